Source: an optimization exercise on an open RTL-to-GDS flow (aim: small area, a short achievable clock period and few clock cycles per item). Production flows keep margins and buffers that such runs may drop. The RTL was checked by simulation tests, not by an equivalence proof against the original design. Order is by start time. A run may have started before the one above it ended, and the first run may already hold edits. The series may have gaps, and a smaller design here may also do less where the tests do not look. Power and IR drop assume default switching activity.

==> run.sh <==
#!/bin/bash
# synth_recipe.tcl (not shown) runs the flow's synth.tcl, then flattens the netlist and writes it again
# the make line also repeats each setting of config.mk as NAME=value (left out here)
make -C /OpenROAD-flow-scripts/flow DESIGN_CONFIG=/design/flow/config.mk WORK_HOME=/design/flow/orfs CLKGATE_MAP_FILE= SYNTH_SCRIPT=/design/flow/synth_recipe.tcl finish
==> config.mk <==
export PLATFORM = sky130hd
export DESIGN_NAME = geofence
export DESIGN_NICKNAME = geofence
export VERILOG_FILES = /design/flow/design.v
export SDC_FILE = /design/flow/constraint.sdc
export NUM_CORES = 4
export LEC_CHECK = 0
export CAP_MARGIN = 20
export CORE_MARGIN = 2
export CORE_UTILIZATION = 35
export SLEW_MARGIN = 20
==> constraint.sdc <==
create_clock -name core_clock -period 11.5 [get_ports {clk}]
set_input_delay 2.3000 -clock core_clock [delete_from_list [all_inputs] [get_ports {clk}]]
set_output_delay 2.3000 -clock core_clock [all_outputs]
set_load 0.01 [all_outputs]
==> design.v <==
module geofence ( clk,reset,X,Y,valid,is_inside);
input clk;
input reset;
input [9:0] X;
input [9:0] Y;
output valid;
output is_inside;
reg [3:0]cur_st,nex_st;
reg [3:0]counter_7_read;
reg [3:0]counter_5_site;
reg [2:0]counter_pos;
reg [2:0]counter_neg;
reg [1:0]counter_4;
reg [2:0]counter_6_judge;
reg [2:0]judge_ans;
reg curve_ans;
reg [2:0]right_place;
reg [9:0]out_x[5:0];
reg [9:0]out_y[5:0];
reg [9:0]right_x[5:0];
reg [9:0]right_y[5:0];
reg [9:0]dot_x;
reg [9:0]dot_y;
reg [9:0]first_temp_x;
reg [9:0]first_temp_y;
reg [9:0]end_temp_x;
reg [9:0]end_temp_y;
reg [9:0]temp_x;
reg [9:0]temp_y;
parameter IDLE=4'd0,READ=4'd1,CAL=4'd2,SITE=4'd3,MOVE=4'd4,JUDGE=4'd5,OUTPUT=4'd6;
assign is_inside=((judge_ans==6)||(judge_ans==0))?1:0;
assign valid=(cur_st==OUTPUT)?1:0;
always @(posedge clk) begin
    if(reset)
        cur_st<=IDLE;
    else
        cur_st<=nex_st;
end
always @(*) begin
    case(cur_st)
        IDLE:nex_st=READ;
        READ:nex_st=(counter_7_read==7)?CAL:READ;
        CAL:nex_st=(counter_4==3)?SITE:CAL;
        SITE:nex_st=MOVE;
        MOVE:nex_st=(counter_5_site==5)?JUDGE:CAL;
        JUDGE:nex_st=(counter_6_judge==5)?OUTPUT:JUDGE;
        OUTPUT:nex_st=IDLE;
        default:nex_st=IDLE;
    endcase
end
always @(posedge clk) begin
    if(reset)
        counter_7_read<=0;
    else if(cur_st==READ)
        counter_7_read<=counter_7_read+1;
    else if(cur_st==CAL)
        counter_7_read<=0;
end
always @(posedge clk) begin
    if(reset)
        counter_4<=0;
    else if(cur_st==CAL)
        counter_4<=counter_4+1;
    else 
        counter_4<=0;
end
always @(*) begin
    case(counter_5_site)
    0:begin
        case(counter_4)
        0:begin
            temp_x=out_x[2];
            temp_y=out_y[2];
        end
        1:begin
            temp_x=out_x[3];
            temp_y=out_y[3];
        end
        2:begin
            temp_x=out_x[4];
            temp_y=out_y[4];
        end
        3:begin
            temp_x=out_x[5];
            temp_y=out_y[5];
        end
        endcase
    end
    1:begin
        case(counter_4)
        0:begin
            temp_x=out_x[1];
            temp_y=out_y[1];
        end
        1:begin
            temp_x=out_x[3];
            temp_y=out_y[3];
        end
        2:begin
            temp_x=out_x[4];
            temp_y=out_y[4];
        end
        3:begin
            temp_x=out_x[5];
            temp_y=out_y[5];
        end
        endcase
    end
    2:begin
        case(counter_4)
        0:begin
            temp_x=out_x[1];
            temp_y=out_y[1];
        end
        1:begin
            temp_x=out_x[2];
            temp_y=out_y[2];
        end
        2:begin
            temp_x=out_x[4];
            temp_y=out_y[4];
        end
        3:begin
            temp_x=out_x[5];
            temp_y=out_y[5];
        end
        endcase
    end
    3:begin
        case(counter_4)
        0:begin
            temp_x=out_x[1];
            temp_y=out_y[1];
        end
        1:begin
            temp_x=out_x[2];
            temp_y=out_y[2];
        end
        2:begin
            temp_x=out_x[3];
            temp_y=out_y[3];
        end
        3:begin
            temp_x=out_x[5];
            temp_y=out_y[5];
        end
        endcase
    end
    4:begin
        case(counter_4)
        0:begin
            temp_x=out_x[1];
            temp_y=out_y[1];
        end
        1:begin
            temp_x=out_x[2];
            temp_y=out_y[2];
        end
        2:begin
            temp_x=out_x[3];
            temp_y=out_y[3];
        end
        3:begin
            temp_x=out_x[4];
            temp_y=out_y[4];
        end
        endcase
    end
    default:begin
        temp_x=0;
        temp_y=0;
    end
    endcase
end
always @(posedge clk) begin
    if(reset)begin
        dot_x<=0;
        dot_y<=0;
    end
    else if(cur_st==IDLE)
        if(counter_7_read==0)begin
            dot_x<=X;
            dot_y<=Y;
        end
end
always @(posedge clk) begin
    if(cur_st==READ)begin
        case(counter_7_read)
        0:out_x[0]<=X;
        1:out_x[1]<=X;
        2:out_x[2]<=X;
        3:out_x[3]<=X;
        4:out_x[4]<=X;
        5:out_x[5]<=X;
        endcase
    end
end
always @(posedge clk) begin
    if(cur_st==READ)begin
        case(counter_7_read)
        0:out_y[0]<=Y;
        1:out_y[1]<=Y;
        2:out_y[2]<=Y;
        3:out_y[3]<=Y;
        4:out_y[4]<=Y;
        5:out_y[5]<=Y;
        endcase
    end
end
always @(posedge clk) begin
    if(reset)
    counter_pos<=0;
    else if(cur_st==CAL)begin
        if(curve_ans==1) 
        counter_pos<=counter_pos+1;
    end
    else if(cur_st==MOVE)
        counter_pos<=0;
end
always @(posedge clk) begin
    if(reset)
    counter_neg<=0;
    else if(cur_st==CAL)begin
        if(curve_ans==0)
        counter_neg<=counter_neg+1;
    end
    else if(cur_st==MOVE)
        counter_neg<=0;
end
always @(posedge clk) begin
    if(reset)
        counter_5_site<=0;
    else if(counter_4==3)
        counter_5_site<=counter_5_site+1;
    else if(cur_st==JUDGE)
        counter_5_site<=0;
end
always @(posedge clk) begin
    if(cur_st==SITE)
        case (counter_pos)
            3'b100: right_place<=5;
            3'b011: right_place<=4;
            3'b010: right_place<=3;
            3'b001: right_place<=2;
            3'b000: right_place<=1;
            default: right_place<=0;
        endcase
end
always @(posedge clk) begin
    if(cur_st==CAL)
    right_x[0]<=out_x[0];
    else if(cur_st==MOVE)begin
        case(right_place)
        1:right_x[1]<=out_x[counter_5_site];
        2:right_x[2]<=out_x[counter_5_site];
        3:right_x[3]<=out_x[counter_5_site];
        4:right_x[4]<=out_x[counter_5_site];
        5:right_x[5]<=out_x[counter_5_site];
        default:right_x[0]<=out_x[0];
    endcase
    end
end
always @(posedge clk) begin
    if(cur_st==CAL)
    right_y[0]<=out_y[0];
    if(cur_st==MOVE)begin
        case(right_place)
        1:right_y[1]<=out_y[counter_5_site];
        2:right_y[2]<=out_y[counter_5_site];
        3:right_y[3]<=out_y[counter_5_site];
        4:right_y[4]<=out_y[counter_5_site];
        5:right_y[5]<=out_y[counter_5_site];
        default:right_y[0]<=out_y[0];
    endcase
    end
end
always @(posedge clk) begin
    if(reset)
        counter_6_judge<=0;
    else if(cur_st==JUDGE)
        counter_6_judge<=counter_6_judge+1;
    else if(cur_st==OUTPUT)
        counter_6_judge<=0;
end
always @(*) begin
    if(cur_st==CAL)begin
        case (counter_5_site)
            0: first_temp_x=out_x[1];
            1: first_temp_x=out_x[2];
            2: first_temp_x=out_x[3];
            3: first_temp_x=out_x[4];
            4: first_temp_x=out_x[5];
            default: first_temp_x=0;
        endcase
    end
    else if(cur_st==JUDGE)begin
        case (counter_6_judge)
            0:first_temp_x=right_x[1];
            1:first_temp_x=right_x[2];
            2:first_temp_x=right_x[3];
            3:first_temp_x=right_x[4];
            4:first_temp_x=right_x[5];
            5:first_temp_x=right_x[0];
            default:first_temp_x=0;
        endcase
    end
    else
        first_temp_x=0;
end
always @(*) begin
    if(cur_st==CAL)begin
        case(counter_5_site)
            0: first_temp_y=out_y[1];
            1: first_temp_y=out_y[2];
            2: first_temp_y=out_y[3];
            3: first_temp_y=out_y[4];
            4: first_temp_y=out_y[5];
            default: first_temp_y=0; 
        endcase 
    end
    else if(cur_st==JUDGE)begin
        case (counter_6_judge)
            0:first_temp_y=right_y[1];
            1:first_temp_y=right_y[2];
            2:first_temp_y=right_y[3];
            3:first_temp_y=right_y[4];
            4:first_temp_y=right_y[5];
            5:first_temp_y=right_y[0];
            default:first_temp_y=0;
        endcase
    end
    else
        first_temp_y=0;
end
always @(*) begin
    if(cur_st==JUDGE)begin
        case (counter_6_judge)
        0:end_temp_x=right_x[0];
        1:end_temp_x=right_x[1];
        2:end_temp_x=right_x[2];
        3:end_temp_x=right_x[3];
        4:end_temp_x=right_x[4];
        5:end_temp_x=right_x[5];
        default:end_temp_x=0;
        endcase
    end
    else end_temp_x=0;
end
always @(*) begin
    if(cur_st==JUDGE)begin
        case (counter_6_judge)
        0:end_temp_y=right_y[0];
        1:end_temp_y=right_y[1];
        2:end_temp_y=right_y[2];
        3:end_temp_y=right_y[3];
        4:end_temp_y=right_y[4];
        5:end_temp_y=right_y[5];
        default:end_temp_y=0;
        endcase
    end
    else end_temp_y=0;
end
always @(*) begin
    if(cur_st==CAL)begin
        curve_ans=curve(first_temp_x,first_temp_y,temp_x,temp_y,out_x[0],out_y[0]);
    end
    else if(cur_st==JUDGE)begin
        curve_ans=curve(dot_x,dot_y,first_temp_x,first_temp_y,end_temp_x,end_temp_y);
    end
    else curve_ans=0;
end
always @(posedge clk) begin
    if(reset)
        judge_ans<=0;
    else if(cur_st==JUDGE)begin
        if(curve_ans==1)
            judge_ans<=judge_ans+1;
    end
    else if(cur_st==READ)
        judge_ans<=0;
end
function curve;
input [9:0]Ax,Ay,Bx,By,Cx,Cy;
reg signed [10:0]dis_1,dis_2,dis_3,dis_4;
reg signed [22:0]mul_1,mul_2; 
begin
    dis_1=Ax-Cx;
    dis_2=Ay-Cy;
    dis_3=Bx-Cx;
    dis_4=By-Cy;
    mul_1=dis_1*dis_4;
    mul_2=dis_3*dis_2;
    if(mul_1>mul_2)
        curve=1; 
    else
        curve=0; 
end
endfunction
endmodule
==> out/qor_table.md, run 1 <==
| Item | Value | Unit |
|---|---|---|
| Outcome | complete, no violations | - |
| Pin count of the biggest net entering global routing | 79 | - |
| Total negative slack | 0 | ps |
| Global Route Usage Sum | 19.8 | % |
| Post-cts gate resize count | 0 | - |
| Total DRC errors in the routed layout | 0 | - |
| Global-route wire length before repair | 167 | mm |
| Worst hold endpoint | dot_x[9] | - |
| Register bit count reported by yosys | 285 | - |
| Final critical-path required period | 10830 | ps |
| Worst slew margin relative to its limit | 21.0 | % |
| Category of the worst setup path capture point | flip-flop | - |
| Overall die width | 328 | µm |
| Vias per cell | 5.34 | - |
| Max-slew violations | 0 | - |
| Warnings from Yosys | 5 | - |
| Count of hold buffers inserted by post-cts repair | 0 | - |
| Mux cell area share after synthesis | 2.01 | % |
| Measured slew at the worst slew-check pin | 1180 | ps |
| Setup repair after global routing missed its margin | false | - |
| Element type at the critical path start | flip-flop | - |
| Required time reported for the critical path endpoint | 11930 | ps |
| Adder-cell share of the synthesized area | 37.5 | % |
| FF+latch area | 8040 | µm² |
| Clock tree from TritonCTS | done | - |
| Number of instances on the worst hold path | 2 | - |
| Router iterations before antenna repair | 9 | - |
| Synth Area per Inst | 9.34 | µm² |
| Remaining global-route overflow | 0 | - |
| Effective utilization at floorplan | 35.4 | % |
| Area of the core | 104000 | µm² |
| Total CTS buffers | 30 | - |
| Min-Delay Startpoint | dot_x[9] | - |
| Number of antenna violations at the first check in global routing | 2 | - |
| Total via count in the routed design | 28600 | - |
| Final setup violating endpoints | 0 | - |
| Footprint of the multi-input gates | 25900 | µm² |
| Io pins | 24 | - |
| Clock insertion delay at the later pin of the skew report | 590 | ps |
| Most used cell along the critical path | fa_1 | - |
| 1st-iter DRT viols | 2995 | - |
| Gate count after technology mapping | 3943 | - |
| CP Max Fanout | 14 | - |
| Max-capacitance violation count | 0 | - |
| Average routed wire per standard cell | 19.9 | µm |
| Final setup skew | 21.7 | ps |
| Class of the tightest hold or removal check | flip-flop to flip-flop | - |
| Most common cell after layout, fill and taps aside | inv_1 | - |
| Fraction of final layout cells with drive strength greater than 1 | 6.86 | % |
| Sinks on Clock Net | 285 | - |
| Number of rows created at floorplan | 118 | - |
| Total Routed Length | 106 | mm |
| Cell family contributing the most delay on the critical path | adder cells | - |
| Dominant register cell in the synthesized netlist | edfxtp_1 | - |
| Data arrival time of the critical path | 11270 | ps |
| Most frequent cells in the layout | inv_1 (644), fa_1 (480), nand2_1 (447) | - |
| Number of buffer cells added on primary ports | 23 | - |
| Worst r2r dst | judge_ans[1] | - |
| Synth unique cells | 73 | - |
| Clock slew at reported path FFs | 60 | ps |
| Final number of hold-violating endpoints | 0 | - |
| DP Wirelength | 84.9 | mm |
| Simple-gate area share of the yosys netlist | 12.9 | % |
| Post-CTS setup-driven buffer insertion count | 0 | - |
| Combinational family with the most area after synthesis | adder cells | - |
| Final worst-path cycle share | 94.2 | % |
| Type of the worst setup path | flip-flop to flip-flop | - |
| Fill count | 10500 | - |
| Xor and xnor fraction of the mapped netlist area | 4.61 | % |
| Clock root buffer | clkbuf_16 | - |
| Via count of the first global-routing pass | 29000 | - |
| Number of levels the H-tree was split into | 1 | - |
| Launching point of the worst reg2reg path | counter_5_site[0] | - |
| Worst reg-to-reg setup slack | 670 | ps |
| Critical path buffers and inverters | 8 | - |
| Length in cells of the worst reg-to-reg path | 42 | - |
| Die Area | 108000 | µm² |
| Async set or reset register ratio after synthesis | 0 | % |
| Slowest stage delay, CP | 500 | ps |
| Combined area of all synthesized cells | 36800 | µm² |
| Slowest cell on crit path | a221oi_1 | - |
| Stages on worst setup path | 42 | - |
| Final nets | 4779 | - |
| Syn-to-layout area delta | 9.12 | % |
| Gpl congestion | 0.930 | - |
| Height of the chip | 328 | µm |
| Number of flops mapped to enable cells by yosys | 233 | - |
| Antenna cell count | 0 | - |
| Number of buffers on the longest clock path | 3 | - |
| Part of the Yosys area used for sequential elements | 21.8 | % |
| Post-synthesis compound-gate area fraction | 13.0 | % |
| Maximum operating frequency | 0.0923 | GHz |
| DRT antenna net count | 0 | - |
-- flip-flops by register name, indices dropped and copies added, names as in the netlist --
signal / count
counter_4: 2
out_x: 60
dot_x: 10
dot_y: 10
cur_st: 3
right_x: 60
out_y: 60
counter_7_read: 4
right_place: 3
judge_ans: 3
right_y: 60
counter_pos: 3
counter_5_site: 4
counter_6_judge: 3
-- layout make-up --
type / instances / share of cell area (%)
well taps: 1380 / 4.30
clock buffers: 37 / 2.17
flip-flops and latches: 285 / 20.0
clock inverters: 19 / 0.588
repair buffers: 127 / 2.53
multi-input cells: 2853 / 64.4
inverters: 645 / 6.02
-- per-stage QoR --
stage / hold WS [ps] / instances / worst slack (ps) / cell area (µm²) / utilization [%]
2_1_floorplan: 432 / 3943 / 1660 / 36800 / -
3_3_place_gp: 444 / 5289 / 738 / 39000 / 37.5
3_5_place_dp: 448 / 5290 / 669 / 39000 / 37.5
4_1_cts: 457 / 5346 / 619 / 40100 / 38.6
5_1_grt: 477 / 5346 / 6.41 / 40200 / 38.7
6_report: 455 / 5346 / 667 / 40200 / 38.7
-- Yosys cell counts (4+ instances only) --
cell type | instances | area share [%]
inv_1 | 644 | 6.6
fa_1 | 480 | 26
nand2_1 | 449 | 4.6
nor2_1 | 363 | 3.7
ha_1 | 335 | 11
edfxtp_1 | 233 | 19
a21oi_1 | 168 | 2.3
clkbuf_1 | 139 | 1.4
xnor2_1 | 119 | 2.8
o21ai_0 | 81 | 1.1
xor2_1 | 75 | 1.8
a22oi_1 | 68 | 1.4
a222oi_1 | 62 | 1.7
mux2_2 | 62 | 1.9
a221oi_1 | 53 | 1.3
nor2b_1 | 53 | 0.90
dfxtp_1 | 52 | 2.8
and2_1 | 51 | 0.87
a21o_1 | 48 | 0.98
nand2b_1 | 40 | 0.68
nand3_1 | 38 | 0.52
and3_1 | 28 | 0.48
a31oi_1 | 25 | 0.42
nor3_1 | 25 | 0.34
o21a_1 | 24 | 0.49
o22ai_1 | 24 | 0.41
o21ai_1 | 22 | 0.30
a211oi_1 | 21 | 0.43
buf_1 | 11 | 0.11
a21boi_0 | 10 | 0.20
buf_2 | 10 | 0.14
or2_1 | 9 | 0.15
nand4_1 | 8 | 0.14
o21bai_1 | 8 | 0.16
or2_2 | 8 | 0.14
a31o_1 | 6 | 0.14
o211ai_1 | 6 | 0.12
a221o_1 | 5 | 0.14
a31o_2 | 5 | 0.12
a32o_1 | 5 | 0.14
a32oi_1 | 5 | 0.12
or3_1 | 5 | 0.085
a21oi_2 | 4 | 0.095
a22o_1 | 4 | 0.095
o2111ai_1 | 4 | 0.095
-- metal layers --
metal	vias to the layer above	global-route usage, %	part of all wire (%)
met4	4	5.73	3.4
met3	201	2.86	8.0
met1	14100	27.6	43
met5	-	0	0.030
met2	1148	32.0	46
li1	13100	-	-
-- how the worst max path moves through the flow --
stage	startpoint	endpoint	slack, ps
CTS	counter_5_site[0]	counter_pos[0]	620
finish	counter_5_site[0]	judge_ans[1]	670
detailed placement	counter_5_site[0]	counter_pos[0]	670
global route	counter_5_site[0]	counter_pos[0]	6
floorplan	counter_6_judge[2]	judge_ans[1]	1660
global placement	counter_5_site[0]	judge_ans[1]	740
-- cell families (layout without fill, tap and decap cells) --
| kind of cell | after synthesis | count (layout) |
|---|---|---|
| compound gates | 687 | 687 |
| xor+xnor | 194 | 194 |
| fa+ha+maj | 815 | 815 |
| buf+inv | 805 | 828 |
| simple gates | 1091 | 1091 |
| flops | 285 | 285 |
| mux | 66 | 66 |
-- worst register-to-register path: cells and delay by family, from the launching register on --
kind	cells	cell delay (ps)
buffers and inverters	8	1110
muxes	1	180
and+or+nand+nor	9	1840
xor gates and xnor gates	3	650
DFF	1	390
adders and majority gates	9	3750
AOI/OAI and AO/OA	12	2740
Testbench counts, summed over its fixed seeds: cycles 73,600, items 1,600.
Power of run 1 is not shown: the default activity estimate is doubtful for this run.
==> run 2, diff against run 1 <==
==> design.v (replaced) <==
module geofence (clk, reset, X, Y, valid, is_inside);
input clk;
input reset;
input [9:0] X;
input [9:0] Y;
output valid;
output is_inside;
reg [2:0] k;             
reg [9:0] px, py;        
reg signed [10:0] rx, ry, lx, ly;    
reg sur;                 
reg line;                
assign valid = (k == 3'd7);
assign is_inside = sur;
wire signed [10:0] xs = {1'b0, X};
wire signed [10:0] ys = {1'b0, Y};
wire signed [10:0] pxs = {1'b0, px};
wire signed [10:0] pys = {1'b0, py};
wire signed [10:0] qx = xs - pxs;
wire signed [10:0] qy = ys - pys;
wire signed [22:0] cr = rx * qy - ry * qx;     
wire signed [22:0] cl = lx * qy - ly * qx;     
wire cr_neg = cr[22];
wire cr_pos = !cr[22] && (cr != 23'sd0);
wire cl_neg = cl[22];
wire cl_pos = !cl[22] && (cl != 23'sd0);
wire cr_zero = !cr_neg && !cr_pos;
wire cl_zero = !cl_neg && !cl_pos;
wire opp = (rx[10] && !qx[10] && qx != 11'sd0) || (!rx[10] && rx != 11'sd0 && qx[10]) ||
           (ry[10] && !qy[10] && qy != 11'sd0) || (!ry[10] && ry != 11'sd0 && qy[10]);
always @(posedge clk) begin
    if (reset)
        k <= 3'd0;
    else
        k <= k + 3'd1;
end
always @(posedge clk) begin
    if (k == 3'd0) begin
        px <= X;
        py <= Y;
    end
end
always @(posedge clk) begin
    if (k == 3'd1) begin
        rx <= qx; ry <= qy;
        lx <= qx; ly <= qy;
        sur <= 1'b0;
        line <= 1'b0;
    end else if (k != 3'd0 && k != 3'd7 && !sur) begin
        if (line) begin
            line <= 1'b0;
            if (cr_neg) begin
                rx <= lx; ry <= ly;
                lx <= rx; ly <= ry;
            end
        end else if (cr_neg && cl_pos) begin
            sur <= 1'b1;
        end else if (!cr_neg && cl_pos) begin
            lx <= qx; ly <= qy;
        end else if (cr_neg && !cl_pos) begin
            rx <= qx; ry <= qy;
        end else if (cr_zero && cl_zero && opp) begin
            lx <= qx; ly <= qy;
            line <= 1'b1;
        end
    end
end
endmodule
==> run 2 against run 1 <==
Net effect: flip-flop and latch count decreased by 216; still clean on timing, DRC and antenna; largest cell class unchanged; register-to-register slack improved by 1800 ps; clock skew decreased by 2.8 ps; critical path depth decreased by 15; maximum frequency decreased by 2.0%; design area decreased by 34%; non-clock buffer count increased by 38; critical endpoint is now ly[7].
==> out/qor_table.md, run 2 <==
| Item | Value | Unit | vs previous |
|---|---|---|---|
| Outcome | complete, no violations | - |  |
| Final setup skew | 18.9 | ps | -2.78 ps |
| DP Wirelength | 49.4 | mm | -42% |
| Class of the tightest hold or removal check | flip-flop to flip-flop | - |  |
| Number of levels the H-tree was split into | 3 | - | +2 |
| Gpl congestion | 0.858 | - | -7.7% |
| Final number of hold-violating endpoints | 0 | - | unchanged |
| Antenna cell count | 0 | - | unchanged |
| Router iterations before antenna repair | 5 | - | -4 |
| DRT antenna net count | 0 | - | unchanged |
| Number of cells after detailed placement | 3488 | - | -34% |
| Slowest cell on crit path | fa_1 | - |  |
| Final critical-path required period | 11050 | ps | +218 ps |
| Area share of the largest cell type after synthesis | 46.2 | % | +20 points |
| Max-capacitance violation count | 0 | - | unchanged |
| Most frequent cells in the layout | inv_1 (663), fa_1 (552), nand2_1 (275) | - |  |
| Most common cell after layout, fill and taps aside | inv_1 | - |  |
| Number of buffers on the longest clock path | 2 | - | -1 |
| Die Area | 70400 | µm² | -35% |
| Type of the worst setup path | input pin to flip-flop | - |  |
| CP Max Fanout | 22 | - | +8 |
| Dominant cells by area after synthesis | fa_1 (46%), inv_1 (10%), ha_1 (9.9%) | - |  |
| Required time reported for the critical path endpoint | 11560 | ps | -370 ps |
| Critical path buffers and inverters | 6 | - | -2 |
| Area of the core | 67400 | µm² | -35% |
| Number of instances on the worst hold path | 1 | - | -1 |
| Part of the Yosys area used for sequential elements | 8.46 | % | -13 points |
| Clock slew at reported path FFs | 70 | ps | about the same |
| Global Route Usage Sum | 17.9 | % | -1.9 points |
| Most frequently used cell type in the post-synthesis netlist | inv_1 | - |  |
| Combined area of all synthesized cells | 23900 | µm² | -35% |
| Element type at the critical path start | input pin | - |  |
| Synth Area per Inst | 9.37 | µm² | +0.32% |
| Most used cell along the critical path | fa_1 | - |  |
| Total CTS buffers | 9 | - | -70% |
| Clock tree from TritonCTS | done | - |  |
| Measured slew at the worst slew-check pin | 956 | ps | -223 ps |
| Setup repair after global routing missed its margin | false | - |  |
| Warnings from Yosys | 1 | - | -4 |
| Gate count after technology mapping | 2550 | - | -35% |
| Total via count in the routed design | 16800 | - | -41% |
| FF+latch area | 2020 | µm² | -75% |
| Clock root buffer | clkbuf_16 | - |  |
| Final setup violating endpoints | 0 | - | unchanged |
| Average routed wire per standard cell | 16.9 | µm | -15% |
| Synth unique cells | 85 | - | +16% |
| Async set or reset register ratio after synthesis | 0 | % | unchanged |
| Number of rows created at floorplan | 95 | - | -19% |
| Remaining global-route overflow | 0 | - | unchanged |
| Pin count of the biggest net entering global routing | 43 | - | -46% |
| Cell family contributing the most delay on the critical path | adder cells | - |  |
| Cell type contributing the most total cell area after synthesis | fa_1 | - |  |
| Io pins | 24 | - | unchanged |
| Stages on worst setup path | 27 | - | -36% |
| Via count of the first global-routing pass | 18200 | - | -37% |
| Count of hold buffers inserted by post-cts repair | 0 | - | unchanged |
| Syn-to-layout area delta | 11.3 | % |  |
| Slowest stage delay, CP | 600 | ps | +100 ps |
| Max-slew violations | 0 | - | unchanged |
| Register bit count reported by yosys | 69 | - | -76% |
| Sinks on Clock Net | 69 | - | -76% |
| Footprint of the multi-input gates | 19200 | µm² | -26% |
| Effective utilization at floorplan | 35.5 | % | about the same |
| Total DRC errors in the routed layout | 0 | - | unchanged |
| Fraction of final layout cells with drive strength greater than 1 | 8.06 | % | +1.2 points |
| Number of flops mapped to enable cells by yosys | 64 | - | -73% |
| Length in cells of the worst reg-to-reg path | 27 | - | -36% |
| Vias per cell | 4.78 | - | -10% |
| Height of the chip | 265 | µm | -19% |
| Number of antenna violations at the first check in global routing | 2 | - | unchanged |
| Category of the worst setup path capture point | flip-flop | - |  |
| Worst slew margin relative to its limit | 36.0 | % | +15 points |
| Clock insertion delay at the later pin of the skew report | 360 | ps | -230 ps |
| Overall die width | 265 | µm | -19% |
| Final nets | 3390 | - | -29% |
| Most used standard cells in the synthesized netlist | inv_1 (663), fa_1 (552), nand2_1 (276) | - |  |
| Number of buffer cells added on primary ports | 23 | - | unchanged |
| 1st-iter DRT viols | 1030 | - | -66% |
| Dominant register cell in the synthesized netlist | edfxtp_1 | - |  |
| Final standard cell count with taps included and fillers excluded | 3504 | - | -34% |
| Fill count | 6730 | - | -36% |
| Global-route wire length before repair | 98.9 | mm | -41% |
| Maximum operating frequency | 0.0905 | GHz | -2.0% |
| Final worst-path cycle share | 96.1 | % | +1.9 points |
| Data arrival time of the critical path | 11110 | ps | -160 ps |
| Total Routed Length | 59.1 | mm | -44% |
==> run 2: final timing paths <==
check | start | end | slack, ps
setup / recovery | Y[3] | ly[7] | 450
hold / removal | k[0] | k[0] | 480
setup reg to reg | py[3] | ly[7] | 2510
hold reg to reg | k[0] | k[0] | 480
==> run 2: layer usage <==
metal	routed length [µm]	GRT usage [%]
met5	13	0
met3	3440	2.23
met1	25800	24.7
met2	28600	30.3
met4	1270	3.83
==> run 2: stage by stage <==
stage          instance area, µm²  setup TNS [ps]  setup WS (ps)  hold WS (ps)  utilization (%)
2_1_floorplan               23900               0            403           433                -
3_3_place_gp                26200           -2170          -98.8           458             38.9
3_5_place_dp                26200           -4380           -158           465             38.9
4_1_cts                     26500               0            146           480             39.4
5_1_grt                     26600               0           6.69           514             39.4
6_report                    26600               0            449           480             39.4
==> run 2: cell families (layout without fill, tap and decap cells) <==
| logic type | Yosys count | in the layout | synth area share (%) |
|---|---|---|---|
| buffers and inverters | 764 | 845 | 12.1 |
| adders and majority gates | 742 | 742 | 56.2 |
| AOI/OAI and AO/OA | 185 | 185 | 5.45 |
| and+or+nand+nor | 723 | 723 | 15.3 |
| DFF | 69 | 69 | 8.46 |
| xor gates and xnor gates | 63 | 63 | 2.31 |
| muxes | 4 | 4 | 0.173 |
==> run 2: what timing repair did <==
| action | in CTS | in global routing |
|---|---|---|
| endpoints found under the setup margin | 0 | 44 |
| gates resized for setup | 0 | 11 |
| endpoints found under the hold margin | 0 | 0 |
| buffers inserted | 0 | 0 |
==> run 2: cell type report <==
type | instances | share of cell area (%)
clock buffers | 9 | 0.847
clock inverters | 7 | 0.306
inverters | 664 | 9.37
multi-input cells | 1717 | 72.1
flip-flops and latches | 69 | 7.61
well taps | 873 | 4.11
repair buffers | 165 | 5.68
Testbench counts for the RTL of run 2, summed over its fixed seeds: cycles 12,800, items 1,600.
Power of run 2 is not shown: default switching activity piles up to over one toggle a cycle in this logic, so the estimate is an artifact.
==> run 3, diff against run 2 <==
==> design.v (replaced) <==
module geofence (clk, reset, X, Y, valid, is_inside);
input clk;
input reset;
input [9:0] X;
input [9:0] Y;
output valid;
output is_inside;
reg [3:0] k;
reg [9:0] px, py;        
reg qxs, qys;            
reg [9:0] qxm, qym;
reg axs, ays, bxs, bys;  
reg [9:0] axm, aym, bxm, bym;
reg rxs, rys, lxs, lys;  
reg [9:0] rxm, rym, lxm, lym;
reg crn, crp;            
reg sur;                 
reg line;                
reg [15:0] occ;          
wire ixs = X < px;
wire iys = Y < py;
always @(posedge clk) begin
    qxs <= ixs;
    qys <= iys;
    qxm <= ixs ? px - X : X - px;
    qym <= iys ? py - Y : Y - py;
end
always @(posedge clk) begin
    if (reset)
        k <= 4'd0;
    else if (valid)
        k <= 4'd0;
    else
        k <= k + 4'd1;
end
always @(posedge clk) begin
    if (k == 4'd0) begin
        px <= X;
        py <= Y;
    end
end
wire qxz = qxm == 10'd0;
wire qyz = qym == 10'd0;
wire ygt = qym > qxm;
wire yeq = qym == qxm;
reg [15:0] cls;
always @(*) begin
    cls = 16'd0;
    if (qyz) begin
        if (!qxz) cls[qxs ? 8 : 0] = 1'b1;
    end else if (qxz) begin
        cls[qys ? 12 : 4] = 1'b1;
    end else begin
        case ({qxs, qys})
        2'b00: cls[yeq ? 2 : (ygt ? 3 : 1)] = 1'b1;
        2'b10: cls[yeq ? 6 : (ygt ? 5 : 7)] = 1'b1;
        2'b11: cls[yeq ? 10 : (ygt ? 11 : 9)] = 1'b1;
        default: cls[yeq ? 14 : (ygt ? 13 : 15)] = 1'b1;
        endcase
    end
end
always @(posedge clk) begin
    if (k == 4'd2)
        occ <= cls;
    else if (k < 4'd8)
        occ <= occ | cls;
end
wire [15:0] allc = occ | cls;    
wire [31:0] allc2 = {allc, allc};
reg q_in, q_out;
integer c, m;
always @(*) begin
    q_in = 1'b1;
    for (c = 0; c < 16; c = c + 1)
        if (allc2[c] && allc2[c + 1 +: 7] == 7'd0)
            q_in = 1'b0;
    q_out = 1'b0;
    for (m = 0; m < 16; m = m + 2)
        if (allc2[m + 9 +: 7] == 7'd0)
            q_out = 1'b1;
end
wire wr = (k == 4'd3) || !k[0];
wire wxs = wr ? rxs : lxs;
wire wys = wr ? rys : lys;
wire [9:0] wxm = wr ? rxm : lxm;
wire [9:0] wym = wr ? rym : lym;
reg uxs, uys;
reg [9:0] uxm, uym;
always @(*) begin
    case (k)
    4'd3, 4'd4: begin uxs = qxs; uys = qys; uxm = qxm; uym = qym; end
    4'd5, 4'd8, 4'd9: begin uxs = axs; uys = ays; uxm = axm; uym = aym; end
    default: begin uxs = bxs; uys = bys; uxm = bxm; uym = bym; end
    endcase
end
always @(posedge clk) begin
    if (k == 4'd4 || k == 4'd6) begin
        axs <= qxs; ays <= qys; axm <= qxm; aym <= qym;
    end
    if (k == 4'd5 || k == 4'd7) begin
        bxs <= qxs; bys <= qys; bxm <= qxm; bym <= qym;
    end
end
reg [20:0] d;            
integer i;
always @(*) begin
    d = 21'd10;
    for (i = 0; i < 10; i = i + 1) begin
        d = d + ({21{uym[i]}} & ({11'd0, wxm} << i));
        d = d + ~({21{uxm[i]}} & ({11'd0, wym} << i));
    end
end
wire sa = wxs ^ uys;
wire sb = wys ^ uxs;
wire dz = d == 21'd0;
wire anz = wxm != 10'd0 && uym != 10'd0;
wire bnz = wym != 10'd0 && uxm != 10'd0;
wire cn = (sa == sb) ? (sa ? !d[20] && !dz : d[20]) : (sa && (anz || bnz));
wire cp = (sa == sb) ? (sa ? d[20] : !d[20] && !dz) : (!sa && (anz || bnz));
always @(posedge clk) begin
    crn <= cn;
    crp <= cp;
end
wire upd = (k == 4'd3) || (k[0] && k >= 4'd5 && k <= 4'd11);
wire rn = (k == 4'd3) ? cn : crn;
wire rp = (k == 4'd3) ? cp : crp;
wire opp = (wxm != 10'd0 && uxm != 10'd0 && wxs != uxs) ||
           (wym != 10'd0 && uym != 10'd0 && wys != uys);
always @(posedge clk) begin
    if (k == 4'd2) begin
        rxs <= qxs; rys <= qys; rxm <= qxm; rym <= qym;
        lxs <= qxs; lys <= qys; lxm <= qxm; lym <= qym;
        sur <= 1'b0;
        line <= 1'b0;
    end else if (upd && !sur) begin
        if (line) begin
            line <= 1'b0;
            if (rn) begin
                rxs <= lxs; rys <= lys; rxm <= lxm; rym <= lym;
                lxs <= rxs; lys <= rys; lxm <= rxm; lym <= rym;
            end
        end else if (rn && cp) begin
            sur <= 1'b1;
        end else if (!rn && cp) begin
            lxs <= uxs; lys <= uys; lxm <= uxm; lym <= uym;
        end else if (rn && !cp) begin
            rxs <= uxs; rys <= uys; rxm <= uxm; rym <= uym;
        end else if (!rn && !rp && !cn && !cp && opp) begin
            lxs <= uxs; lys <= uys; lxm <= uxm; lym <= uym;
            line <= 1'b1;
        end
    end
end
assign valid = ((k == 4'd7) && (q_in || q_out || sur)) ||
               (k > 4'd7 && (sur || k == 4'd12));
assign is_inside = sur || ((k == 4'd7) && q_in);
endmodule
==> run 3 against run 2 <==
Net effect: critical path type is now flip-flop to flip-flop; design area shrank 34%; register-to-register slack got worse by 1800 ps; maximum frequency rose by 2.8%; sequential share of layout area is 17 points higher; hold slack gained 67 ps; global-route usage increased by 0.78 points; critical endpoint is now lym[4]; clock-buffer cell count rose by 13; still clean; synthesized cell count decreased by 36%; setup slack better by 300 ps.
==> out/qor_table.md, run 3 <==
| Item | Value | Unit | vs previous |
|---|---|---|---|
| Maximum operating frequency | 0.0930 | GHz | +2.8% |
| Total negative slack | 0 | ps | unchanged |
| Overall die width | 217 | µm | -18% |
| Count of hold buffers inserted by post-cts repair | 0 | - | unchanged |
| Combinational family with the most area after synthesis | adder cells | - |  |
| Simple-gate area share of the yosys netlist | 15.6 | % | +0.29 points |
| Number of buffers on the longest clock path | 2 | - | unchanged |
| Global-route wire length before repair | 69.1 | mm | -30% |
| Most common cell after layout, fill and taps aside | inv_1 | - |  |
| DRT antenna net count | 0 | - | unchanged |
| CP Max Fanout | 29 | - | +32% |
| Global Route Usage Sum | 18.7 | % | +0.78 points |
| Total DRC errors in the routed layout | 0 | - | unchanged |
| Via count of the first global-routing pass | 12500 | - | -31% |
| Number of antenna violations at the first check in global routing | 0 | - | -2 |
| Largest Register | occ | - |  |
| Clock insertion delay at the later pin of the skew report | 430 | ps | +70 ps |
| Final nets | 1982 | - | -42% |
| Register bit count reported by yosys | 154 | - | +120% |
| Total Routed Length | 43.3 | mm | -27% |
| Mux cell area share after synthesis | 4.26 | % | +4.1 points |
| Routed wl met3 | 2.14 | mm | -38% |
| Data arrival time of the critical path | 10850 | ps | -260 ps |
| Clock tree from TritonCTS | done | - |  |
| Clock slew at reported path FFs | 70 | ps | about the same |
| Min-Delay Startpoint | qxm[6] | - |  |
| Fraction of final layout cells with drive strength greater than 1 | 6.57 | % | -1.5 points |
| Final setup violating endpoints | 0 | - | unchanged |
| Combined area of all synthesized cells | 15800 | µm² | -34% |
| Adder-cell share of the synthesized area | 31.6 | % | -25 points |
| Required time reported for the critical path endpoint | 11590 | ps | +30 ps |
| Most frequent cells in the layout | inv_1 (222), nand2_1 (169), fa_1 (169) | - |  |
| Type of the worst setup path | flip-flop to flip-flop | - |  |
| Effective utilization at floorplan | 35.6 | % | +0.16 points |
| Vias per cell | 5.39 | - | +13% |
| Number of flops mapped to enable cells by yosys | 124 | - | +94% |
| Element type at the critical path start | flip-flop | - |  |
| Launching point of the worst reg2reg path | k[0] | - |  |
| Gate count after technology mapping | 1632 | - | -36% |
| Final setup skew | 11.9 | ps | -6.99 ps |
| Number of buffer cells added on primary ports | 23 | - | unchanged |
| Average routed wire per standard cell | 19.1 | µm | +13% |
| Number of cells after detailed placement | 2235 | - | -36% |
| Wire length the detailed router placed on met1 | 19.8 | mm | -23% |
| Final worst-path cycle share | 93.5 | % | -2.6 points |
| DP Wirelength | 34.1 | mm | -31% |
| Measured slew at the worst slew-check pin | 1080 | ps | +126 ps |
| Xor and xnor fraction of the mapped netlist area | 1.61 | % | -0.70 points |
| Final number of hold-violating endpoints | 0 | - | unchanged |
| Fill count | 4411 | - | -34% |
| Area share of the largest cell type after synthesis | 23.5 | % | -23 points |
| Part of the Yosys area used for sequential elements | 27.3 | % | +19 points |
| Post-cts gate resize count | 0 | - | unchanged |
| Io pins | 24 | - | unchanged |
| Outcome | complete, no violations | - |  |
| Synth Area per Inst | 9.69 | µm² | +3.4% |
| Worst slew margin relative to its limit | 27.9 | % | -8.1 points |
| Synth unique cells | 81 | - | -4.7% |
| Most frequently used cell type in the post-synthesis netlist | inv_1 | - |  |
| Final standard cell count with taps included and fillers excluded | 2267 | - | -35% |
| Sinks on Clock Net | 154 | - | +120% |
| Category of the worst setup path capture point | flip-flop | - |  |
| Number of levels the H-tree was split into | 4 | - | +1 |
| Router iterations before antenna repair | 6 | - | +1 |
| Warnings from Yosys | 1 | - | unchanged |
| Max-slew violations | 0 | - | unchanged |
| Area of the core | 44400 | µm² | -34% |
| Max-capacitance violation count | 0 | - | unchanged |
| Number of rows created at floorplan | 77 | - | -19% |
| Dominant cells by area after synthesis | edfxtp_1 (24%), fa_1 (21%), ha_1 (10%) | - |  |
| Post-CTS setup-driven buffer insertion count | 0 | - | unchanged |
| 1st-iter DRT viols | 973 | - | -5.5% |
| Post-synthesis compound-gate area fraction | 13.0 | % | +7.6 points |
| Number of instances on the worst hold path | 0 | - | -1 |
| Die Area | 46900 | µm² | -33% |
| Cell type contributing the most total cell area after synthesis | edfxtp_1 | - |  |
| Flip-flop count of the largest register after layout | 16 | - |  |
| Dominant register cell in the synthesized netlist | edfxtp_1 | - |  |
| Met2 WL | 20.3 | mm | -29% |
| Final critical-path required period | 10750 | ps | -298 ps |
| Class of the tightest hold or removal check | flip-flop to flip-flop | - |  |
| Total CTS buffers | 17 | - | +8 |
| Syn-to-layout area delta | 10.4 | % |  |
| Async set or reset register ratio after synthesis | 0 | % | unchanged |
| Height of the chip | 217 | µm | -18% |
| Antenna cell count | 0 | - | unchanged |
| Length in cells of the worst reg-to-reg path | 27 | - | unchanged |
| Total via count in the routed design | 12200 | - | -27% |
| Source of the critical timing path | k[0] | - |  |
| DR top layer | met4 | - |  |
| Pin count of the biggest net entering global routing | 73 | - | +70% |
| Setup repair after global routing missed its margin | false | - |  |
| Gpl congestion | 0.902 | - | +5.1% |
| Clock root buffer | clkbuf_16 | - |  |
| Remaining global-route overflow | 0 | - | unchanged |
| Most used standard cells in the synthesized netlist | inv_1 (222), nand2_1 (170), fa_1 (169) | - |  |
==> run 3: final timing paths <==
check | end | slack (ps)
min | bxm[6] | 550
max reg2reg | lym[4] | 750
max | lym[4] | 750
min reg2reg | bxm[6] | 550
==> run 3: kinds of logic (layout without fill, tap and decap cells) <==
group,after synthesis,in the layout
adders and majority gates,298,298
AOI/OAI and AO/OA,305,305
xor gates and xnor gates,29,29
DFF,154,154
and+or+nand+nor,514,514
muxes,64,64
buffers and inverters,268,311
==> run 3: worst max-delay path, cell delays in order, from the launching register on <==
cell and delay, ps:
dfxtp_1 480, ha_1 340, or3b_4 450, nand2_2 660, mux2i_1 650, nor2_1 140
fa_1 560, inv_1 50, fa_1 540, fa_1 470, fa_1 530, fa_1 520
fa_1 520, fa_1 440, ha_1 450, nor2b_1 110, a2111oi_0 650, nand4_1 200
or3_1 340, or4_1 400, a2111oi_1 450, buf_4 220, o21ai_0 130, a21oi_4 220
inv_2 50, a2111o_1 360, o211ai_2 70, buf_4 350
==> run 3: through the flow <==
stage	utilization (%)	hold slack, ps	setup WS, ps	instance area [µm²]
2_1_floorplan	-	458	1030	15800
3_3_place_gp	37.9	529	488	16800
3_5_place_dp	38.0	533	782	16900
4_1_cts	39.3	553	794	17500
5_1_grt	39.3	558	273	17500
6_report	39.3	547	747	17500
==> run 3: layout make-up <==
type	instances	area (µm²)	area share, %
Clock inverter	10	103	0.587
Sequential cell	154	4320	24.8
Inverter	223	837	4.79
Tap cell	592	741	4.24
Timing Repair Buffer	56	473	2.71
Clock buffer	22	508	2.91
Multi-Input combinational cell	1210	10500	60.0
==> run 3: metal layers <==
layer,GRT usage (%),up-vias
li1,-,5688
met1,25.6,6107
met2,31.4,357
met3,1.67,64
met4,5.87,0
met5,0,-
Testbench counts for the RTL of run 3, summed over its fixed seeds: cycles 13,797, items 1,600.
Power of run 3 is left out for the same reason.
==> run 4, diff against run 3 <==
--- a/config.mk
+++ b/config.mk
@@ -5,7 +5,9 @@
 export SDC_FILE = /design/flow/constraint.sdc
 export NUM_CORES = 4
 export LEC_CHECK = 0
+export ABC_CLOCK_PERIOD_IN_PS = 5000
 export CAP_MARGIN = 20
 export CORE_MARGIN = 2
 export CORE_UTILIZATION = 35
+export SETUP_SLACK_MARGIN = 5
 export SLEW_MARGIN = 20
==> run 4 against run 3 <==
Net effect: still clean; hold slack worse by 32 ps; clock skew hardly changed; cell count is 7.4% higher; die area stayed put; synthesized area stayed put; critical path depth is 6 higher; flip-flop and latch count stayed put; synthesized cell count stayed put; sequential share of layout area is 3.3 points lower; routed wire length is 13% higher.
==> out/qor_table.md, run 4 <==
| Item | Value | Unit | vs previous |
|---|---|---|---|
| Slowest stage delay, CP | 590 | ps | -70 ps |
| Total negative slack | 0 | ps | unchanged |
| Mux cell area share after synthesis | 4.26 | % | unchanged |
| CP Max Fanout | 8 | - | -72% |
| Die Area | 46900 | µm² | unchanged |
| Overall die width | 217 | µm | unchanged |
| Syn-to-layout area delta | 28.4 | % |  |
| Number of buffer cells added on primary ports | 23 | - | unchanged |
| Slowest cell on crit path | fa_1 | - |  |
| Area of the core | 44400 | µm² | unchanged |
| Async set or reset register ratio after synthesis | 0 | % | unchanged |
| Clock insertion delay at the later pin of the skew report | 430 | ps | about the same |
| Height of the chip | 217 | µm | unchanged |
| Global-route wire length before repair | 75.0 | mm | +8.6% |
| Required time reported for the critical path endpoint | 11580 | ps | about the same |
| Final nets | 2149 | - | +8.4% |
| DP Wirelength | 34.1 | mm | about the same |
| Combinational family with the most area after synthesis | adder cells | - |  |
| Area share of the largest cell type after synthesis | 23.5 | % | unchanged |
| Number of levels the H-tree was split into | 4 | - | unchanged |
| Clock root buffer | clkbuf_16 | - |  |
| Total Routed Length | 48.8 | mm | +13% |
| Adder-cell share of the synthesized area | 31.6 | % | unchanged |
| Post-synthesis compound-gate area fraction | 13.0 | % | unchanged |
| Class of the tightest hold or removal check | flip-flop to flip-flop | - |  |
| Dominant cells by area after synthesis | edfxtp_1 (24%), fa_1 (21%), ha_1 (10%) | - |  |
| Most frequently used cell type in the post-synthesis netlist | inv_1 | - |  |
| Setup repair after global routing missed its margin | true | - |  |
| Register bit count reported by yosys | 154 | - | unchanged |
| Antenna cell count | 0 | - | unchanged |
| Synth Area per Inst | 9.69 | µm² | unchanged |
| Final number of hold-violating endpoints | 0 | - | unchanged |
| Outcome | complete, no violations | - |  |
| Routed wl met3 | 3.05 | mm | +42% |
| Worst slew margin relative to its limit | 25.2 | % | -2.7 points |
| Dominant register cell in the synthesized netlist | edfxtp_1 | - |  |
| Data arrival time of the critical path | 9100 | ps | -1750 ps |
| Vias per cell | 5.49 | - | +1.9% |
| Gpl congestion | 0.923 | - | +2.3% |
| Via count of the first global-routing pass | 13300 | - | +6.5% |
| Simple-gate area share of the yosys netlist | 15.6 | % | unchanged |
| Fraction of final layout cells with drive strength greater than 1 | 24.5 | % | +18 points |
| Gate count after technology mapping | 1632 | - | unchanged |
| DRT antenna net count | 0 | - | unchanged |
| Cell type contributing the most total cell area after synthesis | edfxtp_1 | - |  |
| Router iterations before antenna repair | 6 | - | unchanged |
| Number of rows created at floorplan | 77 | - | unchanged |
| Io pins | 24 | - | unchanged |
| Max-slew violations | 0 | - | unchanged |
| Flip-flop count of the largest register after layout | 16 | - | unchanged |
| Maximum operating frequency | 0.111 | GHz | +19% |
| Number of antenna violations at the first check in global routing | 0 | - | unchanged |
| Effective utilization at floorplan | 35.6 | % | unchanged |
| Average routed wire per standard cell | 20.0 | µm | +5.0% |
| Element type at the critical path start | flip-flop | - |  |
| Clock slew at reported path FFs | 70 | ps | about the same |
| Largest Register | occ | - |  |
| Remaining global-route overflow | 0 | - | unchanged |
| Number of buffers on the longest clock path | 2 | - | unchanged |
| Most used cell along the critical path | fa_1 | - |  |
| Final critical-path required period | 9020 | ps | -1740 ps |
| Total DRC errors in the routed layout | 0 | - | unchanged |
| Total via count in the routed design | 13400 | - | +9.4% |
| Clock tree from TritonCTS | done | - |  |
| Combined area of all synthesized cells | 15800 | µm² | unchanged |
| Pin count of the biggest net entering global routing | 73 | - | unchanged |
| Final setup skew | 12.0 | ps | +0.0944 ps |
| Final setup violating endpoints | 0 | - | unchanged |
| 1st-iter DRT viols | 1271 | - | +31% |
| Synth unique cells | 81 | - | unchanged |
| Met2 WL | 23.8 | mm | +17% |
| Category of the worst setup path capture point | flip-flop | - |  |
| Part of the Yosys area used for sequential elements | 27.3 | % | unchanged |
| Global Route Usage Sum | 20.5 | % | +1.7 points |
| Type of the worst setup path | flip-flop to flip-flop | - |  |
| Most used standard cells in the synthesized netlist | inv_1 (222), nand2_1 (170), fa_1 (169) | - |  |
| Max-capacitance violation count | 0 | - | unchanged |
| Final worst-path cycle share | 78.4 | % | -15 points |
| Sinks on Clock Net | 154 | - | unchanged |
| Total CTS buffers | 17 | - | unchanged |
| Measured slew at the worst slew-check pin | 1120 | ps | +40.1 ps |
| Most frequent cells in the layout | inv_1 (213), nand2_1 (159), fa_1 (158) | - |  |
| Wire length the detailed router placed on met1 | 20.4 | mm | +3.2% |
| Warnings from Yosys | 1 | - | unchanged |
| Number of flops mapped to enable cells by yosys | 124 | - | unchanged |
| DR top layer | met4 | - |  |
| Most common cell after layout, fill and taps aside | inv_1 | - |  |
| Xor and xnor fraction of the mapped netlist area | 1.61 | % | unchanged |
[run 4: cell counts after synthesis]
Identical to the previous run, type by type.
[run 4: final timing paths]
kind / from / end / slack, ps / cells after the start
setup reg to reg: k[0] / lym[0] / 2480 / 33
hold / removal: qxm[7] / axm[7] / 520 / 0
hold reg to reg: qxm[7] / axm[7] / 520 / 0
setup / recovery: k[0] / lym[0] / 2480 / 33
[run 4: layout make-up]
class                   instances  area (µm²)
fillers                      4132       24100
clock buffers                  17         425
clock inverters                15         139
flip-flops and latches        154        4370
multi-input cells            1217       11700
inverters                     223         847
repair buffers                216        2060
well taps                     592         741
[run 4: routing by layer]
| layer | vias to the layer above | track usage, % |
|---|---|---|
| met4 | 0 | 6.32 |
| met5 | - | 0 |
| met2 | 551 | 35.5 |
| met1 | 6673 | 26.8 |
| met3 | 90 | 2.30 |
| li1 | 6051 | - |
[run 4: what timing repair did]
item	CTS	global route
pin swaps	47	69
hold buffers	0	0
hold endpoints to repair	0	0
endpoints found under the setup margin	50	50
setup buffers	94	62
gates cloned	12	3
gates resized for setup	175	83
[run 4: per-stage QoR]
step	utilization, %	instance area [µm²]	setup slack [ps]	hold WS (ps)	cells
3_5_place_dp	38.3	17000	874	513	2231
4_1_cts	43.6	19400	2620	513	2369
2_1_floorplan	-	16100	2820	458	1632
5_1_grt	45.7	20300	2270	517	2434
6_report	45.7	20300	2480	515	2434
3_3_place_gp	38.3	17000	1040	496	2231
[run 4: cell families (layout without fill, tap and decap cells)]
family,count (synthesis),in the layout
buffers and inverters,268,471
AND/OR/NAND/NOR,514,516
multiplexers,64,64
flip-flops,154,154
adder cells (fa/ha/maj),298,298
XOR/XNOR,29,29
AO/OA/AOI/OAI,305,310
[run 4: worst max-delay path: cells and delay by family (launching register included)]
family | cells | cell delay (ps)
adder cells (fa/ha/maj) | 9 | 3600
AND/OR/NAND/NOR | 6 | 1570
buffers and inverters | 10 | 1340
AO/OA/AOI/OAI | 8 | 1740
flip-flops | 1 | 380
Power of run 4 is left out for the same reason.
==> run 5, diff against run 4 <==
==> design.v (replaced) <==
module geofence (clk, reset, X, Y, valid, is_inside);
input clk;
input reset;
input [9:0] X;
input [9:0] Y;
output valid;
output is_inside;
reg [4:0] k;
reg [9:0] px, py;        
reg [10:0] ps, pd;       
reg qxs, qys;            
reg [9:0] qxm, qym;
reg [15:0] cq;           
reg s0xs, s0ys, s1xs, s1ys, s2xs, s2ys;   
reg [9:0] s0xm, s0ym, s1xm, s1ym, s2xm, s2ym;
reg rxs, rys, lxs, lys;  
reg [9:0] rxm, rym, lxm, lym;
reg [15:0] occ;          
reg [15:0] vin, vout;    
reg sur;                 
reg line;                
wire ixs = X < px;
wire iys = Y < py;
wire ixz = X == px;
wire iyz = Y == py;
wire [10:0] isum = X + Y;
wire [10:0] idif = {1'b0, Y} + {1'b0, ~X};
wire u_neg = isum < ps;
wire u_zero = isum == ps;
wire w_neg = idif < pd;
wire w_zero = idif == pd;
reg ygt, yeq;
always @(*) begin
    case ({ixs, iys})
    2'b00: begin ygt = !w_neg && !w_zero; yeq = w_zero; end
    2'b10: begin ygt = !u_neg && !u_zero; yeq = u_zero; end
    2'b11: begin ygt = w_neg; yeq = w_zero; end
    default: begin ygt = u_neg; yeq = u_zero; end
    endcase
end
reg [15:0] icls;
always @(*) begin
    icls = 16'd0;
    if (iyz) begin
        if (!ixz) icls[ixs ? 8 : 0] = 1'b1;
    end else if (ixz) begin
        icls[iys ? 12 : 4] = 1'b1;
    end else begin
        case ({ixs, iys})
        2'b00: icls[yeq ? 2 : (ygt ? 3 : 1)] = 1'b1;
        2'b10: icls[yeq ? 6 : (ygt ? 5 : 7)] = 1'b1;
        2'b11: icls[yeq ? 10 : (ygt ? 11 : 9)] = 1'b1;
        default: icls[yeq ? 14 : (ygt ? 13 : 15)] = 1'b1;
        endcase
    end
end
always @(posedge clk) begin
    qxs <= ixs;
    qys <= iys;
    qxm <= ixs ? px - X : X - px;
    qym <= iys ? py - Y : Y - py;
    cq <= icls;
end
always @(posedge clk) begin
    if (k == 5'd0) begin
        px <= X;
        py <= Y;
        ps <= X + Y;
        pd <= {1'b0, Y} + {1'b0, ~X};
    end
end
wire done;
always @(posedge clk) begin
    if (reset || done)
        k <= 5'd0;
    else
        k <= k + 5'd1;
end
wire [4:0] kn = k + 5'd1;
wire go = !reset && !done;
reg u1_q, u1_s0, u1_s1, u1_s2;   
reg w1_l;                        
reg u2_s0, u2_s1, u2_s2;         
reg upd, upd1;                   
always @(posedge clk) begin
    u1_q <= go && kn == 5'd3;
    u1_s1 <= go && (kn == 5'd5 || kn == 5'd6 || kn == 5'd14 || kn == 5'd15);
    u1_s2 <= go && (kn == 5'd8 || kn == 5'd9);
    u1_s0 <= go && (kn == 5'd11 || kn == 5'd12);
    w1_l <= go && (kn == 5'd6 || kn == 5'd9 || kn == 5'd12 || kn == 5'd15);
    u2_s0 <= go && (kn == 5'd4 || kn == 5'd13);
    u2_s1 <= go && (kn == 5'd7 || kn == 5'd16);
    u2_s2 <= go && kn == 5'd10;
    upd <= go && (kn == 5'd4 || kn == 5'd7 || kn == 5'd10 || kn == 5'd13 || kn == 5'd16);
    upd1 <= go && kn == 5'd4;
end
always @(posedge clk) begin
    if (k == 5'd3 || k == 5'd6) begin
        s0xs <= qxs; s0ys <= qys; s0xm <= qxm; s0ym <= qym;
    end
    if (k == 5'd4 || k == 5'd7) begin
        s1xs <= qxs; s1ys <= qys; s1xm <= qxm; s1ym <= qym;
    end
    if (k == 5'd5) begin
        s2xs <= qxs; s2ys <= qys; s2xm <= qxm; s2ym <= qym;
    end
end
always @(posedge clk) begin
    if (k == 5'd2)
        occ <= cq;
    else
        occ <= occ | cq;
end
wire [15:0] o = occ | cq;
wire [31:0] o2 = {o, o};
reg [15:0] succ, bad, tin, tout;
reg [7:0] fit;
integer c, m;
always @(*) begin
    for (c = 0; c < 16; c = c + 1)
        succ[c] = o2[c + 1 +: 7] != 7'd0;
    bad = o & ~succ;
end
wire [31:0] bad2 = {bad, bad};
always @(*) begin
    for (c = 0; c < 16; c = c + 1)
        tin[c] = succ[c] && bad2[c + 1 +: 8] == 8'd0;
    for (m = 0; m < 8; m = m + 1)
        fit[m] = o2[2 * m + 9 +: 7] == 7'd0;
    for (c = 0; c < 16; c = c + 1) begin
        tout[c] = 1'b0;
        for (m = 0; m < 8; m = m + 1)
            if (((c - 2 * m + 16) % 16) <= 8 && fit[m])
                tout[c] = 1'b1;
    end
end
always @(posedge clk) begin
    vin <= tin;
    vout <= tin | tout;
end
wire wxs = w1_l ? lxs : rxs;
wire wys = w1_l ? lys : rys;
wire [9:0] wxm = w1_l ? lxm : rxm;
wire [9:0] wym = w1_l ? lym : rym;
wire uxs = (u1_q & qxs) | (u1_s0 & s0xs) | (u1_s1 & s1xs) | (u1_s2 & s2xs);
wire uys = (u1_q & qys) | (u1_s0 & s0ys) | (u1_s1 & s1ys) | (u1_s2 & s2ys);
wire [9:0] uxm = ({10{u1_q}} & qxm) | ({10{u1_s0}} & s0xm) | ({10{u1_s1}} & s1xm) | ({10{u1_s2}} & s2xm);
wire [9:0] uym = ({10{u1_q}} & qym) | ({10{u1_s0}} & s0ym) | ({10{u1_s1}} & s1ym) | ({10{u1_s2}} & s2ym);
wire [20:0] ts, tc;
xtree tree (.wxm(wxm), .wym(wym), .uxm(uxm), .uym(uym), .s(ts), .c(tc));
reg [20:0] xs, xc;       
reg sa, sb, anz, bnz, opp;
always @(posedge clk) begin
    xs <= ts;
    xc <= tc;
    sa <= wxs ^ uys;
    sb <= wys ^ uxs;
    anz <= wxm != 10'd0 && uym != 10'd0;
    bnz <= wym != 10'd0 && uxm != 10'd0;
    opp <= (wxm != 10'd0 && uxm != 10'd0 && wxs != uxs) ||
           (wym != 10'd0 && uym != 10'd0 && wys != uys);
end
wire [20:0] d = xs + xc;
wire dz = d == 21'd0;
wire cn = (sa == sb) ? (sa ? !d[20] && !dz : d[20]) : (sa && (anz || bnz));
wire cp = (sa == sb) ? (sa ? d[20] : !d[20] && !dz) : (!sa && (anz || bnz));
reg crn, crp;            
always @(posedge clk) begin
    crn <= cn;
    crp <= cp;
end
wire rn = upd1 ? cn : crn;
wire rp = upd1 ? cp : crp;
wire vxs = (u2_s0 & s0xs) | (u2_s1 & s1xs) | (u2_s2 & s2xs);
wire vys = (u2_s0 & s0ys) | (u2_s1 & s1ys) | (u2_s2 & s2ys);
wire [9:0] vxm = ({10{u2_s0}} & s0xm) | ({10{u2_s1}} & s1xm) | ({10{u2_s2}} & s2xm);
wire [9:0] vym = ({10{u2_s0}} & s0ym) | ({10{u2_s1}} & s1ym) | ({10{u2_s2}} & s2ym);
always @(posedge clk) begin
    if (k == 5'd2) begin
        rxs <= qxs; rys <= qys; rxm <= qxm; rym <= qym;
        lxs <= qxs; lys <= qys; lxm <= qxm; lym <= qym;
        sur <= 1'b0;
        line <= 1'b0;
    end else if (upd && !sur) begin
        if (line) begin
            line <= 1'b0;
            if (rn) begin
                rxs <= lxs; rys <= lys; rxm <= lxm; rym <= lym;
                lxs <= rxs; lys <= rys; lxm <= rxm; lym <= rym;
            end
        end else if (rn && cp) begin
            sur <= 1'b1;
        end else if (!rn && cp) begin
            lxs <= vxs; lys <= vys; lxm <= vxm; lym <= vym;
        end else if (rn && !cp) begin
            rxs <= vxs; rys <= vys; rxm <= vxm; rym <= vym;
        end else if (!rn && !rp && !cn && !cp && opp) begin
            lxs <= vxs; lys <= vys; lxm <= vxm; lym <= vym;
            line <= 1'b1;
        end
    end
end
wire k7 = k == 5'd7;
wire q_valid = (cq & vout) != 16'd0;
wire q_in = (cq & vin) != 16'd0;
assign done = (k7 && q_valid) || (k >= 5'd8 && sur) || k == 5'd17;
assign valid = done;
assign is_inside = sur || (k7 && q_in);
endmodule
module xtree (wxm, wym, uxm, uym, s, c);
input [9:0] wxm, wym, uxm, uym;
output [20:0] s, c;
wire t1 = (wxm[0] & uym[9]) ^ ~(wym[0] & uxm[9]) ^ (wxm[1] & uym[8]);
wire t2 = ((wxm[0] & uym[9]) & ~(wym[0] & uxm[9])) | ((wxm[0] & uym[9]) & (wxm[1] & uym[8])) | (~(wym[0] & uxm[9]) & (wxm[1] & uym[8]));
wire t3 = (wxm[1] & uym[9]) ^ ~(wym[1] & uxm[9]);
wire t4 = (wxm[1] & uym[9]) & ~(wym[1] & uxm[9]);
wire t5 = (wxm[0] & uym[6]) ^ ~(wym[0] & uxm[6]) ^ (wxm[1] & uym[5]);
wire t6 = ((wxm[0] & uym[6]) & ~(wym[0] & uxm[6])) | ((wxm[0] & uym[6]) & (wxm[1] & uym[5])) | (~(wym[0] & uxm[6]) & (wxm[1] & uym[5]));
wire t7 = (wxm[0] & uym[7]) ^ ~(wym[0] & uxm[7]) ^ (wxm[1] & uym[6]);
wire t8 = ((wxm[0] & uym[7]) & ~(wym[0] & uxm[7])) | ((wxm[0] & uym[7]) & (wxm[1] & uym[6])) | (~(wym[0] & uxm[7]) & (wxm[1] & uym[6]));
wire t9 = ~(wym[1] & uxm[6]) ^ (wxm[2] & uym[5]) ^ ~(wym[2] & uxm[5]);
wire t10 = (~(wym[1] & uxm[6]) & (wxm[2] & uym[5])) | (~(wym[1] & uxm[6]) & ~(wym[2] & uxm[5])) | ((wxm[2] & uym[5]) & ~(wym[2] & uxm[5]));
wire t11 = (wxm[3] & uym[4]) ^ ~(wym[3] & uxm[4]);
wire t12 = (wxm[3] & uym[4]) & ~(wym[3] & uxm[4]);
wire t13 = (wxm[0] & uym[8]) ^ ~(wym[0] & uxm[8]) ^ (wxm[1] & uym[7]);
wire t14 = ((wxm[0] & uym[8]) & ~(wym[0] & uxm[8])) | ((wxm[0] & uym[8]) & (wxm[1] & uym[7])) | (~(wym[0] & uxm[8]) & (wxm[1] & uym[7]));
wire t15 = ~(wym[1] & uxm[7]) ^ (wxm[2] & uym[6]) ^ ~(wym[2] & uxm[6]);
wire t16 = (~(wym[1] & uxm[7]) & (wxm[2] & uym[6])) | (~(wym[1] & uxm[7]) & ~(wym[2] & uxm[6])) | ((wxm[2] & uym[6]) & ~(wym[2] & uxm[6]));
wire t17 = (wxm[3] & uym[5]) ^ ~(wym[3] & uxm[5]) ^ (wxm[4] & uym[4]);
wire t18 = ((wxm[3] & uym[5]) & ~(wym[3] & uxm[5])) | ((wxm[3] & uym[5]) & (wxm[4] & uym[4])) | (~(wym[3] & uxm[5]) & (wxm[4] & uym[4]));
wire t19 = ~(wym[4] & uxm[4]) ^ (wxm[5] & uym[3]) ^ ~(wym[5] & uxm[3]);
wire t20 = (~(wym[4] & uxm[4]) & (wxm[5] & uym[3])) | (~(wym[4] & uxm[4]) & ~(wym[5] & uxm[3])) | ((wxm[5] & uym[3]) & ~(wym[5] & uxm[3]));
wire t21 = (wxm[6] & uym[2]) ^ ~(wym[6] & uxm[2]);
wire t22 = (wxm[6] & uym[2]) & ~(wym[6] & uxm[2]);
wire t23 = ~(wym[1] & uxm[8]) ^ (wxm[2] & uym[7]) ^ ~(wym[2] & uxm[7]);
wire t24 = (~(wym[1] & uxm[8]) & (wxm[2] & uym[7])) | (~(wym[1] & uxm[8]) & ~(wym[2] & uxm[7])) | ((wxm[2] & uym[7]) & ~(wym[2] & uxm[7]));
wire t25 = (wxm[3] & uym[6]) ^ ~(wym[3] & uxm[6]) ^ (wxm[4] & uym[5]);
wire t26 = ((wxm[3] & uym[6]) & ~(wym[3] & uxm[6])) | ((wxm[3] & uym[6]) & (wxm[4] & uym[5])) | (~(wym[3] & uxm[6]) & (wxm[4] & uym[5]));
wire t27 = ~(wym[4] & uxm[5]) ^ (wxm[5] & uym[4]) ^ ~(wym[5] & uxm[4]);
wire t28 = (~(wym[4] & uxm[5]) & (wxm[5] & uym[4])) | (~(wym[4] & uxm[5]) & ~(wym[5] & uxm[4])) | ((wxm[5] & uym[4]) & ~(wym[5] & uxm[4]));
wire t29 = (wxm[6] & uym[3]) ^ ~(wym[6] & uxm[3]) ^ (wxm[7] & uym[2]);
wire t30 = ((wxm[6] & uym[3]) & ~(wym[6] & uxm[3])) | ((wxm[6] & uym[3]) & (wxm[7] & uym[2])) | (~(wym[6] & uxm[3]) & (wxm[7] & uym[2]));
wire t31 = ~(wym[7] & uxm[2]) ^ (wxm[8] & uym[1]) ^ ~(wym[8] & uxm[1]);
wire t32 = (~(wym[7] & uxm[2]) & (wxm[8] & uym[1])) | (~(wym[7] & uxm[2]) & ~(wym[8] & uxm[1])) | ((wxm[8] & uym[1]) & ~(wym[8] & uxm[1]));
wire t33 = (wxm[9] & uym[0]) ^ ~(wym[9] & uxm[0]);
wire t34 = (wxm[9] & uym[0]) & ~(wym[9] & uxm[0]);
wire t35 = (wxm[2] & uym[8]) ^ ~(wym[2] & uxm[8]) ^ (wxm[3] & uym[7]);
wire t36 = ((wxm[2] & uym[8]) & ~(wym[2] & uxm[8])) | ((wxm[2] & uym[8]) & (wxm[3] & uym[7])) | (~(wym[2] & uxm[8]) & (wxm[3] & uym[7]));
wire t37 = ~(wym[3] & uxm[7]) ^ (wxm[4] & uym[6]) ^ ~(wym[4] & uxm[6]);
wire t38 = (~(wym[3] & uxm[7]) & (wxm[4] & uym[6])) | (~(wym[3] & uxm[7]) & ~(wym[4] & uxm[6])) | ((wxm[4] & uym[6]) & ~(wym[4] & uxm[6]));
wire t39 = (wxm[5] & uym[5]) ^ ~(wym[5] & uxm[5]) ^ (wxm[6] & uym[4]);
wire t40 = ((wxm[5] & uym[5]) & ~(wym[5] & uxm[5])) | ((wxm[5] & uym[5]) & (wxm[6] & uym[4])) | (~(wym[5] & uxm[5]) & (wxm[6] & uym[4]));
wire t41 = ~(wym[6] & uxm[4]) ^ (wxm[7] & uym[3]) ^ ~(wym[7] & uxm[3]);
wire t42 = (~(wym[6] & uxm[4]) & (wxm[7] & uym[3])) | (~(wym[6] & uxm[4]) & ~(wym[7] & uxm[3])) | ((wxm[7] & uym[3]) & ~(wym[7] & uxm[3]));
wire t43 = (wxm[8] & uym[2]) ^ ~(wym[8] & uxm[2]) ^ (wxm[9] & uym[1]);
wire t44 = ((wxm[8] & uym[2]) & ~(wym[8] & uxm[2])) | ((wxm[8] & uym[2]) & (wxm[9] & uym[1])) | (~(wym[8] & uxm[2]) & (wxm[9] & uym[1]));
wire t45 = ~(wym[9] & uxm[1]) ^ 1'b1 ^ t2;
wire t46 = (~(wym[9] & uxm[1]) & 1'b1) | (~(wym[9] & uxm[1]) & t2) | (1'b1 & t2);
wire t47 = (wxm[2] & uym[9]) ^ ~(wym[2] & uxm[9]) ^ (wxm[3] & uym[8]);
wire t48 = ((wxm[2] & uym[9]) & ~(wym[2] & uxm[9])) | ((wxm[2] & uym[9]) & (wxm[3] & uym[8])) | (~(wym[2] & uxm[9]) & (wxm[3] & uym[8]));
wire t49 = ~(wym[3] & uxm[8]) ^ (wxm[4] & uym[7]) ^ ~(wym[4] & uxm[7]);
wire t50 = (~(wym[3] & uxm[8]) & (wxm[4] & uym[7])) | (~(wym[3] & uxm[8]) & ~(wym[4] & uxm[7])) | ((wxm[4] & uym[7]) & ~(wym[4] & uxm[7]));
wire t51 = (wxm[5] & uym[6]) ^ ~(wym[5] & uxm[6]) ^ (wxm[6] & uym[5]);
wire t52 = ((wxm[5] & uym[6]) & ~(wym[5] & uxm[6])) | ((wxm[5] & uym[6]) & (wxm[6] & uym[5])) | (~(wym[5] & uxm[6]) & (wxm[6] & uym[5]));
wire t53 = ~(wym[6] & uxm[5]) ^ (wxm[7] & uym[4]) ^ ~(wym[7] & uxm[4]);
wire t54 = (~(wym[6] & uxm[5]) & (wxm[7] & uym[4])) | (~(wym[6] & uxm[5]) & ~(wym[7] & uxm[4])) | ((wxm[7] & uym[4]) & ~(wym[7] & uxm[4]));
wire t55 = (wxm[8] & uym[3]) ^ ~(wym[8] & uxm[3]) ^ (wxm[9] & uym[2]);
wire t56 = ((wxm[8] & uym[3]) & ~(wym[8] & uxm[3])) | ((wxm[8] & uym[3]) & (wxm[9] & uym[2])) | (~(wym[8] & uxm[3]) & (wxm[9] & uym[2]));
wire t57 = (wxm[3] & uym[9]) ^ ~(wym[3] & uxm[9]) ^ (wxm[4] & uym[8]);
wire t58 = ((wxm[3] & uym[9]) & ~(wym[3] & uxm[9])) | ((wxm[3] & uym[9]) & (wxm[4] & uym[8])) | (~(wym[3] & uxm[9]) & (wxm[4] & uym[8]));
wire t59 = ~(wym[4] & uxm[8]) ^ (wxm[5] & uym[7]) ^ ~(wym[5] & uxm[7]);
wire t60 = (~(wym[4] & uxm[8]) & (wxm[5] & uym[7])) | (~(wym[4] & uxm[8]) & ~(wym[5] & uxm[7])) | ((wxm[5] & uym[7]) & ~(wym[5] & uxm[7]));
wire t61 = (wxm[6] & uym[6]) ^ ~(wym[6] & uxm[6]) ^ (wxm[7] & uym[5]);
wire t62 = ((wxm[6] & uym[6]) & ~(wym[6] & uxm[6])) | ((wxm[6] & uym[6]) & (wxm[7] & uym[5])) | (~(wym[6] & uxm[6]) & (wxm[7] & uym[5]));
wire t63 = (wxm[4] & uym[9]) ^ ~(wym[4] & uxm[9]) ^ (wxm[5] & uym[8]);
wire t64 = ((wxm[4] & uym[9]) & ~(wym[4] & uxm[9])) | ((wxm[4] & uym[9]) & (wxm[5] & uym[8])) | (~(wym[4] & uxm[9]) & (wxm[5] & uym[8]));
wire t65 = (wxm[0] & uym[4]) ^ ~(wym[0] & uxm[4]) ^ (wxm[1] & uym[3]);
wire t66 = ((wxm[0] & uym[4]) & ~(wym[0] & uxm[4])) | ((wxm[0] & uym[4]) & (wxm[1] & uym[3])) | (~(wym[0] & uxm[4]) & (wxm[1] & uym[3]));
wire t67 = (wxm[0] & uym[5]) ^ ~(wym[0] & uxm[5]) ^ (wxm[1] & uym[4]);
wire t68 = ((wxm[0] & uym[5]) & ~(wym[0] & uxm[5])) | ((wxm[0] & uym[5]) & (wxm[1] & uym[4])) | (~(wym[0] & uxm[5]) & (wxm[1] & uym[4]));
wire t69 = ~(wym[1] & uxm[4]) ^ (wxm[2] & uym[3]) ^ ~(wym[2] & uxm[3]);
wire t70 = (~(wym[1] & uxm[4]) & (wxm[2] & uym[3])) | (~(wym[1] & uxm[4]) & ~(wym[2] & uxm[3])) | ((wxm[2] & uym[3]) & ~(wym[2] & uxm[3]));
wire t71 = (wxm[3] & uym[2]) ^ ~(wym[3] & uxm[2]);
wire t72 = (wxm[3] & uym[2]) & ~(wym[3] & uxm[2]);
wire t73 = ~(wym[1] & uxm[5]) ^ (wxm[2] & uym[4]) ^ ~(wym[2] & uxm[4]);
wire t74 = (~(wym[1] & uxm[5]) & (wxm[2] & uym[4])) | (~(wym[1] & uxm[5]) & ~(wym[2] & uxm[4])) | ((wxm[2] & uym[4]) & ~(wym[2] & uxm[4]));
wire t75 = (wxm[3] & uym[3]) ^ ~(wym[3] & uxm[3]) ^ (wxm[4] & uym[2]);
wire t76 = ((wxm[3] & uym[3]) & ~(wym[3] & uxm[3])) | ((wxm[3] & uym[3]) & (wxm[4] & uym[2])) | (~(wym[3] & uxm[3]) & (wxm[4] & uym[2]));
wire t77 = ~(wym[4] & uxm[2]) ^ (wxm[5] & uym[1]) ^ ~(wym[5] & uxm[1]);
wire t78 = (~(wym[4] & uxm[2]) & (wxm[5] & uym[1])) | (~(wym[4] & uxm[2]) & ~(wym[5] & uxm[1])) | ((wxm[5] & uym[1]) & ~(wym[5] & uxm[1]));
wire t79 = (wxm[6] & uym[0]) ^ ~(wym[6] & uxm[0]);
wire t80 = (wxm[6] & uym[0]) & ~(wym[6] & uxm[0]);
wire t81 = (wxm[4] & uym[3]) ^ ~(wym[4] & uxm[3]) ^ (wxm[5] & uym[2]);
wire t82 = ((wxm[4] & uym[3]) & ~(wym[4] & uxm[3])) | ((wxm[4] & uym[3]) & (wxm[5] & uym[2])) | (~(wym[4] & uxm[3]) & (wxm[5] & uym[2]));
wire t83 = ~(wym[5] & uxm[2]) ^ (wxm[6] & uym[1]) ^ ~(wym[6] & uxm[1]);
wire t84 = (~(wym[5] & uxm[2]) & (wxm[6] & uym[1])) | (~(wym[5] & uxm[2]) & ~(wym[6] & uxm[1])) | ((wxm[6] & uym[1]) & ~(wym[6] & uxm[1]));
wire t85 = (wxm[7] & uym[0]) ^ ~(wym[7] & uxm[0]) ^ 1'b1;
wire t86 = ((wxm[7] & uym[0]) & ~(wym[7] & uxm[0])) | ((wxm[7] & uym[0]) & 1'b1) | (~(wym[7] & uxm[0]) & 1'b1);
wire t87 = t6 ^ t7 ^ t9;
wire t88 = (t6 & t7) | (t6 & t9) | (t7 & t9);
wire t89 = (wxm[7] & uym[1]) ^ ~(wym[7] & uxm[1]) ^ (wxm[8] & uym[0]);
wire t90 = ((wxm[7] & uym[1]) & ~(wym[7] & uxm[1])) | ((wxm[7] & uym[1]) & (wxm[8] & uym[0])) | (~(wym[7] & uxm[1]) & (wxm[8] & uym[0]));
wire t91 = ~(wym[8] & uxm[0]) ^ 1'b1 ^ t8;
wire t92 = (~(wym[8] & uxm[0]) & 1'b1) | (~(wym[8] & uxm[0]) & t8) | (1'b1 & t8);
wire t93 = t10 ^ t12 ^ t13;
wire t94 = (t10 & t12) | (t10 & t13) | (t12 & t13);
wire t95 = t15 ^ t17 ^ t19;
wire t96 = (t15 & t17) | (t15 & t19) | (t17 & t19);
wire t97 = 1'b1 ^ t1 ^ t14;
wire t98 = (1'b1 & t1) | (1'b1 & t14) | (t1 & t14);
wire t99 = t16 ^ t18 ^ t20;
wire t100 = (t16 & t18) | (t16 & t20) | (t18 & t20);
wire t101 = t22 ^ t23 ^ t25;
wire t102 = (t22 & t23) | (t22 & t25) | (t23 & t25);
wire t103 = t27 ^ t29 ^ t31;
wire t104 = (t27 & t29) | (t27 & t31) | (t29 & t31);
wire t105 = t3 ^ t24 ^ t26;
wire t106 = (t3 & t24) | (t3 & t26) | (t24 & t26);
wire t107 = t28 ^ t30 ^ t32;
wire t108 = (t28 & t30) | (t28 & t32) | (t30 & t32);
wire t109 = t34 ^ t35 ^ t37;
wire t110 = (t34 & t35) | (t34 & t37) | (t35 & t37);
wire t111 = t39 ^ t41 ^ t43;
wire t112 = (t39 & t41) | (t39 & t43) | (t41 & t43);
wire t113 = ~(wym[9] & uxm[2]) ^ t4 ^ t36;
wire t114 = (~(wym[9] & uxm[2]) & t4) | (~(wym[9] & uxm[2]) & t36) | (t4 & t36);
wire t115 = t38 ^ t40 ^ t42;
wire t116 = (t38 & t40) | (t38 & t42) | (t40 & t42);
wire t117 = t44 ^ t46 ^ t47;
wire t118 = (t44 & t46) | (t44 & t47) | (t46 & t47);
wire t119 = t49 ^ t51 ^ t53;
wire t120 = (t49 & t51) | (t49 & t53) | (t51 & t53);
wire t121 = ~(wym[7] & uxm[5]) ^ (wxm[8] & uym[4]) ^ ~(wym[8] & uxm[4]);
wire t122 = (~(wym[7] & uxm[5]) & (wxm[8] & uym[4])) | (~(wym[7] & uxm[5]) & ~(wym[8] & uxm[4])) | ((wxm[8] & uym[4]) & ~(wym[8] & uxm[4]));
wire t123 = (wxm[9] & uym[3]) ^ ~(wym[9] & uxm[3]) ^ t48;
wire t124 = ((wxm[9] & uym[3]) & ~(wym[9] & uxm[3])) | ((wxm[9] & uym[3]) & t48) | (~(wym[9] & uxm[3]) & t48);
wire t125 = t50 ^ t52 ^ t54;
wire t126 = (t50 & t52) | (t50 & t54) | (t52 & t54);
wire t127 = t56 ^ t57 ^ t59;
wire t128 = (t56 & t57) | (t56 & t59) | (t57 & t59);
wire t129 = ~(wym[5] & uxm[8]) ^ (wxm[6] & uym[7]) ^ ~(wym[6] & uxm[7]);
wire t130 = (~(wym[5] & uxm[8]) & (wxm[6] & uym[7])) | (~(wym[5] & uxm[8]) & ~(wym[6] & uxm[7])) | ((wxm[6] & uym[7]) & ~(wym[6] & uxm[7]));
wire t131 = (wxm[7] & uym[6]) ^ ~(wym[7] & uxm[6]) ^ (wxm[8] & uym[5]);
wire t132 = ((wxm[7] & uym[6]) & ~(wym[7] & uxm[6])) | ((wxm[7] & uym[6]) & (wxm[8] & uym[5])) | (~(wym[7] & uxm[6]) & (wxm[8] & uym[5]));
wire t133 = ~(wym[8] & uxm[5]) ^ (wxm[9] & uym[4]) ^ ~(wym[9] & uxm[4]);
wire t134 = (~(wym[8] & uxm[5]) & (wxm[9] & uym[4])) | (~(wym[8] & uxm[5]) & ~(wym[9] & uxm[4])) | ((wxm[9] & uym[4]) & ~(wym[9] & uxm[4]));
wire t135 = t58 ^ t60 ^ t62;
wire t136 = (t58 & t60) | (t58 & t62) | (t60 & t62);
wire t137 = (wxm[5] & uym[9]) ^ ~(wym[5] & uxm[9]) ^ (wxm[6] & uym[8]);
wire t138 = ((wxm[5] & uym[9]) & ~(wym[5] & uxm[9])) | ((wxm[5] & uym[9]) & (wxm[6] & uym[8])) | (~(wym[5] & uxm[9]) & (wxm[6] & uym[8]));
wire t139 = ~(wym[6] & uxm[8]) ^ (wxm[7] & uym[7]) ^ ~(wym[7] & uxm[7]);
wire t140 = (~(wym[6] & uxm[8]) & (wxm[7] & uym[7])) | (~(wym[6] & uxm[8]) & ~(wym[7] & uxm[7])) | ((wxm[7] & uym[7]) & ~(wym[7] & uxm[7]));
wire t141 = (wxm[8] & uym[6]) ^ ~(wym[8] & uxm[6]) ^ (wxm[9] & uym[5]);
wire t142 = ((wxm[8] & uym[6]) & ~(wym[8] & uxm[6])) | ((wxm[8] & uym[6]) & (wxm[9] & uym[5])) | (~(wym[8] & uxm[6]) & (wxm[9] & uym[5]));
wire t143 = (wxm[6] & uym[9]) ^ ~(wym[6] & uxm[9]) ^ (wxm[7] & uym[8]);
wire t144 = ((wxm[6] & uym[9]) & ~(wym[6] & uxm[9])) | ((wxm[6] & uym[9]) & (wxm[7] & uym[8])) | (~(wym[6] & uxm[9]) & (wxm[7] & uym[8]));
wire t145 = (wxm[0] & uym[2]) ^ ~(wym[0] & uxm[2]);
wire t146 = (wxm[0] & uym[2]) & ~(wym[0] & uxm[2]);
wire t147 = (wxm[0] & uym[3]) ^ ~(wym[0] & uxm[3]) ^ (wxm[1] & uym[2]);
wire t148 = ((wxm[0] & uym[3]) & ~(wym[0] & uxm[3])) | ((wxm[0] & uym[3]) & (wxm[1] & uym[2])) | (~(wym[0] & uxm[3]) & (wxm[1] & uym[2]));
wire t149 = ~(wym[1] & uxm[2]) ^ (wxm[2] & uym[1]) ^ ~(wym[2] & uxm[1]);
wire t150 = (~(wym[1] & uxm[2]) & (wxm[2] & uym[1])) | (~(wym[1] & uxm[2]) & ~(wym[2] & uxm[1])) | ((wxm[2] & uym[1]) & ~(wym[2] & uxm[1]));
wire t151 = ~(wym[1] & uxm[3]) ^ (wxm[2] & uym[2]) ^ ~(wym[2] & uxm[2]);
wire t152 = (~(wym[1] & uxm[3]) & (wxm[2] & uym[2])) | (~(wym[1] & uxm[3]) & ~(wym[2] & uxm[2])) | ((wxm[2] & uym[2]) & ~(wym[2] & uxm[2]));
wire t153 = (wxm[3] & uym[1]) ^ ~(wym[3] & uxm[1]) ^ (wxm[4] & uym[0]);
wire t154 = ((wxm[3] & uym[1]) & ~(wym[3] & uxm[1])) | ((wxm[3] & uym[1]) & (wxm[4] & uym[0])) | (~(wym[3] & uxm[1]) & (wxm[4] & uym[0]));
wire t155 = ~(wym[4] & uxm[0]) ^ 1'b1;
wire t156 = ~(wym[4] & uxm[0]) & 1'b1;
wire t157 = (wxm[4] & uym[1]) ^ ~(wym[4] & uxm[1]) ^ (wxm[5] & uym[0]);
wire t158 = ((wxm[4] & uym[1]) & ~(wym[4] & uxm[1])) | ((wxm[4] & uym[1]) & (wxm[5] & uym[0])) | (~(wym[4] & uxm[1]) & (wxm[5] & uym[0]));
wire t159 = ~(wym[5] & uxm[0]) ^ 1'b1 ^ t66;
wire t160 = (~(wym[5] & uxm[0]) & 1'b1) | (~(wym[5] & uxm[0]) & t66) | (1'b1 & t66);
wire t161 = t67 ^ t69 ^ t71;
wire t162 = (t67 & t69) | (t67 & t71) | (t69 & t71);
wire t163 = 1'b1 ^ t5 ^ t68;
wire t164 = (1'b1 & t5) | (1'b1 & t68) | (t5 & t68);
wire t165 = t70 ^ t72 ^ t73;
wire t166 = (t70 & t72) | (t70 & t73) | (t72 & t73);
wire t167 = t75 ^ t77 ^ t79;
wire t168 = (t75 & t77) | (t75 & t79) | (t77 & t79);
wire t169 = t11 ^ t74 ^ t76;
wire t170 = (t11 & t74) | (t11 & t76) | (t74 & t76);
wire t171 = t78 ^ t80 ^ t81;
wire t172 = (t78 & t80) | (t78 & t81) | (t80 & t81);
wire t173 = t83 ^ t85 ^ t87;
wire t174 = (t83 & t85) | (t83 & t87) | (t85 & t87);
wire t175 = t21 ^ t82 ^ t84;
wire t176 = (t21 & t82) | (t21 & t84) | (t82 & t84);
wire t177 = t86 ^ t88 ^ t89;
wire t178 = (t86 & t88) | (t86 & t89) | (t88 & t89);
wire t179 = t91 ^ t93 ^ t95;
wire t180 = (t91 & t93) | (t91 & t95) | (t93 & t95);
wire t181 = t33 ^ t90 ^ t92;
wire t182 = (t33 & t90) | (t33 & t92) | (t90 & t92);
wire t183 = t94 ^ t96 ^ t97;
wire t184 = (t94 & t96) | (t94 & t97) | (t96 & t97);
wire t185 = t99 ^ t101 ^ t103;
wire t186 = (t99 & t101) | (t99 & t103) | (t101 & t103);
wire t187 = t45 ^ t98 ^ t100;
wire t188 = (t45 & t98) | (t45 & t100) | (t98 & t100);
wire t189 = t102 ^ t104 ^ t105;
wire t190 = (t102 & t104) | (t102 & t105) | (t104 & t105);
wire t191 = t107 ^ t109 ^ t111;
wire t192 = (t107 & t109) | (t107 & t111) | (t109 & t111);
wire t193 = t55 ^ t106 ^ t108;
wire t194 = (t55 & t106) | (t55 & t108) | (t106 & t108);
wire t195 = t110 ^ t112 ^ t113;
wire t196 = (t110 & t112) | (t110 & t113) | (t112 & t113);
wire t197 = t115 ^ t117 ^ t119;
wire t198 = (t115 & t117) | (t115 & t119) | (t117 & t119);
wire t199 = t61 ^ t114 ^ t116;
wire t200 = (t61 & t114) | (t61 & t116) | (t114 & t116);
wire t201 = t118 ^ t120 ^ t121;
wire t202 = (t118 & t120) | (t118 & t121) | (t120 & t121);
wire t203 = t123 ^ t125 ^ t127;
wire t204 = (t123 & t125) | (t123 & t127) | (t125 & t127);
wire t205 = t63 ^ t122 ^ t124;
wire t206 = (t63 & t122) | (t63 & t124) | (t122 & t124);
wire t207 = t126 ^ t128 ^ t129;
wire t208 = (t126 & t128) | (t126 & t129) | (t128 & t129);
wire t209 = t131 ^ t133 ^ t135;
wire t210 = (t131 & t133) | (t131 & t135) | (t133 & t135);
wire t211 = ~(wym[9] & uxm[5]) ^ t64 ^ t130;
wire t212 = (~(wym[9] & uxm[5]) & t64) | (~(wym[9] & uxm[5]) & t130) | (t64 & t130);
wire t213 = t132 ^ t134 ^ t136;
wire t214 = (t132 & t134) | (t132 & t136) | (t134 & t136);
wire t215 = t137 ^ t139 ^ t141;
wire t216 = (t137 & t139) | (t137 & t141) | (t139 & t141);
wire t217 = ~(wym[7] & uxm[8]) ^ (wxm[8] & uym[7]) ^ ~(wym[8] & uxm[7]);
wire t218 = (~(wym[7] & uxm[8]) & (wxm[8] & uym[7])) | (~(wym[7] & uxm[8]) & ~(wym[8] & uxm[7])) | ((wxm[8] & uym[7]) & ~(wym[8] & uxm[7]));
wire t219 = (wxm[9] & uym[6]) ^ ~(wym[9] & uxm[6]) ^ t138;
wire t220 = ((wxm[9] & uym[6]) & ~(wym[9] & uxm[6])) | ((wxm[9] & uym[6]) & t138) | (~(wym[9] & uxm[6]) & t138);
wire t221 = t140 ^ t142 ^ t143;
wire t222 = (t140 & t142) | (t140 & t143) | (t142 & t143);
wire t223 = (wxm[7] & uym[9]) ^ ~(wym[7] & uxm[9]) ^ (wxm[8] & uym[8]);
wire t224 = ((wxm[7] & uym[9]) & ~(wym[7] & uxm[9])) | ((wxm[7] & uym[9]) & (wxm[8] & uym[8])) | (~(wym[7] & uxm[9]) & (wxm[8] & uym[8]));
wire t225 = ~(wym[8] & uxm[8]) ^ (wxm[9] & uym[7]) ^ ~(wym[9] & uxm[7]);
wire t226 = (~(wym[8] & uxm[8]) & (wxm[9] & uym[7])) | (~(wym[8] & uxm[8]) & ~(wym[9] & uxm[7])) | ((wxm[9] & uym[7]) & ~(wym[9] & uxm[7]));
wire t227 = (wxm[0] & uym[1]) ^ ~(wym[0] & uxm[1]);
wire t228 = (wxm[0] & uym[1]) & ~(wym[0] & uxm[1]);
wire t229 = (wxm[1] & uym[1]) ^ ~(wym[1] & uxm[1]) ^ (wxm[2] & uym[0]);
wire t230 = ((wxm[1] & uym[1]) & ~(wym[1] & uxm[1])) | ((wxm[1] & uym[1]) & (wxm[2] & uym[0])) | (~(wym[1] & uxm[1]) & (wxm[2] & uym[0]));
wire t231 = ~(wym[2] & uxm[0]) ^ 1'b1;
wire t232 = ~(wym[2] & uxm[0]) & 1'b1;
wire t233 = (wxm[3] & uym[0]) ^ ~(wym[3] & uxm[0]) ^ 1'b1;
wire t234 = ((wxm[3] & uym[0]) & ~(wym[3] & uxm[0])) | ((wxm[3] & uym[0]) & 1'b1) | (~(wym[3] & uxm[0]) & 1'b1);
wire t235 = t146 ^ t147 ^ t149;
wire t236 = (t146 & t147) | (t146 & t149) | (t147 & t149);
wire t237 = t65 ^ t148 ^ t150;
wire t238 = (t65 & t148) | (t65 & t150) | (t148 & t150);
wire t239 = t151 ^ t153 ^ t155;
wire t240 = (t151 & t153) | (t151 & t155) | (t153 & t155);
wire t241 = t152 ^ t154 ^ t156;
wire t242 = (t152 & t154) | (t152 & t156) | (t154 & t156);
wire t243 = t157 ^ t159 ^ t161;
wire t244 = (t157 & t159) | (t157 & t161) | (t159 & t161);
wire t245 = t158 ^ t160 ^ t162;
wire t246 = (t158 & t160) | (t158 & t162) | (t160 & t162);
wire t247 = t163 ^ t165 ^ t167;
wire t248 = (t163 & t165) | (t163 & t167) | (t165 & t167);
wire t249 = t164 ^ t166 ^ t168;
wire t250 = (t164 & t166) | (t164 & t168) | (t166 & t168);
wire t251 = t169 ^ t171 ^ t173;
wire t252 = (t169 & t171) | (t169 & t173) | (t171 & t173);
wire t253 = t170 ^ t172 ^ t174;
wire t254 = (t170 & t172) | (t170 & t174) | (t172 & t174);
wire t255 = t175 ^ t177 ^ t179;
wire t256 = (t175 & t177) | (t175 & t179) | (t177 & t179);
wire t257 = t176 ^ t178 ^ t180;
wire t258 = (t176 & t178) | (t176 & t180) | (t178 & t180);
wire t259 = t181 ^ t183 ^ t185;
wire t260 = (t181 & t183) | (t181 & t185) | (t183 & t185);
wire t261 = t182 ^ t184 ^ t186;
wire t262 = (t182 & t184) | (t182 & t186) | (t184 & t186);
wire t263 = t187 ^ t189 ^ t191;
wire t264 = (t187 & t189) | (t187 & t191) | (t189 & t191);
wire t265 = t188 ^ t190 ^ t192;
wire t266 = (t188 & t190) | (t188 & t192) | (t190 & t192);
wire t267 = t193 ^ t195 ^ t197;
wire t268 = (t193 & t195) | (t193 & t197) | (t195 & t197);
wire t269 = t194 ^ t196 ^ t198;
wire t270 = (t194 & t196) | (t194 & t198) | (t196 & t198);
wire t271 = t199 ^ t201 ^ t203;
wire t272 = (t199 & t201) | (t199 & t203) | (t201 & t203);
wire t273 = t200 ^ t202 ^ t204;
wire t274 = (t200 & t202) | (t200 & t204) | (t202 & t204);
wire t275 = t205 ^ t207 ^ t209;
wire t276 = (t205 & t207) | (t205 & t209) | (t207 & t209);
wire t277 = t206 ^ t208 ^ t210;
wire t278 = (t206 & t208) | (t206 & t210) | (t208 & t210);
wire t279 = t211 ^ t213 ^ t215;
wire t280 = (t211 & t213) | (t211 & t215) | (t213 & t215);
wire t281 = t212 ^ t214 ^ t216;
wire t282 = (t212 & t214) | (t212 & t216) | (t214 & t216);
wire t283 = t217 ^ t219 ^ t221;
wire t284 = (t217 & t219) | (t217 & t221) | (t219 & t221);
wire t285 = t144 ^ t218 ^ t220;
wire t286 = (t144 & t218) | (t144 & t220) | (t218 & t220);
wire t287 = t222 ^ t223 ^ t225;
wire t288 = (t222 & t223) | (t222 & t225) | (t223 & t225);
wire t289 = (wxm[8] & uym[9]) ^ ~(wym[8] & uxm[9]) ^ (wxm[9] & uym[8]);
wire t290 = ((wxm[8] & uym[9]) & ~(wym[8] & uxm[9])) | ((wxm[8] & uym[9]) & (wxm[9] & uym[8])) | (~(wym[8] & uxm[9]) & (wxm[9] & uym[8]));
wire t291 = ~(wym[9] & uxm[8]) ^ t224 ^ t226;
wire t292 = (~(wym[9] & uxm[8]) & t224) | (~(wym[9] & uxm[8]) & t226) | (t224 & t226);
wire t293 = (wxm[1] & uym[0]) ^ ~(wym[1] & uxm[0]);
wire t294 = (wxm[1] & uym[0]) & ~(wym[1] & uxm[0]);
wire t295 = t145 ^ t228 ^ t229;
wire t296 = (t145 & t228) | (t145 & t229) | (t228 & t229);
wire t297 = t230 ^ t232 ^ t233;
wire t298 = (t230 & t232) | (t230 & t233) | (t232 & t233);
wire t299 = t234 ^ t236 ^ t237;
wire t300 = (t234 & t236) | (t234 & t237) | (t236 & t237);
wire t301 = t238 ^ t240 ^ t241;
wire t302 = (t238 & t240) | (t238 & t241) | (t240 & t241);
wire t303 = t242 ^ t244 ^ t245;
wire t304 = (t242 & t244) | (t242 & t245) | (t244 & t245);
wire t305 = t246 ^ t248 ^ t249;
wire t306 = (t246 & t248) | (t246 & t249) | (t248 & t249);
wire t307 = t250 ^ t252 ^ t253;
wire t308 = (t250 & t252) | (t250 & t253) | (t252 & t253);
wire t309 = t254 ^ t256 ^ t257;
wire t310 = (t254 & t256) | (t254 & t257) | (t256 & t257);
wire t311 = t258 ^ t260 ^ t261;
wire t312 = (t258 & t260) | (t258 & t261) | (t260 & t261);
wire t313 = t262 ^ t264 ^ t265;
wire t314 = (t262 & t264) | (t262 & t265) | (t264 & t265);
wire t315 = t266 ^ t268 ^ t269;
wire t316 = (t266 & t268) | (t266 & t269) | (t268 & t269);
wire t317 = t270 ^ t272 ^ t273;
wire t318 = (t270 & t272) | (t270 & t273) | (t272 & t273);
wire t319 = t274 ^ t276 ^ t277;
wire t320 = (t274 & t276) | (t274 & t277) | (t276 & t277);
wire t321 = t278 ^ t280 ^ t281;
wire t322 = (t278 & t280) | (t278 & t281) | (t280 & t281);
wire t323 = t282 ^ t284 ^ t285;
wire t324 = (t282 & t284) | (t282 & t285) | (t284 & t285);
wire t325 = t286 ^ t288 ^ t289;
wire t326 = (t286 & t288) | (t286 & t289) | (t288 & t289);
wire t327 = (wxm[9] & uym[9]) ^ ~(wym[9] & uxm[9]) ^ t290;
wire t328 = ((wxm[9] & uym[9]) & ~(wym[9] & uxm[9])) | ((wxm[9] & uym[9]) & t290) | (~(wym[9] & uxm[9]) & t290);
wire t329 = (wxm[0] & uym[0]) ^ ~(wym[0] & uxm[0]);
wire t330 = (wxm[0] & uym[0]) & ~(wym[0] & uxm[0]);
wire t331 = 1'b1 ^ t227 ^ t293;
wire t332 = (1'b1 & t227) | (1'b1 & t293) | (t227 & t293);
wire t333 = t231 ^ t294 ^ t295;
wire t334 = (t231 & t294) | (t231 & t295) | (t294 & t295);
wire t335 = t235 ^ t296 ^ t297;
wire t336 = (t235 & t296) | (t235 & t297) | (t296 & t297);
wire t337 = t239 ^ t298 ^ t299;
wire t338 = (t239 & t298) | (t239 & t299) | (t298 & t299);
wire t339 = t243 ^ t300 ^ t301;
wire t340 = (t243 & t300) | (t243 & t301) | (t300 & t301);
wire t341 = t247 ^ t302 ^ t303;
wire t342 = (t247 & t302) | (t247 & t303) | (t302 & t303);
wire t343 = t251 ^ t304 ^ t305;
wire t344 = (t251 & t304) | (t251 & t305) | (t304 & t305);
wire t345 = t255 ^ t306 ^ t307;
wire t346 = (t255 & t306) | (t255 & t307) | (t306 & t307);
wire t347 = t259 ^ t308 ^ t309;
wire t348 = (t259 & t308) | (t259 & t309) | (t308 & t309);
wire t349 = t263 ^ t310 ^ t311;
wire t350 = (t263 & t310) | (t263 & t311) | (t310 & t311);
wire t351 = t267 ^ t312 ^ t313;
wire t352 = (t267 & t312) | (t267 & t313) | (t312 & t313);
wire t353 = t271 ^ t314 ^ t315;
wire t354 = (t271 & t314) | (t271 & t315) | (t314 & t315);
wire t355 = t275 ^ t316 ^ t317;
wire t356 = (t275 & t316) | (t275 & t317) | (t316 & t317);
wire t357 = t279 ^ t318 ^ t319;
wire t358 = (t279 & t318) | (t279 & t319) | (t318 & t319);
wire t359 = t283 ^ t320 ^ t321;
wire t360 = (t283 & t320) | (t283 & t321) | (t320 & t321);
wire t361 = t287 ^ t322 ^ t323;
wire t362 = (t287 & t322) | (t287 & t323) | (t322 & t323);
wire t363 = t291 ^ t324 ^ t325;
wire t364 = (t291 & t324) | (t291 & t325) | (t324 & t325);
wire t365 = t292 ^ t326 ^ t327;
wire t366 = (t292 & t326) | (t292 & t327) | (t326 & t327);
assign s[0] = 1'b1;
assign c[0] = t329;
assign s[1] = t330;
assign c[1] = t331;
assign s[2] = t332;
assign c[2] = t333;
assign s[3] = t334;
assign c[3] = t335;
assign s[4] = t336;
assign c[4] = t337;
assign s[5] = t338;
assign c[5] = t339;
assign s[6] = t340;
assign c[6] = t341;
assign s[7] = t342;
assign c[7] = t343;
assign s[8] = t344;
assign c[8] = t345;
assign s[9] = t346;
assign c[9] = t347;
assign s[10] = t348;
assign c[10] = t349;
assign s[11] = t350;
assign c[11] = t351;
assign s[12] = t352;
assign c[12] = t353;
assign s[13] = t354;
assign c[13] = t355;
assign s[14] = t356;
assign c[14] = t357;
assign s[15] = t358;
assign c[15] = t359;
assign s[16] = t360;
assign c[16] = t361;
assign s[17] = t362;
assign c[17] = t363;
assign s[18] = t364;
assign c[18] = t365;
assign s[19] = t328;
assign c[19] = t366;
assign s[20] = 1'b1;
assign c[20] = 1'b0;
endmodule
--- a/config.mk
+++ b/config.mk
@@ -5,7 +5,6 @@
 export SDC_FILE = /design/flow/constraint.sdc
 export NUM_CORES = 4
 export LEC_CHECK = 0
-export ABC_CLOCK_PERIOD_IN_PS = 5000
 export CAP_MARGIN = 20
 export CORE_MARGIN = 2
 export CORE_UTILIZATION = 35
==> run 5 against run 4 <==
Net effect: clock skew increased by 11 ps; maximum frequency up 44%; non-clock buffer count is 174 lower; synthesized cell count up 27%; cell count is 19% higher; synthesized area up 28%; global-route usage decreased by 2.2 points; die area is 28% higher; still clean on timing, DRC and antenna; critical path type is now input pin to flip-flop; first-iteration DRC count down 21%; setup slack improved by 2800 ps; flip-flop and latch count is 147 higher; critical path depth is 14 lower.
==> out/qor_table.md, run 5 <==
| Item | Value | Unit | vs previous |
|---|---|---|---|
| Outcome | complete, no violations | - |  |
| Clock tree from TritonCTS | done | - |  |
| Post-DP Area | 21400 | µm² | +26% |
| Measured slew at the worst slew-check pin | 1100 | ps | -20.5 ps |
| Maximum operating frequency | 0.160 | GHz | +44% |
| Number of flops mapped to enable cells by yosys | 152 | - | +23% |
| Dominant register cell in the synthesized netlist | edfxtp_1 | - |  |
| Gate count after technology mapping | 2072 | - | +27% |
| Final setup skew | 23.0 | ps | +11.0 ps |
| Final nets | 2416 | - | +12% |
| Average routed wire per standard cell | 19.0 | µm | -5.4% |
| Max-slew violations | 0 | - | unchanged |
| Global Route Usage Sum | 18.3 | % | -2.2 points |
| Part of the Yosys area used for sequential elements | 37.2 | % | +9.9 points |
| Die Area | 59900 | µm² | +28% |
| Data arrival time of the critical path | 6690 | ps | -2410 ps |
| CP Max Fanout | 9 | - | +1 |
| Fraction of final layout cells with drive strength greater than 1 | 6.49 | % | -18 points |
| Worst slew margin relative to its limit | 26.6 | % | +1.4 points |
| Most frequently used cell type in the post-synthesis netlist | inv_1 | - |  |
| Number of buffers on the longest clock path | 3 | - | +1 |
| Synth unique cells | 71 | - | -12% |
| Cell type contributing the most total cell area after synthesis | edfxtp_1 | - |  |
| DRT antenna net count | 0 | - | unchanged |
| Setup repair after global routing missed its margin | false | - |  |
| Number of buffer cells added on primary ports | 23 | - | unchanged |
| Number of levels the H-tree was split into | 2 | - | -2 |
| Sinks on Clock Net | 301 | - | +95% |
| Clock insertion delay at the later pin of the skew report | 560 | ps | +130 ps |
| Clock slew at reported path FFs | 60 | ps | about the same |
| Io pins | 24 | - | unchanged |
| Combined area of all synthesized cells | 20300 | µm² | +28% |
| Dominant cells by area after synthesis | edfxtp_1 (22%), fa_1 (17%), dfxtp_1 (15%) | - |  |
| Antenna cell count | 0 | - | unchanged |
| Class of the tightest hold or removal check | flip-flop to flip-flop | - |  |
| Max-capacitance violation count | 0 | - | unchanged |
| Total DRC errors in the routed layout | 0 | - | unchanged |
| Via count of the first global-routing pass | 15600 | - | +17% |
| Area share of the largest cell type after synthesis | 22.5 | % | -1.1 points |
| Warnings from Yosys | 1 | - | unchanged |
| Total CTS buffers | 36 | - | +19 |
| Power Dens Cells | 217 | nW/µm² |  |
| Required time reported for the critical path endpoint | 11940 | ps | +360 ps |
| Element type at the critical path start | input pin | - |  |
| Vias per cell | 5.19 | - | -5.5% |
| Count of hold buffers inserted by post-cts repair | 0 | - | unchanged |
| Effective utilization at floorplan | 35.3 | % | -0.30 points |
| Synth Area per Inst | 9.79 | µm² | +1.1% |
| Gpl congestion | 0.918 | - | -0.52% |
| Final worst-path cycle share | 54.4 | % | -24 points |
| Pin count of the biggest net entering global routing | 48 | - | -34% |
| DP Wirelength | 42.1 | mm | +23% |
| Overall die width | 245 | µm | +13% |
| Remaining global-route overflow | 0 | - | unchanged |
| Number of rows created at floorplan | 88 | - | +14% |
| Leak Pwr | 0.00957 | µW |  |
| Most frequent cells in the layout | inv_1 (264), nand2_1 (253), nor2_1 (213) | - |  |
| Category of the worst setup path capture point | flip-flop | - |  |
| Most used standard cells in the synthesized netlist | inv_1 (265), nand2_1 (253), nor2_1 (213) | - |  |
| Total via count in the routed design | 15000 | - | +12% |
| Final setup violating endpoints | 0 | - | unchanged |
| Height of the chip | 245 | µm | +13% |
| Router iterations before antenna repair | 5 | - | -1 |
| Clock root buffer | clkbuf_16 | - |  |
| Largest voltage drop on the vdd net | 118 | µV |  |
| Fill count | 5626 | - | +36% |
| Register bit count reported by yosys | 301 | - | +95% |
| Number of antenna violations at the first check in global routing | 0 | - | unchanged |
| Biggest regs | xc (20), xs (19) | - |  |
| 1st-iter DRT viols | 1006 | - | -21% |
| Syn-to-layout area delta | 12.1 | % |  |
| Type of the worst setup path | input pin to flip-flop | - |  |
| Most common cell after layout, fill and taps aside | inv_1 | - |  |
| Largest Register | xc | - |  |
| Async set or reset register ratio after synthesis | 0 | % | unchanged |
| Flip-flop count of the largest register after layout | 20 | - | +4 |
| Final number of hold-violating endpoints | 0 | - | unchanged |
| Global-route wire length before repair | 86.6 | mm | +16% |
| Final critical-path required period | 6250 | ps | -2770 ps |
| Area of the core | 57500 | µm² | +29% |
| Worst reg-to-reg setup slack | 6480 | ps | +4000 ps |
| Total Routed Length | 54.8 | mm | +12% |
| Total negative slack | 0 | ps | unchanged |
| Final design instance area without fill | 22700 | µm² | +12% |
-- run 5: changes by cell type after synthesis, sizes merged, moves of 28 or more --
cell    change
dfxtp     +119
nand2      +83
nor2       +77
a22oi      +56
nor2b      -52
inv        +42
a21oi      +28
edfxtp     +28
-- run 5: layout make-up --
class / count / area, µm² / share of cell area (%)
multi-input cells: 1451 / 11600 / 50.9
flip-flops and latches: 301 / 7550 / 33.2
inverters: 265 / 998 / 4.39
clock buffers: 41 / 983 / 4.32
well taps: 765 / 957 / 4.21
repair buffers: 42 / 385 / 1.69
clock inverters: 25 / 288 / 1.27
repair inverters: 1 / 5.00 / 0.0220
-- run 5: repair_timing --
action | in CTS | in global routing
setup endpoints to repair | 4 | 16
resized for setup | 2 | 8
setup buffers | 0 | 2
gates cloned | 1 | 0
pin swaps | 0 | 0
-- run 5: logic make-up (layout without fill, tap and decap cells) --
family	count (synthesis)	in the layout	share of synthesized area, %
and+or+nand+nor	669	669	14.7
AOI/OAI and AO/OA	378	378	12.4
buffers and inverters	320	374	5.96
DFF	301	301	37.2
adders and majority gates	296	296	24.5
muxes	64	64	3.34
xor gates and xnor gates	44	44	1.90
-- run 5: final timing paths --
check	start	end	depth (start not counted)
worst min-delay path	occ[9]	occ[9]	1
worst min register to register	occ[9]	occ[9]	1
worst max register to register	w1_l	xc[11]	12
worst max-delay path	Y[0]	cq[14]	19
-- run 5: routing by layer --
layer	global-route usage, %	wire, µm	up-vias
li1	-	-	7097
met5	0	0	-
met2	31.0	25800	434
met1	23.9	24400	7361
met3	2.46	2870	115
met4	6.37	1720	0
-- run 5: worst max-delay path, cell delays in order --
cell	delay [ps]
clkdlybuf4s50_1	550
ha_1	290
fa_1	410
a21o_1	200
a21oi_1	250
o21bai_1	100
a21oi_1	240
o21bai_1	100
a21oi_1	250
xnor2_1	180
ha_1	280
a21o_1	180
a21o_1	170
a211o_1	300
nand2b_1	70
a21boi_0	100
o31ai_2	320
a21o_2	300
nor3_1	90
-- run 5: through the flow --
step / instances / setup slack (ps) / util, % / total power [µW] / hold WS, ps
final: 2891 / 5250 / 39.6 / 4950 / 453
after floorplan: 2072 / 5630 / - / 3100 / 418
after global placement: 2821 / 4300 / 37.2 / 3680 / 427
after CTS: 2889 / 5120 / 39.5 / 4970 / 456
after detailed placement: 2822 / 4200 / 37.3 / 3740 / 442
after global routing: 2891 / 4980 / 39.6 / 5330 / 470
-- run 5: report_power, final --
part	internal, µW	switching, µW
Clock	716	492
Sequential	1440	147
Combinational	843	1310
Total	2990	1950
Testbench counts for the RTL of run 5, summed over its fixed seeds: cycles 15,062, items 1,600.
==> run 6, diff against run 5 <==
==> flow/run.sh (new file) <==
#!/bin/bash
# Standard layout, with timing repair aiming for a period of about 4.7 ns
# (setup margin 6.8 ns at the design's 11.5 ns clock).
set -euo pipefail
bash standard.sh SETUP_SLACK_MARGIN=6.8 finish > flow.log 2>&1
==> standard.sh (new file) <==
#!/bin/bash
# synth_recipe.tcl (not shown) runs the flow's synth.tcl, then flattens the netlist and writes it again
# the make line also repeats each setting of config.mk as NAME=value (left out here)
make -C /OpenROAD-flow-scripts/flow DESIGN_CONFIG=/design/flow/config.mk WORK_HOME=/design/flow/orfs CLKGATE_MAP_FILE= SYNTH_SCRIPT=/design/flow/synth_recipe.tcl "${@:-finish}"
--- a/config.mk
+++ b/config.mk
@@ -8,5 +8,4 @@
 export CAP_MARGIN = 20
 export CORE_MARGIN = 2
 export CORE_UTILIZATION = 35
-export SETUP_SLACK_MARGIN = 5
 export SLEW_MARGIN = 20
removed: run.sh
==> run 6 against run 5 <==
Net effect: total power grew 2.5%; non-clock buffer count grew 45; clock skew shrank 3.1 ps; largest power group unchanged; still clean; design area grew 4.6%; cell count grew 1.6%; clock power is essentially flat; sequential share of layout area shrank 1.4 points; setup slack gained 830 ps; register-to-register slack gained 460 ps; synthesized area is the same.
==> out/qor_table.md, run 6 <==
| Item | Value | Unit | vs previous |
|---|---|---|---|
| Measured slew at the worst slew-check pin | 1120 | ps | +18.2 ps |
| Average routed wire per standard cell | 19.0 | µm | +0.24% |
| Total via count in the routed design | 15300 | - | +2.1% |
| Async set or reset register ratio after synthesis | 0 | % | unchanged |
| Largest voltage drop on the vdd net | 156 | µV | +33% |
| Final number of hold-violating endpoints | 0 | - | unchanged |
| Total negative slack | 0 | ps | unchanged |
| DRT antenna net count | 0 | - | unchanged |
| Category of the worst setup path capture point | flip-flop | - |  |
| CP Max Fanout | 5 | - | -4 |
| Most common cell after layout, fill and taps aside | inv_1 | - |  |
| Cell type contributing the most total cell area after synthesis | edfxtp_1 | - |  |
| Gate count after technology mapping | 2072 | - | unchanged |
| Power Dens Cells | 213 | nW/µm² | -2.1% |
| Required time reported for the critical path endpoint | 11990 | ps | +50 ps |
| Flip-flop count of the largest register after layout | 20 | - | unchanged |
| Syn-to-layout area delta | 17.3 | % |  |
| DP Wirelength | 41.5 | mm | -1.4% |
| Sinks on Clock Net | 301 | - | unchanged |
| Final setup violating endpoints | 0 | - | unchanged |
| Final worst-path cycle share | 47.1 | % | -7.2 points |
| Biggest regs | xc (20), xs (19) | - |  |
| Global-route wire length before repair | 88.9 | mm | +2.6% |
| Warnings from Yosys | 1 | - | unchanged |
| Die Area | 59900 | µm² | unchanged |
| Post-DP Area | 21500 | µm² | +0.54% |
| Io pins | 24 | - | unchanged |
| Effective utilization at floorplan | 35.3 | % | unchanged |
| Type of the worst setup path | input pin to flip-flop | - |  |
| 1st-iter DRT viols | 1037 | - | +3.1% |
| Setup repair after global routing missed its margin | true | - |  |
| Part of the Yosys area used for sequential elements | 37.2 | % | unchanged |
| Dominant register cell in the synthesized netlist | edfxtp_1 | - |  |
| Synth Area per Inst | 9.79 | µm² | unchanged |
| Register bit count reported by yosys | 301 | - | unchanged |
| Most used standard cells in the synthesized netlist | inv_1 (265), nand2_1 (253), nor2_1 (213) | - |  |
| Dominant cells by area after synthesis | edfxtp_1 (22%), fa_1 (17%), dfxtp_1 (15%) | - |  |
| Router iterations before antenna repair | 6 | - | +1 |
| Tot Pwr | 5070 | µW | +2.5% |
| Clock tree from TritonCTS | done | - |  |
| Fill count | 5575 | - | -0.91% |
| Most frequent cells in the layout | inv_1 (258), nand2_1 (247), nor2_1 (209) | - |  |
| Leak Pwr | 0.00992 | µW | +3.7% |
| Maximum operating frequency | 0.185 | GHz | +15% |
| Final design instance area without fill | 23800 | µm² | +4.6% |
| Global Route Usage Sum | 18.7 | % | +0.39 points |
| Overall die width | 245 | µm | unchanged |
| Total DRC errors in the routed layout | 0 | - | unchanged |
| Most frequently used cell type in the post-synthesis netlist | inv_1 | - |  |
| Largest Register | xc | - |  |
| Class of the tightest hold or removal check | flip-flop to flip-flop | - |  |
| Total CTS buffers | 36 | - | unchanged |
| Remaining global-route overflow | 0 | - | unchanged |
| Fraction of final layout cells with drive strength greater than 1 | 13.9 | % | +7.4 points |
| Area share of the largest cell type after synthesis | 22.5 | % | unchanged |
| Outcome | complete, no violations | - |  |
| Total Routed Length | 55.8 | mm | +1.8% |
| Worst slew margin relative to its limit | 25.3 | % | -1.3 points |
| Final setup skew | 19.8 | ps | -3.15 ps |
| Number of antenna violations at the first check in global routing | 0 | - | unchanged |
| Clock slew at reported path FFs | 60 | ps | about the same |
| Combined area of all synthesized cells | 20300 | µm² | unchanged |
| Gpl congestion | 0.921 | - | +0.35% |
| Number of buffer cells added on primary ports | 23 | - | unchanged |
| Max-slew violations | 0 | - | unchanged |
| Clock insertion delay at the later pin of the skew report | 560 | ps | about the same |
| Vias per cell | 5.21 | - | +0.46% |
| Clock root buffer | clkbuf_16 | - |  |
| FF+latch area | 7560 | µm² | +0.15% |
| Antenna cell count | 0 | - | unchanged |
| Worst hold margin | 446 | ps | -6.46 ps |
| Max-capacitance violation count | 0 | - | unchanged |
| Number of flops mapped to enable cells by yosys | 152 | - | unchanged |
| Synth unique cells | 71 | - | unchanged |
| Height of the chip | 245 | µm | unchanged |
| Area of the core | 57500 | µm² | unchanged |
| Final critical-path required period | 5420 | ps | -832 ps |
| Pin count of the biggest net entering global routing | 48 | - | unchanged |
| Data arrival time of the critical path | 5910 | ps | -780 ps |
| Number of levels the H-tree was split into | 2 | - | unchanged |
| Number of buffers on the longest clock path | 3 | - | unchanged |
| Final nets | 2462 | - | +1.9% |
| Footprint of the multi-input gates | 12200 | µm² | +5.7% |
| Worst reg-to-reg setup slack | 6940 | ps | +460 ps |
| Number of rows created at floorplan | 88 | - | unchanged |
| Via count of the first global-routing pass | 16100 | - | +3.1% |
| Element type at the critical path start | input pin | - |  |
==> run 6: layer usage <==
layer / vias up / routed length (µm) / part of all wire [%] / global-route usage (%)
li1: 7173 / - / - / -
met1: 7516 / 23900 / 43 / 24.0
met2: 509 / 26600 / 48 / 31.7
met3: 118 / 3290 / 5.9 / 2.98
met4: 0 / 1950 / 3.5 / 6.81
met5: - / 0 / 0 / 0
==> run 6: path summary, 6_finish.rpt <==
kind	endpoint	cells after the start	from
setup / recovery	cq[8]	22	X[1]
setup reg to reg	xc[10]	13	u1_s1
hold / removal	occ[9]	1	occ[9]
hold reg to reg	occ[9]	1	occ[9]
==> run 6: metrics by stage <==
stage                     setup WS (ps)  cells  util (%)
after floorplan                    6090   2072         -
after global placement             4400   2820      37.5
after detailed placement           4320   2820      37.5
after CTS                          6190   2920      40.7
after global routing               5910   2937      41.4
final                              6080   2937      41.4
==> run 6: cells by family (layout without fill, tap and decap cells) <==
kind of cell	count (synthesis)	in the layout	synth area share, %
simple gates	669	669	14.7
buf+inv	320	419	5.96
compound gates	378	379	12.4
mux	64	64	3.34
flops	301	301	37.2
fa+ha+maj	296	296	24.5
xor+xnor	44	44	1.90
==> run 6: what timing repair did <==
action / CTS / global route
endpoints found under the hold margin: 0 / 0
cloned: 2 / 0
pin swaps: 51 / 51
hold buffers: 0 / 0
resized for setup: 121 / 74
setup endpoints to repair: 54 / 42
buffers inserted: 32 / 17
==> run 6: cell type report <==
cell class / count / area share, %
clock buffer: 45 / 4.19
clock inverter: 21 / 1.06
inverter: 265 / 4.23
multi-input combinational: 1452 / 51.5
sequential: 301 / 31.8
tap: 765 / 4.02
timing repair buffer: 87 / 3.24
timing repair inverter: 1 / 0.0315
==> run 6: critical path: stages <==
cell	delay (ps)
buf_12	90
clkinvlp_4	130
ha_4	290
nand2b_4	110
a21oi_2	50
nor2_2	110
o21bai_1	110
a21oi_2	180
o21bai_1	120
a21oi_2	180
o21bai_1	110
a21oi_2	150
xor2_1	210
ha_1	280
buf_4	140
a21o_1	180
a211o_1	300
nand2b_1	100
a21boi_2	70
o31ai_4	280
a21o_1	270
o2bb2ai_1	140
==> run 6: where the power goes <==
group          internal [µW]  leakage [µW]  switching (µW)
registers               1440       0.00267             156
logic                    923       0.00664            1360
clock network            713      0.000602             474
total                   3070       0.00992            1990
==> run 7, diff against run 6 <==
--- a/design.v
+++ b/design.v
@@ -7,7 +7,7 @@
 output is_inside;
 reg [4:0] k;
 reg [9:0] px, py;        
-reg [10:0] ps, pd;       
+reg [11:0] ms, md;       
 reg qxs, qys;            
 reg [9:0] qxm, qym;
 reg [15:0] cq;           
@@ -19,16 +19,18 @@
 reg [15:0] vin, vout;    
 reg sur;                 
 reg line;                
-wire ixs = X < px;
-wire iys = Y < py;
-wire ixz = X == px;
-wire iyz = Y == py;
-wire [10:0] isum = X + Y;
-wire [10:0] idif = {1'b0, Y} + {1'b0, ~X};
-wire u_neg = isum < ps;
-wire u_zero = isum == ps;
-wire w_neg = idif < pd;
-wire w_zero = idif == pd;
+wire [10:0] dx = {1'b0, X} - {1'b0, px};
+wire [10:0] dy = {1'b0, Y} - {1'b0, py};
+wire ixs = dx[10];
+wire iys = dy[10];
+wire ixz = dx == 11'd0;
+wire iyz = dy == 11'd0;
+wire [11:0] ut = {2'b0, X} + {2'b0, Y} + ms;
+wire [11:0] wt = {2'b0, Y} - {2'b0, X} + md;
+wire u_neg = ut[11];
+wire u_zero = ut == 12'd0;
+wire w_neg = wt[11];
+wire w_zero = wt == 12'd0;
 reg ygt, yeq;
 always @(*) begin
     case ({ixs, iys})
@@ -57,16 +59,16 @@
 always @(posedge clk) begin
     qxs <= ixs;
     qys <= iys;
-    qxm <= ixs ? px - X : X - px;
-    qym <= iys ? py - Y : Y - py;
+    qxm <= ixs ? px - X : dx[9:0];
+    qym <= iys ? py - Y : dy[9:0];
     cq <= icls;
 end
 always @(posedge clk) begin
     if (k == 5'd0) begin
         px <= X;
         py <= Y;
-        ps <= X + Y;
-        pd <= {1'b0, Y} + {1'b0, ~X};
+        ms <= 12'd0 - {2'b0, X} - {2'b0, Y};
+        md <= {2'b0, X} - {2'b0, Y};
     end
 end
 wire done;
==> run.sh (new file) <==
#!/bin/bash
# synth_recipe.tcl (not shown) runs the flow's synth.tcl, then flattens the netlist and writes it again
# the make line also repeats each setting of config.mk as NAME=value (left out here)
make -C /OpenROAD-flow-scripts/flow DESIGN_CONFIG=/design/flow/config.mk WORK_HOME=/design/flow/orfs CLKGATE_MAP_FILE= SYNTH_SCRIPT=/design/flow/synth_recipe.tcl finish
--- a/config.mk
+++ b/config.mk
@@ -5,7 +5,9 @@
 export SDC_FILE = /design/flow/constraint.sdc
 export NUM_CORES = 4
 export LEC_CHECK = 0
+export ABC_CLOCK_PERIOD_IN_PS = 4500
 export CAP_MARGIN = 20
 export CORE_MARGIN = 2
 export CORE_UTILIZATION = 35
+export SETUP_SLACK_MARGIN = 5
 export SLEW_MARGIN = 20
removed: flow/run.sh
removed: standard.sh
==> run 7 against run 6 <==
Net effect: hold slack better by 29 ps; flip-flop and latch count unchanged; sequential power about the same; cell count up 6.2%; combinational power up 11%; clock skew up 1.5 ps; clock power about the same; maximum frequency down 13%; still clean on timing, DRC and antenna; critical path depth down 1; utilization down 2.1 points.
==> out/qor_table.md, run 7 <==
| Item | Value | Unit | vs previous |
|---|---|---|---|
| Biggest regs | xc (20), xs (19) | - |  |
| Average routed wire per standard cell | 19.1 | µm | +0.75% |
| Synth unique cells | 82 | - | +15% |
| Total negative slack | 0 | ps | unchanged |
| Required time reported for the critical path endpoint | 12000 | ps | about the same |
| Final worst-path cycle share | 54.4 | % | +7.3 points |
| Worst r2r dst | xc[10] | - |  |
| Combined area of all synthesized cells | 21800 | µm² | +7.6% |
| Number of antenna violations at the first check in global routing | 0 | - | unchanged |
| Worst hold margin | 476 | ps | +29.5 ps |
| Setup repair after global routing missed its margin | false | - |  |
| Router iterations before antenna repair | 5 | - | -1 |
| Most common cell after layout, fill and taps aside | nand2_1 | - |  |
| Length in cells of the worst reg-to-reg path | 12 | - | -1 |
| Category of the worst setup path capture point | flip-flop | - |  |
| Number of rows created at floorplan | 91 | - | +3.4% |
| Worst path cell trace | buf_2, inv_1, ha_1, a21oi_1, o21bai_1, a21o_1, a21o_1, a21o_1, a21oi_1, xnor2_1, ha_1, a21o_1, a2111oi_1, a21oi_1, nor2_2, mux2i_1, nor4_1, a311oi_2, o211ai_1, or4_4, nor2_1 | - |  |
| Gate count after technology mapping | 2238 | - | +8.0% |
| Slowest cell on crit path | or4_4 | - |  |
| Overall die width | 254 | µm | +3.7% |
| Pin count of the biggest net entering global routing | 44 | - | -8.3% |
| Number of instances on the worst hold path | 1 | - | unchanged |
| Vias per cell | 5.28 | - | +1.3% |
| Gpl congestion | 0.924 | - | +0.36% |
| Maximum operating frequency | 0.160 | GHz | -13% |
| Leak Pwr | 0.0102 | µW | +2.8% |
| Most frequent cells in the layout | nand2_1 (255), inv_1 (241), nor2_1 (225) | - |  |
| Data arrival time of the critical path | 6760 | ps | +850 ps |
| Cell type contributing the most total cell area after synthesis | edfxtp_1 | - |  |
| Final number of hold-violating endpoints | 0 | - | unchanged |
| Antenna cell count | 0 | - | unchanged |
| Io pins | 24 | - | unchanged |
| Final setup skew | 21.4 | ps | +1.53 ps |
| Clock slew at reported path FFs | 60 | ps | about the same |
| Worst hold endpoint | occ[2] | - |  |
| Total DRC errors in the routed layout | 0 | - | unchanged |
| Total via count in the routed design | 16500 | - | +7.5% |
| Global Route Usage Sum | 18.8 | % | +0.15 points |
| Final setup violating endpoints | 0 | - | unchanged |
| Total CTS buffers | 37 | - | +2.8% |
| Synth Area per Inst | 9.76 | µm² | -0.38% |
| Class of the tightest hold or removal check | flip-flop to flip-flop | - |  |
| Measured slew at the worst slew-check pin | 1140 | ps | +16.5 ps |
| Async set or reset register ratio after synthesis | 0 | % | unchanged |
| Flip-flop count of the largest register after layout | 20 | - | unchanged |
| Height of the chip | 254 | µm | +3.7% |
| Clock insertion delay at the later pin of the skew report | 570 | ps | about the same |
| Area share of the largest cell type after synthesis | 20.9 | % | -1.6 points |
| Warnings from Yosys | 1 | - | unchanged |
| Number of levels the H-tree was split into | 2 | - | unchanged |
| DP Wirelength | 46.3 | mm | +12% |
| Via count of the first global-routing pass | 17000 | - | +5.7% |
| Min-Delay Startpoint | occ[2] | - |  |
| Fill count | 6121 | - | +9.8% |
| Global-route wire length before repair | 94.8 | mm | +6.6% |
| 1st-iter DRT viols | 1148 | - | +11% |
| Largest voltage drop on the vdd net | 123 | µV | -21% |
| Die Area | 64400 | µm² | +7.5% |
| Largest Register | xc | - |  |
| Power Dens Cells | 219 | nW/µm² | +3.1% |
| Clock root buffer | clkbuf_16 | - |  |
| Worst slew margin relative to its limit | 24.3 | % | -1.0 points |
| CP Max Fanout | 9 | - | +4 |
| Most used cell along the critical path | a21o_1 | - |  |
| Dominant register cell in the synthesized netlist | edfxtp_1 | - |  |
| Most frequently used cell type in the post-synthesis netlist | nand2_1 | - |  |
| Number of cells after detailed placement | 3042 | - | +7.9% |
| Type of the worst setup path | input pin to flip-flop | - |  |
| Outcome | complete, no violations | - |  |
| Number of buffer cells added on primary ports | 23 | - | unchanged |
| Effective utilization at floorplan | 35.4 | % | +0.076 points |
| Remaining global-route overflow | 0 | - | unchanged |
| Register bit count reported by yosys | 301 | - | unchanged |
| Syn-to-layout area delta | 11.2 | % |  |
| Number of buffers on the longest clock path | 3 | - | unchanged |
| Post-Place Worst Slack | 3910 | ps | -407 ps |
| Total Routed Length | 59.7 | mm | +7.0% |
| Fraction of final layout cells with drive strength greater than 1 | 6.93 | % | -6.9 points |
| Least setup slack across all paths after layout | 5240 | ps | -843 ps |
| Max-capacitance violation count | 0 | - | unchanged |
| Area of the core | 61700 | µm² | +7.4% |
| Final nets | 2592 | - | +5.3% |
| Launching point of the worst reg2reg path | u1_q | - |  |
| Number of flops mapped to enable cells by yosys | 152 | - | unchanged |
| Max-slew violations | 0 | - | unchanged |
| Dominant cells by area after synthesis | edfxtp_1 (21%), fa_1 (17%), dfxtp_1 (14%) | - |  |
| Clock tree from TritonCTS | done | - |  |
| Part of the Yosys area used for sequential elements | 34.6 | % | -2.6 points |
| Slowest stage delay, CP | 470 | ps | +170 ps |
| Sinks on Clock Net | 301 | - | unchanged |
| Final critical-path required period | 6260 | ps | +843 ps |
| Worst reg-to-reg setup slack | 6470 | ps | -470 ps |
| Final standard cell count with taps included and fillers excluded | 3118 | - | +6.2% |
| Element type at the critical path start | input pin | - |  |
| Most used standard cells in the synthesized netlist | nand2_1 (255), inv_1 (243), nor2_1 (226) | - |  |
| DRT antenna net count | 0 | - | unchanged |
run 7: cell types whose count changed after synthesis, sizes merged, moves of 12 or more:
cell	change
a21o	+31
inv	-22
xnor2	+20
nor2b	+15
xor2	+14
fa	+13
nor2	+13
nand3	-12
run 7: power by group:
part | leakage, µW | internal (µW) | switching (µW) | total [µW]
clock | 0.000607 | 713 | 485 | 1200
combinational | 0.00693 | 1010 | 1530 | 2540
sequential | 0.00266 | 1440 | 150 | 1590
run 7: critical path, delay by kind of cell:
kind / cells / cell delay, ps
XOR/XNOR: 1 / 90
adder cells (fa/ha/maj): 2 / 610
AND/OR/NAND/NOR: 4 / 860
AO/OA/AOI/OAI: 11 / 2190
multiplexers: 1 / 200
buffers and inverters: 2 / 490
run 7: timing repair:
| action | 4_1_cts | 5_1_grt |
|---|---|---|
| setup buffers | 0 | 8 |
| hold buffers | 0 | 0 |
| resized for setup | 17 | 22 |
| endpoints found under the setup margin | 13 | 9 |
| pin swaps | 0 | 2 |
run 7: logic make-up (layout without fill, tap and decap cells):
| kind of cell | after synthesis | after routing | synth area share, % |
|---|---|---|---|
| mux | 63 | 63 | 3.09 |
| fa+ha+maj | 318 | 318 | 24.5 |
| compound gates | 467 | 467 | 14.7 |
| simple gates | 701 | 701 | 14.6 |
| buf+inv | 310 | 353 | 5.37 |
| flops | 301 | 301 | 34.6 |
| xor+xnor | 78 | 78 | 3.13 |
run 7: stage by stage:
stage	util (%)	area, µm²	power, µW
finish	39.4	24300	5330
floorplan	-	21800	3410
CTS	39.2	24200	5350
detailed placement	37.2	22900	4130
global route	39.4	24300	5780
global placement	37.2	22900	4070
run 7: worst max-delay path by stage:
stage / slack [ps] / from / endpoint / cells after the start
global placement: 4050 / X[2] / cq[9] / 23
finish: 5240 / X[1] / cq[1] / 21
CTS: 5010 / X[0] / cq[1] / 22
global route: 5010 / X[1] / cq[1] / 21
detailed placement: 3910 / X[2] / cq[1] / 23
floorplan: 5430 / X[2] / cq[9] / 22
run 7: final cells by class:
cell class | instances | area, µm² | share of cell area (%)
multi-input combinational | 1627 | 13100 | 54.1
sequential | 301 | 7550 | 31.1
tap | 837 | 1050 | 4.31
clock buffer | 47 | 1030 | 4.24
inverter | 243 | 918 | 3.78
timing repair buffer | 42 | 353 | 1.45
clock inverter | 21 | 243 | 1.00
run 7: routing by layer:
metal  vias up  share of wire, %  GRT usage [%]
li1       7711                 -              -
met1      8076                43           24.1
met2       558                48           32.5
met3       123               5.8           2.38
met4         0               3.3           6.91
met5         -                 0              0
Testbench counts for the RTL of run 7, summed over its fixed seeds: cycles 15,062, items 1,600.
==> run 8, diff against run 7 <==
==> flow/run.sh (new file) <==
#!/bin/bash
# Standard layout, with timing repair aiming for a period of about 4.3 ns
# (setup margin 7.2 ns at the design's 11.5 ns clock).
set -euo pipefail
bash standard.sh SETUP_SLACK_MARGIN=7.2 finish > flow.log 2>&1
==> standard.sh (new file) <==
#!/bin/bash
# synth_recipe.tcl (not shown) runs the flow's synth.tcl, then flattens the netlist and writes it again
# the make line also repeats each setting of config.mk as NAME=value (left out here)
make -C /OpenROAD-flow-scripts/flow DESIGN_CONFIG=/design/flow/config.mk WORK_HOME=/design/flow/orfs CLKGATE_MAP_FILE= SYNTH_SCRIPT=/design/flow/synth_recipe.tcl "${@:-finish}"
--- a/config.mk
+++ b/config.mk
@@ -9,5 +9,4 @@
 export CAP_MARGIN = 20
 export CORE_MARGIN = 2
 export CORE_UTILIZATION = 35
-export SETUP_SLACK_MARGIN = 5
 export SLEW_MARGIN = 20
removed: run.sh
==> run 8 against run 7 <==
Net effect: still clean; clock skew down 6.2 ps; sequential share of layout area decreased by 2.8 points; routed wire length grew 7.7%; clock power down 3%; first-iteration DRC count rose by 6.0%; synthesized cell count stayed put; clock-buffer cell count grew 1; via count up 4.2%; utilization increased by 4.2 points; setup slack better by 580 ps; total power rose by 4.3%; non-clock buffer count rose by 121; critical path type unchanged; largest power group unchanged; highest routed layer unchanged.
==> out/qor_table.md, run 8 <==
| Item | Value | Unit | vs previous |
|---|---|---|---|
| Outcome | complete, no violations | - |  |
| Area share of the largest cell type after synthesis | 20.9 | % | unchanged |
| Total via count in the routed design | 17200 | - | +4.2% |
| Category of the worst setup path capture point | flip-flop | - |  |
| DRT antenna net count | 0 | - | unchanged |
| Antenna cell count | 0 | - | unchanged |
| Synth unique cells | 82 | - | unchanged |
| Vias per cell | 5.30 | - | +0.31% |
| Max-capacitance violation count | 0 | - | unchanged |
| Switching portion of total power | 40.8 | % | +0.24 points |
| Total Routed Length | 64.3 | mm | +7.7% |
| Final number of hold-violating endpoints | 0 | - | unchanged |
| Clock tree from TritonCTS | done | - |  |
| Count of hold buffers inserted by post-cts repair | 0 | - | unchanged |
| Combinational fraction of design power | 50.3 | % | +2.6 points |
| Slowest stage delay, CP | 570 | ps | +100 ps |
| Setup repair after global routing missed its margin | true | - |  |
| Type of the worst setup path | input pin to flip-flop | - |  |
| Area of the core | 61700 | µm² | unchanged |
| Flip-flop count of the largest register after layout | 20 | - | unchanged |
| Maximum operating frequency | 0.176 | GHz | +10% |
| Final setup skew | 15.2 | ps | -6.15 ps |
| Final setup violating endpoints | 0 | - | unchanged |
| Final nets | 2713 | - | +4.7% |
| Seq pwr share | 28.9 | % | -0.9 points |
| Overall die width | 254 | µm | unchanged |
| Router iterations before antenna repair | 5 | - | unchanged |
| Combined area of all synthesized cells | 21800 | µm² | unchanged |
| Tot Pwr | 5560 | µW | +4.3% |
| Most common cell after layout, fill and taps aside | nand2_1 | - |  |
| Slowest cell on crit path | or4_4 | - |  |
| Number of levels the H-tree was split into | 2 | - | unchanged |
| Pin count of the biggest net entering global routing | 45 | - | +2.3% |
| Data arrival time of the critical path | 6190 | ps | -570 ps |
| Cell type contributing the most total cell area after synthesis | edfxtp_1 | - |  |
| Most used standard cells in the synthesized netlist | nand2_1 (255), inv_1 (243), nor2_1 (226) | - |  |
| DP Wirelength | 46.1 | mm | -0.42% |
| Total negative slack | 0 | ps | unchanged |
| Max-slew violations | 0 | - | unchanged |
| Dominant register cell in the synthesized netlist | edfxtp_1 | - |  |
| Internal | 3290 | µW | +3.9% |
| Worst path cell trace | clkdlybuf4s15_1, inv_1, ha_2, a21o_1, a21o_1, a21oi_2, xnor2_2, ha_4, a21o_1, a2111oi_4, a21oi_2, buf_4, o22ai_4, nor3_2, buf_4, mux2_4, or4_4, nor2_4 | - |  |
| Most frequent cells in the layout | nand2_1 (232), inv_1 (216), nor2_1 (213) | - |  |
| Element type at the critical path start | input pin | - |  |
| Part of the Yosys area used for sequential elements | 34.6 | % | unchanged |
| Global-route wire length before repair | 98.8 | mm | +4.3% |
| Effective utilization at floorplan | 35.4 | % | unchanged |
| Net switching component of the power | 2270 | µW | +4.9% |
| Clock slew at reported path FFs | 60 | ps | about the same |
| Number of antenna violations at the first check in global routing | 0 | - | unchanged |
| Warnings from Yosys | 1 | - | unchanged |
| Dominant cells by area after synthesis | edfxtp_1 (21%), fa_1 (17%), dfxtp_1 (14%) | - |  |
| Global Route Usage Sum | 19.7 | % | +0.90 points |
| Total CTS buffers | 36 | - | -2.7% |
| Measured slew at the worst slew-check pin | 1110 | ps | -23.6 ps |
| Gate count after technology mapping | 2238 | - | unchanged |
| Class of the tightest hold or removal check | flip-flop to flip-flop | - |  |
| Total DRC errors in the routed layout | 0 | - | unchanged |
| Height of the chip | 254 | µm | unchanged |
| Number of rows created at floorplan | 91 | - | unchanged |
| Fraction of final layout cells with drive strength greater than 1 | 22.2 | % | +15 points |
| Final worst-path cycle share | 49.4 | % | -5.0 points |
| Remaining global-route overflow | 0 | - | unchanged |
| Required time reported for the critical path endpoint | 12010 | ps | about the same |
| Fill count | 5900 | - | -3.6% |
| Synth Area per Inst | 9.76 | µm² | unchanged |
| Register bit count reported by yosys | 301 | - | unchanged |
| Final critical-path required period | 5680 | ps | -579 ps |
| Leak Pwr | 0.0111 | µW | +8.9% |
| Clock root buffer | clkbuf_16 | - |  |
| Number of flops mapped to enable cells by yosys | 152 | - | unchanged |
| Largest Register | xc | - |  |
| Syn-to-layout area delta | 23.0 | % |  |
| Gpl congestion | 0.917 | - | -0.80% |
| Average routed wire per standard cell | 19.9 | µm | +3.7% |
| Largest voltage drop on the vdd net | 118 | µV | -4.0% |
| Sinks on Clock Net | 301 | - | unchanged |
| Power Dens Cells | 207 | nW/µm² | -5.7% |
| Number of buffers on the longest clock path | 3 | - | unchanged |
| Number of buffer cells added on primary ports | 23 | - | unchanged |
| 1st-iter DRT viols | 1217 | - | +6.0% |
| Most used cell along the critical path | a21o_1 | - |  |
| Die Area | 64400 | µm² | unchanged |
| Via count of the first global-routing pass | 17600 | - | +3.5% |
| Share of power burned in the clock network | 20.8 | % | -1.7 points |
| Biggest regs | xc (20), xs (19) | - |  |
| Clock insertion delay at the later pin of the skew report | 570 | ps | about the same |
| Worst slew margin relative to its limit | 25.8 | % | +1.5 points |
| CP Max Fanout | 7 | - | -2 |
| Io pins | 24 | - | unchanged |
| Async set or reset register ratio after synthesis | 0 | % | unchanged |
| Most frequently used cell type in the post-synthesis netlist | nand2_1 | - |  |
## run 8: changes by cell type in the layout (fill, tap and decap cells not counted), moves of 17 or more
| cell | before | now |
|---|---|---|
| mux2i_1 | 37 | 14 |
| buf_6 | 0 | 25 |
| buf_4 | 19 | 98 |
| inv_1 | 241 | 216 |
| fa_2 | 0 | 19 |
| nand2_1 | 255 | 232 |
| mux2i_4 | 0 | 17 |
| fa_1 | 182 | 163 |
| nand2_2 | 0 | 18 |
| ha_1 | 135 | 104 |
## run 8: stage by stage
stage | hold slack, ps | utilization (%) | std cells | area, µm² | setup slack (ps)
after floorplan | 444 | - | 2238 | 22000 | 5610
after global placement | 458 | 37.4 | 3041 | 23100 | 4060
after detailed placement | 464 | 37.4 | 3041 | 23100 | 3950
after CTS | 477 | 41.4 | 3177 | 25600 | 5670
after global routing | 503 | 43.5 | 3238 | 26900 | 5670
final | 476 | 43.5 | 3238 | 26900 | 5820
## run 8: worst paths after layout
kind / start / end / slack, ps / cells after the start
hold / removal: occ[2] / occ[2] / 480 / 1
hold reg to reg: occ[2] / occ[2] / 480 / 1
setup reg to reg: u1_s1 / xc[10] / 7190 / 13
setup / recovery: X[5] / cq[5] / 5820 / 18
## run 8: layout make-up
| type | count | area [µm²] | area share, % |
|---|---|---|---|
| clock buffer | 48 | 1050 | 3.90 |
| tap | 837 | 1050 | 3.90 |
| inverter | 243 | 958 | 3.57 |
| multi-input combinational | 1628 | 14400 | 53.5 |
| timing repair buffer | 163 | 1680 | 6.25 |
| clock inverter | 18 | 166 | 0.620 |
| sequential | 301 | 7590 | 28.2 |
## run 8: timing repair
item	CTS	global route
resized for setup	292	181
pin swaps	59	98
setup endpoints to repair	120	96
buffers inserted	68	57
cloned	2	4
## run 8: worst max-delay path: cells and delay by family
| kind | cells | cell delay [ps] |
|---|---|---|
| XOR/XNOR | 1 | 150 |
| buffers and inverters | 4 | 770 |
| AND/OR/NAND/NOR | 3 | 750 |
| multiplexers | 1 | 300 |
| AO/OA/AOI/OAI | 7 | 1280 |
| adder cells (fa/ha/maj) | 2 | 630 |
## run 8: power groups by stage
stage	sequential (µW)	combinational, µW	clock, µW
3_3_place_gp	1610	2490	0
3_5_place_dp	1610	2530	0
2_1_floorplan	1550	1870	0
4_1_cts	1600	2650	1180
5_1_grt	1630	3130	1230
6_report	1610	2790	1160
## run 8: cells by family (layout without fill, tap and decap cells)
group                    after synthesis  in the layout  share of synthesized area (%)
AND/OR/NAND/NOR                      701            701                           14.6
AO/OA/AOI/OAI                        467            467                           14.7
adder cells (fa/ha/maj)              318            318                           24.5
buffers and inverters                310            472                           5.37
flip-flops                           301            301                           34.6
XOR/XNOR                              78             78                           3.13
multiplexers                          63             64                           3.09
## run 8: layer usage
| metal | wire length (µm) | up-vias | track usage (%) |
|---|---|---|---|
| met1 | 26900 | 8477 | 24.9 |
| li1 | - | 7949 | - |
| met5 | 0 | - | 0 |
| met4 | 2540 | 0 | 7.34 |
| met2 | 31400 | 580 | 34.4 |
| met3 | 3440 | 149 | 2.55 |
==> run 9, diff against run 8 <==
--- a/design.v
+++ b/design.v
@@ -8,13 +8,11 @@
 reg [4:0] k;
 reg [9:0] px, py;        
 reg [11:0] ms, md;       
-reg qxs, qys;            
-reg [9:0] qxm, qym;
+reg [21:0] q;            
 reg [15:0] cq;           
-reg s0xs, s0ys, s1xs, s1ys, s2xs, s2ys;   
-reg [9:0] s0xm, s0ym, s1xm, s1ym, s2xm, s2ym;
-reg rxs, rys, lxs, lys;  
-reg [9:0] rxm, rym, lxm, lym;
+reg [21:0] sa3, sb4;     
+reg [21:0] r, l;         
+reg [21:0] w, u;         
 reg [15:0] occ;          
 reg [15:0] vin, vout;    
 reg sur;                 
@@ -56,11 +54,9 @@
         endcase
     end
 end
+wire [21:0] iq = {ixs, iys, ixs ? px - X : dx[9:0], iys ? py - Y : dy[9:0]};
 always @(posedge clk) begin
-    qxs <= ixs;
-    qys <= iys;
-    qxm <= ixs ? px - X : dx[9:0];
-    qym <= iys ? py - Y : dy[9:0];
+    q <= iq;
     cq <= icls;
 end
 always @(posedge clk) begin
@@ -78,34 +74,20 @@
     else
         k <= k + 5'd1;
 end
-wire [4:0] kn = k + 5'd1;
-wire go = !reset && !done;
-reg u1_q, u1_s0, u1_s1, u1_s2;   
-reg w1_l;                        
-reg u2_s0, u2_s1, u2_s2;         
-reg upd, upd1;                   
-always @(posedge clk) begin
-    u1_q <= go && kn == 5'd3;
-    u1_s1 <= go && (kn == 5'd5 || kn == 5'd6 || kn == 5'd14 || kn == 5'd15);
-    u1_s2 <= go && (kn == 5'd8 || kn == 5'd9);
-    u1_s0 <= go && (kn == 5'd11 || kn == 5'd12);
-    w1_l <= go && (kn == 5'd6 || kn == 5'd9 || kn == 5'd12 || kn == 5'd15);
-    u2_s0 <= go && (kn == 5'd4 || kn == 5'd13);
-    u2_s1 <= go && (kn == 5'd7 || kn == 5'd16);
-    u2_s2 <= go && kn == 5'd10;
-    upd <= go && (kn == 5'd4 || kn == 5'd7 || kn == 5'd10 || kn == 5'd13 || kn == 5'd16);
-    upd1 <= go && kn == 5'd4;
+wire ld_r = k == 5'd2 || k == 5'd4 || k == 5'd7 || k == 5'd10 || k == 5'd13;
+wire ld_l = k == 5'd5 || k == 5'd8 || k == 5'd11 || k == 5'd14;
+reg upd, upd1;           
+always @(posedge clk) begin
+    upd <= !reset && !done && (k == 5'd3 || k == 5'd6 || k == 5'd9 || k == 5'd12 || k == 5'd15);
+    upd1 <= !reset && !done && k == 5'd3;
 end
 always @(posedge clk) begin
-    if (k == 5'd3 || k == 5'd6) begin
-        s0xs <= qxs; s0ys <= qys; s0xm <= qxm; s0ym <= qym;
-    end
-    if (k == 5'd4 || k == 5'd7) begin
-        s1xs <= qxs; s1ys <= qys; s1xm <= qxm; s1ym <= qym;
-    end
-    if (k == 5'd5) begin
-        s2xs <= qxs; s2ys <= qys; s2xm <= qxm; s2ym <= qym;
-    end
+    if (k == 5'd5)
+        sa3 <= q;
+    else if (k == 5'd7)
+        sa3 <= q;
+    if (k == 5'd6)
+        sb4 <= q;
 end
 always @(posedge clk) begin
     if (k == 5'd2)
@@ -140,14 +122,8 @@
     vin <= tin;
     vout <= tin | tout;
 end
-wire wxs = w1_l ? lxs : rxs;
-wire wys = w1_l ? lys : rys;
-wire [9:0] wxm = w1_l ? lxm : rxm;
-wire [9:0] wym = w1_l ? lym : rym;
-wire uxs = (u1_q & qxs) | (u1_s0 & s0xs) | (u1_s1 & s1xs) | (u1_s2 & s2xs);
-wire uys = (u1_q & qys) | (u1_s0 & s0ys) | (u1_s1 & s1ys) | (u1_s2 & s2ys);
-wire [9:0] uxm = ({10{u1_q}} & qxm) | ({10{u1_s0}} & s0xm) | ({10{u1_s1}} & s1xm) | ({10{u1_s2}} & s2xm);
-wire [9:0] uym = ({10{u1_q}} & qym) | ({10{u1_s0}} & s0ym) | ({10{u1_s1}} & s1ym) | ({10{u1_s2}} & s2ym);
+wire wxs = w[21], wys = w[20], uxs = u[21], uys = u[20];
+wire [9:0] wxm = w[19:10], wym = w[9:0], uxm = u[19:10], uym = u[9:0];
 wire [20:0] ts, tc;
 xtree tree (.wxm(wxm), .wym(wym), .uxm(uxm), .uym(uym), .s(ts), .c(tc));
 reg [20:0] xs, xc;       
@@ -173,35 +149,57 @@
 end
 wire rn = upd1 ? cn : crn;
 wire rp = upd1 ? cp : crp;
-wire vxs = (u2_s0 & s0xs) | (u2_s1 & s1xs) | (u2_s2 & s2xs);
-wire vys = (u2_s0 & s0ys) | (u2_s1 & s1ys) | (u2_s2 & s2ys);
-wire [9:0] vxm = ({10{u2_s0}} & s0xm) | ({10{u2_s1}} & s1xm) | ({10{u2_s2}} & s2xm);
-wire [9:0] vym = ({10{u2_s0}} & s0ym) | ({10{u2_s1}} & s1ym) | ({10{u2_s2}} & s2ym);
-always @(posedge clk) begin
+reg [21:0] rnx, lnx;
+reg surnx, linenx;
+always @(*) begin
+    rnx = r;
+    lnx = l;
+    surnx = sur;
+    linenx = line;
     if (k == 5'd2) begin
-        rxs <= qxs; rys <= qys; rxm <= qxm; rym <= qym;
-        lxs <= qxs; lys <= qys; lxm <= qxm; lym <= qym;
-        sur <= 1'b0;
-        line <= 1'b0;
+        rnx = q;
+        lnx = q;
+        surnx = 1'b0;
+        linenx = 1'b0;
     end else if (upd && !sur) begin
         if (line) begin
-            line <= 1'b0;
+            linenx = 1'b0;
             if (rn) begin
-                rxs <= lxs; rys <= lys; rxm <= lxm; rym <= lym;
-                lxs <= rxs; lys <= rys; lxm <= rxm; lym <= rym;
+                rnx = l;
+                lnx = r;
             end
         end else if (rn && cp) begin
-            sur <= 1'b1;
+            surnx = 1'b1;
         end else if (!rn && cp) begin
-            lxs <= vxs; lys <= vys; lxm <= vxm; lym <= vym;
+            lnx = u;
         end else if (rn && !cp) begin
-            rxs <= vxs; rys <= vys; rxm <= vxm; rym <= vym;
+            rnx = u;
         end else if (!rn && !rp && !cn && !cp && opp) begin
-            lxs <= vxs; lys <= vys; lxm <= vxm; lym <= vym;
-            line <= 1'b1;
+            lnx = u;
+            linenx = 1'b1;
         end
     end
 end
+always @(posedge clk) begin
+    r <= rnx;
+    l <= lnx;
+    sur <= surnx;
+    line <= linenx;
+end
+always @(posedge clk) begin
+    if (ld_r)
+        w <= rnx;
+    else if (ld_l)
+        w <= l;
+    case (k)
+    5'd2: u <= iq;
+    5'd4: u <= q;
+    5'd7: u <= sa3;
+    5'd10: u <= sb4;
+    5'd13: u <= sa3;
+    default: ;
+    endcase
+end
 wire k7 = k == 5'd7;
 wire q_valid = (cq & vout) != 16'd0;
 wire q_in = (cq & vin) != 16'd0;
--- a/config.mk
+++ b/config.mk
@@ -5,7 +5,6 @@
 export SDC_FILE = /design/flow/constraint.sdc
 export NUM_CORES = 4
 export LEC_CHECK = 0
-export ABC_CLOCK_PERIOD_IN_PS = 4500
 export CAP_MARGIN = 20
 export CORE_MARGIN = 2
 export CORE_UTILIZATION = 35
==> run 9 against run 8 <==
Net effect: still clean; synthesized cell count grew 5.5%; global-route usage fell by 1.1 points; highest routed layer unchanged; clock-buffer cell count up 5; clock power grew 9%; sequential share of layout area grew 0.39 points; die area increased by 5.0%; synthesized area is 5.1% higher; maximum frequency rose by 9.2%; utilization is 1.2 points lower; critical path depth shrank 3; setup slack improved by 480 ps; non-clock buffer count down 21.
==> out/qor_table.md, run 9 <==
| Item | Value | Unit | vs previous |
|---|---|---|---|
| Outcome | complete, no violations | - |  |
| Area of the core | 64700 | µm² | +4.8% |
| Worst slew margin relative to its limit | 29.0 | % | +3.3 points |
| Net switching component of the power | 3190 | µW | +41% |
| Dominant register cell in the synthesized netlist | dfxtp_1 | - |  |
| Cell type contributing the most total cell area after synthesis | edfxtp_1 | - |  |
| Largest voltage drop on the vdd net | 122 | µV | +3.2% |
| Total DRC errors in the routed layout | 0 | - | unchanged |
| CP Max Fanout | 5 | - | -2 |
| Final number of hold-violating endpoints | 0 | - | unchanged |
| Final worst-path cycle share | 45.3 | % | -4.2 points |
| Most used standard cells in the synthesized netlist | inv_1 (265), nand2_1 (264), fa_1 (182) | - |  |
| Synth unique cells | 80 | - | -2.4% |
| Warnings from Yosys | 1 | - | unchanged |
| Maximum operating frequency | 0.192 | GHz | +9.2% |
| Combinational fraction of design power | 57.6 | % | +7.3 points |
| Area share of the largest cell type after synthesis | 19.9 | % | -1.0 points |
| 1st-iter DRT viols | 1194 | - | -1.9% |
| Clock slew at reported path FFs | 60 | ps | about the same |
| Remaining global-route overflow | 0 | - | unchanged |
| Most common cell after layout, fill and taps aside | nand2_1 | - |  |
| Least setup slack across all paths after layout | 6300 | ps | +478 ps |
| Total via count in the routed design | 17700 | - | +3.0% |
| Gpl congestion | 0.893 | - | -2.6% |
| Worst reg-to-reg setup slack | 7390 | ps | +200 ps |
| Clock root buffer | clkbuf_16 | - |  |
| Io pins | 24 | - | unchanged |
| Router iterations before antenna repair | 5 | - | unchanged |
| Seq pwr share | 25.3 | % | -3.6 points |
| Max-capacitance violation count | 0 | - | unchanged |
| Final setup violating endpoints | 0 | - | unchanged |
| Element type at the critical path start | input pin | - |  |
| Vias per cell | 5.31 | - | +0.31% |
| Total negative slack | 0 | ps | unchanged |
| Global-route wire length before repair | 100 | mm | +1.5% |
| Switching portion of total power | 43.2 | % | +2.4 points |
| Clock insertion delay at the later pin of the skew report | 560 | ps | about the same |
| Syn-to-layout area delta | 19.3 | % |  |
| Most frequently used cell type in the post-synthesis netlist | inv_1 | - |  |
| Number of buffers on the longest clock path | 3 | - | unchanged |
| Most frequent cells in the layout | nand2_1 (263), inv_1 (253), fa_1 (178) | - |  |
| Setup repair after global routing missed its margin | true | - |  |
| Post-Place Worst Slack | 4400 | ps | +455 ps |
| Measured slew at the worst slew-check pin | 1060 | ps | -47.5 ps |
| Total CTS buffers | 39 | - | +8.3% |
| Synth Area per Inst | 9.72 | µm² | -0.38% |
| Max-slew violations | 0 | - | unchanged |
| Required time reported for the critical path endpoint | 11970 | ps | -40 ps |
| Antenna cell count | 0 | - | unchanged |
| Total Routed Length | 62.8 | mm | -2.3% |
| DP Wirelength | 44.6 | mm | -3.3% |
| Share of power burned in the clock network | 17.2 | % | -3.6 points |
| Power Dens Cells | 270 | nW/µm² | +30% |
| Final nets | 2779 | - | +2.4% |
| Leak Pwr | 0.0115 | µW | +3.4% |
| Internal | 4200 | µW | +28% |
| Via count of the first global-routing pass | 18600 | - | +6.0% |
| Final design utilization | 42.3 | % | -1.2 points |
| Sinks on Clock Net | 315 | - | +4.7% |
| Async set or reset register ratio after synthesis | 0 | % | unchanged |
| Register bit count reported by yosys | 315 | - | +4.7% |
| Die Area | 67600 | µm² | +5.0% |
| Type of the worst setup path | input pin to flip-flop | - |  |
| Clock tree from TritonCTS | done | - |  |
| Global Route Usage Sum | 18.6 | % | -1.1 points |
| Final critical-path required period | 5200 | ps | -478 ps |
| Fraction of final layout cells with drive strength greater than 1 | 18.9 | % | -3.3 points |
| Number of antenna violations at the first check in global routing | 0 | - | unchanged |
| Category of the worst setup path capture point | flip-flop | - |  |
| Part of the Yosys area used for sequential elements | 34.1 | % | -0.45 points |
| Data arrival time of the critical path | 5670 | ps | -520 ps |
| Average routed wire per standard cell | 18.9 | µm | -4.8% |
| Number of flops mapped to enable cells by yosys | 152 | - | unchanged |
| Final setup skew | 13.9 | ps | -1.31 ps |
| Count of hold buffers inserted by post-cts repair | 0 | - | unchanged |
| Gate count after technology mapping | 2361 | - | +5.5% |
| Number of buffer cells added on primary ports | 23 | - | unchanged |
| Class of the tightest hold or removal check | flip-flop to flip-flop | - |  |
| Number of levels the H-tree was split into | 2 | - | unchanged |
| Combined area of all synthesized cells | 22900 | µm² | +5.1% |
| Effective utilization at floorplan | 35.5 | % | +0.087 points |
| Dominant cells by area after synthesis | edfxtp_1 (20%), fa_1 (16%), dfxtp_1 (14%) | - |  |
| Number of rows created at floorplan | 93 | - | +2.2% |
| Overall die width | 260 | µm | +2.5% |
| Height of the chip | 260 | µm | +2.5% |
| DRT antenna net count | 0 | - | unchanged |
| Worst hold margin | 451 | ps | -24.2 ps |
| Fill count | 6234 | - | +5.7% |
| Pin count of the biggest net entering global routing | 48 | - | +6.7% |
run 9: cell count changes after synthesis, sizes merged, moves of 21 or more:
cell,delta
nor2,-115
o21ai,+64
a22oi,-62
and2,+62
a21boi,+47
clkbuf,+43
nand2b,+25
inv,+24
a211oi,+23
a222oi,+21
run 9: timing repair:
action | in CTS | in global routing
buffers inserted | 66 | 35
setup endpoints to repair | 139 | 112
resized for setup | 236 | 95
cloned | 2 | 0
pin swaps | 62 | 68
run 9: final cells by class:
class	instances	area, µm²	share of cell area (%)
Multi-Input combinational cell	1674	14800	53.9
Timing Repair Buffer	142	1310	4.78
Clock buffer	53	1170	4.29
Sequential cell	315	7840	28.6
Inverter	267	1060	3.88
Tap cell	855	1070	3.91
Clock inverter	19	164	0.599
run 9: path summary, 6_finish.rpt:
| path | startpoint | to | depth (start not counted) |
|---|---|---|---|
| worst min-delay path | occ[15] | occ[15] | 1 |
| worst min register to register | occ[15] | occ[15] | 1 |
| worst max register to register | xc[3] | w[17] | 15 |
| worst max-delay path | Y[3] | cq[14] | 15 |
run 9: power by group through the flow:
stage	logic (µW)	registers (µW)	clock network, µW
2_1_floorplan	3010	1730	0
3_3_place_gp	3790	1860	0
3_5_place_dp	3900	1870	0
4_1_cts	4130	1850	1300
5_1_grt	4880	1900	1340
6_report	4250	1870	1270
run 9: cell families (layout without fill, tap and decap cells):
| kind of cell | after synthesis | in the layout | synth area share [%] |
|---|---|---|---|
| AOI/OAI and AO/OA | 526 | 526 | 15.9 |
| xor gates and xnor gates | 67 | 67 | 2.56 |
| adders and majority gates | 318 | 318 | 23.3 |
| buffers and inverters | 373 | 481 | 6.19 |
| DFF | 315 | 315 | 34.1 |
| muxes | 67 | 67 | 3.12 |
| and+or+nand+nor | 695 | 696 | 14.8 |
run 9: per-stage QoR:
step	std cells	area (µm²)	total power [µW]
after floorplan	2361	23200	4740
after CTS	3290	26700	7290
after detailed placement	3150	24200	5770
after global routing	3325	27400	8120
final	3325	27400	7380
after global placement	3150	24200	5650
run 9: critical path, cell delays in order:
cell      delay (ps)
buf_2            210
fa_1             470
ha_1             360
nor2b_2          180
buf_4            130
nor4_1           250
a22oi_1          130
or2_2            290
a21oi_2          260
o221ai_2         160
nor4b_1          300
mux2i_1          160
buf_4            160
nand2b_4         170
nor4_4           150
run 9: layer usage:
| layer | global-route usage, % | wire (µm) |
|---|---|---|
| met1 | 22.7 | 26300 |
| met2 | 32.7 | 31100 |
| met3 | 3.25 | 3270 |
| met4 | 6.87 | 2200 |
| met5 | 0 | 0 |
Testbench counts for the RTL of run 9, summed over its fixed seeds: cycles 15,062, items 1,600.
==> run 10, diff against run 9 <==
--- a/design.v
+++ b/design.v
@@ -14,7 +14,7 @@
 reg [21:0] r, l;         
 reg [21:0] w, u;         
 reg [15:0] occ;          
-reg [15:0] vin, vout;    
+reg vld, ins;            
 reg sur;                 
 reg line;                
 wire [10:0] dx = {1'b0, X} - {1'b0, px};
@@ -29,31 +29,14 @@
 wire u_zero = ut == 12'd0;
 wire w_neg = wt[11];
 wire w_zero = wt == 12'd0;
-reg ygt, yeq;
-always @(*) begin
-    case ({ixs, iys})
-    2'b00: begin ygt = !w_neg && !w_zero; yeq = w_zero; end
-    2'b10: begin ygt = !u_neg && !u_zero; yeq = u_zero; end
-    2'b11: begin ygt = w_neg; yeq = w_zero; end
-    default: begin ygt = u_neg; yeq = u_zero; end
-    endcase
-end
-reg [15:0] icls;
-always @(*) begin
-    icls = 16'd0;
-    if (iyz) begin
-        if (!ixz) icls[ixs ? 8 : 0] = 1'b1;
-    end else if (ixz) begin
-        icls[iys ? 12 : 4] = 1'b1;
-    end else begin
-        case ({ixs, iys})
-        2'b00: icls[yeq ? 2 : (ygt ? 3 : 1)] = 1'b1;
-        2'b10: icls[yeq ? 6 : (ygt ? 5 : 7)] = 1'b1;
-        2'b11: icls[yeq ? 10 : (ygt ? 11 : 9)] = 1'b1;
-        default: icls[yeq ? 14 : (ygt ? 13 : 15)] = 1'b1;
-        endcase
-    end
-end
+wire xn = ixs, xz = ixz, xp = !ixs && !ixz;
+wire yn = iys, yz = iyz, yp = !iys && !iyz;
+wire un = u_neg, uz = u_zero, up = !u_neg && !u_zero;
+wire wn = w_neg, wz = w_zero, wp = !w_neg && !w_zero;
+wire [15:0] icls = {xp & yn & up, xp & yn & uz, xp & yn & un, xz & yn,
+                    xn & yn & wn, xn & yn & wz, xn & yn & wp, yz & xn,
+                    xn & yp & un, xn & yp & uz, xn & yp & up, xz & yp,
+                    xp & yp & wp, xp & yp & wz, xp & yp & wn, yz & xp};
 wire [21:0] iq = {ixs, iys, ixs ? px - X : dx[9:0], iys ? py - Y : dy[9:0]};
 always @(posedge clk) begin
     q <= iq;
@@ -67,7 +50,7 @@
         md <= {2'b0, X} - {2'b0, Y};
     end
 end
-wire done;
+wire done = vld;
 always @(posedge clk) begin
     if (reset || done)
         k <= 5'd0;
@@ -118,10 +101,6 @@
                 tout[c] = 1'b1;
     end
 end
-always @(posedge clk) begin
-    vin <= tin;
-    vout <= tin | tout;
-end
 wire wxs = w[21], wys = w[20], uxs = u[21], uys = u[20];
 wire [9:0] wxm = w[19:10], wym = w[9:0], uxm = u[19:10], uym = u[9:0];
 wire [20:0] ts, tc;
@@ -200,12 +179,19 @@
     default: ;
     endcase
 end
-wire k7 = k == 5'd7;
-wire q_valid = (cq & vout) != 16'd0;
-wire q_in = (cq & vin) != 16'd0;
-assign done = (k7 && q_valid) || (k >= 5'd8 && sur) || k == 5'd17;
-assign valid = done;
-assign is_inside = sur || (k7 && q_in);
+wire q_valid = (icls & (tin | tout)) != 16'd0;
+wire q_in = (icls & tin) != 16'd0;
+always @(posedge clk) begin
+    if (reset || vld) begin
+        vld <= 1'b0;
+        ins <= 1'b0;
+    end else begin
+        vld <= (k == 5'd6 && q_valid) || (k >= 5'd7 && surnx) || k == 5'd16;
+        ins <= (k == 5'd6 && q_in) || (k >= 5'd7 && surnx);
+    end
+end
+assign valid = vld;
+assign is_inside = ins;
 endmodule
 module xtree (wxm, wym, uxm, uym, s, c);
 input [9:0] wxm, wym, uxm, uym;
==> run 10 against run 9 <==
Net effect: sequential power shrank 4%; setup slack worse by 460 ps; maximum frequency fell by 8.1%; critical path type unchanged.
==> out/qor_table.md, run 10 <==
| Item | Value | Unit | vs previous |
|---|---|---|---|
| Required time reported for the critical path endpoint | 11940 | ps | -30 ps |
| Async set or reset register ratio after synthesis | 0 | % | unchanged |
| Syn-to-layout area delta | 18.6 | % |  |
| Worst reg-to-reg setup slack | 7340 | ps | -50 ps |
| Switching portion of total power | 46.4 | % | +3.2 points |
| DP Wirelength | 45.6 | mm | +2.2% |
| Source of the critical timing path | X[1] | - |  |
| Type of the worst setup path | input pin to flip-flop | - |  |
| Min-Delay Startpoint | cq[3] | - |  |
| CP Max Fanout | 6 | - | +1 |
| Final design instance area without fill | 27000 | µm² | -1.6% |
| Worst r2r dst | xc[10] | - |  |
| Worst slew margin relative to its limit | 30.9 | % | +1.8 points |
| Total negative slack | 0 | ps | unchanged |
| Worst hold margin | 432 | ps | -19.7 ps |
| Number of buffers on the longest clock path | 3 | - | unchanged |
| Setup repair after global routing missed its margin | true | - |  |
| Outcome | complete, no violations | - |  |
| Vias per cell | 5.49 | - | +3.3% |
| Critical path buffers and inverters | 5 | - | +2 |
| Slowest cell on crit path | fa_2 | - |  |
| Max-capacitance violation count | 0 | - | unchanged |
| Total via count in the routed design | 18700 | - | +5.6% |
| Post-DP Area | 23900 | µm² | -1.2% |
| Final worst-path cycle share | 49.2 | % | +4.0 points |
| Most used standard cells in the synthesized netlist | inv_1 (265), nand2_1 (256), nor2_1 (190) | - |  |
| Most common cell after layout, fill and taps aside | nand2_1 | - |  |
| Leak Pwr | 0.0109 | µW | -5.3% |
| Data arrival time of the critical path | 6110 | ps | +440 ps |
| Clock slew at reported path FFs | 60 | ps | about the same |
| Area of the core | 64300 | µm² | -0.54% |
| Global-route wire length before repair | 104 | mm | +3.6% |
| Seq pwr share | 23.1 | % | -2.2 points |
| Global Route Usage Sum | 19.3 | % | +0.74 points |
| Slowest stage delay, CP | 420 | ps | -50 ps |
| Most frequent cells in the layout | nand2_1 (253), inv_1 (242), nor2_1 (182) | - |  |
| Remaining global-route overflow | 0 | - | unchanged |
| Combinational fraction of design power | 62.6 | % | +5.0 points |
| Most frequently used cell type in the post-synthesis netlist | inv_1 | - |  |
| Gate count after technology mapping | 2466 | - | +4.4% |
| Pin count of the biggest net entering global routing | 78 | - | +63% |
| Warnings from Yosys | 1 | - | unchanged |
| Height of the chip | 259 | µm | -0.48% |
| Cell family contributing the most delay on the critical path | compound AO/OA/AOI/OAI gates | - |  |
| Total DRC errors in the routed layout | 0 | - | unchanged |
| DRT antenna net count | 0 | - | unchanged |
| Power Dens Cells | 287 | nW/µm² | +6.5% |
| Final nets | 2853 | - | +2.7% |
| Sinks on Clock Net | 285 | - | -9.5% |
| Dominant register cell in the synthesized netlist | edfxtp_1 | - |  |
| Number of flops mapped to enable cells by yosys | 152 | - | unchanged |
| Final number of hold-violating endpoints | 0 | - | unchanged |
| Number of levels the H-tree was split into | 2 | - | unchanged |
| Die Area | 67000 | µm² | -0.96% |
| Area share of the largest cell type after synthesis | 20.1 | % | +0.19 points |
| Clock insertion delay at the later pin of the skew report | 560 | ps | about the same |
| Class of the tightest hold or removal check | flip-flop to flip-flop | - |  |
| Final standard cell count with taps included and fillers excluded | 3400 | - | +2.3% |
| Net switching component of the power | 3590 | µW | +13% |
| Dominant cells by area after synthesis | edfxtp_1 (20%), fa_1 (16%), dfxtp_1 (12%) | - |  |
| Worst hold endpoint | occ[3] | - |  |
| Category of the worst setup path capture point | flip-flop | - |  |
| Synth Area per Inst | 9.22 | µm² | -5.2% |
| Stages on worst setup path | 24 | - | +9 |
| Overall die width | 259 | µm | -0.48% |
| Fraction of final layout cells with drive strength greater than 1 | 16.1 | % | -2.8 points |
| Clock tree from TritonCTS | done | - |  |
| Combined area of all synthesized cells | 22700 | µm² | -0.97% |
| Worst path cell trace | buf_12, clkinvlp_4, fa_2, a21oi_2, nor2_1, nor2_1, o21bai_1, a21oi_2, o21bai_1, a21oi_1, xnor2_1, ha_1, a21o_1, a41o_1, buf_4, a31oi_4, nor4_4, buf_4, buf_6, and2_4, a21oi_1, and4_1, nand4_1, a31o_2 | - |  |
| Part of the Yosys area used for sequential elements | 31.8 | % | -2.3 points |
| Router iterations before antenna repair | 6 | - | +1 |
| Gpl congestion | 0.908 | - | +1.7% |
| Launching point of the worst reg2reg path | u[15] | - |  |
| Antenna cell count | 0 | - | unchanged |
| Max-slew violations | 0 | - | unchanged |
| Element type at the critical path start | input pin | - |  |
| Share of power burned in the clock network | 14.3 | % | -2.9 points |
| Number of instances on the worst hold path | 1 | - | unchanged |
| Final setup skew | 21.2 | ps | +7.34 ps |
| Least setup slack across all paths after layout | 5840 | ps | -457 ps |
| Total CTS buffers | 35 | - | -10% |
| Largest voltage drop on the vdd net | 144 | µV | +18% |
| 1st-iter DRT viols | 1829 | - | +53% |
| Number of cells after detailed placement | 3239 | - | +2.8% |
| Number of rows created at floorplan | 93 | - | unchanged |
| Register bit count reported by yosys | 285 | - | -9.5% |
| Maximum operating frequency | 0.177 | GHz | -8.1% |
| Length in cells of the worst reg-to-reg path | 11 | - | -4 |
| Internal | 4150 | µW | -1.1% |
| Final setup violating endpoints | 0 | - | unchanged |
| Via count of the first global-routing pass | 19100 | - | +2.7% |
| Number of buffer cells added on primary ports | 23 | - | unchanged |
| Io pins | 24 | - | unchanged |
| Post-Place Worst Slack | 3850 | ps | -558 ps |
| Effective utilization at floorplan | 35.3 | % | -0.15 points |
| Measured slew at the worst slew-check pin | 1030 | ps | -30.2 ps |
| Number of antenna violations at the first check in global routing | 0 | - | unchanged |
| Cell type contributing the most total cell area after synthesis | edfxtp_1 | - |  |
| Average routed wire per standard cell | 19.3 | µm | +2.1% |
| Synth unique cells | 83 | - | +3.8% |
| Clock root buffer | clkbuf_16 | - |  |
| Total Routed Length | 65.6 | mm | +4.4% |
| Final critical-path required period | 5660 | ps | +457 ps |
==> run 10: stage by stage <==
| step | util (%) | total power (µW) |
|---|---|---|
| 6_report | 41.9 | 7740 |
| 5_1_grt | 41.9 | 8580 |
| 4_1_cts | 40.9 | 7660 |
| 3_5_place_dp | 37.2 | 6290 |
| 3_3_place_gp | 37.2 | 6090 |
| 2_1_floorplan | - | 5050 |
==> run 10: cell families after synthesis <==
kind of cell / count (synthesis) / synth area share, %
AND/OR/NAND/NOR: 809 / 17.3
AO/OA/AOI/OAI: 555 / 16.4
buffers and inverters: 389 / 6.63
adder cells (fa/ha/maj): 313 / 23.2
flip-flops: 285 / 31.8
XOR/XNOR: 76 / 2.93
multiplexers: 39 / 1.73
==> run 10: final cells by class <==
type | instances | area (µm²)
Clock buffer | 41 | 971
Clock inverter | 23 | 173
Fill cell | 6200 | 37400
Inverter | 265 | 1040
Multi-Input combinational cell | 1796 | 15200
Sequential cell | 285 | 7230
Tap cell | 855 | 1070
Timing Repair Buffer | 135 | 1260
==> run 10: worst max path at each step <==
stage                     slack [ps]  endpoint
after floorplan                 5580       vld
after global placement          3940       ins
after detailed placement        3850       ins
after CTS                       5710       ins
after global routing            5630       vld
final                           5840       vld
==> run 10: layer usage <==
layer	part of all wire, %	global-route usage, %	routed length [µm]
met1	42	24.0	27700
met2	48	33.5	31700
met3	5.6	2.88	3690
met4	3.8	8.03	2490
met5	0	0	0
==> run 10: power by group through the flow <==
stage / Clock (µW) / Combinational, µW / Sequential [µW]
after floorplan: 0 / 3420 / 1630
after global placement: 0 / 4310 / 1780
after detailed placement: 0 / 4500 / 1790
after CTS: 1140 / 4750 / 1780
after global routing: 1170 / 5590 / 1820
final: 1110 / 4840 / 1790
==> run 10: timing repair <==
action,in CTS,in global routing
gates cloned,4,2
resized for setup,229,97
setup buffers,68,23
hold buffers,0,0
pin swaps,56,56
setup endpoints to repair,139,111
Testbench counts for the RTL of run 10, summed over its fixed seeds: cycles 15,062, items 1,600.
==> run 11, diff against run 10 <==
==> flow/run.sh (replaced) <==
#!/bin/bash
# Standard layout, with timing repair aiming for a period of about 5.0 ns
# (setup margin 6.5 ns at the design's 11.5 ns clock).
set -euo pipefail
bash standard.sh SETUP_SLACK_MARGIN=6.5 finish > flow.log 2>&1
--- a/config.mk
+++ b/config.mk
@@ -5,7 +5,8 @@
 export SDC_FILE = /design/flow/constraint.sdc
 export NUM_CORES = 4
 export LEC_CHECK = 0
+export ABC_CLOCK_PERIOD_IN_PS = 5500
 export CAP_MARGIN = 20
 export CORE_MARGIN = 2
-export CORE_UTILIZATION = 35
+export CORE_UTILIZATION = 50
 export SLEW_MARGIN = 20
==> run 11 against run 10 <==
Net effect: combinational power is 6.8% lower; routed wire length is 3.6% lower; cell count is 9.2% lower; die area is 30% lower; synthesized area stayed put; utilization is 14 points higher; clock skew is 5.7 ps lower; first-iteration DRC count is 32% lower; global-route usage is 7.6 points higher.
==> out/qor_table.md, run 11 <==
| Item | Value | Unit | vs previous |
|---|---|---|---|
| Outcome | complete, no violations | - |  |
| Final setup violating endpoints | 0 | - | unchanged |
| Pin count of the biggest net entering global routing | 69 | - | -12% |
| Launching point of the worst reg2reg path | xs[13] | - |  |
| Leak Pwr | 0.0105 | µW | -3.8% |
| Global-route wire length before repair | 101 | mm | -3.3% |
| Average routed wire per standard cell | 20.5 | µm | +6.2% |
| Dominant register cell in the synthesized netlist | edfxtp_1 | - |  |
| Vias per cell | 5.90 | - | +7.5% |
| Clock slew at reported path FFs | 50 | ps | about the same |
| Overall die width | 217 | µm | -16% |
| Power Dens Cells | 292 | nW/µm² | +1.8% |
| Clock insertion delay at the later pin of the skew report | 550 | ps | about the same |
| Area of the core | 45100 | µm² | -30% |
| Router iterations before antenna repair | 6 | - | unchanged |
| Gpl congestion | 0.907 | - | -0.18% |
| Number of buffers on the longest clock path | 3 | - | unchanged |
| CP Max Fanout | 3 | - | -3 |
| Class of the tightest hold or removal check | flip-flop to flip-flop | - |  |
| Element type at the critical path start | input pin | - |  |
| Clock root buffer | clkbuf_16 | - |  |
| Cell type contributing the most total cell area after synthesis | edfxtp_1 | - |  |
| Most frequent cells in the layout | inv_1 (256), nand2_1 (255), nor2_1 (185) | - |  |
| Max-slew violations | 0 | - | unchanged |
| Length in cells of the worst reg-to-reg path | 12 | - | +1 |
| Number of antenna violations at the first check in global routing | 0 | - | unchanged |
| Number of flops mapped to enable cells by yosys | 152 | - | unchanged |
| Remaining global-route overflow | 0 | - | unchanged |
| Fraction of final layout cells with drive strength greater than 1 | 9.36 | % | -6.7 points |
| Register bit count reported by yosys | 285 | - | unchanged |
| Footprint of the multi-input gates | 14500 | µm² | -4.6% |
| Final critical-path required period | 5750 | ps | +91.0 ps |
| Worst r2r dst | w[17] | - |  |
| Part of the Yosys area used for sequential elements | 31.8 | % | unchanged |
| Number of buffer cells added on primary ports | 23 | - | unchanged |
| Synth unique cells | 83 | - | unchanged |
| Number of rows created at floorplan | 78 | - | -16% |
| Final number of hold-violating endpoints | 0 | - | unchanged |
| Final nets | 2797 | - | -2.0% |
| Async set or reset register ratio after synthesis | 0 | % | unchanged |
| Effective utilization at floorplan | 50.4 | % | +15 points |
| Height of the chip | 217 | µm | -16% |
| Most common cell after layout, fill and taps aside | inv_1 | - |  |
| Total CTS buffers | 35 | - | unchanged |
| DRT antenna net count | 0 | - | unchanged |
| Final design instance area without fill | 25400 | µm² | -6.0% |
| Worst reg-to-reg setup slack | 6470 | ps | -870 ps |
| Dominant cells by area after synthesis | edfxtp_1 (20%), fa_1 (16%), dfxtp_1 (12%) | - |  |
| Setup repair after global routing missed its margin | true | - |  |
| Min-Delay Startpoint | cq[3] | - |  |
| Measured slew at the worst slew-check pin | 1000 | ps | -31.3 ps |
| DP Wirelength | 45.8 | mm | +0.49% |
| Most frequently used cell type in the post-synthesis netlist | inv_1 | - |  |
| Total DRC errors in the routed layout | 0 | - | unchanged |
| Total Routed Length | 63.2 | mm | -3.6% |
| Area share of the largest cell type after synthesis | 20.1 | % | unchanged |
| Die Area | 47200 | µm² | -30% |
| Via count of the first global-routing pass | 18800 | - | -2.0% |
| Io pins | 24 | - | unchanged |
| Simple-gate area share of the yosys netlist | 17.3 | % | unchanged |
| Combined area of all synthesized cells | 22700 | µm² | unchanged |
| Clock tree from TritonCTS | done | - |  |
| Post-DP Area | 23500 | µm² | -1.9% |
| Mux cell area share after synthesis | 1.73 | % | unchanged |
| Synth Area per Inst | 9.22 | µm² | unchanged |
| Final standard cell count with taps included and fillers excluded | 3088 | - | -9.2% |
| Xor and xnor fraction of the mapped netlist area | 2.93 | % | unchanged |
| Antenna cell count | 0 | - | unchanged |
| Gate count after technology mapping | 2466 | - | unchanged |
| Worst slew margin relative to its limit | 33.0 | % | +2.1 points |
| Required time reported for the critical path endpoint | 11990 | ps | +50 ps |
| Most used standard cells in the synthesized netlist | inv_1 (265), nand2_1 (256), nor2_1 (190) | - |  |
| Number of instances on the worst hold path | 1 | - | unchanged |
| Max-capacitance violation count | 0 | - | unchanged |
| 1st-iter DRT viols | 1245 | - | -32% |
| Syn-to-layout area delta | 11.6 | % |  |
| Combinational family with the most area after synthesis | adder cells | - |  |
| Category of the worst setup path capture point | flip-flop | - |  |
| Warnings from Yosys | 1 | - | unchanged |
| Maximum operating frequency | 0.174 | GHz | -1.6% |
| Final design utilization | 56.2 | % | +14 points |
| Total negative slack | 0 | ps | unchanged |
| Type of the worst setup path | input pin to flip-flop | - |  |
| Final setup skew | 15.5 | ps | -5.68 ps |
| Number of levels the H-tree was split into | 2 | - | unchanged |
| Post-synthesis compound-gate area fraction | 16.4 | % | unchanged |
| Sinks on Clock Net | 285 | - | unchanged |
| Adder-cell share of the synthesized area | 23.2 | % | unchanged |
| Fill count | 4074 | - | -34% |
| FF+latch area | 7230 | µm² | unchanged |
| Data arrival time of the critical path | 6240 | ps | +130 ps |
| Number of cells after detailed placement | 2985 | - | -7.8% |
| Global Route Usage Sum | 26.9 | % | +7.6 points |
| Worst hold endpoint | occ[3] | - |  |
| Final worst-path cycle share | 50.0 | % | +0.79 points |
| Total via count in the routed design | 18200 | - | -2.3% |
| Largest voltage drop on the vdd net | 217 | µV | +50% |
==> run 11: repair_timing <==
action / 4_1_cts / 5_1_grt
gates resized for setup: 103 / 68
gates cloned: 0 / 1
buffers inserted: 26 / 13
endpoints found under the hold margin: 0 / 0
hold buffers: 0 / 0
endpoints found under the setup margin: 103 / 66
pin swaps: 24 / 28
==> run 11: power by group <==
part	leakage, µW	internal (µW)	switching [µW]
sequential	0.00253	1480	307
clock	0.000562	665	449
combinational	0.00737	1850	2660
total	0.0105	3990	3420
==> run 11: per-layer routing <==
layer / share of wire (%) / up-vias / track usage [%] / wire (µm)
li1: - / 8558 / - / -
met1: 41 / 8958 / 32.6 / 25600
met2: 51 / 565 / 48.2 / 32000
met3: 5.2 / 149 / 3.75 / 3320
met4: 3.7 / 0 / 10.5 / 2330
met5: 0 / - / 0 / 0
==> run 11: cell families after synthesis <==
kind of cell / count (synthesis)
flip-flops: 285
adder cells (fa/ha/maj): 313
multiplexers: 39
XOR/XNOR: 76
AND/OR/NAND/NOR: 809
AO/OA/AOI/OAI: 555
buffers and inverters: 389
==> run 11: layout make-up <==
class,count,area share [%]
Inverter,265,4.00
Timing Repair Buffer,82,2.80
Clock inverter,13,0.464
Multi-Input combinational cell,1793,57.2
Clock buffer,50,4.04
Sequential cell,285,28.5
Tap cell,600,2.96
==> run 11: worst max path at each step <==
stage	startpoint	end	slack (ps)	cells after the start
after floorplan	X[1]	vld	5580	21
after global placement	X[2]	ins	3990	22
after detailed placement	X[2]	ins	3890	22
after CTS	Y[0]	ins	5680	25
after global routing	X[1]	ins	5470	26
final	X[1]	ins	5750	26
==> run 11: through the flow <==
step / worst slack [ps] / total power (µW) / hold WS (ps)
final: 5750 / 7410 / 427
after global routing: 5470 / 8260 / 463
after CTS: 5680 / 7440 / 432
after detailed placement: 3890 / 6260 / 419
after global placement: 3990 / 6100 / 411
after floorplan: 5580 / 5020 / 406
==> run 11: worst max-delay path, stage by stage <==
cell and delay, ps:
buf_6 70, buf_6 110, clkinvlp_4 120, buf_12 150, ha_4 210, a21oi_2 120
o21bai_1 90, a21oi_1 160, o21bai_2 90, a21o_1 170, a21oi_2 130, xnor2_1 130
ha_1 270, a21o_1 190, a21o_1 160, a41o_4 270, a31oi_4 160, nor4_4 50
buf_4 170, buf_6 120, buf_6 110, or4_4 460, o311ai_1 80, nor2_1 90
nand4_1 100, a31o_2 160
==> run 12, diff against run 11 <==
==> flow/run.sh (replaced) <==
#!/bin/bash
# Standard layout, with timing repair aiming for a period of about 4.3 ns
# (setup margin 7.2 ns at the design's 11.5 ns clock).
set -euo pipefail
bash standard.sh SETUP_SLACK_MARGIN=7.2 finish > flow.log 2>&1
--- a/config.mk
+++ b/config.mk
@@ -5,8 +5,8 @@
 export SDC_FILE = /design/flow/constraint.sdc
 export NUM_CORES = 4
 export LEC_CHECK = 0
-export ABC_CLOCK_PERIOD_IN_PS = 5500
+export ABC_CLOCK_PERIOD_IN_PS = 4500
 export CAP_MARGIN = 20
 export CORE_MARGIN = 2
-export CORE_UTILIZATION = 50
+export CORE_UTILIZATION = 35
 export SLEW_MARGIN = 20
==> run 12 against run 11 <==
Net effect: synthesized area is the same; design area grew 6.3%; die area up 42%; critical path depth fell by 2; critical path type unchanged.
==> out/qor_table.md, run 12 <==
| Item | Value | Unit | vs previous |
|---|---|---|---|
| Total DRC errors in the routed layout | 0 | - | unchanged |
| Cell type contributing the most total cell area after synthesis | edfxtp_1 | - |  |
| Total CTS buffers | 35 | - | unchanged |
| Class of the tightest hold or removal check | flip-flop to flip-flop | - |  |
| Synth Area per Inst | 9.22 | µm² | unchanged |
| Maximum operating frequency | 0.177 | GHz | +1.6% |
| Number of buffers on the longest clock path | 3 | - | unchanged |
| Number of levels the H-tree was split into | 2 | - | unchanged |
| Category of the worst setup path capture point | flip-flop | - |  |
| Router iterations before antenna repair | 6 | - | unchanged |
| Overall die width | 259 | µm | +19% |
| Switching portion of total power | 46.4 | % | +0.26 points |
| Measured slew at the worst slew-check pin | 1030 | ps | +31.3 ps |
| Die Area | 67000 | µm² | +42% |
| Fraction of final layout cells with drive strength greater than 1 | 16.1 | % | +6.7 points |
| Vias per cell | 5.49 | - | -7.0% |
| Fill count | 6200 | - | +52% |
| Io pins | 24 | - | unchanged |
| Internal | 4150 | µW | +3.9% |
| Length in cells of the worst reg-to-reg path | 11 | - | -1 |
| Global-route wire length before repair | 104 | mm | +3.4% |
| Average routed wire per standard cell | 19.3 | µm | -5.8% |
| Worst reg-to-reg setup slack | 7340 | ps | +870 ps |
| Clock insertion delay at the later pin of the skew report | 560 | ps | about the same |
| Required time reported for the critical path endpoint | 11940 | ps | -50 ps |
| Number of antenna violations at the first check in global routing | 0 | - | unchanged |
| Launching point of the worst reg2reg path | u[15] | - |  |
| Worst hold endpoint | occ[3] | - |  |
| CP Max Fanout | 6 | - | +3 |
| Max-capacitance violation count | 0 | - | unchanged |
| Final design utilization | 41.9 | % | -14 points |
| Dominant cells by area after synthesis | edfxtp_1 (20%), fa_1 (16%), dfxtp_1 (12%) | - |  |
| Area of the core | 64300 | µm² | +43% |
| Global Route Usage Sum | 19.3 | % | -7.6 points |
| Number of instances on the worst hold path | 1 | - | unchanged |
| Register bit count reported by yosys | 285 | - | unchanged |
| 1st-iter DRT viols | 1829 | - | +47% |
| Total via count in the routed design | 18700 | - | +2.4% |
| Combined area of all synthesized cells | 22700 | µm² | unchanged |
| Final worst-path cycle share | 49.2 | % | -0.79 points |
| Final design instance area without fill | 27000 | µm² | +6.3% |
| Final critical-path required period | 5660 | ps | -91.0 ps |
| Final setup skew | 21.2 | ps | +5.68 ps |
| Outcome | complete, no violations | - |  |
| Data arrival time of the critical path | 6110 | ps | -130 ps |
| Combinational fraction of design power | 62.6 | % | +1.7 points |
| Gpl congestion | 0.908 | - | +0.18% |
| Worst r2r dst | xc[10] | - |  |
| Number of flops mapped to enable cells by yosys | 152 | - | unchanged |
| DRT antenna net count | 0 | - | unchanged |
| Most used standard cells in the synthesized netlist | inv_1 (265), nand2_1 (256), nor2_1 (190) | - |  |
| Element type at the critical path start | input pin | - |  |
| Final setup violating endpoints | 0 | - | unchanged |
| Total negative slack | 0 | ps | unchanged |
| Slowest cell on crit path | fa_2 | - |  |
| Most frequent cells in the layout | nand2_1 (253), inv_1 (242), nor2_1 (182) | - |  |
| Synth unique cells | 83 | - | unchanged |
| Number of buffer cells added on primary ports | 23 | - | unchanged |
| Final number of hold-violating endpoints | 0 | - | unchanged |
| Worst hold margin | 432 | ps | +5.22 ps |
| Total Routed Length | 65.6 | mm | +3.7% |
| Pin count of the biggest net entering global routing | 78 | - | +13% |
| Max-slew violations | 0 | - | unchanged |
| Min-Delay Startpoint | cq[3] | - |  |
| Net switching component of the power | 3590 | µW | +5.0% |
| Clock tree from TritonCTS | done | - |  |
| Area share of the largest cell type after synthesis | 20.1 | % | unchanged |
| Worst path cell trace | buf_12, clkinvlp_4, fa_2, a21oi_2, nor2_1, nor2_1, o21bai_1, a21oi_2, o21bai_1, a21oi_1, xnor2_1, ha_1, a21o_1, a41o_1, buf_4, a31oi_4, nor4_4, buf_4, buf_6, and2_4, a21oi_1, and4_1, nand4_1, a31o_2 | - |  |
| Part of the Yosys area used for sequential elements | 31.8 | % | unchanged |
| DP Wirelength | 45.6 | mm | -0.49% |
| Share of power burned in the clock network | 14.3 | % | -0.7 points |
| Dominant register cell in the synthesized netlist | edfxtp_1 | - |  |
| Clock slew at reported path FFs | 60 | ps | about the same |
| Clock root buffer | clkbuf_16 | - |  |
| Sinks on Clock Net | 285 | - | unchanged |
| Antenna cell count | 0 | - | unchanged |
| Post-DP Area | 23900 | µm² | +1.9% |
| Effective utilization at floorplan | 35.3 | % | -15 points |
| Warnings from Yosys | 1 | - | unchanged |
| Number of cells after detailed placement | 3239 | - | +8.5% |
| Number of rows created at floorplan | 93 | - | +19% |
| Final standard cell count with taps included and fillers excluded | 3400 | - | +10% |
| Async set or reset register ratio after synthesis | 0 | % | unchanged |
| Power Dens Cells | 287 | nW/µm² | -1.8% |
| Worst slew margin relative to its limit | 30.9 | % | -2.1 points |
| Final nets | 2853 | - | +2.0% |
| Gate count after technology mapping | 2466 | - | unchanged |
| Type of the worst setup path | input pin to flip-flop | - |  |
| Largest voltage drop on the vdd net | 144 | µV | -33% |
| Syn-to-layout area delta | 18.6 | % |  |
| Most common cell after layout, fill and taps aside | nand2_1 | - |  |
| Leak Pwr | 0.0109 | µW | +4.0% |
| Seq pwr share | 23.1 | % | -1.0 points |
| Setup repair after global routing missed its margin | true | - |  |
| Via count of the first global-routing pass | 19100 | - | +2.0% |
| Height of the chip | 259 | µm | +19% |
| Remaining global-route overflow | 0 | - | unchanged |
| Slowest stage delay, CP | 420 | ps | -40 ps |
| Most frequently used cell type in the post-synthesis netlist | inv_1 | - |  |
run 12: cell count changes in the layout (fill, tap and decap cells not counted), sizes merged, moves of 3 or more:
| cell | change |
|---|---|
| buf | +55 |
| a21o | +3 |
| clkbuf | -10 |
| clkinvlp | +3 |
| dlygate4sd2 | -3 |
| clkinv | +7 |
run 12: final cells by class:
| type | instances | area [µm²] | share of cell area (%) |
|---|---|---|---|
| inverters | 265 | 1040 | 3.86 |
| clock inverters | 23 | 173 | 0.641 |
| well taps | 855 | 1070 | 3.97 |
| clock buffers | 41 | 971 | 3.60 |
| flip-flops and latches | 285 | 7230 | 26.8 |
| repair buffers | 135 | 1260 | 4.69 |
| multi-input cells | 1796 | 15200 | 56.4 |
run 12: worst max path at each step:
| stage | start | end | depth (start not counted) |
|---|---|---|---|
| 2_1_floorplan | X[1] | vld | 21 |
| 3_3_place_gp | X[1] | ins | 22 |
| 3_5_place_dp | X[1] | ins | 22 |
| 4_1_cts | Y[0] | ins | 24 |
| 5_1_grt | X[1] | vld | 23 |
| 6_report | X[1] | vld | 24 |
run 12: logic make-up after synthesis:
group                    count (synthesis)  share of synthesized area (%)
adder cells (fa/ha/maj)                313                           23.2
buffers and inverters                  389                           6.63
AO/OA/AOI/OAI                          555                           16.4
flip-flops                             285                           31.8
AND/OR/NAND/NOR                        809                           17.3
XOR/XNOR                                76                           2.93
multiplexers                            39                           1.73
run 12: repair_timing:
action	in CTS	in global routing
pin swaps	56	56
gates cloned	4	2
endpoints found under the setup margin	139	111
setup buffers	68	23
gates resized for setup	229	97
hold buffers	0	0
run 12: stage by stage:
stage | total power [µW] | setup WS [ps]
6_report | 7740 | 5840
5_1_grt | 8580 | 5630
4_1_cts | 7660 | 5710
3_5_place_dp | 6290 | 3850
3_3_place_gp | 6090 | 3940
2_1_floorplan | 5050 | 5580
run 12: metal layers:
layer	wire length (µm)	part of all wire [%]	track usage (%)	vias up
met2	31700	48	33.5	635
li1	-	-	-	8698
met4	2490	3.8	8.03	0
met1	27700	42	24.0	9178
met5	0	0	0	-
met3	3690	5.6	2.88	155
run 12: power groups by stage:
stage	Sequential, µW	Combinational, µW	Clock (µW)
after floorplan	1630	3420	0
after global placement	1780	4310	0
after detailed placement	1790	4500	0
after CTS	1780	4750	1140
after global routing	1820	5590	1170
final	1790	4840	1110
run 12: critical path, delay by kind of cell:
family / cells / cell delay [ps]
and+or+nand+nor: 6 / 660
adders and majority gates: 2 / 700
xor gates and xnor gates: 1 / 150
AOI/OAI and AO/OA: 10 / 1620
buffers and inverters: 5 / 660
==> run 13, diff against run 12 <==
--- a/design.v
+++ b/design.v
@@ -9,35 +9,31 @@
 reg [9:0] px, py;        
 reg [11:0] ms, md;       
 reg [21:0] q;            
-reg [15:0] cq;           
+reg [7:0] cq;            
 reg [21:0] sa3, sb4;     
 reg [21:0] r, l;         
 reg [21:0] w, u;         
-reg [15:0] occ;          
+reg [7:0] occ;           
 reg vld, ins;            
 reg sur;                 
 reg line;                
 wire [10:0] dx = {1'b0, X} - {1'b0, px};
 wire [10:0] dy = {1'b0, Y} - {1'b0, py};
-wire ixs = dx[10];
-wire iys = dy[10];
-wire ixz = dx == 11'd0;
-wire iyz = dy == 11'd0;
+wire [10:0] nx = {1'b0, px} - {1'b0, X};
+wire [10:0] ny = {1'b0, py} - {1'b0, Y};
+wire [11:0] ms1 = ms - 12'd1;
+wire [11:0] md1 = md - 12'd1;
 wire [11:0] ut = {2'b0, X} + {2'b0, Y} + ms;
+wire [11:0] ut1 = {2'b0, X} + {2'b0, Y} + ms1;
 wire [11:0] wt = {2'b0, Y} - {2'b0, X} + md;
-wire u_neg = ut[11];
-wire u_zero = ut == 12'd0;
-wire w_neg = wt[11];
-wire w_zero = wt == 12'd0;
-wire xn = ixs, xz = ixz, xp = !ixs && !ixz;
-wire yn = iys, yz = iyz, yp = !iys && !iyz;
-wire un = u_neg, uz = u_zero, up = !u_neg && !u_zero;
-wire wn = w_neg, wz = w_zero, wp = !w_neg && !w_zero;
-wire [15:0] icls = {xp & yn & up, xp & yn & uz, xp & yn & un, xz & yn,
-                    xn & yn & wn, xn & yn & wz, xn & yn & wp, yz & xn,
-                    xn & yp & un, xn & yp & uz, xn & yp & up, xz & yp,
-                    xp & yp & wp, xp & yp & wz, xp & yp & wn, yz & xp};
-wire [21:0] iq = {ixs, iys, ixs ? px - X : dx[9:0], iys ? py - Y : dy[9:0]};
+wire [11:0] wt1 = {2'b0, Y} - {2'b0, X} + md1;
+wire xneg = dx[10], xpos = nx[10];
+wire yneg = dy[10], ypos = ny[10];
+wire uneg = ut[11], upos = !ut1[11];
+wire wneg = wt[11], wpos = !wt1[11];
+wire [7:0] icls = {yneg & !uneg, !xneg & uneg, xneg & !wpos, !ypos & wpos,
+                   ypos & !upos, !xpos & upos, xpos & !wneg, !yneg & wneg};
+wire [21:0] iq = {xneg, yneg, xneg ? nx[9:0] : dx[9:0], yneg ? ny[9:0] : dy[9:0]};
 always @(posedge clk) begin
     q <= iq;
     cq <= icls;
@@ -78,27 +74,25 @@
     else
         occ <= occ | cq;
 end
-wire [15:0] o = occ | cq;
-wire [31:0] o2 = {o, o};
-reg [15:0] succ, bad, tin, tout;
-reg [7:0] fit;
-integer c, m;
+wire [7:0] o = occ | cq;
+wire [15:0] o2 = {o, o};
+reg [7:0] succ, bad, tin, tout, fit;
+integer c;
 always @(*) begin
-    for (c = 0; c < 16; c = c + 1)
-        succ[c] = o2[c + 1 +: 7] != 7'd0;
+    for (c = 0; c < 8; c = c + 1)
+        succ[c] = o2[c + 1 +: 3] != 3'd0;
     bad = o & ~succ;
 end
-wire [31:0] bad2 = {bad, bad};
+wire [15:0] bad2 = {bad, bad};
 always @(*) begin
-    for (c = 0; c < 16; c = c + 1)
-        tin[c] = succ[c] && bad2[c + 1 +: 8] == 8'd0;
-    for (m = 0; m < 8; m = m + 1)
-        fit[m] = o2[2 * m + 9 +: 7] == 7'd0;
-    for (c = 0; c < 16; c = c + 1) begin
-        tout[c] = 1'b0;
-        for (m = 0; m < 8; m = m + 1)
-            if (((c - 2 * m + 16) % 16) <= 8 && fit[m])
-                tout[c] = 1'b1;
+    for (c = 0; c < 8; c = c + 1)
+        fit[c] = o2[c + 4 +: 4] == 4'd0;
+end
+wire [15:0] fit2 = {fit, fit};
+always @(*) begin
+    for (c = 0; c < 8; c = c + 1) begin
+        tin[c] = succ[c] && bad2[c + 1 +: 4] == 4'd0;
+        tout[c] = fit2[c + 5 +: 4] != 4'd0;
     end
 end
 wire wxs = w[21], wys = w[20], uxs = u[21], uys = u[20];
@@ -117,10 +111,11 @@
     opp <= (wxm != 10'd0 && uxm != 10'd0 && wxs != uxs) ||
            (wym != 10'd0 && uym != 10'd0 && wys != uys);
 end
-wire [20:0] d = xs + xc;
-wire dz = d == 21'd0;
-wire cn = (sa == sb) ? (sa ? !d[20] && !dz : d[20]) : (sa && (anz || bnz));
-wire cp = (sa == sb) ? (sa ? d[20] : !d[20] && !dz) : (!sa && (anz || bnz));
+wire [20:0] cy = {1'b0, xs[19:0]} + {1'b0, xc[19:0]};
+wire dneg = xs[20] ^ xc[20] ^ cy[20];
+wire dz = (xs ^ xc) == {xs[19:0] | xc[19:0], 1'b0};
+wire cn = (sa == sb) ? (sa ? !dneg && !dz : dneg) : (sa && (anz || bnz));
+wire cp = (sa == sb) ? (sa ? dneg : !dneg && !dz) : (!sa && (anz || bnz));
 reg crn, crp;            
 always @(posedge clk) begin
     crn <= cn;
@@ -179,8 +174,8 @@
     default: ;
     endcase
 end
-wire q_valid = (icls & (tin | tout)) != 16'd0;
-wire q_in = (icls & tin) != 16'd0;
+wire q_valid = (icls & (tin | tout)) != 8'd0;
+wire q_in = (icls & tin) != 8'd0;
 always @(posedge clk) begin
     if (reset || vld) begin
         vld <= 1'b0;
==> flow/run.sh (replaced) <==
#!/bin/bash
# Standard layout, with timing repair aiming for a period of about 4.0 ns
# (setup margin 7.5 ns at the design's 11.5 ns clock).
set -euo pipefail
bash standard.sh SETUP_SLACK_MARGIN=7.5 finish > flow.log 2>&1
--- a/config.mk
+++ b/config.mk
@@ -5,8 +5,7 @@
 export SDC_FILE = /design/flow/constraint.sdc
 export NUM_CORES = 4
 export LEC_CHECK = 0
-export ABC_CLOCK_PERIOD_IN_PS = 4500
 export CAP_MARGIN = 20
 export CORE_MARGIN = 2
-export CORE_UTILIZATION = 35
+export CORE_UTILIZATION = 50
 export SLEW_MARGIN = 20
==> run 13 against run 12 <==
Net effect: still clean on timing, DRC and antenna; critical path depth fell by 1; maximum frequency is 5.0% lower; non-clock buffer count is 99 higher; flip-flop and latch count shrank 16; first-iteration DRC count decreased by 23%; critical path type unchanged; critical endpoint unchanged; largest cell class unchanged.
==> out/qor_table.md, run 13 <==
| Item | Value | Unit | vs previous |
|---|---|---|---|
| Outcome | complete, no violations | - |  |
| Wire length the detailed router placed on met1 | 27.8 | mm | +0.32% |
| Pin count of the biggest net entering global routing | 71 | - | -9.0% |
| DP Wirelength | 41.2 | mm | -9.7% |
| Element type at the critical path start | input pin | - |  |
| Length in cells of the worst reg-to-reg path | 11 | - | unchanged |
| Part of the Yosys area used for sequential elements | 32.3 | % | +0.50 points |
| Average routed wire per standard cell | 20.6 | µm | +7.0% |
| CP Max Fanout | 8 | - | +2 |
| DR top layer | met4 | - |  |
| Number of buffer cells added on primary ports | 23 | - | unchanged |
| Number of buffers on the longest clock path | 3 | - | unchanged |
| Worst hold endpoint | occ[3] | - |  |
| Type of the worst setup path | input pin to flip-flop | - |  |
| Slowest stage delay, CP | 410 | ps | about the same |
| DRT antenna net count | 0 | - | unchanged |
| Power Dens Cells | 257 | nW/µm² | -10% |
| Total DRC errors in the routed layout | 0 | - | unchanged |
| Most frequent cells in the layout | inv_1 (329), nand2_1 (199), buf_4 (176) | - |  |
| Final standard cell count with taps included and fillers excluded | 2959 | - | -13% |
| Synth unique cells | 76 | - | -8.4% |
| Final number of hold-violating endpoints | 0 | - | unchanged |
| Most common cell after layout, fill and taps aside | inv_1 | - |  |
| Total CTS buffers | 34 | - | -2.9% |
| Class of the tightest hold or removal check | flip-flop to flip-flop | - |  |
| Overall die width | 211 | µm | -19% |
| Register bit count reported by yosys | 269 | - | -5.6% |
| Global-route wire length before repair | 94.1 | mm | -9.5% |
| Die Area | 44400 | µm² | -34% |
| Routed wl met3 | 4.37 | mm | +18% |
| Cell family contributing the most delay on the critical path | compound AO/OA/AOI/OAI gates | - |  |
| Setup repair after global routing missed its margin | true | - |  |
| Async set or reset register ratio after synthesis | 0 | % | unchanged |
| Clock insertion delay at the later pin of the skew report | 550 | ps | about the same |
| Largest voltage drop on the vdd net | 188 | µV | +30% |
| Area share of the largest cell type after synthesis | 21.3 | % | +1.3 points |
| Height of the chip | 211 | µm | -19% |
| Number of levels the H-tree was split into | 2 | - | unchanged |
| Synth Area per Inst | 9.62 | µm² | +4.4% |
| Max-capacitance violation count | 0 | - | unchanged |
| Most used standard cells in the synthesized netlist | inv_1 (352), nand2_1 (202), ha_1 (198) | - |  |
| Final setup skew | 11.2 | ps | -10.1 ps |
| Clock tree from TritonCTS | done | - |  |
| Dominant cells by area after synthesis | edfxtp_1 (21%), fa_1 (16%), ha_1 (12%) | - |  |
| Io pins | 24 | - | unchanged |
| Worst reg-to-reg setup slack | 7630 | ps | +290 ps |
| Total Routed Length | 61.1 | mm | -6.8% |
| Clock slew at reported path FFs | 60 | ps | about the same |
| Slowest cell on crit path | a2111o_1 | - |  |
| Global Route Usage Sum | 27.4 | % | +8.1 points |
| Final setup violating endpoints | 0 | - | unchanged |
| Launching point of the worst reg2reg path | u[9] | - |  |
| Syn-to-layout area delta | 22.5 | % |  |
| Final critical-path required period | 5960 | ps | +296 ps |
| Vias per cell | 5.70 | - | +3.8% |
| Warnings from Yosys | 1 | - | unchanged |
| Via count of the first global-routing pass | 16800 | - | -12% |
| Number of rows created at floorplan | 75 | - | -19% |
| Data arrival time of the critical path | 6370 | ps | +260 ps |
| Sinks on Clock Net | 269 | - | -5.6% |
| Max-slew violations | 0 | - | unchanged |
| Gate count after technology mapping | 2222 | - | -9.9% |
| Met2 WL | 27.8 | mm | -12% |
| Dominant register cell in the synthesized netlist | edfxtp_1 | - |  |
| Total negative slack | 0 | ps | unchanged |
| Worst r2r dst | xc[12] | - |  |
| Combined area of all synthesized cells | 21400 | µm² | -5.9% |
| Clock root buffer | clkbuf_16 | - |  |
| Required time reported for the critical path endpoint | 11910 | ps | -30 ps |
| Critical path buffers and inverters | 4 | - | -1 |
| Router iterations before antenna repair | 6 | - | unchanged |
| Fraction of final layout cells with drive strength greater than 1 | 21.7 | % | +5.6 points |
| Maximum operating frequency | 0.168 | GHz | -5.0% |
| Number of antenna violations at the first check in global routing | 2 | - | +2 |
| Total via count in the routed design | 16900 | - | -9.7% |
| Number of flops mapped to enable cells by yosys | 152 | - | unchanged |
| Leak Pwr | 0.0115 | µW | +5.5% |
| Final nets | 2786 | - | -2.3% |
| 1st-iter DRT viols | 1411 | - | -23% |
| Measured slew at the worst slew-check pin | 833 | ps | -202 ps |
| Final worst-path cycle share | 51.8 | % | +2.6 points |
| Number of cells after detailed placement | 2703 | - | -17% |
| Cell type contributing the most total cell area after synthesis | edfxtp_1 | - |  |
| Gpl congestion | 0.885 | - | -2.5% |
| Category of the worst setup path capture point | flip-flop | - |  |
| Area of the core | 42000 | µm² | -35% |
| Remaining global-route overflow | 0 | - | unchanged |
| Min-Delay Startpoint | cq[3] | - |  |
| Antenna cell count | 0 | - | unchanged |
| Effective utilization at floorplan | 50.9 | % | +16 points |
| Worst slew margin relative to its limit | 44.5 | % | +14 points |
| Most frequently used cell type in the post-synthesis netlist | inv_1 | - |  |
| Number of instances on the worst hold path | 1 | - | unchanged |
| Worst path cell trace | buf_12, clkinvlp_4, ha_4, inv_1, a21o_1, a21oi_2, o21bai_1, a21oi_2, o21bai_1, a21oi_2, mux2i_1, and2_4, ha_4, inv_2, ha_4, a21oi_4, nor2_1, a211o_1, a311oi_4, mux2i_1, a2111o_1, o31ai_2, o211ai_1 | - |  |
==> run 13: final cells by class <==
class / instances / area [µm²]
Inverter: 354 / 1400
Sequential cell: 269 / 6910
Timing Repair Buffer: 234 / 2030
Clock buffer: 50 / 992
Fill cell: 3478 / 15900
Clock inverter: 11 / 123
Tap cell: 539 / 674
Multi-Input combinational cell: 1502 / 14100
==> run 13: cells by family after synthesis <==
family | count (synthesis) | synth area share (%)
AND/OR/NAND/NOR | 573 | 12.9
buffers and inverters | 454 | 8.03
AO/OA/AOI/OAI | 412 | 12.7
adder cells (fa/ha/maj) | 369 | 27.6
flip-flops | 269 | 32.3
XOR/XNOR | 80 | 3.28
multiplexers | 65 | 3.22
==> run 13: where the power goes <==
group | total [µW] | internal [µW] | leakage [µW] | switching [µW]
combinational | 4020 | 1750 | 0.00852 | 2270
clock | 1070 | 646 | 0.000553 | 424
sequential | 1650 | 1400 | 0.00239 | 241
==> run 13: worst max-delay path by stage <==
| stage | from | end | slack (ps) | depth (start not counted) |
|---|---|---|---|---|
| finish | X[1] | vld | 5540 | 23 |
| global route | Y[0] | vld | 5310 | 26 |
| CTS | X[0] | vld | 5510 | 23 |
| detailed placement | X[1] | vld | 3680 | 23 |
| global placement | X[1] | vld | 3790 | 23 |
| floorplan | X[0] | vld | 5240 | 22 |
==> run 13: stage by stage <==
stage | setup slack, ps | area (µm²) | total power, µW | util [%] | hold slack [ps]
final | 5540 | 26200 | 6740 | 62.3 | 451
after global routing | 5310 | 26200 | 7460 | 62.3 | 482
after CTS | 5510 | 25000 | 6580 | 59.5 | 451
after detailed placement | 3680 | 22500 | 5290 | 53.4 | 437
after global placement | 3790 | 22500 | 5240 | 53.4 | 427
after floorplan | 5240 | 21800 | 4190 | - | 419
==> run 13: metal layers <==
layer  vias to the layer above  GRT usage [%]
met2                       622           43.8
li1                       7784              -
met3                        87           3.58
met4                         0           6.51
met5                         -              0
met1                      8367           39.7
==> run 13: repair_timing <==
action	CTS	global route
hold buffers	0	0
resized for setup	202	121
buffers inserted	105	87
gates cloned	1	2
setup endpoints to repair	120	120
pin swaps	83	88
Testbench counts for the RTL of run 13, summed over its fixed seeds: cycles 15,151, items 1,600.
==> run 14, diff against run 13 <==
==> flow/run.sh (replaced) <==
#!/bin/bash
# Standard layout, with timing repair aiming for a period of about 4.3 ns
# (setup margin 7.2 ns at the design's 11.5 ns clock).
set -euo pipefail
bash standard.sh SETUP_SLACK_MARGIN=7.2 finish > flow.log 2>&1
--- a/config.mk
+++ b/config.mk
@@ -7,5 +7,5 @@
 export LEC_CHECK = 0
 export CAP_MARGIN = 20
 export CORE_MARGIN = 2
-export CORE_UTILIZATION = 50
+export CORE_UTILIZATION = 35
 export SLEW_MARGIN = 20
==> run 14 against run 13 <==
Net effect: clock power is 5% higher; highest routed layer unchanged; setup slack worse by 0.88 ps; clock skew is 16 ps higher; sequential power is 4% higher; die area is 42% higher; cell count is 4.3% higher; routed wire length is 2.6% lower; hold slack better by 3.8 ps; first-iteration DRC count is 18% lower.
==> out/qor_table.md, run 14 <==
| Item | Value | Unit | vs previous |
|---|---|---|---|
| Slowest stage delay, CP | 340 | ps | -70 ps |
| Number of flops mapped to enable cells by yosys | 152 | - | unchanged |
| Total CTS buffers | 34 | - | unchanged |
| Fraction of final layout cells with drive strength greater than 1 | 16.4 | % | -5.3 points |
| Sinks on Clock Net | 269 | - | unchanged |
| Total Routed Length | 59.5 | mm | -2.6% |
| Setup repair after global routing missed its margin | true | - |  |
| Xor and xnor fraction of the mapped netlist area | 3.28 | % | unchanged |
| Outcome | complete, no violations | - |  |
| Final worst-path cycle share | 51.8 | % | about the same |
| Adder-cell share of the synthesized area | 27.6 | % | unchanged |
| Worst hold margin | 455 | ps | +3.77 ps |
| Power Dens Cells | 263 | nW/µm² | +2.2% |
| Io pins | 24 | - | unchanged |
| Register bit count reported by yosys | 269 | - | unchanged |
| Largest voltage drop on the vdd net | 173 | µV | -8.2% |
| Height of the chip | 251 | µm | +19% |
| Area share of the largest cell type after synthesis | 21.3 | % | unchanged |
| Combined area of all synthesized cells | 21400 | µm² | unchanged |
| Overall die width | 251 | µm | +19% |
| Synth Area per Inst | 9.62 | µm² | unchanged |
| Gate count after technology mapping | 2222 | - | unchanged |
| Element type at the critical path start | input pin | - |  |
| Class of the tightest hold or removal check | flip-flop to flip-flop | - |  |
| Source of the critical timing path | X[1] | - |  |
| Final number of hold-violating endpoints | 0 | - | unchanged |
| Total DRC errors in the routed layout | 0 | - | unchanged |
| Critical path buffers and inverters | 6 | - | +2 |
| Number of rows created at floorplan | 90 | - | +20% |
| Final nets | 2668 | - | -4.2% |
| Data arrival time of the critical path | 6390 | ps | +20 ps |
| Syn-to-layout area delta | 18.3 | % |  |
| Total via count in the routed design | 16300 | - | -3.2% |
| Slowest cell on crit path | a311oi_4 | - |  |
| Maximum operating frequency | 0.168 | GHz | about the same |
| Total negative slack | 0 | ps | unchanged |
| Category of the worst setup path capture point | flip-flop | - |  |
| Min-Delay Startpoint | cq[1] | - |  |
| Final setup skew | 26.7 | ps | +15.5 ps |
| Via count of the first global-routing pass | 17100 | - | +1.5% |
| Cell type contributing the most total cell area after synthesis | edfxtp_1 | - |  |
| Cell family contributing the most delay on the critical path | compound AO/OA/AOI/OAI gates | - |  |
| Clock slew at reported path FFs | 70 | ps | about the same |
| Number of buffer cells added on primary ports | 23 | - | unchanged |
| Worst slew margin relative to its limit | 23.0 | % | -21 points |
| Post-DP Area | 22700 | µm² | +1.1% |
| Dominant cells by area after synthesis | edfxtp_1 (21%), fa_1 (16%), ha_1 (12%) | - |  |
| Leak Pwr | 0.0108 | µW | -5.4% |
| Router iterations before antenna repair | 6 | - | unchanged |
| Number of antenna violations at the first check in global routing | 0 | - | -2 |
| Part of the Yosys area used for sequential elements | 32.3 | % | unchanged |
| Measured slew at the worst slew-check pin | 1150 | ps | +322 ps |
| Worst r2r dst | xc[9] | - |  |
| Launching point of the worst reg2reg path | u[5] | - |  |
| Max-capacitance violation count | 0 | - | unchanged |
| Number of levels the H-tree was split into | 2 | - | unchanged |
| Mux cell area share after synthesis | 3.22 | % | unchanged |
| Clock insertion delay at the later pin of the skew report | 560 | ps | about the same |
| Average routed wire per standard cell | 19.3 | µm | -6.6% |
| Number of instances on the worst hold path | 1 | - | unchanged |
| Max-slew violations | 0 | - | unchanged |
| Effective utilization at floorplan | 35.4 | % | -15 points |
| Global Route Usage Sum | 18.8 | % | -8.6 points |
| DP Wirelength | 41.5 | mm | +0.84% |
| Remaining global-route overflow | 0 | - | unchanged |
| Length in cells of the worst reg-to-reg path | 10 | - | -1 |
| Most common cell after layout, fill and taps aside | inv_1 | - |  |
| Simple-gate area share of the yosys netlist | 12.9 | % | unchanged |
| Clock root buffer | clkbuf_16 | - |  |
| Most frequent cells in the layout | inv_1 (331), nand2_1 (201), fa_1 (165) | - |  |
| Final critical-path required period | 5960 | ps | +0.880 ps |
| Required time reported for the critical path endpoint | 11930 | ps | +20 ps |
| Count of hold buffers inserted by post-cts repair | 0 | - | unchanged |
| Warnings from Yosys | 1 | - | unchanged |
| Post-synthesis compound-gate area fraction | 12.7 | % | unchanged |
| Area of the core | 60400 | µm² | +44% |
| Most frequently used cell type in the post-synthesis netlist | inv_1 | - |  |
| Pin count of the biggest net entering global routing | 77 | - | +8.5% |
| Worst hold endpoint | occ[1] | - |  |
| Tot Pwr | 6650 | µW | -1.3% |
| Number of buffers on the longest clock path | 3 | - | unchanged |
| Type of the worst setup path | input pin to flip-flop | - |  |
| Die Area | 63100 | µm² | +42% |
| Clock tree from TritonCTS | done | - |  |
| Gpl congestion | 0.903 | - | +2.0% |
| Final design instance area without fill | 25300 | µm² | -3.4% |
| 1st-iter DRT viols | 1158 | - | -18% |
| Synth unique cells | 76 | - | unchanged |
| Global-route wire length before repair | 93.6 | mm | -0.53% |
| Vias per cell | 5.29 | - | -7.2% |
| DRT antenna net count | 0 | - | unchanged |
| Combinational family with the most area after synthesis | adder cells | - |  |
| Dominant register cell in the synthesized netlist | edfxtp_1 | - |  |
| CP Max Fanout | 3 | - | -5 |
| Worst reg-to-reg setup slack | 7400 | ps | -230 ps |
| Most used standard cells in the synthesized netlist | inv_1 (352), nand2_1 (202), ha_1 (198) | - |  |
| Async set or reset register ratio after synthesis | 0 | % | unchanged |
| Final setup violating endpoints | 0 | - | unchanged |
-- run 14: cell counts after synthesis --
Identical to the previous run, type by type.
-- run 14: power breakdown --
part / total [µW] / switching, µW / internal [µW] / leakage [µW]
registers: 1710 / 309 / 1400 / 0.00239
clock network: 1120 / 446 / 678 / 0.000572
logic: 3810 / 2150 / 1660 / 0.00788
total: 6650 / 2900 / 3750 / 0.0108
-- run 14: final cells by class --
class / instances / area, µm²
Clock buffer: 48 / 1030
Clock inverter: 14 / 150
Tap cell: 782 / 978
Fill cell: 5700 / 35100
Antenna cell: 1 / 2.50
Inverter: 354 / 1400
Multi-Input combinational cell: 1500 / 13800
Timing Repair Buffer: 118 / 1020
Sequential cell: 269 / 6910
-- run 14: layer usage --
| layer | part of all wire, % | vias to the layer above | global-route usage, % |
|---|---|---|---|
| met5 | 0 | - | 0 |
| met4 | 3.5 | 0 | 7.57 |
| met3 | 5.6 | 123 | 2.77 |
| met2 | 49 | 507 | 32.3 |
| met1 | 42 | 8131 | 23.7 |
| li1 | - | 7553 | - |
-- run 14: worst max path at each step --
| stage | end | slack, ps | cells past startpoint |
|---|---|---|---|
| after floorplan | vld | 5240 | 22 |
| after global placement | vld | 3780 | 22 |
| after detailed placement | vld | 3680 | 22 |
| after CTS | ins | 5720 | 24 |
| after global routing | ins | 5340 | 25 |
| final | ins | 5540 | 25 |
-- run 14: what timing repair did --
| item | 4_1_cts | 5_1_grt |
|---|---|---|
| pin swaps | 49 | 53 |
| gates resized for setup | 203 | 74 |
| hold endpoints to repair | 0 | 0 |
| setup endpoints to repair | 64 | 37 |
| setup buffers | 49 | 28 |
| gates cloned | 1 | 0 |
-- run 14: logic make-up (layout without fill, tap and decap cells) --
logic type	count (synthesis)	after routing
flip-flops	269	269
multiplexers	65	65
XOR/XNOR	80	80
buffers and inverters	454	534
AO/OA/AOI/OAI	412	413
other	0	1
adder cells (fa/ha/maj)	369	369
AND/OR/NAND/NOR	573	573
-- run 14: through the flow --
| stage | utilization, % | std cells | setup WS, ps |
|---|---|---|---|
| 2_1_floorplan | - | 2222 | 5240 |
| 3_3_place_gp | 37.6 | 2945 | 3780 |
| 3_5_place_dp | 37.6 | 2945 | 3680 |
| 4_1_cts | 41.0 | 3057 | 5720 |
| 5_1_grt | 41.9 | 3085 | 5340 |
| 6_report | 41.9 | 3086 | 5540 |
==> run 15, diff against run 14 <==
--- a/design.v
+++ b/design.v
@@ -9,11 +9,13 @@
 reg [9:0] px, py;        
 reg [11:0] ms, md;       
 reg [21:0] q;            
-reg [7:0] cq;            
+reg [7:0] sg;            
 reg [21:0] sa3, sb4;     
 reg [21:0] r, l;         
 reg [21:0] w, u;         
 reg [7:0] occ;           
+reg [7:0] vin, vout;     
+reg k7;                  
 reg vld, ins;            
 reg sur;                 
 reg line;                
@@ -31,12 +33,10 @@
 wire yneg = dy[10], ypos = ny[10];
 wire uneg = ut[11], upos = !ut1[11];
 wire wneg = wt[11], wpos = !wt1[11];
-wire [7:0] icls = {yneg & !uneg, !xneg & uneg, xneg & !wpos, !ypos & wpos,
-                   ypos & !upos, !xpos & upos, xpos & !wneg, !yneg & wneg};
 wire [21:0] iq = {xneg, yneg, xneg ? nx[9:0] : dx[9:0], yneg ? ny[9:0] : dy[9:0]};
 always @(posedge clk) begin
     q <= iq;
-    cq <= icls;
+    sg <= {xneg, xpos, yneg, ypos, uneg, upos, wneg, wpos};
 end
 always @(posedge clk) begin
     if (k == 5'd0) begin
@@ -46,7 +46,7 @@
         md <= {2'b0, X} - {2'b0, Y};
     end
 end
-wire done = vld;
+wire done = valid;
 always @(posedge clk) begin
     if (reset || done)
         k <= 5'd0;
@@ -68,6 +68,10 @@
     if (k == 5'd6)
         sb4 <= q;
 end
+wire gxn = sg[7], gxp = sg[6], gyn = sg[5], gyp = sg[4];
+wire gun = sg[3], gup = sg[2], gwn = sg[1], gwp = sg[0];
+wire [7:0] cq = {gyn & !gun, !gxn & gun, gxn & !gwp, !gyp & gwp,
+                 gyp & !gup, !gxp & gup, gxp & !gwn, !gyn & gwn};
 always @(posedge clk) begin
     if (k == 5'd2)
         occ <= cq;
@@ -95,6 +99,11 @@
         tout[c] = fit2[c + 5 +: 4] != 4'd0;
     end
 end
+always @(posedge clk) begin
+    vin <= tin;
+    vout <= tin | tout;
+    k7 <= !reset && !done && k == 5'd6;
+end
 wire wxs = w[21], wys = w[20], uxs = u[21], uys = u[20];
 wire [9:0] wxm = w[19:10], wym = w[9:0], uxm = u[19:10], uym = u[9:0];
 wire [20:0] ts, tc;
@@ -174,19 +183,19 @@
     default: ;
     endcase
 end
-wire q_valid = (icls & (tin | tout)) != 8'd0;
-wire q_in = (icls & tin) != 8'd0;
+wire q_valid = k7 && (cq & vout) != 8'd0;
+wire q_in = k7 && (cq & vin) != 8'd0;
 always @(posedge clk) begin
-    if (reset || vld) begin
+    if (reset || done) begin
         vld <= 1'b0;
         ins <= 1'b0;
     end else begin
-        vld <= (k == 5'd6 && q_valid) || (k >= 5'd7 && surnx) || k == 5'd16;
-        ins <= (k == 5'd6 && q_in) || (k >= 5'd7 && surnx);
+        vld <= (k >= 5'd7 && surnx) || k == 5'd16;
+        ins <= k >= 5'd7 && surnx;
     end
 end
-assign valid = vld;
-assign is_inside = ins;
+assign valid = vld || q_valid;
+assign is_inside = ins || q_in;
 endmodule
 module xtree (wxm, wym, uxm, uym, s, c);
 input [9:0] wxm, wym, uxm, uym;
==> flow/run.sh (replaced) <==
#!/bin/bash
# Standard layout, with timing repair aiming for a period of about 3.9 ns
# (setup margin 7.6 ns at the design's 11.5 ns clock).
set -euo pipefail
bash standard.sh SETUP_SLACK_MARGIN=7.6 finish > flow.log 2>&1
--- a/config.mk
+++ b/config.mk
@@ -7,5 +7,5 @@
 export LEC_CHECK = 0
 export CAP_MARGIN = 20
 export CORE_MARGIN = 2
-export CORE_UTILIZATION = 35
+export CORE_UTILIZATION = 40
 export SLEW_MARGIN = 20
==> run 15 against run 14 <==
Net effect: still clean; combinational power is 12% lower; largest cell class unchanged; critical path depth is 6 lower; flip-flop and latch count is 15 higher; largest power group unchanged.
==> out/qor_table.md, run 15 <==
| Item | Value | Unit | vs previous |
|---|---|---|---|
| Async set or reset register ratio after synthesis | 0 | % | unchanged |
| Dominant register cell in the synthesized netlist | edfxtp_1 | - |  |
| Least setup slack across all paths after layout | 6800 | ps | +1260 ps |
| Power Dens Cells | 229 | nW/µm² | -13% |
| Net switching component of the power | 2520 | µW | -13% |
| DP Wirelength | 39.7 | mm | -4.4% |
| Switching portion of total power | 41.3 | % | -2.4 points |
| Gate count after technology mapping | 2224 | - | +0.090% |
| Final setup skew | 19.2 | ps | -7.50 ps |
| Seq pwr share | 26.0 | % | +0.2 points |
| Critical path buffers and inverters | 3 | - | -3 |
| Number of buffers on the longest clock path | 3 | - | unchanged |
| Die Area | 56600 | µm² | -10% |
| Remaining global-route overflow | 0 | - | unchanged |
| Post-Place Worst Slack | 5000 | ps | +1330 ps |
| Slowest cell on crit path | fa_2 | - |  |
| Final critical-path required period | 4700 | ps | -1260 ps |
| Clock slew at reported path FFs | 60 | ps | about the same |
| Worst slew margin relative to its limit | 23.3 | % | +0.23 points |
| Gpl congestion | 0.877 | - | -2.9% |
| Fraction of final layout cells with drive strength greater than 1 | 23.2 | % | +6.8 points |
| Cell type contributing the most total cell area after synthesis | edfxtp_1 | - |  |
| Syn-to-layout area delta | 21.6 | % |  |
| Register bit count reported by yosys | 284 | - | +5.6% |
| Outcome | complete, no violations | - |  |
| Io pins | 24 | - | unchanged |
| Global-route wire length before repair | 94.6 | mm | +1.0% |
| Final design utilization | 49.3 | % | +7.4 points |
| Final design instance area without fill | 26600 | µm² | +5.2% |
| Average routed wire per standard cell | 19.3 | µm | about the same |
| DRT antenna net count | 0 | - | unchanged |
| Count of hold buffers inserted by post-cts repair | 0 | - | unchanged |
| Vias per cell | 5.32 | - | +0.67% |
| Effective utilization at floorplan | 40.6 | % | +5.2 points |
| Total Routed Length | 59.8 | mm | +0.46% |
| Class of the tightest hold or removal check | flip-flop to flip-flop | - |  |
| Number of instances on the worst hold path | 1 | - | unchanged |
| Clock insertion delay at the later pin of the skew report | 570 | ps | about the same |
| Measured slew at the worst slew-check pin | 1150 | ps | -4.68 ps |
| Final worst-path cycle share | 40.9 | % | -11 points |
| Combinational fraction of design power | 55.2 | % | -2.1 points |
| Synth unique cells | 66 | - | -13% |
| Cell family contributing the most delay on the critical path | adder cells | - |  |
| Most frequent cells in the layout | inv_1 (346), nand2_1 (185), buf_4 (172) | - |  |
| Max-slew violations | 0 | - | unchanged |
| Total DRC errors in the routed layout | 0 | - | unchanged |
| Worst path cell trace | buf_12, ha_4, fa_2, nand2b_1, a21oi_2, nor2_2, o21bai_1, a21oi_2, o21bai_1, a21oi_2, xor2_1, inv_1, ha_4, inv_2, ha_4, o21ai_2, nand2b_1, a31oi_1, xnor2_1 | - |  |
| Number of buffer cells added on primary ports | 23 | - | unchanged |
| Data arrival time of the critical path | 5200 | ps | -1190 ps |
| Worst r2r dst | xc[12] | - |  |
| Number of levels the H-tree was split into | 2 | - | unchanged |
| Most used standard cells in the synthesized netlist | inv_1 (378), ha_1 (198), nand2_1 (187) | - |  |
| Global Route Usage Sum | 21.1 | % | +2.3 points |
| Element type at the critical path start | input pin | - |  |
| Area of the core | 53900 | µm² | -11% |
| Post-DP Area | 22900 | µm² | +1.0% |
| CP Max Fanout | 5 | - | +2 |
| Sinks on Clock Net | 284 | - | +5.6% |
| Final number of hold-violating endpoints | 0 | - | unchanged |
| Combined area of all synthesized cells | 21900 | µm² | +2.4% |
| Most common cell after layout, fill and taps aside | inv_1 | - |  |
| Number of rows created at floorplan | 85 | - | -5.6% |
| Worst hold margin | 452 | ps | -2.60 ps |
| Pin count of the biggest net entering global routing | 72 | - | -6.5% |
| Leak Pwr | 0.0113 | µW | +4.1% |
| Total negative slack | 0 | ps | unchanged |
| Clock tree from TritonCTS | done | - |  |
| Worst reg-to-reg setup slack | 7630 | ps | +230 ps |
| Number of flops mapped to enable cells by yosys | 152 | - | unchanged |
| Number of antenna violations at the first check in global routing | 0 | - | unchanged |
| Required time reported for the critical path endpoint | 12010 | ps | +80 ps |
| Slowest stage delay, CP | 370 | ps | +30 ps |
| Total CTS buffers | 35 | - | +2.9% |
| Type of the worst setup path | input pin to flip-flop | - |  |
| Setup repair after global routing missed its margin | true | - |  |
| Maximum operating frequency | 0.213 | GHz | +27% |
| Most frequently used cell type in the post-synthesis netlist | inv_1 | - |  |
| Final nets | 2766 | - | +3.7% |
| Synth Area per Inst | 9.84 | µm² | +2.3% |
| Dominant cells by area after synthesis | edfxtp_1 (21%), fa_1 (16%), dfxtp_1 (12%) | - |  |
| Max-capacitance violation count | 0 | - | unchanged |
| Via count of the first global-routing pass | 17300 | - | +1.6% |
| Category of the worst setup path capture point | flip-flop | - |  |
| Warnings from Yosys | 1 | - | unchanged |
| Area share of the largest cell type after synthesis | 20.9 | % | -0.49 points |
| Min-Delay Startpoint | occ[1] | - |  |
| Launching point of the worst reg2reg path | w[13] | - |  |
| Internal | 3580 | µW | -4.5% |
| Share of power burned in the clock network | 18.8 | % | +1.9 points |
| Part of the Yosys area used for sequential elements | 32.9 | % | +0.62 points |
| Total via count in the routed design | 16500 | - | +1.1% |
| 1st-iter DRT viols | 1487 | - | +28% |
| Antenna cell count | 0 | - | -1 |
| Overall die width | 238 | µm | -5.3% |
| Router iterations before antenna repair | 7 | - | +1 |
| Height of the chip | 238 | µm | -5.3% |
| Worst hold endpoint | occ[1] | - |  |
| Fill count | 4850 | - | -15% |
| Length in cells of the worst reg-to-reg path | 10 | - | unchanged |
| Clock root buffer | clkbuf_16 | - |  |
| Largest voltage drop on the vdd net | 136 | µV | -21% |
| Final setup violating endpoints | 0 | - | unchanged |
[run 15: changes by cell type after synthesis, moves of 15 or more]
cell and change:
nor2_1 -49, a41oi_1 +21, inv_1 +26, dfxtp_1 +15
nand2_1 -15, a211oi_2 +20, a21oi_1 -64, a221oi_1 -18
nand2b_1 +35, o22ai_1 -24, o21ai_1 +25, o311ai_0 +18
nor3b_1 +22
[run 15: worst register-to-register path: stages, from the launching register on]
cell	delay (ps)
edfxtp_1	540
buf_4	210
buf_4	120
nand2_1	80
fa_1	440
fa_1	490
fa_1	430
fa_2	550
fa_1	420
inv_2	60
fa_1	400
[run 15: cell families (layout without fill, tap and decap cells)]
group | Yosys count | after routing | synth area share [%]
compound gates | 377 | 378 | 12.3
xor+xnor | 78 | 78 | 3.12
mux | 63 | 63 | 3.09
flops | 284 | 284 | 32.9
buf+inv | 487 | 664 | 8.45
fa+ha+maj | 369 | 369 | 27.0
simple gates | 566 | 566 | 13.2
[run 15: how the worst max path moves through the flow]
stage               cells past startpoint  endpoint  slack [ps]  from
floorplan                              18     sg[2]        6510  X[1]
global placement                       19     sg[2]        5110  X[1]
detailed placement                     12      u[9]        5000  Y[1]
CTS                                    19     sg[2]        6800  Y[0]
global route                           19     sg[2]        6650  X[1]
finish                                 19     sg[2]        6800  Y[0]
[run 15: what timing repair did]
action | CTS | global route
gates resized for setup | 241 | 122
setup endpoints to repair | 149 | 105
endpoints found under the hold margin | 0 | 0
setup buffers | 127 | 56
cloned | 1 | 0
pin swaps | 64 | 92
[run 15: power groups by stage]
stage                     Sequential (µW)  Combinational (µW)  Clock [µW]
final                                1580                3360        1150
after global routing                 1610                3840        1210
after CTS                            1580                3220        1170
after detailed placement             1650                2970           0
after global placement               1640                2840           0
after floorplan                      1530                2240           0
[run 15: final cells by class]
type / count / area [µm²] / area share, %
multi-input combinational: 1454 / 14000 / 52.6
sequential: 284 / 7210 / 27.1
timing repair buffer: 221 / 1890 / 7.10
inverter: 379 / 1450 / 5.45
clock buffer: 49 / 1020 / 3.84
tap: 696 / 871 / 3.27
clock inverter: 15 / 178 / 0.668
[run 15: layer usage]
layer / global-route usage (%) / share of wire (%)
met5: 0 / 0
met4: 7.57 / 3.3
met3: 3.33 / 5.1
met2: 37.2 / 50
met1: 26.2 / 42
[run 15: stage by stage]
step | cells | total power (µW)
3_5_place_dp | 2850 | 4620
5_1_grt | 3098 | 6650
2_1_floorplan | 2224 | 3770
6_report | 3098 | 6090
3_3_place_gp | 2849 | 4470
4_1_cts | 3042 | 5980
Testbench counts for the RTL of run 15, summed over its fixed seeds: cycles 15,151, items 1,600.
==> run 16, diff against run 15 <==
==> flow/run.sh (replaced) <==
#!/bin/bash
# Standard layout, with timing repair aiming for a period of about 4.3 ns
# (setup margin 7.2 ns at the design's 11.5 ns clock).
set -euo pipefail
bash standard.sh SETUP_SLACK_MARGIN=7.2 finish > flow.log 2>&1
--- a/config.mk
+++ b/config.mk
@@ -7,5 +7,5 @@
 export LEC_CHECK = 0
 export CAP_MARGIN = 20
 export CORE_MARGIN = 2
-export CORE_UTILIZATION = 40
+export CORE_UTILIZATION = 35
 export SLEW_MARGIN = 20
==> run 16 against run 15 <==
Net effect: still clean on timing, DRC and antenna; design area shrank 3.2%; first-iteration DRC count shrank 7.5%; setup slack lost 54 ps; sequential power grew 3%; clock power shrank 5%; clock-buffer cell count shrank 2; combinational power shrank 6.8%; critical path depth is the same; total power shrank 3.9%; die area grew 14%; maximum frequency shrank 1.1%; clock skew grew 12 ps.
==> out/qor_table.md, run 16 <==
| Item | Value | Unit | vs previous |
|---|---|---|---|
| Outcome | complete, no violations | - |  |
| Element type at the critical path start | input pin | - |  |
| Most used cell along the critical path | a21oi_2 | - |  |
| Die Area | 64600 | µm² | +14% |
| Final setup violating endpoints | 0 | - | unchanged |
| Total via count in the routed design | 16200 | - | -1.6% |
| DRT antenna net count | 0 | - | unchanged |
| Most used standard cells in the synthesized netlist | inv_1 (378), ha_1 (198), nand2_1 (187) | - |  |
| Mux cell area share after synthesis | 3.09 | % | unchanged |
| Total DRC errors in the routed layout | 0 | - | unchanged |
| Class of the tightest hold or removal check | flip-flop to flip-flop | - |  |
| Fill count | 5875 | - | +21% |
| Clock root buffer | clkbuf_16 | - |  |
| Footprint of the multi-input gates | 13900 | µm² | -0.72% |
| Remaining global-route overflow | 0 | - | unchanged |
| Worst path cell trace | buf_12, clkinvlp_4, buf_6, fa_2, a21oi_2, nor2_1, nor2_2, o21bai_2, a21oi_2, o21bai_1, a21oi_2, xor2_1, ha_1, inv_1, ha_1, o21ai_1, nand2b_1, a31oi_2, xnor2_1 | - |  |
| Warnings from Yosys | 1 | - | unchanged |
| Synth unique cells | 66 | - | unchanged |
| Worst hold endpoint | occ[1] | - |  |
| Most used routing layer in global routing | met2 | - |  |
| Cell family contributing the most delay on the critical path | compound AO/OA/AOI/OAI gates | - |  |
| Number of instances on the worst hold path | 1 | - | unchanged |
| Number of cells after detailed placement | 2993 | - | +5.0% |
| Average routed wire per standard cell | 18.2 | µm | -5.5% |
| Setup repair after global routing missed its margin | true | - |  |
| Fraction of final layout cells with drive strength greater than 1 | 17.9 | % | -5.4 points |
| Sinks on Clock Net | 284 | - | unchanged |
| Min-Delay Startpoint | occ[1] | - |  |
| Overall die width | 254 | µm | +6.8% |
| Dominant cells by area after synthesis | edfxtp_1 (21%), fa_1 (16%), dfxtp_1 (12%) | - |  |
| Global-route wire length before repair | 91.1 | mm | -3.7% |
| Launching point of the worst reg2reg path | u[9] | - |  |
| Vias per cell | 5.18 | - | -2.7% |
| Antenna cell count | 0 | - | unchanged |
| Length in cells of the worst reg-to-reg path | 12 | - | +2 |
| Total CTS buffers | 34 | - | -2.9% |
| Required time reported for the critical path endpoint | 11960 | ps | -50 ps |
| Category of the worst setup path capture point | flip-flop | - |  |
| 1st-iter DRT viols | 1375 | - | -7.5% |
| Global routing met1 resource utilization | 22.1 | % | -4.1 points |
| Final standard cell count with taps included and fillers excluded | 3133 | - | +1.1% |
| Post-synthesis compound-gate area fraction | 12.3 | % | unchanged |
| Most frequent cells in the layout | inv_1 (355), nand2_1 (184), fa_1 (166), ha_1 (166), edfxtp_1 (152) | - |  |
| Number of rows created at floorplan | 91 | - | +7.1% |
| Simple-gate area share of the yosys netlist | 13.2 | % | unchanged |
| Data arrival time of the critical path | 5220 | ps | +20 ps |
| Combined area of all synthesized cells | 21900 | µm² | unchanged |
| Xor and xnor fraction of the mapped netlist area | 3.12 | % | unchanged |
| Number of buffers on the longest clock path | 3 | - | unchanged |
| Adder-cell share of the synthesized area | 27.0 | % | unchanged |
| Combinational family with the most area after synthesis | adder cells | - |  |
| Type of the worst setup path | input pin to flip-flop | - |  |
| Worst reg-to-reg setup slack | 7400 | ps | -230 ps |
| Part of the Yosys area used for sequential elements | 32.9 | % | unchanged |
| Number of flops mapped to enable cells by yosys | 152 | - | unchanged |
| Syn-to-layout area delta | 17.7 | % |  |
| Max-slew violations | 0 | - | unchanged |
| Critical path buffers and inverters | 4 | - | +1 |
| Most frequently used cell type in the post-synthesis netlist | inv_1 | - |  |
| Maximum operating frequency | 0.210 | GHz | -1.1% |
| Final number of hold-violating endpoints | 0 | - | unchanged |
| Final worst-path cycle share | 41.3 | % | +0.47 points |
| Final design instance area without fill | 25800 | µm² | -3.2% |
| CP Max Fanout | 3 | - | -2 |
| Leak Pwr | 0.0107 | µW | -5.0% |
| Via count of the first global-routing pass | 17200 | - | -0.61% |
| Final nets | 2661 | - | -3.8% |
| Count of hold buffers inserted by post-cts repair | 0 | - | unchanged |
| Io pins | 24 | - | unchanged |
| Clock insertion delay at the later pin of the skew report | 570 | ps | about the same |
| Area share of the largest cell type after synthesis | 20.9 | % | unchanged |
| Router iterations before antenna repair | 6 | - | -1 |
| Pin count of the biggest net entering global routing | 72 | - | unchanged |
| Source of the critical timing path | X[1] | - |  |
| Dominant register cell in the synthesized netlist | edfxtp_1 | - |  |
| Largest voltage drop on the vdd net | 110 | µV | -19% |
| Final critical-path required period | 4750 | ps | +53.8 ps |
| Global Route Usage Sum | 17.8 | % | -3.3 points |
| GR Util met3 | 2.97 | % | -0.36 points |
| Effective utilization at floorplan | 35.4 | % | -5.2 points |
| Number of levels the H-tree was split into | 2 | - | unchanged |
| Slowest stage delay, CP | 370 | ps | about the same |
| Number of antenna violations at the first check in global routing | 0 | - | unchanged |
| Power Dens Cells | 227 | nW/µm² | -0.81% |
| DP Wirelength | 39.5 | mm | -0.60% |
| Worst slew margin relative to its limit | 25.2 | % | +1.9 points |
| Synth Area per Inst | 9.84 | µm² | unchanged |
| Register bit count reported by yosys | 284 | - | unchanged |
| Max-capacitance violation count | 0 | - | unchanged |
| Area of the core | 61800 | µm² | +15% |
| Cell type contributing the most total cell area after synthesis | edfxtp_1 | - |  |
| Post-DP Area | 23100 | µm² | +0.76% |
| Stages on worst setup path | 19 | - | unchanged |
| Measured slew at the worst slew-check pin | 1120 | ps | -28.5 ps |
| Worst r2r dst | xc[12] | - |  |
| Total Routed Length | 57.2 | mm | -4.4% |
| Clock slew at reported path FFs | 60 | ps | about the same |
| FF+latch area | 7210 | µm² | about the same |
| Final setup skew | 31.0 | ps | +11.8 ps |
| Slowest cell on crit path | fa_2 | - |  |
| Total negative slack | 0 | ps | unchanged |
| Gate count after technology mapping | 2224 | - | unchanged |
| GR Layer Usage met2 | 31.4 | % | -5.8 points |
| Most common cell after layout, fill and taps aside | inv_1 | - |  |
| Gpl congestion | 0.883 | - | +0.75% |
| Clock tree from TritonCTS | done | - |  |
| Height of the chip | 254 | µm | +6.8% |
| Number of buffer cells added on primary ports | 23 | - | unchanged |
| Async set or reset register ratio after synthesis | 0 | % | unchanged |
run 16: changes by cell type in the layout (fill, tap and decap cells not counted), sizes merged:
| cell | change |
|---|---|
| bufinv | -1 |
| a2111o | -1 |
| clkdlybuf4s15 | +3 |
| clkdlybuf4s50 | -2 |
| dlygate4sd2 | +2 |
| clkinvlp | +1 |
| buf | -105 |
| inv | +1 |
| clkinv | -1 |
| clkbuf | -3 |
run 16: timing repair:
item / 4_1_cts / 5_1_grt
pin swaps: 86 / 57
setup endpoints to repair: 82 / 43
gates cloned: 0 / 0
buffers inserted: 53 / 25
gates resized for setup: 228 / 86
endpoints found under the hold margin: 0 / 0
run 16: logic make-up after synthesis:
kind of cell / count (synthesis)
AO/OA/AOI/OAI: 377
multiplexers: 63
XOR/XNOR: 78
adder cells (fa/ha/maj): 369
AND/OR/NAND/NOR: 566
buffers and inverters: 487
flip-flops: 284
run 16: final cells by class:
class | instances | area share, %
well taps | 837 | 4.06
multi-input cells | 1453 | 53.9
repair buffers | 118 | 4.09
flip-flops and latches | 284 | 28.0
clock inverters | 15 | 0.631
clock buffers | 47 | 3.73
inverters | 379 | 5.63
run 16: how the worst max path moves through the flow:
| stage | end | slack (ps) |
|---|---|---|
| CTS | sg[2] | 6790 |
| global placement | sg[2] | 5110 |
| global route | sg[2] | 6620 |
| finish | sg[0] | 6750 |
| detailed placement | sg[2] | 5020 |
| floorplan | sg[2] | 6510 |
run 16: report_power, final:
group | internal (µW) | total, µW | leakage, µW | switching, µW
Combinational | 1390 | 3130 | 0.00766 | 1740
Clock | 621 | 1090 | 0.000547 | 466
Sequential | 1410 | 1630 | 0.00251 | 225
run 16: layer usage:
layer,wire [µm],vias to the layer above
met5,0,-
met4,1690,0
met3,3370,128
met2,28300,548
met1,23800,8033
li1,-,7506
run 16: stage by stage:
step	util, %	total power, µW	setup WS (ps)	hold slack (ps)
finish	41.7	5850	6750	459
detailed placement	37.4	4620	5020	448
CTS	40.7	5830	6790	463
global placement	37.4	4460	5110	437
floorplan	-	3770	6510	427
global route	41.7	6450	6620	480
==> run 17, diff against run 16 <==
--- a/design.v
+++ b/design.v
@@ -24,15 +24,16 @@
 wire [10:0] nx = {1'b0, px} - {1'b0, X};
 wire [10:0] ny = {1'b0, py} - {1'b0, Y};
 wire [11:0] ms1 = ms - 12'd1;
-wire [11:0] md1 = md - 12'd1;
-wire [11:0] ut = {2'b0, X} + {2'b0, Y} + ms;
-wire [11:0] ut1 = {2'b0, X} + {2'b0, Y} + ms1;
-wire [11:0] wt = {2'b0, Y} - {2'b0, X} + md;
-wire [11:0] wt1 = {2'b0, Y} - {2'b0, X} + md1;
+wire [11:0] mdp = md + 12'd1;
+wire uneg, un1, wneg, wn1;
+sgn3 s_u (.a({2'b0, X}), .b({2'b0, Y}), .c(ms), .s(uneg));
+sgn3 s_u1 (.a({2'b0, X}), .b({2'b0, Y}), .c(ms1), .s(un1));
+sgn3 s_w (.a({2'b0, Y}), .b(~{2'b0, X}), .c(mdp), .s(wneg));
+sgn3 s_w1 (.a({2'b0, Y}), .b(~{2'b0, X}), .c(md), .s(wn1));
 wire xneg = dx[10], xpos = nx[10];
 wire yneg = dy[10], ypos = ny[10];
-wire uneg = ut[11], upos = !ut1[11];
-wire wneg = wt[11], wpos = !wt1[11];
+wire upos = !un1;
+wire wpos = !wn1;
 wire [21:0] iq = {xneg, yneg, xneg ? nx[9:0] : dx[9:0], yneg ? ny[9:0] : dy[9:0]};
 always @(posedge clk) begin
     q <= iq;
@@ -197,6 +198,12 @@
 assign valid = vld || q_valid;
 assign is_inside = ins || q_in;
 endmodule
+module sgn3 (a, b, c, s);
+input [11:0] a, b, c;
+output s;
+wire [11:0] t = a + b + c;
+assign s = t[11];
+endmodule
 module xtree (wxm, wym, uxm, uym, s, c);
 input [9:0] wxm, wym, uxm, uym;
 output [20:0] s, c;
--- a/config.mk
+++ b/config.mk
@@ -9,3 +9,5 @@
 export CORE_MARGIN = 2
 export CORE_UTILIZATION = 35
 export SLEW_MARGIN = 20
+export SYNTH_HIERARCHICAL = 1
+export SYNTH_MINIMUM_KEEP_SIZE = 0
==> run 17 against run 16 <==
Net effect: still clean on timing, DRC and antenna; via count grew 0.78%; sequential power grew 6%; hold slack lost 2.5 ps.
==> out/qor_table.md, run 17 <==
| Item | Value | Unit | vs previous |
|---|---|---|---|
| Final setup skew | 20.9 | ps | -10.1 ps |
| Required time reported for the critical path endpoint | 11820 | ps | -140 ps |
| Dominant cells by area after synthesis | edfxtp_1 (20%), fa_1 (18%), dfxtp_1 (12%) | - |  |
| Pin count of the biggest net entering global routing | 49 | - | -32% |
| Sinks on Clock Net | 287 | - | +1.1% |
| Final number of hold-violating endpoints | 0 | - | unchanged |
| Seq pwr share | 25.8 | % | -2.1 points |
| Height of the chip | 259 | µm | +2.1% |
| Final nets | 2733 | - | +2.7% |
| Count of hold buffers inserted by post-cts repair | 0 | - | unchanged |
| Power Dens Cells | 257 | nW/µm² | +13% |
| Leak Pwr | 0.0112 | µW | +4.7% |
| DP Wirelength | 41.3 | mm | +4.8% |
| Class of the tightest hold or removal check | flip-flop to flip-flop | - |  |
| Register bit count reported by yosys | 287 | - | +1.1% |
| Adder-cell share of the synthesized area | 27.4 | % | +0.40 points |
| Clock insertion delay at the later pin of the skew report | 570 | ps | about the same |
| Part of the Yosys area used for sequential elements | 31.8 | % | -1.1 points |
| Total Routed Length | 57.2 | mm | about the same |
| Net switching component of the power | 2870 | µW | +18% |
| Outcome | complete, no violations | - |  |
| Setup repair after global routing missed its margin | true | - |  |
| Clock tree from TritonCTS | done | - |  |
| Async set or reset register ratio after synthesis | 0 | % | unchanged |
| Number of flops mapped to enable cells by yosys | 152 | - | unchanged |
| Final worst-path cycle share | 38.5 | % | -2.8 points |
| Measured slew at the worst slew-check pin | 923 | ps | -198 ps |
| Worst slew margin relative to its limit | 38.4 | % | +13 points |
| Category of the worst setup path capture point | flip-flop | - |  |
| Gate count after technology mapping | 2295 | - | +3.2% |
| Total DRC errors in the routed layout | 0 | - | unchanged |
| Fill count | 6208 | - | +5.7% |
| Footprint of the multi-input gates | 14100 | µm² | +1.5% |
| Combinational fraction of design power | 56.6 | % | +3.1 points |
| Mux cell area share after synthesis | 3.40 | % | +0.30 points |
| Number of levels the H-tree was split into | 2 | - | unchanged |
| Overall die width | 259 | µm | +2.1% |
| Clock slew at reported path FFs | 60 | ps | about the same |
| Share of power burned in the clock network | 17.5 | % | -1.1 points |
| Xor and xnor fraction of the mapped netlist area | 3.60 | % | +0.48 points |
| Syn-to-layout area delta | 14.3 | % |  |
| Total via count in the routed design | 16300 | - | +0.78% |
| Antenna cell count | 0 | - | unchanged |
| Simple-gate area share of the yosys netlist | 14.3 | % | +1.1 points |
| DRT antenna net count | 0 | - | unchanged |
| Post-synthesis compound-gate area fraction | 9.96 | % | -2.3 points |
| Number of rows created at floorplan | 93 | - | +2.2% |
| Vias per cell | 5.07 | - | -1.9% |
| Most frequent cells in the layout | inv_1 (340), nand2_1 (220), fa_1 (206) | - |  |
| Remaining global-route overflow | 0 | - | unchanged |
| Router iterations before antenna repair | 5 | - | -1 |
| Switching portion of total power | 42.8 | % | +1.2 points |
| Synth unique cells | 70 | - | +6.1% |
| Number of antenna violations at the first check in global routing | 0 | - | unchanged |
| Final setup violating endpoints | 0 | - | unchanged |
| Most common cell after layout, fill and taps aside | inv_1 | - |  |
| Most used standard cells in the synthesized netlist | inv_1 (355), nand2_1 (221), fa_1 (209) | - |  |
| Total negative slack | 0 | ps | unchanged |
| Combined area of all synthesized cells | 22800 | µm² | +4.3% |
| Io pins | 24 | - | unchanged |
| Area of the core | 64500 | µm² | +4.3% |
| Combinational family with the most area after synthesis | adder cells | - |  |
| Critical path buffers and inverters | 3 | - | -1 |
| Most frequently used cell type in the post-synthesis netlist | inv_1 | - |  |
| Final critical-path required period | 4430 | ps | -321 ps |
| Number of buffer cells added on primary ports | 23 | - | unchanged |
| Number of buffers on the longest clock path | 3 | - | unchanged |
| Type of the worst setup path | input pin to flip-flop | - |  |
| Warnings from Yosys | 7 | - | +6 |
| Synth Area per Inst | 9.95 | µm² | +1.1% |
| Fraction of final layout cells with drive strength greater than 1 | 14.1 | % | -3.7 points |
| FF+latch area | 7270 | µm² | +0.85% |
| Total CTS buffers | 36 | - | +5.9% |
| Slowest cell on crit path | clkdlybuf4s18_2 | - |  |
| Gpl congestion | 0.875 | - | -0.88% |
| Tot Pwr | 6700 | µW | +14% |
| Maximum operating frequency | 0.226 | GHz | +7.3% |
| 1st-iter DRT viols | 1209 | - | -12% |
| Average routed wire per standard cell | 17.8 | µm | -2.7% |
| Effective utilization at floorplan | 35.4 | % | about the same |
| Global-route wire length before repair | 92.1 | mm | +1.1% |
| Worst path cell trace | clkdlybuf4s18_2, inv_2, ha_4, and2_1, o21ai_2, nand3_4, buf_6, mux2i_2, a221oi_2, o221ai_2, xor2_1, o21a_1 | - |  |
| Slowest stage delay, CP | 300 | ps | -70 ps |
| Global Route Usage Sum | 17.1 | % | -0.69 points |
| Clock root buffer | clkbuf_16 | - |  |
| Internal | 3830 | µW | +12% |
| Area share of the largest cell type after synthesis | 20.0 | % | -0.87 points |
| Cell family contributing the most delay on the critical path | compound AO/OA/AOI/OAI gates | - |  |
| Max-slew violations | 0 | - | unchanged |
| CP Max Fanout | 8 | - | +5 |
| Element type at the critical path start | input pin | - |  |
| Cell type contributing the most total cell area after synthesis | edfxtp_1 | - |  |
| Data arrival time of the critical path | 4750 | ps | -470 ps |
| Die Area | 67300 | µm² | +4.3% |
| Largest voltage drop on the vdd net | 165 | µV | +50% |
| Via count of the first global-routing pass | 17300 | - | +0.23% |
| Max-capacitance violation count | 0 | - | unchanged |
| Dominant register cell in the synthesized netlist | edfxtp_1 | - |  |
==> run 17: changes by cell type after synthesis, sizes merged, moves of 22 or more <==
cell | before | now
nand2 | 187 | 221
nor2 | 62 | 95
nand3 | 48 | 116
buf | 15 | 89
inv | 378 | 355
ha | 198 | 165
fa | 171 | 209
o311ai | 23 | 0
a31oi | 6 | 29
nor3b | 25 | 3
clkbuf | 93 | 41
nand2b | 44 | 16
==> run 17: area by class of cell <==
| cell class | instances | share of cell area, % |
|---|---|---|
| clock buffer | 44 | 3.65 |
| clock inverter | 22 | 0.992 |
| inverter | 355 | 5.25 |
| multi-input combinational | 1539 | 54.0 |
| sequential | 287 | 27.9 |
| tap | 855 | 4.10 |
| timing repair buffer | 118 | 4.18 |
==> run 17: final timing paths <==
kind | start | end | slack [ps] | cells after the start
min | occ[6] | occ[6] | 460 | 1
max reg2reg | u[13] | xc[9] | 7310 | 8
max | X[5] | u[19] | 7070 | 12
min reg2reg | occ[6] | occ[6] | 460 | 1
==> run 17: repair_timing <==
item	4_1_cts	5_1_grt
gates resized for setup	166	66
pin swaps	19	32
gates cloned	1	0
setup buffers	28	48
setup endpoints to repair	86	55
==> run 17: logic make-up (layout without fill, tap and decap cells) <==
family                   count (synthesis)  count (layout)
multiplexers                            68              68
flip-flops                             287             287
buffers and inverters                  485             539
AND/OR/NAND/NOR                        658             659
AO/OA/AOI/OAI                          325             325
adder cells (fa/ha/maj)                374             374
XOR/XNOR                                94              94
other                                    4              19
==> run 17: per-stage QoR <==
step	utilization, %	hold slack, ps	cell area [µm²]	cells	setup slack [ps]
detailed placement	36.8	440	23700	3077	5200
CTS	39.4	459	25400	3172	7060
finish	40.5	457	26100	3220	7070
global route	40.5	490	26100	3220	7020
floorplan	-	427	23100	2310	6870
global placement	36.8	440	23700	3077	5280
==> run 17: modules after synthesis, one instance, submodules excluded <==
module    cell area [µm²]  cells  flip-flops and latches  copies in the design
xtree                5620    602                       0                     1
geofence            15100   1465                     287                     1
sgn3                  533     57                       0                     4
==> run 17: routing by layer <==
metal	part of all wire, %	GRT usage (%)	vias up
met4	3.5	6.11	0
met2	49	29.8	461
met1	43	21.7	8107
met5	0	0	-
li1	-	-	7642
met3	4.5	2.39	131
==> run 17: power groups by stage <==
stage	sequential [µW]	clock [µW]	combinational, µW
after global placement	1760	0	3540
after floorplan	1640	0	3990
after detailed placement	1770	0	3680
final	1730	1170	3790
after global routing	1760	1250	4490
after CTS	1760	1200	3740
Testbench counts for the RTL of run 17, summed over its fixed seeds: cycles 15,151, items 1,600.
==> run 18, diff against run 17 <==
==> flow/run.sh (replaced) <==
#!/bin/bash
# Standard layout, with timing repair aiming for a period of about 3.9 ns
# (setup margin 7.6 ns at the design's 11.5 ns clock).
set -euo pipefail
bash standard.sh SETUP_SLACK_MARGIN=7.6 finish > flow.log 2>&1
==> run 18 against run 17 <==
Net effect: routed wire length rose by 7.4%; sequential share of layout area down 1.8 points; die area unchanged; first-iteration DRC count up 9.3%; synthesized area unchanged; cell count increased by 4.1%; setup slack got worse by 20 ps; design area grew 6.8%; critical endpoint is now u[7].
==> out/qor_table.md, run 18 <==
| Item | Value | Unit | vs previous |
|---|---|---|---|
| Total DRC errors in the routed layout | 0 | - | unchanged |
| Final nets | 2866 | - | +4.9% |
| Least setup slack across all paths after layout | 7050 | ps | -20.2 ps |
| Length in cells of the worst reg-to-reg path | 10 | - | +2 |
| Register bit count reported by yosys | 287 | - | unchanged |
| Setup repair after global routing missed its margin | true | - |  |
| Number of rows created at floorplan | 93 | - | unchanged |
| Number of buffer cells added on primary ports | 23 | - | unchanged |
| Category of the worst setup path capture point | flip-flop | - |  |
| Slowest stage delay, CP | 360 | ps | +60 ps |
| Seq pwr share | 24.1 | % | -1.7 points |
| Most common cell after layout, fill and taps aside | inv_1 | - |  |
| Critical path buffers and inverters | 3 | - | unchanged |
| Area of the core | 64500 | µm² | unchanged |
| Slowest cell on crit path | fa_2 | - |  |
| Share of power burned in the clock network | 15.8 | % | -1.7 points |
| Final design utilization | 43.2 | % | +2.7 points |
| 1st-iter DRT viols | 1322 | - | +9.3% |
| DP Wirelength | 41.4 | mm | +0.22% |
| Final setup skew | 16.7 | ps | -4.17 ps |
| Clock tree from TritonCTS | done | - |  |
| Clock root buffer | clkbuf_16 | - |  |
| Required time reported for the critical path endpoint | 11810 | ps | about the same |
| CP Max Fanout | 3 | - | -5 |
| Final setup violating endpoints | 0 | - | unchanged |
| Worst r2r dst | xc[11] | - |  |
| Most frequently used cell type in the post-synthesis netlist | inv_1 | - |  |
| Class of the tightest hold or removal check | flip-flop to flip-flop | - |  |
| Number of flops mapped to enable cells by yosys | 152 | - | unchanged |
| Final critical-path required period | 4450 | ps | +20.2 ps |
| Worst slew margin relative to its limit | 42.1 | % | +3.7 points |
| Number of levels the H-tree was split into | 2 | - | unchanged |
| Worst path cell trace | buf_12, inv_4, ha_4, fa_2, nor2b_2, o21ai_2, a211oi_4, nor3b_4, buf_6, mux2_4, o221ai_4, a41oi_2, xnor2_2, o21a_1 | - |  |
| Io pins | 24 | - | unchanged |
| Number of instances on the worst hold path | 1 | - | unchanged |
| Max-capacitance violation count | 0 | - | unchanged |
| Type of the worst setup path | input pin to flip-flop | - |  |
| Router iterations before antenna repair | 5 | - | unchanged |
| Net switching component of the power | 3020 | µW | +5.4% |
| Total Routed Length | 61.4 | mm | +7.4% |
| Number of buffers on the longest clock path | 3 | - | unchanged |
| Worst hold endpoint | occ[6] | - |  |
| Vias per cell | 5.08 | - | about the same |
| Leak Pwr | 0.0120 | µW | +7.0% |
| Measured slew at the worst slew-check pin | 867 | ps | -56.0 ps |
| Combined area of all synthesized cells | 22800 | µm² | unchanged |
| Combinational fraction of design power | 60.1 | % | +3.5 points |
| Final number of hold-violating endpoints | 0 | - | unchanged |
| Total negative slack | 0 | ps | unchanged |
| Sinks on Clock Net | 287 | - | unchanged |
| Effective utilization at floorplan | 35.4 | % | unchanged |
| Cell family contributing the most delay on the critical path | compound AO/OA/AOI/OAI gates | - |  |
| Part of the Yosys area used for sequential elements | 31.8 | % | unchanged |
| Post-Place Worst Slack | 5100 | ps | -101 ps |
| Final worst-path cycle share | 38.7 | % | +0.18 points |
| Remaining global-route overflow | 0 | - | unchanged |
| Power Dens Cells | 253 | nW/µm² | -1.4% |
| Average routed wire per standard cell | 18.3 | µm | +3.2% |
| Largest voltage drop on the vdd net | 192 | µV | +16% |
| Area share of the largest cell type after synthesis | 20.0 | % | unchanged |
| Dominant register cell in the synthesized netlist | edfxtp_1 | - |  |
| Overall die width | 259 | µm | unchanged |
| Data arrival time of the critical path | 4760 | ps | about the same |
| Syn-to-layout area delta | 22.0 | % |  |
| Async set or reset register ratio after synthesis | 0 | % | unchanged |
| Number of antenna violations at the first check in global routing | 1 | - | +1 |
| Total via count in the routed design | 17000 | - | +4.2% |
| Switching portion of total power | 42.8 | % | about the same |
| Maximum operating frequency | 0.225 | GHz | -0.45% |
| Gate count after technology mapping | 2295 | - | unchanged |
| Cell type contributing the most total cell area after synthesis | edfxtp_1 | - |  |
| Pin count of the biggest net entering global routing | 49 | - | unchanged |
| Most used standard cells in the synthesized netlist | inv_1 (355), nand2_1 (221), fa_1 (209) | - |  |
| Outcome | complete, no violations | - |  |
| Fraction of final layout cells with drive strength greater than 1 | 24.8 | % | +11 points |
| Launching point of the worst reg2reg path | w[4] | - |  |
| DRT antenna net count | 0 | - | unchanged |
| Global Route Usage Sum | 18.0 | % | +0.90 points |
| Total CTS buffers | 35 | - | -2.8% |
| Dominant cells by area after synthesis | edfxtp_1 (20%), fa_1 (18%), dfxtp_1 (12%) | - |  |
| Warnings from Yosys | 7 | - | unchanged |
| Die Area | 67300 | µm² | unchanged |
| Synth unique cells | 70 | - | unchanged |
| Max-slew violations | 0 | - | unchanged |
| Min-Delay Startpoint | occ[6] | - |  |
| Via count of the first global-routing pass | 17900 | - | +3.7% |
| Internal | 4030 | µW | +5.2% |
| Synth Area per Inst | 9.95 | µm² | unchanged |
| Element type at the critical path start | input pin | - |  |
| Gpl congestion | 0.854 | - | -2.4% |
| Antenna cell count | 0 | - | unchanged |
| Worst reg-to-reg setup slack | 7540 | ps | +230 ps |
| Clock insertion delay at the later pin of the skew report | 560 | ps | about the same |
| Most frequent cells in the layout | inv_1 (312), nand2_1 (213), buf_4 (184) | - |  |
| Height of the chip | 259 | µm | unchanged |
| Global-route wire length before repair | 96.4 | mm | +4.6% |
| Clock slew at reported path FFs | 60 | ps | about the same |
==> run 18: layer usage <==
layer	global-route usage [%]	routed length, µm	vias up
met2	32.1	30700	506
met4	6.31	1870	0
met3	2.37	2730	130
met1	22.3	26100	8455
li1	-	-	7929
met5	0	0	-
==> run 18: kinds of logic after synthesis <==
logic type	after synthesis	share of synthesized area [%]
mux	68	3.40
compound gates	325	9.96
other cells	4	0.0657
buf+inv	485	9.52
simple gates	658	14.3
fa+ha+maj	374	27.4
flops	287	31.8
xor+xnor	94	3.60
==> run 18: stage by stage <==
stage	instances	hold slack [ps]	power [µW]	cell area, µm²
floorplan	2310	427	5650	23200
global placement	3075	439	5320	23800
detailed placement	3075	449	5490	23800
CTS	3302	462	6920	27100
global route	3352	477	7760	27900
finish	3352	459	7050	27900
==> run 18: final cells by class <==
cell class / instances / area [µm²]
Tap cell: 855 / 1070
Inverter: 355 / 1410
Sequential cell: 287 / 7280
Timing Repair Buffer: 252 / 2310
Clock inverter: 13 / 138
Clock buffer: 51 / 1010
Multi-Input combinational cell: 1539 / 14700
Fill cell: 6034 / 36600
==> run 18: how the worst max path moves through the flow <==
stage	startpoint	end	cells past startpoint
6_report	Y[0]	u[7]	14
5_1_grt	X[0]	u[19]	13
2_1_floorplan	Y[7]	u[7]	12
3_3_place_gp	Y[1]	u[9]	12
3_5_place_dp	Y[1]	u[9]	12
4_1_cts	Y[0]	u[9]	14
==> run 18: per-module statistics from Yosys (local to each module, per instance) <==
module | area, µm² | cells | times used
geofence | 15100 | 1465 | 1
sgn3 | 533 | 57 | 4
xtree | 5620 | 602 | 1
==> run 18: what timing repair did <==
item,CTS,global route
endpoints found under the hold margin,0,0
hold buffers,0,0
pin swaps,103,103
gates resized for setup,333,128
setup endpoints to repair,151,103
cloned,0,1
setup buffers,163,49
==> run 18: power groups by stage <==
stage | Clock, µW | Sequential [µW] | Combinational, µW
4_1_cts | 1140 | 1690 | 4080
3_5_place_dp | 0 | 1780 | 3720
6_report | 1110 | 1700 | 4240
5_1_grt | 1180 | 1730 | 4850
3_3_place_gp | 0 | 1760 | 3560
2_1_floorplan | 0 | 1640 | 4010
==> run 19, diff against run 18 <==
--- a/design.v
+++ b/design.v
@@ -19,10 +19,10 @@
 reg vld, ins;            
 reg sur;                 
 reg line;                
-wire [10:0] dx = {1'b0, X} - {1'b0, px};
-wire [10:0] dy = {1'b0, Y} - {1'b0, py};
-wire [10:0] nx = {1'b0, px} - {1'b0, X};
-wire [10:0] ny = {1'b0, py} - {1'b0, Y};
+wire xneg, xpos, yneg, ypos;
+wire [9:0] xmag, ymag;
+absd a_x (.a(X), .b(px), .neg(xneg), .pos(xpos), .mag(xmag));
+absd a_y (.a(Y), .b(py), .neg(yneg), .pos(ypos), .mag(ymag));
 wire [11:0] ms1 = ms - 12'd1;
 wire [11:0] mdp = md + 12'd1;
 wire uneg, un1, wneg, wn1;
@@ -30,11 +30,9 @@
 sgn3 s_u1 (.a({2'b0, X}), .b({2'b0, Y}), .c(ms1), .s(un1));
 sgn3 s_w (.a({2'b0, Y}), .b(~{2'b0, X}), .c(mdp), .s(wneg));
 sgn3 s_w1 (.a({2'b0, Y}), .b(~{2'b0, X}), .c(md), .s(wn1));
-wire xneg = dx[10], xpos = nx[10];
-wire yneg = dy[10], ypos = ny[10];
 wire upos = !un1;
 wire wpos = !wn1;
-wire [21:0] iq = {xneg, yneg, xneg ? nx[9:0] : dx[9:0], yneg ? ny[9:0] : dy[9:0]};
+wire [21:0] iq = {xneg, yneg, xmag, ymag};
 always @(posedge clk) begin
     q <= iq;
     sg <= {xneg, xpos, yneg, ypos, uneg, upos, wneg, wpos};
@@ -204,6 +202,16 @@
 wire [11:0] t = a + b + c;
 assign s = t[11];
 endmodule
+module absd (a, b, neg, pos, mag);
+input [9:0] a, b;
+output neg, pos;
+output [9:0] mag;
+wire [10:0] d = {1'b0, a} - {1'b0, b};
+wire [10:0] n = {1'b0, b} - {1'b0, a};
+assign neg = d[10];
+assign pos = n[10];
+assign mag = neg ? n[9:0] : d[9:0];
+endmodule
 module xtree (wxm, wym, uxm, uym, s, c);
 input [9:0] wxm, wym, uxm, uym;
 output [20:0] s, c;
==> flow/run.sh (replaced) <==
#!/bin/bash
# Standard layout, with timing repair aiming for a period of about 4.1 ns
# (setup margin 7.4 ns at the design's 11.5 ns clock).
set -euo pipefail
bash standard.sh SETUP_SLACK_MARGIN=7.4 finish > flow.log 2>&1
==> run 19 against run 18 <==
Net effect: clock-buffer cell count down 2; synthesized area down 1.2%; synthesized cell count is 5.1% lower; combinational power shrank 25%; register-to-register slack got worse by 80 ps; routed wire length down 11%; total power shrank 16%; non-clock buffer count decreased by 74; utilization decreased by 2.3 points; setup slack improved by 300 ps; global-route usage is 1.7 points lower; cell count is 5.3% lower; critical path type unchanged; critical endpoint is now u[12]; largest cell class unchanged; largest power group unchanged; highest routed layer unchanged.
==> out/qor_table.md, run 19 <==
| Item | Value | Unit | vs previous |
|---|---|---|---|
| Clock root buffer | clkbuf_16 | - |  |
| Number of cells after detailed placement | 2973 | - | -3.3% |
| Number of buffers on the longest clock path | 3 | - | unchanged |
| Number of antenna violations at the first check in global routing | 0 | - | -1 |
| Most frequent cells in the layout | inv_1 (343), nand2_1 (198), fa_1 (196) | - |  |
| Register bit count reported by yosys | 287 | - | unchanged |
| Final critical-path required period | 4150 | ps | -298 ps |
| Maximum operating frequency | 0.241 | GHz | +7.2% |
| DP Wirelength | 38.7 | mm | -6.6% |
| Io pins | 24 | - | unchanged |
| Category of the worst setup path capture point | flip-flop | - |  |
| Antenna cell count | 0 | - | unchanged |
| Via count of the first global-routing pass | 16600 | - | -7.4% |
| Synth unique cells | 73 | - | +4.3% |
| Gate count after technology mapping | 2179 | - | -5.1% |
| Element type at the critical path start | input pin | - |  |
| Most common cell after layout, fill and taps aside | inv_1 | - |  |
| Total Routed Length | 54.8 | mm | -11% |
| Final design instance area without fill | 26300 | µm² | -5.8% |
| Least setup slack across all paths after layout | 7350 | ps | +298 ps |
| DR top layer | met4 | - |  |
| Cell type contributing the most total cell area after synthesis | edfxtp_1 | - |  |
| Syn-to-layout area delta | 16.4 | % |  |
| Largest voltage drop on the vdd net | 111 | µV | -42% |
| Async set or reset register ratio after synthesis | 0 | % | unchanged |
| Clock tree from TritonCTS | done | - |  |
| Fraction of final layout cells with drive strength greater than 1 | 20.7 | % | -4.1 points |
| Remaining global-route overflow | 0 | - | unchanged |
| Max-slew violations | 0 | - | unchanged |
| Final setup violating endpoints | 0 | - | unchanged |
| Dominant cells by area after synthesis | edfxtp_1 (20%), fa_1 (19%), dfxtp_1 (12%) | - |  |
| Worst slew margin relative to its limit | 34.4 | % | -7.7 points |
| Overall die width | 258 | µm | -0.61% |
| Number of flops mapped to enable cells by yosys | 152 | - | unchanged |
| Outcome | complete, no violations | - |  |
| Final worst-path cycle share | 36.1 | % | -2.6 points |
| Number of levels the H-tree was split into | 2 | - | unchanged |
| Dominant register cell in the synthesized netlist | edfxtp_1 | - |  |
| DRT antenna net count | 0 | - | unchanged |
| Effective utilization at floorplan | 35.2 | % | -0.25 points |
| Number of rows created at floorplan | 93 | - | unchanged |
| Setup repair after global routing missed its margin | true | - |  |
| Wire length the detailed router placed on met1 | 23.1 | mm | -11% |
| Measured slew at the worst slew-check pin | 983 | ps | +116 ps |
| Global Route Usage Sum | 16.4 | % | -1.7 points |
| Area share of the largest cell type after synthesis | 20.2 | % | +0.25 points |
| Number of instances on the worst hold path | 1 | - | unchanged |
| 1st-iter DRT viols | 1017 | - | -23% |
| Router iterations before antenna repair | 5 | - | unchanged |
| Routed wl met3 | 2.40 | mm | -12% |
| Final nets | 2689 | - | -6.2% |
| Max-capacitance violation count | 0 | - | unchanged |
| Final number of hold-violating endpoints | 0 | - | unchanged |
| Post-Place Worst Slack | 5660 | ps | +563 ps |
| Pin count of the biggest net entering global routing | 55 | - | +12% |
| Vias per cell | 4.97 | - | -2.1% |
| Part of the Yosys area used for sequential elements | 32.2 | % | +0.40 points |
| Power Dens Cells | 225 | nW/µm² | -11% |
| Die Area | 66500 | µm² | -1.2% |
| Most frequently used cell type in the post-synthesis netlist | inv_1 | - |  |
| Total DRC errors in the routed layout | 0 | - | unchanged |
| Post-DP Area | 23500 | µm² | -1.5% |
| CP Max Fanout | 5 | - | +2 |
| Sinks on Clock Net | 287 | - | unchanged |
| Combined area of all synthesized cells | 22600 | µm² | -1.2% |
| Height of the chip | 258 | µm | -0.61% |
| Global-route wire length before repair | 87.3 | mm | -9.4% |
| Final setup skew | 19.3 | ps | +2.60 ps |
| Warnings from Yosys | 7 | - | unchanged |
| Type of the worst setup path | input pin to flip-flop | - |  |
| Met2 WL | 27.4 | mm | -11% |
| Required time reported for the critical path endpoint | 11780 | ps | -30 ps |
| Total CTS buffers | 34 | - | -2.9% |
| Gpl congestion | 0.854 | - | about the same |
| Fill count | 6097 | - | +1.0% |
| Most used standard cells in the synthesized netlist | inv_1 (360), fa_1 (209), nand2_1 (198) | - |  |
| Area of the core | 64100 | µm² | -0.54% |
| Total via count in the routed design | 15800 | - | -7.3% |
| Length in cells of the worst reg-to-reg path | 8 | - | -2 |
| Clock insertion delay at the later pin of the skew report | 540 | ps | -20 ps |
| Clock slew at reported path FFs | 60 | ps | about the same |
| Leak Pwr | 0.0115 | µW | -4.7% |
| Average routed wire per standard cell | 17.3 | µm | -5.7% |
| Synth Area per Inst | 10.4 | µm² | +4.0% |
| Final standard cell count with taps included and fillers excluded | 3174 | - | -5.3% |
| Data arrival time of the critical path | 4440 | ps | -320 ps |
| Class of the tightest hold or removal check | flip-flop to flip-flop | - |  |
| Number of buffer cells added on primary ports | 23 | - | unchanged |
| Total negative slack | 0 | ps | unchanged |
## run 19: cell types whose count changed after synthesis, sizes merged, moves of 7 or more
cell	change
mux2	+21
clkbuf	-13
nand3	-90
nand4	+8
o21ai	-23
and3	+8
a211oi	-29
and4	-9
mux2i	-8
xor2	-7
a31oi	-21
nand2	-23
a221oi	+23
a21oi	+38
## run 19: worst paths after layout
check	endpoint	slack, ps	startpoint
worst min-delay path	occ[7]	480	occ[7]
worst max-delay path	u[12]	7350	X[0]
worst max register to register	xc[13]	7460	w[5]
worst min register to register	occ[7]	480	occ[7]
## run 19: layout make-up
cell class              instances  area [µm²]  share of cell area, %
clock inverters                13        91.3                  0.348
inverters                     360        1400                   5.31
clock buffers                  49        1070                   4.09
multi-input cells            1432       13800                   52.6
flip-flops and latches        287        7280                   27.7
repair buffers                178        1520                   5.80
well taps                     855        1070                   4.07
## run 19: metrics by stage
step	hold WS (ps)	util (%)	power, µW
after floorplan	442	-	4700
after global placement	455	36.6	4530
after detailed placement	465	36.6	4640
after CTS	479	39.9	5900
after global routing	505	40.9	6530
final	476	40.9	5920
## run 19: worst max-delay path, stage by stage
cell      delay [ps]
buf_12            90
buf_12           110
inv_12            30
ha_4             150
fa_2             340
and2b_2          260
o21bai_4          70
a311oi_4         270
buf_4            170
nor2_4            60
mux2_4           330
xnor2_2          140
nand2_1           70
nand2_1           50
## run 19: power breakdown
group / switching (µW) / internal (µW)
Clock: 453 / 659
Combinational: 1770 / 1410
Sequential: 191 / 1440
## run 19: routing by layer
| metal | GRT usage, % | up-vias |
|---|---|---|
| met5 | 0 | - |
| met4 | 6.26 | 0 |
| met3 | 2.51 | 111 |
| met2 | 28.8 | 386 |
| met1 | 20.1 | 7902 |
| li1 | - | 7373 |
## run 19: modules after synthesis, one instance, submodules excluded
module / flip-flops and latches / cells / area [µm²] / times used
geofence: 287 / 1107 / 12900 / 1
absd: 0 / 121 / 910 / 2
sgn3: 0 / 57 / 548 / 4
xtree: 0 / 602 / 5620 / 1
## run 19: cells by family after synthesis
group                    Yosys count  share of synthesized area, %
AND/OR/NAND/NOR                  546                          12.1
AO/OA/AOI/OAI                    317                          10.9
XOR/XNOR                          92                          3.64
other                              4                        0.0665
buffers and inverters            477                          9.44
flip-flops                       287                          32.2
adder cells (fa/ha/maj)          374                          27.7
multiplexers                      82                          3.98
## run 19: what timing repair did
item,CTS,global route
setup buffers,88,49
endpoints found under the setup margin,144,65
pin swaps,27,52
hold buffers,0,0
cloned,2,0
gates resized for setup,169,99
Testbench counts for the RTL of run 19, summed over its fixed seeds: cycles 15,151, items 1,600.
==> run 20, diff against run 19 <==
==> flow/run.sh (replaced) <==
#!/bin/bash
# Standard layout, with timing repair aiming for a period of about 4.3 ns
# (setup margin 7.2 ns at the design's 11.5 ns clock).
set -euo pipefail
bash standard.sh SETUP_SLACK_MARGIN=7.2 finish > flow.log 2>&1
==> run 20 against run 19 <==
Net effect: hold slack worse by 1.4 ps; clock power fell by 7%; clock skew down 2.5 ps; die area unchanged; flip-flop and latch count unchanged; routed wire length decreased by 5.0%; clock-buffer cell count is the same; maximum frequency shrank 1.0%.
==> out/qor_table.md, run 20 <==
| Item | Value | Unit | vs previous |
|---|---|---|---|
| Dominant register cell in the synthesized netlist | edfxtp_1 | - |  |
| Source of the critical timing path | u[3] | - |  |
| Number of antenna violations at the first check in global routing | 0 | - | unchanged |
| Measured slew at the worst slew-check pin | 968 | ps | -15.3 ps |
| Syn-to-layout area delta | 10.8 | % |  |
| Mux cell area share after synthesis | 3.98 | % | unchanged |
| Router iterations before antenna repair | 5 | - | unchanged |
| Number of buffer cells added on primary ports | 23 | - | unchanged |
| Final design utilization | 39.0 | % | -2.0 points |
| Antenna cell count | 0 | - | unchanged |
| Outcome | complete, no violations | - |  |
| Total negative slack | 0 | ps | unchanged |
| Final critical-path required period | 4200 | ps | +42.8 ps |
| Dominant cells by area after synthesis | edfxtp_1 (20%), fa_1 (19%), dfxtp_1 (12%) | - |  |
| Count of hold buffers inserted by post-cts repair | 0 | - | unchanged |
| Most frequent cells in the layout | inv_1 (358), fa_1 (206), nand2_1 (198) | - |  |
| Vias per cell | 4.94 | - | -0.50% |
| Launching point of the worst reg2reg path | u[3] | - |  |
| Number of flops mapped to enable cells by yosys | 152 | - | unchanged |
| Average routed wire per standard cell | 16.9 | µm | -2.3% |
| Xor and xnor fraction of the mapped netlist area | 3.64 | % | unchanged |
| Required time reported for the critical path endpoint | 11910 | ps | +130 ps |
| Gate count after technology mapping | 2179 | - | unchanged |
| Gpl congestion | 0.888 | - | +4.0% |
| 1st-iter DRT viols | 1003 | - | -1.4% |
| Fraction of final layout cells with drive strength greater than 1 | 14.2 | % | -6.6 points |
| Number of rows created at floorplan | 93 | - | unchanged |
| Combined area of all synthesized cells | 22600 | µm² | unchanged |
| Worst path cell trace | nand2_1, fa_1, fa_1, fa_1, fa_1, fa_1, inv_1, fa_1 | - |  |
| Async set or reset register ratio after synthesis | 0 | % | unchanged |
| Height of the chip | 258 | µm | unchanged |
| Seq pwr share | 29.0 | % | +1.5 points |
| Switching portion of total power | 41.2 | % | +0.38 points |
| Power Dens Cells | 227 | nW/µm² | +0.77% |
| Combinational family with the most area after synthesis | adder cells | - |  |
| Adder-cell share of the synthesized area | 27.7 | % | unchanged |
| Net switching component of the power | 2340 | µW | -3.2% |
| Register bit count reported by yosys | 287 | - | unchanged |
| Number of levels the H-tree was split into | 2 | - | unchanged |
| Total DRC errors in the routed layout | 0 | - | unchanged |
| Final nets | 2604 | - | -3.2% |
| Worst slew margin relative to its limit | 35.5 | % | +1.0 points |
| Combinational fraction of design power | 52.9 | % | -0.8 points |
| Most common cell after layout, fill and taps aside | inv_1 | - |  |
| Cell type contributing the most total cell area after synthesis | edfxtp_1 | - |  |
| Final worst-path cycle share | 36.5 | % | +0.37 points |
| Effective utilization at floorplan | 35.2 | % | unchanged |
| Max-capacitance violation count | 0 | - | unchanged |
| Io pins | 24 | - | unchanged |
| Pin count of the biggest net entering global routing | 52 | - | -5.5% |
| Internal | 3340 | µW | -4.7% |
| Leak Pwr | 0.0109 | µW | -4.7% |
| Clock root buffer | clkbuf_16 | - |  |
| Share of power burned in the clock network | 18.1 | % | -0.7 points |
| Clock tree from TritonCTS | done | - |  |
| Final number of hold-violating endpoints | 0 | - | unchanged |
| Cell family contributing the most delay on the critical path | adder cells | - |  |
| Data arrival time of the critical path | 4600 | ps | +160 ps |
| Min-Delay Startpoint | occ[3] | - |  |
| Remaining global-route overflow | 0 | - | unchanged |
| Most used cell along the critical path | fa_1 | - |  |
| Category of the worst setup path capture point | flip-flop | - |  |
| Worst hold margin | 475 | ps | -1.45 ps |
| Final setup skew | 16.8 | ps | -2.50 ps |
| DP Wirelength | 38.1 | mm | -1.4% |
| Sinks on Clock Net | 287 | - | unchanged |
| Area of the core | 64100 | µm² | unchanged |
| Synth unique cells | 73 | - | unchanged |
| Slowest cell on crit path | edfxtp_1 | - |  |
| Setup repair after global routing missed its margin | true | - |  |
| Clock slew at reported path FFs | 60 | ps | about the same |
| Class of the tightest hold or removal check | flip-flop to flip-flop | - |  |
| Type of the worst setup path | flip-flop to flip-flop | - |  |
| Die Area | 66500 | µm² | unchanged |
| Element type at the critical path start | flip-flop | - |  |
| Post-synthesis compound-gate area fraction | 10.9 | % | unchanged |
| Simple-gate area share of the yosys netlist | 12.1 | % | unchanged |
| Warnings from Yosys | 7 | - | unchanged |
| Maximum operating frequency | 0.238 | GHz | -1.0% |
| Global Route Usage Sum | 15.8 | % | -0.52 points |
| CP Max Fanout | 13 | - | +8 |
| Max-slew violations | 0 | - | unchanged |
| Final design instance area without fill | 25000 | µm² | -4.8% |
| Clock insertion delay at the later pin of the skew report | 540 | ps | about the same |
| Global-route wire length before repair | 84.8 | mm | -2.9% |
| Critical path buffers and inverters | 1 | - | -3 |
| Synth Area per Inst | 10.4 | µm² | unchanged |
| Overall die width | 258 | µm | unchanged |
| Most frequently used cell type in the post-synthesis netlist | inv_1 | - |  |
| Largest voltage drop on the vdd net | 122 | µV | +10% |
| Slowest stage delay, CP | 740 | ps | +400 ps |
| Total Routed Length | 52.1 | mm | -5.0% |
| Total via count in the routed design | 15300 | - | -3.2% |
| Total CTS buffers | 34 | - | unchanged |
| Area share of the largest cell type after synthesis | 20.2 | % | unchanged |
| DRT antenna net count | 0 | - | unchanged |
| Via count of the first global-routing pass | 16100 | - | -3.1% |
| Part of the Yosys area used for sequential elements | 32.2 | % | unchanged |
| Most used standard cells in the synthesized netlist | inv_1 (360), fa_1 (209), nand2_1 (198) | - |  |
| Final setup violating endpoints | 0 | - | unchanged |
| Number of buffers on the longest clock path | 3 | - | unchanged |
| Post-DP Area | 23300 | µm² | -0.50% |
[run 20: cell counts after synthesis]
No cell type changed its count.
[run 20: metrics by stage]
step | instances | total power (µW) | setup slack (ps)
after floorplan | 2194 | 4690 | 7060
after global placement | 2970 | 4510 | 5700
after detailed placement | 2970 | 4650 | 5710
after CTS | 3045 | 5740 | 7190
after global routing | 3088 | 6280 | 7190
final | 3088 | 5680 | 7300
[run 20: cell families after synthesis]
family | Yosys count
XOR/XNOR | 92
multiplexers | 82
adder cells (fa/ha/maj) | 374
buffers and inverters | 477
AND/OR/NAND/NOR | 546
other | 4
flip-flops | 287
AO/OA/AOI/OAI | 317
[run 20: path summary, 6_finish.rpt]
kind | to | slack, ps | depth (start not counted)
worst max-delay path | xc[9] | 7300 | 8
worst max register to register | xc[9] | 7300 | 8
worst min register to register | occ[3] | 480 | 1
worst min-delay path | occ[3] | 480 | 1
[run 20: cell type report]
cell class | instances | area (µm²)
clock buffers | 49 | 938
well taps | 855 | 1070
clock inverters | 12 | 109
fillers | 6158 | 39100
multi-input cells | 1433 | 13500
repair buffers | 92 | 748
flip-flops and latches | 287 | 7270
inverters | 360 | 1360
[run 20: power groups by stage]
| stage | logic, µW | clock network, µW | registers (µW) |
|---|---|---|---|
| CTS | 3010 | 1060 | 1670 |
| floorplan | 3110 | 0 | 1580 |
| global placement | 2840 | 0 | 1670 |
| finish | 3000 | 1030 | 1650 |
| global route | 3500 | 1090 | 1680 |
| detailed placement | 2960 | 0 | 1690 |
[run 20: routing by layer]
layer	routed length, µm	GRT usage, %	up-vias	part of all wire, %
met5	0	0	-	0
met4	1560	5.44	0	3.0
met3	2220	2.23	102	4.3
met2	25700	27.9	369	49
met1	22500	19.8	7598	43
li1	-	-	7199	-
[run 20: worst register-to-register path: cells and delay by family, from the launching register on]
| kind | cells | cell delay, ps |
|---|---|---|
| adder cells (fa/ha/maj) | 6 | 3090 |
| buffers and inverters | 1 | 50 |
| flip-flops | 1 | 740 |
| AND/OR/NAND/NOR | 1 | 180 |
[run 20: per-module statistics from Yosys (local to each module, per instance)]
module,area [µm²],flops+latches,cells inside,times used
absd,910,0,121,2
geofence,12900,287,1107,1
sgn3,548,0,57,4
xtree,5620,0,602,1
[run 20: what timing repair did]
item / CTS / global route
pin swaps: 5 / 14
cloned: 1 / 2
gates resized for setup: 95 / 61
setup endpoints to repair: 101 / 60
setup buffers: 13 / 41
==> run 21, diff against run 20 <==
--- a/design.v
+++ b/design.v
@@ -105,13 +105,14 @@
 end
 wire wxs = w[21], wys = w[20], uxs = u[21], uys = u[20];
 wire [9:0] wxm = w[19:10], wym = w[9:0], uxm = u[19:10], uym = u[9:0];
-wire [20:0] ts, tc;
-xtree tree (.wxm(wxm), .wym(wym), .uxm(uxm), .uym(uym), .s(ts), .c(tc));
-reg [20:0] xs, xc;       
+wire [20:0] ts, tc, te;
+xtree tree (.wxm(wxm), .wym(wym), .uxm(uxm), .uym(uym), .s(ts), .c(tc), .e(te));
+reg [20:0] xs, xc, xe;   
 reg sa, sb, anz, bnz, opp;
 always @(posedge clk) begin
     xs <= ts;
     xc <= tc;
+    xe <= te;
     sa <= wxs ^ uys;
     sb <= wys ^ uxs;
     anz <= wxm != 10'd0 && uym != 10'd0;
@@ -119,9 +120,8 @@
     opp <= (wxm != 10'd0 && uxm != 10'd0 && wxs != uxs) ||
            (wym != 10'd0 && uym != 10'd0 && wys != uys);
 end
-wire [20:0] cy = {1'b0, xs[19:0]} + {1'b0, xc[19:0]};
-wire dneg = xs[20] ^ xc[20] ^ cy[20];
-wire dz = (xs ^ xc) == {xs[19:0] | xc[19:0], 1'b0};
+wire dneg, dz;
+signz sz (.a(xs), .b(xc), .c(xe), .neg(dneg), .zero(dz));
 wire cn = (sa == sb) ? (sa ? !dneg && !dz : dneg) : (sa && (anz || bnz));
 wire cp = (sa == sb) ? (sa ? dneg : !dneg && !dz) : (!sa && (anz || bnz));
 reg crn, crp;            
@@ -212,9 +212,18 @@
 assign pos = n[10];
 assign mag = neg ? n[9:0] : d[9:0];
 endmodule
-module xtree (wxm, wym, uxm, uym, s, c);
+module signz (a, b, c, neg, zero);
+input [20:0] a, b, c;
+output neg, zero;
+wire [20:0] s = a ^ b ^ c;
+wire [20:0] k = {(a[19:0] & b[19:0]) | (a[19:0] & c[19:0]) | (b[19:0] & c[19:0]), 1'b0};
+wire [20:0] cy = {1'b0, s[19:0]} + {1'b0, k[19:0]};
+assign neg = s[20] ^ k[20] ^ cy[20];
+assign zero = (s ^ k) == {s[19:0] | k[19:0], 1'b0};
+endmodule
+module xtree (wxm, wym, uxm, uym, s, c, e);
 input [9:0] wxm, wym, uxm, uym;
-output [20:0] s, c;
+output [20:0] s, c, e;
 wire t1 = (wxm[0] & uym[9]) ^ ~(wym[0] & uxm[9]) ^ (wxm[1] & uym[8]);
 wire t2 = ((wxm[0] & uym[9]) & ~(wym[0] & uxm[9])) | ((wxm[0] & uym[9]) & (wxm[1] & uym[8])) | (~(wym[0] & uxm[9]) & (wxm[1] & uym[8]));
 wire t3 = (wxm[1] & uym[9]) ^ ~(wym[1] & uxm[9]);
@@ -543,84 +552,67 @@
 wire t326 = (t286 & t288) | (t286 & t289) | (t288 & t289);
 wire t327 = (wxm[9] & uym[9]) ^ ~(wym[9] & uxm[9]) ^ t290;
 wire t328 = ((wxm[9] & uym[9]) & ~(wym[9] & uxm[9])) | ((wxm[9] & uym[9]) & t290) | (~(wym[9] & uxm[9]) & t290);
-wire t329 = (wxm[0] & uym[0]) ^ ~(wym[0] & uxm[0]);
-wire t330 = (wxm[0] & uym[0]) & ~(wym[0] & uxm[0]);
-wire t331 = 1'b1 ^ t227 ^ t293;
-wire t332 = (1'b1 & t227) | (1'b1 & t293) | (t227 & t293);
-wire t333 = t231 ^ t294 ^ t295;
-wire t334 = (t231 & t294) | (t231 & t295) | (t294 & t295);
-wire t335 = t235 ^ t296 ^ t297;
-wire t336 = (t235 & t296) | (t235 & t297) | (t296 & t297);
-wire t337 = t239 ^ t298 ^ t299;
-wire t338 = (t239 & t298) | (t239 & t299) | (t298 & t299);
-wire t339 = t243 ^ t300 ^ t301;
-wire t340 = (t243 & t300) | (t243 & t301) | (t300 & t301);
-wire t341 = t247 ^ t302 ^ t303;
-wire t342 = (t247 & t302) | (t247 & t303) | (t302 & t303);
-wire t343 = t251 ^ t304 ^ t305;
-wire t344 = (t251 & t304) | (t251 & t305) | (t304 & t305);
-wire t345 = t255 ^ t306 ^ t307;
-wire t346 = (t255 & t306) | (t255 & t307) | (t306 & t307);
-wire t347 = t259 ^ t308 ^ t309;
-wire t348 = (t259 & t308) | (t259 & t309) | (t308 & t309);
-wire t349 = t263 ^ t310 ^ t311;
-wire t350 = (t263 & t310) | (t263 & t311) | (t310 & t311);
-wire t351 = t267 ^ t312 ^ t313;
-wire t352 = (t267 & t312) | (t267 & t313) | (t312 & t313);
-wire t353 = t271 ^ t314 ^ t315;
-wire t354 = (t271 & t314) | (t271 & t315) | (t314 & t315);
-wire t355 = t275 ^ t316 ^ t317;
-wire t356 = (t275 & t316) | (t275 & t317) | (t316 & t317);
-wire t357 = t279 ^ t318 ^ t319;
-wire t358 = (t279 & t318) | (t279 & t319) | (t318 & t319);
-wire t359 = t283 ^ t320 ^ t321;
-wire t360 = (t283 & t320) | (t283 & t321) | (t320 & t321);
-wire t361 = t287 ^ t322 ^ t323;
-wire t362 = (t287 & t322) | (t287 & t323) | (t322 & t323);
-wire t363 = t291 ^ t324 ^ t325;
-wire t364 = (t291 & t324) | (t291 & t325) | (t324 & t325);
-wire t365 = t292 ^ t326 ^ t327;
-wire t366 = (t292 & t326) | (t292 & t327) | (t326 & t327);
-assign s[0] = 1'b1;
-assign c[0] = t329;
-assign s[1] = t330;
-assign c[1] = t331;
-assign s[2] = t332;
-assign c[2] = t333;
-assign s[3] = t334;
-assign c[3] = t335;
-assign s[4] = t336;
-assign c[4] = t337;
-assign s[5] = t338;
-assign c[5] = t339;
-assign s[6] = t340;
-assign c[6] = t341;
-assign s[7] = t342;
-assign c[7] = t343;
-assign s[8] = t344;
-assign c[8] = t345;
-assign s[9] = t346;
-assign c[9] = t347;
-assign s[10] = t348;
-assign c[10] = t349;
-assign s[11] = t350;
-assign c[11] = t351;
-assign s[12] = t352;
-assign c[12] = t353;
-assign s[13] = t354;
-assign c[13] = t355;
-assign s[14] = t356;
-assign c[14] = t357;
-assign s[15] = t358;
-assign c[15] = t359;
-assign s[16] = t360;
-assign c[16] = t361;
-assign s[17] = t362;
-assign c[17] = t363;
-assign s[18] = t364;
-assign c[18] = t365;
+assign s[0] = (wxm[0] & uym[0]);
+assign c[0] = ~(wym[0] & uxm[0]);
+assign e[0] = 1'b1;
+assign s[1] = 1'b1;
+assign c[1] = t227;
+assign e[1] = t293;
+assign s[2] = t231;
+assign c[2] = t294;
+assign e[2] = t295;
+assign s[3] = t235;
+assign c[3] = t296;
+assign e[3] = t297;
+assign s[4] = t239;
+assign c[4] = t298;
+assign e[4] = t299;
+assign s[5] = t243;
+assign c[5] = t300;
+assign e[5] = t301;
+assign s[6] = t247;
+assign c[6] = t302;
+assign e[6] = t303;
+assign s[7] = t251;
+assign c[7] = t304;
+assign e[7] = t305;
+assign s[8] = t255;
+assign c[8] = t306;
+assign e[8] = t307;
+assign s[9] = t259;
+assign c[9] = t308;
+assign e[9] = t309;
+assign s[10] = t263;
+assign c[10] = t310;
+assign e[10] = t311;
+assign s[11] = t267;
+assign c[11] = t312;
+assign e[11] = t313;
+assign s[12] = t271;
+assign c[12] = t314;
+assign e[12] = t315;
+assign s[13] = t275;
+assign c[13] = t316;
+assign e[13] = t317;
+assign s[14] = t279;
+assign c[14] = t318;
+assign e[14] = t319;
+assign s[15] = t283;
+assign c[15] = t320;
+assign e[15] = t321;
+assign s[16] = t287;
+assign c[16] = t322;
+assign e[16] = t323;
+assign s[17] = t291;
+assign c[17] = t324;
+assign e[17] = t325;
+assign s[18] = t292;
+assign c[18] = t326;
+assign e[18] = t327;
 assign s[19] = t328;
-assign c[19] = t366;
+assign c[19] = 1'b0;
+assign e[19] = 1'b0;
 assign s[20] = 1'b1;
 assign c[20] = 1'b0;
+assign e[20] = 1'b0;
 endmodule
==> flow/run.sh (replaced) <==
#!/bin/bash
# Standard layout, with timing repair aiming for a period of about 4.0 ns
# (setup margin 7.5 ns at the design's 11.5 ns clock).
set -euo pipefail
bash standard.sh SETUP_SLACK_MARGIN=7.5 finish > flow.log 2>&1
==> run 21 against run 20 <==
Net effect: synthesized area grew 3.3%; clock skew grew 12 ps; utilization grew 2.3 points; maximum frequency shrank 5.8%; non-clock buffer count grew 25; global-route usage grew 1.4 points; synthesized cell count grew 3.8%; setup slack lost 260 ps; still clean on timing, DRC and antenna; clock power grew 15%; via count grew 5.5%.
==> out/qor_table.md, run 21 <==
| Item | Value | Unit | vs previous |
|---|---|---|---|
| Outcome | complete, no violations | - |  |
| Overall die width | 262 | µm | +1.6% |
| Final nets | 2694 | - | +3.5% |
| Via count of the first global-routing pass | 17400 | - | +8.5% |
| Area share of the largest cell type after synthesis | 19.6 | % | -0.65 points |
| Worst r2r dst | l[21] | - |  |
| Clock root buffer | clkbuf_16 | - |  |
| Worst slew margin relative to its limit | 28.3 | % | -7.1 points |
| Final setup skew | 28.5 | ps | +11.7 ps |
| Synth unique cells | 80 | - | +9.6% |
| Final setup violating endpoints | 0 | - | unchanged |
| Worst hold endpoint | occ[5] | - |  |
| Total via count in the routed design | 16100 | - | +5.5% |
| Effective utilization at floorplan | 35.4 | % | +0.20 points |
| Launching point of the worst reg2reg path | xc[12] | - |  |
| Final design utilization | 41.3 | % | +2.3 points |
| Final critical-path required period | 4450 | ps | +256 ps |
| Most common cell after layout, fill and taps aside | inv_1 | - |  |
| Leak Pwr | 0.0117 | µW | +7.3% |
| Min-Delay Startpoint | occ[5] | - |  |
| Max-capacitance violation count | 0 | - | unchanged |
| Clock slew at reported path FFs | 60 | ps | about the same |
| Synth Area per Inst | 10.3 | µm² | -0.42% |
| Setup repair after global routing missed its margin | true | - |  |
| Element type at the critical path start | flip-flop | - |  |
| Global Route Usage Sum | 17.2 | % | +1.4 points |
| Number of rows created at floorplan | 94 | - | +1.1% |
| Io pins | 24 | - | unchanged |
| Number of levels the H-tree was split into | 2 | - | unchanged |
| Tot Pwr | 6530 | µW | +15% |
| Clock insertion delay at the later pin of the skew report | 560 | ps | +20 ps |
| Required time reported for the critical path endpoint | 11760 | ps | -150 ps |
| Global-route wire length before repair | 93.4 | mm | +10% |
| Dominant register cell in the synthesized netlist | dfxtp_1 | - |  |
| Height of the chip | 262 | µm | +1.6% |
| Most frequent cells in the layout | inv_1 (324), nand2_1 (211), fa_1 (202) | - |  |
| Final worst-path cycle share | 38.7 | % | +2.2 points |
| Sinks on Clock Net | 308 | - | +7.3% |
| Number of antenna violations at the first check in global routing | 0 | - | unchanged |
| Part of the Yosys area used for sequential elements | 33.0 | % | +0.77 points |
| Cell type contributing the most total cell area after synthesis | edfxtp_1 | - |  |
| Register bit count reported by yosys | 308 | - | +7.3% |
| Least setup slack across all paths after layout | 7050 | ps | -256 ps |
| Pin count of the biggest net entering global routing | 45 | - | -13% |
| CP Max Fanout | 5 | - | -8 |
| Number of flops mapped to enable cells by yosys | 152 | - | unchanged |
| Data arrival time of the critical path | 4710 | ps | +110 ps |
| Combined area of all synthesized cells | 23300 | µm² | +3.3% |
| Antenna cell count | 0 | - | unchanged |
| Remaining global-route overflow | 0 | - | unchanged |
| Number of buffers on the longest clock path | 3 | - | unchanged |
| Class of the tightest hold or removal check | flip-flop to flip-flop | - |  |
| Area of the core | 65900 | µm² | +2.7% |
| Warnings from Yosys | 7 | - | unchanged |
| Total DRC errors in the routed layout | 0 | - | unchanged |
| Power Dens Cells | 240 | nW/µm² | +5.7% |
| Total Routed Length | 57.9 | mm | +11% |
| DP Wirelength | 40.2 | mm | +5.5% |
| Fraction of final layout cells with drive strength greater than 1 | 18.5 | % | +4.3 points |
| Number of instances on the worst hold path | 1 | - | unchanged |
| Total negative slack | 0 | ps | unchanged |
| Async set or reset register ratio after synthesis | 0 | % | unchanged |
| Clock tree from TritonCTS | done | - |  |
| Dominant cells by area after synthesis | edfxtp_1 (20%), fa_1 (18%), dfxtp_1 (13%) | - |  |
| Length in cells of the worst reg-to-reg path | 16 | - | +8 |
| Largest voltage drop on the vdd net | 111 | µV | -9.4% |
| Average routed wire per standard cell | 18.1 | µm | +7.6% |
| Most frequently used cell type in the post-synthesis netlist | inv_1 | - |  |
| Syn-to-layout area delta | 16.7 | % |  |
| DRT antenna net count | 0 | - | unchanged |
| Fill count | 6328 | - | +2.8% |
| Maximum operating frequency | 0.225 | GHz | -5.8% |
| Worst hold margin | 465 | ps | -10.1 ps |
| Gate count after technology mapping | 2261 | - | +3.8% |
| Measured slew at the worst slew-check pin | 1070 | ps | +105 ps |
| 1st-iter DRT viols | 1090 | - | +8.7% |
| Final number of hold-violating endpoints | 0 | - | unchanged |
| Die Area | 68700 | µm² | +3.3% |
| Worst reg-to-reg setup slack | 7050 | ps | -260 ps |
| Post-Place Worst Slack | 5850 | ps | +146 ps |
| Most used standard cells in the synthesized netlist | inv_1 (339), nand2_1 (217), fa_1 (212) | - |  |
| Type of the worst setup path | flip-flop to flip-flop | - |  |
| Vias per cell | 5.04 | - | +2.0% |
| Gpl congestion | 0.885 | - | -0.29% |
| Number of buffer cells added on primary ports | 23 | - | unchanged |
| Max-slew violations | 0 | - | unchanged |
| Router iterations before antenna repair | 5 | - | unchanged |
| Total CTS buffers | 37 | - | +8.8% |
| Category of the worst setup path capture point | flip-flop | - |  |
==> run 21: metrics by stage <==
stage	cell area [µm²]	instances
floorplan	23700	2280
finish	27200	3192
detailed placement	24200	3041
CTS	26600	3175
global placement	24200	3041
global route	27200	3192
==> run 21: layout make-up <==
class	count	area [µm²]	share of cell area, %
multi-input cells	1495	14700	53.9
flip-flops and latches	308	7700	28.3
inverters	340	1320	4.87
repair buffers	117	1200	4.41
clock buffers	53	1110	4.08
well taps	864	1080	3.97
clock inverters	15	126	0.465
==> run 21: kinds of logic after synthesis <==
group / share of synthesized area [%]
AO/OA/AOI/OAI: 10.8
XOR/XNOR: 3.86
adder cells (fa/ha/maj): 26.9
buffers and inverters: 9.53
flip-flops: 33.0
multiplexers: 3.88
other: 0.0644
AND/OR/NAND/NOR: 12.0
==> run 21: repair_timing <==
item	in CTS	in global routing
setup endpoints to repair	137	106
gates cloned	5	1
resized for setup	275	80
buffers inserted	61	16
pin swaps	89	51
hold buffers	0	0
hold endpoints to repair	0	0
==> run 21: worst max path at each step <==
| stage | slack (ps) | endpoint | start |
|---|---|---|---|
| floorplan | 6940 | u[12] | X[0] |
| global placement | 5920 | u[2] | Y[1] |
| detailed placement | 5850 | u[12] | X[2] |
| CTS | 7040 | w[1] | xe[16] |
| global route | 6940 | w[21] | xe[13] |
| finish | 7050 | l[21] | xc[12] |
==> run 21: critical path: stages (launching register included) <==
cell	delay [ps]
dfxtp_1	320
fa_1	510
ha_4	310
nand4_4	120
nor4_4	400
or4b_4	560
nand3_4	140
xor2_4	240
inv_2	70
o31a_4	330
a21oi_4	230
buf_12	140
buf_6	100
buf_6	90
o21ai_4	90
o21ai_4	280
clkbuf_16	220
==> run 21: Yosys stat by module, one instance, submodules excluded <==
module    flops+latches  cells inside  times used
xtree                 0           583           1
sgn3                  0            55           4
geofence            308          1063           1
absd                  0           121           2
signz                 0           153           1
==> run 21: per-layer routing <==
metal  track usage [%]  vias up  wire [µm]
met3              2.50      109       2280
met4              5.24        0       1670
li1                  -     7485          -
met5                 0        -          0
met2              31.2      382      29400
met1              21.1     8127      24600
==> run 21: where the power goes <==
part | switching [µW] | internal, µW
Combinational | 1880 | 1670
Clock | 484 | 701
Sequential | 278 | 1520
Total | 2640 | 3890
Testbench counts for the RTL of run 21, summed over its fixed seeds: cycles 15,151, items 1,600.
==> run 22, diff against run 21 <==
==> flow/run.sh (replaced) <==
#!/bin/bash
# Standard layout, with timing repair aiming for a period of about 4.3 ns
# (setup margin 7.2 ns at the design's 11.5 ns clock).
set -euo pipefail
bash standard.sh SETUP_SLACK_MARGIN=7.2 finish > flow.log 2>&1
==> run 22 against run 21 <==
Net effect: total power shrank 0.60%; design area decreased by 3.6%; combinational power about the same; register-to-register slack better by 60 ps; largest cell class unchanged; highest routed layer unchanged.
==> out/qor_table.md, run 22 <==
| Item | Value | Unit | vs previous |
|---|---|---|---|
| Outcome | complete, no violations | - |  |
| Final nets | 2659 | - | -1.3% |
| Syn-to-layout area delta | 12.6 | % |  |
| Die Area | 68700 | µm² | unchanged |
| Most common cell after layout, fill and taps aside | inv_1 | - |  |
| Number of antenna violations at the first check in global routing | 0 | - | unchanged |
| Total DRC errors in the routed layout | 0 | - | unchanged |
| Clock insertion delay at the later pin of the skew report | 560 | ps | about the same |
| Gpl congestion | 0.871 | - | -1.6% |
| Data arrival time of the critical path | 4780 | ps | +70 ps |
| Setup repair after global routing missed its margin | true | - |  |
| Fill count | 6304 | - | -0.38% |
| Power Dens Cells | 247 | nW/µm² | +3.1% |
| Number of flops mapped to enable cells by yosys | 152 | - | unchanged |
| Final setup violating endpoints | 0 | - | unchanged |
| Most used standard cells in the synthesized netlist | inv_1 (339), nand2_1 (217), fa_1 (212) | - |  |
| Total negative slack | 0 | ps | unchanged |
| Synth unique cells | 80 | - | unchanged |
| Remaining global-route overflow | 0 | - | unchanged |
| Overall die width | 262 | µm | unchanged |
| Final setup skew | 27.4 | ps | -1.10 ps |
| Total Routed Length | 56.5 | mm | -2.4% |
| Final design utilization | 39.8 | % | -1.5 points |
| Worst reg-to-reg setup slack | 7100 | ps | +60 ps |
| Number of buffer cells added on primary ports | 23 | - | unchanged |
| Measured slew at the worst slew-check pin | 1090 | ps | +17.8 ps |
| Clock slew at reported path FFs | 60 | ps | about the same |
| Effective utilization at floorplan | 35.4 | % | unchanged |
| Clock root buffer | clkbuf_16 | - |  |
| Final critical-path required period | 4400 | ps | -55.2 ps |
| Average routed wire per standard cell | 17.9 | µm | -1.3% |
| Global-route wire length before repair | 91.1 | mm | -2.5% |
| Clock tree from TritonCTS | done | - |  |
| Final worst-path cycle share | 38.2 | % | -0.48 points |
| FF+latch area | 7710 | µm² | about the same |
| Count of hold buffers inserted by post-cts repair | 0 | - | unchanged |
| Fraction of final layout cells with drive strength greater than 1 | 13.3 | % | -5.2 points |
| Length in cells of the worst reg-to-reg path | 17 | - | +1 |
| Global Route Usage Sum | 16.7 | % | -0.48 points |
| Final number of hold-violating endpoints | 0 | - | unchanged |
| CP Max Fanout | 5 | - | unchanged |
| Cell type contributing the most total cell area after synthesis | edfxtp_1 | - |  |
| Register bit count reported by yosys | 308 | - | unchanged |
| Launching point of the worst reg2reg path | xe[9] | - |  |
| Largest voltage drop on the vdd net | 147 | µV | +32% |
| Maximum operating frequency | 0.227 | GHz | +1.3% |
| Most frequently used cell type in the post-synthesis netlist | inv_1 | - |  |
| Worst hold endpoint | occ[1] | - |  |
| Number of rows created at floorplan | 94 | - | unchanged |
| Part of the Yosys area used for sequential elements | 33.0 | % | unchanged |
| Number of buffers on the longest clock path | 3 | - | unchanged |
| Dominant register cell in the synthesized netlist | dfxtp_1 | - |  |
| Most frequent cells in the layout | inv_1 (334), nand2_1 (216), fa_1 (204) | - |  |
| Antenna cell count | 0 | - | unchanged |
| Max-capacitance violation count | 0 | - | unchanged |
| Required time reported for the critical path endpoint | 11880 | ps | +120 ps |
| Max-slew violations | 0 | - | unchanged |
| Footprint of the multi-input gates | 14100 | µm² | -4.0% |
| Class of the tightest hold or removal check | flip-flop to flip-flop | - |  |
| Worst r2r dst | w[15] | - |  |
| Worst slew margin relative to its limit | 27.2 | % | -1.2 points |
| Number of levels the H-tree was split into | 2 | - | unchanged |
| Combined area of all synthesized cells | 23300 | µm² | unchanged |
| Pin count of the biggest net entering global routing | 45 | - | unchanged |
| Leak Pwr | 0.0115 | µW | -2.2% |
| Height of the chip | 262 | µm | unchanged |
| DRT antenna net count | 0 | - | unchanged |
| DP Wirelength | 40.4 | mm | +0.52% |
| Async set or reset register ratio after synthesis | 0 | % | unchanged |
| Via count of the first global-routing pass | 17000 | - | -2.5% |
| Element type at the critical path start | flip-flop | - |  |
| Warnings from Yosys | 7 | - | unchanged |
| Sinks on Clock Net | 308 | - | unchanged |
| Area of the core | 65900 | µm² | unchanged |
| 1st-iter DRT viols | 1089 | - | -0.092% |
| Vias per cell | 5.05 | - | about the same |
| Type of the worst setup path | flip-flop to flip-flop | - |  |
| Io pins | 24 | - | unchanged |
| Router iterations before antenna repair | 5 | - | unchanged |
| Number of instances on the worst hold path | 1 | - | unchanged |
| Total CTS buffers | 35 | - | -5.4% |
| Total via count in the routed design | 15900 | - | -1.2% |
| Synth Area per Inst | 10.3 | µm² | unchanged |
| Dominant cells by area after synthesis | edfxtp_1 (20%), fa_1 (18%), dfxtp_1 (13%) | - |  |
| Min-Delay Startpoint | occ[1] | - |  |
| Area share of the largest cell type after synthesis | 19.6 | % | unchanged |
| Category of the worst setup path capture point | flip-flop | - |  |
| Gate count after technology mapping | 2261 | - | unchanged |
## run 22: area by class of cell
| type | count | area share [%] |
|---|---|---|
| multi-input cells | 1493 | 53.7 |
| flip-flops and latches | 308 | 29.4 |
| inverters | 340 | 4.92 |
| well taps | 864 | 4.12 |
| clock buffers | 45 | 3.72 |
| repair buffers | 86 | 3.57 |
| clock inverters | 18 | 0.644 |
## run 22: through the flow
| stage | setup slack, ps | area [µm²] | cells | hold slack, ps | power (µW) |
|---|---|---|---|---|---|
| 6_report | 7100 | 26200 | 3154 | 452 | 6490 |
| 3_5_place_dp | 5920 | 23900 | 3039 | 440 | 4690 |
| 3_3_place_gp | 5950 | 23900 | 3039 | 437 | 4560 |
| 2_1_floorplan | 6940 | 23400 | 2280 | 427 | 4430 |
| 4_1_cts | 7090 | 26000 | 3146 | 454 | 6380 |
| 5_1_grt | 6950 | 26200 | 3154 | 476 | 7060 |
## run 22: logic make-up (layout without fill, tap and decap cells)
family	Yosys count	count (layout)	synth area share, %
DFF	308	308	33.0
xor gates and xnor gates	101	101	3.86
adders and majority gates	373	373	26.9
other	4	23	0.0644
buffers and inverters	481	489	9.53
and+or+nand+nor	580	581	12.0
AOI/OAI and AO/OA	329	330	10.8
muxes	85	85	3.88
## run 22: worst max-delay path: stages, from the launching register on
cell       delay, ps
dfxtp_2          320
fa_1             610
ha_4             230
a21oi_1          190
o21ai_0          110
a222oi_1         540
nand3_4          160
xor2_4           210
buf_6            160
or4_4            420
o311ai_4         100
a211oi_4          70
buf_12           180
buf_12           120
clkbuf_16        160
mux2i_1          120
a211o_1          360
o211ai_2         150
## run 22: modules after synthesis, one instance, submodules excluded
module    flip-flops and latches  area [µm²]  times used
absd                           0         910           2
geofence                     308       12600           1
sgn3                           0         522           4
signz                          0        1430           1
xtree                          0        5330           1
## run 22: power breakdown
part / internal [µW] / leakage [µW] / switching (µW)
combinational: 1700 / 0.00817 / 1870
sequential: 1520 / 0.00272 / 284
clock: 650 / 0.000567 / 471
total: 3870 / 0.0115 / 2630
## run 22: routing by layer
layer	up-vias	track usage, %	wire length (µm)
met5	-	0	0
met4	0	6.36	2260
met3	122	2.53	2370
met2	418	29.7	28200
met1	7981	20.4	23700
li1	7394	-	-
## run 22: worst max-delay path by stage
stage	startpoint	endpoint	slack, ps	depth (start not counted)
after floorplan	X[0]	u[12]	6940	10
after global placement	X[2]	u[12]	5950	10
after detailed placement	Y[1]	u[2]	5920	10
after CTS	xe[7]	l[1]	7090	18
after global routing	xe[19]	w[7]	6950	17
final	xe[9]	w[15]	7100	17
## run 22: repair_timing
| action | CTS | global route |
|---|---|---|
| resized for setup | 193 | 64 |
| endpoints found under the setup margin | 129 | 79 |
| gates cloned | 8 | 1 |
| setup buffers | 36 | 7 |
| pin swaps | 44 | 35 |
==> run 23, diff against run 22 <==
==> design.v: back to that of run 19 <==
==> flow/run.sh (replaced) <==
#!/bin/bash
# Standard layout, with timing repair aiming for a period of about 4.5 ns
# (setup margin 7.0 ns at the design's 11.5 ns clock).
set -euo pipefail
bash standard.sh SETUP_SLACK_MARGIN=7.0 finish > flow.log 2>&1
==> run 23 against run 22 <==
Net effect: clock-buffer cell count fell by 6; die area fell by 3.2%; non-clock buffer count fell by 39; first-iteration DRC count down 4.1%; clock skew is 16 ps lower; register-to-register slack gained 110 ps; utilization decreased by 1.6 points; clock power decreased by 7%; design area shrank 6.5%; combinational power is 17% lower; critical endpoint is now is_inside; largest cell class unchanged.
==> out/qor_table.md, run 23 <==
| Item | Value | Unit | vs previous |
|---|---|---|---|
| Outcome | complete, no violations | - |  |
| Height of the chip | 258 | µm | -1.6% |
| Power Dens Cells | 232 | nW/µm² | -6.2% |
| Cell family contributing the most delay on the critical path | buffers and inverters | - |  |
| Data arrival time of the critical path | 2100 | ps | -2680 ps |
| Final setup violating endpoints | 0 | - | unchanged |
| Fraction of final layout cells with drive strength greater than 1 | 11.3 | % | -2.0 points |
| Most used standard cells in the synthesized netlist | inv_1 (360), fa_1 (209), nand2_1 (198) | - |  |
| DP Wirelength | 38.6 | mm | -4.5% |
| Leak Pwr | 0.0107 | µW | -6.8% |
| Number of antenna violations at the first check in global routing | 0 | - | unchanged |
| Register bit count reported by yosys | 287 | - | -6.8% |
| Type of the worst setup path | flip-flop to output port | - |  |
| Final number of hold-violating endpoints | 0 | - | unchanged |
| Total Routed Length | 52.1 | mm | -7.8% |
| Async set or reset register ratio after synthesis | 0 | % | unchanged |
| Measured slew at the worst slew-check pin | 948 | ps | -143 ps |
| Syn-to-layout area delta | 8.74 | % |  |
| Total DRC errors in the routed layout | 0 | - | unchanged |
| Synth Area per Inst | 10.4 | µm² | +0.43% |
| Class of the tightest hold or removal check | flip-flop to flip-flop | - |  |
| Post-DP Area | 23300 | µm² | -2.5% |
| Router iterations before antenna repair | 8 | - | +3 |
| Synth unique cells | 73 | - | -8.8% |
| Final setup skew | 11.1 | ps | -16.3 ps |
| Clock insertion delay at the later pin of the skew report | 600 | ps | +40 ps |
| Required time reported for the critical path endpoint | 9200 | ps | -2680 ps |
| Slowest cell on crit path | clkdlybuf4s50_1 | - |  |
| Total via count in the routed design | 15000 | - | -5.7% |
| CP Max Fanout | 5 | - | unchanged |
| Number of flops mapped to enable cells by yosys | 152 | - | unchanged |
| Count of hold buffers inserted by post-cts repair | 0 | - | unchanged |
| Gpl congestion | 0.879 | - | +0.98% |
| Vias per cell | 4.94 | - | -2.1% |
| Clock root buffer | clkbuf_16 | - |  |
| Via count of the first global-routing pass | 16300 | - | -4.1% |
| Number of buffer cells added on primary ports | 23 | - | unchanged |
| Dominant register cell in the synthesized netlist | edfxtp_1 | - |  |
| Number of cells after detailed placement | 2970 | - | -2.3% |
| Average routed wire per standard cell | 17.2 | µm | -4.3% |
| Maximum operating frequency | 0.227 | GHz | about the same |
| Area of the core | 64100 | µm² | -2.7% |
| Final standard cell count with taps included and fillers excluded | 3038 | - | -3.7% |
| Worst slew margin relative to its limit | 36.8 | % | +9.6 points |
| Total negative slack | 0 | ps | unchanged |
| Io pins | 24 | - | unchanged |
| Dominant cells by area after synthesis | edfxtp_1 (20%), fa_1 (19%), dfxtp_1 (12%) | - |  |
| Slowest stage delay, CP | 470 | ps | -140 ps |
| Combined area of all synthesized cells | 22600 | µm² | -3.2% |
| Part of the Yosys area used for sequential elements | 32.2 | % | -0.77 points |
| Area share of the largest cell type after synthesis | 20.2 | % | +0.65 points |
| Overall die width | 258 | µm | -1.6% |
| 1st-iter DRT viols | 1044 | - | -4.1% |
| Gate count after technology mapping | 2179 | - | -3.6% |
| Remaining global-route overflow | 0 | - | unchanged |
| Pin count of the biggest net entering global routing | 51 | - | +13% |
| Die Area | 66500 | µm² | -3.2% |
| DRT antenna net count | 0 | - | unchanged |
| Final critical-path required period | 4400 | ps | +0.910 ps |
| Antenna cell count | 0 | - | unchanged |
| Effective utilization at floorplan | 35.2 | % | -0.20 points |
| Most frequent cells in the layout | inv_1 (358), fa_1 (208), nand2_1 (198) | - |  |
| Least setup slack across all paths after layout | 7100 | ps | -0.910 ps |
| Clock tree from TritonCTS | done | - |  |
| Category of the worst setup path capture point | output port | - |  |
| Largest voltage drop on the vdd net | 143 | µV | -2.4% |
| Worst path cell trace | nor2b_4, a22oi_1, nand4_1, a21o_1, clkdlybuf4s50_1 | - |  |
| Final worst-path cycle share | 38.2 | % | about the same |
| Final nets | 2554 | - | -3.9% |
| Number of buffers on the longest clock path | 3 | - | unchanged |
| Post-Place Worst Slack | 5480 | ps | -446 ps |
| Final design instance area without fill | 24500 | µm² | -6.5% |
| Number of levels the H-tree was split into | 1 | - | -1 |
| Number of rows created at floorplan | 93 | - | -1.1% |
| Tot Pwr | 5700 | µW | -12% |
| Max-capacitance violation count | 0 | - | unchanged |
| Critical path buffers and inverters | 1 | - | -3 |
| Sinks on Clock Net | 287 | - | -6.8% |
| Total CTS buffers | 31 | - | -11% |
| Warnings from Yosys | 7 | - | unchanged |
| Global-route wire length before repair | 85.2 | mm | -6.5% |
| Most frequently used cell type in the post-synthesis netlist | inv_1 | - |  |
| Setup repair after global routing missed its margin | false | - |  |
| Global Route Usage Sum | 15.7 | % | -1.0 points |
| Cell type contributing the most total cell area after synthesis | edfxtp_1 | - |  |
| Clock slew at reported path FFs | 60 | ps | about the same |
| Max-slew violations | 0 | - | unchanged |
| Fill count | 6236 | - | -1.1% |
| Most common cell after layout, fill and taps aside | inv_1 | - |  |
| Element type at the critical path start | flip-flop | - |  |
==> run 23: cell types whose count changed in the layout (fill, tap and decap cells not counted), moves of 21 or more <==
cell | before | now
a21oi_1 | 44 | 88
a221o_1 | 22 | 0
a222oi_1 | 1 | 22
a22o_1 | 24 | 3
ha_1 | 137 | 163
inv_1 | 334 | 358
mux2_2 | 3 | 43
mux2i_1 | 58 | 35
o21ai_0 | 78 | 40
xor2_1 | 46 | 25
==> run 23: worst paths after layout <==
kind | end | startpoint | slack [ps] | cells past startpoint
max | is_inside | sg[0] | 7100 | 5
max reg2reg | xc[11] | u[16] | 7210 | 10
min reg2reg | occ[5] | occ[5] | 470 | 1
min | occ[5] | occ[5] | 470 | 1
==> run 23: layout make-up <==
cell class | instances | area, µm² | share of cell area, %
Clock buffer | 39 | 836 | 3.41
Clock inverter | 19 | 219 | 0.893
Inverter | 360 | 1360 | 5.54
Timing Repair Buffer | 47 | 362 | 1.47
Tap cell | 855 | 1070 | 4.36
Sequential cell | 287 | 7270 | 29.7
Multi-Input combinational cell | 1431 | 13400 | 54.7
==> run 23: stage by stage <==
step           hold slack (ps)  utilization (%)
5_1_grt                    509             38.3
4_1_cts                    471             38.2
6_report                   467             38.3
3_3_place_gp               456             36.4
2_1_floorplan              442                -
3_5_place_dp               456             36.4
==> run 23: cells by family after synthesis <==
logic type      share of synthesized area, %
xor+xnor                                3.64
mux                                     3.98
buf+inv                                 9.44
simple gates                            12.1
other cells                           0.0665
flops                                   32.2
fa+ha+maj                               27.7
compound gates                          10.9
==> run 23: modules after synthesis (local to each module, per instance) <==
module,cells,times used,flops+latches,cell area (µm²)
absd,121,2,0,910
geofence,1107,1,287,12900
sgn3,57,4,0,548
xtree,602,1,0,5620
==> run 23: where the power goes <==
part	internal [µW]	switching, µW
logic	1300	1680
clock network	606	434
registers	1430	244
==> run 23: per-layer routing <==
metal | GRT usage, % | up-vias | share of wire (%)
met2 | 28.5 | 336 | 50
met3 | 1.92 | 97 | 3.9
met4 | 4.78 | 0 | 3.2
li1 | - | 7093 | -
met5 | 0 | - | 0
met1 | 19.5 | 7479 | 43
==> run 23: what timing repair did <==
item                                    in CTS  in global routing
pin swaps                                    2                  3
resized for setup                           58                 42
endpoints found under the setup margin      64                 71
buffers inserted                             3                  6
gates cloned                                 0                  1
Testbench counts for the RTL of run 23, summed over its fixed seeds: cycles 15,151, items 1,600.
==> run 24, diff against run 23 <==
==> flow/run.sh (replaced) <==
#!/bin/bash
# Standard layout, with timing repair aiming for a period of about 4.3 ns
# (setup margin 7.2 ns at the design's 11.5 ns clock).
set -euo pipefail
bash standard.sh SETUP_SLACK_MARGIN=7.2 finish > flow.log 2>&1
--- a/config.mk
+++ b/config.mk
@@ -7,7 +7,7 @@
 export LEC_CHECK = 0
 export CAP_MARGIN = 20
 export CORE_MARGIN = 2
-export CORE_UTILIZATION = 35
+export CORE_UTILIZATION = 45
 export SLEW_MARGIN = 20
 export SYNTH_HIERARCHICAL = 1
 export SYNTH_MINIMUM_KEEP_SIZE = 0
==> run 24 against run 23 <==
Net effect: clock-buffer cell count rose by 9; cell count down 3.5%; sequential power decreased by 2%; critical endpoint is now sg[0]; largest cell class unchanged; largest power group unchanged.
==> out/qor_table.md, run 24 <==
| Item | Value | Unit | vs previous |
|---|---|---|---|
| Cell type contributing the most total cell area after synthesis | edfxtp_1 | - |  |
| Number of levels the H-tree was split into | 2 | - | +1 |
| Internal | 3450 | µW | +3.3% |
| Launching point of the worst reg2reg path | w[18] | - |  |
| Router iterations before antenna repair | 7 | - | -1 |
| Clock tree from TritonCTS | done | - |  |
| Final worst-path cycle share | 36.5 | % | -1.7 points |
| Remaining global-route overflow | 0 | - | unchanged |
| Source of the critical timing path | X[6] | - |  |
| Required time reported for the critical path endpoint | 11950 | ps | +2750 ps |
| Synth unique cells | 73 | - | unchanged |
| Sinks on Clock Net | 287 | - | unchanged |
| Power Dens Cells | 233 | nW/µm² | +0.24% |
| Setup repair after global routing missed its margin | true | - |  |
| Final nets | 2626 | - | +2.8% |
| Effective utilization at floorplan | 45.2 | % | +10 points |
| Number of buffer cells added on primary ports | 23 | - | unchanged |
| Category of the worst setup path capture point | flip-flop | - |  |
| Area share of the largest cell type after synthesis | 20.2 | % | unchanged |
| Part of the Yosys area used for sequential elements | 32.2 | % | unchanged |
| Combinational fraction of design power | 52.2 | % | about the same |
| DP Wirelength | 38.7 | mm | +0.32% |
| Most frequently used cell type in the post-synthesis netlist | inv_1 | - |  |
| Data arrival time of the critical path | 4650 | ps | +2550 ps |
| Least setup slack across all paths after layout | 7300 | ps | +197 ps |
| 1st-iter DRT viols | 889 | - | -15% |
| Max-slew violations | 0 | - | unchanged |
| Number of antenna violations at the first check in global routing | 0 | - | unchanged |
| Most common cell after layout, fill and taps aside | inv_1 | - |  |
| Post-Place Worst Slack | 5730 | ps | +255 ps |
| Synth Area per Inst | 10.4 | µm² | unchanged |
| Number of buffers on the longest clock path | 3 | - | unchanged |
| Tot Pwr | 5840 | µW | +2.5% |
| Number of rows created at floorplan | 82 | - | -12% |
| Clock root buffer | clkbuf_16 | - |  |
| Element type at the critical path start | input pin | - |  |
| Total Routed Length | 53.8 | mm | +3.2% |
| Clock slew at reported path FFs | 60 | ps | about the same |
| Net switching component of the power | 2390 | µW | +1.3% |
| Fraction of final layout cells with drive strength greater than 1 | 15.2 | % | +3.9 points |
| Final number of hold-violating endpoints | 0 | - | unchanged |
| Number of flops mapped to enable cells by yosys | 152 | - | unchanged |
| Global-route wire length before repair | 87.1 | mm | +2.3% |
| Class of the tightest hold or removal check | flip-flop to flip-flop | - |  |
| Total negative slack | 0 | ps | unchanged |
| Average routed wire per standard cell | 18.3 | µm | +7.0% |
| Warnings from Yosys | 7 | - | unchanged |
| Gate count after technology mapping | 2179 | - | unchanged |
| Pin count of the biggest net entering global routing | 55 | - | +7.8% |
| Measured slew at the worst slew-check pin | 1110 | ps | +166 ps |
| Syn-to-layout area delta | 11.1 | % |  |
| Final design utilization | 50.3 | % | +12 points |
| Combined area of all synthesized cells | 22600 | µm² | unchanged |
| Dominant cells by area after synthesis | edfxtp_1 (20%), fa_1 (19%), dfxtp_1 (12%) | - |  |
| Global Route Usage Sum | 21.0 | % | +5.3 points |
| Final setup skew | 23.6 | ps | +12.5 ps |
| Final critical-path required period | 4200 | ps | -197 ps |
| Total via count in the routed design | 15400 | - | +2.6% |
| Worst reg-to-reg setup slack | 7340 | ps | +130 ps |
| Share of power burned in the clock network | 19.6 | % | +1.3 points |
| Largest voltage drop on the vdd net | 122 | µV | -14% |
| Gpl congestion | 0.854 | - | -2.8% |
| Count of hold buffers inserted by post-cts repair | 0 | - | unchanged |
| Final setup violating endpoints | 0 | - | unchanged |
| Seq pwr share | 28.1 | % | -1.4 points |
| Total DRC errors in the routed layout | 0 | - | unchanged |
| Min-Delay Startpoint | occ[5] | - |  |
| Max-capacitance violation count | 0 | - | unchanged |
| Async set or reset register ratio after synthesis | 0 | % | unchanged |
| Height of the chip | 228 | µm | -12% |
| Clock insertion delay at the later pin of the skew report | 560 | ps | -40 ps |
| Type of the worst setup path | input pin to flip-flop | - |  |
| Worst slew margin relative to its limit | 25.7 | % | -11 points |
| DRT antenna net count | 0 | - | unchanged |
| Most frequent cells in the layout | inv_1 (358), fa_1 (206), nand2_1 (198) | - |  |
| Via count of the first global-routing pass | 16200 | - | -0.44% |
| Switching portion of total power | 40.9 | % | -0.46 points |
| Overall die width | 228 | µm | -12% |
| Worst hold margin | 472 | ps | +4.98 ps |
| CP Max Fanout | 10 | - | +5 |
| Dominant register cell in the synthesized netlist | edfxtp_1 | - |  |
| Most used standard cells in the synthesized netlist | inv_1 (360), fa_1 (209), nand2_1 (198) | - |  |
| Total CTS buffers | 36 | - | +16% |
| Vias per cell | 5.25 | - | +6.3% |
| Maximum operating frequency | 0.238 | GHz | +4.7% |
| Leak Pwr | 0.0111 | µW | +3.7% |
| Outcome | complete, no violations | - |  |
| Die Area | 51900 | µm² | -22% |
| Io pins | 24 | - | unchanged |
| Area of the core | 49900 | µm² | -22% |
| Register bit count reported by yosys | 287 | - | unchanged |
==> run 24: what timing repair did <==
item	4_1_cts	5_1_grt
cloned	2	0
pin swaps	4	11
setup endpoints to repair	103	61
buffers inserted	14	59
resized for setup	93	58
==> run 24: final timing paths <==
path                            endpoint  cells after the start
worst min-delay path              occ[5]                      1
worst min register to register    occ[5]                      1
worst max register to register    xc[11]                      9
worst max-delay path               sg[0]                      9
==> run 24: layout make-up <==
class | count | area (µm²)
multi-input cells | 1432 | 13500
well taps | 672 | 841
inverters | 360 | 1360
fillers | 4598 | 24800
diodes | 1 | 2.50
clock buffers | 48 | 986
clock inverters | 18 | 211
flip-flops and latches | 287 | 7270
repair buffers | 113 | 930
==> run 24: stage by stage <==
step	area (µm²)	instances
6_report	25100	2931
3_5_place_dp	23100	2789
3_3_place_gp	23100	2789
5_1_grt	25100	2930
2_1_floorplan	22700	2194
4_1_cts	24600	2871
==> run 24: per-module statistics from Yosys (local to each module, per instance) <==
module | flip-flops and latches | cell area (µm²) | cells | copies in the design
absd | 0 | 910 | 121 | 2
geofence | 287 | 12900 | 1107 | 1
sgn3 | 0 | 548 | 57 | 4
xtree | 0 | 5620 | 602 | 1
==> run 24: worst max-delay path, cell delays in order <==
cell	delay (ps)
clkdlybuf4s18_2	360
inv_1	220
fa_1	500
ha_1	310
and3_1	210
a221oi_1	390
o221ai_2	160
xnor2_1	150
inv_1	60
==> run 24: cells by family after synthesis <==
logic type,synth area share (%)
other,0.0665
buffers and inverters,9.44
XOR/XNOR,3.64
flip-flops,32.2
adder cells (fa/ha/maj),27.7
multiplexers,3.98
AO/OA/AOI/OAI,10.9
AND/OR/NAND/NOR,12.1
==> run 24: power groups by stage <==
stage / Clock (µW) / Combinational, µW / Sequential, µW
floorplan: 0 / 3110 / 1580
finish: 1140 / 3050 / 1640
global placement: 0 / 2850 / 1680
global route: 1210 / 3590 / 1670
detailed placement: 0 / 2960 / 1690
CTS: 1170 / 3020 / 1680
==> run 24: layer usage <==
metal	track usage (%)	wire [µm]	vias to the layer above
met1	26.0	22700	7661
li1	-	-	7246
met2	37.6	27000	378
met5	0	0	-
met3	2.63	2430	105
met4	7.68	1630	0
==> run 25, diff against run 24 <==
--- a/design.v
+++ b/design.v
@@ -23,15 +23,11 @@
 wire [9:0] xmag, ymag;
 absd a_x (.a(X), .b(px), .neg(xneg), .pos(xpos), .mag(xmag));
 absd a_y (.a(Y), .b(py), .neg(yneg), .pos(ypos), .mag(ymag));
-wire [11:0] ms1 = ms - 12'd1;
-wire [11:0] mdp = md + 12'd1;
-wire uneg, un1, wneg, wn1;
-sgn3 s_u (.a({2'b0, X}), .b({2'b0, Y}), .c(ms), .s(uneg));
-sgn3 s_u1 (.a({2'b0, X}), .b({2'b0, Y}), .c(ms1), .s(un1));
-sgn3 s_w (.a({2'b0, Y}), .b(~{2'b0, X}), .c(mdp), .s(wneg));
-sgn3 s_w1 (.a({2'b0, Y}), .b(~{2'b0, X}), .c(md), .s(wn1));
-wire upos = !un1;
-wire wpos = !wn1;
+wire uneg, unp, wneg, wnp;
+sgn3 s_u (.a({2'b0, X}), .b({2'b0, Y}), .c(ms), .neg(uneg), .nonpos(unp));
+sgn3 s_w (.a({2'b0, Y}), .b(~{2'b0, X}), .c(md), .neg(wneg), .nonpos(wnp));
+wire upos = !unp;
+wire wpos = !wnp;
 wire [21:0] iq = {xneg, yneg, xmag, ymag};
 always @(posedge clk) begin
     q <= iq;
@@ -42,7 +38,7 @@
         px <= X;
         py <= Y;
         ms <= 12'd0 - {2'b0, X} - {2'b0, Y};
-        md <= {2'b0, X} - {2'b0, Y};
+        md <= {2'b0, X} - {2'b0, Y} + 12'd1;
     end
 end
 wire done = valid;
@@ -196,11 +192,14 @@
 assign valid = vld || q_valid;
 assign is_inside = ins || q_in;
 endmodule
-module sgn3 (a, b, c, s);
+module sgn3 (a, b, c, neg, nonpos);
 input [11:0] a, b, c;
-output s;
-wire [11:0] t = a + b + c;
-assign s = t[11];
+output neg, nonpos;
+wire [11:0] s = a ^ b ^ c;
+wire [11:0] k = {(a[10:0] & b[10:0]) | (a[10:0] & c[10:0]) | (b[10:0] & c[10:0]), 1'b0};
+wire [11:0] cy = {1'b0, s[10:0]} + {1'b0, k[10:0]};
+assign neg = s[11] ^ k[11] ^ cy[11];
+assign nonpos = neg || (s ^ k) == {s[10:0] | k[10:0], 1'b0};
 endmodule
 module absd (a, b, neg, pos, mag);
 input [9:0] a, b;
--- a/config.mk
+++ b/config.mk
@@ -7,7 +7,7 @@
 export LEC_CHECK = 0
 export CAP_MARGIN = 20
 export CORE_MARGIN = 2
-export CORE_UTILIZATION = 45
+export CORE_UTILIZATION = 35
 export SLEW_MARGIN = 20
 export SYNTH_HIERARCHICAL = 1
 export SYNTH_MINIMUM_KEEP_SIZE = 0
==> run 25 against run 24 <==
Net effect: clock skew down 4.8 ps; design area is 0.92% higher; total power increased by 3.9%; maximum frequency shrank 1.6%; synthesized cell count rose by 5.0%; sequential power increased by 4%; hold slack gained 9.4 ps; non-clock buffer count down 3; flip-flop and latch count increased by 2; via count up 7.5%; clock power hardly changed; global-route usage shrank 3.5 points.
==> out/qor_table.md, run 25 <==
| Item | Value | Unit | vs previous |
|---|---|---|---|
| Outcome | complete, no violations | - |  |
| Min-Delay Startpoint | occ[3] | - |  |
| Most common cell after layout, fill and taps aside | inv_1 | - |  |
| Async set or reset register ratio after synthesis | 0 | % | unchanged |
| Most used standard cells in the synthesized netlist | inv_1 (345), fa_1 (191), nand2_1 (188) | - |  |
| Max-capacitance violation count | 0 | - | unchanged |
| Fraction of final layout cells with drive strength greater than 1 | 11.8 | % | -3.4 points |
| Overall die width | 257 | µm | +13% |
| Leak Pwr | 0.0107 | µW | -3.1% |
| Vias per cell | 5.21 | - | -0.69% |
| Number of instances on the worst hold path | 1 | - | unchanged |
| Worst r2r dst | xc[10] | - |  |
| Area share of the largest cell type after synthesis | 20.6 | % | +0.37 points |
| Gate count after technology mapping | 2289 | - | +5.0% |
| Tot Pwr | 6060 | µW | +3.9% |
| Largest voltage drop on the vdd net | 134 | µV | +9.1% |
| Final worst-path cycle share | 37.1 | % | +0.58 points |
| Class of the tightest hold or removal check | flip-flop to flip-flop | - |  |
| Sinks on Clock Net | 289 | - | +0.70% |
| Part of the Yosys area used for sequential elements | 32.6 | % | +0.43 points |
| Max-slew violations | 0 | - | unchanged |
| Required time reported for the critical path endpoint | 11830 | ps | -120 ps |
| Final setup skew | 18.8 | ps | -4.81 ps |
| Die Area | 66200 | µm² | +27% |
| Data arrival time of the critical path | 4600 | ps | -50 ps |
| Measured slew at the worst slew-check pin | 1130 | ps | +14.7 ps |
| Final critical-path required period | 4270 | ps | +67.1 ps |
| Clock slew at reported path FFs | 60 | ps | about the same |
| Dominant register cell in the synthesized netlist | edfxtp_1 | - |  |
| Most frequently used cell type in the post-synthesis netlist | inv_1 | - |  |
| Number of antenna violations at the first check in global routing | 0 | - | unchanged |
| Global-route wire length before repair | 92.7 | mm | +6.4% |
| Final nets | 2677 | - | +1.9% |
| Cell type contributing the most total cell area after synthesis | edfxtp_1 | - |  |
| Router iterations before antenna repair | 6 | - | -1 |
| Number of buffers on the longest clock path | 3 | - | unchanged |
| Average routed wire per standard cell | 18.3 | µm | about the same |
| Element type at the critical path start | input pin | - |  |
| Global Route Usage Sum | 17.5 | % | -3.5 points |
| Warnings from Yosys | 7 | - | unchanged |
| Final setup violating endpoints | 0 | - | unchanged |
| Number of flops mapped to enable cells by yosys | 154 | - | +1.3% |
| Category of the worst setup path capture point | flip-flop | - |  |
| Launching point of the worst reg2reg path | u[16] | - |  |
| Synth unique cells | 74 | - | +1.4% |
| Via count of the first global-routing pass | 17300 | - | +6.6% |
| Slowest cell on crit path | fa_2 | - |  |
| Dominant cells by area after synthesis | edfxtp_1 (21%), fa_1 (17%), dfxtp_1 (12%) | - |  |
| Power Dens Cells | 240 | nW/µm² | +2.9% |
| Clock tree from TritonCTS | done | - |  |
| Worst hold margin | 482 | ps | +9.42 ps |
| Syn-to-layout area delta | 12.7 | % |  |
| Final number of hold-violating endpoints | 0 | - | unchanged |
| Gpl congestion | 0.867 | - | +1.4% |
| Setup repair after global routing missed its margin | true | - |  |
| 1st-iter DRT viols | 1436 | - | +62% |
| Area of the core | 63200 | µm² | +27% |
| Synth Area per Inst | 9.80 | µm² | -5.3% |
| Effective utilization at floorplan | 35.5 | % | -9.7 points |
| Count of hold buffers inserted by post-cts repair | 0 | - | unchanged |
| Number of levels the H-tree was split into | 2 | - | unchanged |
| Io pins | 24 | - | unchanged |
| Register bit count reported by yosys | 289 | - | +0.70% |
| DRT antenna net count | 0 | - | unchanged |
| DP Wirelength | 40.8 | mm | +5.3% |
| Height of the chip | 257 | µm | +13% |
| Worst reg-to-reg setup slack | 7300 | ps | -40 ps |
| Worst hold endpoint | occ[3] | - |  |
| Number of rows created at floorplan | 92 | - | +12% |
| Length in cells of the worst reg-to-reg path | 11 | - | +2 |
| CP Max Fanout | 4 | - | -6 |
| Total via count in the routed design | 16500 | - | +7.5% |
| Slowest stage delay, CP | 380 | ps | -120 ps |
| Most used cell along the critical path | a21oi_2 | - |  |
| Antenna cell count | 0 | - | -1 |
| Worst path cell trace | buf_6, buf_12, inv_16, ha_4, inv_4, fa_2, a21o_1, a21oi_2, o21bai_1, a21oi_2, o21bai_1, a21oi_2, xnor2_2, nand3_2, o21ba_4 | - |  |
| Total CTS buffers | 34 | - | -5.6% |
| Most frequent cells in the layout | inv_1 (339), nand2_1 (188), fa_1 (187) | - |  |
| Combined area of all synthesized cells | 22400 | µm² | -0.50% |
| Clock root buffer | clkbuf_16 | - |  |
| Pin count of the biggest net entering global routing | 98 | - | +78% |
| Total negative slack | 0 | ps | unchanged |
| Worst slew margin relative to its limit | 24.7 | % | -0.98 points |
| Maximum operating frequency | 0.234 | GHz | -1.6% |
| Clock insertion delay at the later pin of the skew report | 570 | ps | about the same |
| Type of the worst setup path | input pin to flip-flop | - |  |
| Number of buffer cells added on primary ports | 23 | - | unchanged |
| Remaining global-route overflow | 0 | - | unchanged |
| Total Routed Length | 58.2 | mm | +8.2% |
| Total DRC errors in the routed layout | 0 | - | unchanged |
==> run 25: cell types whose count changed after synthesis, moves of 18 or more <==
cell	delta
a31oi_1	+46
mux2_2	-43
o21ai_0	+33
a21oi_1	+27
a32oi_1	+23
clkbuf_1	+23
nand4_1	+22
o22ai_1	+22
a21oi_2	-20
a221oi_2	-20
and2_1	+19
fa_1	-18
==> run 25: cell families (layout without fill, tap and decap cells) <==
logic type	Yosys count	count (layout)	share of synthesized area (%)
adder cells (fa/ha/maj)	355	355	26.2
multiplexers	39	39	1.78
XOR/XNOR	96	96	3.81
AND/OR/NAND/NOR	593	593	13.3
AO/OA/AOI/OAI	425	426	12.5
buffers and inverters	488	517	9.73
flip-flops	289	289	32.6
other	4	11	0.0669
==> run 25: layout make-up <==
cell class,count,area (µm²)
Fill cell,6115,37900
Multi-Input combinational cell,1520,13400
Sequential cell,289,7340
Inverter,345,1340
Tap cell,846,1060
Timing Repair Buffer,110,1010
Clock buffer,51,996
Clock inverter,11,151
==> run 25: worst max path at each step <==
stage	start	to	slack, ps	cells after the start
6_report	X[0]	md[11]	7230	15
5_1_grt	X[0]	md[11]	7100	15
2_1_floorplan	X[0]	md[11]	6980	13
3_5_place_dp	Y[0]	md[11]	5850	13
4_1_cts	u[1]	xc[11]	7200	9
3_3_place_gp	Y[0]	md[11]	5940	13
==> run 25: per-layer routing <==
layer | up-vias | track usage [%] | share of wire [%]
met5 | - | 0 | 0
met4 | 0 | 7.27 | 3.3
met3 | 138 | 2.93 | 6.4
met2 | 583 | 30.3 | 49
met1 | 8165 | 21.6 | 41
li1 | 7655 | - | -
==> run 25: power by group <==
part / leakage, µW / switching, µW / internal (µW)
Sequential: 0.00256 / 238 / 1460
Combinational: 0.00761 / 1870 / 1370
Clock: 0.000552 / 467 / 653
==> run 25: metrics by stage <==
step / instances / setup WS (ps) / util (%) / cell area, µm²
after floorplan: 2296 / 6980 / - / 22600
after global placement: 3039 / 5940 / 36.7 / 23200
after detailed placement: 3039 / 5850 / 36.7 / 23200
after CTS: 3127 / 7200 / 39.1 / 24700
after global routing: 3172 / 7100 / 40.0 / 25300
final: 3172 / 7230 / 40.0 / 25300
==> run 25: worst max-delay path, delay by kind of cell <==
kind | cells | cell delay [ps]
xor gates and xnor gates | 1 | 160
buffers and inverters | 4 | 340
and+or+nand+nor | 1 | 110
AOI/OAI and AO/OA | 7 | 1160
adders and majority gates | 2 | 520
==> run 25: repair_timing <==
item	CTS	global route
gates cloned	1	0
buffers inserted	25	45
gates resized for setup	110	60
setup endpoints to repair	126	76
pin swaps	17	28
==> run 25: modules after synthesis, one instance, submodules excluded <==
module    copies in the design  cells inside  cell area [µm²]
geofence                     1          1255            13300
xtree                        1           602             5620
absd                         2           121              910
sgn3                         2            95              836
Testbench counts for the RTL of run 25, summed over its fixed seeds: cycles 15,151, items 1,600.
==> run 26, diff against run 25 <==
--- a/config.mk
+++ b/config.mk
@@ -7,7 +7,7 @@
 export LEC_CHECK = 0
 export CAP_MARGIN = 20
 export CORE_MARGIN = 2
-export CORE_UTILIZATION = 35
+export CORE_UTILIZATION = 45
 export SLEW_MARGIN = 20
 export SYNTH_HIERARCHICAL = 1
 export SYNTH_MINIMUM_KEEP_SIZE = 0
==> run 26 against run 25 <==
Net effect: largest cell class unchanged; cell count fell by 5.6%; first-iteration DRC count is 22% lower; clock skew rose by 5.5 ps; utilization grew 11 points; via count fell by 0.95%; clock-buffer cell count grew 4; highest routed layer unchanged; routed wire length shrank 4.0%; synthesized cell count unchanged; die area shrank 22%; maximum frequency fell by 1.5%; sequential share of layout area up 0.25 points.
==> out/qor_table.md, run 26 <==
| Item | Value | Unit | vs previous |
|---|---|---|---|
| Total DRC errors in the routed layout | 0 | - | unchanged |
| Sinks on Clock Net | 289 | - | unchanged |
| Max-capacitance violation count | 0 | - | unchanged |
| Height of the chip | 227 | µm | -12% |
| Total negative slack | 0 | ps | unchanged |
| Number of flops mapped to enable cells by yosys | 154 | - | unchanged |
| Worst hold margin | 476 | ps | -5.12 ps |
| Final number of hold-violating endpoints | 0 | - | unchanged |
| Final setup violating endpoints | 0 | - | unchanged |
| Combined area of all synthesized cells | 22400 | µm² | unchanged |
| Overall die width | 227 | µm | -12% |
| Global Route Usage Sum | 21.9 | % | +4.4 points |
| Clock root buffer | clkbuf_16 | - |  |
| Total Routed Length | 55.9 | mm | -4.0% |
| Pin count of the biggest net entering global routing | 98 | - | unchanged |
| Type of the worst setup path | input pin to flip-flop | - |  |
| Die Area | 51700 | µm² | -22% |
| Largest voltage drop on the vdd net | 129 | µV | -3.5% |
| Remaining global-route overflow | 0 | - | unchanged |
| Dominant cells by area after synthesis | edfxtp_1 (21%), fa_1 (17%), dfxtp_1 (12%) | - |  |
| Gpl congestion | 0.888 | - | +2.4% |
| Final critical-path required period | 4330 | ps | +63.4 ps |
| Dominant register cell in the synthesized netlist | edfxtp_1 | - |  |
| Total CTS buffers | 36 | - | +5.9% |
| Via count of the first global-routing pass | 16900 | - | -2.2% |
| Worst slew margin relative to its limit | 29.3 | % | +4.6 points |
| Async set or reset register ratio after synthesis | 0 | % | unchanged |
| Number of rows created at floorplan | 81 | - | -12% |
| Required time reported for the critical path endpoint | 11820 | ps | about the same |
| Area of the core | 49100 | µm² | -22% |
| Number of buffers on the longest clock path | 3 | - | unchanged |
| Most common cell after layout, fill and taps aside | inv_1 | - |  |
| Final nets | 2679 | - | +0.075% |
| Average routed wire per standard cell | 18.7 | µm | +1.7% |
| Number of antenna violations at the first check in global routing | 0 | - | unchanged |
| Category of the worst setup path capture point | flip-flop | - |  |
| DP Wirelength | 39.3 | mm | -3.5% |
| Slowest stage delay, CP | 370 | ps | about the same |
| Cell type contributing the most total cell area after synthesis | edfxtp_1 | - |  |
| 1st-iter DRT viols | 1122 | - | -22% |
| Number of buffer cells added on primary ports | 23 | - | unchanged |
| Global-route wire length before repair | 88.9 | mm | -4.1% |
| Most used standard cells in the synthesized netlist | inv_1 (345), fa_1 (191), nand2_1 (188) | - |  |
| Outcome | complete, no violations | - |  |
| Gate count after technology mapping | 2289 | - | unchanged |
| Element type at the critical path start | input pin | - |  |
| Total via count in the routed design | 16400 | - | -0.95% |
| Effective utilization at floorplan | 45.8 | % | +10 points |
| Synth unique cells | 74 | - | unchanged |
| Most used cell along the critical path | a21oi_2 | - |  |
| Antenna cell count | 0 | - | unchanged |
| Clock tree from TritonCTS | done | - |  |
| Fraction of final layout cells with drive strength greater than 1 | 12.0 | % | +0.19 points |
| Max-slew violations | 0 | - | unchanged |
| Area share of the largest cell type after synthesis | 20.6 | % | unchanged |
| Syn-to-layout area delta | 11.8 | % |  |
| Number of levels the H-tree was split into | 2 | - | unchanged |
| Slowest cell on crit path | fa_2 | - |  |
| Vias per cell | 5.47 | - | +4.9% |
| Router iterations before antenna repair | 6 | - | unchanged |
| Synth Area per Inst | 9.80 | µm² | unchanged |
| Register bit count reported by yosys | 289 | - | unchanged |
| Final worst-path cycle share | 37.7 | % | +0.55 points |
| CP Max Fanout | 4 | - | unchanged |
| Io pins | 24 | - | unchanged |
| Setup repair after global routing missed its margin | true | - |  |
| Measured slew at the worst slew-check pin | 1060 | ps | -68.7 ps |
| Clock slew at reported path FFs | 60 | ps | about the same |
| Data arrival time of the critical path | 4650 | ps | +50 ps |
| Class of the tightest hold or removal check | flip-flop to flip-flop | - |  |
| Leak Pwr | 0.0108 | µW | +0.35% |
| Maximum operating frequency | 0.231 | GHz | -1.5% |
| Most frequent cells in the layout | inv_1 (337), nand2_1 (188), fa_1 (187) | - |  |
| Warnings from Yosys | 7 | - | unchanged |
| Most frequently used cell type in the post-synthesis netlist | inv_1 | - |  |
| Final setup skew | 24.3 | ps | +5.51 ps |
| Part of the Yosys area used for sequential elements | 32.6 | % | unchanged |
| Clock insertion delay at the later pin of the skew report | 570 | ps | about the same |
| Worst path cell trace | buf_6, buf_12, inv_16, ha_4, inv_4, fa_2, a21o_1, a21oi_2, o21bai_1, a21oi_2, o21bai_1, a21oi_2, xnor2_2, nand3_2, o21ba_4 | - |  |
| DRT antenna net count | 0 | - | unchanged |
| Power Dens Cells | 241 | nW/µm² | +0.57% |
## run 26: final timing paths
path	from	end	slack [ps]	cells past startpoint
setup / recovery	X[0]	md[11]	7170	15
hold / removal	occ[7]	occ[7]	480	1
setup reg to reg	w[14]	xc[11]	7330	10
hold reg to reg	occ[7]	occ[7]	480	1
## run 26: where the power goes
| part | total (µW) | switching (µW) | internal [µW] |
|---|---|---|---|
| Sequential | 1690 | 235 | 1460 |
| Clock | 1170 | 464 | 704 |
| Combinational | 3190 | 1840 | 1350 |
## run 26: cell type report
class	count	area (µm²)
timing repair buffer	108	948
tap	664	831
clock inverter	11	138
sequential	289	7340
clock buffer	55	1090
fill	4534	24000
inverter	345	1340
multi-input combinational	1522	13400
## run 26: logic make-up (layout without fill, tap and decap cells)
kind of cell | Yosys count | after routing | share of synthesized area, %
adders and majority gates | 355 | 355 | 26.2
and+or+nand+nor | 593 | 595 | 13.3
buffers and inverters | 488 | 519 | 9.73
DFF | 289 | 289 | 32.6
xor gates and xnor gates | 96 | 96 | 3.81
muxes | 39 | 39 | 1.78
other | 4 | 11 | 0.0669
AOI/OAI and AO/OA | 425 | 426 | 12.5
## run 26: per-layer routing
| layer | part of all wire (%) | up-vias | wire (µm) | track usage, % |
|---|---|---|---|---|
| li1 | - | 7676 | - | - |
| met1 | 42 | 8026 | 23200 | 27.1 |
| met5 | 0 | - | 0 | 0 |
| met2 | 49 | 563 | 27400 | 38.7 |
| met3 | 6.0 | 119 | 3360 | 2.88 |
| met4 | 3.3 | 0 | 1860 | 8.79 |
## run 26: critical path: cells and delay by family
| family | cells | cell delay, ps |
|---|---|---|
| simple gates | 1 | 120 |
| xor+xnor | 1 | 170 |
| compound gates | 7 | 1220 |
| fa+ha+maj | 2 | 500 |
| buf+inv | 4 | 330 |
## run 26: through the flow
stage / utilization (%) / total power (µW) / cell area, µm² / std cells / setup WS [ps]
after floorplan: - / 4890 / 22600 / 2296 / 6980
after detailed placement: 46.7 / 4810 / 22900 / 2854 / 5860
after CTS: 49.8 / 6050 / 24400 / 2939 / 7160
after global placement: 46.7 / 4710 / 22900 / 2854 / 5900
final: 51.1 / 6050 / 25100 / 2994 / 7170
after global routing: 51.1 / 6670 / 25100 / 2994 / 7090
## run 26: modules after synthesis (local to each module, per instance)
module / cells inside / flip-flops and latches
xtree: 602 / 0
sgn3: 95 / 0
geofence: 1255 / 289
absd: 121 / 0
## run 26: what timing repair did
action                                  CTS  global route
gates resized for setup                 105            62
endpoints found under the setup margin  127            67
setup buffers                            18            52
gates cloned                              1             2
hold buffers                              0             0
pin swaps                                15            30
endpoints found under the hold margin     0             0
==> run 27, diff against run 26 <==
--- a/design.v
+++ b/design.v
@@ -23,11 +23,15 @@
 wire [9:0] xmag, ymag;
 absd a_x (.a(X), .b(px), .neg(xneg), .pos(xpos), .mag(xmag));
 absd a_y (.a(Y), .b(py), .neg(yneg), .pos(ypos), .mag(ymag));
-wire uneg, unp, wneg, wnp;
-sgn3 s_u (.a({2'b0, X}), .b({2'b0, Y}), .c(ms), .neg(uneg), .nonpos(unp));
-sgn3 s_w (.a({2'b0, Y}), .b(~{2'b0, X}), .c(md), .neg(wneg), .nonpos(wnp));
-wire upos = !unp;
-wire wpos = !wnp;
+wire [11:0] ms1 = ms - 12'd1;
+wire [11:0] mdp = md + 12'd1;
+wire uneg, un1, wneg, wn1;
+sgn3 s_u (.a({2'b0, X}), .b({2'b0, Y}), .c(ms), .s(uneg));
+sgn3 s_u1 (.a({2'b0, X}), .b({2'b0, Y}), .c(ms1), .s(un1));
+sgn3 s_w (.a({2'b0, Y}), .b(~{2'b0, X}), .c(mdp), .s(wneg));
+sgn3 s_w1 (.a({2'b0, Y}), .b(~{2'b0, X}), .c(md), .s(wn1));
+wire upos = !un1;
+wire wpos = !wn1;
 wire [21:0] iq = {xneg, yneg, xmag, ymag};
 always @(posedge clk) begin
     q <= iq;
@@ -38,7 +42,7 @@
         px <= X;
         py <= Y;
         ms <= 12'd0 - {2'b0, X} - {2'b0, Y};
-        md <= {2'b0, X} - {2'b0, Y} + 12'd1;
+        md <= {2'b0, X} - {2'b0, Y};
     end
 end
 wire done = valid;
@@ -192,14 +196,11 @@
 assign valid = vld || q_valid;
 assign is_inside = ins || q_in;
 endmodule
-module sgn3 (a, b, c, neg, nonpos);
+module sgn3 (a, b, c, s);
 input [11:0] a, b, c;
-output neg, nonpos;
-wire [11:0] s = a ^ b ^ c;
-wire [11:0] k = {(a[10:0] & b[10:0]) | (a[10:0] & c[10:0]) | (b[10:0] & c[10:0]), 1'b0};
-wire [11:0] cy = {1'b0, s[10:0]} + {1'b0, k[10:0]};
-assign neg = s[11] ^ k[11] ^ cy[11];
-assign nonpos = neg || (s ^ k) == {s[10:0] | k[10:0], 1'b0};
+output s;
+wire [11:0] t = a + b + c;
+assign s = t[11];
 endmodule
 module absd (a, b, neg, pos, mag);
 input [9:0] a, b;
==> run.sh (new file) <==
#!/bin/bash
# synth_recipe.tcl (not shown) runs the flow's synth.tcl, then flattens the netlist and writes it again
# the make line also repeats each setting of config.mk as NAME=value (left out here)
make -C /OpenROAD-flow-scripts/flow DESIGN_CONFIG=/design/flow/config.mk WORK_HOME=/design/flow/orfs CLKGATE_MAP_FILE= SYNTH_SCRIPT=/design/flow/synth_recipe.tcl finish
--- a/config.mk
+++ b/config.mk
@@ -7,7 +7,8 @@
 export LEC_CHECK = 0
 export CAP_MARGIN = 20
 export CORE_MARGIN = 2
-export CORE_UTILIZATION = 45
+export CORE_UTILIZATION = 35
+export SETUP_SLACK_MARGIN = 5
 export SLEW_MARGIN = 20
 export SYNTH_HIERARCHICAL = 1
 export SYNTH_MINIMUM_KEEP_SIZE = 0
removed: flow/run.sh
removed: standard.sh
==> run 27 against run 26 <==
Net effect: still clean on timing, DRC and antenna; global-route usage down 5.9 points; sequential power about the same; die area up 29%; clock skew decreased by 10 ps; via count decreased by 8.3%; routed wire length decreased by 6.4%; synthesized area grew 0.50%; combinational power down 9.4%; first-iteration DRC count decreased by 12%; largest cell class unchanged.
==> out/qor_table.md, run 27 <==
| Item | Value | Unit | vs previous |
|---|---|---|---|
| Outcome | complete, no violations | - |  |
| Dominant register cell in the synthesized netlist | edfxtp_1 | - |  |
| DP Wirelength | 38.8 | mm | -1.3% |
| Final design instance area without fill | 24500 | µm² | -2.4% |
| Warnings from Yosys | 7 | - | unchanged |
| Post-DP Area | 23300 | µm² | +1.6% |
| Post-CTS setup-driven buffer insertion count | 0 | - | -18 |
| Syn-to-layout area delta | 8.58 | % |  |
| Tot Pwr | 5730 | µW | -5.2% |
| Effective utilization at floorplan | 35.2 | % | -11 points |
| Data arrival time of the critical path | 5840 | ps | +1190 ps |
| Global Route Usage Sum | 16.0 | % | -5.9 points |
| Footprint of the multi-input gates | 13300 | µm² | -1.1% |
| Clock slew at reported path FFs | 60 | ps | about the same |
| FF+latch area | 7270 | µm² | -0.99% |
| Most common cell after layout, fill and taps aside | inv_1 | - |  |
| Max-slew violations | 0 | - | unchanged |
| Count of hold buffers inserted by post-cts repair | 0 | - | unchanged |
| Switching portion of total power | 40.6 | % | -1.3 points |
| Fraction of final layout cells with drive strength greater than 1 | 9.10 | % | -2.9 points |
| Final setup skew | 14.4 | ps | -9.96 ps |
| Clock insertion delay at the later pin of the skew report | 550 | ps | -20 ps |
| Number of flops mapped to enable cells by yosys | 152 | - | -1.3% |
| Io pins | 24 | - | unchanged |
| Share of power burned in the clock network | 20.4 | % | +1.1 points |
| Required time reported for the critical path endpoint | 11790 | ps | -30 ps |
| Clock tree from TritonCTS | done | - |  |
| Type of the worst setup path | input pin to flip-flop | - |  |
| Worst slew margin relative to its limit | 29.2 | % | -0.13 points |
| Total Routed Length | 52.3 | mm | -6.4% |
| Largest voltage drop on the vdd net | 135 | µV | +4.6% |
| Vias per cell | 4.95 | - | -9.5% |
| Clock root buffer | clkbuf_16 | - |  |
| Dominant cells by area after synthesis | edfxtp_1 (20%), fa_1 (19%), dfxtp_1 (12%) | - |  |
| Synth Area per Inst | 10.4 | µm² | +5.6% |
| Height of the chip | 258 | µm | +13% |
| Net switching component of the power | 2320 | µW | -8.3% |
| Least setup slack across all paths after layout | 5960 | ps | -1210 ps |
| Number of antenna violations at the first check in global routing | 0 | - | unchanged |
| DRT antenna net count | 0 | - | unchanged |
| Maximum operating frequency | 0.180 | GHz | -22% |
| Power Dens Cells | 234 | nW/µm² | -2.9% |
| Async set or reset register ratio after synthesis | 0 | % | unchanged |
| Number of rows created at floorplan | 93 | - | +15% |
| Die Area | 66500 | µm² | +29% |
| Measured slew at the worst slew-check pin | 1060 | ps | +2.01 ps |
| 1st-iter DRT viols | 987 | - | -12% |
| Overall die width | 258 | µm | +13% |
| Most used standard cells in the synthesized netlist | inv_1 (360), fa_1 (209), nand2_1 (198) | - |  |
| Final critical-path required period | 5540 | ps | +1210 ps |
| Area of the core | 64100 | µm² | +31% |
| Leak Pwr | 0.0106 | µW | -1.2% |
| Max-capacitance violation count | 0 | - | unchanged |
| Combined area of all synthesized cells | 22600 | µm² | +0.50% |
| Slowest cell on crit path | clkdlybuf4s50_1 | - |  |
| Setup repair after global routing missed its margin | false | - |  |
| Synth unique cells | 73 | - | -1.4% |
| Post-Place Worst Slack | 5370 | ps | -498 ps |
| Cell type contributing the most total cell area after synthesis | edfxtp_1 | - |  |
| Class of the tightest hold or removal check | flip-flop to flip-flop | - |  |
| Combinational fraction of design power | 50.4 | % | -2.3 points |
| Pin count of the biggest net entering global routing | 53 | - | -46% |
| Final number of hold-violating endpoints | 0 | - | unchanged |
| Router iterations before antenna repair | 7 | - | +1 |
| Average routed wire per standard cell | 17.2 | µm | -7.6% |
| Total DRC errors in the routed layout | 0 | - | unchanged |
| Final setup violating endpoints | 0 | - | unchanged |
| Sinks on Clock Net | 287 | - | -0.69% |
| Number of buffers on the longest clock path | 3 | - | unchanged |
| Total via count in the routed design | 15000 | - | -8.3% |
| Worst path cell trace | clkdlybuf4s50_1, inv_1, ha_1, xnor2_1, ha_1, o21ai_0, a21boi_0, o21ai_0, a21boi_0, o21ai_0, a21boi_0, o21ai_0, a21boi_0, o21ai_0 | - |  |
| Part of the Yosys area used for sequential elements | 32.2 | % | -0.43 points |
| Element type at the critical path start | input pin | - |  |
| Most frequent cells in the layout | inv_1 (360), fa_1 (209), nand2_1 (198) | - |  |
| Via count of the first global-routing pass | 16200 | - | -4.1% |
| Post-cts gate resize count | 0 | - | -100% |
| Remaining global-route overflow | 0 | - | unchanged |
| Category of the worst setup path capture point | flip-flop | - |  |
| Most frequently used cell type in the post-synthesis netlist | inv_1 | - |  |
| Antenna cell count | 0 | - | unchanged |
| Global-route wire length before repair | 85.4 | mm | -4.0% |
| Final nets | 2548 | - | -4.9% |
| Slowest stage delay, CP | 780 | ps | +410 ps |
| Register bit count reported by yosys | 287 | - | -0.69% |
| Total CTS buffers | 35 | - | -2.8% |
| Seq pwr share | 29.2 | % | +1.2 points |
| Internal | 3400 | µW | -3.1% |
| Number of levels the H-tree was split into | 2 | - | unchanged |
| Final worst-path cycle share | 48.2 | % | +11 points |
| Total negative slack | 0 | ps | unchanged |
| Fill count | 6236 | - | +38% |
| Number of buffer cells added on primary ports | 23 | - | unchanged |
| Gate count after technology mapping | 2179 | - | -4.8% |
| Gpl congestion | 0.855 | - | -3.6% |
| Most used cell along the critical path | o21ai_0 | - |  |
| CP Max Fanout | 10 | - | +6 |
| Area share of the largest cell type after synthesis | 20.2 | % | -0.37 points |
-- run 27: cell types whose count changed after synthesis, moves of 19 or more --
cell	previous run	this run
o21ai_0	80	47
mux2_2	0	43
a21oi_2	0	20
a21oi_1	118	91
nand4_1	36	14
o22ai_1	23	1
a31oi_1	49	3
and2_1	121	102
clkbuf_1	49	26
a32oi_1	23	0
a221oi_2	0	20
-- run 27: worst paths after layout --
check	start	endpoint	slack (ps)	cells after the start
worst min register to register	q[11]	sa3[11]	490	0
worst max register to register	xs[19]	w[0]	7070	12
worst min-delay path	q[11]	sa3[11]	490	0
worst max-delay path	X[1]	ms[11]	5960	14
-- run 27: layer usage --
layer  share of wire [%]  track usage, %  vias up
met3                 3.8            1.93       94
met2                  50            28.6      314
li1                    -               -     7064
met5                   0               0        -
met1                  43            19.8     7550
met4                 2.8            5.84        0
-- run 27: logic make-up (layout without fill, tap and decap cells) --
group | after synthesis | in the layout | share of synthesized area [%]
xor gates and xnor gates | 92 | 92 | 3.64
adders and majority gates | 374 | 374 | 27.7
AOI/OAI and AO/OA | 317 | 317 | 10.9
muxes | 82 | 82 | 3.98
DFF | 287 | 287 | 32.2
buffers and inverters | 477 | 460 | 9.44
and+or+nand+nor | 546 | 546 | 12.1
other | 4 | 19 | 0.0665
-- run 27: layout make-up --
type	count	share of cell area, %
Inverter	360	5.52
Sequential cell	287	29.7
Clock buffer	43	3.87
Tap cell	855	4.37
Clock inverter	19	1.02
Timing Repair Buffer	38	1.40
Multi-Input combinational cell	1430	54.1
-- run 27: Yosys stat by module, one instance, submodules excluded --
module / cells inside / cell area (µm²) / copies in the design
absd: 121 / 910 / 2
geofence: 1107 / 12900 / 1
sgn3: 57 / 548 / 4
xtree: 602 / 5620 / 1
-- run 27: critical path, delay by kind of cell --
kind	cells	cell delay, ps
adders and majority gates	2	640
buffers and inverters	2	1040
xor gates and xnor gates	1	150
AOI/OAI and AO/OA	9	1710
-- run 27: power groups by stage --
stage / Clock [µW] / Combinational, µW / Sequential [µW]
2_1_floorplan: 0 / 3100 / 1580
3_3_place_gp: 0 / 2840 / 1670
3_5_place_dp: 0 / 2950 / 1690
4_1_cts: 1200 / 2960 / 1670
5_1_grt: 1220 / 3380 / 1700
6_report: 1170 / 2890 / 1670
-- run 27: through the flow --
stage               utilization [%]  instances  hold WS (ps)
floorplan                         -       2194           442
CTS                            38.2       3032           489
detailed placement             36.3       2970           475
global placement               36.3       2970           457
global route                   38.2       3032           508
finish                         38.2       3032           486
Testbench counts for the RTL of run 27, summed over its fixed seeds: cycles 15,151, items 1,600.
==> run 28, diff against run 27 <==
--- a/design.v
+++ b/design.v
@@ -52,17 +52,16 @@
     else
         k <= k + 5'd1;
 end
-wire ld_r = k == 5'd2 || k == 5'd4 || k == 5'd7 || k == 5'd10 || k == 5'd13;
-wire ld_l = k == 5'd5 || k == 5'd8 || k == 5'd11 || k == 5'd14;
-reg upd, upd1;           
+wire ld_r = k == 5'd2 || k == 5'd6 || k == 5'd9 || k == 5'd12;
+wire ld_l = k == 5'd7 || k == 5'd10 || k == 5'd13;
+reg upd, upd1, upd2;     
 always @(posedge clk) begin
-    upd <= !reset && !done && (k == 5'd3 || k == 5'd6 || k == 5'd9 || k == 5'd12 || k == 5'd15);
+    upd <= !reset && !done && (k == 5'd3 || k == 5'd5 || k == 5'd8 || k == 5'd11 || k == 5'd14);
     upd1 <= !reset && !done && k == 5'd3;
+    upd2 <= !reset && !done && k == 5'd5;
 end
 always @(posedge clk) begin
-    if (k == 5'd5)
-        sa3 <= q;
-    else if (k == 5'd7)
+    if (k == 5'd3 || k == 5'd5 || k == 5'd7)
         sa3 <= q;
     if (k == 5'd6)
         sb4 <= q;
@@ -129,8 +128,18 @@
     crn <= cn;
     crp <= cp;
 end
-wire rn = upd1 ? cn : crn;
-wire rp = upd1 ? cp : crp;
+reg rsw;
+wire cur_r = upd1 || (upd2 && rsw);
+wire cur_l = !(upd2 && rsw);
+wire rn = cur_r ? cn : crn;
+wire rp = cur_r ? cp : crp;
+wire ln = cur_l ? cn : crn;
+wire lp = cur_l ? cp : crp;
+wire [21:0] v = upd1 ? sa3 : u;    
+always @(posedge clk) begin
+    if (upd1)
+        rsw <= rn && !lp;
+end
 reg [21:0] rnx, lnx;
 reg surnx, linenx;
 always @(*) begin
@@ -150,14 +159,14 @@
                 rnx = l;
                 lnx = r;
             end
-        end else if (rn && cp) begin
+        end else if (rn && lp) begin
             surnx = 1'b1;
-        end else if (!rn && cp) begin
-            lnx = u;
-        end else if (rn && !cp) begin
-            rnx = u;
-        end else if (!rn && !rp && !cn && !cp && opp) begin
-            lnx = u;
+        end else if (!rn && lp) begin
+            lnx = v;
+        end else if (rn && !lp) begin
+            rnx = v;
+        end else if (!rn && !rp && !ln && !lp && opp) begin
+            lnx = v;
             linenx = 1'b1;
         end
     end
@@ -173,12 +182,12 @@
         w <= rnx;
     else if (ld_l)
         w <= l;
+    else if (k == 5'd4)
+        w <= sa3;
     case (k)
-    5'd2: u <= iq;
-    5'd4: u <= q;
-    5'd7: u <= sa3;
-    5'd10: u <= sb4;
-    5'd13: u <= sa3;
+    5'd2, 5'd3: u <= iq;
+    5'd6, 5'd12: u <= sa3;
+    5'd9: u <= sb4;
     default: ;
     endcase
 end
@@ -189,7 +198,7 @@
         vld <= 1'b0;
         ins <= 1'b0;
     end else begin
-        vld <= (k >= 5'd7 && surnx) || k == 5'd16;
+        vld <= (k >= 5'd7 && surnx) || k == 5'd15;
         ins <= k >= 5'd7 && surnx;
     end
 end
==> flow/run.sh (new file) <==
#!/bin/bash
# Standard layout, with timing repair aiming for a period of about 4.3 ns
# (setup margin 7.2 ns at the design's 11.5 ns clock).
set -euo pipefail
bash standard.sh SETUP_SLACK_MARGIN=7.2 finish > flow.log 2>&1
==> standard.sh (new file) <==
#!/bin/bash
# synth_recipe.tcl (not shown) runs the flow's synth.tcl, then flattens the netlist and writes it again
# the make line also repeats each setting of config.mk as NAME=value (left out here)
make -C /OpenROAD-flow-scripts/flow DESIGN_CONFIG=/design/flow/config.mk WORK_HOME=/design/flow/orfs CLKGATE_MAP_FILE= SYNTH_SCRIPT=/design/flow/synth_recipe.tcl "${@:-finish}"
--- a/config.mk
+++ b/config.mk
@@ -8,7 +8,6 @@
 export CAP_MARGIN = 20
 export CORE_MARGIN = 2
 export CORE_UTILIZATION = 35
-export SETUP_SLACK_MARGIN = 5
 export SLEW_MARGIN = 20
 export SYNTH_HIERARCHICAL = 1
 export SYNTH_MINIMUM_KEEP_SIZE = 0
removed: run.sh
==> run 28 against run 27 <==
Net effect: still clean; clock-buffer cell count is 6 higher; clock power is 6% lower; non-clock buffer count is 59 higher; largest cell class unchanged; largest power group unchanged; highest routed layer unchanged.
==> out/qor_table.md, run 28 <==
| Item | Value | Unit | vs previous |
|---|---|---|---|
| Largest voltage drop on the vdd net | 128 | µV | -5.1% |
| Measured slew at the worst slew-check pin | 1120 | ps | +58.1 ps |
| Power Dens Cells | 230 | nW/µm² | -1.7% |
| Antenna cell count | 0 | - | unchanged |
| Total DRC errors in the routed layout | 0 | - | unchanged |
| Required time reported for the critical path endpoint | 11810 | ps | +20 ps |
| Max-slew violations | 0 | - | unchanged |
| GR Util met3 | 2.21 | % | +0.27 points |
| Combined area of all synthesized cells | 24200 | µm² | +7.3% |
| Final worst-path cycle share | 36.6 | % | -12 points |
| Total via count in the routed design | 17500 | - | +16% |
| Via count of the first global-routing pass | 18300 | - | +13% |
| Remaining global-route overflow | 0 | - | unchanged |
| Worst r2r dst | xc[8] | - |  |
| Category of the worst setup path capture point | flip-flop | - |  |
| Data arrival time of the critical path | 4520 | ps | -1320 ps |
| Min-Delay Startpoint | occ[4] | - |  |
| Router iterations before antenna repair | 6 | - | -1 |
| Total negative slack | 0 | ps | unchanged |
| Final nets | 2856 | - | +12% |
| Worst hold endpoint | occ[4] | - |  |
| Type of the worst setup path | input pin to flip-flop | - |  |
| Most frequently used cell type in the post-synthesis netlist | inv_1 | - |  |
| Number of instances on the worst hold path | 1 | - | +1 |
| Final setup violating endpoints | 0 | - | unchanged |
| Fraction of final layout cells with drive strength greater than 1 | 11.6 | % | +2.5 points |
| Worst hold margin | 459 | ps | -27.6 ps |
| Element type at the critical path start | input pin | - |  |
| Area of the core | 68500 | µm² | +6.8% |
| Die Area | 71200 | µm² | +7.1% |
| Cell type contributing the most total cell area after synthesis | edfxtp_1 | - |  |
| Clock root buffer | clkbuf_16 | - |  |
| Effective utilization at floorplan | 35.3 | % | +0.15 points |
| Gate count after technology mapping | 2450 | - | +12% |
| Maximum operating frequency | 0.238 | GHz | +32% |
| Most common cell after layout, fill and taps aside | inv_1 | - |  |
| Final design instance area without fill | 26500 | µm² | +8.2% |
| Dominant cells by area after synthesis | edfxtp_1 (19%), fa_1 (17%), dfxtp_1 (11%) | - |  |
| Overall die width | 267 | µm | +3.5% |
| Max-capacitance violation count | 0 | - | unchanged |
| Number of antenna violations at the first check in global routing | 0 | - | unchanged |
| Final critical-path required period | 4210 | ps | -1340 ps |
| Most used routing layer in global routing | met2 | - |  |
| Length in cells of the worst reg-to-reg path | 11 | - | -1 |
| Outcome | complete, no violations | - |  |
| Number of rows created at floorplan | 96 | - | +3.2% |
| Worst slew margin relative to its limit | 25.2 | % | -4.0 points |
| Clock tree from TritonCTS | done | - |  |
| Dominant register cell in the synthesized netlist | edfxtp_1 | - |  |
| Setup repair after global routing missed its margin | true | - |  |
| 1st-iter DRT viols | 1366 | - | +38% |
| Global-route wire length before repair | 97.7 | mm | +14% |
| Final setup skew | 24.2 | ps | +9.81 ps |
| Synth unique cells | 85 | - | +16% |
| DP Wirelength | 43.5 | mm | +12% |
| Global routing met1 resource utilization | 22.0 | % | +2.2 points |
| Clock slew at reported path FFs | 60 | ps | about the same |
| Height of the chip | 267 | µm | +3.5% |
| Global Route Usage Sum | 17.2 | % | +1.2 points |
| Synth Area per Inst | 9.87 | µm² | -4.6% |
| Total CTS buffers | 35 | - | unchanged |
| Post-DP Area | 24800 | µm² | +6.3% |
| Number of buffer cells added on primary ports | 23 | - | unchanged |
| Part of the Yosys area used for sequential elements | 30.2 | % | -2.0 points |
| Leak Pwr | 0.0113 | µW | +6.2% |
| Number of levels the H-tree was split into | 2 | - | unchanged |
| CP Max Fanout | 10 | - | unchanged |
| Io pins | 24 | - | unchanged |
| Launching point of the worst reg2reg path | w[2] | - |  |
| GR Layer Usage met2 | 29.5 | % | +0.92 points |
| Gpl congestion | 0.877 | - | +2.5% |
| Number of flops mapped to enable cells by yosys | 153 | - | +0.66% |
| Most used standard cells in the synthesized netlist | inv_1 (360), nand2_1 (250), fa_1 (209) | - |  |
| Number of buffers on the longest clock path | 3 | - | unchanged |
| Least setup slack across all paths after layout | 7290 | ps | +1340 ps |
| Pin count of the biggest net entering global routing | 72 | - | +36% |
| Warnings from Yosys | 7 | - | unchanged |
| Average routed wire per standard cell | 17.9 | µm | +4.0% |
| Class of the tightest hold or removal check | flip-flop to flip-flop | - |  |
| Tot Pwr | 6090 | µW | +6.3% |
| Total Routed Length | 60.4 | mm | +16% |
| Most frequent cells in the layout | inv_1 (358), nand2_1 (250), fa_1 (206) | - |  |
| Async set or reset register ratio after synthesis | 0 | % | unchanged |
| Final number of hold-violating endpoints | 0 | - | unchanged |
| Vias per cell | 5.19 | - | +4.7% |
| Worst reg-to-reg setup slack | 7300 | ps | +230 ps |
| Clock insertion delay at the later pin of the skew report | 550 | ps | about the same |
| Syn-to-layout area delta | 9.51 | % |  |
| DRT antenna net count | 0 | - | unchanged |
| Post-Place Worst Slack | 5580 | ps | +209 ps |
| Sinks on Clock Net | 289 | - | +0.70% |
| Register bit count reported by yosys | 289 | - | +0.70% |
| Area share of the largest cell type after synthesis | 19.0 | % | -1.2 points |
## run 28: critical path, cell delays in order
cell and delay [ps]:
buf_6 160, clkinvlp_4 130, ha_4 180, xnor2_1 130, ha_1 340, a21o_1 200, a21oi_2 160, o21ai_1 80
a21oi_1 190, nand2b_1 150, a21boi_1 80, o21ai_1 130, nand2_1 70, a21oi_2 130, xnor2_1 70
## run 28: final cells by class
type	instances	area, µm²
clock buffers	49	990
repair buffers	97	817
flip-flops and latches	289	7320
well taps	882	1100
clock inverters	15	153
multi-input cells	1677	14700
fillers	6727	42000
inverters	360	1360
## run 28: how the worst max path moves through the flow
| stage | from | to | slack [ps] | cells after the start |
|---|---|---|---|---|
| 2_1_floorplan | X[1] | ms[10] | 7050 | 14 |
| 3_3_place_gp | X[1] | ms[11] | 5660 | 14 |
| 3_5_place_dp | X[1] | ms[11] | 5580 | 14 |
| 4_1_cts | X[1] | ms[11] | 7200 | 14 |
| 5_1_grt | X[1] | ms[11] | 7120 | 14 |
| 6_report | X[1] | ms[10] | 7290 | 15 |
## run 28: timing repair
action	in CTS	in global routing
resized for setup	92	42
buffers inserted	5	51
gates cloned	0	2
hold buffers	0	0
pin swaps	0	8
setup endpoints to repair	124	52
## run 28: kinds of logic (layout without fill, tap and decap cells)
| kind of cell | after synthesis | after routing | share of synthesized area, % |
|---|---|---|---|
| AND/OR/NAND/NOR | 714 | 716 | 15.5 |
| buffers and inverters | 501 | 521 | 9.99 |
| AO/OA/AOI/OAI | 428 | 428 | 13.0 |
| adder cells (fa/ha/maj) | 374 | 374 | 25.8 |
| flip-flops | 289 | 289 | 30.2 |
| XOR/XNOR | 96 | 96 | 3.54 |
| multiplexers | 44 | 44 | 1.87 |
| other | 4 | 19 | 0.0620 |
## run 28: routing by layer
metal / part of all wire (%) / wire length (µm)
met5: 0 / 0
met4: 3.1 / 1870
met3: 5.7 / 3460
met2: 48 / 29100
met1: 43 / 26000
## run 28: Yosys stat by module, one instance, submodules excluded
| module | area (µm²) | times used | cells |
|---|---|---|---|
| xtree | 5620 | 1 | 602 |
| absd | 910 | 2 | 121 |
| geofence | 14500 | 1 | 1374 |
| sgn3 | 553 | 4 | 58 |
## run 28: per-stage QoR
stage	util [%]	cells
floorplan	-	2465
global placement	36.2	3247
detailed placement	36.2	3247
CTS	38.0	3316
global route	38.7	3369
finish	38.7	3369
## run 28: report_power, final
part | internal [µW] | total (µW) | switching [µW]
logic | 1390 | 3280 | 1890
clock network | 651 | 1100 | 450
registers | 1470 | 1700 | 240
Testbench counts for the RTL of run 28, summed over its fixed seeds: cycles 14,865, items 1,600.
==> run 29, diff against run 28 <==
--- a/config.mk
+++ b/config.mk
@@ -7,7 +7,7 @@
 export LEC_CHECK = 0
 export CAP_MARGIN = 20
 export CORE_MARGIN = 2
-export CORE_UTILIZATION = 35
+export CORE_UTILIZATION = 45
 export SLEW_MARGIN = 20
 export SYNTH_HIERARCHICAL = 1
 export SYNTH_MINIMUM_KEEP_SIZE = 0
==> run 29 against run 28 <==
Net effect: still clean on timing, DRC and antenna; first-iteration DRC count down 2.9%; design area fell by 0.82%; die area is 22% lower; total power is 2.0% higher; cell count fell by 5.9%; clock power up 5%; critical path type is now flip-flop to flip-flop.
==> out/qor_table.md, run 29 <==
| Item | Value | Unit | vs previous |
|---|---|---|---|
| Outcome | complete, no violations | - |  |
| Total DRC errors in the routed layout | 0 | - | unchanged |
| Number of buffers on the longest clock path | 3 | - | unchanged |
| Average routed wire per standard cell | 19.2 | µm | +7.3% |
| Fill count | 4903 | - | -27% |
| Setup repair after global routing missed its margin | true | - |  |
| Power Dens Cells | 236 | nW/µm² | +2.9% |
| Max-capacitance violation count | 0 | - | unchanged |
| Final critical-path required period | 4220 | ps | +12.6 ps |
| Worst reg-to-reg setup slack | 7280 | ps | -20 ps |
| Post-DP Area | 24500 | µm² | -1.0% |
| Switching portion of total power | 42.4 | % | +0.12 points |
| Synth unique cells | 85 | - | unchanged |
| Most used cell along the critical path | fa_1 | - |  |
| Number of buffer cells added on primary ports | 23 | - | unchanged |
| Worst path cell trace | nand2_1, fa_1, inv_1, fa_1, fa_1, fa_1, fa_1, inv_1, fa_1 | - |  |
| Leak Pwr | 0.0113 | µW | about the same |
| DP Wirelength | 43.9 | mm | +0.94% |
| Combinational fraction of design power | 53.8 | % | about the same |
| Register bit count reported by yosys | 289 | - | unchanged |
| Max-slew violations | 0 | - | unchanged |
| Total negative slack | 0 | ps | unchanged |
| Total CTS buffers | 36 | - | +2.9% |
| Fraction of final layout cells with drive strength greater than 1 | 11.5 | % | -0.057 points |
| Final setup skew | 24.4 | ps | +0.274 ps |
| Maximum operating frequency | 0.237 | GHz | -0.30% |
| Most used standard cells in the synthesized netlist | inv_1 (360), nand2_1 (250), fa_1 (209) | - |  |
| Combined area of all synthesized cells | 24200 | µm² | unchanged |
| Final worst-path cycle share | 36.7 | % | +0.11 points |
| Launching point of the worst reg2reg path | u[12] | - |  |
| Global-route wire length before repair | 98.4 | mm | +0.67% |
| Pin count of the biggest net entering global routing | 72 | - | unchanged |
| Share of power burned in the clock network | 18.7 | % | +0.6 points |
| Final nets | 2850 | - | -0.21% |
| Synth Area per Inst | 9.87 | µm² | unchanged |
| Min-Delay Startpoint | q[16] | - |  |
| Footprint of the multi-input gates | 14800 | µm² | +0.21% |
| FF+latch area | 7330 | µm² | about the same |
| Antenna cell count | 0 | - | unchanged |
| Via count of the first global-routing pass | 18000 | - | -1.6% |
| Net switching component of the power | 2640 | µW | +2.3% |
| Overall die width | 236 | µm | -12% |
| Final design utilization | 49.7 | % | +11 points |
| Gpl congestion | 0.856 | - | -2.4% |
| Dominant cells by area after synthesis | edfxtp_1 (19%), fa_1 (17%), dfxtp_1 (11%) | - |  |
| Global Route Usage Sum | 22.1 | % | +4.9 points |
| Number of flops mapped to enable cells by yosys | 153 | - | unchanged |
| Most common cell after layout, fill and taps aside | inv_1 | - |  |
| Measured slew at the worst slew-check pin | 1110 | ps | -9.27 ps |
| Async set or reset register ratio after synthesis | 0 | % | unchanged |
| Worst r2r dst | xc[11] | - |  |
| Number of cells after detailed placement | 3053 | - | -6.0% |
| Most frequent cells in the layout | inv_1 (357), nand2_1 (250), fa_1 (206) | - |  |
| Die Area | 55600 | µm² | -22% |
| Dominant register cell in the synthesized netlist | edfxtp_1 | - |  |
| Cell family contributing the most delay on the critical path | adder cells | - |  |
| Length in cells of the worst reg-to-reg path | 9 | - | -2 |
| Cell type contributing the most total cell area after synthesis | edfxtp_1 | - |  |
| Internal | 3580 | µW | +1.8% |
| Effective utilization at floorplan | 45.8 | % | +10 points |
| Final standard cell count with taps included and fillers excluded | 3170 | - | -5.9% |
| Clock insertion delay at the later pin of the skew report | 570 | ps | +20 ps |
| Type of the worst setup path | flip-flop to flip-flop | - |  |
| Clock tree from TritonCTS | done | - |  |
| Number of instances on the worst hold path | 0 | - | -1 |
| Total via count in the routed design | 17300 | - | -0.83% |
| Most frequently used cell type in the post-synthesis netlist | inv_1 | - |  |
| Io pins | 24 | - | unchanged |
| Largest voltage drop on the vdd net | 143 | µV | +12% |
| Worst slew margin relative to its limit | 25.8 | % | +0.62 points |
| Count of hold buffers inserted by post-cts repair | 0 | - | unchanged |
| Gate count after technology mapping | 2450 | - | unchanged |
| Remaining global-route overflow | 0 | - | unchanged |
| Required time reported for the critical path endpoint | 11920 | ps | +110 ps |
| Slowest cell on crit path | edfxtp_1 | - |  |
| Final setup violating endpoints | 0 | - | unchanged |
| Worst hold margin | 451 | ps | -8.00 ps |
| Final design instance area without fill | 26300 | µm² | -0.82% |
| Total Routed Length | 61.0 | mm | +0.93% |
| Sinks on Clock Net | 289 | - | unchanged |
| Worst hold endpoint | sb4[16] | - |  |
| Router iterations before antenna repair | 5 | - | -1 |
| Height of the chip | 236 | µm | -12% |
| Warnings from Yosys | 7 | - | unchanged |
| Critical path buffers and inverters | 2 | - | unchanged |
| Area share of the largest cell type after synthesis | 19.0 | % | unchanged |
| Number of levels the H-tree was split into | 2 | - | unchanged |
| Part of the Yosys area used for sequential elements | 30.2 | % | unchanged |
| Data arrival time of the critical path | 4640 | ps | +120 ps |
| DRT antenna net count | 0 | - | unchanged |
| Class of the tightest hold or removal check | flip-flop to flip-flop | - |  |
| Element type at the critical path start | flip-flop | - |  |
| CP Max Fanout | 12 | - | +2 |
| Clock slew at reported path FFs | 60 | ps | about the same |
| Slowest stage delay, CP | 770 | ps | +430 ps |
| Clock root buffer | clkbuf_16 | - |  |
| Number of rows created at floorplan | 84 | - | -13% |
| Category of the worst setup path capture point | flip-flop | - |  |
| Vias per cell | 5.47 | - | +5.4% |
| Number of antenna violations at the first check in global routing | 1 | - | +1 |
| Area of the core | 52900 | µm² | -23% |
| 1st-iter DRT viols | 1326 | - | -2.9% |
| Final number of hold-violating endpoints | 0 | - | unchanged |
| Syn-to-layout area delta | 8.61 | % |  |
| Seq pwr share | 27.5 | % | -0.5 points |
run 29: worst reg2reg max path, cell delays in order, from the launching register on:
cell and delay [ps]:
edfxtp_1 770, nand2_1 160, fa_1 540, inv_1 60
fa_1 500, fa_1 460, fa_1 520, fa_1 550
inv_1 50, fa_1 450
run 29: cells by family after synthesis:
| group | count (synthesis) | synth area share (%) |
|---|---|---|
| mux | 44 | 1.87 |
| fa+ha+maj | 374 | 25.8 |
| xor+xnor | 96 | 3.54 |
| compound gates | 428 | 13.0 |
| simple gates | 714 | 15.5 |
| flops | 289 | 30.2 |
| buf+inv | 501 | 9.99 |
| other cells | 4 | 0.0620 |
run 29: area by class of cell:
class / instances / share of cell area, %
clock inverters: 13 / 0.567
well taps: 688 / 3.28
clock buffers: 53 / 4.02
repair buffers: 89 / 2.82
flip-flops and latches: 289 / 27.9
multi-input cells: 1678 / 56.2
inverters: 360 / 5.17
run 29: power by group through the flow:
stage | Clock [µW] | Combinational (µW) | Sequential, µW
global placement | 0 | 3110 | 1740
global route | 1230 | 3880 | 1740
CTS | 1190 | 3300 | 1740
finish | 1160 | 3340 | 1710
floorplan | 0 | 3440 | 1620
detailed placement | 0 | 3270 | 1750
run 29: through the flow:
stage	power, µW	setup WS [ps]
final	6210	7280
after floorplan	5050	7050
after detailed placement	5030	5630
after CTS	6240	7170
after global placement	4850	5670
after global routing	6850	7150
run 29: repair_timing:
| item | in CTS | in global routing |
|---|---|---|
| buffers inserted | 4 | 44 |
| gates cloned | 1 | 2 |
| setup endpoints to repair | 124 | 59 |
| pin swaps | 1 | 11 |
| resized for setup | 93 | 51 |
run 29: per-layer routing:
layer	share of wire, %	global-route usage [%]	up-vias
met2	49	38.6	502
met1	42	28.0	8595
met4	2.7	7.39	0
li1	-	-	8142
met5	0	0	-
met3	5.5	3.38	96
run 29: worst max path at each step:
stage	to	depth (start not counted)	slack, ps	start
finish	xc[11]	9	7280	u[12]
global route	ms[11]	14	7150	X[1]
CTS	ms[11]	14	7170	X[0]
detailed placement	ms[11]	14	5630	X[1]
global placement	ms[11]	14	5670	X[1]
floorplan	ms[10]	14	7050	X[1]
run 29: Yosys stat by module (local to each module, per instance):
module	cell area, µm²	copies in the design
geofence	14500	1
xtree	5620	1
absd	910	2
sgn3	553	4
==> run 30, diff against run 29 <==
--- a/design.v
+++ b/design.v
@@ -37,12 +37,14 @@
     q <= iq;
     sg <= {xneg, xpos, yneg, ypos, uneg, upos, wneg, wpos};
 end
+wire [11:0] ims, imd;
+pcon pc (.x(X), .y(Y), .ms(ims), .md(imd));
 always @(posedge clk) begin
     if (k == 5'd0) begin
         px <= X;
         py <= Y;
-        ms <= 12'd0 - {2'b0, X} - {2'b0, Y};
-        md <= {2'b0, X} - {2'b0, Y};
+        ms <= ims;
+        md <= imd;
     end
 end
 wire done = valid;
@@ -221,6 +223,12 @@
 assign pos = n[10];
 assign mag = neg ? n[9:0] : d[9:0];
 endmodule
+module pcon (x, y, ms, md);
+input [9:0] x, y;
+output [11:0] ms, md;
+assign ms = 12'd0 - {2'b0, x} - {2'b0, y};
+assign md = {2'b0, x} - {2'b0, y};
+endmodule
 module xtree (wxm, wym, uxm, uym, s, c);
 input [9:0] wxm, wym, uxm, uym;
 output [20:0] s, c;
--- a/config.mk
+++ b/config.mk
@@ -7,7 +7,7 @@
 export LEC_CHECK = 0
 export CAP_MARGIN = 20
 export CORE_MARGIN = 2
-export CORE_UTILIZATION = 45
+export CORE_UTILIZATION = 35
 export SLEW_MARGIN = 20
 export SYNTH_HIERARCHICAL = 1
 export SYNTH_MINIMUM_KEEP_SIZE = 0
==> run 30 against run 29 <==
Net effect: non-clock buffer count down 8; first-iteration DRC count grew 5.0%; routed wire length grew 0.34%; synthesized cell count grew 1.1%; combinational power grew 5%; hold slack better by 3.6 ps; register-to-register slack is essentially flat; setup slack worse by 30 ps; via count rose by 0.77%; clock power is 9% lower; synthesized area is 1.3% lower; global-route usage shrank 4.6 points; highest routed layer unchanged.
==> out/qor_table.md, run 30 <==
| Item | Value | Unit | vs previous |
|---|---|---|---|
| Worst reg-to-reg setup slack | 7280 | ps | about the same |
| Dominant register cell in the synthesized netlist | edfxtp_1 | - |  |
| Number of buffer cells added on primary ports | 23 | - | unchanged |
| Overall die width | 265 | µm | +12% |
| Type of the worst setup path | input pin to flip-flop | - |  |
| DR top layer | met4 | - |  |
| Worst path cell trace | clkbuf_4, inv_2, ha_2, nor3b_4, xnor2_1, ha_1, a21oi_1, o22ai_1, nor2_1, o21ai_1, a21oi_1, xnor2_1 | - |  |
| Final worst-path cycle share | 37.0 | % | +0.26 points |
| Mux cell area share after synthesis | 3.76 | % | +1.9 points |
| Worst slew margin relative to its limit | 25.2 | % | -0.68 points |
| Part of the Yosys area used for sequential elements | 30.9 | % | +0.66 points |
| Router iterations before antenna repair | 6 | - | +1 |
| Total CTS buffers | 35 | - | -2.8% |
| Max-capacitance violation count | 0 | - | unchanged |
| Total DRC errors in the routed layout | 0 | - | unchanged |
| Antenna cell count | 0 | - | unchanged |
| Element type at the critical path start | input pin | - |  |
| Combined area of all synthesized cells | 23900 | µm² | -1.3% |
| Routed wl met3 | 3.38 | mm | +0.39% |
| Count of hold buffers inserted by post-cts repair | 0 | - | unchanged |
| Most frequent cells in the layout | inv_1 (356), nand2_1 (311), fa_1 (207) | - |  |
| Clock slew at reported path FFs | 60 | ps | about the same |
| Height of the chip | 265 | µm | +12% |
| Remaining global-route overflow | 0 | - | unchanged |
| Post-synthesis compound-gate area fraction | 11.2 | % | -1.7 points |
| Most used standard cells in the synthesized netlist | inv_1 (358), nand2_1 (312), fa_1 (209) | - |  |
| Final critical-path required period | 4250 | ps | +30.5 ps |
| Global Route Usage Sum | 17.5 | % | -4.6 points |
| Power Dens Cells | 242 | nW/µm² | +2.3% |
| Syn-to-layout area delta | 9.60 | % |  |
| Io pins | 24 | - | unchanged |
| Number of instances on the worst hold path | 1 | - | +1 |
| 1st-iter DRT viols | 1392 | - | +5.0% |
| Leak Pwr | 0.0114 | µW | +1.1% |
| Vias per cell | 5.18 | - | -5.2% |
| Largest voltage drop on the vdd net | 147 | µV | +2.1% |
| Area share of the largest cell type after synthesis | 19.5 | % | +0.51 points |
| Number of flops mapped to enable cells by yosys | 155 | - | +1.3% |
| Fraction of final layout cells with drive strength greater than 1 | 9.65 | % | -1.9 points |
| Launching point of the worst reg2reg path | xs[15] | - |  |
| Clock insertion delay at the later pin of the skew report | 550 | ps | -20 ps |
| Category of the worst setup path capture point | flip-flop | - |  |
| Gate count after technology mapping | 2477 | - | +1.1% |
| Final setup skew | 20.8 | ps | -3.67 ps |
| Total via count in the routed design | 17500 | - | +0.77% |
| Source of the critical timing path | X[1] | - |  |
| Simple-gate area share of the yosys netlist | 14.6 | % | -0.84 points |
| Sinks on Clock Net | 291 | - | +0.69% |
| Number of buffers on the longest clock path | 3 | - | unchanged |
| Final number of hold-violating endpoints | 0 | - | unchanged |
| Clock tree from TritonCTS | done | - |  |
| Adder-cell share of the synthesized area | 26.2 | % | +0.35 points |
| Post-DP Area | 24600 | µm² | +0.23% |
| Most frequently used cell type in the post-synthesis netlist | inv_1 | - |  |
| Maximum operating frequency | 0.235 | GHz | -0.72% |
| Total negative slack | 0 | ps | unchanged |
| Combinational family with the most area after synthesis | adder cells | - |  |
| Worst r2r dst | l[17] | - |  |
| CP Max Fanout | 10 | - | -2 |
| Register bit count reported by yosys | 291 | - | +0.69% |
| Worst hold endpoint | occ[2] | - |  |
| Total Routed Length | 61.2 | mm | +0.34% |
| Number of antenna violations at the first check in global routing | 0 | - | -1 |
| Effective utilization at floorplan | 35.4 | % | -10 points |
| Number of rows created at floorplan | 95 | - | +13% |
| DP Wirelength | 43.8 | mm | -0.27% |
| Xor and xnor fraction of the mapped netlist area | 3.84 | % | +0.30 points |
| Most common cell after layout, fill and taps aside | inv_1 | - |  |
| Final setup violating endpoints | 0 | - | unchanged |
| Dominant cells by area after synthesis | edfxtp_1 (19%), fa_1 (18%), dfxtp_1 (11%) | - |  |
| Pin count of the biggest net entering global routing | 57 | - | -21% |
| Fill count | 6591 | - | +34% |
| Synth unique cells | 87 | - | +2.4% |
| DRT antenna net count | 0 | - | unchanged |
| Global-route wire length before repair | 97.9 | mm | -0.49% |
| Synth Area per Inst | 9.64 | µm² | -2.4% |
| Slowest cell on crit path | ha_1 | - |  |
| Measured slew at the worst slew-check pin | 1120 | ps | +11.4 ps |
| Max-slew violations | 0 | - | unchanged |
| Area of the core | 67400 | µm² | +27% |
| Final design instance area without fill | 26200 | µm² | -0.43% |
| Wire length the detailed router placed on met1 | 25.3 | mm | -1.8% |
| Class of the tightest hold or removal check | flip-flop to flip-flop | - |  |
| Clock root buffer | clkbuf_16 | - |  |
| Cell type contributing the most total cell area after synthesis | edfxtp_1 | - |  |
| Met2 WL | 30.3 | mm | +0.55% |
| Warnings from Yosys | 7 | - | unchanged |
| Gpl congestion | 0.899 | - | +5.0% |
| Final nets | 2868 | - | +0.63% |
| Slowest stage delay, CP | 360 | ps | -410 ps |
| Required time reported for the critical path endpoint | 11770 | ps | -150 ps |
| Min-Delay Startpoint | occ[2] | - |  |
| Number of levels the H-tree was split into | 2 | - | unchanged |
| Data arrival time of the critical path | 4520 | ps | -120 ps |
| Length in cells of the worst reg-to-reg path | 12 | - | +3 |
| Via count of the first global-routing pass | 18300 | - | +2.0% |
| Async set or reset register ratio after synthesis | 0 | % | unchanged |
| Setup repair after global routing missed its margin | true | - |  |
| Average routed wire per standard cell | 18.2 | µm | -5.6% |
| Die Area | 70300 | µm² | +26% |
| Outcome | complete, no violations | - |  |
-- run 30: cell types whose count changed in the layout (fill, tap and decap cells not counted), moves of 15 or more --
| cell | change |
|---|---|
| nor3b_1 | -15 |
| o221ai_1 | +22 |
| mux2i_1 | +18 |
| nand3_1 | +28 |
| and2_1 | +19 |
| a21oi_1 | +59 |
| nor2_1 | -31 |
| and2b_2 | -15 |
| nand2b_1 | -23 |
| a311oi_1 | -16 |
| nand2_1 | +61 |
| a211oi_1 | -69 |
| a211oi_2 | -25 |
| o31ai_1 | -21 |
-- run 30: final cells by class --
cell class / count / area, µm² / area share, %
clock buffers: 53 / 995 / 3.80
clock inverters: 9 / 80.1 / 0.306
inverters: 358 / 1340 / 5.14
multi-input cells: 1705 / 14600 / 55.7
flip-flops and latches: 291 / 7390 / 28.2
well taps: 873 / 1090 / 4.18
repair buffers: 81 / 696 / 2.66
-- run 30: metrics by stage --
step,hold WS (ps),cells,util (%),power (µW),setup WS (ps)
finish,454,3370,38.8,6330,7250
global route,486,3370,38.8,7030,7140
CTS,459,3330,38.3,6370,7140
detailed placement,445,3263,36.4,5260,6010
global placement,430,3263,36.4,5090,6050
floorplan,419,2492,-,5270,7140
-- run 30: power by group --
part	internal [µW]	switching, µW
sequential	1480	274
combinational	1520	1990
clock	621	437
total	3620	2700
-- run 30: metal layers --
layer	up-vias	global-route usage (%)
li1	8135	-
met1	8607	21.6
met2	580	30.9
met3	147	2.36
met4	0	7.21
met5	-	0
-- run 30: how the worst max path moves through the flow --
stage,depth (start not counted),end
floorplan,11,u[12]
global placement,11,u[2]
detailed placement,11,u[2]
CTS,12,u[2]
global route,12,u[2]
finish,12,ms[10]
-- run 30: repair_timing --
item                       4_1_cts  5_1_grt
resized for setup               83       60
setup endpoints to repair       81       42
cloned                           1        2
pin swaps                        4       12
buffers inserted                 4       38
-- run 30: cell families (layout without fill, tap and decap cells) --
kind of cell / count (synthesis) / count (layout)
other: 4 / 19
xor gates and xnor gates: 103 / 103
muxes: 85 / 85
buffers and inverters: 499 / 501
DFF: 291 / 291
adders and majority gates: 374 / 374
and+or+nand+nor: 720 / 722
AOI/OAI and AO/OA: 401 / 402
-- run 30: critical path, delay by kind of cell --
| family | cells | cell delay [ps] |
|---|---|---|
| AO/OA/AOI/OAI | 4 | 720 |
| XOR/XNOR | 2 | 180 |
| buffers and inverters | 2 | 300 |
| AND/OR/NAND/NOR | 2 | 470 |
| adder cells (fa/ha/maj) | 2 | 550 |
-- run 30: modules after synthesis (local to each module, per instance) --
| module | flops+latches | cells inside |
|---|---|---|
| absd | 0 | 121 |
| geofence | 291 | 1284 |
| pcon | 0 | 129 |
| sgn3 | 0 | 55 |
| xtree | 0 | 602 |
Testbench counts for the RTL of run 30, summed over its fixed seeds: cycles 14,865, items 1,600.
==> run 31, diff against run 30 <==
--- a/design.v
+++ b/design.v
@@ -63,7 +63,7 @@
     upd2 <= !reset && !done && k == 5'd5;
 end
 always @(posedge clk) begin
-    if (k == 5'd3 || k == 5'd5 || k == 5'd7)
+    if (k == 5'd5 || k == 5'd7)
         sa3 <= q;
     if (k == 5'd6)
         sb4 <= q;
@@ -131,13 +131,11 @@
     crp <= cp;
 end
 reg rsw;
-wire cur_r = upd1 || (upd2 && rsw);
-wire cur_l = !(upd2 && rsw);
-wire rn = cur_r ? cn : crn;
-wire rp = cur_r ? cp : crp;
-wire ln = cur_l ? cn : crn;
-wire lp = cur_l ? cp : crp;
-wire [21:0] v = upd1 ? sa3 : u;    
+wire rn = upd1 ? cn : upd2 ? (rsw ? crp : cp) : crn;
+wire rp = upd1 ? cp : upd2 ? (rsw ? crn : cn) : crp;
+wire ln = upd1 ? cn : upd2 ? (rsw ? cp : crp) : cn;
+wire lp = upd1 ? cp : upd2 ? (rsw ? cn : crn) : cp;
+wire [21:0] v = u;       
 always @(posedge clk) begin
     if (upd1)
         rsw <= rn && !lp;
@@ -184,10 +182,12 @@
         w <= rnx;
     else if (ld_l)
         w <= l;
-    else if (k == 5'd4)
-        w <= sa3;
+    else if (k == 5'd3)
+        w <= iq;
     case (k)
-    5'd2, 5'd3: u <= iq;
+    5'd2: u <= iq;
+    5'd4: u <= r;
+    5'd5: u <= w;
     5'd6, 5'd12: u <= sa3;
     5'd9: u <= sb4;
     default: ;
==> run 31 against run 30 <==
Net effect: still clean on timing, DRC and antenna; utilization rose by 1.2 points; synthesized area shrank 1.4%; clock skew down 5.2 ps; register-to-register slack about the same; die area is 1.4% lower; first-iteration DRC count down 2.5%; total power rose by 7.0%; sequential share of layout area is 0.68 points lower; critical path type unchanged; largest cell class unchanged; highest routed layer unchanged.
==> out/qor_table.md, run 31 <==
| Item | Value | Unit | vs previous |
|---|---|---|---|
| Total Routed Length | 61.7 | mm | +0.92% |
| Dominant cells by area after synthesis | edfxtp_1 (20%), fa_1 (18%), dfxtp_1 (12%) | - |  |
| Part of the Yosys area used for sequential elements | 31.4 | % | +0.45 points |
| Pin count of the biggest net entering global routing | 49 | - | -14% |
| Cell type contributing the most total cell area after synthesis | edfxtp_1 | - |  |
| Area of the core | 66900 | µm² | -0.71% |
| Clock tree from TritonCTS | done | - |  |
| DRT antenna net count | 0 | - | unchanged |
| Total via count in the routed design | 17000 | - | -2.6% |
| Max-capacitance violation count | 0 | - | unchanged |
| Class of the tightest hold or removal check | flip-flop to flip-flop | - |  |
| Largest voltage drop on the vdd net | 133 | µV | -9.0% |
| Number of levels the H-tree was split into | 2 | - | unchanged |
| Tot Pwr | 6770 | µW | +7.0% |
| Final design instance area without fill | 26800 | µm² | +2.3% |
| Power Dens Cells | 253 | nW/µm² | +4.6% |
| Total DRC errors in the routed layout | 0 | - | unchanged |
| Clock root buffer | clkbuf_16 | - |  |
| Required time reported for the critical path endpoint | 11900 | ps | +130 ps |
| Final number of hold-violating endpoints | 0 | - | unchanged |
| Element type at the critical path start | input pin | - |  |
| Height of the chip | 263 | µm | -0.70% |
| Via count of the first global-routing pass | 17800 | - | -3.2% |
| Number of antenna violations at the first check in global routing | 0 | - | unchanged |
| Leak Pwr | 0.0114 | µW | about the same |
| Final nets | 2812 | - | -2.0% |
| Overall die width | 263 | µm | -0.70% |
| Clock slew at reported path FFs | 60 | ps | about the same |
| Seq pwr share | 25.7 | % | -2.1 points |
| Outcome | complete, no violations | - |  |
| 1st-iter DRT viols | 1357 | - | -2.5% |
| Combinational fraction of design power | 57.5 | % | +2.0 points |
| Total negative slack | 0 | ps | unchanged |
| Setup repair after global routing missed its margin | true | - |  |
| DP Wirelength | 41.8 | mm | -4.5% |
| Vias per cell | 5.13 | - | -0.98% |
| Final setup skew | 15.5 | ps | -5.23 ps |
| Warnings from Yosys | 7 | - | unchanged |
| CP Max Fanout | 7 | - | -3 |
| Worst slew margin relative to its limit | 31.0 | % | +5.8 points |
| Effective utilization at floorplan | 35.2 | % | -0.26 points |
| Most common cell after layout, fill and taps aside | inv_1 | - |  |
| Net switching component of the power | 2910 | µW | +7.5% |
| Area share of the largest cell type after synthesis | 19.8 | % | +0.28 points |
| Category of the worst setup path capture point | flip-flop | - |  |
| Type of the worst setup path | input pin to flip-flop | - |  |
| Number of rows created at floorplan | 95 | - | unchanged |
| Gpl congestion | 0.868 | - | -3.4% |
| Number of buffer cells added on primary ports | 23 | - | unchanged |
| Maximum operating frequency | 0.230 | GHz | -2.3% |
| Internal | 3860 | µW | +6.7% |
| Io pins | 24 | - | unchanged |
| Combined area of all synthesized cells | 23500 | µm² | -1.4% |
| Post-DP Area | 24300 | µm² | -1.1% |
| Router iterations before antenna repair | 8 | - | +2 |
| Fraction of final layout cells with drive strength greater than 1 | 12.8 | % | +3.2 points |
| Synth unique cells | 78 | - | -10% |
| Gate count after technology mapping | 2369 | - | -4.4% |
| Sinks on Clock Net | 291 | - | unchanged |
| Most frequently used cell type in the post-synthesis netlist | inv_1 | - |  |
| Data arrival time of the critical path | 4750 | ps | +230 ps |
| Fill count | 6462 | - | -2.0% |
| Syn-to-layout area delta | 13.8 | % |  |
| Final setup violating endpoints | 0 | - | unchanged |
| Footprint of the multi-input gates | 14500 | µm² | -0.24% |
| Total CTS buffers | 36 | - | +2.9% |
| Antenna cell count | 0 | - | unchanged |
| Share of power burned in the clock network | 16.7 | % | about the same |
| Average routed wire per standard cell | 18.6 | µm | +2.6% |
| Number of buffers on the longest clock path | 3 | - | unchanged |
| Die Area | 69300 | µm² | -1.4% |
| Most used standard cells in the synthesized netlist | inv_1 (365), nand2_1 (223), fa_1 (209) | - |  |
| Synth Area per Inst | 9.93 | µm² | +3.1% |
| Async set or reset register ratio after synthesis | 0 | % | unchanged |
| Dominant register cell in the synthesized netlist | edfxtp_1 | - |  |
| Max-slew violations | 0 | - | unchanged |
| Global Route Usage Sum | 17.6 | % | about the same |
| Final critical-path required period | 4350 | ps | +99.3 ps |
| Global-route wire length before repair | 96.6 | mm | -1.3% |
| Most frequent cells in the layout | inv_1 (360), nand2_1 (222), fa_1 (207) | - |  |
| Measured slew at the worst slew-check pin | 1020 | ps | -98.1 ps |
| Clock insertion delay at the later pin of the skew report | 550 | ps | about the same |
| Register bit count reported by yosys | 291 | - | unchanged |
| Final worst-path cycle share | 37.8 | % | +0.86 points |
| Number of flops mapped to enable cells by yosys | 155 | - | unchanged |
| Switching portion of total power | 42.9 | % | +0.20 points |
| Remaining global-route overflow | 0 | - | unchanged |
| FF+latch area | 7380 | µm² | -0.12% |
==> run 31: final timing paths <==
kind | startpoint | end | slack [ps] | depth (start not counted)
setup / recovery | X[0] | w[15] | 7150 | 14
hold / removal | q[14] | sb4[14] | 450 | 0
setup reg to reg | u[18] | xc[9] | 7280 | 9
hold reg to reg | q[14] | sb4[14] | 450 | 0
==> run 31: per-module statistics from Yosys, one instance, submodules excluded <==
module | area [µm²] | cells inside
absd | 910 | 121
sgn3 | 542 | 57
geofence | 13000 | 1168
xtree | 5620 | 602
pcon | 975 | 129
==> run 31: critical path: stages <==
cell and delay (ps):
buf_12 110, inv_12 30, ha_4 150, fa_2 340
and2b_2 260, o21bai_4 70, a311oi_4 290, nor2_4 90
buf_4 140, mux2i_1 230, xor2_1 330, mux2i_1 120
o21ai_0 150, o21bai_1 120
==> run 31: cell families (layout without fill, tap and decap cells) <==
logic type / count (synthesis) / after routing / synth area share (%)
compound gates: 431 / 432 / 12.6
xor+xnor: 103 / 103 / 3.90
fa+ha+maj: 374 / 374 / 26.6
buf+inv: 504 / 560 / 9.53
flops: 291 / 291 / 31.4
mux: 85 / 85 / 3.81
other cells: 4 / 19 / 0.0638
simple gates: 577 / 579 / 12.2
==> run 31: layer usage <==
layer	routed length (µm)	part of all wire (%)	track usage, %
met1	25200	41	21.3
met2	30700	50	31.3
met3	3470	5.6	2.40
met4	2350	3.8	7.06
met5	0	0	0
==> run 31: final cells by class <==
cell class	instances	share of cell area (%)
tap	873	4.08
timing repair buffer	129	4.42
multi-input combinational	1592	54.3
inverter	366	5.22
clock buffer	46	3.86
sequential	291	27.6
clock inverter	19	0.584
==> run 31: per-stage QoR <==
stage / util [%] / cells / setup slack, ps / hold slack, ps
after floorplan: - / 2384 / 6940 / 425
after global placement: 36.3 / 3158 / 5750 / 435
after detailed placement: 36.3 / 3158 / 5710 / 439
after CTS: 38.6 / 3246 / 7180 / 452
after global routing: 40.0 / 3316 / 7010 / 465
final: 40.0 / 3316 / 7150 / 450
==> run 31: power by group through the flow <==
| stage | logic (µW) | clock network, µW | registers (µW) |
|---|---|---|---|
| final | 3900 | 1130 | 1740 |
| after global routing | 4540 | 1200 | 1780 |
| after CTS | 3780 | 1160 | 1780 |
| after detailed placement | 3690 | 0 | 1800 |
| after global placement | 3560 | 0 | 1790 |
| after floorplan | 3990 | 0 | 1660 |
==> run 31: repair_timing <==
item	CTS	global route
resized for setup	168	61
pin swaps	10	18
setup endpoints to repair	129	62
setup buffers	20	69
cloned	3	1
hold buffers	0	0
Testbench counts for the RTL of run 31, summed over its fixed seeds: cycles 14,865, items 1,600.

==> re-timing with driven ports <==
The flow's constraints put no driver on any port. The routed layouts listed below were extracted and timed again, unchanged, in two steps. Step 1: set_driving_cell puts a clkbuf_16 on clk and a buf_2 on each other input, an assumption about the parent block. Step 2 times the ports against the registers' clock, not the clock port: input delays grow and output delays shrink by t, the midpoint of the rising clock arrivals with the driver on. Slacks: ideal ports / drivers / drivers and shift; pairs: ideal ports / drivers.
run	t (ns)	setup slack, ns	cell pins on the clock port's net
run 1	0.638	0.667 / 0.667 / 0.667	1
run 2	0.395	0.449 / 0.465 / 0.070	1
run 3	0.474	0.747 / 0.747 / 0.747	1
run 4	0.480	2.482 / 2.482 / 2.482	1
run 5	0.608	5.249 / 5.280 / 4.672	1
run 6	0.607	6.082 / 6.074 / 5.467	1
run 7	0.612	5.239 / 5.274 / 4.662	1
run 8	0.623	5.818 / 5.821 / 5.198	1
run 9	0.616	6.296 / 6.283 / 5.667	1
run 10	0.603	5.839 / 5.830 / 5.226	1
run 11	0.597	5.748 / 5.768 / 5.171	1
run 12	0.603	5.839 / 5.830 / 5.226	1
run 13	0.601	5.543 / 5.519 / 4.918	1
run 14	0.603	5.542 / 5.517 / 4.914	1
run 15	0.616	6.802 / 6.756 / 6.140	1
run 16	0.611	6.748 / 6.731 / 6.119	1
run 17	0.616	7.069 / 7.097 / 6.481	1
run 18	0.605	7.049 / 7.028 / 6.423	1
run 19	0.592	7.347 / 7.319 / 6.727	1
run 20	0.595	7.304 / 7.248 / 6.727	1
run 21	0.601	7.047 / 7.047 / 6.752	1
run 22	0.599	7.103 / 7.103 / 6.710	1
run 23	0.657	7.102 / 7.041 / 6.507	1
run 24	0.602	7.298 / 7.281 / 6.721	1
run 25	0.627	7.231 / 7.243 / 6.629	1
run 26	0.613	7.168 / 7.190 / 6.578	1
run 27	0.600	5.956 / 5.960 / 5.360	1
run 28	0.603	7.293 / 7.266 / 6.709	1
run 29	0.613	7.280 / 7.243 / 6.682	1
run 30	0.595	7.250 / 7.253 / 6.693	1
run 31	0.598	7.151 / 7.141 / 6.543	1
After both steps every run listed still meets setup and hold. For run 15, which loses most, drivers alone change the setup slack by -0.046 ns; drivers and shift together by -0.662 ns.
